This design comes from an exercise in tuning for small area and a short achievable clock period on the open sky130 flow, not from production work. RTL that was checked went through simulation tests only; none was proved equivalent to the original. Runs are listed by start time; runs that overlapped did not see each other's results, and the first one shown may already differ from the original design. Not every run is shown, and edits may drop behaviour that the tests do not exercise. Function not checked in runs 1, 6 to 11, 13, 14, 18, 19, 24 to 26, 29, 30 and 32 to 34: the RTL went through the layout flow alone.

===== design/flow/run.sh =====
#!/bin/bash
# synth_recipe.tcl (not shown) runs the flow's synth.tcl, then flattens the netlist and writes it again
# the make line also repeats each setting of config.mk as NAME=value (left out here)
make -C /OpenROAD-flow-scripts/flow DESIGN_CONFIG=/design/flow/config.mk WORK_HOME=/design/flow/orfs CLKGATE_MAP_FILE= SYNTH_SCRIPT=/design/flow/synth_recipe.tcl finish

===== design/flow/config.mk =====
export PLATFORM = sky130hd
export DESIGN_NAME = ks_vandana_fp_div
export DESIGN_NICKNAME = ks_vandana_fp_div
export VERILOG_FILES = /design/flow/design.v
export SDC_FILE = /design/flow/constraint.sdc
export NUM_CORES = 4
export LEC_CHECK = 0
export CAP_MARGIN = 20
export CORE_MARGIN = 2
export CORE_UTILIZATION = 40
export SLEW_MARGIN = 20

===== design/flow/constraint.sdc =====
create_clock -name core_clock -period 120.0 [get_ports {clk}]
set_input_delay 24.0000 -clock core_clock [delete_from_list [all_inputs] [get_ports {clk}]]
set_output_delay 24.0000 -clock core_clock [all_outputs]
set_load 0.01 [all_outputs]

===== design/flow/design.v =====
module ks_vandana_fp_div(
	a1,
	b1,
	c,
	clk
);
	input wire [31:0] a1;
	input wire [31:0] b1;
	input wire clk;
	output reg [31:0] c;
	reg [31:0] a;
	reg [31:0] b;
	reg sa;
	reg sb;
	reg sc;
	reg [7:0] ea;
	reg [7:0] eb;
	reg [7:0] ec;
	reg [23:0] ma;
	reg [23:0] mb;
	reg [23:0] mc;
	reg [49:0] rq;
	always @(posedge clk) begin
		a <= a1;
		b <= b1;
		c[31] <= sc;
		c[30:23] <= ec;
		c[22:0] <= mc[22:0];
	end
	always @(*) begin : sv2v_autoblock_1
		reg [0:1] _sv2v_jump;
		_sv2v_jump = 2'b00;
		sa = a[31];
		sb = b[31];
		sc = sa ^ sb;
		ea = a[30:23];
		eb = b[30:23];
		ec = (ea - eb) + 8'b01111111;
		ma = 24'b000000000000000000000000 + a[22:0];
		mb = 24'b000000000000000000000000 + b[22:0];
		mc = 24'b000000000000000000000000;
		rq = 50'b00000000000000000000000000000000000000000000000000;
		ma[23] = 1;
		mb[23] = 1;
		rq[46:23] = ma[23:0];
		begin : sv2v_autoblock_2
			reg signed [31:0] t;
			for (t = 0; t < 24; t = t + 1)
				begin
					rq = rq << 1;
					rq[49] = 0;
					rq[49:24] = rq[49:24] - mb[23:0];
					if (rq[49] == 1)
						rq[49:24] = rq[49:24] + mb[23:0];
					else
						rq[0] = 1;
				end
		end
		mc = rq[23:0];
		begin : sv2v_autoblock_3
			reg signed [31:0] l;
			begin : sv2v_autoblock_4
				reg signed [31:0] _sv2v_value_on_break;
				for (l = 0; l < 25; l = l + 1)
					if (_sv2v_jump < 2'b10) begin
						_sv2v_jump = 2'b00;
						if (~mc[23]) begin
							if (mc != 0) begin
								mc = mc << 1;
								ec = ec - 1;
								if (mc[23])
									_sv2v_jump = 2'b10;
							end
							else
								mc = mc;
						end
						_sv2v_value_on_break = l;
					end
				if (!(_sv2v_jump < 2'b10))
					l = _sv2v_value_on_break;
				if (_sv2v_jump != 2'b11)
					_sv2v_jump = 2'b00;
			end
		end
	end
endmodule

==> flow_summary.toml, run 1 <==
[worst_setup_path]
startpoint_type = "register"
cp_num_cells = 634
r2r_start = "b[0]$_DFF_P_"
critPathKind = "register to register"
end_kind = "register"
r2r-end = "c[29]$_DFF_P_"
cp-endpoint = "c[29]$_DFF_P_"
cp_max_fo = 35
crit_buf_inv = 31
critical_path.most_common_cell = "a21o_1"
cp.arrival_ns = 110.81
reg2regPathDepth = 634
worstSetupStartpoint = "b[0]$_DFF_P_"
rrSetupSlack_ns = 9.52
critPathRequiredTime_ns = 120.33
crit_slowest_cell = "a31oi_1"
critPathMaxStageDelay_ns = 0.71
cpLargestDelayFamily = "compound AO/OA/AOI/OAI gates"

[clock_network]
cts_tree = "done"
cts.clk_slew.worst_paths_ns = 0.10
htree_levels = 3
cts_buffer_depth = 2
clock-sinks = 96
root_buffer = "clkbuf_16"
clock_latency_ns = 0.41
numCtsBuffers = 9

[detailed_routing]
vias_per_cell = 5.85
postRouteAntennaNets = 0
dr.pass1.iters = 8
wl_um = 230000
vias = 63200
drt_iter0_markers = 4839
drc = 0
avgRoutedWirePerCell_um = 21.3

[sta]
fmax_ghz = 0.00905
hold_violations = 0
tightest_slew_ns = 1.30
layout_min_cycle_time_ns = 110.48
drv_slew = 0
finClkSkew_ns = 0.0285
slew_headroom = 0.121
layout_setup_ws_ns = 9.52
finalHoldWorstSlack_ns = 0.433
fin_setup_tns_ns = 0
fin_crit_sh = 0.921
setup_viol = 0

[worst_hold_path]
hold_path.startpoint = "b[31]$_DFF_P_"
min_to = "c[31]$_DFF_P_"
holdPathStages = 1
min_path_type = "register to register"

[place]
place.gp.congestion = 0.995
dpl.cell_count = 10700
io_buffers = 96
dp_slack_ns = -0.693
dpl.hpwl_um = 181000

[finish]
fill_cells = 15400
final_cell_mix = "1084 x ha_1, 838 x a21oi_1, 806 x nand2_1, 710 x nor2_1, 686 x o21ai_0"
fin_cells = 10800
diodes = 0
final_nets = 9960
drive_above_1_share = 0.0772
final_common_cell = "ha_1"
synthToLayoutAreaGrowth_pct = 10.2

[synthesis]
synthXorXnorAreaFrac = 0.147
ys.flop_type = "dfxtp_1"
synth_top_family_by_area = "compound AO/OA/AOI/OAI gates"
synth.area.top_cells = "ha_1 23%, xnor2_1 9.4%, a21oi_1 7.3%, o21ai_0 6.6%, nand2_1 5.1%"
synth-compound-area-share = 0.315
syn_area_um2 = 60000
yosys.area.top_type = "ha_1"
yosys_warnings = 1
synth_seq_cells = 96
synth_cell_types = 131
async_flop_share = 0
synthCells = 8610
synth-adder-area-share = 0.235
synth_edf_count = 0
yosysSeqAreaShare = 0.0320
syn_area_per_cell_um2 = 6.97
synthSimpleGateAreaFrac = 0.195
muxShareOfSynthArea = 0.0265
netlist.area_leader.share = 0.227

[flow_run]
drv_cap = 0

[grt]
grt_start_max_net_pins = 53
grt_pass1_vias = 60000
overflow = 0
grt_pass1_wl_um = 348000
grt_usage = 0.289
antenna_found_initial = 16

[floorplan]
die_w_um = 391
core_um2 = 149000
die-area_um2 = 153000
start_util = 0.402
die_h_um = 391
ioPinCount = 97
num_rows = 142

[status]
outcome = "timing/DRC/antenna clean"
## state kept, by name, indices dropped and copies added (netlist names)
name	flops
c	32
a	32
b	32
## cells in the mapped netlist (14+ instances only)
| cell type | n |
|---|---|
| ha_1 | 1088 |
| a21oi_1 | 878 |
| nand2_1 | 813 |
| o21ai_0 | 787 |
| nor2_1 | 719 |
| xnor2_1 | 642 |
| inv_1 | 562 |
| a21o_1 | 322 |
| xor2_1 | 319 |
| o21bai_1 | 268 |
| nor3_1 | 168 |
| nand2b_1 | 155 |
| clkbuf_1 | 145 |
| nand3_1 | 129 |
| o21a_1 | 127 |
| nor2b_1 | 105 |
| dfxtp_1 | 96 |
| a21boi_0 | 84 |
| mux2_2 | 81 |
| and2_1 | 69 |
| a211oi_1 | 65 |
| nand4_1 | 61 |
| and3_1 | 52 |
| o31ai_1 | 52 |
| mux2i_1 | 51 |
| o211ai_1 | 48 |
| or3_1 | 48 |
| a31oi_1 | 42 |
| o21ai_1 | 40 |
| or2_2 | 36 |
| buf_1 | 31 |
| nor4_1 | 31 |
| a211o_1 | 26 |
| fa_1 | 25 |
| o2111ai_1 | 20 |
| or4_1 | 18 |
| a22oi_1 | 17 |
| and4_1 | 17 |
| buf_2 | 17 |
| o22ai_1 | 17 |
| a221oi_1 | 14 |
| a41oi_1 | 14 |
| nor3b_1 | 14 |
## stage by stage
stage / instance area, um^2 / utilization
after floorplan: 60000 / -
after global placement: 64500 / 0.431
after detailed placement: 64500 / 0.431
after CTS: 64800 / 0.434
after global routing: 66100 / 0.443
final: 66100 / 0.443
## cell type report
cell class | instances | area, um^2 | area share
sequential | 96 | 1940 | 0.0293
tap | 2016 | 2520 | 0.0381
timing repair buffer | 358 | 3060 | 0.0463
inverter | 564 | 2120 | 0.0320
clock buffer | 12 | 268 | 0.00405
clock inverter | 3 | 22.5 | 0.000341
multi-input combinational | 7753 | 56200 | 0.850
## repair_timing
action / CTS / global route
hold buffers: 0 / 0
hold endpoints to repair: 0 / 0
resized for setup: 19 / 316
gates cloned: 0 / 2
setup endpoints to repair: 7 / 29
setup buffers: 2 / 47
pin swaps: 1 / 62
## metal layers
metal / vias up / global-route usage / share of wire
li1: 31400 / - / -
met2: 1818 / 0.496 / 0.46
met3: 398 / 0.0287 / 0.060
met1: 29600 / 0.377 / 0.44
met4: 8 / 0.0935 / 0.038
met5: - / 0 / 0.00022
## cell families (layout without fill, tap and decap cells)
| family | after synthesis | after routing |
|---|---|---|
| flops | 96 | 96 |
| mux | 142 | 142 |
| xor+xnor | 982 | 982 |
| buf+inv | 762 | 937 |
| fa+ha+maj | 1114 | 1114 |
| compound gates | 3014 | 3014 |
| simple gates | 2500 | 2501 |
Power of run 1 is not shown: the default activity estimate is doubtful for this run.
==> run 2, diff against run 1 <==
==> design/flow/design.v (replaced) <==
module ks_vandana_fp_div(
	a1,
	b1,
	c,
	clk
);
	input wire [31:0] a1;
	input wire [31:0] b1;
	input wire clk;
	output wire [31:0] c;
	localparam integer K1 = 7;
	localparam integer K2 = 18;
	wire [26:0] ys [0:24];
	wire [26:0] yc [0:24];
	wire [23:0] qp;    
	wire [23:0] qn;    
	wire [23:0] mb_s [0:24];
	wire [26:0] w_s, w_c;
	wire        sc0 = a1[31] ^ b1[31];
	wire [7:0]  e0  = (a1[30:23] - b1[30:23]) + 8'd127;
	assign ys[0] = {3'b000, 1'b1, a1[22:0]};
	assign yc[0] = 27'd0;
	assign mb_s[0] = {1'b1, b1[22:0]};
	reg        sc1, sc2;
	reg [7:0]  e1, e2;
	reg [22:0] mb1, mb2;
	reg [26:0] ys1, yc1, ys2, yc2;
	wire [23:0] dp, dn;   
	reg [23:24-K1] qp1, qn1;
	reg [23:24-K2] qp2, qn2;
	genvar j;
	generate
		for (j = 1; j <= 24; j = j + 1) begin : step
			wire [26:0] s_in, c_in;
			wire [23:0] mb;
			if (j == K1 + 1) begin : from1
				assign s_in = ys1;
				assign c_in = yc1;
				assign mb = {1'b1, mb1};
			end else if (j == K2 + 1) begin : from2
				assign s_in = ys2;
				assign c_in = yc2;
				assign mb = {1'b1, mb2};
			end else begin : direct
				assign s_in = ys[j-1];
				assign c_in = yc[j-1];
				assign mb = mb_s[j-1];
			end
			wire [3:0] est = s_in[26:23] + c_in[26:23];
			wire pos = ~est[3];
			wire neg = est[3] & ~(&est);
			wire [26:0] m = ({27{pos}} & ~{3'b000, mb}) | ({27{neg}} & {3'b000, mb});
			wire [26:0] so = s_in ^ c_in ^ m;
			wire [26:0] co = (s_in & c_in) | (s_in & m) | (c_in & m);
			wire [26:0] wc = {co[25:0], pos};
			assign ys[j] = {so[25:0], 1'b0};
			assign yc[j] = {wc[25:0], 1'b0};
			assign mb_s[j] = mb;
			if (j == 24) begin : last
				assign w_s = so;
				assign w_c = wc;
			end
			assign dp[24-j] = pos;
			assign dn[24-j] = neg;
		end
	endgenerate
	always @(posedge clk) begin
		sc1 <= sc0;
		e1 <= e0;
		mb1 <= b1[22:0];
		ys1 <= ys[K1];
		yc1 <= yc[K1];
		sc2 <= sc1;
		e2 <= e1;
		mb2 <= mb1;
		ys2 <= ys[K2];
		yc2 <= yc[K2];
		qp1[23:24-K1] <= dp[23:24-K1];
		qn1[23:24-K1] <= dn[23:24-K1];
		qp2[23:24-K2] <= {qp1[23:24-K1], dp[23-K1:24-K2]};
		qn2[23:24-K2] <= {qn1[23:24-K1], dn[23-K1:24-K2]};
	end
	assign qp = {qp2[23:24-K2], dp[23-K2:0]};
	assign qn = {qn2[23:24-K2], dn[23-K2:0]};
	wire [26:0] w = w_s + w_c;
	wire [23:0] f = qp - qn - {23'd0, w[26]};
	wire [22:0] frac = f[23] ? f[22:0] : {f[21:0], 1'b0};
	wire [7:0]  ex = f[23] ? e2 : e2 - 8'd1;
	assign c = {sc2, ex, frac};
endmodule
==> flow_summary.toml, run 2 <==
[status]
outcome = "timing/DRC/antenna clean"

[floorplan]
die_h_um = 273
start_util = 0.404
num_rows = 98
ioPinCount = 97
die-area_um2 = 74500
core_um2 = 71500
die_w_um = 273

[finish]
final_common_cell = "inv_1"
final_cell_mix = "589 x inv_1, 535 x fa_1, 352 x a21oi_1, 344 x nor2_1, 253 x nand2_1"
synthToLayoutAreaGrowth_pct = 8.84
reg.largest.list = "ys1 x26, ys2 x26"
drive_above_1_share = 0.0479
final_nets = 4070

[synthesis]
async_flop_share = 0
synth_common_cells = "589 x inv_1, 535 x fa_1, 352 x a21oi_1, 344 x nor2_1, 253 x nand2_1"
ys.flop_type = "dfxtp_1"
synth_most_common_cell = "inv_1"
yosysSeqAreaShare = 0.145
synth.area.top_cells = "fa_1 37%, dfxtp_1 15%, ha_1 8.2%, inv_1 7.6%, a21oi_1 6.1%"
synth_seq_cells = 210
synthCells = 3323
syn_area_um2 = 28900
synth_cell_types = 73
syn_area_per_cell_um2 = 8.70
yosys_warnings = 1
yosys.area.top_type = "fa_1"
synth_edf_count = 0
netlist.area_leader.share = 0.370

[grt]
overflow = 0
grt_usage = 0.206
antenna_found_initial = 2
grt_start_max_net_pins = 47
grt_pass1_wl_um = 122000
grt_pass1_vias = 22100

[sta]
drv_slew = 0
tightest_slew_ns = 1.14
fin_setup_tns_ns = 0
layout_min_cycle_time_ns = 45.19
grt_setup_unrepaired = "false"
fmax_ghz = 0.0221
setup_viol = 0
fin_crit_sh = 0.377
finClkSkew_ns = 0.0258
slew_headroom = 0.236
hold_violations = 0

[clock_network]
numCtsBuffers = 25
cts_buffer_depth = 3
cts.repair.resized = 0
root_buffer = "clkbuf_16"
cts.clk_slew.worst_paths_ns = 0.06
clock_latency_ns = 0.54
post_cts_buffers = 0
clock-sinks = 210
cts_hold_buf = 0
htree_levels = 1
cts_tree = "done"

[place]
io_buffers = 96
place.gp.congestion = 0.866
dpl.hpwl_um = 60800

[worst_setup_path]
end_kind = "primary output"
cp.arrival_ns = 21.19
cp_max_fo = 36
reg2regPathDepth = 111
cpLargestDelayFamily = "adder cells"
worstSetupStartpoint = "ys2[24]$_DFF_P_"
cp_num_cells = 89
r2r_start = "ys1[24]$_DFF_P_"
startpoint_type = "register"
critPathKind = "register to primary output"
crit_buf_inv = 23
critical_path.most_common_cell = "inv_1"
r2r-end = "ys2[16]$_DFF_P_"
cp-endpoint = "c[30]"
crit_slowest_cell = "and2_1"
rrSetupSlack_ns = 89.93
critPathRequiredTime_ns = 96.00
critPathMaxStageDelay_ns = 0.77

[flow_run]
drv_cap = 0

[detailed_routing]
drt_iter0_markers = 1008
dr.pass1.iters = 5
wl_um = 74500
vias_per_cell = 4.95
drc = 0
avgRoutedWirePerCell_um = 17.5
postRouteAntennaNets = 0
vias = 21000

[worst_hold_path]
min_path_type = "register to register"
## run 2: cell types whose count changed after synthesis, moves of 281 or more
cell	previous run	this run
a21oi_1	878	352
fa_1	25	535
ha_1	1088	190
nand2_1	813	253
nor2_1	719	344
o21ai_0	787	228
xnor2_1	642	90
xor2_1	319	38
## run 2: layer usage
| layer | global-route usage | part of all wire | up-vias |
|---|---|---|---|
| met5 | 0 | 0 | - |
| met4 | 0.0613 | 0.032 | 0 |
| li1 | - | - | 10300 |
| met2 | 0.377 | 0.51 | 379 |
| met1 | 0.260 | 0.42 | 10200 |
| met3 | 0.0131 | 0.029 | 117 |
## run 2: cell families after synthesis
| group | synth area share |
|---|---|
| AOI/OAI and AO/OA | 0.136 |
| and+or+nand+nor | 0.101 |
| muxes | 0.00896 |
| DFF | 0.145 |
| adders and majority gates | 0.453 |
| buffers and inverters | 0.106 |
| xor gates and xnor gates | 0.0502 |
## run 2: worst min path at each step
stage | startpoint | to | slack, ns | cells past startpoint
2_1_floorplan | e1[0]$_DFF_P_ | e2[0]$_DFF_P_ | 0.31 | 0
3_3_place_gp | e1[5]$_DFF_P_ | e2[5]$_DFF_P_ | 0.31 | 0
3_5_place_dp | qn1[0]$_DFF_P_ | qn2[11]$_DFF_P_ | 0.31 | 0
4_1_cts | qn1[0]$_DFF_P_ | qn2[11]$_DFF_P_ | 0.33 | 0
5_1_grt | e1[4]$_DFF_P_ | e2[4]$_DFF_P_ | 0.33 | 0
6_report | sc1$_DFF_P_ | sc2$_DFF_P_ | 0.33 | 0
## run 2: layout make-up
cell class	count	area, um^2
Clock buffer	32	692
Clock inverter	13	141
Tap cell	950	1190
Timing Repair Buffer	139	1280
Inverter	595	2240
Sequential cell	210	4210
Multi-Input combinational cell	2309	21700
Fill cell	6995	40000
Antenna cell	1	2.50
## run 2: through the flow
stage           util  setup slack [ns]  hold WS (ns)  instances  area, um^2
2_1_floorplan      -             77.15         0.310       3323       28900
3_3_place_gp   0.429             75.71         0.311       4203       30600
3_5_place_dp   0.429             75.35         0.312       4203       30600
4_1_cts        0.440             74.73         0.326       4248       31500
5_1_grt        0.440             73.10         0.331       4248       31500
6_report       0.440             74.81         0.326       4249       31500
Power of run 2 is not shown: default switching activity piles up to over one toggle a cycle in this logic, so the estimate is an artifact.
==> run 3, diff against run 2 <==
==> design/flow/design.v (replaced) <==
module ks_vandana_fp_div(
	a1,
	b1,
	c,
	clk
);
	input wire [31:0] a1;
	input wire [31:0] b1;
	input wire clk;
	output wire [31:0] c;
	localparam integer K1 = 3;
	localparam integer K2 = 12;
	function [2:0] sel;    
		input [6:0] est;
		input [2:0] di;
		reg signed [6:0] e, m2, m1, m0, mm1;
		reg ge2, ge1, ge0, gem1;
		begin
			e = est;
			case (di)
				3'd0: begin m2 = 7'sd12; m1 = 7'sd4; m0 = -7'sd4; mm1 = -7'sd13; end
				3'd1: begin m2 = 7'sd14; m1 = 7'sd4; m0 = -7'sd6; mm1 = -7'sd15; end
				3'd2: begin m2 = 7'sd15; m1 = 7'sd4; m0 = -7'sd6; mm1 = -7'sd16; end
				3'd3: begin m2 = 7'sd16; m1 = 7'sd4; m0 = -7'sd6; mm1 = -7'sd18; end
				3'd4: begin m2 = 7'sd18; m1 = 7'sd6; m0 = -7'sd8; mm1 = -7'sd20; end
				3'd5: begin m2 = 7'sd20; m1 = 7'sd6; m0 = -7'sd8; mm1 = -7'sd20; end
				3'd6: begin m2 = 7'sd20; m1 = 7'sd8; m0 = -7'sd8; mm1 = -7'sd22; end
				default: begin m2 = 7'sd24; m1 = 7'sd8; m0 = -7'sd8; mm1 = -7'sd24; end
			endcase
			ge2 = e >= m2;
			ge1 = e >= m1;
			ge0 = e >= m0;
			gem1 = e >= mm1;
			sel = {ge1, ge2 | ~gem1, (ge1 & ~ge2) | (gem1 & ~ge0)};
		end
	endfunction
	wire        sc0 = a1[31] ^ b1[31];
	wire [7:0]  e0  = (a1[30:23] - b1[30:23]) + 8'd127;
	wire        q1  = a1[22] | ~b1[22];
	wire [26:0] ys [2:13];
	wire [26:0] yc [2:13];
	wire [23:0] mbv [1:13];
	wire [2:0]  dig [2:13];    
	wire [24:0] vs, vc;        
	assign mbv[1] = {1'b1, b1[22:0]};
	assign ys[2] = {2'b00, 1'b1, a1[22:0], q1};
	assign yc[2] = q1 ? ~{1'b0, 1'b1, b1[22:0], 2'b00} : 27'd0;
	reg        sc1, sc2;
	reg [7:0]  e1, e2;
	reg [22:0] mb1, mb2;
	reg [26:0] ys1, yc1, ys2, yc2;
	reg        q1_1, q1_2;
	reg [3*K1-1:0] dg1;         
	reg [3*K2-1:0] dg2;         
	genvar j;
	generate
		for (j = 2; j <= 13; j = j + 1) begin : step
			wire [26:0] s_in, c_in;
			wire [23:0] mb;
			if (j == K1 + 1) begin : from1
				assign s_in = ys1;
				assign c_in = yc1;
				assign mb = {1'b1, mb1};
			end else if (j == K2 + 1) begin : from2
				assign s_in = ys2;
				assign c_in = yc2;
				assign mb = {1'b1, mb2};
			end else begin : direct
				assign s_in = ys[j];
				assign c_in = yc[j];
				assign mb = mbv[j-1];
			end
			assign mbv[j] = mb;
			wire [6:0] est = s_in[26:20] + c_in[26:20];
			wire [2:0] q = sel(est, mb[22:20]);
			wire qpos = q[2];
			wire two = q[1];
			wire one = q[0];
			wire [24:0] t = ({25{one}} & {1'b0, mb}) | ({25{two}} & {mb, 1'b0});
			wire [24:0] m = t ^ {25{qpos}};
			wire [24:0] so = s_in[24:0] ^ c_in[24:0] ^ m;
			wire [24:0] co = (s_in[24:0] & c_in[24:0]) | (s_in[24:0] & m) | (c_in[24:0] & m);
			wire [24:0] wc = {co[23:0], qpos};
			assign dig[j] = q;
			if (j < 13) begin : nxt
				assign ys[j+1] = {so, 2'b00};
				assign yc[j+1] = {wc, 2'b00};
			end else begin : last
				assign vs = so;
				assign vc = wc;
			end
		end
	endgenerate
	wire [3*12-1:0] dall;
	generate
		for (j = 2; j <= 13; j = j + 1) begin : gath
			assign dall[3*(13-j)+2:3*(13-j)] = dig[j];
		end
	endgenerate
	always @(posedge clk) begin
		sc1 <= sc0;
		e1 <= e0;
		mb1 <= b1[22:0];
		q1_1 <= q1;
		ys1 <= ys[K1+1];
		yc1 <= yc[K1+1];
		dg1 <= dall[35:36-3*(K1-1)];
		sc2 <= sc1;
		e2 <= e1;
		mb2 <= mb1;
		q1_2 <= q1_1;
		ys2 <= ys[K2+1];
		yc2 <= yc[K2+1];
		dg2 <= {dg1, dall[35-3*(K1-1):36-3*(K2-1)]};
	end
	wire [35:0] dq = {dg2, dall[35-3*(K2-1):0]};
	wire [24:0] qp, qn;
	assign qp[24] = q1_2;
	assign qn[24] = 1'b0;
	generate
		for (j = 2; j <= 13; j = j + 1) begin : conv
			wire [2:0] d = dq[3*(13-j)+2:3*(13-j)];
			assign qp[2*(13-j)+1:2*(13-j)] = d[2] ? d[1:0] : 2'b00;
			assign qn[2*(13-j)+1:2*(13-j)] = d[2] ? 2'b00 : d[1:0];
		end
	endgenerate
	wire [24:0] v = vs + vc;
	wire [24:0] f = qp - qn - {24'd0, v[24]};
	wire [22:0] frac = f[23] ? f[22:0] : {f[21:0], 1'b0};
	wire [7:0]  ex = f[23] ? e2 : e2 - 8'd1;
	assign c = {sc2, ex, frac};
endmodule
==> flow_summary.toml, run 3 <==
[detailed_routing]
drt_iter0_markers = 1339
drc = 0
vias_per_cell = 5.46
avgRoutedWirePerCell_um = 18.4
vias = 20300
wl_um = 68400
postRouteAntennaNets = 0
dr.pass1.iters = 5

[worst_setup_path]
critical_path.most_common_cell = "fa_1"
worstSetupStartpoint = "mb1[22]$_DFF_P_"
end_kind = "register"
r2r_start = "mb1[22]$_DFF_P_"
r2r-end = "ys2[22]$_DFF_P_"
critPathMaxStageDelay_ns = 0.97
critPathKind = "register to register"
cp-endpoint = "ys2[22]$_DFF_P_"
cp_max_fo = 44
cp.arrival_ns = 39.76
crit_slowest_cell = "o21ai_2"
startpoint_type = "register"
rrSetupSlack_ns = 80.58
reg2regPathDepth = 135
critPathRequiredTime_ns = 120.35

[place]
dpl.hpwl_um = 55500
dpl_cell_area_um2 = 27900
io_buffers = 96
dpl.cell_count = 3683
place.gp.congestion = 0.903

[synthesis]
async_flop_share = 0
syn_area_per_cell_um2 = 9.12
synth_seq_cells = 197
synth_top_family_by_area = "adder cells"
synth_edf_count = 0
synth-adder-area-share = 0.343
muxShareOfSynthArea = 0.0217
synth.area.top_cells = "fa_1 19%, ha_1 15%, dfxtp_1 15%, xnor2_1 9.1%, a22oi_1 6.8%"
synth_common_cells = "378 x inv_1, 319 x ha_1, 272 x xnor2_1, 249 x fa_1, 239 x a22oi_1"
ys.flop_type = "dfxtp_1"
synthCells = 2874
yosysSeqAreaShare = 0.151
synth-compound-area-share = 0.190
syn_area_um2 = 26200
synthSimpleGateAreaFrac = 0.0802
synth_cell_types = 90
yosys_warnings = 1
netlist.area_leader.share = 0.190
synth_most_common_cell = "inv_1"
yosys.area.top_type = "fa_1"
synthXorXnorAreaFrac = 0.133

[sta]
setup_viol = 0
drv_slew = 0
layout_min_cycle_time_ns = 39.42
grt_setup_unrepaired = "false"
finClkSkew_ns = 0.0175
fin_setup_tns_ns = 0
slew_headroom = 0.276
hold_violations = 0
fin_crit_sh = 0.328
fmax_ghz = 0.0254
tightest_slew_ns = 1.08

[clock_network]
root_buffer = "clkbuf_16"
cts_tree = "done"
htree_levels = 4
clock-sinks = 197
cts.repair.resized = 0
cts_hold_buf = 0
cts_buffer_depth = 2
numCtsBuffers = 17
cts.clk_slew.worst_paths_ns = 0.08
clock_latency_ns = 0.47
post_cts_buffers = 0

[finish]
final_common_cell = "inv_1"
final_cell_mix = "378 x inv_1, 319 x ha_1, 272 x xnor2_1, 249 x fa_1, 239 x a22oi_1"
reg.largest.list = "dg2 x33, ys1 x25, ys2 x25"
regMostFlops = "dg2"
largest_register_ff_count = 33
design_area_um2 = 28500
multi_input_area_um2 = 20300
fin_cells = 3716
fill_cells = 6266
regArea_um2 = 3940
synthToLayoutAreaGrowth_pct = 8.90
drive_above_1_share = 0.0476
final_nets = 3482

[grt]
grt_start_max_net_pins = 45
overflow = 0
antenna_found_initial = 0
grt_usage = 0.204
grt_pass1_vias = 21100
grt_pass1_wl_um = 112000

[floorplan]
start_util = 0.406
die-area_um2 = 67600
die_w_um = 260
num_rows = 93
ioPinCount = 97
die_h_um = 260
core_um2 = 64600

[worst_hold_path]
min_path_type = "register to register"

[status]
outcome = "timing/DRC/antenna clean"

[flow_run]
drv_cap = 0
run 3: changes by cell type after synthesis, moves of 83 or more:
cell	delta
xor2_1	+83
o21ai_0	-178
a22oi_1	+233
nand2_1	-148
ha_1	+129
a21oi_1	-246
fa_1	-286
xnor2_1	+182
inv_1	-211
nor2_1	-250
run 3: kinds of logic after synthesis:
group,after synthesis
flops,197
buf+inv,555
simple gates,415
mux,54
xor+xnor,395
fa+ha+maj,570
compound gates,688
run 3: area by class of cell:
class	instances	share of cell area
flip-flops and latches	197	0.138
multi-input cells	2122	0.710
inverters	382	0.0502
repair buffers	129	0.0432
clock inverters	12	0.00500
well taps	855	0.0375
diodes	1	0.0000877
clock buffers	18	0.0154
run 3: how the worst min path moves through the flow:
stage / cells past startpoint / start / end / slack, ns
final: 0 / e1[0]$_DFF_P_ / e2[0]$_DFF_P_ / 0.33
after global placement: 0 / e1[0]$_DFF_P_ / e2[0]$_DFF_P_ / 0.31
after floorplan: 0 / dg1[0]$_DFF_P_ / dg2[27]$_DFF_P_ / 0.31
after CTS: 0 / e1[5]$_DFF_P_ / e2[5]$_DFF_P_ / 0.33
after global routing: 0 / e1[0]$_DFF_P_ / e2[0]$_DFF_P_ / 0.33
after detailed placement: 0 / e1[5]$_DFF_P_ / e2[5]$_DFF_P_ / 0.31
run 3: worst max-delay path, delay by kind of cell (launching register included):
family | cells | cell delay (ns)
AOI/OAI and AO/OA | 45 | 13.40
xor gates and xnor gates | 16 | 4.00
adders and majority gates | 34 | 13.18
buffers and inverters | 13 | 1.74
DFF | 1 | 0.30
muxes | 5 | 2.16
and+or+nand+nor | 22 | 4.46
run 3: per-stage QoR:
| step | hold WS, ns | setup WS [ns] | util |
|---|---|---|---|
| after detailed placement | 0.312 | 80.56 | 0.432 |
| after CTS | 0.328 | 80.46 | 0.441 |
| final | 0.328 | 80.58 | 0.442 |
| after floorplan | 0.310 | 85.57 | - |
| after global placement | 0.310 | 81.44 | 0.432 |
| after global routing | 0.332 | 77.78 | 0.442 |
run 3: per-layer routing:
layer / share of wire / wire length [um] / global-route usage
met4: 0.019 / 1280 / 0.0503
met5: 0 / 0 / 0
met2: 0.49 / 33800 / 0.359
met1: 0.45 / 31100 / 0.269
met3: 0.033 / 2270 / 0.0187
Power of run 3 is left out for the same reason.
==> run 4, diff against run 3 <==
--- a/design/flow/design.v
+++ b/design/flow/design.v
@@ -10,30 +10,6 @@
 	output wire [31:0] c;
 	localparam integer K1 = 3;
 	localparam integer K2 = 12;
-	function [2:0] sel;    
-		input [6:0] est;
-		input [2:0] di;
-		reg signed [6:0] e, m2, m1, m0, mm1;
-		reg ge2, ge1, ge0, gem1;
-		begin
-			e = est;
-			case (di)
-				3'd0: begin m2 = 7'sd12; m1 = 7'sd4; m0 = -7'sd4; mm1 = -7'sd13; end
-				3'd1: begin m2 = 7'sd14; m1 = 7'sd4; m0 = -7'sd6; mm1 = -7'sd15; end
-				3'd2: begin m2 = 7'sd15; m1 = 7'sd4; m0 = -7'sd6; mm1 = -7'sd16; end
-				3'd3: begin m2 = 7'sd16; m1 = 7'sd4; m0 = -7'sd6; mm1 = -7'sd18; end
-				3'd4: begin m2 = 7'sd18; m1 = 7'sd6; m0 = -7'sd8; mm1 = -7'sd20; end
-				3'd5: begin m2 = 7'sd20; m1 = 7'sd6; m0 = -7'sd8; mm1 = -7'sd20; end
-				3'd6: begin m2 = 7'sd20; m1 = 7'sd8; m0 = -7'sd8; mm1 = -7'sd22; end
-				default: begin m2 = 7'sd24; m1 = 7'sd8; m0 = -7'sd8; mm1 = -7'sd24; end
-			endcase
-			ge2 = e >= m2;
-			ge1 = e >= m1;
-			ge0 = e >= m0;
-			gem1 = e >= mm1;
-			sel = {ge1, ge2 | ~gem1, (ge1 & ~ge2) | (gem1 & ~ge0)};
-		end
-	endfunction
 	wire        sc0 = a1[31] ^ b1[31];
 	wire [7:0]  e0  = (a1[30:23] - b1[30:23]) + 8'd127;
 	wire        q1  = a1[22] | ~b1[22];
@@ -71,15 +47,18 @@
 				assign mb = mbv[j-1];
 			end
 			assign mbv[j] = mb;
-			wire [6:0] est = s_in[26:20] + c_in[26:20];
-			wire [2:0] q = sel(est, mb[22:20]);
-			wire qpos = q[2];
-			wire two = q[1];
-			wire one = q[0];
-			wire [24:0] t = ({25{one}} & {1'b0, mb}) | ({25{two}} & {mb, 1'b0});
-			wire [24:0] m = t ^ {25{qpos}};
-			wire [24:0] so = s_in[24:0] ^ c_in[24:0] ^ m;
-			wire [24:0] co = (s_in[24:0] & c_in[24:0]) | (s_in[24:0] & m) | (c_in[24:0] & m);
+			wire qpos, two, one;
+			r4_sel u_sel (.sh(s_in[26:20]), .ch(c_in[26:20]), .di(mb[22:20]),
+				.qpos(qpos), .two(two), .one(one));
+			wire [2:0] q = {qpos, two, one};
+			wire [24:0] so, co;
+			wire [24:0] mbl = {1'b0, mb};
+			wire [24:0] mbh = {mb, 1'b0};
+			genvar i;
+			for (i = 0; i < 25; i = i + 1) begin : bt
+				wire m = ((one & mbl[i]) | (two & mbh[i])) ^ qpos;
+				r4_fa u_fa (.a(s_in[i]), .b(c_in[i]), .ci(m), .s(so[i]), .co(co[i]));
+			end
 			wire [24:0] wc = {co[23:0], qpos};
 			assign dig[j] = q;
 			if (j < 13) begin : nxt
@@ -130,3 +109,34 @@
 	wire [7:0]  ex = f[23] ? e2 : e2 - 8'd1;
 	assign c = {sc2, ex, frac};
 endmodule
+module r4_sel(sh, ch, di, qpos, two, one);
+input wire [6:0] sh; input wire [6:0] ch; input wire [2:0] di; output wire qpos, two, one;
+wire [6:0] e = sh + ch;
+wire ge1 = ~e[6] & (e[5] | e[4] | e[3] | (e[2] & (~di[2] | e[1])));
+wire ge0 = ~e[6] | (e[5] & e[4] & e[3] & (e[2] | (di[2] ? (e[1] | e[0]) : (e[1] & e[0]))));
+reg ge2, gem1;
+always @(*) begin
+  case (di)
+    3'd0: begin ge2 = ~e[6] & (e[5:0] >= 6'd12); gem1 = ~e[6] | (e[5:0] >= 6'd51); end
+    3'd1: begin ge2 = ~e[6] & (e[5:0] >= 6'd14); gem1 = ~e[6] | (e[5:0] >= 6'd49); end
+    3'd2: begin ge2 = ~e[6] & (e[5:0] >= 6'd15); gem1 = ~e[6] | (e[5:0] >= 6'd48); end
+    3'd3: begin ge2 = ~e[6] & (e[5:0] >= 6'd16); gem1 = ~e[6] | (e[5:0] >= 6'd46); end
+    3'd4: begin ge2 = ~e[6] & (e[5:0] >= 6'd18); gem1 = ~e[6] | (e[5:0] >= 6'd44); end
+    3'd5: begin ge2 = ~e[6] & (e[5:0] >= 6'd20); gem1 = ~e[6] | (e[5:0] >= 6'd44); end
+    3'd6: begin ge2 = ~e[6] & (e[5:0] >= 6'd20); gem1 = ~e[6] | (e[5:0] >= 6'd42); end
+    3'd7: begin ge2 = ~e[6] & (e[5:0] >= 6'd24); gem1 = ~e[6] | (e[5:0] >= 6'd40); end
+  endcase
+end
+assign qpos = ge1;
+assign two = ge2 | ~gem1;
+assign one = (ge1 & ~ge2) | (gem1 & ~ge0);
+endmodule
+module r4_fa(a, b, ci, s, co);
+	input wire a;
+	input wire b;
+	input wire ci;
+	output wire s;
+	output wire co;
+	assign s = a ^ b ^ ci;
+	assign co = (a & b) | (a & ci) | (b & ci);
+endmodule
--- a/design/flow/config.mk
+++ b/design/flow/config.mk
@@ -9,3 +9,4 @@
 export CORE_MARGIN = 2
 export CORE_UTILIZATION = 40
 export SLEW_MARGIN = 20
+export SYNTH_HIERARCHICAL = 1
==> flow_summary.toml, run 4 <==
[detailed_routing]
wl_um = 58900
drt_iter0_markers = 1071
vias = 18500
dr.pass1.iters = 6
vias_per_cell = 5.72
postRouteAntennaNets = 0
drc = 0
avgRoutedWirePerCell_um = 18.2

[floorplan]
die-area_um2 = 62700
ioPinCount = 97
die_w_um = 250
num_rows = 90
die_h_um = 250
core_um2 = 60100
start_util = 0.404

[synthesis]
ys.flop_type = "dfxtp_1"
synthXorXnorAreaFrac = 0.135
synth.area.top_cells = "fa_1 26%, dfxtp_1 17%, xnor2_1 12%, a22oi_1 8.2%, ha_1 6.8%"
synth_common_cells = "327 x xnor2_1, 313 x fa_1, 264 x a22oi_1, 201 x dfxtp_1, 141 x clkbuf_1"
synth_most_common_cell = "xnor2_1"
synth_top_family_by_area = "adder cells"
yosysSeqAreaShare = 0.166
synth-adder-area-share = 0.331
synthSimpleGateAreaFrac = 0.0872
synth_edf_count = 0
synthCells = 2414
synth-compound-area-share = 0.225
synth_seq_cells = 201
yosys_warnings = 8
syn_area_um2 = 24300
syn_area_per_cell_um2 = 10.1
netlist.area_leader.share = 0.258
yosys.area.top_type = "fa_1"
synth_cell_types = 73
async_flop_share = 0
muxShareOfSynthArea = 0.0166

[finish]
drive_above_1_share = 0.0878
synthToLayoutAreaGrowth_pct = 10.9
final_common_cell = "xnor2_1"
fill_cells = 5815
final_nets = 2944
fin_cells = 3232
regMostFlops = "dg2"
final_cell_mix = "327 x xnor2_1, 313 x fa_1, 264 x a22oi_1, 198 x dfxtp_1, 132 x ha_1"
diodes = 0
largest_register_ff_count = 32

[clock_network]
post_cts_buffers = 0
root_buffer = "clkbuf_16"
cts.repair.resized = 0
cts_tree = "done"
cts_buffer_depth = 3
cts_hold_buf = 0
htree_levels = 1
clock_latency_ns = 0.52
cts.clk_slew.worst_paths_ns = 0.07
clock-sinks = 201
numCtsBuffers = 22

[sta]
finalHoldWorstSlack_ns = 0.323
tightest_slew_ns = 0.972
slew_headroom = 0.351
finClkSkew_ns = 0.0234
hold_violations = 0
layout_min_cycle_time_ns = 33.25
fin_crit_sh = 0.277
fin_setup_tns_ns = 0
setup_viol = 0
grt_setup_unrepaired = "false"
fmax_ghz = 0.0301
drv_slew = 0

[worst_setup_path]
r2r_start = "ys1[20]$_DFF_P_"
cp_max_fo = 17
end_kind = "primary output"
rrSetupSlack_ns = 89.37
worstSetupStartpoint = "ys2[20]$_DFF_P_"
cp.arrival_ns = 9.25
critPathKind = "register to primary output"
startpoint_type = "register"
critPathMaxStageDelay_ns = 0.64
critPathRequiredTime_ns = 96.00
crit_slowest_cell = "fa_1"
critical_path.most_common_cell = "ha_1"

[place]
dpl.cell_count = 3192
place.gp.congestion = 0.871
dpl.hpwl_um = 46200
io_buffers = 96

[grt]
grt_pass1_vias = 19200
overflow = 0
grt_usage = 0.187
antenna_found_initial = 0
grt_pass1_wl_um = 98200
grt_start_max_net_pins = 83

[worst_hold_path]
min_path_type = "register to register"
hold_path.startpoint = "e1[7]$_DFF_P_"

[flow_run]
drv_cap = 0

[status]
outcome = "timing/DRC/antenna clean"
## run 4: area by class of cell
type / count / area, um^2 / share of cell area
Clock buffer: 26 / 617 / 0.0229
Clock inverter: 14 / 145 / 0.00539
Inverter: 69 / 259 / 0.00962
Multi-Input combinational cell: 2014 / 19700 / 0.732
Sequential cell: 201 / 4030 / 0.150
Tap cell: 782 / 978 / 0.0363
Timing Repair Buffer: 126 / 1190 / 0.0443
## run 4: modules after synthesis (local to each module, per instance)
module / flops+latches / cells
r4_fa: 0 / 1
ks_vandana_fp_div: 201 / 1346
r4_sel: 0 / 64
## run 4: cells by family after synthesis
| family | count (synthesis) |
|---|---|
| buffers and inverters | 246 |
| adder cells (fa/ha/maj) | 457 |
| other | 2 |
| multiplexers | 37 |
| flip-flops | 201 |
| AO/OA/AOI/OAI | 708 |
| AND/OR/NAND/NOR | 390 |
| XOR/XNOR | 373 |
## run 4: path summary, 6_finish.rpt
| check | cells after the start | endpoint |
|---|---|---|
| max | 28 | c[26] |
| min | 0 | e2[7]$_DFF_P_ |
| max reg2reg | 90 | ys2[21]$_DFF_P_ |
| min reg2reg | 0 | e2[7]$_DFF_P_ |
## run 4: metal layers
| layer | global-route usage | part of all wire |
|---|---|---|
| met1 | 0.244 | 0.45 |
| met2 | 0.333 | 0.49 |
| met3 | 0.0202 | 0.037 |
| met4 | 0.0376 | 0.018 |
| met5 | 0 | 0 |
## run 4: per-stage QoR
stage	area, um^2	setup WS [ns]	utilization
floorplan	24400	88.57	-
global placement	26100	87.19	0.435
detailed placement	26200	87.33	0.435
CTS	26900	86.75	0.448
global route	26900	86.17	0.448
finish	26900	86.75	0.448
## run 4: critical path, delay by kind of cell, from the launching register on
| family | cells | cell delay, ns |
|---|---|---|
| fa+ha+maj | 5 | 1.99 |
| buf+inv | 2 | 0.80 |
| compound gates | 13 | 3.14 |
| simple gates | 5 | 1.79 |
| flops | 1 | 0.34 |
| xor+xnor | 3 | 0.69 |
Power of run 4 is left out for the same reason.
==> run 5, diff against run 4 <==
--- a/design/flow/config.mk
+++ b/design/flow/config.mk
@@ -7,6 +7,7 @@
 export LEC_CHECK = 0
 export CAP_MARGIN = 20
 export CORE_MARGIN = 2
-export CORE_UTILIZATION = 40
+export CORE_UTILIZATION = 65
+export PLACE_DENSITY = 0.75
 export SLEW_MARGIN = 20
 export SYNTH_HIERARCHICAL = 1
==> flow_summary.toml, run 5 <==
[status]
outcome = "timing/DRC/antenna clean"

[synthesis]
synth_cell_types = 73
syn_area_um2 = 24300
synth_edf_count = 0
synth_common_cells = "327 x xnor2_1, 313 x fa_1, 264 x a22oi_1, 201 x dfxtp_1, 141 x clkbuf_1"
yosys_warnings = 8
synth_most_common_cell = "xnor2_1"
ys.flop_type = "dfxtp_1"
netlist.area_leader.share = 0.258
synthCells = 2414
syn_area_per_cell_um2 = 10.1
yosysSeqAreaShare = 0.166
yosys.area.top_type = "fa_1"
synth.area.top_cells = "fa_1 26%, dfxtp_1 17%, xnor2_1 12%, a22oi_1 8.2%, ha_1 6.8%"
async_flop_share = 0
synth_seq_cells = 201

[worst_setup_path]
critPathRequiredTime_ns = 96.00
critPathKind = "register to primary output"
end_kind = "primary output"
crit_slowest_cell = "o32ai_4"
cp_max_fo = 19
critPathMaxStageDelay_ns = 0.76
startpoint_type = "register"
critical_path.most_common_cell = "ha_1"
cp.arrival_ns = 9.32

[grt]
grt_pass1_vias = 19500
grt_usage = 0.303
antenna_found_initial = 0
grt_start_max_net_pins = 83
overflow = 0
grt_pass1_wl_um = 97200

[finish]
regMostFlops = "dg2"
drive_above_1_share = 0.0870
final_nets = 2943
final_common_cell = "xnor2_1"
synthToLayoutAreaGrowth_pct = 9.41
largest_register_ff_count = 32
final_cell_mix = "327 x xnor2_1, 313 x fa_1, 264 x a22oi_1, 198 x dfxtp_1, 132 x ha_1"

[detailed_routing]
wl_um = 58700
vias = 18900
drc = 0
avgRoutedWirePerCell_um = 20.1
postRouteAntennaNets = 0
drt_iter0_markers = 1376
dr.pass1.iters = 6
vias_per_cell = 6.47

[clock_network]
post_cts_buffers = 0
clock-sinks = 201
clock_latency_ns = 0.51
cts.clk_slew.worst_paths_ns = 0.06
numCtsBuffers = 22
htree_levels = 1
cts_tree = "done"
cts_buffer_depth = 3
root_buffer = "clkbuf_16"
cts.repair.resized = 0
cts_hold_buf = 0

[worst_hold_path]
min_path_type = "register to register"

[floorplan]
ioPinCount = 97
start_util = 0.661
die_w_um = 197
num_rows = 70
core_um2 = 36700
die-area_um2 = 38900
die_h_um = 197

[sta]
tightest_slew_ns = 0.952
fmax_ghz = 0.0300
hold_violations = 0
fin_crit_sh = 0.278
slew_headroom = 0.365
layout_min_cycle_time_ns = 33.32
grt_setup_unrepaired = "false"
finClkSkew_ns = 0.0161
drv_slew = 0
setup_viol = 0
fin_setup_tns_ns = 0

[flow_run]
drv_cap = 0

[place]
place.gp.congestion = 0.910
dpl.hpwl_um = 44500
io_buffers = 96
-- run 5: cell counts after synthesis --
No cell type changed its count.
-- run 5: path summary, 6_finish.rpt --
check	slack [ns]	from	depth (start not counted)	endpoint
hold reg to reg	0.33	dg1[1]$_DFF_P_	0	dg2[28]$_DFF_P_
hold / removal	0.33	dg1[1]$_DFF_P_	0	dg2[28]$_DFF_P_
setup / recovery	86.68	ys2[20]$_DFF_P_	28	c[26]
setup reg to reg	89.23	ys1[20]$_DFF_P_	90	ys2[20]$_DFF_P_
-- run 5: metal layers --
layer	vias to the layer above	GRT usage	wire, um
met5	-	0	0
met4	0	0.0905	1570
met3	110	0.0306	3060
met2	656	0.553	29800
met1	9436	0.380	24200
li1	8680	-	-
-- run 5: cell families after synthesis --
logic type / Yosys count / synth area share
multiplexers: 37 / 0.0166
buffers and inverters: 246 / 0.0394
XOR/XNOR: 373 / 0.135
other: 2 / 0.000309
AO/OA/AOI/OAI: 708 / 0.225
flip-flops: 201 / 0.166
AND/OR/NAND/NOR: 390 / 0.0872
adder cells (fa/ha/maj): 457 / 0.331
-- run 5: layout make-up --
cell class              count  area, um^2
well taps                 468         586
clock inverters            14         188
diodes                      1        2.50
clock buffers              26         607
inverters                  69         259
repair buffers            125        1180
flip-flops and latches    201        4030
multi-input cells        2014       19700
fillers                  2738       10100
-- run 5: stage by stage --
stage / hold slack [ns] / std cells / util / area, um^2 / setup WS (ns)
CTS: 0.326 / 2916 / 0.723 / 26500 / 86.51
floorplan: 0.310 / 2461 / - / 24400 / 88.57
detailed placement: 0.312 / 2876 / 0.701 / 25700 / 87.04
global route: 0.329 / 2917 / 0.723 / 26500 / 86.18
finish: 0.326 / 2918 / 0.723 / 26500 / 86.68
global placement: 0.310 / 2876 / 0.701 / 25700 / 87.24
-- run 5: per-module statistics from Yosys (local to each module, per instance) --
module / flip-flops and latches / cells inside
ks_vandana_fp_div: 201 / 1346
r4_sel: 0 / 64
r4_fa: 0 / 1
-- run 5: worst max-delay path: cells and delay by family (launching register included) --
kind                     cells  cell delay (ns)
AND/OR/NAND/NOR              7             2.15
flip-flops                   1             0.33
AO/OA/AOI/OAI               11             2.76
buffers and inverters        2             0.81
adder cells (fa/ha/maj)      5             2.03
XOR/XNOR                     3             0.71
Power of run 5 is left out for the same reason.
==> run 6, diff against run 5 <==
==> design/flow/design.v (replaced) <==
module ks_vandana_fp_div(
	a1,
	b1,
	c,
	clk
);
	input wire [31:0] a1;
	input wire [31:0] b1;
	input wire clk;
	output wire [31:0] c;
	localparam integer K1 = 3;
	function [2:0] sel;    
		input [6:0] e;
		input [2:0] di;
		reg ge1, ge0, ge2, gem1;
		begin
			ge1 = ~e[6] & (e[5] | e[4] | e[3] | (e[2] & (~di[2] | e[1])));
			ge0 = ~e[6] | (e[5] & e[4] & e[3] & (e[2] | (di[2] ? (e[1] | e[0]) : (e[1] & e[0]))));
			case (di)
				3'd0: begin ge2 = ~e[6] & (e[5:0] >= 6'd12); gem1 = ~e[6] | (e[5:0] >= 6'd51); end
				3'd1: begin ge2 = ~e[6] & (e[5:0] >= 6'd14); gem1 = ~e[6] | (e[5:0] >= 6'd49); end
				3'd2: begin ge2 = ~e[6] & (e[5:0] >= 6'd15); gem1 = ~e[6] | (e[5:0] >= 6'd48); end
				3'd3: begin ge2 = ~e[6] & (e[5:0] >= 6'd16); gem1 = ~e[6] | (e[5:0] >= 6'd46); end
				3'd4: begin ge2 = ~e[6] & (e[5:0] >= 6'd18); gem1 = ~e[6] | (e[5:0] >= 6'd44); end
				3'd5: begin ge2 = ~e[6] & (e[5:0] >= 6'd20); gem1 = ~e[6] | (e[5:0] >= 6'd44); end
				3'd6: begin ge2 = ~e[6] & (e[5:0] >= 6'd20); gem1 = ~e[6] | (e[5:0] >= 6'd42); end
				3'd7: begin ge2 = ~e[6] & (e[5:0] >= 6'd24); gem1 = ~e[6] | (e[5:0] >= 6'd40); end
			endcase
			sel = {ge1, ge2 | ~gem1, (ge1 & ~ge2) | (gem1 & ~ge0)};
		end
	endfunction
	wire        sc0 = a1[31] ^ b1[31];
	wire [7:0]  e0  = (a1[30:23] - b1[30:23]) + 8'd127;
	wire        q1  = a1[22] | ~b1[22];
	wire [26:0] ys [2:13];
	wire [26:0] yc [2:13];
	wire [23:0] mbv [1:13];
	wire [2:0]  dig [2:13];    
	wire [24:0] vs, vc;        
	assign mbv[1] = {1'b1, b1[22:0]};
	assign ys[2] = {2'b00, 1'b1, a1[22:0], q1};
	assign yc[2] = q1 ? ~{1'b0, 1'b1, b1[22:0], 2'b00} : 27'd0;
	reg        sc1, sc2;
	reg [7:0]  e1, e2;
	reg [22:0] mb1;
	reg [26:0] ys1, yc1;
	reg [24:0] vs2, vc2;
	reg        q1_1, q1_2;
	reg [3*K1-1:3] dg1;         
	reg [35:0] dg2;             
	genvar j;
	generate
		for (j = 2; j <= 13; j = j + 1) begin : step
			wire [26:0] s_in, c_in;
			wire [23:0] mb;
			if (j == K1 + 1) begin : from1
				assign s_in = ys1;
				assign c_in = yc1;
				assign mb = {1'b1, mb1};
			end else begin : direct
				assign s_in = ys[j];
				assign c_in = yc[j];
				assign mb = mbv[j-1];
			end
			assign mbv[j] = mb;
			wire qpos, two, one;
			wire [6:0] est;
			r4_est u_est (.a(s_in[26:20]), .b(c_in[26:20]), .e(est));
			assign {qpos, two, one} = sel(est, mb[22:20]);
			wire [2:0] q = {qpos, two, one};
			wire [24:0] so, co;
			wire [24:0] mbl = {1'b0, mb};
			wire [24:0] mbh = {mb, 1'b0};
			genvar i;
			for (i = 0; i < 25; i = i + 1) begin : bt
				wire nt, m;
				r4_aoi22 u_t (.a(one), .b(mbl[i]), .c(two), .d(mbh[i]), .y(nt));
				r4_xnor2 u_m (.a(nt), .b(qpos), .y(m));
				r4_fa u_fa (.a(s_in[i]), .b(c_in[i]), .ci(m), .s(so[i]), .co(co[i]));
			end
			wire [24:0] wc = {co[23:0], qpos};
			assign dig[j] = q;
			if (j < 13) begin : nxt
				assign ys[j+1] = {so, 2'b00};
				assign yc[j+1] = {wc, 2'b00};
			end else begin : last
				assign vs = so;
				assign vc = wc;
			end
		end
	endgenerate
	wire [3*12-1:0] dall;
	generate
		for (j = 2; j <= 13; j = j + 1) begin : gath
			assign dall[3*(13-j)+2:3*(13-j)] = dig[j];
		end
	endgenerate
	always @(posedge clk) begin
		sc1 <= sc0;
		e1 <= e0;
		mb1 <= b1[22:0];
		q1_1 <= q1;
		ys1 <= ys[K1+1];
		yc1 <= yc[K1+1];
		dg1 <= dall[35:36-3*(K1-1)];
		sc2 <= sc1;
		e2 <= e1;
		q1_2 <= q1_1;
		vs2 <= vs;
		vc2 <= vc;
		dg2 <= {dg1, dall[35-3*(K1-1):0]};
	end
	wire [35:0] dq = dg2;
	wire [24:0] qp, qn;
	assign qp[24] = q1_2;
	assign qn[24] = 1'b0;
	generate
		for (j = 2; j <= 13; j = j + 1) begin : conv
			wire [2:0] d = dq[3*(13-j)+2:3*(13-j)];
			assign qp[2*(13-j)+1:2*(13-j)] = d[2] ? d[1:0] : 2'b00;
			assign qn[2*(13-j)+1:2*(13-j)] = d[2] ? 2'b00 : d[1:0];
		end
	endgenerate
	wire [24:0] v = vs2 + vc2;
	wire [24:0] f = qp - qn - {24'd0, v[24]};
	wire [22:0] frac = f[23] ? f[22:0] : {f[21:0], 1'b0};
	wire [7:0]  ex = f[23] ? e2 : e2 - 8'd1;
	assign c = {sc2, ex, frac};
endmodule
module r4_fa(a, b, ci, s, co);
	input wire a;
	input wire b;
	input wire ci;
	output wire s;
	output wire co;
	assign s = a ^ b ^ ci;
	assign co = (a & b) | (a & ci) | (b & ci);
endmodule
module r4_est(a, b, e);
	input wire [6:0] a;
	input wire [6:0] b;
	output wire [6:0] e;
	wire [6:0] g, p;
	genvar k;
	generate
		for (k = 0; k < 7; k = k + 1) begin : pg
			r4_ha u_ha (.a(a[k]), .b(b[k]), .s(p[k]), .co(g[k]));
		end
	endgenerate
	wire c1 = g[0];
	wire c2, c3, c4, c5, c6, g32, p32, g54, p54;
	r4_ao21 u_c2 (.a(p[1]), .b(g[0]), .c(g[1]), .y(c2));
	r4_ao21 u_g32 (.a(p[3]), .b(g[2]), .c(g[3]), .y(g32));
	r4_and2 u_p32 (.a(p[3]), .b(p[2]), .y(p32));
	r4_ao21 u_g54 (.a(p[5]), .b(g[4]), .c(g[5]), .y(g54));
	r4_and2 u_p54 (.a(p[5]), .b(p[4]), .y(p54));
	r4_ao21 u_c3 (.a(p[2]), .b(c2), .c(g[2]), .y(c3));
	r4_ao21 u_c4 (.a(p32), .b(c2), .c(g32), .y(c4));
	r4_ao21 u_c5 (.a(p[4]), .b(c4), .c(g[4]), .y(c5));
	r4_ao21 u_c6 (.a(p54), .b(c4), .c(g54), .y(c6));
	assign e[0] = p[0];
	r4_xor2 u_e1 (.a(p[1]), .b(c1), .y(e[1]));
	r4_xor2 u_e2 (.a(p[2]), .b(c2), .y(e[2]));
	r4_xor2 u_e3 (.a(p[3]), .b(c3), .y(e[3]));
	r4_xor2 u_e4 (.a(p[4]), .b(c4), .y(e[4]));
	r4_xor2 u_e5 (.a(p[5]), .b(c5), .y(e[5]));
	r4_xor2 u_e6 (.a(p[6]), .b(c6), .y(e[6]));
endmodule
module r4_ha(a, b, s, co);
	input wire a;
	input wire b;
	output wire s;
	output wire co;
	assign s = a ^ b;
	assign co = a & b;
endmodule
module r4_ao21(a, b, c, y);
	input wire a;
	input wire b;
	input wire c;
	output wire y;
	assign y = (a & b) | c;
endmodule
module r4_and2(a, b, y);
	input wire a;
	input wire b;
	output wire y;
	assign y = a & b;
endmodule
module r4_xor2(a, b, y);
	input wire a;
	input wire b;
	output wire y;
	assign y = a ^ b;
endmodule
module r4_aoi22(a, b, c, d, y);
	input wire a;
	input wire b;
	input wire c;
	input wire d;
	output wire y;
	assign y = ~((a & b) | (c & d));
endmodule
module r4_xnor2(a, b, y);
	input wire a;
	input wire b;
	output wire y;
	assign y = ~(a ^ b);
endmodule
--- a/design/flow/config.mk
+++ b/design/flow/config.mk
@@ -7,7 +7,6 @@
 export LEC_CHECK = 0
 export CAP_MARGIN = 20
 export CORE_MARGIN = 2
-export CORE_UTILIZATION = 65
-export PLACE_DENSITY = 0.75
+export CORE_UTILIZATION = 40
 export SLEW_MARGIN = 20
 export SYNTH_HIERARCHICAL = 1
==> flow_summary.toml, run 6 <==
[status]
outcome = "timing/DRC/antenna clean"

[grt]
grt_pass1_vias = 18200
grt_usage = 0.204
grt_pass1_wl_um = 98500
overflow = 0
antenna_found_initial = 0
grt_start_max_net_pins = 65

[synthesis]
netlist.area_leader.share = 0.257
synth_cell_types = 68
yosys_warnings = 7
yosysSeqAreaShare = 0.154
synth_common_cells = "327 x xnor2_1, 301 x fa_1, 300 x a22oi_2, 181 x dfxtp_1, 142 x ha_1"
syn_area_um2 = 23500
synthCells = 2157
yosys.area.top_type = "fa_1"
async_flop_share = 0
synth_edf_count = 0
synth_most_common_cell = "xnor2_1"
synth.area.top_cells = "fa_1 26%, a22oi_2 16%, dfxtp_1 15%, xnor2_1 12%, ha_1 7.6%"
ys.flop_type = "dfxtp_1"
syn_area_per_cell_um2 = 10.9
synth_seq_cells = 181

[finish]
final_common_cell = "xnor2_1"
reg.largest.list = "dg2 x36, vs2 x25, ys1 x25"
drive_above_1_share = 0.184
synthToLayoutAreaGrowth_pct = 14.1
diodes = 0
largest_register_ff_count = 36
regMostFlops = "dg2"
final_core_util = 0.463
final_cell_mix = "327 x xnor2_1, 301 x fa_1, 300 x a22oi_2, 178 x dfxtp_1, 142 x ha_1"
fill_cells = 5437
final_nets = 2851

[worst_hold_path]
min_path_type = "register to register"

[sta]
finClkSkew_ns = 0.0134
fin_setup_tns_ns = 0
fin_crit_sh = 0.307
layout_min_cycle_time_ns = 36.85
hold_violations = 0
tightest_slew_ns = 1.13
layout_setup_ws_ns = 83.15
setup_viol = 0
drv_slew = 0
grt_setup_unrepaired = "false"
finalHoldWorstSlack_ns = 0.324
fmax_ghz = 0.0271
slew_headroom = 0.245

[detailed_routing]
dr.pass1.iters = 5
drc = 0
vias = 17300
postRouteAntennaNets = 0
vias_per_cell = 5.54
avgRoutedWirePerCell_um = 19.7
drt_iter0_markers = 1113
wl_um = 61600

[worst_setup_path]
startpoint_type = "register"
end_kind = "register"
cp_max_fo = 42
critPathRequiredTime_ns = 120.32
crit_slowest_cell = "a21oi_4"
critPathKind = "register to register"
critPathMaxStageDelay_ns = 0.93
cp.arrival_ns = 37.17
rrSetupSlack_ns = 83.15
critical_path.most_common_cell = "a21o_1"

[floorplan]
num_rows = 88
core_um2 = 57900
die_w_um = 246
die-area_um2 = 60700
start_util = 0.406
ioPinCount = 97
die_h_um = 246

[clock_network]
clock-sinks = 181
clock_latency_ns = 0.44
htree_levels = 4
cts.repair.resized = 0
post_cts_buffers = 0
cts_tree = "done"
cts_hold_buf = 0
numCtsBuffers = 17
root_buffer = "clkbuf_16"
cts.clk_slew.worst_paths_ns = 0.08
cts_buffer_depth = 2

[place]
dpl.hpwl_um = 48200
io_buffers = 96
dp_slack_ns = 82.20
place.gp.congestion = 0.868

[flow_run]
drv_cap = 0
-- run 6: cell types whose count changed after synthesis, moves of 39 or more --
cell | previous run | this run
a21oi_1 | 69 | 123
xor2_1 | 46 | 85
nor2_1 | 113 | 70
clkbuf_1 | 141 | 56
a22oi_2 | 0 | 300
a22oi_1 | 264 | 1
a21o_1 | 19 | 106
-- run 6: final cells by class --
| type | count | area, um^2 | area share |
|---|---|---|---|
| clock buffer | 18 | 429 | 0.0160 |
| clock inverter | 12 | 145 | 0.00542 |
| inverter | 47 | 176 | 0.00658 |
| multi-input combinational | 1951 | 20000 | 0.746 |
| sequential | 181 | 3630 | 0.135 |
| tap | 765 | 957 | 0.0357 |
| timing repair buffer | 145 | 1470 | 0.0548 |
-- run 6: through the flow --
step / instances / instance area [um^2]
final: 3119 / 26800
after global routing: 3119 / 26800
after CTS: 3114 / 26700
after detailed placement: 3084 / 26100
after global placement: 3082 / 26000
after floorplan: 2252 / 23800
-- run 6: per-module statistics from Yosys (local to each module, per instance) --
module | flops+latches | cells inside
r4_ao21 | 0 | 1
ks_vandana_fp_div | 181 | 981
r4_xor2 | 0 | 1
r4_aoi22 | 0 | 1
r4_xnor2 | 0 | 1
r4_ha | 0 | 1
r4_est | 0 | 1
r4_and2 | 0 | 1
r4_fa | 0 | 1
-- run 6: cells by family (layout without fill, tap and decap cells) --
| family | after synthesis | after routing | synth area share |
|---|---|---|---|
| AO/OA/AOI/OAI | 683 | 683 | 0.267 |
| XOR/XNOR | 412 | 412 | 0.154 |
| AND/OR/NAND/NOR | 295 | 295 | 0.0611 |
| adder cells (fa/ha/maj) | 445 | 445 | 0.333 |
| multiplexers | 19 | 19 | 0.00884 |
| buffers and inverters | 120 | 222 | 0.0219 |
| flip-flops | 181 | 181 | 0.154 |
| other | 2 | 97 | 0.000320 |
-- run 6: worst paths after layout --
kind / end / start / cells past startpoint
worst min register to register: e2[3]$_DFF_P_ / e1[3]$_DFF_P_ / 0
worst min-delay path: e2[3]$_DFF_P_ / e1[3]$_DFF_P_ / 0
worst max register to register: vs2[21]$_DFF_P_ / mb1[21]$_DFF_P_ / 111
worst max-delay path: vs2[21]$_DFF_P_ / mb1[21]$_DFF_P_ / 111
-- run 6: worst max-delay path: cells and delay by family, from the launching register on --
| kind | cells | cell delay, ns |
|---|---|---|
| AOI/OAI and AO/OA | 52 | 14.67 |
| DFF | 1 | 0.32 |
| buffers and inverters | 11 | 4.42 |
| xor gates and xnor gates | 19 | 6.36 |
| and+or+nand+nor | 10 | 2.73 |
| adders and majority gates | 19 | 8.11 |
-- run 6: routing by layer --
layer,routed length [um],global-route usage,vias up
met2,30600,0.361,385
met4,1310,0.0521,0
li1,-,-,8050
met5,0,0,-
met1,27800,0.266,8770
met3,1850,0.0195,77
Power of run 6 is left out for the same reason.
==> run 7, diff against run 6 <==
--- a/design/flow/design.v
+++ b/design/flow/design.v
@@ -10,10 +10,13 @@
 	output wire [31:0] c;
 	localparam integer K1 = 3;
 	function [2:0] sel;    
-		input [6:0] e;
+		input [6:0] sh;
+		input [6:0] ch;
 		input [2:0] di;
+		reg [6:0] e;
 		reg ge1, ge0, ge2, gem1;
 		begin
+			e = sh + ch;
 			ge1 = ~e[6] & (e[5] | e[4] | e[3] | (e[2] & (~di[2] | e[1])));
 			ge0 = ~e[6] | (e[5] & e[4] & e[3] & (e[2] | (di[2] ? (e[1] | e[0]) : (e[1] & e[0]))));
 			case (di)
@@ -64,18 +67,14 @@
 			end
 			assign mbv[j] = mb;
 			wire qpos, two, one;
-			wire [6:0] est;
-			r4_est u_est (.a(s_in[26:20]), .b(c_in[26:20]), .e(est));
-			assign {qpos, two, one} = sel(est, mb[22:20]);
+			assign {qpos, two, one} = sel(s_in[26:20], c_in[26:20], mb[22:20]);
 			wire [2:0] q = {qpos, two, one};
 			wire [24:0] so, co;
 			wire [24:0] mbl = {1'b0, mb};
 			wire [24:0] mbh = {mb, 1'b0};
 			genvar i;
 			for (i = 0; i < 25; i = i + 1) begin : bt
-				wire nt, m;
-				r4_aoi22 u_t (.a(one), .b(mbl[i]), .c(two), .d(mbh[i]), .y(nt));
-				r4_xnor2 u_m (.a(nt), .b(qpos), .y(m));
+				wire m = ((one & mbl[i]) | (two & mbh[i])) ^ qpos;
 				r4_fa u_fa (.a(s_in[i]), .b(c_in[i]), .ci(m), .s(so[i]), .co(co[i]));
 			end
 			wire [24:0] wc = {co[23:0], qpos};
@@ -136,74 +135,3 @@
 	assign s = a ^ b ^ ci;
 	assign co = (a & b) | (a & ci) | (b & ci);
 endmodule
-module r4_est(a, b, e);
-	input wire [6:0] a;
-	input wire [6:0] b;
-	output wire [6:0] e;
-	wire [6:0] g, p;
-	genvar k;
-	generate
-		for (k = 0; k < 7; k = k + 1) begin : pg
-			r4_ha u_ha (.a(a[k]), .b(b[k]), .s(p[k]), .co(g[k]));
-		end
-	endgenerate
-	wire c1 = g[0];
-	wire c2, c3, c4, c5, c6, g32, p32, g54, p54;
-	r4_ao21 u_c2 (.a(p[1]), .b(g[0]), .c(g[1]), .y(c2));
-	r4_ao21 u_g32 (.a(p[3]), .b(g[2]), .c(g[3]), .y(g32));
-	r4_and2 u_p32 (.a(p[3]), .b(p[2]), .y(p32));
-	r4_ao21 u_g54 (.a(p[5]), .b(g[4]), .c(g[5]), .y(g54));
-	r4_and2 u_p54 (.a(p[5]), .b(p[4]), .y(p54));
-	r4_ao21 u_c3 (.a(p[2]), .b(c2), .c(g[2]), .y(c3));
-	r4_ao21 u_c4 (.a(p32), .b(c2), .c(g32), .y(c4));
-	r4_ao21 u_c5 (.a(p[4]), .b(c4), .c(g[4]), .y(c5));
-	r4_ao21 u_c6 (.a(p54), .b(c4), .c(g54), .y(c6));
-	assign e[0] = p[0];
-	r4_xor2 u_e1 (.a(p[1]), .b(c1), .y(e[1]));
-	r4_xor2 u_e2 (.a(p[2]), .b(c2), .y(e[2]));
-	r4_xor2 u_e3 (.a(p[3]), .b(c3), .y(e[3]));
-	r4_xor2 u_e4 (.a(p[4]), .b(c4), .y(e[4]));
-	r4_xor2 u_e5 (.a(p[5]), .b(c5), .y(e[5]));
-	r4_xor2 u_e6 (.a(p[6]), .b(c6), .y(e[6]));
-endmodule
-module r4_ha(a, b, s, co);
-	input wire a;
-	input wire b;
-	output wire s;
-	output wire co;
-	assign s = a ^ b;
-	assign co = a & b;
-endmodule
-module r4_ao21(a, b, c, y);
-	input wire a;
-	input wire b;
-	input wire c;
-	output wire y;
-	assign y = (a & b) | c;
-endmodule
-module r4_and2(a, b, y);
-	input wire a;
-	input wire b;
-	output wire y;
-	assign y = a & b;
-endmodule
-module r4_xor2(a, b, y);
-	input wire a;
-	input wire b;
-	output wire y;
-	assign y = a ^ b;
-endmodule
-module r4_aoi22(a, b, c, d, y);
-	input wire a;
-	input wire b;
-	input wire c;
-	input wire d;
-	output wire y;
-	assign y = ~((a & b) | (c & d));
-endmodule
-module r4_xnor2(a, b, y);
-	input wire a;
-	input wire b;
-	output wire y;
-	assign y = ~(a ^ b);
-endmodule
--- a/design/flow/config.mk
+++ b/design/flow/config.mk
@@ -5,6 +5,7 @@
 export SDC_FILE = /design/flow/constraint.sdc
 export NUM_CORES = 4
 export LEC_CHECK = 0
+export ABC_AREA = 1
 export CAP_MARGIN = 20
 export CORE_MARGIN = 2
 export CORE_UTILIZATION = 40
==> flow_summary.toml, run 7 <==
[status]
outcome = "timing/DRC/antenna clean"

[worst_setup_path]
cpLargestDelayFamily = "adder cells"
critPathRequiredTime_ns = 120.35
cp_max_fo = 27
critical_path.most_common_cell = "nand2_1"
crit_slowest_cell = "clkinv_1"
critPathKind = "register to register"
crit_buf_inv = 24
cp.arrival_ns = 35.08
end_kind = "register"
startpoint_type = "register"
critPathMaxStageDelay_ns = 0.81

[grt]
antenna_found_initial = 0
grt_usage = 0.227
grt-busiest-layer = "met2"
gr-usage-met2 = 0.382
met1_usage = 0.315
grt_pass1_vias = 23200
overflow = 0
grtUsageMet3 = 0.0237
grt_pass1_wl_um = 123000
grt_start_max_net_pins = 32

[synthesis]
synth_common_cells = "1677 x nand2_1, 405 x nand3_1, 313 x fa_1, 201 x inv_1, 181 x dfxtp_1"
synth_edf_count = 0
async_flop_share = 0
yosys.area.top_type = "nand2_1"
synth_seq_cells = 181
ys.flop_type = "dfxtp_1"
yosys_warnings = 7
syn_area_um2 = 25700
synth.area.top_cells = "nand2_1 24%, fa_1 24%, dfxtp_1 14%, nand3_1 7.9%, ha_1 6.3%"
synth_most_common_cell = "nand2_1"
syn_area_per_cell_um2 = 6.80
yosysSeqAreaShare = 0.141
netlist.area_leader.share = 0.245
synthCells = 3787
synth_cell_types = 65

[place]
dpl.hpwl_um = 59800
dpl_cell_area_um2 = 27200
place.gp.congestion = 0.891
dpl.cell_count = 4611
io_buffers = 96

[detailed_routing]
postRouteAntennaNets = 0
avgRoutedWirePerCell_um = 16.1
dr.pass1.iters = 6
vias_per_cell = 5.20
wl_um = 75000
drt_iter0_markers = 1895
drc = 0
vias = 24200

[clock_network]
cts.clk_slew.worst_paths_ns = 0.08
cts_buffer_depth = 2
clock-sinks = 181
cts.repair.resized = 0
cts_tree = "done"
post_cts_buffers = 0
cts_hold_buf = 0
numCtsBuffers = 17
clock_latency_ns = 0.49
root_buffer = "clkbuf_16"
htree_levels = 4

[floorplan]
die-area_um2 = 66400
start_util = 0.406
ioPinCount = 97
core_um2 = 63300
num_rows = 92
die_w_um = 258
die_h_um = 258

[sta]
fin_setup_tns_ns = 0
finClkSkew_ns = 0.0203
setup_viol = 0
slew_headroom = 0.224
tightest_slew_ns = 1.16
drv_slew = 0
layout_min_cycle_time_ns = 34.73
finalHoldWorstSlack_ns = 0.331
fin_crit_sh = 0.289
fmax_ghz = 0.0288
grt_setup_unrepaired = "false"
hold_violations = 0

[finish]
final_common_cell = "nand2_1"
design_area_um2 = 27800
diodes = 0
final_cell_mix = "1677 x nand2_1, 405 x nand3_1, 313 x fa_1, 201 x inv_1, 181 x dfxtp_1"
final_nets = 4291
drive_above_1_share = 0.0416
synthToLayoutAreaGrowth_pct = 8.20
largest_register_ff_count = 36
fin_cells = 4643
regMostFlops = "dg2"
reg.largest.list = "dg2 x36, vs2 x25, ys1 x25"

[worst_hold_path]
min_path_type = "register to register"

[flow_run]
drv_cap = 0
==> run 7: changes by cell type after synthesis, sizes merged, moves of 103 or more <==
| cell | delta |
|---|---|
| a21o | -103 |
| a22oi | -299 |
| inv | +184 |
| nand2 | +1629 |
| nand3 | +382 |
| xnor2 | -302 |
==> run 7: metrics by stage <==
stage | util | setup slack [ns]
after floorplan | - | 89.94
after global placement | 0.429 | 85.44
after detailed placement | 0.430 | 85.28
after CTS | 0.440 | 85.19
after global routing | 0.440 | 82.15
final | 0.440 | 85.27
==> run 7: layer usage <==
metal | vias up | part of all wire
met1 | 11400 | 0.46
met3 | 72 | 0.050
met4 | 0 | 0.014
li1 | 12000 | -
met2 | 691 | 0.47
met5 | - | 0
==> run 7: final timing paths <==
check                  startpoint              end  slack (ns)  depth (start not counted)
hold / removal      e1[0]$_DFF_P_    e2[0]$_DFF_P_        0.33                          0
setup reg to reg  ys1[20]$_DFF_P_  vs2[19]$_DFF_P_       85.27                        140
hold reg to reg     e1[0]$_DFF_P_    e2[0]$_DFF_P_        0.33                          0
setup / recovery  ys1[20]$_DFF_P_  vs2[19]$_DFF_P_       85.27                        140
==> run 7: Yosys stat by module, one instance, submodules excluded <==
| module | copies in the design | cell area, um^2 | flops+latches |
|---|---|---|---|
| r4_fa | 300 | 20.0 | 0 |
| ks_vandana_fp_div | 1 | 19700 | 181 |
==> run 7: cell type report <==
type                       instances  area (um^2)
tap                              846         1060
clock buffer                      17          425
clock inverter                    15          225
inverter                         237          890
multi-input combinational       3229        20500
fill                            6586        35500
timing repair buffer             118         1130
sequential                       181         3620
==> run 7: logic make-up after synthesis <==
kind of cell	share of synthesized area
and+or+nand+nor	0.373
adders and majority gates	0.306
buffers and inverters	0.0696
AOI/OAI and AO/OA	0.0667
DFF	0.141
xor gates and xnor gates	0.0437
other	0.000292
==> run 7: worst register-to-register path: cells and delay by family (launching register included) <==
family          cells  cell delay [ns]
fa+ha+maj          30            11.57
buf+inv            24             7.91
flops               1             0.34
compound gates     15             2.14
simple gates       64            10.50
xor+xnor            7             2.20
Power of run 7 is left out for the same reason.
==> run 8, diff against run 7 <==
--- a/design/flow/design.v
+++ b/design/flow/design.v
@@ -9,6 +9,7 @@
 	input wire clk;
 	output wire [31:0] c;
 	localparam integer K1 = 3;
+	localparam integer K2 = 12;
 	function [2:0] sel;    
 		input [6:0] sh;
 		input [6:0] ch;
@@ -45,12 +46,11 @@
 	assign yc[2] = q1 ? ~{1'b0, 1'b1, b1[22:0], 2'b00} : 27'd0;
 	reg        sc1, sc2;
 	reg [7:0]  e1, e2;
-	reg [22:0] mb1;
-	reg [26:0] ys1, yc1;
-	reg [24:0] vs2, vc2;
+	reg [22:0] mb1, mb2;
+	reg [26:0] ys1, yc1, ys2, yc2;
 	reg        q1_1, q1_2;
-	reg [3*K1-1:3] dg1;         
-	reg [35:0] dg2;             
+	reg [3*K1-1:0] dg1;         
+	reg [3*K2-1:0] dg2;         
 	genvar j;
 	generate
 		for (j = 2; j <= 13; j = j + 1) begin : step
@@ -60,6 +60,10 @@
 				assign s_in = ys1;
 				assign c_in = yc1;
 				assign mb = {1'b1, mb1};
+			end else if (j == K2 + 1) begin : from2
+				assign s_in = ys2;
+				assign c_in = yc2;
+				assign mb = {1'b1, mb2};
 			end else begin : direct
 				assign s_in = ys[j];
 				assign c_in = yc[j];
@@ -104,12 +108,13 @@
 		dg1 <= dall[35:36-3*(K1-1)];
 		sc2 <= sc1;
 		e2 <= e1;
+		mb2 <= mb1;
 		q1_2 <= q1_1;
-		vs2 <= vs;
-		vc2 <= vc;
-		dg2 <= {dg1, dall[35-3*(K1-1):0]};
+		ys2 <= ys[K2+1];
+		yc2 <= yc[K2+1];
+		dg2 <= {dg1, dall[35-3*(K1-1):36-3*(K2-1)]};
 	end
-	wire [35:0] dq = dg2;
+	wire [35:0] dq = {dg2, dall[35-3*(K2-1):0]};
 	wire [24:0] qp, qn;
 	assign qp[24] = q1_2;
 	assign qn[24] = 1'b0;
@@ -120,7 +125,7 @@
 			assign qn[2*(13-j)+1:2*(13-j)] = d[2] ? 2'b00 : d[1:0];
 		end
 	endgenerate
-	wire [24:0] v = vs2 + vc2;
+	wire [24:0] v = vs + vc;
 	wire [24:0] f = qp - qn - {24'd0, v[24]};
 	wire [22:0] frac = f[23] ? f[22:0] : {f[21:0], 1'b0};
 	wire [7:0]  ex = f[23] ? e2 : e2 - 8'd1;
--- a/design/flow/config.mk
+++ b/design/flow/config.mk
@@ -5,7 +5,6 @@
 export SDC_FILE = /design/flow/constraint.sdc
 export NUM_CORES = 4
 export LEC_CHECK = 0
-export ABC_AREA = 1
 export CAP_MARGIN = 20
 export CORE_MARGIN = 2
 export CORE_UTILIZATION = 40
==> flow_summary.toml, run 8 <==
[status]
outcome = "timing/DRC/antenna clean"

[worst_hold_path]
min_to = "e2[4]$_DFF_P_"
hold_path.startpoint = "e1[4]$_DFF_P_"
holdPathStages = 0
min_path_type = "register to register"

[clock_network]
cts_buffer_depth = 3
cts.clk_slew.worst_paths_ns = 0.06
cts_tree = "done"
root_buffer = "clkbuf_16"
clock_latency_ns = 0.55
numCtsBuffers = 24
clock-sinks = 201
cts_hold_buf = 0
htree_levels = 1
cts.repair.resized = 0
post_cts_buffers = 0

[finish]
synthToLayoutAreaGrowth_pct = 10.2
final_nets = 2885
final_common_cell = "xnor2_1"
final_cell_mix = "331 x xnor2_1, 314 x fa_1, 209 x a22oi_1, 199 x dfxtp_1, 132 x a21oi_1"
multi_input_area_um2 = 18700
fill_cells = 5418
drive_above_1_share = 0.0735
diodes = 0
regMostFlops = "dg2"
regArea_um2 = 4030
largest_register_ff_count = 32

[worst_setup_path]
cp_max_fo = 34
critPathMaxStageDelay_ns = 0.55
crit_slowest_cell = "clkdlybuf4s50_1"
startpoint_type = "register"
crit_buf_inv = 4
r2r-end = "ys2[7]$_DFF_P_"
reg2regPathDepth = 106
r2r_start = "ys1[20]$_DFF_P_"
cp.arrival_ns = 9.96
critPathKind = "register to primary output"
end_kind = "primary output"
cp_num_cells = 34
critPathRequiredTime_ns = 96.00
rrSetupSlack_ns = 86.64
cpLargestDelayFamily = "compound AO/OA/AOI/OAI gates"

[synthesis]
syn_area_um2 = 23600
synthCells = 2367
synth_most_common_cell = "xnor2_1"
yosys.area.top_type = "fa_1"
netlist.area_leader.share = 0.267
syn_area_per_cell_um2 = 9.96
yosysSeqAreaShare = 0.171
synth_edf_count = 0
synth_seq_cells = 201
async_flop_share = 0
synth_common_cells = "331 x xnor2_1, 314 x fa_1, 209 x a22oi_1, 201 x dfxtp_1, 135 x a21oi_1"
synth.area.top_cells = "fa_1 27%, dfxtp_1 17%, xnor2_1 12%, ha_1 6.9%, a22oi_1 6.7%"
yosys_warnings = 7
ys.flop_type = "dfxtp_1"
synth_cell_types = 93

[grt]
overflow = 0
antenna_found_initial = 0
grt_usage = 0.200
grt_start_max_net_pins = 57
grt_pass1_wl_um = 99400
grt_pass1_vias = 18400

[detailed_routing]
dr.pass1.iters = 5
avgRoutedWirePerCell_um = 19.5
drt_iter0_markers = 1355
drc = 0
vias_per_cell = 5.71
wl_um = 61500
postRouteAntennaNets = 0
vias = 18000

[floorplan]
num_rows = 88
die-area_um2 = 60900
die_w_um = 247
start_util = 0.406
die_h_um = 247
core_um2 = 58000
ioPinCount = 97

[sta]
layout_min_cycle_time_ns = 33.96
grt_setup_unrepaired = "false"
fin_setup_tns_ns = 0
fmax_ghz = 0.0294
setup_viol = 0
finClkSkew_ns = 0.0207
slew_headroom = 0.252
fin_crit_sh = 0.283
hold_violations = 0
drv_slew = 0
tightest_slew_ns = 1.12

[place]
dpl.hpwl_um = 48200
place.gp.congestion = 0.851
io_buffers = 96

[flow_run]
drv_cap = 0
-- run 8: cell count changes in the layout (fill, tap and decap cells not counted), sizes merged, moves of 49 or more --
cell	delta
xor2	-65
nor2	-51
a221oi	+49
nand3	-380
inv	-163
a22oi	+242
xnor2	+308
nand2	-1609
-- run 8: through the flow --
stage / worst slack, ns / hold WS [ns] / instances / cell area (um^2) / util
final: 86.04 / 0.325 / 3158 / 26000 / 0.448
after global routing: 84.12 / 0.333 / 3158 / 26000 / 0.448
after floorplan: 88.62 / 0.310 / 2410 / 23700 / -
after global placement: 86.67 / 0.312 / 3115 / 25100 / 0.433
after CTS: 86.00 / 0.326 / 3158 / 26000 / 0.448
after detailed placement: 86.63 / 0.312 / 3115 / 25100 / 0.433
-- run 8: worst max path at each step --
stage,startpoint,to
after floorplan,ys2[20]$_DFF_P_,c[10]
after global placement,yc2[21]$_DFF_P_,c[30]
after detailed placement,yc2[21]$_DFF_P_,c[30]
after CTS,yc2[21]$_DFF_P_,c[30]
after global routing,ys1[20]$_DFF_P_,ys2[18]$_DFF_P_
final,yc2[21]$_DFF_P_,c[30]
-- run 8: cell families after synthesis --
family                     after synthesis  share of synthesized area
muxes                                   21                     0.0104
DFF                                    201                      0.171
xor gates and xnor gates               362                      0.135
and+or+nand+nor                        357                     0.0752
AOI/OAI and AO/OA                      715                      0.222
other                                    2                   0.000318
adders and majority gates              454                      0.340
buffers and inverters                  255                     0.0460
-- run 8: modules after synthesis, one instance, submodules excluded --
| module | times used | cells inside |
|---|---|---|
| ks_vandana_fp_div | 1 | 2067 |
| r4_fa | 300 | 1 |
-- run 8: final cells by class --
| type | count | share of cell area |
|---|---|---|
| timing repair buffer | 124 | 0.0451 |
| clock buffer | 28 | 0.0253 |
| inverter | 71 | 0.0103 |
| tap | 765 | 0.0368 |
| clock inverter | 15 | 0.00795 |
| multi-input combinational | 1954 | 0.720 |
| sequential | 201 | 0.155 |
-- run 8: routing by layer --
metal  part of all wire  routed length (um)  GRT usage
met5                  0                   0          0
met1               0.45               27800      0.274
met4              0.020                1230     0.0452
met3              0.045                2750     0.0203
met2               0.48               29700      0.341
-- run 8: worst reg2reg max path: cells and delay by family (launching register included) --
family	cells	cell delay [ns]
AO/OA/AOI/OAI	48	13.26
adder cells (fa/ha/maj)	26	10.21
XOR/XNOR	15	4.67
AND/OR/NAND/NOR	15	3.93
multiplexers	1	0.55
flip-flops	1	0.34
buffers and inverters	1	0.30
Power of run 8 is left out for the same reason.
==> run 9, diff against run 8 <==
==> design/flow/design.v (replaced) <==
module ks_vandana_fp_div(
	a1,
	b1,
	c,
	clk
);
	input wire [31:0] a1;
	input wire [31:0] b1;
	input wire clk;
	output wire [31:0] c;
	localparam integer K1 = 3;
	wire        sc0 = a1[31] ^ b1[31];
	wire [7:0]  e0  = (a1[30:23] - b1[30:23]) + 8'd127;
	wire        q1  = a1[22] | ~b1[22];
	wire [26:0] ys [2:13];
	wire [26:0] yc [2:13];
	wire [23:0] mbv [1:13];
	wire [2:0]  dig [2:13];    
	wire [24:0] vs, vc;        
	assign mbv[1] = {1'b1, b1[22:0]};
	assign ys[2] = {2'b00, 1'b1, a1[22:0], q1};
	assign yc[2] = q1 ? ~{1'b0, 1'b1, b1[22:0], 2'b00} : 27'd0;
	reg        sc1, sc2;
	reg [7:0]  e1, e2;
	reg [22:0] mb1;
	reg [26:0] ys1, yc1;
	reg [24:0] vs2, vc2;
	reg        q1_1, q1_2;
	reg [3*K1-1:3] dg1;         
	reg [35:0] dg2;             
	genvar j;
	generate
		for (j = 2; j <= 13; j = j + 1) begin : step
			wire [26:0] s_in, c_in;
			wire [23:0] mb;
			if (j == K1 + 1) begin : from1
				assign s_in = ys1;
				assign c_in = yc1;
				assign mb = {1'b1, mb1};
			end else begin : direct
				assign s_in = ys[j];
				assign c_in = yc[j];
				assign mb = mbv[j-1];
			end
			assign mbv[j] = mb;
			wire qpos, two, one;
			r4_sel u_sel (.sh(s_in[26:20]), .ch(c_in[26:20]), .di(mb[22:20]),
				.qpos(qpos), .two(two), .one(one));
			wire [2:0] q = {qpos, two, one};
			wire [24:0] so, co;
			wire [24:0] mbl = {1'b0, mb};
			wire [24:0] mbh = {mb, 1'b0};
			genvar i;
			for (i = 0; i < 25; i = i + 1) begin : bt
				wire m = ((one & mbl[i]) | (two & mbh[i])) ^ qpos;
				r4_fa u_fa (.a(s_in[i]), .b(c_in[i]), .ci(m), .s(so[i]), .co(co[i]));
			end
			wire [24:0] wc = {co[23:0], qpos};
			assign dig[j] = q;
			if (j < 13) begin : nxt
				assign ys[j+1] = {so, 2'b00};
				assign yc[j+1] = {wc, 2'b00};
			end else begin : last
				assign vs = so;
				assign vc = wc;
			end
		end
	endgenerate
	wire [3*12-1:0] dall;
	generate
		for (j = 2; j <= 13; j = j + 1) begin : gath
			assign dall[3*(13-j)+2:3*(13-j)] = dig[j];
		end
	endgenerate
	always @(posedge clk) begin
		sc1 <= sc0;
		e1 <= e0;
		mb1 <= b1[22:0];
		q1_1 <= q1;
		ys1 <= ys[K1+1];
		yc1 <= yc[K1+1];
		dg1 <= dall[35:36-3*(K1-1)];
		sc2 <= sc1;
		e2 <= e1;
		q1_2 <= q1_1;
		vs2 <= vs;
		vc2 <= vc;
		dg2 <= {dg1, dall[35-3*(K1-1):0]};
	end
	wire [35:0] dq = dg2;
	wire [24:0] qp, qn;
	assign qp[24] = q1_2;
	assign qn[24] = 1'b0;
	generate
		for (j = 2; j <= 13; j = j + 1) begin : conv
			wire [2:0] d = dq[3*(13-j)+2:3*(13-j)];
			assign qp[2*(13-j)+1:2*(13-j)] = d[2] ? d[1:0] : 2'b00;
			assign qn[2*(13-j)+1:2*(13-j)] = d[2] ? 2'b00 : d[1:0];
		end
	endgenerate
	wire [24:0] v = vs2 + vc2;
	wire [24:0] f = qp - qn - {24'd0, v[24]};
	wire [22:0] frac = f[23] ? f[22:0] : {f[21:0], 1'b0};
	wire [7:0]  ex = f[23] ? e2 : e2 - 8'd1;
	assign c = {sc2, ex, frac};
endmodule
module r4_sel(sh, ch, di, qpos, two, one);
input wire [6:0] sh; input wire [6:0] ch; input wire [2:0] di; output wire qpos, two, one;
wire [6:0] e = sh + ch;
wire ge1 = ~e[6] & (e[5] | e[4] | e[3] | (e[2] & (~di[2] | e[1])));
wire ge0 = ~e[6] | (e[5] & e[4] & e[3] & (e[2] | (di[2] ? (e[1] | e[0]) : (e[1] & e[0]))));
reg ge2, gem1;
always @(*) begin
  case (di)
    3'd0: begin ge2 = ~e[6] & (e[5:0] >= 6'd12); gem1 = ~e[6] | (e[5:0] >= 6'd51); end
    3'd1: begin ge2 = ~e[6] & (e[5:0] >= 6'd14); gem1 = ~e[6] | (e[5:0] >= 6'd49); end
    3'd2: begin ge2 = ~e[6] & (e[5:0] >= 6'd15); gem1 = ~e[6] | (e[5:0] >= 6'd48); end
    3'd3: begin ge2 = ~e[6] & (e[5:0] >= 6'd16); gem1 = ~e[6] | (e[5:0] >= 6'd46); end
    3'd4: begin ge2 = ~e[6] & (e[5:0] >= 6'd18); gem1 = ~e[6] | (e[5:0] >= 6'd44); end
    3'd5: begin ge2 = ~e[6] & (e[5:0] >= 6'd20); gem1 = ~e[6] | (e[5:0] >= 6'd44); end
    3'd6: begin ge2 = ~e[6] & (e[5:0] >= 6'd20); gem1 = ~e[6] | (e[5:0] >= 6'd42); end
    3'd7: begin ge2 = ~e[6] & (e[5:0] >= 6'd24); gem1 = ~e[6] | (e[5:0] >= 6'd40); end
  endcase
end
assign qpos = ge1;
assign two = ge2 | ~gem1;
assign one = (ge1 & ~ge2) | (gem1 & ~ge0);
endmodule
module r4_fa(a, b, ci, s, co);
	input wire a;
	input wire b;
	input wire ci;
	output wire s;
	output wire co;
	assign s = a ^ b ^ ci;
	assign co = (a & b) | (a & ci) | (b & ci);
endmodule
==> flow_summary.toml, run 9 <==
[sta]
drv_slew = 0
fin_crit_sh = 0.277
finClkSkew_ns = 0.0106
setup_viol = 0
slew_headroom = 0.302
tightest_slew_ns = 1.05
fmax_ghz = 0.0300
grt_setup_unrepaired = "false"
hold_violations = 0
fin_setup_tns_ns = 0
layout_min_cycle_time_ns = 33.28
finalHoldWorstSlack_ns = 0.326

[finish]
diodes = 0
synthToLayoutAreaGrowth_pct = 10.7
final_common_cell = "xnor2_1"
largest_register_ff_count = 36
regMostFlops = "dg2"
final_core_util = 0.448
reg.largest.list = "dg2 x36, vs2 x25, ys1 x25"
drive_above_1_share = 0.0832
final_nets = 2912
final_cell_mix = "324 x xnor2_1, 313 x fa_1, 265 x a22oi_1, 178 x dfxtp_1, 130 x ha_1"
fin_cells = 3190

[floorplan]
num_rows = 89
die_w_um = 248
start_util = 0.404
ioPinCount = 97
die-area_um2 = 61500
core_um2 = 58900
die_h_um = 248

[worst_setup_path]
critPathMaxStageDelay_ns = 0.67
critical_path.most_common_cell = "fa_1"
crit_slowest_cell = "o32ai_2"
startpoint_type = "register"
reg2regPathDepth = 98
cp-endpoint = "vs2[14]$_DFF_P_"
cp_max_fo = 25
cp.arrival_ns = 33.60
rrSetupSlack_ns = 86.72
r2r-end = "vs2[14]$_DFF_P_"
end_kind = "register"
critPathRequiredTime_ns = 120.32
critPathKind = "register to register"
worstSetupStartpoint = "ys1[20]$_DFF_P_"
r2r_start = "ys1[20]$_DFF_P_"

[clock_network]
cts.clk_slew.worst_paths_ns = 0.07
cts_buffer_depth = 2
cts.repair.resized = 0
cts_tree = "done"
htree_levels = 4
cts_hold_buf = 0
post_cts_buffers = 0
numCtsBuffers = 17
root_buffer = "clkbuf_16"
clock_latency_ns = 0.45
clock-sinks = 181

[synthesis]
synth_edf_count = 0
netlist.area_leader.share = 0.263
synthCells = 2384
syn_area_per_cell_um2 = 9.99
synth.area.top_cells = "fa_1 26%, dfxtp_1 15%, xnor2_1 12%, a22oi_1 8.4%, ha_1 6.8%"
syn_area_um2 = 23800
async_flop_share = 0
synth_most_common_cell = "xnor2_1"
yosys.area.top_type = "fa_1"
ys.flop_type = "dfxtp_1"
synth_cell_types = 74
synth_common_cells = "324 x xnor2_1, 313 x fa_1, 265 x a22oi_1, 181 x dfxtp_1, 154 x clkbuf_1"
synth_seq_cells = 181
yosysSeqAreaShare = 0.152
yosys_warnings = 8

[status]
outcome = "timing/DRC/antenna clean"

[grt]
grt_usage = 0.200
overflow = 0
grt_start_max_net_pins = 91
grt_pass1_vias = 18900
antenna_found_initial = 0
grt_pass1_wl_um = 99800

[detailed_routing]
avgRoutedWirePerCell_um = 19.2
dr.pass1.iters = 6
drc = 0
wl_um = 61100
postRouteAntennaNets = 0
vias_per_cell = 5.84
drt_iter0_markers = 1450
vias = 18600

[place]
dpl.hpwl_um = 48200
dpl.cell_count = 3158
place.gp.congestion = 0.848
io_buffers = 96

[flow_run]
drv_cap = 0

[worst_hold_path]
min_path_type = "register to register"
==> run 9: kinds of logic (layout without fill, tap and decap cells) <==
family | Yosys count | in the layout | share of synthesized area
AOI/OAI and AO/OA | 715 | 715 | 0.229
xor gates and xnor gates | 371 | 371 | 0.136
adders and majority gates | 455 | 455 | 0.336
buffers and inverters | 239 | 225 | 0.0388
DFF | 181 | 181 | 0.152
muxes | 39 | 39 | 0.0193
other | 2 | 49 | 0.000315
and+or+nand+nor | 382 | 382 | 0.0875
==> run 9: modules after synthesis (local to each module, per instance) <==
module,flip-flops and latches,times used,area (um^2),cells inside
ks_vandana_fp_div,181,1,11800,1316
r4_sel,0,12,504,64
r4_fa,0,300,20.0,1
==> run 9: metrics by stage <==
step	worst slack, ns	instance area [um^2]
3_3_place_gp	87.34	25700
4_1_cts	86.86	26400
5_1_grt	84.92	26400
2_1_floorplan	86.26	24000
3_5_place_dp	86.94	25700
6_report	86.72	26400
==> run 9: worst min path at each step <==
stage	from	slack (ns)	cells after the start	to
5_1_grt	e1[0]$_DFF_P_	0.33	0	e2[0]$_DFF_P_
4_1_cts	dg1[3]$_DFF_P_	0.33	0	dg2[30]$_DFF_P_
6_report	dg1[8]$_DFF_P_	0.33	0	dg2[35]$_DFF_P_
2_1_floorplan	dg1[3]$_DFF_P_	0.31	0	dg2[30]$_DFF_P_
3_3_place_gp	sc1$_DFF_P_	0.31	0	sc2$_DFF_P_
3_5_place_dp	dg1[3]$_DFF_P_	0.31	0	dg2[30]$_DFF_P_
==> run 9: cell type report <==
cell class | count | area, um^2
clock buffers | 20 | 467
clock inverters | 12 | 190
fillers | 5532 | 32500
inverters | 68 | 255
multi-input cells | 2011 | 19700
flip-flops and latches | 181 | 3630
well taps | 773 | 967
repair buffers | 125 | 1180
==> run 9: per-layer routing <==
metal / global-route usage / wire length (um) / vias up
li1: - / - / 8608
met1: 0.268 / 27500 / 9421
met2: 0.337 / 29600 / 509
met3: 0.0256 / 2550 / 99
met4: 0.0549 / 1410 / 0
met5: 0 / 0 / -
==> run 9: critical path, delay by kind of cell, from the launching register on <==
kind | cells | cell delay, ns
AO/OA/AOI/OAI | 49 | 13.76
adder cells (fa/ha/maj) | 29 | 13.55
buffers and inverters | 8 | 2.51
XOR/XNOR | 10 | 2.34
multiplexers | 1 | 0.46
flip-flops | 1 | 0.33
AND/OR/NAND/NOR | 1 | 0.14
Power of run 9 is left out for the same reason.
==> run 10, diff against run 9 <==
--- a/design/flow/design.v
+++ b/design/flow/design.v
@@ -9,6 +9,29 @@
 	input wire clk;
 	output wire [31:0] c;
 	localparam integer K1 = 3;
+	function [2:0] sel;    
+		input [6:0] sh;
+		input [6:0] ch;
+		input [2:0] di;
+		reg [6:0] e;
+		reg ge1, ge0, ge2, gem1;
+		begin
+			e = sh + ch;
+			ge1 = ~e[6] & (e[5] | e[4] | e[3] | (e[2] & (~di[2] | e[1])));
+			ge0 = ~e[6] | (e[5] & e[4] & e[3] & (e[2] | (di[2] ? (e[1] | e[0]) : (e[1] & e[0]))));
+			case (di)
+				3'd0: begin ge2 = ~e[6] & (e[5:0] >= 6'd12); gem1 = ~e[6] | (e[5:0] >= 6'd51); end
+				3'd1: begin ge2 = ~e[6] & (e[5:0] >= 6'd14); gem1 = ~e[6] | (e[5:0] >= 6'd49); end
+				3'd2: begin ge2 = ~e[6] & (e[5:0] >= 6'd15); gem1 = ~e[6] | (e[5:0] >= 6'd48); end
+				3'd3: begin ge2 = ~e[6] & (e[5:0] >= 6'd16); gem1 = ~e[6] | (e[5:0] >= 6'd46); end
+				3'd4: begin ge2 = ~e[6] & (e[5:0] >= 6'd18); gem1 = ~e[6] | (e[5:0] >= 6'd44); end
+				3'd5: begin ge2 = ~e[6] & (e[5:0] >= 6'd20); gem1 = ~e[6] | (e[5:0] >= 6'd44); end
+				3'd6: begin ge2 = ~e[6] & (e[5:0] >= 6'd20); gem1 = ~e[6] | (e[5:0] >= 6'd42); end
+				3'd7: begin ge2 = ~e[6] & (e[5:0] >= 6'd24); gem1 = ~e[6] | (e[5:0] >= 6'd40); end
+			endcase
+			sel = {ge1, ge2 | ~gem1, (ge1 & ~ge2) | (gem1 & ~ge0)};
+		end
+	endfunction
 	wire        sc0 = a1[31] ^ b1[31];
 	wire [7:0]  e0  = (a1[30:23] - b1[30:23]) + 8'd127;
 	wire        q1  = a1[22] | ~b1[22];
@@ -44,16 +67,22 @@
 			end
 			assign mbv[j] = mb;
 			wire qpos, two, one;
-			r4_sel u_sel (.sh(s_in[26:20]), .ch(c_in[26:20]), .di(mb[22:20]),
-				.qpos(qpos), .two(two), .one(one));
+			assign {qpos, two, one} = sel(s_in[26:20], c_in[26:20], mb[22:20]);
 			wire [2:0] q = {qpos, two, one};
 			wire [24:0] so, co;
 			wire [24:0] mbl = {1'b0, mb};
 			wire [24:0] mbh = {mb, 1'b0};
 			genvar i;
-			for (i = 0; i < 25; i = i + 1) begin : bt
+			for (i = (j == 2) ? 0 : 2; i < 25; i = i + 1) begin : bt
 				wire m = ((one & mbl[i]) | (two & mbh[i])) ^ qpos;
 				r4_fa u_fa (.a(s_in[i]), .b(c_in[i]), .ci(m), .s(so[i]), .co(co[i]));
+			end
+			if (j > 2) begin : blo
+				for (i = 0; i < 2; i = i + 1) begin : bl
+					wire m = ((one & mbl[i]) | (two & mbh[i])) ^ qpos;
+					assign so[i] = m;
+					assign co[i] = 1'b0;
+				end
 			end
 			wire [24:0] wc = {co[23:0], qpos};
 			assign dig[j] = q;
@@ -104,28 +133,6 @@
 	wire [7:0]  ex = f[23] ? e2 : e2 - 8'd1;
 	assign c = {sc2, ex, frac};
 endmodule
-module r4_sel(sh, ch, di, qpos, two, one);
-input wire [6:0] sh; input wire [6:0] ch; input wire [2:0] di; output wire qpos, two, one;
-wire [6:0] e = sh + ch;
-wire ge1 = ~e[6] & (e[5] | e[4] | e[3] | (e[2] & (~di[2] | e[1])));
-wire ge0 = ~e[6] | (e[5] & e[4] & e[3] & (e[2] | (di[2] ? (e[1] | e[0]) : (e[1] & e[0]))));
-reg ge2, gem1;
-always @(*) begin
-  case (di)
-    3'd0: begin ge2 = ~e[6] & (e[5:0] >= 6'd12); gem1 = ~e[6] | (e[5:0] >= 6'd51); end
-    3'd1: begin ge2 = ~e[6] & (e[5:0] >= 6'd14); gem1 = ~e[6] | (e[5:0] >= 6'd49); end
-    3'd2: begin ge2 = ~e[6] & (e[5:0] >= 6'd15); gem1 = ~e[6] | (e[5:0] >= 6'd48); end
-    3'd3: begin ge2 = ~e[6] & (e[5:0] >= 6'd16); gem1 = ~e[6] | (e[5:0] >= 6'd46); end
-    3'd4: begin ge2 = ~e[6] & (e[5:0] >= 6'd18); gem1 = ~e[6] | (e[5:0] >= 6'd44); end
-    3'd5: begin ge2 = ~e[6] & (e[5:0] >= 6'd20); gem1 = ~e[6] | (e[5:0] >= 6'd44); end
-    3'd6: begin ge2 = ~e[6] & (e[5:0] >= 6'd20); gem1 = ~e[6] | (e[5:0] >= 6'd42); end
-    3'd7: begin ge2 = ~e[6] & (e[5:0] >= 6'd24); gem1 = ~e[6] | (e[5:0] >= 6'd40); end
-  endcase
-end
-assign qpos = ge1;
-assign two = ge2 | ~gem1;
-assign one = (ge1 & ~ge2) | (gem1 & ~ge0);
-endmodule
 module r4_fa(a, b, ci, s, co);
 	input wire a;
 	input wire b;
==> flow_summary.toml, run 10 <==
[worst_setup_path]
critPathMaxStageDelay_ns = 0.93
crit_buf_inv = 4
cp.arrival_ns = 38.84
critical_path.most_common_cell = "fa_1"
critPathKind = "register to register"
cpLargestDelayFamily = "compound AO/OA/AOI/OAI gates"
critPathRequiredTime_ns = 120.35
cp_max_fo = 47
end_kind = "register"
startpoint_type = "register"
crit_slowest_cell = "dfxtp_2"

[synthesis]
netlist.area_leader.share = 0.242
yosysSeqAreaShare = 0.147
yosys.area.top_type = "fa_1"
syn_area_per_cell_um2 = 9.38
synth_cell_types = 101
synthCells = 2561
ys.flop_type = "dfxtp_1"
synth_most_common_cell = "fa_1"
synth_edf_count = 0
syn_area_um2 = 24000
synth_common_cells = "291 x fa_1, 204 x xnor2_1, 200 x a21oi_1, 186 x clkbuf_1, 177 x dfxtp_1"
yosys_warnings = 7
synth_seq_cells = 177
synth.area.top_cells = "fa_1 24%, dfxtp_1 15%, xnor2_1 7.4%, ha_1 6.6%, a22oi_1 4.4%"
async_flop_share = 0

[status]
outcome = "timing/DRC/antenna clean"

[sta]
finClkSkew_ns = 0.0166
hold_violations = 0
setup_viol = 0
grt_setup_unrepaired = "false"
tightest_slew_ns = 1.08
fmax_ghz = 0.0260
slew_headroom = 0.279
fin_crit_sh = 0.321
drv_slew = 0
layout_min_cycle_time_ns = 38.49
fin_setup_tns_ns = 0

[detailed_routing]
vias = 20200
wl_um = 67700
dr.pass1.iters = 6
drt_iter0_markers = 1566
postRouteAntennaNets = 0
avgRoutedWirePerCell_um = 20.8
drc = 0
vias_per_cell = 6.20

[floorplan]
die-area_um2 = 62100
die_w_um = 249
num_rows = 89
ioPinCount = 97
core_um2 = 59200
start_util = 0.406
die_h_um = 249

[grt]
grt_pass1_wl_um = 109000
grt_pass1_vias = 19600
antenna_found_initial = 1
grt_usage = 0.213
overflow = 0
grt_start_max_net_pins = 51

[finish]
synthToLayoutAreaGrowth_pct = 8.15
reg.largest.list = "dg2 x36, vs2 x25, ys1 x25"
final_common_cell = "fa_1"
largest_register_ff_count = 36
final_nets = 2959
final_cell_mix = "291 x fa_1, 204 x xnor2_1, 197 x a21oi_1, 158 x dfxtp_1, 141 x a22oi_1"
drive_above_1_share = 0.0824
regMostFlops = "dg2"
design_area_um2 = 26000
diodes = 0

[flow_run]
drv_cap = 0

[place]
dpl.hpwl_um = 52300
dpl_cell_area_um2 = 25300
io_buffers = 96
place.gp.congestion = 0.869

[clock_network]
cts_tree = "done"
htree_levels = 4
root_buffer = "clkbuf_16"
clock-sinks = 177
cts.clk_slew.worst_paths_ns = 0.07
cts_hold_buf = 0
cts_buffer_depth = 2
post_cts_buffers = 0
cts.repair.resized = 0
clock_latency_ns = 0.48
numCtsBuffers = 17

[worst_hold_path]
min_path_type = "register to register"
[run 10: cell count changes in the layout (fill, tap and decap cells not counted), moves of 28 or more]
cell and change:
a21o_1 +38, a32oi_1 +44, conb_1 -28, nand2_1 +42, nor2_1 -31, a221oi_1 +92
xnor2_1 -120, a22oi_1 -124, a21oi_1 +126, a221o_1 +57
[run 10: area by class of cell]
cell class	count	area, um^2
Timing Repair Buffer	135	1260
Fill cell	5715	33300
Inverter	80	300
Clock inverter	15	184
Clock buffer	17	425
Tap cell	773	967
Sequential cell	177	3570
Multi-Input combinational cell	2065	19300
[run 10: logic make-up (layout without fill, tap and decap cells)]
logic type,after synthesis,in the layout,share of synthesized area
buffers and inverters,338,247,0.0577
other,2,21,0.000313
xor gates and xnor gates,241,241,0.0885
adders and majority gates,424,424,0.311
and+or+nand+nor,386,386,0.0823
DFF,177,177,0.147
AOI/OAI and AO/OA,945,945,0.291
muxes,48,48,0.0220
[run 10: worst paths after layout]
| check | startpoint | end | slack [ns] | cells past startpoint |
|---|---|---|---|---|
| setup / recovery | mb1[20]$_DFF_P_ | vs2[4]$_DFF_P_ | 81.51 | 118 |
| setup reg to reg | mb1[20]$_DFF_P_ | vs2[4]$_DFF_P_ | 81.51 | 118 |
| hold reg to reg | e1[1]$_DFF_P_ | e2[1]$_DFF_P_ | 0.32 | 0 |
| hold / removal | e1[1]$_DFF_P_ | e2[1]$_DFF_P_ | 0.32 | 0 |
[run 10: stage by stage]
stage / utilization / cells / hold slack [ns] / worst slack (ns)
2_1_floorplan: - / 2580 / 0.310 / 88.99
3_3_place_gp: 0.427 / 3228 / 0.311 / 82.52
3_5_place_dp: 0.428 / 3230 / 0.312 / 81.70
4_1_cts: 0.438 / 3262 / 0.325 / 81.65
5_1_grt: 0.439 / 3262 / 0.338 / 78.76
6_report: 0.439 / 3262 / 0.324 / 81.51
[run 10: modules after synthesis, one instance, submodules excluded]
| module | cell area [um^2] | cells | copies in the design |
|---|---|---|---|
| ks_vandana_fp_div | 18500 | 2283 | 1 |
| r4_fa | 20.0 | 1 | 278 |
[run 10: per-layer routing]
layer / vias to the layer above / wire [um] / track usage
li1: 9286 / - / -
met1: 10100 / 30400 / 0.294
met2: 710 / 32500 / 0.358
met3: 79 / 3550 / 0.0206
met4: 0 / 1310 / 0.0575
met5: - / 0 / 0
Power of run 10 is left out for the same reason.
==> run 11, diff against run 10 <==
--- a/design/flow/design.v
+++ b/design/flow/design.v
@@ -70,16 +70,22 @@
 			assign {qpos, two, one} = sel(s_in[26:20], c_in[26:20], mb[22:20]);
 			wire [2:0] q = {qpos, two, one};
 			wire [24:0] so, co;
+			wire one_b, two_b, qpos_b;
+			r4_buf u_b1 (.a(one), .y(one_b));
+			r4_buf u_b2 (.a(two), .y(two_b));
+			r4_buf u_b3 (.a(qpos), .y(qpos_b));
 			wire [24:0] mbl = {1'b0, mb};
 			wire [24:0] mbh = {mb, 1'b0};
 			genvar i;
 			for (i = (j == 2) ? 0 : 2; i < 25; i = i + 1) begin : bt
-				wire m = ((one & mbl[i]) | (two & mbh[i])) ^ qpos;
+				wire m = (i >= 16) ? (((one & mbl[i]) | (two & mbh[i])) ^ qpos)
+					: (((one_b & mbl[i]) | (two_b & mbh[i])) ^ qpos_b);
 				r4_fa u_fa (.a(s_in[i]), .b(c_in[i]), .ci(m), .s(so[i]), .co(co[i]));
 			end
 			if (j > 2) begin : blo
 				for (i = 0; i < 2; i = i + 1) begin : bl
-					wire m = ((one & mbl[i]) | (two & mbh[i])) ^ qpos;
+					wire m = (i >= 16) ? (((one & mbl[i]) | (two & mbh[i])) ^ qpos)
+					: (((one_b & mbl[i]) | (two_b & mbh[i])) ^ qpos_b);
 					assign so[i] = m;
 					assign co[i] = 1'b0;
 				end
@@ -142,3 +148,8 @@
 	assign s = a ^ b ^ ci;
 	assign co = (a & b) | (a & ci) | (b & ci);
 endmodule
+module r4_buf(a, y);
+	input wire a;
+	output wire y;
+	assign y = a;
+endmodule
==> flow_summary.toml, run 11 <==
[synthesis]
async_flop_share = 0
synth_most_common_cell = "xnor2_1"
synth_seq_cells = 177
yosys_warnings = 7
ys.flop_type = "dfxtp_1"
yosysSeqAreaShare = 0.154
synth.area.top_cells = "fa_1 25%, dfxtp_1 15%, xnor2_1 12%, a22oi_1 7.1%, ha_1 6.9%"
syn_area_per_cell_um2 = 9.51
netlist.area_leader.share = 0.254
syn_area_um2 = 23000
synthCells = 2415
synth_common_cells = "326 x xnor2_1, 291 x fa_1, 218 x a22oi_1, 177 x dfxtp_1, 159 x clkbuf_1"
yosys.area.top_type = "fa_1"
synth_edf_count = 0
synth_cell_types = 97

[sta]
setup_viol = 0
slew_headroom = 0.262
finClkSkew_ns = 0.0111
layout_min_cycle_time_ns = 38.22
fin_setup_tns_ns = 0
fmax_ghz = 0.0262
tightest_slew_ns = 1.11
fin_crit_sh = 0.319
drv_slew = 0
grt_setup_unrepaired = "false"
hold_violations = 0

[finish]
reg.largest.list = "dg2 x36, vs2 x25, ys1 x25"
final_nets = 2831
diodes = 0
final_common_cell = "xnor2_1"
largest_register_ff_count = 36
drive_above_1_share = 0.0542
final_core_util = 0.438
final_cell_mix = "325 x xnor2_1, 291 x fa_1, 218 x a22oi_1, 174 x dfxtp_1, 144 x a21oi_1"
synthToLayoutAreaGrowth_pct = 7.95
regMostFlops = "dg2"
fill_cells = 5485

[clock_network]
cts.repair.resized = 0
cts_hold_buf = 0
post_cts_buffers = 0
cts.clk_slew.worst_paths_ns = 0.07
clock_latency_ns = 0.48
root_buffer = "clkbuf_16"
htree_levels = 4
cts_tree = "done"
numCtsBuffers = 17
cts_buffer_depth = 2
clock-sinks = 177

[floorplan]
core_um2 = 56600
start_util = 0.406
die-area_um2 = 59300
die_w_um = 244
die_h_um = 244
num_rows = 87
ioPinCount = 97

[place]
place.gp.congestion = 0.900
dpl.hpwl_um = 50700
io_buffers = 96

[grt]
grt_pass1_wl_um = 103000
grt_usage = 0.218
grt_pass1_vias = 18900
grt_start_max_net_pins = 57
antenna_found_initial = 0
overflow = 0

[worst_setup_path]
critPathRequiredTime_ns = 120.36
cp_max_fo = 43
startpoint_type = "register"
critical_path.most_common_cell = "fa_1"
cp.arrival_ns = 38.58
crit_slowest_cell = "a32o_1"
critPathMaxStageDelay_ns = 0.89
critPathKind = "register to register"
end_kind = "register"

[detailed_routing]
drt_iter0_markers = 1461
vias = 18400
drc = 0
dr.pass1.iters = 8
wl_um = 64400
vias_per_cell = 5.89
avgRoutedWirePerCell_um = 20.7
postRouteAntennaNets = 0

[worst_hold_path]
min_path_type = "register to register"

[flow_run]
drv_cap = 0

[status]
outcome = "timing/DRC/antenna clean"
## run 11: cell type report
type	instances	area (um^2)	share of cell area
Tap cell	756	946	0.0382
Clock inverter	12	149	0.00601
Timing Repair Buffer	126	1190	0.0480
Inverter	69	262	0.0105
Multi-Input combinational cell	1957	18300	0.737
Clock buffer	19	433	0.0175
Sequential cell	177	3550	0.143
## run 11: critical path: cells and delay by family (launching register included)
family / cells / cell delay [ns]
buffers and inverters: 7 / 2.39
AO/OA/AOI/OAI: 58 / 16.23
flip-flops: 1 / 0.31
XOR/XNOR: 14 / 4.23
adder cells (fa/ha/maj): 27 / 10.64
AND/OR/NAND/NOR: 16 / 4.16
## run 11: path summary, 6_finish.rpt
path	end	start	cells after the start	slack, ns
setup / recovery	vs2[8]$_DFF_P_	mb1[22]$_DFF_P_	122	81.78
hold / removal	e2[1]$_DFF_P_	e1[1]$_DFF_P_	0	0.32
setup reg to reg	vs2[8]$_DFF_P_	mb1[22]$_DFF_P_	122	81.78
hold reg to reg	e2[1]$_DFF_P_	e1[1]$_DFF_P_	0	0.32
## run 11: kinds of logic after synthesis
kind of cell | after synthesis | share of synthesized area
xor+xnor | 365 | 0.141
other cells | 2 | 0.000327
flops | 177 | 0.154
buf+inv | 300 | 0.0571
simple gates | 395 | 0.0810
compound gates | 730 | 0.231
fa+ha+maj | 423 | 0.325
mux | 23 | 0.0105
## run 11: stage by stage
step / std cells / hold slack [ns] / worst slack, ns / cell area [um^2]
final: 3116 / 0.321 / 81.78 / 24800
after global routing: 3116 / 0.334 / 79.02 / 24800
after CTS: 3115 / 0.325 / 81.03 / 24800
after detailed placement: 3084 / 0.312 / 81.09 / 24200
after global placement: 3084 / 0.312 / 82.31 / 24200
after floorplan: 2434 / 0.310 / 88.24 / 23000
## run 11: per-layer routing
| layer | global-route usage | vias up | part of all wire | wire length [um] |
|---|---|---|---|---|
| met4 | 0.0834 | 0 | 0.030 | 1920 |
| met2 | 0.382 | 628 | 0.51 | 32600 |
| met5 | 0 | - | 0 | 0 |
| met1 | 0.272 | 9221 | 0.42 | 26800 |
| li1 | - | 8402 | - | - |
| met3 | 0.0300 | 116 | 0.047 | 3050 |
## run 11: modules after synthesis (local to each module, per instance)
module | cells | flops+latches | cell area (um^2) | copies in the design
ks_vandana_fp_div | 2101 | 177 | 17100 | 1
r4_buf | 1 | 0 | 7.51 | 36
r4_fa | 1 | 0 | 20.0 | 278
Power of run 11 is left out for the same reason.
==> run 12, diff against run 11 <==
--- a/design/flow/design.v
+++ b/design/flow/design.v
@@ -9,29 +9,6 @@
 	input wire clk;
 	output wire [31:0] c;
 	localparam integer K1 = 3;
-	function [2:0] sel;    
-		input [6:0] sh;
-		input [6:0] ch;
-		input [2:0] di;
-		reg [6:0] e;
-		reg ge1, ge0, ge2, gem1;
-		begin
-			e = sh + ch;
-			ge1 = ~e[6] & (e[5] | e[4] | e[3] | (e[2] & (~di[2] | e[1])));
-			ge0 = ~e[6] | (e[5] & e[4] & e[3] & (e[2] | (di[2] ? (e[1] | e[0]) : (e[1] & e[0]))));
-			case (di)
-				3'd0: begin ge2 = ~e[6] & (e[5:0] >= 6'd12); gem1 = ~e[6] | (e[5:0] >= 6'd51); end
-				3'd1: begin ge2 = ~e[6] & (e[5:0] >= 6'd14); gem1 = ~e[6] | (e[5:0] >= 6'd49); end
-				3'd2: begin ge2 = ~e[6] & (e[5:0] >= 6'd15); gem1 = ~e[6] | (e[5:0] >= 6'd48); end
-				3'd3: begin ge2 = ~e[6] & (e[5:0] >= 6'd16); gem1 = ~e[6] | (e[5:0] >= 6'd46); end
-				3'd4: begin ge2 = ~e[6] & (e[5:0] >= 6'd18); gem1 = ~e[6] | (e[5:0] >= 6'd44); end
-				3'd5: begin ge2 = ~e[6] & (e[5:0] >= 6'd20); gem1 = ~e[6] | (e[5:0] >= 6'd44); end
-				3'd6: begin ge2 = ~e[6] & (e[5:0] >= 6'd20); gem1 = ~e[6] | (e[5:0] >= 6'd42); end
-				3'd7: begin ge2 = ~e[6] & (e[5:0] >= 6'd24); gem1 = ~e[6] | (e[5:0] >= 6'd40); end
-			endcase
-			sel = {ge1, ge2 | ~gem1, (ge1 & ~ge2) | (gem1 & ~ge0)};
-		end
-	endfunction
 	wire        sc0 = a1[31] ^ b1[31];
 	wire [7:0]  e0  = (a1[30:23] - b1[30:23]) + 8'd127;
 	wire        q1  = a1[22] | ~b1[22];
@@ -67,25 +44,20 @@
 			end
 			assign mbv[j] = mb;
 			wire qpos, two, one;
-			assign {qpos, two, one} = sel(s_in[26:20], c_in[26:20], mb[22:20]);
+			r4_sel u_sel (.sh(s_in[26:20]), .ch(c_in[26:20]), .di(mb[22:20]),
+				.qpos(qpos), .two(two), .one(one));
 			wire [2:0] q = {qpos, two, one};
 			wire [24:0] so, co;
-			wire one_b, two_b, qpos_b;
-			r4_buf u_b1 (.a(one), .y(one_b));
-			r4_buf u_b2 (.a(two), .y(two_b));
-			r4_buf u_b3 (.a(qpos), .y(qpos_b));
 			wire [24:0] mbl = {1'b0, mb};
 			wire [24:0] mbh = {mb, 1'b0};
 			genvar i;
 			for (i = (j == 2) ? 0 : 2; i < 25; i = i + 1) begin : bt
-				wire m = (i >= 16) ? (((one & mbl[i]) | (two & mbh[i])) ^ qpos)
-					: (((one_b & mbl[i]) | (two_b & mbh[i])) ^ qpos_b);
+				wire m = ((one & mbl[i]) | (two & mbh[i])) ^ qpos;
 				r4_fa u_fa (.a(s_in[i]), .b(c_in[i]), .ci(m), .s(so[i]), .co(co[i]));
 			end
 			if (j > 2) begin : blo
 				for (i = 0; i < 2; i = i + 1) begin : bl
-					wire m = (i >= 16) ? (((one & mbl[i]) | (two & mbh[i])) ^ qpos)
-					: (((one_b & mbl[i]) | (two_b & mbh[i])) ^ qpos_b);
+					wire m = ((one & mbl[i]) | (two & mbh[i])) ^ qpos;
 					assign so[i] = m;
 					assign co[i] = 1'b0;
 				end
@@ -139,6 +111,28 @@
 	wire [7:0]  ex = f[23] ? e2 : e2 - 8'd1;
 	assign c = {sc2, ex, frac};
 endmodule
+module r4_sel(sh, ch, di, qpos, two, one);
+input wire [6:0] sh; input wire [6:0] ch; input wire [2:0] di; output wire qpos, two, one;
+wire [6:0] e = sh + ch;
+wire ge1 = ~e[6] & (e[5] | e[4] | e[3] | (e[2] & (~di[2] | e[1])));
+wire ge0 = ~e[6] | (e[5] & e[4] & e[3] & (e[2] | (di[2] ? (e[1] | e[0]) : (e[1] & e[0]))));
+reg ge2, gem1;
+always @(*) begin
+  case (di)
+    3'd0: begin ge2 = ~e[6] & (e[5:0] >= 6'd12); gem1 = ~e[6] | (e[5:0] >= 6'd51); end
+    3'd1: begin ge2 = ~e[6] & (e[5:0] >= 6'd14); gem1 = ~e[6] | (e[5:0] >= 6'd49); end
+    3'd2: begin ge2 = ~e[6] & (e[5:0] >= 6'd15); gem1 = ~e[6] | (e[5:0] >= 6'd48); end
+    3'd3: begin ge2 = ~e[6] & (e[5:0] >= 6'd16); gem1 = ~e[6] | (e[5:0] >= 6'd46); end
+    3'd4: begin ge2 = ~e[6] & (e[5:0] >= 6'd18); gem1 = ~e[6] | (e[5:0] >= 6'd44); end
+    3'd5: begin ge2 = ~e[6] & (e[5:0] >= 6'd20); gem1 = ~e[6] | (e[5:0] >= 6'd44); end
+    3'd6: begin ge2 = ~e[6] & (e[5:0] >= 6'd20); gem1 = ~e[6] | (e[5:0] >= 6'd42); end
+    3'd7: begin ge2 = ~e[6] & (e[5:0] >= 6'd24); gem1 = ~e[6] | (e[5:0] >= 6'd40); end
+  endcase
+end
+assign qpos = ge1;
+assign two = ge2 | ~gem1;
+assign one = (ge1 & ~ge2) | (gem1 & ~ge0);
+endmodule
 module r4_fa(a, b, ci, s, co);
 	input wire a;
 	input wire b;
@@ -148,8 +142,3 @@
 	assign s = a ^ b ^ ci;
 	assign co = (a & b) | (a & ci) | (b & ci);
 endmodule
-module r4_buf(a, y);
-	input wire a;
-	output wire y;
-	assign y = a;
-endmodule
==> flow_summary.toml, run 12 <==
[detailed_routing]
vias_per_cell = 5.78
avgRoutedWirePerCell_um = 19.0
wl_um = 59300
vias = 18000
drc = 0
dr.pass1.iters = 7
postRouteAntennaNets = 0
drt_iter0_markers = 1309

[sta]
layout_min_cycle_time_ns = 33.21
fin_setup_tns_ns = 0
fin_crit_sh = 0.277
hold_violations = 0
grt_setup_unrepaired = "false"
finalHoldWorstSlack_ns = 0.329
setup_viol = 0
fmax_ghz = 0.0301
layout_setup_ws_ns = 86.79
slew_headroom = 0.292
drv_slew = 0
finClkSkew_ns = 0.0116
tightest_slew_ns = 1.06

[grt]
antenna_found_initial = 0
grt_start_max_net_pins = 91
grt_usage = 0.198
overflow = 0
grt_pass1_wl_um = 98000
grt_pass1_vias = 18500

[synthesis]
async_flop_share = 0
ys.flop_type = "dfxtp_1"
synth_most_common_cell = "xnor2_1"
yosys.area.top_type = "fa_1"
synth_edf_count = 0
synth_seq_cells = 177
synthCells = 2342
yosysSeqAreaShare = 0.152
yosys_warnings = 8
synth.area.top_cells = "fa_1 25%, dfxtp_1 15%, xnor2_1 12%, a22oi_1 8.5%, ha_1 6.9%"
netlist.area_leader.share = 0.251
synth_cell_types = 80
syn_area_um2 = 23200
synth_common_cells = "327 x xnor2_1, 291 x fa_1, 264 x a22oi_1, 177 x dfxtp_1, 153 x clkbuf_1"
syn_area_per_cell_um2 = 9.92

[place]
place.gp.congestion = 0.844
dp_slack_ns = 87.03
dpl.hpwl_um = 47000
io_buffers = 96
dpl_cell_area_um2 = 25000

[finish]
final_cell_mix = "327 x xnor2_1, 291 x fa_1, 264 x a22oi_1, 174 x dfxtp_1, 128 x ha_1"
drive_above_1_share = 0.0851
design_area_um2 = 25600
reg.largest.list = "dg2 x36, vs2 x25, ys1 x25"
final_common_cell = "xnor2_1"
synthToLayoutAreaGrowth_pct = 10.3
regMostFlops = "dg2"
diodes = 0
largest_register_ff_count = 36
final_nets = 2822

[worst_setup_path]
cp_max_fo = 25
reg2regPathDepth = 100
critPathMaxStageDelay_ns = 0.67
crit_slowest_cell = "fa_1"
cp.arrival_ns = 33.54
end_kind = "register"
startpoint_type = "register"
critPathRequiredTime_ns = 120.34
critical_path.most_common_cell = "fa_1"
critPathKind = "register to register"

[floorplan]
die_w_um = 245
die-area_um2 = 60000
num_rows = 88
core_um2 = 57600
ioPinCount = 97
start_util = 0.404
die_h_um = 245

[status]
outcome = "timing/DRC/antenna clean"

[clock_network]
cts_hold_buf = 0
numCtsBuffers = 17
cts.clk_slew.worst_paths_ns = 0.08
cts_buffer_depth = 2
cts_tree = "done"
post_cts_buffers = 0
root_buffer = "clkbuf_16"
htree_levels = 4
cts.repair.resized = 0
clock-sinks = 177
clock_latency_ns = 0.46

[worst_hold_path]
holdPathStages = 0
min_path_type = "register to register"

[flow_run]
drv_cap = 0
run 12: cell count changes after synthesis, sizes merged, moves of 16 or more:
cell    change
o32ai      +34
a22oi      +41
a221oi     -20
or2        +33
a21oi      -82
a221o      -24
a311o      +21
nand2      -63
nor3b      +26
o21bai     -19
a21o       -40
buf        -54
mux2       +16
a211oi     +23
run 12: cell type report:
type	instances	area, um^2
inverters	66	250
well taps	765	957
repair buffers	125	1180
fillers	5495	31900
clock buffers	17	425
clock inverters	15	184
flip-flops and latches	177	3550
multi-input cells	1951	19100
run 12: final timing paths:
| check | from | end | slack (ns) |
|---|---|---|---|
| setup / recovery | ys1[20]$_DFF_P_ | vs2[16]$_DFF_P_ | 86.79 |
| hold / removal | dg1[8]$_DFF_P_ | dg2[35]$_DFF_P_ | 0.33 |
| setup reg to reg | ys1[20]$_DFF_P_ | vs2[16]$_DFF_P_ | 86.79 |
| hold reg to reg | dg1[8]$_DFF_P_ | dg2[35]$_DFF_P_ | 0.33 |
run 12: modules after synthesis, one instance, submodules excluded:
| module | flip-flops and latches | cells |
|---|---|---|
| r4_fa | 0 | 1 |
| r4_sel | 0 | 64 |
| ks_vandana_fp_div | 177 | 1296 |
run 12: kinds of logic after synthesis:
| kind of cell | after synthesis | share of synthesized area |
|---|---|---|
| buf+inv | 237 | 0.0394 |
| simple gates | 366 | 0.0878 |
| xor+xnor | 371 | 0.140 |
| other cells | 2 | 0.000323 |
| fa+ha+maj | 431 | 0.325 |
| compound gates | 713 | 0.235 |
| mux | 45 | 0.0207 |
| flops | 177 | 0.152 |
run 12: per-stage QoR:
step,instances,util
CTS,3116,0.445
finish,3116,0.445
global route,3116,0.445
detailed placement,3084,0.435
floorplan,2365,-
global placement,3084,0.435
run 12: layer usage:
layer / vias up / global-route usage / wire, um
li1: 8443 / - / -
met1: 9172 / 0.260 / 26900
met2: 359 / 0.351 / 29800
met3: 52 / 0.0224 / 1750
met4: 0 / 0.0398 / 852
met5: - / 0 / 0
run 12: worst max-delay path, delay by kind of cell, from the launching register on:
| family | cells | cell delay, ns |
|---|---|---|
| DFF | 1 | 0.34 |
| buffers and inverters | 10 | 3.13 |
| xor gates and xnor gates | 10 | 2.37 |
| adders and majority gates | 30 | 14.11 |
| AOI/OAI and AO/OA | 50 | 13.06 |
Power of run 12 is left out for the same reason.
==> run 13, diff against run 12 <==
--- a/design/flow/design.v
+++ b/design/flow/design.v
@@ -48,16 +48,22 @@
 				.qpos(qpos), .two(two), .one(one));
 			wire [2:0] q = {qpos, two, one};
 			wire [24:0] so, co;
+			wire one_b, two_b, qpos_b;
+			r4_buf u_b1 (.a(one), .y(one_b));
+			r4_buf u_b2 (.a(two), .y(two_b));
+			r4_buf u_b3 (.a(qpos), .y(qpos_b));
 			wire [24:0] mbl = {1'b0, mb};
 			wire [24:0] mbh = {mb, 1'b0};
 			genvar i;
 			for (i = (j == 2) ? 0 : 2; i < 25; i = i + 1) begin : bt
-				wire m = ((one & mbl[i]) | (two & mbh[i])) ^ qpos;
+				wire m = (i >= 16) ? (((one & mbl[i]) | (two & mbh[i])) ^ qpos)
+					: (((one_b & mbl[i]) | (two_b & mbh[i])) ^ qpos_b);
 				r4_fa u_fa (.a(s_in[i]), .b(c_in[i]), .ci(m), .s(so[i]), .co(co[i]));
 			end
 			if (j > 2) begin : blo
 				for (i = 0; i < 2; i = i + 1) begin : bl
-					wire m = ((one & mbl[i]) | (two & mbh[i])) ^ qpos;
+					wire m = (i >= 16) ? (((one & mbl[i]) | (two & mbh[i])) ^ qpos)
+					: (((one_b & mbl[i]) | (two_b & mbh[i])) ^ qpos_b);
 					assign so[i] = m;
 					assign co[i] = 1'b0;
 				end
@@ -142,3 +148,8 @@
 	assign s = a ^ b ^ ci;
 	assign co = (a & b) | (a & ci) | (b & ci);
 endmodule
+module r4_buf(a, y);
+	input wire a;
+	output wire y;
+	assign y = a;
+endmodule
==> flow_summary.toml, run 13 <==
[finish]
reg.largest.list = "dg2 x36, vs2 x25, ys1 x25"
fill_cells = 5486
diodes = 0
final_nets = 2812
regMostFlops = "dg2"
drive_above_1_share = 0.0854
largest_register_ff_count = 36
synthToLayoutAreaGrowth_pct = 8.96
final_common_cell = "xnor2_1"
final_core_util = 0.442
final_cell_mix = "325 x xnor2_1, 291 x fa_1, 264 x a22oi_1, 174 x dfxtp_1, 128 x ha_1"

[worst_setup_path]
critPathMaxStageDelay_ns = 0.67
rrSetupSlack_ns = 86.01
critical_path.most_common_cell = "fa_1"
reg2regPathDepth = 100
startpoint_type = "register"
cp_max_fo = 25
r2r-end = "vs2[6]$_DFF_P_"
critPathRequiredTime_ns = 120.32
critPathKind = "register to register"
r2r_start = "ys1[20]$_DFF_P_"
cp.arrival_ns = 34.31
crit_slowest_cell = "fa_1"
end_kind = "register"

[synthesis]
synth_cell_types = 72
synth_common_cells = "325 x xnor2_1, 291 x fa_1, 264 x a22oi_1, 177 x dfxtp_1, 169 x clkbuf_1"
netlist.area_leader.share = 0.248
synth_most_common_cell = "xnor2_1"
syn_area_um2 = 23500
syn_area_per_cell_um2 = 9.86
synthCells = 2380
yosys_warnings = 8
async_flop_share = 0
synth_seq_cells = 177
synth_edf_count = 0
yosysSeqAreaShare = 0.151
yosys.area.top_type = "fa_1"
ys.flop_type = "dfxtp_1"
synth.area.top_cells = "fa_1 25%, dfxtp_1 15%, xnor2_1 12%, a22oi_1 8.4%, ha_1 6.8%"

[sta]
layout_min_cycle_time_ns = 33.99
setup_viol = 0
fin_crit_sh = 0.283
tightest_slew_ns = 1.06
drv_slew = 0
grt_setup_unrepaired = "false"
fmax_ghz = 0.0294
finalHoldWorstSlack_ns = 0.329
finClkSkew_ns = 0.0164
slew_headroom = 0.296
fin_setup_tns_ns = 0
hold_violations = 0

[clock_network]
numCtsBuffers = 17
root_buffer = "clkbuf_16"
cts_tree = "done"
cts.clk_slew.worst_paths_ns = 0.08
clock_latency_ns = 0.46
post_cts_buffers = 0
cts_buffer_depth = 2
cts.repair.resized = 0
htree_levels = 4
cts_hold_buf = 0
clock-sinks = 177

[grt]
grt_pass1_wl_um = 94600
grt_usage = 0.190
grt_start_max_net_pins = 91
antenna_found_initial = 0
overflow = 0
grt_pass1_vias = 18100

[detailed_routing]
vias_per_cell = 5.74
wl_um = 57900
drt_iter0_markers = 1012
drc = 0
dr.pass1.iters = 5
vias = 17800
postRouteAntennaNets = 0
avgRoutedWirePerCell_um = 18.6

[worst_hold_path]
hold_path.startpoint = "sc1$_DFF_P_"
min_to = "sc2$_DFF_P_"
min_path_type = "register to register"
holdPathStages = 0

[floorplan]
die-area_um2 = 60600
ioPinCount = 97
die_h_um = 246
die_w_um = 246
start_util = 0.406
core_um2 = 57800
num_rows = 88

[place]
io_buffers = 96
dpl.hpwl_um = 44700
place.gp.congestion = 0.866

[status]
outcome = "timing/DRC/antenna clean"

[flow_run]
drv_cap = 0
[run 13: critical path: cells and delay by family, from the launching register on]
kind	cells	cell delay [ns]
fa+ha+maj	30	14.25
compound gates	50	13.43
xor+xnor	10	2.30
flops	1	0.35
buf+inv	10	3.38
[run 13: per-module statistics from Yosys (local to each module, per instance)]
| module | cells inside | area, um^2 |
|---|---|---|
| ks_vandana_fp_div | 1298 | 11600 |
| r4_buf | 1 | 7.51 |
| r4_fa | 1 | 20.0 |
| r4_sel | 64 | 504 |
[run 13: area by class of cell]
class,count,area (um^2),area share
inverter,68,255,0.00999
tap,765,957,0.0374
timing repair buffer,125,1180,0.0461
clock inverter,15,188,0.00734
sequential,177,3550,0.139
multi-input combinational,1939,19000,0.744
clock buffer,17,425,0.0166
[run 13: worst max path at each step]
stage                       to  slack, ns       startpoint  cells past startpoint
2_1_floorplan  vs2[10]$_DFF_P_      87.63  mb1[20]$_DFF_P_                    109
3_3_place_gp   vs2[16]$_DFF_P_      86.59  ys1[20]$_DFF_P_                    100
3_5_place_dp   vs2[16]$_DFF_P_      86.07  ys1[20]$_DFF_P_                    100
4_1_cts         vs2[6]$_DFF_P_      85.99  ys1[20]$_DFF_P_                    100
5_1_grt        vs2[16]$_DFF_P_      84.24  ys1[20]$_DFF_P_                    100
6_report        vs2[6]$_DFF_P_      86.01  ys1[20]$_DFF_P_                    100
[run 13: cells by family after synthesis]
logic type / Yosys count / synth area share
compound gates: 700 / 0.228
xor+xnor: 376 / 0.140
fa+ha+maj: 431 / 0.322
buf+inv: 287 / 0.0523
flops: 177 / 0.151
mux: 45 / 0.0208
other cells: 2 / 0.000320
simple gates: 362 / 0.0850
[run 13: stage by stage]
stage	setup slack (ns)	instance area, um^2	instances
5_1_grt	84.24	25600	3106
4_1_cts	85.99	25600	3106
2_1_floorplan	87.63	23500	2403
3_5_place_dp	86.07	24900	3074
6_report	86.01	25600	3106
3_3_place_gp	86.59	24900	3074
[run 13: metal layers]
metal,part of all wire,track usage,vias to the layer above
li1,-,-,8390
met1,0.47,0.261,9029
met2,0.48,0.320,368
met3,0.034,0.0225,55
met4,0.012,0.0371,0
met5,0,0,-
Power of run 13 is left out for the same reason.
==> run 14, diff against run 13 <==
--- a/design/flow/design.v
+++ b/design/flow/design.v
@@ -48,22 +48,16 @@
 				.qpos(qpos), .two(two), .one(one));
 			wire [2:0] q = {qpos, two, one};
 			wire [24:0] so, co;
-			wire one_b, two_b, qpos_b;
-			r4_buf u_b1 (.a(one), .y(one_b));
-			r4_buf u_b2 (.a(two), .y(two_b));
-			r4_buf u_b3 (.a(qpos), .y(qpos_b));
 			wire [24:0] mbl = {1'b0, mb};
 			wire [24:0] mbh = {mb, 1'b0};
 			genvar i;
 			for (i = (j == 2) ? 0 : 2; i < 25; i = i + 1) begin : bt
-				wire m = (i >= 16) ? (((one & mbl[i]) | (two & mbh[i])) ^ qpos)
-					: (((one_b & mbl[i]) | (two_b & mbh[i])) ^ qpos_b);
+				wire m = ((one & mbl[i]) | (two & mbh[i])) ^ qpos;
 				r4_fa u_fa (.a(s_in[i]), .b(c_in[i]), .ci(m), .s(so[i]), .co(co[i]));
 			end
 			if (j > 2) begin : blo
 				for (i = 0; i < 2; i = i + 1) begin : bl
-					wire m = (i >= 16) ? (((one & mbl[i]) | (two & mbh[i])) ^ qpos)
-					: (((one_b & mbl[i]) | (two_b & mbh[i])) ^ qpos_b);
+					wire m = ((one & mbl[i]) | (two & mbh[i])) ^ qpos;
 					assign so[i] = m;
 					assign co[i] = 1'b0;
 				end
@@ -119,7 +113,8 @@
 endmodule
 module r4_sel(sh, ch, di, qpos, two, one);
 input wire [6:0] sh; input wire [6:0] ch; input wire [2:0] di; output wire qpos, two, one;
-wire [6:0] e = sh + ch;
+wire [6:0] e;
+r4_est u_est (.a(sh), .b(ch), .e(e));
 wire ge1 = ~e[6] & (e[5] | e[4] | e[3] | (e[2] & (~di[2] | e[1])));
 wire ge0 = ~e[6] | (e[5] & e[4] & e[3] & (e[2] | (di[2] ? (e[1] | e[0]) : (e[1] & e[0]))));
 reg ge2, gem1;
@@ -148,8 +143,60 @@
 	assign s = a ^ b ^ ci;
 	assign co = (a & b) | (a & ci) | (b & ci);
 endmodule
-module r4_buf(a, y);
-	input wire a;
+module r4_est(a, b, e);
+	input wire [6:0] a;
+	input wire [6:0] b;
+	output wire [6:0] e;
+	wire [6:0] g, p;
+	genvar k;
+	generate
+		for (k = 0; k < 7; k = k + 1) begin : pg
+			r4_ha u_ha (.a(a[k]), .b(b[k]), .s(p[k]), .co(g[k]));
+		end
+	endgenerate
+	wire c1 = g[0];
+	wire c2, c3, c4, c5, c6, g32, p32, g54, p54;
+	r4_ao21 u_c2 (.a(p[1]), .b(g[0]), .c(g[1]), .y(c2));
+	r4_ao21 u_g32 (.a(p[3]), .b(g[2]), .c(g[3]), .y(g32));
+	r4_and2 u_p32 (.a(p[3]), .b(p[2]), .y(p32));
+	r4_ao21 u_g54 (.a(p[5]), .b(g[4]), .c(g[5]), .y(g54));
+	r4_and2 u_p54 (.a(p[5]), .b(p[4]), .y(p54));
+	r4_ao21 u_c3 (.a(p[2]), .b(c2), .c(g[2]), .y(c3));
+	r4_ao21 u_c4 (.a(p32), .b(c2), .c(g32), .y(c4));
+	r4_ao21 u_c5 (.a(p[4]), .b(c4), .c(g[4]), .y(c5));
+	r4_ao21 u_c6 (.a(p54), .b(c4), .c(g54), .y(c6));
+	assign e[0] = p[0];
+	r4_xor2 u_e1 (.a(p[1]), .b(c1), .y(e[1]));
+	r4_xor2 u_e2 (.a(p[2]), .b(c2), .y(e[2]));
+	r4_xor2 u_e3 (.a(p[3]), .b(c3), .y(e[3]));
+	r4_xor2 u_e4 (.a(p[4]), .b(c4), .y(e[4]));
+	r4_xor2 u_e5 (.a(p[5]), .b(c5), .y(e[5]));
+	r4_xor2 u_e6 (.a(p[6]), .b(c6), .y(e[6]));
+endmodule
+module r4_ha(a, b, s, co);
+	input wire a;
+	input wire b;
+	output wire s;
+	output wire co;
+	assign s = a ^ b;
+	assign co = a & b;
+endmodule
+module r4_ao21(a, b, c, y);
+	input wire a;
+	input wire b;
+	input wire c;
 	output wire y;
-	assign y = a;
-endmodule
+	assign y = (a & b) | c;
+endmodule
+module r4_and2(a, b, y);
+	input wire a;
+	input wire b;
+	output wire y;
+	assign y = a & b;
+endmodule
+module r4_xor2(a, b, y);
+	input wire a;
+	input wire b;
+	output wire y;
+	assign y = a ^ b;
+endmodule
==> flow_summary.toml, run 14 <==
[worst_setup_path]
cp.arrival_ns = 37.10
cp_max_fo = 25
critPathRequiredTime_ns = 120.31
startpoint_type = "register"
critPathMaxStageDelay_ns = 0.87
critical_path.most_common_cell = "a21o_1"
end_kind = "register"
critPathKind = "register to register"
crit_slowest_cell = "o31a_1"

[clock_network]
numCtsBuffers = 17
cts.repair.resized = 0
clock-sinks = 177
post_cts_buffers = 0
cts_buffer_depth = 2
cts_tree = "done"
root_buffer = "clkbuf_16"
htree_levels = 4
clock_latency_ns = 0.45
cts.clk_slew.worst_paths_ns = 0.08
cts_hold_buf = 0

[finish]
regMostFlops = "dg2"
fin_cells = 3014
final_nets = 2729
final_common_cell = "xnor2_1"
regArea_um2 = 3550
fill_cells = 5291
synthToLayoutAreaGrowth_pct = 8.92
largest_register_ff_count = 36
reg.largest.list = "dg2 x36, vs2 x25, ys1 x25"
final_cell_mix = "308 x xnor2_1, 279 x fa_1, 264 x a22oi_1, 174 x dfxtp_1, 140 x ha_1"
diodes = 0
multi_input_area_um2 = 18100
drive_above_1_share = 0.0660

[sta]
finalHoldWorstSlack_ns = 0.328
tightest_slew_ns = 1.08
fin_setup_tns_ns = 0
finClkSkew_ns = 0.0179
slew_headroom = 0.278
hold_violations = 0
setup_viol = 0
fmax_ghz = 0.0272
drv_slew = 0
layout_setup_ws_ns = 83.21
grt_setup_unrepaired = "false"
layout_min_cycle_time_ns = 36.79
fin_crit_sh = 0.307

[detailed_routing]
vias = 17100
wl_um = 55200
drt_iter0_markers = 1232
dr.pass1.iters = 5
vias_per_cell = 5.67
postRouteAntennaNets = 0
drc = 0
avgRoutedWirePerCell_um = 18.3

[grt]
grt_start_max_net_pins = 91
grt_pass1_wl_um = 91100
grt_pass1_vias = 17600
grt_usage = 0.186
antenna_found_initial = 0
overflow = 0

[worst_hold_path]
min_path_type = "register to register"

[synthesis]
synth.area.top_cells = "fa_1 25%, dfxtp_1 16%, xnor2_1 12%, a22oi_1 8.8%, ha_1 7.8%"
netlist.area_leader.share = 0.247
yosys.area.top_type = "fa_1"
async_flop_share = 0
synth_most_common_cell = "xnor2_1"
yosysSeqAreaShare = 0.157
ys.flop_type = "dfxtp_1"
synth_cell_types = 74
synth_common_cells = "308 x xnor2_1, 279 x fa_1, 264 x a22oi_1, 177 x dfxtp_1"
syn_area_per_cell_um2 = 9.89
syn_area_um2 = 22600
synthCells = 2282
synth_seq_cells = 177
synth_edf_count = 0
yosys_warnings = 8

[floorplan]
ioPinCount = 97
die_w_um = 242
core_um2 = 56100
die-area_um2 = 58300
die_h_um = 242
num_rows = 87
start_util = 0.403

[flow_run]
drv_cap = 0

[place]
dpl.cell_count = 2982
dpl.hpwl_um = 43000
dp_slack_ns = 83.99
place.gp.congestion = 0.850
io_buffers = 96

[status]
outcome = "timing/DRC/antenna clean"
==> run 14: metrics by stage <==
| step | cell area (um^2) | util |
|---|---|---|
| floorplan | 22700 | - |
| global placement | 24000 | 0.428 |
| detailed placement | 24000 | 0.428 |
| CTS | 24600 | 0.439 |
| global route | 24600 | 0.439 |
| finish | 24600 | 0.439 |
==> run 14: cells by family after synthesis <==
group / synth area share
other: 0.000333
AND/OR/NAND/NOR: 0.0802
flip-flops: 0.157
multiplexers: 0.00432
buffers and inverters: 0.0494
AO/OA/AOI/OAI: 0.216
XOR/XNOR: 0.157
adder cells (fa/ha/maj): 0.336
==> run 14: path summary, 6_finish.rpt <==
kind / endpoint / slack, ns / cells past startpoint / from
worst max register to register: vs2[8]$_DFF_P_ / 83.21 / 119 / yc1[21]$_DFF_P_
worst max-delay path: vs2[8]$_DFF_P_ / 83.21 / 119 / yc1[21]$_DFF_P_
worst min register to register: dg2[35]$_DFF_P_ / 0.33 / 0 / dg1[8]$_DFF_P_
worst min-delay path: dg2[35]$_DFF_P_ / 0.33 / 0 / dg1[8]$_DFF_P_
==> run 14: critical path: cells and delay by family (launching register included) <==
kind | cells | cell delay [ns]
XOR/XNOR | 20 | 7.05
AO/OA/AOI/OAI | 54 | 15.77
AND/OR/NAND/NOR | 24 | 4.68
flip-flops | 1 | 0.34
adder cells (fa/ha/maj) | 20 | 8.41
buffers and inverters | 1 | 0.34
==> run 14: metal layers <==
layer	track usage	share of wire
met1	0.245	0.45
met2	0.327	0.49
met3	0.0191	0.039
met4	0.0462	0.016
met5	0	0
==> run 14: cell type report <==
cell class,instances,area share
Multi-Input combinational cell,1864,0.736
Sequential cell,177,0.144
Timing Repair Buffer,127,0.0485
Tap cell,756,0.0385
Clock buffer,19,0.0184
Inverter,58,0.00885
Clock inverter,13,0.00509
==> run 14: Yosys stat by module, one instance, submodules excluded, excerpt <==
module / flops+latches / cell area, um^2 / cells
r4_fa: 0 / 20.0 / 1
r4_and2: 0 / 6.26 / 1
r4_ao21: 0 / 7.51 / 1
r4_est: 0 / 7.51 / 1
r4_sel: 0 / 234 / 34
r4_ha: 0 / 12.5 / 1
ks_vandana_fp_div: 177 / 11600 / 1320
Power of run 14 is left out for the same reason.
==> run 15, diff against run 14 <==
--- a/design/flow/design.v
+++ b/design/flow/design.v
@@ -113,8 +113,7 @@
 endmodule
 module r4_sel(sh, ch, di, qpos, two, one);
 input wire [6:0] sh; input wire [6:0] ch; input wire [2:0] di; output wire qpos, two, one;
-wire [6:0] e;
-r4_est u_est (.a(sh), .b(ch), .e(e));
+wire [6:0] e = sh + ch;
 wire ge1 = ~e[6] & (e[5] | e[4] | e[3] | (e[2] & (~di[2] | e[1])));
 wire ge0 = ~e[6] | (e[5] & e[4] & e[3] & (e[2] | (di[2] ? (e[1] | e[0]) : (e[1] & e[0]))));
 reg ge2, gem1;
@@ -143,60 +142,3 @@
 	assign s = a ^ b ^ ci;
 	assign co = (a & b) | (a & ci) | (b & ci);
 endmodule
-module r4_est(a, b, e);
-	input wire [6:0] a;
-	input wire [6:0] b;
-	output wire [6:0] e;
-	wire [6:0] g, p;
-	genvar k;
-	generate
-		for (k = 0; k < 7; k = k + 1) begin : pg
-			r4_ha u_ha (.a(a[k]), .b(b[k]), .s(p[k]), .co(g[k]));
-		end
-	endgenerate
-	wire c1 = g[0];
-	wire c2, c3, c4, c5, c6, g32, p32, g54, p54;
-	r4_ao21 u_c2 (.a(p[1]), .b(g[0]), .c(g[1]), .y(c2));
-	r4_ao21 u_g32 (.a(p[3]), .b(g[2]), .c(g[3]), .y(g32));
-	r4_and2 u_p32 (.a(p[3]), .b(p[2]), .y(p32));
-	r4_ao21 u_g54 (.a(p[5]), .b(g[4]), .c(g[5]), .y(g54));
-	r4_and2 u_p54 (.a(p[5]), .b(p[4]), .y(p54));
-	r4_ao21 u_c3 (.a(p[2]), .b(c2), .c(g[2]), .y(c3));
-	r4_ao21 u_c4 (.a(p32), .b(c2), .c(g32), .y(c4));
-	r4_ao21 u_c5 (.a(p[4]), .b(c4), .c(g[4]), .y(c5));
-	r4_ao21 u_c6 (.a(p54), .b(c4), .c(g54), .y(c6));
-	assign e[0] = p[0];
-	r4_xor2 u_e1 (.a(p[1]), .b(c1), .y(e[1]));
-	r4_xor2 u_e2 (.a(p[2]), .b(c2), .y(e[2]));
-	r4_xor2 u_e3 (.a(p[3]), .b(c3), .y(e[3]));
-	r4_xor2 u_e4 (.a(p[4]), .b(c4), .y(e[4]));
-	r4_xor2 u_e5 (.a(p[5]), .b(c5), .y(e[5]));
-	r4_xor2 u_e6 (.a(p[6]), .b(c6), .y(e[6]));
-endmodule
-module r4_ha(a, b, s, co);
-	input wire a;
-	input wire b;
-	output wire s;
-	output wire co;
-	assign s = a ^ b;
-	assign co = a & b;
-endmodule
-module r4_ao21(a, b, c, y);
-	input wire a;
-	input wire b;
-	input wire c;
-	output wire y;
-	assign y = (a & b) | c;
-endmodule
-module r4_and2(a, b, y);
-	input wire a;
-	input wire b;
-	output wire y;
-	assign y = a & b;
-endmodule
-module r4_xor2(a, b, y);
-	input wire a;
-	input wire b;
-	output wire y;
-	assign y = a ^ b;
-endmodule
--- a/design/flow/config.mk
+++ b/design/flow/config.mk
@@ -5,8 +5,8 @@
 export SDC_FILE = /design/flow/constraint.sdc
 export NUM_CORES = 4
 export LEC_CHECK = 0
-export CAP_MARGIN = 20
+export CAP_MARGIN = 0
 export CORE_MARGIN = 2
 export CORE_UTILIZATION = 40
-export SLEW_MARGIN = 20
+export SLEW_MARGIN = 0
 export SYNTH_HIERARCHICAL = 1
==> flow_summary.toml, run 15 <==
[status]
outcome = "timing/DRC/antenna clean"

[detailed_routing]
postRouteAntennaNets = 0
avgRoutedWirePerCell_um = 19.0
vias_per_cell = 5.78
drc = 0
vias = 18000
dr.pass1.iters = 7
wl_um = 59300
drt_iter0_markers = 1309

[floorplan]
die_w_um = 245
die_h_um = 245
core_um2 = 57600
num_rows = 88
ioPinCount = 97
start_util = 0.404
die-area_um2 = 60000

[flow_run]
drv_cap = 0

[sta]
hold_violations = 0
grt_setup_unrepaired = "false"
layout_setup_ws_ns = 86.79
fin_setup_tns_ns = 0
tightest_slew_ns = 1.06
fmax_ghz = 0.0301
layout_min_cycle_time_ns = 33.21
finClkSkew_ns = 0.0116
fin_crit_sh = 0.277
setup_viol = 0
slew_headroom = 0.292
drv_slew = 0

[worst_setup_path]
cpLargestDelayFamily = "adder cells"
startpoint_type = "register"
critPathKind = "register to register"
rrSetupSlack_ns = 86.79
crit_buf_inv = 10
cp_max_fo = 25
end_kind = "register"
r2r_start = "ys1[20]$_DFF_P_"
critical_path.most_common_cell = "fa_1"
reg2regPathDepth = 100
critPathRequiredTime_ns = 120.34
cp_num_cells = 100
critPathMaxStageDelay_ns = 0.67
cp.arrival_ns = 33.54
worstSetupStartpoint = "ys1[20]$_DFF_P_"
r2r-end = "vs2[16]$_DFF_P_"
crit_slowest_cell = "fa_1"

[synthesis]
synth_edf_count = 0
async_flop_share = 0
yosys_warnings = 8
yosys.area.top_type = "fa_1"
synth_most_common_cell = "xnor2_1"
synth_cell_types = 80
yosysSeqAreaShare = 0.152
synth.area.top_cells = "fa_1 25%, dfxtp_1 15%, xnor2_1 12%, a22oi_1 8.5%, ha_1 6.9%"
syn_area_um2 = 23200
netlist.area_leader.share = 0.251
syn_area_per_cell_um2 = 9.92
synthCells = 2342
synth_common_cells = "327 x xnor2_1, 291 x fa_1, 264 x a22oi_1, 177 x dfxtp_1, 153 x clkbuf_1"
synth_seq_cells = 177
ys.flop_type = "dfxtp_1"

[finish]
fill_cells = 5495
final_nets = 2822
diodes = 0
final_cell_mix = "327 x xnor2_1, 291 x fa_1, 264 x a22oi_1, 174 x dfxtp_1, 128 x ha_1"
synthToLayoutAreaGrowth_pct = 10.3
drive_above_1_share = 0.0851
reg.largest.list = "dg2 x36, vs2 x25, ys1 x25"
regMostFlops = "dg2"
largest_register_ff_count = 36
final_common_cell = "xnor2_1"

[place]
place.gp.congestion = 0.844
dpl.hpwl_um = 47000
dp_slack_ns = 87.03
io_buffers = 96

[worst_hold_path]
holdPathStages = 0
min_to = "dg2[35]$_DFF_P_"
hold_path.startpoint = "dg1[8]$_DFF_P_"
min_path_type = "register to register"

[grt]
grt_pass1_vias = 18500
grt_usage = 0.198
grt_pass1_wl_um = 98000
antenna_found_initial = 0
overflow = 0
grt_start_max_net_pins = 91

[clock_network]
clock-sinks = 177
root_buffer = "clkbuf_16"
clock_latency_ns = 0.46
cts_hold_buf = 0
cts_tree = "done"
cts.clk_slew.worst_paths_ns = 0.08
cts.repair.resized = 0
cts_buffer_depth = 2
post_cts_buffers = 0
numCtsBuffers = 17
htree_levels = 4
==> run 15: cells by family after synthesis <==
| kind of cell | after synthesis | synth area share |
|---|---|---|
| mux | 45 | 0.0207 |
| simple gates | 366 | 0.0878 |
| buf+inv | 237 | 0.0394 |
| compound gates | 713 | 0.235 |
| fa+ha+maj | 431 | 0.325 |
| other cells | 2 | 0.000323 |
| xor+xnor | 371 | 0.140 |
| flops | 177 | 0.152 |
==> run 15: routing by layer <==
layer,vias up,GRT usage,wire length (um)
met2,359,0.351,29800
met3,52,0.0224,1750
met1,9172,0.260,26900
li1,8443,-,-
met4,0,0.0398,852
met5,-,0,0
==> run 15: worst max path at each step <==
stage	endpoint	slack [ns]
after floorplan	vs2[10]$_DFF_P_	86.26
after global placement	ys1[18]$_DFF_P_	87.64
after detailed placement	vs2[16]$_DFF_P_	87.03
after CTS	vs2[16]$_DFF_P_	86.97
after global routing	vs2[16]$_DFF_P_	85.01
final	vs2[16]$_DFF_P_	86.79
==> run 15: Yosys stat by module, one instance, submodules excluded <==
module / cells inside / area (um^2)
r4_fa: 1 / 20.0
ks_vandana_fp_div: 1296 / 11600
r4_sel: 64 / 504
==> run 15: per-stage QoR <==
step	hold WS, ns	area (um^2)	instances	util
after floorplan	0.310	23300	2365	-
after global placement	0.310	25000	3084	0.435
after detailed placement	0.312	25000	3084	0.435
after CTS	0.330	25600	3116	0.445
after global routing	0.333	25600	3116	0.445
final	0.329	25600	3116	0.445
==> run 15: final cells by class <==
class | count | area (um^2) | share of cell area
multi-input cells | 1951 | 19100 | 0.745
flip-flops and latches | 177 | 3550 | 0.138
repair buffers | 125 | 1180 | 0.0460
well taps | 765 | 957 | 0.0373
clock buffers | 17 | 425 | 0.0166
inverters | 66 | 250 | 0.00976
clock inverters | 15 | 184 | 0.00717
Power of run 15 is left out for the same reason.
==> run 16, diff against run 15 <==
==> design/flow/config.mk (replaced) <==
export PLATFORM = sky130hd
export DESIGN_NAME = ks_vandana_fp_div
export DESIGN_NICKNAME = ks_vandana_fp_div
export VERILOG_FILES = /design/flow/design.v
export SDC_FILE = /design/flow/constraint.sdc
export NUM_CORES = 4
export LEC_CHECK = 0
export CAP_MARGIN = 20
export CORE_MARGIN = 2
export CORE_UTILIZATION = 60
export PLACE_DENSITY = 0.85
export SLEW_MARGIN = 20
export SYNTH_HIERARCHICAL = 1
==> flow_summary.toml, run 16 <==
[status]
outcome = "timing/DRC/antenna clean"

[clock_network]
numCtsBuffers = 17
clock-sinks = 177
cts_buffer_depth = 2
clock_latency_ns = 0.45
cts.repair.resized = 0
cts_hold_buf = 0
htree_levels = 4
root_buffer = "clkbuf_16"
cts_tree = "done"
post_cts_buffers = 0
cts.clk_slew.worst_paths_ns = 0.07

[synthesis]
synthXorXnorAreaFrac = 0.140
synth-adder-area-share = 0.325
synth_top_family_by_area = "adder cells"
synth_common_cells = "327 x xnor2_1, 291 x fa_1, 264 x a22oi_1, 177 x dfxtp_1, 153 x clkbuf_1"
ys.flop_type = "dfxtp_1"
synth-compound-area-share = 0.235
synthCells = 2342
synth.area.top_cells = "fa_1 25%, dfxtp_1 15%, xnor2_1 12%, a22oi_1 8.5%, ha_1 6.9%"
syn_area_per_cell_um2 = 9.92
synth_cell_types = 80
synth_edf_count = 0
synth_seq_cells = 177
netlist.area_leader.share = 0.251
yosysSeqAreaShare = 0.152
async_flop_share = 0
synth_most_common_cell = "xnor2_1"
yosys_warnings = 8
yosys.area.top_type = "fa_1"
synthSimpleGateAreaFrac = 0.0878
muxShareOfSynthArea = 0.0207
syn_area_um2 = 23200

[grt]
antenna_found_initial = 0
grt_start_max_net_pins = 91
overflow = 0
grt_pass1_wl_um = 96500
grt_usage = 0.289
grt_pass1_vias = 19000

[sta]
setup_viol = 0
slew_headroom = 0.307
layout_min_cycle_time_ns = 33.52
fin_setup_tns_ns = 0
finClkSkew_ns = 0.0107
hold_violations = 0
drv_slew = 0
fmax_ghz = 0.0298
tightest_slew_ns = 1.04
layout_setup_ws_ns = 86.48
grt_setup_unrepaired = "false"
fin_crit_sh = 0.279

[floorplan]
start_util = 0.604
ioPinCount = 97
num_rows = 72
core_um2 = 38500
die_w_um = 201
die_h_um = 201
die-area_um2 = 40300

[worst_hold_path]
holdPathStages = 0
hold_path.startpoint = "e1[2]$_DFF_P_"
min_path_type = "register to register"
min_to = "e2[2]$_DFF_P_"

[detailed_routing]
vias_per_cell = 6.54
drc = 0
drt_iter0_markers = 1704
avgRoutedWirePerCell_um = 20.5
postRouteAntennaNets = 0
dr.pass1.iters = 6
wl_um = 58700
vias = 18800

[worst_setup_path]
rrSetupSlack_ns = 86.48
critPathRequiredTime_ns = 120.32
startpoint_type = "register"
end_kind = "register"
reg2regPathDepth = 99
cp.arrival_ns = 33.83
cp_max_fo = 25
critPathKind = "register to register"
crit_slowest_cell = "fa_1"
critPathMaxStageDelay_ns = 0.67
r2r-end = "vs2[8]$_DFF_P_"
r2r_start = "ys1[21]$_DFF_P_"
critical_path.most_common_cell = "fa_1"

[place]
dpl_cell_area_um2 = 24700
dp_slack_ns = 86.88
io_buffers = 96
dpl.cell_count = 2837
dpl.hpwl_um = 44900
place.gp.congestion = 0.915

[finish]
largest_register_ff_count = 36
diodes = 0
regArea_um2 = 3550
multi_input_area_um2 = 19100
fin_cells = 2869
drive_above_1_share = 0.0846
reg.largest.list = "dg2 x36, vs2 x25, ys1 x25"
fill_cells = 2877
final_nets = 2822
final_cell_mix = "327 x xnor2_1, 291 x fa_1, 264 x a22oi_1, 174 x dfxtp_1, 128 x ha_1"
final_common_cell = "xnor2_1"
regMostFlops = "dg2"
design_area_um2 = 25300
synthToLayoutAreaGrowth_pct = 8.96

[flow_run]
drv_cap = 0
==> run 16: worst max-delay path by stage <==
| stage | start | end |
|---|---|---|
| after floorplan | mb1[20]$_DFF_P_ | vs2[10]$_DFF_P_ |
| after global placement | b1[22] | ys1[20]$_DFF_P_ |
| after detailed placement | ys1[21]$_DFF_P_ | vs2[8]$_DFF_P_ |
| after CTS | ys1[21]$_DFF_P_ | vs2[8]$_DFF_P_ |
| after global routing | ys1[21]$_DFF_P_ | vs2[8]$_DFF_P_ |
| final | ys1[21]$_DFF_P_ | vs2[8]$_DFF_P_ |
==> run 16: area by class of cell <==
type	count	area share
Sequential cell	177	0.140
Inverter	66	0.00988
Tap cell	518	0.0256
Clock inverter	14	0.00697
Clock buffer	18	0.0169
Timing Repair Buffer	125	0.0465
Multi-Input combinational cell	1951	0.754
==> run 16: logic make-up (layout without fill, tap and decap cells) <==
family	after synthesis	after routing
adder cells (fa/ha/maj)	431	431
other	2	25
AND/OR/NAND/NOR	366	366
flip-flops	177	177
multiplexers	45	45
buffers and inverters	237	223
XOR/XNOR	371	371
AO/OA/AOI/OAI	713	713
==> run 16: per-layer routing <==
layer,track usage,vias to the layer above,routed length (um),share of wire
met2,0.510,851,29800,0.51
met3,0.0347,137,3610,0.061
met5,0,-,0,0
met1,0.367,9329,23600,0.40
met4,0.102,0,1670,0.028
li1,-,8449,-,-
==> run 16: metrics by stage <==
| step | hold WS, ns | util |
|---|---|---|
| floorplan | 0.310 | - |
| global placement | 0.311 | 0.643 |
| detailed placement | 0.312 | 0.643 |
| CTS | 0.327 | 0.658 |
| global route | 0.335 | 0.658 |
| finish | 0.327 | 0.658 |
==> run 16: critical path: cells and delay by family (launching register included) <==
family / cells / cell delay (ns)
and+or+nand+nor: 1 / 0.15
adders and majority gates: 29 / 13.56
xor gates and xnor gates: 10 / 2.39
muxes: 1 / 0.47
DFF: 1 / 0.48
buffers and inverters: 9 / 2.83
AOI/OAI and AO/OA: 49 / 13.42
==> run 16: modules after synthesis, one instance, submodules excluded <==
module	cells	area (um^2)
r4_sel	64	504
r4_fa	1	20.0
ks_vandana_fp_div	1296	11600
Power of run 16 is left out for the same reason.
==> run 17, diff against run 16 <==
--- a/design/flow/config.mk
+++ b/design/flow/config.mk
@@ -5,9 +5,9 @@
 export SDC_FILE = /design/flow/constraint.sdc
 export NUM_CORES = 4
 export LEC_CHECK = 0
+export ABC_AREA = 1
 export CAP_MARGIN = 20
 export CORE_MARGIN = 2
-export CORE_UTILIZATION = 60
-export PLACE_DENSITY = 0.85
+export CORE_UTILIZATION = 40
 export SLEW_MARGIN = 20
 export SYNTH_HIERARCHICAL = 1
==> flow_summary.toml, run 17 <==
[status]
outcome = "timing/DRC/antenna clean"

[sta]
fmax_ghz = 0.0277
setup_viol = 0
fin_setup_tns_ns = 0
fin_crit_sh = 0.301
grt_setup_unrepaired = "false"
drv_slew = 0
finClkSkew_ns = 0.0185
hold_violations = 0
tightest_slew_ns = 1.09
layout_min_cycle_time_ns = 36.10
slew_headroom = 0.270

[flow_run]
drv_cap = 0

[synthesis]
synth_cell_types = 45
netlist.area_leader.share = 0.231
synth_edf_count = 0
synth_common_cells = "655 x nand2_1, 332 x xor2_1, 291 x fa_1, 275 x nand3_1, 271 x inv_1"
synth_seq_cells = 177
synth.area.top_cells = "fa_1 23%, dfxtp_1 14%, xor2_1 12%, nand2_1 9.7%, o22ai_1 6.5%"
yosys_warnings = 8
synthCells = 3246
syn_area_per_cell_um2 = 7.77
async_flop_share = 0
yosysSeqAreaShare = 0.140
ys.flop_type = "dfxtp_1"
yosys.area.top_type = "fa_1"
synth_most_common_cell = "nand2_1"
syn_area_um2 = 25200

[finish]
drive_above_1_share = 0.0691
final_nets = 3713
diodes = 0
final_cell_mix = "655 x nand2_1, 332 x xor2_1, 291 x fa_1, 275 x nand3_1, 271 x inv_1"
synthToLayoutAreaGrowth_pct = 8.70
reg.largest.list = "dg2 x36, vs2 x25, ys1 x25"
largest_register_ff_count = 36
regMostFlops = "dg2"
final_common_cell = "nand2_1"

[detailed_routing]
vias_per_cell = 5.29
drt_iter0_markers = 1571
postRouteAntennaNets = 0
avgRoutedWirePerCell_um = 17.2
dr.pass1.iters = 13
drc = 0
vias = 21600
wl_um = 70500

[floorplan]
num_rows = 92
die-area_um2 = 65100
core_um2 = 62700
die_w_um = 255
ioPinCount = 97
start_util = 0.402
die_h_um = 255

[grt]
antenna_found_initial = 1
overflow = 0
grt_usage = 0.219
grt_pass1_vias = 20900
grt_start_max_net_pins = 33
grt_pass1_wl_um = 113000

[worst_setup_path]
r2r_start = "ys1[20]$_DFF_P_"
critical_path.most_common_cell = "nand2_1"
startpoint_type = "register"
cp.arrival_ns = 36.45
worstSetupStartpoint = "ys1[20]$_DFF_P_"
crit_slowest_cell = "a21oi_4"
critPathRequiredTime_ns = 120.35
critPathKind = "register to register"
end_kind = "register"
critPathMaxStageDelay_ns = 0.86
cp_max_fo = 27

[worst_hold_path]
hold_path.startpoint = "e1[0]$_DFF_P_"
min_path_type = "register to register"

[clock_network]
root_buffer = "clkbuf_16"
cts_tree = "done"
cts_hold_buf = 0
cts.clk_slew.worst_paths_ns = 0.07
post_cts_buffers = 0
htree_levels = 4
numCtsBuffers = 17
cts_buffer_depth = 2
clock-sinks = 177
clock_latency_ns = 0.48
cts.repair.resized = 0

[place]
place.gp.congestion = 0.869
dpl.hpwl_um = 55600
io_buffers = 96
==> run 17: cell count changes in the layout (fill, tap and decap cells not counted), sizes merged, moves of 263 or more <==
cell / delta
xor2: +312
nand2: +620
a22oi: -264
xnor2: -302
o22ai: +263
nand3: +270
==> run 17: stage by stage <==
stage	util	setup WS (ns)	std cells	instance area (um^2)	hold WS [ns]
final	0.437	83.90	4088	27400	0.328
after detailed placement	0.427	84.13	4056	26800	0.313
after floorplan	-	89.55	3269	25300	0.310
after CTS	0.437	84.09	4088	27400	0.330
after global placement	0.427	84.93	4056	26800	0.310
after global routing	0.437	80.88	4088	27400	0.333
==> run 17: path summary, 6_finish.rpt <==
kind	depth (start not counted)	to	slack, ns
setup / recovery	150	vs2[4]$_DFF_P_	83.90
hold / removal	0	e2[0]$_DFF_P_	0.33
setup reg to reg	150	vs2[4]$_DFF_P_	83.90
hold reg to reg	0	e2[0]$_DFF_P_	0.33
==> run 17: cells by family after synthesis <==
kind of cell,Yosys count,synth area share
other,2,0.000298
AND/OR/NAND/NOR,1276,0.225
adder cells (fa/ha/maj),419,0.294
buffers and inverters,480,0.0766
flip-flops,177,0.140
AO/OA/AOI/OAI,511,0.120
XOR/XNOR,381,0.143
==> run 17: per-module statistics from Yosys (local to each module, per instance) <==
module	times used	flip-flops and latches	area (um^2)	cells
ks_vandana_fp_div	1	177	11600	1480
r4_fa	278	0	20.0	1
r4_sel	12	0	671	124
==> run 17: routing by layer <==
metal	GRT usage	wire length [um]	vias up
met3	0.0268	3410	114
met4	0.0784	2520	0
met5	0	0	-
met1	0.294	31900	10300
li1	-	-	10500
met2	0.364	32700	668
==> run 17: area by class of cell <==
type,instances,area (um^2)
clock buffers,18,439
inverters,311,1170
clock inverters,14,170
multi-input cells,2612,20000
well taps,846,1060
fillers,6313,35300
flip-flops and latches,177,3550
repair buffers,110,1070
==> run 17: worst max-delay path: cells and delay by family, from the launching register on <==
family / cells / cell delay [ns]
adders and majority gates: 30 / 12.51
and+or+nand+nor: 76 / 8.61
AOI/OAI and AO/OA: 20 / 7.39
buffers and inverters: 14 / 4.86
xor gates and xnor gates: 10 / 2.09
DFF: 1 / 0.33
Power of run 17 is left out for the same reason.
==> run 18, diff against run 17 <==
--- a/design/flow/design.v
+++ b/design/flow/design.v
@@ -44,23 +44,18 @@
 			end
 			assign mbv[j] = mb;
 			wire qpos, two, one;
-			r4_sel u_sel (.sh(s_in[26:20]), .ch(c_in[26:20]), .di(mb[22:20]),
-				.qpos(qpos), .two(two), .one(one));
+			wire [24:0] m;
+			r4_ctl u_ctl (.sh(s_in[26:20]), .ch(c_in[26:20]), .mb(mb),
+				.qpos(qpos), .two(two), .one(one), .m(m));
 			wire [2:0] q = {qpos, two, one};
 			wire [24:0] so, co;
-			wire [24:0] mbl = {1'b0, mb};
-			wire [24:0] mbh = {mb, 1'b0};
 			genvar i;
 			for (i = (j == 2) ? 0 : 2; i < 25; i = i + 1) begin : bt
-				wire m = ((one & mbl[i]) | (two & mbh[i])) ^ qpos;
-				r4_fa u_fa (.a(s_in[i]), .b(c_in[i]), .ci(m), .s(so[i]), .co(co[i]));
+				r4_fa u_fa (.a(s_in[i]), .b(c_in[i]), .ci(m[i]), .s(so[i]), .co(co[i]));
 			end
 			if (j > 2) begin : blo
-				for (i = 0; i < 2; i = i + 1) begin : bl
-					wire m = ((one & mbl[i]) | (two & mbh[i])) ^ qpos;
-					assign so[i] = m;
-					assign co[i] = 1'b0;
-				end
+				assign so[1:0] = m[1:0];
+				assign co[1:0] = 2'b00;
 			end
 			wire [24:0] wc = {co[23:0], qpos};
 			assign dig[j] = q;
@@ -133,6 +128,18 @@
 assign two = ge2 | ~gem1;
 assign one = (ge1 & ~ge2) | (gem1 & ~ge0);
 endmodule
+module r4_ctl(sh, ch, mb, qpos, two, one, m);
+	input wire [6:0] sh;
+	input wire [6:0] ch;
+	input wire [23:0] mb;
+	output wire qpos;
+	output wire two;
+	output wire one;
+	output wire [24:0] m;
+	r4_sel u_sel (.sh(sh), .ch(ch), .di(mb[22:20]), .qpos(qpos), .two(two), .one(one));
+	wire [24:0] t = ({25{one}} & {1'b0, mb}) | ({25{two}} & {mb, 1'b0});
+	assign m = t ^ {25{qpos}};
+endmodule
 module r4_fa(a, b, ci, s, co);
 	input wire a;
 	input wire b;
--- a/design/flow/config.mk
+++ b/design/flow/config.mk
@@ -5,7 +5,6 @@
 export SDC_FILE = /design/flow/constraint.sdc
 export NUM_CORES = 4
 export LEC_CHECK = 0
-export ABC_AREA = 1
 export CAP_MARGIN = 20
 export CORE_MARGIN = 2
 export CORE_UTILIZATION = 40
==> flow_summary.toml, run 18 <==
[clock_network]
numCtsBuffers = 17
htree_levels = 4
cts.repair.resized = 0
clock_latency_ns = 0.47
root_buffer = "clkbuf_16"
post_cts_buffers = 0
cts_tree = "done"
cts.clk_slew.worst_paths_ns = 0.07
cts_buffer_depth = 2
cts_hold_buf = 0
clock-sinks = 177

[finish]
regMostFlops = "dg2"
diodes = 0
fill_cells = 5867
multi_input_area_um2 = 20900
synthToLayoutAreaGrowth_pct = 9.70
reg.largest.list = "dg2 x36, vs2 x25, ys1 x25"
largest_register_ff_count = 36
final_nets = 3013
final_cell_mix = "353 x xnor2_1, 291 x fa_1, 216 x a22oi_2, 173 x dfxtp_1, 128 x ha_1"
drive_above_1_share = 0.163
final_common_cell = "xnor2_1"
regArea_um2 = 3550

[synthesis]
synth_seq_cells = 177
synth_edf_count = 0
synth.area.top_cells = "fa_1 23%, dfxtp_1 14%, xnor2_1 12%, a22oi_2 11%, ha_1 6.3%"
synth_common_cells = "353 x xnor2_1, 291 x fa_1, 216 x a22oi_2, 177 x dfxtp_1, 128 x ha_1"
netlist.area_leader.share = 0.231
async_flop_share = 0
yosysSeqAreaShare = 0.140
yosys_warnings = 8
synth_most_common_cell = "xnor2_1"
syn_area_um2 = 25300
ys.flop_type = "dfxtp_1"
yosys.area.top_type = "fa_1"
synthCells = 2452
synth_cell_types = 78
syn_area_per_cell_um2 = 10.3

[worst_setup_path]
cp_num_cells = 119
critPathMaxStageDelay_ns = 0.91
reg2regPathDepth = 119
crit_slowest_cell = "a31oi_4"
cpLargestDelayFamily = "compound AO/OA/AOI/OAI gates"
cp.arrival_ns = 40.45
critical_path.most_common_cell = "fa_1"
r2r_start = "ys1[20]$_DFF_P_"
critPathKind = "register to register"
cp-endpoint = "vs2[3]$_DFF_P_"
worstSetupStartpoint = "ys1[20]$_DFF_P_"
r2r-end = "vs2[3]$_DFF_P_"
critPathRequiredTime_ns = 120.34
crit_buf_inv = 7
cp_max_fo = 28
rrSetupSlack_ns = 79.89
end_kind = "register"
startpoint_type = "register"

[detailed_routing]
avgRoutedWirePerCell_um = 19.7
vias = 19500
drt_iter0_markers = 1317
postRouteAntennaNets = 0
dr.pass1.iters = 5
wl_um = 66700
vias_per_cell = 5.75
drc = 0

[floorplan]
die_h_um = 255
die-area_um2 = 65200
core_um2 = 62700
ioPinCount = 97
die_w_um = 255
start_util = 0.403
num_rows = 92

[worst_hold_path]
min_path_type = "register to register"

[sta]
fmax_ghz = 0.0249
hold_violations = 0
layout_setup_ws_ns = 79.89
finClkSkew_ns = 0.0146
grt_setup_unrepaired = "false"
fin_setup_tns_ns = 0
slew_headroom = 0.217
setup_viol = 0
tightest_slew_ns = 1.17
fin_crit_sh = 0.334
drv_slew = 0
layout_min_cycle_time_ns = 40.11

[place]
dp_slack_ns = 78.61
place.gp.congestion = 0.868
dpl.hpwl_um = 51700
io_buffers = 96

[grt]
grt_usage = 0.202
overflow = 0
met1_usage = 0.270
antenna_found_initial = 0
grt_pass1_vias = 20000
grtUsageMet3 = 0.0283
grt_start_max_net_pins = 59
grt_pass1_wl_um = 108000
gr-usage-met2 = 0.346
grt-busiest-layer = "met2"

[status]
outcome = "timing/DRC/antenna clean"

[flow_run]
drv_cap = 0
run 18: cell types whose count changed after synthesis, moves of 44 or more:
cell,delta
nand2_1,-537
xnor2_1,+340
xor2_1,-308
o22ai_1,-239
nand3_1,-223
a22oi_2,+216
inv_1,-190
clkbuf_1,-108
nor2_1,-102
a22oi_1,+60
o21ai_0,-51
a31oi_1,+50
a21o_1,+47
buf_6,+44
run 18: logic make-up (layout without fill, tap and decap cells):
kind of cell	after synthesis	count (layout)	synth area share
AOI/OAI and AO/OA	714	714	0.251
xor gates and xnor gates	402	402	0.147
adders and majority gates	431	431	0.299
buffers and inverters	206	248	0.0543
and+or+nand+nor	490	490	0.0960
other	2	49	0.000297
DFF	177	177	0.140
muxes	30	30	0.0126
run 18: routing by layer:
metal	up-vias	share of wire	wire, um
li1	8959	-	-
met1	9887	0.45	30100
met2	543	0.49	32500
met3	76	0.044	2930
met4	0	0.018	1200
met5	-	0	0
run 18: layout make-up:
cell class              count  area share
clock buffers              17      0.0153
clock inverters            14     0.00578
inverters                  81      0.0110
multi-input cells        2116       0.753
flip-flops and latches    177       0.128
well taps                 846      0.0382
repair buffers            136      0.0491
run 18: worst min-delay path by stage:
stage	startpoint	to	slack (ns)	cells past startpoint
6_report	e1[5]$_DFF_P_	e2[5]$_DFF_P_	0.33	0
5_1_grt	dg1[7]$_DFF_P_	dg2[34]$_DFF_P_	0.34	0
4_1_cts	e1[5]$_DFF_P_	e2[5]$_DFF_P_	0.33	0
3_5_place_dp	e1[5]$_DFF_P_	e2[5]$_DFF_P_	0.31	0
3_3_place_gp	dg1[3]$_DFF_P_	dg2[30]$_DFF_P_	0.31	0
2_1_floorplan	dg1[3]$_DFF_P_	dg2[30]$_DFF_P_	0.31	0
run 18: modules after synthesis, one instance, submodules excluded:
| module | times used | flops+latches | cells | cell area, um^2 |
|---|---|---|---|---|
| r4_ctl | 12 | 0 | 57 | 557 |
| r4_sel | 12 | 0 | 76 | 548 |
| ks_vandana_fp_div | 1 | 177 | 578 | 6450 |
| r4_fa | 278 | 0 | 1 | 20.0 |
run 18: stage by stage:
stage,util,hold WS [ns],std cells,cell area (um^2)
after floorplan,-,0.310,2499,25400
after global placement,0.430,0.311,3351,27000
after detailed placement,0.431,0.313,3352,27000
after CTS,0.440,0.331,3383,27600
after global routing,0.442,0.335,3387,27700
final,0.442,0.331,3387,27700
Power of run 18 is left out for the same reason.
==> run 19, diff against run 18 <==
--- a/design/flow/design.v
+++ b/design/flow/design.v
@@ -44,18 +44,23 @@
 			end
 			assign mbv[j] = mb;
 			wire qpos, two, one;
-			wire [24:0] m;
-			r4_ctl u_ctl (.sh(s_in[26:20]), .ch(c_in[26:20]), .mb(mb),
-				.qpos(qpos), .two(two), .one(one), .m(m));
+			r4_sel u_sel (.sh(s_in[26:20]), .ch(c_in[26:20]), .di(mb[22:20]),
+				.qpos(qpos), .two(two), .one(one));
 			wire [2:0] q = {qpos, two, one};
 			wire [24:0] so, co;
+			wire [24:0] mbl = {1'b0, mb};
+			wire [24:0] mbh = {mb, 1'b0};
 			genvar i;
 			for (i = (j == 2) ? 0 : 2; i < 25; i = i + 1) begin : bt
-				r4_fa u_fa (.a(s_in[i]), .b(c_in[i]), .ci(m[i]), .s(so[i]), .co(co[i]));
+				wire m = ((one & mbl[i]) | (two & mbh[i])) ^ qpos;
+				r4_fa u_fa (.a(s_in[i]), .b(c_in[i]), .ci(m), .s(so[i]), .co(co[i]));
 			end
 			if (j > 2) begin : blo
-				assign so[1:0] = m[1:0];
-				assign co[1:0] = 2'b00;
+				for (i = 0; i < 2; i = i + 1) begin : bl
+					wire m = ((one & mbl[i]) | (two & mbh[i])) ^ qpos;
+					assign so[i] = m;
+					assign co[i] = 1'b0;
+				end
 			end
 			wire [24:0] wc = {co[23:0], qpos};
 			assign dig[j] = q;
@@ -113,32 +118,21 @@
 wire ge0 = ~e[6] | (e[5] & e[4] & e[3] & (e[2] | (di[2] ? (e[1] | e[0]) : (e[1] & e[0]))));
 reg ge2, gem1;
 always @(*) begin
-  case (di)
-    3'd0: begin ge2 = ~e[6] & (e[5:0] >= 6'd12); gem1 = ~e[6] | (e[5:0] >= 6'd51); end
-    3'd1: begin ge2 = ~e[6] & (e[5:0] >= 6'd14); gem1 = ~e[6] | (e[5:0] >= 6'd49); end
-    3'd2: begin ge2 = ~e[6] & (e[5:0] >= 6'd15); gem1 = ~e[6] | (e[5:0] >= 6'd48); end
-    3'd3: begin ge2 = ~e[6] & (e[5:0] >= 6'd16); gem1 = ~e[6] | (e[5:0] >= 6'd46); end
-    3'd4: begin ge2 = ~e[6] & (e[5:0] >= 6'd18); gem1 = ~e[6] | (e[5:0] >= 6'd44); end
-    3'd5: begin ge2 = ~e[6] & (e[5:0] >= 6'd20); gem1 = ~e[6] | (e[5:0] >= 6'd44); end
-    3'd6: begin ge2 = ~e[6] & (e[5:0] >= 6'd20); gem1 = ~e[6] | (e[5:0] >= 6'd42); end
-    3'd7: begin ge2 = ~e[6] & (e[5:0] >= 6'd24); gem1 = ~e[6] | (e[5:0] >= 6'd40); end
-  endcase
+  if (di[2]) begin
+    if (di[1]) begin ge2 = ~e[6] & (e[5:0] >= 6'd22); gem1 = ~e[6] | (e[5:0] >= 6'd41); end
+    else begin ge2 = ~e[6] & (e[5:0] >= 6'd19); gem1 = ~e[6] | (e[5:0] >= 6'd44); end
+  end else begin
+    case (di[1:0])
+      2'd0: begin ge2 = ~e[6] & (e[5:0] >= 6'd12); gem1 = ~e[6] | (e[5:0] >= 6'd51); end
+      2'd1: begin ge2 = ~e[6] & (e[5:0] >= 6'd14); gem1 = ~e[6] | (e[5:0] >= 6'd49); end
+      2'd2: begin ge2 = ~e[6] & (e[5:0] >= 6'd15); gem1 = ~e[6] | (e[5:0] >= 6'd48); end
+      default: begin ge2 = ~e[6] & (e[5:0] >= 6'd16); gem1 = ~e[6] | (e[5:0] >= 6'd46); end
+    endcase
+  end
 end
 assign qpos = ge1;
 assign two = ge2 | ~gem1;
 assign one = (ge1 & ~ge2) | (gem1 & ~ge0);
-endmodule
-module r4_ctl(sh, ch, mb, qpos, two, one, m);
-	input wire [6:0] sh;
-	input wire [6:0] ch;
-	input wire [23:0] mb;
-	output wire qpos;
-	output wire two;
-	output wire one;
-	output wire [24:0] m;
-	r4_sel u_sel (.sh(sh), .ch(ch), .di(mb[22:20]), .qpos(qpos), .two(two), .one(one));
-	wire [24:0] t = ({25{one}} & {1'b0, mb}) | ({25{two}} & {mb, 1'b0});
-	assign m = t ^ {25{qpos}};
 endmodule
 module r4_fa(a, b, ci, s, co);
 	input wire a;
==> flow_summary.toml, run 19 <==
[synthesis]
synthCells = 2381
yosys_warnings = 8
yosys.area.top_type = "fa_1"
synth_common_cells = "348 x xnor2_1, 291 x fa_1, 264 x a22oi_1, 177 x dfxtp_1, 143 x clkbuf_1"
async_flop_share = 0
yosysSeqAreaShare = 0.151
syn_area_per_cell_um2 = 9.85
synth_seq_cells = 177
synth_most_common_cell = "xnor2_1"
synth_edf_count = 0
synth.area.top_cells = "fa_1 25%, dfxtp_1 15%, xnor2_1 13%, a22oi_1 8.5%, ha_1 6.8%"
netlist.area_leader.share = 0.249
synth_cell_types = 79
ys.flop_type = "dfxtp_1"
syn_area_um2 = 23400

[place]
dpl.hpwl_um = 46600
place.gp.congestion = 0.860
dpl.cell_count = 3112
io_buffers = 96

[clock_network]
numCtsBuffers = 17
htree_levels = 4
cts.repair.resized = 0
cts.clk_slew.worst_paths_ns = 0.07
root_buffer = "clkbuf_16"
cts_tree = "done"
cts_buffer_depth = 2
post_cts_buffers = 0
cts_hold_buf = 0
clock-sinks = 177
clock_latency_ns = 0.46

[worst_setup_path]
cp.arrival_ns = 38.34
startpoint_type = "register"
crit_slowest_cell = "a21oi_2"
critPathRequiredTime_ns = 120.34
cp_max_fo = 25
critPathKind = "register to register"
end_kind = "register"
rrSetupSlack_ns = 82.00
critPathMaxStageDelay_ns = 0.87

[sta]
grt_setup_unrepaired = "false"
setup_viol = 0
layout_min_cycle_time_ns = 38.00
tightest_slew_ns = 1.09
fmax_ghz = 0.0263
finClkSkew_ns = 0.0150
hold_violations = 0
finalHoldWorstSlack_ns = 0.324
fin_setup_tns_ns = 0
slew_headroom = 0.269
drv_slew = 0
fin_crit_sh = 0.317

[status]
outcome = "timing/DRC/antenna clean"

[finish]
drive_above_1_share = 0.0663
fin_cells = 3147
diodes = 0
reg.largest.list = "dg2 x36, vs2 x25, ys1 x25"
final_nets = 2853
largest_register_ff_count = 36
final_common_cell = "xnor2_1"
final_cell_mix = "348 x xnor2_1, 291 x fa_1, 264 x a22oi_1, 174 x dfxtp_1, 128 x ha_1"
regMostFlops = "dg2"
synthToLayoutAreaGrowth_pct = 9.66

[detailed_routing]
drc = 0
dr.pass1.iters = 7
wl_um = 60000
avgRoutedWirePerCell_um = 19.1
drt_iter0_markers = 1106
postRouteAntennaNets = 0
vias_per_cell = 5.84
vias = 18400

[grt]
grt_pass1_vias = 18900
overflow = 0
grt_start_max_net_pins = 95
antenna_found_initial = 0
grt_pass1_wl_um = 98200
grt_usage = 0.199

[floorplan]
start_util = 0.406
die-area_um2 = 60600
die_w_um = 246
ioPinCount = 97
die_h_um = 246
core_um2 = 57800
num_rows = 88

[flow_run]
drv_cap = 0

[worst_hold_path]
min_path_type = "register to register"
==> run 19: logic make-up after synthesis <==
logic type | share of synthesized area
compound gates | 0.230
fa+ha+maj | 0.322
xor+xnor | 0.152
simple gates | 0.0890
buf+inv | 0.0427
flops | 0.151
mux | 0.0121
other cells | 0.000320
==> run 19: critical path: cells and delay by family (launching register included) <==
family,cells,cell delay (ns)
compound gates,48,13.57
flops,1,0.33
xor+xnor,20,3.82
simple gates,12,7.08
fa+ha+maj,30,12.98
==> run 19: layout make-up <==
cell class | instances | area (um^2)
clock buffers | 17 | 425
clock inverters | 15 | 149
fillers | 5402 | 32100
inverters | 65 | 244
multi-input cells | 1990 | 19200
flip-flops and latches | 177 | 3550
well taps | 765 | 957
repair buffers | 118 | 1170
==> run 19: final timing paths <==
check | from | end | cells after the start
hold reg to reg | e1[6]$_DFF_P_ | e2[6]$_DFF_P_ | 0
setup reg to reg | ys1[20]$_DFF_P_ | vs2[10]$_DFF_P_ | 110
setup / recovery | ys1[20]$_DFF_P_ | vs2[10]$_DFF_P_ | 110
hold / removal | e1[6]$_DFF_P_ | e2[6]$_DFF_P_ | 0
==> run 19: modules after synthesis (local to each module, per instance) <==
module | flip-flops and latches | area, um^2 | times used
ks_vandana_fp_div | 177 | 11700 | 1
r4_fa | 0 | 20.0 | 278
r4_sel | 0 | 514 | 12
==> run 19: metal layers <==
layer / part of all wire / wire length [um] / GRT usage / up-vias
li1: - / - / - / 8549
met1: 0.45 / 26700 / 0.260 / 9303
met2: 0.50 / 29900 / 0.346 / 440
met3: 0.038 / 2290 / 0.0211 / 79
met4: 0.019 / 1130 / 0.0569 / 0
met5: 0 / 0 / 0 / -
==> run 19: metrics by stage <==
stage	util	setup slack, ns	cell area [um^2]
floorplan	-	85.54	23500
global placement	0.433	81.27	25000
detailed placement	0.433	80.58	25000
CTS	0.443	80.59	25600
global route	0.445	79.52	25700
finish	0.445	82.00	25700
Power of run 19 is left out for the same reason.
==> run 20, diff against run 19 <==
--- a/design/flow/design.v
+++ b/design/flow/design.v
@@ -118,17 +118,16 @@
 wire ge0 = ~e[6] | (e[5] & e[4] & e[3] & (e[2] | (di[2] ? (e[1] | e[0]) : (e[1] & e[0]))));
 reg ge2, gem1;
 always @(*) begin
-  if (di[2]) begin
-    if (di[1]) begin ge2 = ~e[6] & (e[5:0] >= 6'd22); gem1 = ~e[6] | (e[5:0] >= 6'd41); end
-    else begin ge2 = ~e[6] & (e[5:0] >= 6'd19); gem1 = ~e[6] | (e[5:0] >= 6'd44); end
-  end else begin
-    case (di[1:0])
-      2'd0: begin ge2 = ~e[6] & (e[5:0] >= 6'd12); gem1 = ~e[6] | (e[5:0] >= 6'd51); end
-      2'd1: begin ge2 = ~e[6] & (e[5:0] >= 6'd14); gem1 = ~e[6] | (e[5:0] >= 6'd49); end
-      2'd2: begin ge2 = ~e[6] & (e[5:0] >= 6'd15); gem1 = ~e[6] | (e[5:0] >= 6'd48); end
-      default: begin ge2 = ~e[6] & (e[5:0] >= 6'd16); gem1 = ~e[6] | (e[5:0] >= 6'd46); end
-    endcase
-  end
+  case (di)
+    3'd0: begin ge2 = ~e[6] & (e[5:0] >= 6'd12); gem1 = ~e[6] | (e[5:0] >= 6'd51); end
+    3'd1: begin ge2 = ~e[6] & (e[5:0] >= 6'd14); gem1 = ~e[6] | (e[5:0] >= 6'd49); end
+    3'd2: begin ge2 = ~e[6] & (e[5:0] >= 6'd15); gem1 = ~e[6] | (e[5:0] >= 6'd48); end
+    3'd3: begin ge2 = ~e[6] & (e[5:0] >= 6'd16); gem1 = ~e[6] | (e[5:0] >= 6'd46); end
+    3'd4: begin ge2 = ~e[6] & (e[5:0] >= 6'd18); gem1 = ~e[6] | (e[5:0] >= 6'd44); end
+    3'd5: begin ge2 = ~e[6] & (e[5:0] >= 6'd20); gem1 = ~e[6] | (e[5:0] >= 6'd44); end
+    3'd6: begin ge2 = ~e[6] & (e[5:0] >= 6'd20); gem1 = ~e[6] | (e[5:0] >= 6'd42); end
+    3'd7: begin ge2 = ~e[6] & (e[5:0] >= 6'd24); gem1 = ~e[6] | (e[5:0] >= 6'd40); end
+  endcase
 end
 assign qpos = ge1;
 assign two = ge2 | ~gem1;
--- a/design/flow/config.mk
+++ b/design/flow/config.mk
@@ -8,5 +8,6 @@
 export CAP_MARGIN = 20
 export CORE_MARGIN = 2
 export CORE_UTILIZATION = 40
+export CTS_BUF_LIST = sky130_fd_sc_hd__clkbuf_4 sky130_fd_sc_hd__clkbuf_8
 export SLEW_MARGIN = 20
 export SYNTH_HIERARCHICAL = 1
==> flow_summary.toml, run 20 <==
[synthesis]
synth_most_common_cell = "xnor2_1"
yosys.area.top_type = "fa_1"
async_flop_share = 0
synth_common_cells = "327 x xnor2_1, 291 x fa_1, 264 x a22oi_1, 177 x dfxtp_1, 153 x clkbuf_1"
synth_cell_types = 80
netlist.area_leader.share = 0.251
synth_edf_count = 0
ys.flop_type = "dfxtp_1"
synth_seq_cells = 177
syn_area_per_cell_um2 = 9.92
syn_area_um2 = 23200
yosys_warnings = 8
synth.area.top_cells = "fa_1 25%, dfxtp_1 15%, xnor2_1 12%, a22oi_1 8.5%, ha_1 6.9%"
synthCells = 2342
yosysSeqAreaShare = 0.152

[floorplan]
num_rows = 88
core_um2 = 57600
start_util = 0.404
ioPinCount = 97
die_h_um = 245
die-area_um2 = 60000
die_w_um = 245

[detailed_routing]
drt_iter0_markers = 1231
drc = 0
wl_um = 59300
postRouteAntennaNets = 0
avgRoutedWirePerCell_um = 19.0
dr.pass1.iters = 5
vias_per_cell = 5.77
vias = 18000

[clock_network]
cts_buffer_depth = 2
cts.repair.resized = 0
clock_latency_ns = 0.52
numCtsBuffers = 17
cts.clk_slew.worst_paths_ns = 0.11
htree_levels = 4
cts_hold_buf = 0
root_buffer = "clkbuf_8"
post_cts_buffers = 0
clock-sinks = 177
cts_tree = "done"

[status]
outcome = "timing/DRC/antenna clean"

[worst_setup_path]
cp_max_fo = 25
cpLargestDelayFamily = "adder cells"
critPathKind = "register to register"
cp.arrival_ns = 33.60
crit_slowest_cell = "fa_1"
startpoint_type = "register"
end_kind = "register"
crit_buf_inv = 10
critPathRequiredTime_ns = 120.38
critPathMaxStageDelay_ns = 0.67
critical_path.most_common_cell = "fa_1"

[finish]
drive_above_1_share = 0.0851
synthToLayoutAreaGrowth_pct = 9.49
regMostFlops = "dg2"
fill_cells = 5524
final_common_cell = "xnor2_1"
reg.largest.list = "dg2 x36, vs2 x25, ys1 x25"
final_nets = 2822
diodes = 0
largest_register_ff_count = 36
final_cell_mix = "327 x xnor2_1, 291 x fa_1, 264 x a22oi_1, 174 x dfxtp_1, 128 x ha_1"

[sta]
slew_headroom = 0.289
fin_crit_sh = 0.277
grt_setup_unrepaired = "false"
finClkSkew_ns = 0.0258
layout_min_cycle_time_ns = 33.22
tightest_slew_ns = 1.07
hold_violations = 0
drv_slew = 0
setup_viol = 0
fin_setup_tns_ns = 0
fmax_ghz = 0.0301

[place]
dpl.hpwl_um = 47000
io_buffers = 96
place.gp.congestion = 0.844

[worst_hold_path]
min_path_type = "register to register"

[grt]
grt_pass1_wl_um = 97800
antenna_found_initial = 0
grt_pass1_vias = 18500
overflow = 0
grt_usage = 0.198
grt_start_max_net_pins = 91

[flow_run]
drv_cap = 0
run 20: cell types whose count changed after synthesis, sizes merged, moves of 14 or more:
cell	previous run	this run
nand4	44	4
nor2	89	105
a21o	29	11
mux2	11	25
xor2	60	44
a21oi	121	71
nor3b	1	26
nor2b	1	15
xnor2	348	327
nand4b	15	1
o32ai	1	36
a2bb2oi	0	15
nand2	45	62
o21bai	40	8
run 20: path summary, 6_finish.rpt:
kind                    from         endpoint  slack, ns  cells past startpoint
max          ys1[20]$_DFF_P_  vs2[16]$_DFF_P_      86.78                    100
min            e1[5]$_DFF_P_    e2[5]$_DFF_P_       0.34                      0
max reg2reg  ys1[20]$_DFF_P_  vs2[16]$_DFF_P_      86.78                    100
min reg2reg    e1[5]$_DFF_P_    e2[5]$_DFF_P_       0.34                      0
run 20: modules after synthesis, one instance, submodules excluded:
module	cell area (um^2)	flops+latches
r4_fa	20.0	0
ks_vandana_fp_div	11600	177
r4_sel	504	0
run 20: per-stage QoR:
stage          utilization  std cells  instance area, um^2  setup WS [ns]  hold slack, ns
5_1_grt              0.442       3116                25400          85.00           0.342
3_5_place_dp         0.435       3084                25000          87.03           0.312
3_3_place_gp         0.435       3084                25000          87.64           0.310
6_report             0.442       3116                25400          86.78           0.336
4_1_cts              0.442       3116                25400          86.96           0.338
2_1_floorplan            -       2365                23300          86.26           0.310
run 20: per-layer routing:
| layer | vias up | wire length, um | global-route usage | part of all wire |
|---|---|---|---|---|
| met3 | 50 | 1970 | 0.0206 | 0.033 |
| li1 | 8443 | - | - | - |
| met2 | 382 | 29700 | 0.349 | 0.50 |
| met1 | 9114 | 26800 | 0.260 | 0.45 |
| met5 | - | 0 | 0 | 0 |
| met4 | 0 | 841 | 0.0425 | 0.014 |
run 20: kinds of logic after synthesis:
kind of cell	share of synthesized area
AOI/OAI and AO/OA	0.235
xor gates and xnor gates	0.140
adders and majority gates	0.325
buffers and inverters	0.0394
DFF	0.152
muxes	0.0207
other	0.000323
and+or+nand+nor	0.0878
run 20: layout make-up:
class | instances | area [um^2] | area share
sequential | 177 | 3550 | 0.139
multi-input combinational | 1951 | 19100 | 0.750
clock inverter | 15 | 184 | 0.00723
timing repair buffer | 125 | 1180 | 0.0463
tap | 765 | 957 | 0.0376
clock buffer | 17 | 234 | 0.00919
inverter | 66 | 250 | 0.00983
Power of run 20 is left out for the same reason.
==> run 21, diff against run 20 <==
==> design/flow/flow/run.sh (new file) <==
#!/bin/bash
# The standard layout (standard.sh), with the input and output ports
# buffered by the smallest buffer cell instead of the flow's default one.
# The full output of the flow goes to flow.log in this folder.
export BUFFER_PORTS_ARGS="-buffer_cell sky130_fd_sc_hd__buf_1"
bash standard.sh > flow.log 2>&1
==> design/flow/standard.sh (new file) <==
#!/bin/bash
# synth_recipe.tcl (not shown) runs the flow's synth.tcl, then flattens the netlist and writes it again
# the make line also repeats each setting of config.mk as NAME=value (left out here)
make -C /OpenROAD-flow-scripts/flow DESIGN_CONFIG=/design/flow/config.mk WORK_HOME=/design/flow/orfs CLKGATE_MAP_FILE= SYNTH_SCRIPT=/design/flow/synth_recipe.tcl "${@:-finish}"
--- a/design/flow/config.mk
+++ b/design/flow/config.mk
@@ -8,6 +8,5 @@
 export CAP_MARGIN = 20
 export CORE_MARGIN = 2
 export CORE_UTILIZATION = 40
-export CTS_BUF_LIST = sky130_fd_sc_hd__clkbuf_4 sky130_fd_sc_hd__clkbuf_8
 export SLEW_MARGIN = 20
 export SYNTH_HIERARCHICAL = 1
removed: design/flow/run.sh
==> flow_summary.toml, run 21 <==
[status]
outcome = "timing/DRC/antenna clean"

[synthesis]
synth_seq_cells = 177
synthSimpleGateAreaFrac = 0.0878
synthXorXnorAreaFrac = 0.140
synth_most_common_cell = "xnor2_1"
synth_common_cells = "327 x xnor2_1, 291 x fa_1, 264 x a22oi_1, 177 x dfxtp_1, 153 x clkbuf_1"
synth-compound-area-share = 0.235
synth_top_family_by_area = "adder cells"
syn_area_um2 = 23200
syn_area_per_cell_um2 = 9.92
ys.flop_type = "dfxtp_1"
yosysSeqAreaShare = 0.152
netlist.area_leader.share = 0.251
synth_cell_types = 80
muxShareOfSynthArea = 0.0207
synth-adder-area-share = 0.325
yosys_warnings = 8
yosys.area.top_type = "fa_1"
synth_edf_count = 0
synthCells = 2342
synth.area.top_cells = "fa_1 25%, dfxtp_1 15%, xnor2_1 12%, a22oi_1 8.5%, ha_1 6.9%"
async_flop_share = 0

[sta]
tightest_slew_ns = 1.06
layout_min_cycle_time_ns = 34.22
finalHoldWorstSlack_ns = 0.322
slew_headroom = 0.290
finClkSkew_ns = 0.0198
drv_slew = 0
fmax_ghz = 0.0292
layout_setup_ws_ns = 85.78
hold_violations = 0
grt_setup_unrepaired = "false"
setup_viol = 0
fin_setup_tns_ns = 0
fin_crit_sh = 0.285

[finish]
fill_cells = 5464
final_cell_mix = "327 x xnor2_1, 291 x fa_1, 264 x a22oi_1, 173 x dfxtp_1, 128 x ha_1"
final_common_cell = "xnor2_1"
final_nets = 2825
multi_input_area_um2 = 19100
drive_above_1_share = 0.0867
regMostFlops = "dg2"
regArea_um2 = 3550
largest_register_ff_count = 36
reg.largest.list = "dg2 x36, vs2 x25, ys1 x25"
synthToLayoutAreaGrowth_pct = 7.82
diodes = 0

[worst_setup_path]
startpoint_type = "register"
critPathKind = "register to register"
crit_slowest_cell = "dfxtp_2"
critPathRequiredTime_ns = 120.34
cp_max_fo = 56
critPathMaxStageDelay_ns = 0.89
end_kind = "register"
cp.arrival_ns = 34.55
critical_path.most_common_cell = "fa_1"

[clock_network]
cts_buffer_depth = 2
clock-sinks = 177
cts_tree = "done"
numCtsBuffers = 17
cts.clk_slew.worst_paths_ns = 0.08
htree_levels = 4
post_cts_buffers = 0
cts.repair.resized = 0
root_buffer = "clkbuf_16"
cts_hold_buf = 0
clock_latency_ns = 0.46

[flow_run]
drv_cap = 0

[floorplan]
die_h_um = 245
ioPinCount = 97
core_um2 = 57600
die-area_um2 = 60000
num_rows = 88
die_w_um = 245
start_util = 0.404

[detailed_routing]
drt_iter0_markers = 1153
drc = 0
avgRoutedWirePerCell_um = 19.7
wl_um = 61400
postRouteAntennaNets = 0
dr.pass1.iters = 5
vias_per_cell = 5.84
vias = 18200

[grt]
grt_pass1_wl_um = 99300
grt_start_max_net_pins = 66
antenna_found_initial = 0
grt_pass1_vias = 18900
grt_usage = 0.203
overflow = 0

[place]
dp_slack_ns = 86.13
io_buffers = 96
dpl.hpwl_um = 46700
place.gp.congestion = 0.898

[worst_hold_path]
min_path_type = "register to register"
-- run 21: worst max-delay path, delay by kind of cell (launching register included) --
family          cells  cell delay (ns)
xor+xnor           10             2.24
mux                 1             0.51
compound gates     49            13.11
flops               1             0.89
buf+inv            10             3.74
fa+ha+maj          28            13.36
-- run 21: area by class of cell --
class,count,share of cell area
Sequential cell,177,0.142
Multi-Input combinational cell,1951,0.762
Inverter,66,0.00999
Timing Repair Buffer,128,0.0248
Clock buffer,17,0.0170
Tap cell,765,0.0382
Clock inverter,15,0.00644
-- run 21: worst paths after layout --
| kind | from | end | slack (ns) | depth (start not counted) |
|---|---|---|---|---|
| setup reg to reg | mb1[20]$_DFF_P_ | vs2[5]$_DFF_P_ | 85.78 | 98 |
| hold / removal | dg1[4]$_DFF_P_ | dg2[31]$_DFF_P_ | 0.32 | 0 |
| setup / recovery | mb1[20]$_DFF_P_ | vs2[5]$_DFF_P_ | 85.78 | 98 |
| hold reg to reg | dg1[4]$_DFF_P_ | dg2[31]$_DFF_P_ | 0.32 | 0 |
-- run 21: cell families (layout without fill, tap and decap cells) --
group                    after synthesis  after routing
AO/OA/AOI/OAI                        713            713
buffers and inverters                237            226
XOR/XNOR                             371            371
AND/OR/NAND/NOR                      366            366
adder cells (fa/ha/maj)              431            431
flip-flops                           177            177
multiplexers                          45             45
other                                  2             25
-- run 21: metrics by stage --
| step | std cells | area (um^2) | utilization |
|---|---|---|---|
| final | 3119 | 25100 | 0.435 |
| after global routing | 3119 | 25100 | 0.435 |
| after CTS | 3119 | 25100 | 0.435 |
| after detailed placement | 3087 | 24500 | 0.425 |
| after global placement | 3086 | 24400 | 0.424 |
| after floorplan | 2365 | 23300 | - |
-- run 21: routing by layer --
layer | wire length (um) | up-vias | track usage | share of wire
li1 | - | 8443 | - | -
met1 | 27800 | 9231 | 0.268 | 0.45
met2 | 29800 | 485 | 0.347 | 0.49
met3 | 2890 | 62 | 0.0308 | 0.047
met4 | 921 | 0 | 0.0484 | 0.015
met5 | 0 | - | 0 | 0
-- run 21: modules after synthesis (local to each module, per instance) --
module,cells inside,flops+latches
r4_sel,64,0
r4_fa,1,0
ks_vandana_fp_div,1296,177
Power of run 21 is left out for the same reason.
==> run 22, diff against run 21 <==
==> design/flow/run.sh (new file) <==
#!/bin/bash
# synth_recipe.tcl (not shown) runs the flow's synth.tcl, then flattens the netlist and writes it again
# the make line also repeats each setting of config.mk as NAME=value (left out here)
make -C /OpenROAD-flow-scripts/flow DESIGN_CONFIG=/design/flow/config.mk WORK_HOME=/design/flow/orfs CLKGATE_MAP_FILE= SYNTH_SCRIPT=/design/flow/synth_recipe.tcl finish
--- a/design/flow/config.mk
+++ b/design/flow/config.mk
@@ -8,5 +8,6 @@
 export CAP_MARGIN = 20
 export CORE_MARGIN = 2
 export CORE_UTILIZATION = 40
+export CTS_BUF_LIST = sky130_fd_sc_hd__clkbuf_8
 export SLEW_MARGIN = 20
 export SYNTH_HIERARCHICAL = 1
removed: design/flow/flow/run.sh
removed: design/flow/standard.sh
==> flow_summary.toml, run 22 <==
[finish]
final_common_cell = "xnor2_1"
final_nets = 2822
multi_input_area_um2 = 19100
regMostFlops = "dg2"
fill_cells = 5524
reg.largest.list = "dg2 x36, vs2 x25, ys1 x25"
diodes = 0
fin_cells = 3116
regArea_um2 = 3550
final_cell_mix = "327 x xnor2_1, 291 x fa_1, 264 x a22oi_1, 174 x dfxtp_1, 128 x ha_1"
drive_above_1_share = 0.0851
largest_register_ff_count = 36
synthToLayoutAreaGrowth_pct = 9.49

[place]
io_buffers = 96
place.gp.congestion = 0.844
dp_slack_ns = 87.03
dpl.hpwl_um = 47000
dpl.cell_count = 3084

[clock_network]
numCtsBuffers = 17
clock-sinks = 177
cts.repair.resized = 0
cts_buffer_depth = 2
htree_levels = 4
cts.clk_slew.worst_paths_ns = 0.11
cts_tree = "done"
clock_latency_ns = 0.52
post_cts_buffers = 0
cts_hold_buf = 0
root_buffer = "clkbuf_8"

[synthesis]
synthCells = 2342
async_flop_share = 0
syn_area_per_cell_um2 = 9.92
synth.area.top_cells = "fa_1 25%, dfxtp_1 15%, xnor2_1 12%, a22oi_1 8.5%, ha_1 6.9%"
synth_most_common_cell = "xnor2_1"
ys.flop_type = "dfxtp_1"
yosys_warnings = 8
syn_area_um2 = 23200
yosys.area.top_type = "fa_1"
netlist.area_leader.share = 0.251
synth_common_cells = "327 x xnor2_1, 291 x fa_1, 264 x a22oi_1, 177 x dfxtp_1, 153 x clkbuf_1"
synth_seq_cells = 177
synth_cell_types = 80
synth_edf_count = 0
yosysSeqAreaShare = 0.152

[worst_setup_path]
cp.arrival_ns = 33.60
critPathKind = "register to register"
critPathMaxStageDelay_ns = 0.67
end_kind = "register"
critical_path.most_common_cell = "fa_1"
startpoint_type = "register"
critPathRequiredTime_ns = 120.38
crit_slowest_cell = "fa_1"
cp_max_fo = 25

[sta]
setup_viol = 0
hold_violations = 0
layout_min_cycle_time_ns = 33.22
layout_setup_ws_ns = 86.78
fin_setup_tns_ns = 0
drv_slew = 0
grt_setup_unrepaired = "false"
slew_headroom = 0.289
tightest_slew_ns = 1.07
fin_crit_sh = 0.277
finClkSkew_ns = 0.0258
fmax_ghz = 0.0301

[floorplan]
die_h_um = 245
ioPinCount = 97
num_rows = 88
die-area_um2 = 60000
start_util = 0.404
core_um2 = 57600
die_w_um = 245

[detailed_routing]
wl_um = 59300
vias_per_cell = 5.77
dr_wl_met3_um = 1970
highest_layer = "met4"
drc = 0
avgRoutedWirePerCell_um = 19.0
postRouteAntennaNets = 0
drt_iter0_markers = 1231
dr.pass1.iters = 5
vias = 18000
wl_met1_um = 26800
met2_length_um = 29700

[grt]
grt_pass1_vias = 18500
grt_pass1_wl_um = 97800
overflow = 0
grt_usage = 0.198
grt_start_max_net_pins = 91
antenna_found_initial = 0

[flow_run]
drv_cap = 0

[status]
outcome = "timing/DRC/antenna clean"

[worst_hold_path]
min_path_type = "register to register"
[run 22: layout make-up]
cell class	count	area share
Multi-Input combinational cell	1951	0.750
Sequential cell	177	0.139
Timing Repair Buffer	125	0.0463
Tap cell	765	0.0376
Inverter	66	0.00983
Clock buffer	17	0.00919
Clock inverter	15	0.00723
[run 22: per-stage QoR]
step | area [um^2] | hold WS, ns | utilization
floorplan | 23300 | 0.310 | -
global placement | 25000 | 0.310 | 0.435
detailed placement | 25000 | 0.312 | 0.435
CTS | 25400 | 0.338 | 0.442
global route | 25400 | 0.342 | 0.442
finish | 25400 | 0.336 | 0.442
[run 22: path summary, 6_finish.rpt]
kind / start / end / slack, ns / cells after the start
worst min-delay path: e1[5]$_DFF_P_ / e2[5]$_DFF_P_ / 0.34 / 0
worst max-delay path: ys1[20]$_DFF_P_ / vs2[16]$_DFF_P_ / 86.78 / 100
worst max register to register: ys1[20]$_DFF_P_ / vs2[16]$_DFF_P_ / 86.78 / 100
worst min register to register: e1[5]$_DFF_P_ / e2[5]$_DFF_P_ / 0.34 / 0
[run 22: metal layers]
metal / vias up / GRT usage
met3: 50 / 0.0206
met5: - / 0
met1: 9114 / 0.260
met2: 382 / 0.349
met4: 0 / 0.0425
li1: 8443 / -
[run 22: worst max-delay path: cells and delay by family (launching register included)]
family | cells | cell delay (ns)
buffers and inverters | 10 | 3.16
adders and majority gates | 30 | 14.12
DFF | 1 | 0.35
xor gates and xnor gates | 10 | 2.38
AOI/OAI and AO/OA | 50 | 13.06
[run 22: kinds of logic after synthesis]
group                      share of synthesized area
AOI/OAI and AO/OA                              0.235
adders and majority gates                      0.325
xor gates and xnor gates                       0.140
and+or+nand+nor                               0.0878
buffers and inverters                         0.0394
DFF                                            0.152
muxes                                         0.0207
other                                       0.000323
[run 22: modules after synthesis, one instance, submodules excluded]
module             copies in the design  flip-flops and latches  cells
r4_sel                               12                       0     64
ks_vandana_fp_div                     1                     177   1296
r4_fa                               278                       0      1
Power of run 22 is left out for the same reason.
==> run 23, diff against run 22 <==
==> design/flow/flow/run.sh (new file) <==
#!/bin/bash
# The standard layout (standard.sh), with the input and output ports
# buffered by the two-drive buffer cell instead of the flow's default one.
# The full output of the flow goes to flow.log in this folder.
export BUFFER_PORTS_ARGS="-buffer_cell sky130_fd_sc_hd__buf_2"
bash standard.sh > flow.log 2>&1
==> design/flow/standard.sh (new file) <==
#!/bin/bash
# synth_recipe.tcl (not shown) runs the flow's synth.tcl, then flattens the netlist and writes it again
# the make line also repeats each setting of config.mk as NAME=value (left out here)
make -C /OpenROAD-flow-scripts/flow DESIGN_CONFIG=/design/flow/config.mk WORK_HOME=/design/flow/orfs CLKGATE_MAP_FILE= SYNTH_SCRIPT=/design/flow/synth_recipe.tcl "${@:-finish}"
removed: design/flow/run.sh
==> flow_summary.toml, run 23 <==
[synthesis]
synth_cell_types = 80
yosys.area.top_type = "fa_1"
synthCells = 2342
synth_common_cells = "327 x xnor2_1, 291 x fa_1, 264 x a22oi_1, 177 x dfxtp_1, 153 x clkbuf_1"
synth_edf_count = 0
synth_seq_cells = 177
synth_top_family_by_area = "adder cells"
syn_area_um2 = 23200
yosys_warnings = 8
async_flop_share = 0
yosysSeqAreaShare = 0.152
synth-adder-area-share = 0.325
synth.area.top_cells = "fa_1 25%, dfxtp_1 15%, xnor2_1 12%, a22oi_1 8.5%, ha_1 6.9%"
synth_most_common_cell = "xnor2_1"
netlist.area_leader.share = 0.251
syn_area_per_cell_um2 = 9.92
ys.flop_type = "dfxtp_1"
muxShareOfSynthArea = 0.0207
synthSimpleGateAreaFrac = 0.0878
synthXorXnorAreaFrac = 0.140
synth-compound-area-share = 0.235

[clock_network]
root_buffer = "clkbuf_8"
cts_tree = "done"
post_cts_buffers = 0
cts_hold_buf = 0
cts_buffer_depth = 2
cts.repair.resized = 0
numCtsBuffers = 17
htree_levels = 4
cts.clk_slew.worst_paths_ns = 0.11
clock_latency_ns = 0.51
clock-sinks = 177

[sta]
slew_headroom = 0.264
drv_slew = 0
fin_crit_sh = 0.275
hold_violations = 0
fin_setup_tns_ns = 0
fmax_ghz = 0.0302
layout_setup_ws_ns = 86.94
finClkSkew_ns = 0.0185
layout_min_cycle_time_ns = 33.06
finalHoldWorstSlack_ns = 0.318
setup_viol = 0
grt_setup_unrepaired = "false"
tightest_slew_ns = 1.10

[detailed_routing]
postRouteAntennaNets = 0
vias_per_cell = 5.82
vias = 18100
dr.pass1.iters = 6
drc = 0
wl_um = 61200
drt_iter0_markers = 1223
avgRoutedWirePerCell_um = 19.6

[worst_setup_path]
crit_buf_inv = 8
critPathRequiredTime_ns = 120.38
reg2regPathDepth = 96
end_kind = "register"
r2r-end = "vs2[17]$_DFF_P_"
cpLargestDelayFamily = "compound AO/OA/AOI/OAI gates"
critical_path.most_common_cell = "fa_1"
r2r_start = "mb1[22]$_DFF_P_"
crit_slowest_cell = "dfxtp_2"
critPathKind = "register to register"
cp_num_cells = 96
cp.arrival_ns = 33.44
critPathMaxStageDelay_ns = 0.77
cp_max_fo = 50
rrSetupSlack_ns = 86.94
startpoint_type = "register"

[floorplan]
die-area_um2 = 60000
start_util = 0.404
ioPinCount = 97
die_w_um = 245
die_h_um = 245
core_um2 = 57600
num_rows = 88

[finish]
final_cell_mix = "327 x xnor2_1, 291 x fa_1, 264 x a22oi_1, 173 x dfxtp_1, 128 x ha_1"
design_area_um2 = 25000
final_common_cell = "xnor2_1"
largest_register_ff_count = 36
regMostFlops = "dg2"
fill_cells = 5519
synthToLayoutAreaGrowth_pct = 7.44
reg.largest.list = "dg2 x36, vs2 x25, ys1 x25"
final_nets = 2824
drive_above_1_share = 0.127

[worst_hold_path]
holdPathStages = 0
min_to = "dg2[35]$_DFF_P_"
min_path_type = "register to register"
hold_path.startpoint = "dg1[8]$_DFF_P_"

[place]
dp_slack_ns = 87.17
dpl.hpwl_um = 48300
dpl_cell_area_um2 = 24600
io_buffers = 96
place.gp.congestion = 0.871

[grt]
grt_usage = 0.202
grt_start_max_net_pins = 71
grt_pass1_wl_um = 98200
antenna_found_initial = 1
grt_pass1_vias = 18200
overflow = 0

[flow_run]
drv_cap = 0

[status]
outcome = "timing/DRC/antenna clean"
## run 23: cells by family (layout without fill, tap and decap cells)
kind of cell	after synthesis	in the layout
AOI/OAI and AO/OA	713	713
xor gates and xnor gates	371	371
other	2	26
adders and majority gates	431	431
DFF	177	177
buffers and inverters	237	225
muxes	45	45
and+or+nand+nor	366	366
## run 23: per-stage QoR
step                cells  utilization
finish               3119        0.434
global route         3119        0.434
CTS                  3118        0.434
detailed placement   3086        0.427
global placement     3086        0.427
floorplan            2365            -
## run 23: metal layers
layer	wire, um	vias to the layer above	GRT usage
met4	1070	0	0.0488
met2	30100	486	0.349
met3	2620	57	0.0213
met1	27400	9156	0.270
li1	-	8440	-
met5	0	-	0
## run 23: worst max-delay path by stage
stage | start | to | slack, ns
global route | mb1[22]$_DFF_P_ | vs2[4]$_DFF_P_ | 85.17
detailed placement | mb1[22]$_DFF_P_ | vs2[8]$_DFF_P_ | 87.17
finish | mb1[22]$_DFF_P_ | vs2[17]$_DFF_P_ | 86.94
floorplan | mb1[20]$_DFF_P_ | vs2[10]$_DFF_P_ | 86.26
global placement | mb1[22]$_DFF_P_ | vs2[20]$_DFF_P_ | 87.90
CTS | mb1[22]$_DFF_P_ | vs2[8]$_DFF_P_ | 87.08
## run 23: worst reg2reg max path: cells and delay by family (launching register included)
family | cells | cell delay [ns]
and+or+nand+nor | 2 | 0.28
adders and majority gates | 26 | 12.23
AOI/OAI and AO/OA | 47 | 13.26
xor gates and xnor gates | 10 | 2.18
buffers and inverters | 8 | 2.81
muxes | 3 | 1.39
DFF | 1 | 0.77
## run 23: per-module statistics from Yosys, one instance, submodules excluded
module | area, um^2 | flip-flops and latches | cells
r4_sel | 504 | 0 | 64
r4_fa | 20.0 | 0 | 1
ks_vandana_fp_div | 11600 | 177 | 1296
## run 23: area by class of cell
| type | count | area (um^2) | share of cell area |
|---|---|---|---|
| clock buffer | 17 | 234 | 0.00937 |
| timing repair buffer | 127 | 713 | 0.0286 |
| antenna | 1 | 2.50 | 0.000100 |
| sequential | 177 | 3550 | 0.142 |
| clock inverter | 15 | 170 | 0.00681 |
| inverter | 66 | 250 | 0.0100 |
| multi-input combinational | 1951 | 19100 | 0.765 |
| tap | 765 | 957 | 0.0383 |
Power of run 23 is left out for the same reason.
==> run 24, diff against run 23 <==
--- a/design/flow/design.v
+++ b/design/flow/design.v
@@ -8,49 +8,326 @@
 	input wire [31:0] b1;
 	input wire clk;
 	output wire [31:0] c;
-	localparam integer K1 = 3;
+	localparam integer KS = 3;
+	function [2:0] q1sel;
+		input [7:0] ab;
+		begin
+			case (ab)
+			8'h00: q1sel = 3'd2;
+			8'h01: q1sel = 3'd2;
+			8'h02: q1sel = 3'd2;
+			8'h03: q1sel = 3'd2;
+			8'h04: q1sel = 3'd2;
+			8'h05: q1sel = 3'd2;
+			8'h06: q1sel = 3'd1;
+			8'h07: q1sel = 3'd1;
+			8'h08: q1sel = 3'd1;
+			8'h09: q1sel = 3'd1;
+			8'h0a: q1sel = 3'd1;
+			8'h0b: q1sel = 3'd1;
+			8'h0c: q1sel = 3'd1;
+			8'h0d: q1sel = 3'd1;
+			8'h0e: q1sel = 3'd1;
+			8'h0f: q1sel = 3'd1;
+			8'h10: q1sel = 3'd2;
+			8'h11: q1sel = 3'd2;
+			8'h12: q1sel = 3'd2;
+			8'h13: q1sel = 3'd2;
+			8'h14: q1sel = 3'd2;
+			8'h15: q1sel = 3'd2;
+			8'h16: q1sel = 3'd2;
+			8'h17: q1sel = 3'd1;
+			8'h18: q1sel = 3'd1;
+			8'h19: q1sel = 3'd1;
+			8'h1a: q1sel = 3'd1;
+			8'h1b: q1sel = 3'd1;
+			8'h1c: q1sel = 3'd1;
+			8'h1d: q1sel = 3'd1;
+			8'h1e: q1sel = 3'd1;
+			8'h1f: q1sel = 3'd1;
+			8'h20: q1sel = 3'd2;
+			8'h21: q1sel = 3'd2;
+			8'h22: q1sel = 3'd2;
+			8'h23: q1sel = 3'd2;
+			8'h24: q1sel = 3'd2;
+			8'h25: q1sel = 3'd2;
+			8'h26: q1sel = 3'd2;
+			8'h27: q1sel = 3'd2;
+			8'h28: q1sel = 3'd2;
+			8'h29: q1sel = 3'd1;
+			8'h2a: q1sel = 3'd1;
+			8'h2b: q1sel = 3'd1;
+			8'h2c: q1sel = 3'd1;
+			8'h2d: q1sel = 3'd1;
+			8'h2e: q1sel = 3'd1;
+			8'h2f: q1sel = 3'd1;
+			8'h30: q1sel = 3'd2;
+			8'h31: q1sel = 3'd2;
+			8'h32: q1sel = 3'd2;
+			8'h33: q1sel = 3'd2;
+			8'h34: q1sel = 3'd2;
+			8'h35: q1sel = 3'd2;
+			8'h36: q1sel = 3'd2;
+			8'h37: q1sel = 3'd2;
+			8'h38: q1sel = 3'd2;
+			8'h39: q1sel = 3'd2;
+			8'h3a: q1sel = 3'd1;
+			8'h3b: q1sel = 3'd1;
+			8'h3c: q1sel = 3'd1;
+			8'h3d: q1sel = 3'd1;
+			8'h3e: q1sel = 3'd1;
+			8'h3f: q1sel = 3'd1;
+			8'h40: q1sel = 3'd2;
+			8'h41: q1sel = 3'd2;
+			8'h42: q1sel = 3'd2;
+			8'h43: q1sel = 3'd2;
+			8'h44: q1sel = 3'd2;
+			8'h45: q1sel = 3'd2;
+			8'h46: q1sel = 3'd2;
+			8'h47: q1sel = 3'd2;
+			8'h48: q1sel = 3'd2;
+			8'h49: q1sel = 3'd2;
+			8'h4a: q1sel = 3'd2;
+			8'h4b: q1sel = 3'd1;
+			8'h4c: q1sel = 3'd1;
+			8'h4d: q1sel = 3'd1;
+			8'h4e: q1sel = 3'd1;
+			8'h4f: q1sel = 3'd1;
+			8'h50: q1sel = 3'd3;
+			8'h51: q1sel = 3'd2;
+			8'h52: q1sel = 3'd2;
+			8'h53: q1sel = 3'd2;
+			8'h54: q1sel = 3'd2;
+			8'h55: q1sel = 3'd2;
+			8'h56: q1sel = 3'd2;
+			8'h57: q1sel = 3'd2;
+			8'h58: q1sel = 3'd2;
+			8'h59: q1sel = 3'd2;
+			8'h5a: q1sel = 3'd2;
+			8'h5b: q1sel = 3'd2;
+			8'h5c: q1sel = 3'd2;
+			8'h5d: q1sel = 3'd1;
+			8'h5e: q1sel = 3'd1;
+			8'h5f: q1sel = 3'd1;
+			8'h60: q1sel = 3'd3;
+			8'h61: q1sel = 3'd3;
+			8'h62: q1sel = 3'd2;
+			8'h63: q1sel = 3'd2;
+			8'h64: q1sel = 3'd2;
+			8'h65: q1sel = 3'd2;
+			8'h66: q1sel = 3'd2;
+			8'h67: q1sel = 3'd2;
+			8'h68: q1sel = 3'd2;
+			8'h69: q1sel = 3'd2;
+			8'h6a: q1sel = 3'd2;
+			8'h6b: q1sel = 3'd2;
+			8'h6c: q1sel = 3'd2;
+			8'h6d: q1sel = 3'd2;
+			8'h6e: q1sel = 3'd1;
+			8'h6f: q1sel = 3'd1;
+			8'h70: q1sel = 3'd3;
+			8'h71: q1sel = 3'd3;
+			8'h72: q1sel = 3'd3;
+			8'h73: q1sel = 3'd2;
+			8'h74: q1sel = 3'd2;
+			8'h75: q1sel = 3'd2;
+			8'h76: q1sel = 3'd2;
+			8'h77: q1sel = 3'd2;
+			8'h78: q1sel = 3'd2;
+			8'h79: q1sel = 3'd2;
+			8'h7a: q1sel = 3'd2;
+			8'h7b: q1sel = 3'd2;
+			8'h7c: q1sel = 3'd2;
+			8'h7d: q1sel = 3'd2;
+			8'h7e: q1sel = 3'd2;
+			8'h7f: q1sel = 3'd1;
+			8'h80: q1sel = 3'd3;
+			8'h81: q1sel = 3'd3;
+			8'h82: q1sel = 3'd3;
+			8'h83: q1sel = 3'd3;
+			8'h84: q1sel = 3'd2;
+			8'h85: q1sel = 3'd2;
+			8'h86: q1sel = 3'd2;
+			8'h87: q1sel = 3'd2;
+			8'h88: q1sel = 3'd2;
+			8'h89: q1sel = 3'd2;
+			8'h8a: q1sel = 3'd2;
+			8'h8b: q1sel = 3'd2;
+			8'h8c: q1sel = 3'd2;
+			8'h8d: q1sel = 3'd2;
+			8'h8e: q1sel = 3'd2;
+			8'h8f: q1sel = 3'd2;
+			8'h90: q1sel = 3'd3;
+			8'h91: q1sel = 3'd3;
+			8'h92: q1sel = 3'd3;
+			8'h93: q1sel = 3'd3;
+			8'h94: q1sel = 3'd2;
+			8'h95: q1sel = 3'd2;
+			8'h96: q1sel = 3'd2;
+			8'h97: q1sel = 3'd2;
+			8'h98: q1sel = 3'd2;
+			8'h99: q1sel = 3'd2;
+			8'h9a: q1sel = 3'd2;
+			8'h9b: q1sel = 3'd2;
+			8'h9c: q1sel = 3'd2;
+			8'h9d: q1sel = 3'd2;
+			8'h9e: q1sel = 3'd2;
+			8'h9f: q1sel = 3'd2;
+			8'ha0: q1sel = 3'd3;
+			8'ha1: q1sel = 3'd3;
+			8'ha2: q1sel = 3'd3;
+			8'ha3: q1sel = 3'd3;
+			8'ha4: q1sel = 3'd3;
+			8'ha5: q1sel = 3'd2;
+			8'ha6: q1sel = 3'd2;
+			8'ha7: q1sel = 3'd2;
+			8'ha8: q1sel = 3'd2;
+			8'ha9: q1sel = 3'd2;
+			8'haa: q1sel = 3'd2;
+			8'hab: q1sel = 3'd2;
+			8'hac: q1sel = 3'd2;
+			8'had: q1sel = 3'd2;
+			8'hae: q1sel = 3'd2;
+			8'haf: q1sel = 3'd2;
+			8'hb0: q1sel = 3'd3;
+			8'hb1: q1sel = 3'd3;
+			8'hb2: q1sel = 3'd3;
+			8'hb3: q1sel = 3'd3;
+			8'hb4: q1sel = 3'd3;
+			8'hb5: q1sel = 3'd3;
+			8'hb6: q1sel = 3'd2;
+			8'hb7: q1sel = 3'd2;
+			8'hb8: q1sel = 3'd2;
+			8'hb9: q1sel = 3'd2;
+			8'hba: q1sel = 3'd2;
+			8'hbb: q1sel = 3'd2;
+			8'hbc: q1sel = 3'd2;
+			8'hbd: q1sel = 3'd2;
+			8'hbe: q1sel = 3'd2;
+			8'hbf: q1sel = 3'd2;
+			8'hc0: q1sel = 3'd3;
+			8'hc1: q1sel = 3'd3;
+			8'hc2: q1sel = 3'd3;
+			8'hc3: q1sel = 3'd3;
+			8'hc4: q1sel = 3'd3;
+			8'hc5: q1sel = 3'd3;
+			8'hc6: q1sel = 3'd3;
+			8'hc7: q1sel = 3'd2;
+			8'hc8: q1sel = 3'd2;
+			8'hc9: q1sel = 3'd2;
+			8'hca: q1sel = 3'd2;
+			8'hcb: q1sel = 3'd2;
+			8'hcc: q1sel = 3'd2;
+			8'hcd: q1sel = 3'd2;
+			8'hce: q1sel = 3'd2;
+			8'hcf: q1sel = 3'd2;
+			8'hd0: q1sel = 3'd4;
+			8'hd1: q1sel = 3'd3;
+			8'hd2: q1sel = 3'd3;
+			8'hd3: q1sel = 3'd3;
+			8'hd4: q1sel = 3'd3;
+			8'hd5: q1sel = 3'd3;
+			8'hd6: q1sel = 3'd3;
+			8'hd7: q1sel = 3'd3;
+			8'hd8: q1sel = 3'd2;
+			8'hd9: q1sel = 3'd2;
+			8'hda: q1sel = 3'd2;
+			8'hdb: q1sel = 3'd2;
+			8'hdc: q1sel = 3'd2;
+			8'hdd: q1sel = 3'd2;
+			8'hde: q1sel = 3'd2;
+			8'hdf: q1sel = 3'd2;
+			8'he0: q1sel = 3'd4;
+			8'he1: q1sel = 3'd3;
+			8'he2: q1sel = 3'd3;
+			8'he3: q1sel = 3'd3;
+			8'he4: q1sel = 3'd3;
+			8'he5: q1sel = 3'd3;
+			8'he6: q1sel = 3'd3;
+			8'he7: q1sel = 3'd3;
+			8'he8: q1sel = 3'd2;
+			8'he9: q1sel = 3'd2;
+			8'hea: q1sel = 3'd2;
+			8'heb: q1sel = 3'd2;
+			8'hec: q1sel = 3'd2;
+			8'hed: q1sel = 3'd2;
+			8'hee: q1sel = 3'd2;
+			8'hef: q1sel = 3'd2;
+			8'hf0: q1sel = 3'd4;
+			8'hf1: q1sel = 3'd4;
+			8'hf2: q1sel = 3'd3;
+			8'hf3: q1sel = 3'd3;
+			8'hf4: q1sel = 3'd3;
+			8'hf5: q1sel = 3'd3;
+			8'hf6: q1sel = 3'd3;
+			8'hf7: q1sel = 3'd3;
+			8'hf8: q1sel = 3'd3;
+			8'hf9: q1sel = 3'd2;
+			8'hfa: q1sel = 3'd2;
+			8'hfb: q1sel = 3'd2;
+			8'hfc: q1sel = 3'd2;
+			8'hfd: q1sel = 3'd2;
+			8'hfe: q1sel = 3'd2;
+			8'hff: q1sel = 3'd2;
+			endcase
+		end
+	endfunction
 	wire        sc0 = a1[31] ^ b1[31];
 	wire [7:0]  e0  = (a1[30:23] - b1[30:23]) + 8'd127;
-	wire        q1  = a1[22] | ~b1[22];
-	wire [26:0] ys [2:13];
-	wire [26:0] yc [2:13];
-	wire [23:0] mbv [1:13];
-	wire [2:0]  dig [2:13];    
+	wire [2:0]  q1  = q1sel({a1[22:19], b1[22:19]});
+	wire [23:0] mb0 = {1'b1, b1[22:0]};
+	wire [26:0] p0 = {1'b1, a1[22:0], 3'b010};
+	wire [26:0] p1 = ~({27{q1[0]}} & {1'b0, mb0, 2'b00});
+	wire [26:0] p2 = ~(({27{q1[1]}} & {mb0, 3'b000}) | ({27{q1[2]}} & {mb0[22:0], 4'b0000}));
+	wire [26:0] s0, c0;
+	genvar i;
+	generate
+		for (i = 0; i < 27; i = i + 1) begin : first
+			r4_fa u_fa (.a(p0[i]), .b(p1[i]), .ci(p2[i]), .s(s0[i]), .co(c0[i]));
+		end
+	endgenerate
+	wire [26:0] ys [2:12];
+	wire [26:0] yc [2:12];
+	wire [23:0] mbv [1:12];
+	wire [2:0]  dig [2:12];    
+	wire [2:0]  dsel [2:12];   
 	wire [24:0] vs, vc;        
-	assign mbv[1] = {1'b1, b1[22:0]};
-	assign ys[2] = {2'b00, 1'b1, a1[22:0], q1};
-	assign yc[2] = q1 ? ~{1'b0, 1'b1, b1[22:0], 2'b00} : 27'd0;
+	assign mbv[1] = mb0;
+	assign ys[2] = s0;
+	assign yc[2] = {c0[25:0], 1'b0};
 	reg        sc1, sc2;
 	reg [7:0]  e1, e2;
 	reg [22:0] mb1;
 	reg [26:0] ys1, yc1;
+	reg [2:0]  qs1;            
 	reg [24:0] vs2, vc2;
-	reg        q1_1, q1_2;
-	reg [3*K1-1:3] dg1;         
-	reg [35:0] dg2;             
+	reg [2:0]  q1_1, q1_2;
+	reg [3*(KS-1)-1:0] dg1;    
+	reg [32:0] dg2;            
 	genvar j;
 	generate
-		for (j = 2; j <= 13; j = j + 1) begin : step
+		for (j = 2; j <= 12; j = j + 1) begin : step
 			wire [26:0] s_in, c_in;
 			wire [23:0] mb;
-			if (j == K1 + 1) begin : from1
+			wire qpos, two, one;
+			r4_sel u_sel (.sh(ys[j][26:20]), .ch(yc[j][26:20]), .di(mbv[j-1][22:20]),
+				.qpos(dsel[j][2]), .two(dsel[j][1]), .one(dsel[j][0]));
+			if (j == KS) begin : from1
 				assign s_in = ys1;
 				assign c_in = yc1;
 				assign mb = {1'b1, mb1};
+				assign {qpos, two, one} = qs1;
 			end else begin : direct
 				assign s_in = ys[j];
 				assign c_in = yc[j];
 				assign mb = mbv[j-1];
+				assign {qpos, two, one} = dsel[j];
 			end
 			assign mbv[j] = mb;
-			wire qpos, two, one;
-			r4_sel u_sel (.sh(s_in[26:20]), .ch(c_in[26:20]), .di(mb[22:20]),
-				.qpos(qpos), .two(two), .one(one));
-			wire [2:0] q = {qpos, two, one};
+			assign dig[j] = {qpos, two, one};
 			wire [24:0] so, co;
 			wire [24:0] mbl = {1'b0, mb};
 			wire [24:0] mbh = {mb, 1'b0};
-			genvar i;
 			for (i = (j == 2) ? 0 : 2; i < 25; i = i + 1) begin : bt
 				wire m = ((one & mbl[i]) | (two & mbh[i])) ^ qpos;
 				r4_fa u_fa (.a(s_in[i]), .b(c_in[i]), .ci(m), .s(so[i]), .co(co[i]));
@@ -63,8 +340,7 @@
 				end
 			end
 			wire [24:0] wc = {co[23:0], qpos};
-			assign dig[j] = q;
-			if (j < 13) begin : nxt
+			if (j < 12) begin : nxt
 				assign ys[j+1] = {so, 2'b00};
 				assign yc[j+1] = {wc, 2'b00};
 			end else begin : last
@@ -73,10 +349,10 @@
 			end
 		end
 	endgenerate
-	wire [3*12-1:0] dall;
+	wire [32:0] dall;
 	generate
-		for (j = 2; j <= 13; j = j + 1) begin : gath
-			assign dall[3*(13-j)+2:3*(13-j)] = dig[j];
+		for (j = 2; j <= 12; j = j + 1) begin : gath
+			assign dall[3*(12-j)+2:3*(12-j)] = dig[j];
 		end
 	endgenerate
 	always @(posedge clk) begin
@@ -84,25 +360,25 @@
 		e1 <= e0;
 		mb1 <= b1[22:0];
 		q1_1 <= q1;
-		ys1 <= ys[K1+1];
-		yc1 <= yc[K1+1];
-		dg1 <= dall[35:36-3*(K1-1)];
+		ys1 <= ys[KS];
+		yc1 <= yc[KS];
+		qs1 <= dsel[KS];
+		dg1 <= {dall[32:33-3*(KS-2)], dsel[KS]};
 		sc2 <= sc1;
 		e2 <= e1;
 		q1_2 <= q1_1;
 		vs2 <= vs;
 		vc2 <= vc;
-		dg2 <= {dg1, dall[35-3*(K1-1):0]};
+		dg2 <= {dg1, dall[32-3*(KS-1):0]};
 	end
-	wire [35:0] dq = dg2;
 	wire [24:0] qp, qn;
-	assign qp[24] = q1_2;
-	assign qn[24] = 1'b0;
+	assign qp[24:22] = q1_2;
+	assign qn[24:22] = 3'd0;
 	generate
-		for (j = 2; j <= 13; j = j + 1) begin : conv
-			wire [2:0] d = dq[3*(13-j)+2:3*(13-j)];
-			assign qp[2*(13-j)+1:2*(13-j)] = d[2] ? d[1:0] : 2'b00;
-			assign qn[2*(13-j)+1:2*(13-j)] = d[2] ? 2'b00 : d[1:0];
+		for (j = 2; j <= 12; j = j + 1) begin : conv
+			wire [2:0] d = dg2[3*(12-j)+2:3*(12-j)];
+			assign qp[2*(12-j)+1:2*(12-j)] = d[2] ? d[1:0] : 2'b00;
+			assign qn[2*(12-j)+1:2*(12-j)] = d[2] ? 2'b00 : d[1:0];
 		end
 	endgenerate
 	wire [24:0] v = vs2 + vc2;
==> flow_summary.toml, run 24 <==
[grt]
grt_pass1_wl_um = 101000
grt_usage = 0.208
antenna_found_initial = 0
grt_pass1_vias = 18600
overflow = 0
grt_start_max_net_pins = 73

[clock_network]
cts.repair.resized = 0
clock_latency_ns = 0.54
cts.clk_slew.worst_paths_ns = 0.10
htree_levels = 4
numCtsBuffers = 17
cts_buffer_depth = 2
root_buffer = "clkbuf_8"
clock-sinks = 176
cts_tree = "done"
cts_hold_buf = 0
post_cts_buffers = 0

[flow_run]
drv_cap = 0

[sta]
fin_crit_sh = 0.337
finClkSkew_ns = 0.0228
hold_violations = 0
fmax_ghz = 0.0247
layout_min_cycle_time_ns = 40.42
slew_headroom = 0.288
grt_setup_unrepaired = "false"
drv_slew = 0
tightest_slew_ns = 1.07
setup_viol = 0
fin_setup_tns_ns = 0

[place]
io_buffers = 96
place.gp.congestion = 0.913
dpl.hpwl_um = 49400

[detailed_routing]
postRouteAntennaNets = 0
dr.pass1.iters = 7
wl_um = 63200
drt_iter0_markers = 1374
vias = 18700
drc = 0
avgRoutedWirePerCell_um = 19.5
vias_per_cell = 5.78

[worst_setup_path]
startpoint_type = "register"
cp.arrival_ns = 40.83
end_kind = "register"
rrSetupSlack_ns = 79.58
cp_max_fo = 52
critPathMaxStageDelay_ns = 0.90
reg2regPathDepth = 112
critPathKind = "register to register"
r2r_start = "mb1[20]$_DFF_P_"
crit_slowest_cell = "a22o_1"
critical_path.most_common_cell = "xnor2_1"
r2r-end = "vs2[17]$_DFF_P_"
critPathRequiredTime_ns = 120.41

[finish]
largest_register_ff_count = 33
synthToLayoutAreaGrowth_pct = 5.72
regMostFlops = "dg2"
final_cell_mix = "330 x xnor2_1, 294 x fa_1, 262 x a22oi_1, 194 x nand2_1, 173 x dfxtp_1"
fill_cells = 5648
final_common_cell = "xnor2_1"
diodes = 0
reg.largest.list = "dg2 x33, vs2 x25"
final_nets = 2938
final_core_util = 0.429
drive_above_1_share = 0.118

[floorplan]
num_rows = 88
die-area_um2 = 60700
die_w_um = 246
core_um2 = 57900
die_h_um = 246
ioPinCount = 97
start_util = 0.406

[synthesis]
synth_seq_cells = 176
netlist.area_leader.share = 0.250
synth_cell_types = 78
synth_edf_count = 0
synth_most_common_cell = "xnor2_1"
synth_top_family_by_area = "adder cells"
yosysSeqAreaShare = 0.150
syn_area_um2 = 23500
synthCells = 2475
synth-adder-area-share = 0.316
synth-compound-area-share = 0.228
synth_common_cells = "330 x xnor2_1, 294 x fa_1, 262 x a22oi_1, 194 x nand2_1, 176 x dfxtp_1"
synthXorXnorAreaFrac = 0.139
yosys_warnings = 8
ys.flop_type = "dfxtp_1"
synthSimpleGateAreaFrac = 0.113
muxShareOfSynthArea = 0.0106
async_flop_share = 0
syn_area_per_cell_um2 = 9.50
yosys.area.top_type = "fa_1"
synth.area.top_cells = "fa_1 25%, dfxtp_1 15%, xnor2_1 12%, a22oi_1 8.4%, ha_1 6.5%"

[worst_hold_path]
holdPathStages = 0
hold_path.startpoint = "e1[3]$_DFF_P_"
min_to = "e2[3]$_DFF_P_"
min_path_type = "register to register"

[status]
outcome = "timing/DRC/antenna clean"
-- run 24: changes by cell type after synthesis, sizes merged, moves of 22 or more --
| cell | previous run | this run |
|---|---|---|
| or2 | 37 | 5 |
| a311o | 24 | 1 |
| nand2 | 62 | 194 |
| a21oi | 71 | 166 |
| inv | 66 | 44 |
| o32ai | 36 | 0 |
-- run 24: cell families after synthesis --
family                   Yosys count
AND/OR/NAND/NOR                  516
XOR/XNOR                         370
AO/OA/AOI/OAI                    742
buffers and inverters            228
multiplexers                      24
other                              2
flip-flops                       176
adder cells (fa/ha/maj)          417
-- run 24: worst max-delay path by stage --
stage	startpoint	endpoint	slack (ns)	cells after the start
after floorplan	b1[20]	dg1[0]$_DFF_P_	88.81	28
after global placement	mb1[20]$_DFF_P_	vs2[14]$_DFF_P_	81.25	112
after detailed placement	mb1[20]$_DFF_P_	vs2[17]$_DFF_P_	79.94	112
after CTS	mb1[20]$_DFF_P_	vs2[17]$_DFF_P_	79.89	112
after global routing	mb1[20]$_DFF_P_	vs2[18]$_DFF_P_	77.07	112
final	mb1[20]$_DFF_P_	vs2[17]$_DFF_P_	79.58	112
-- run 24: routing by layer --
| layer | GRT usage | routed length (um) | vias to the layer above |
|---|---|---|---|
| met1 | 0.279 | 28300 | 9345 |
| met4 | 0.0555 | 1330 | 0 |
| met3 | 0.0276 | 2830 | 62 |
| met2 | 0.353 | 30700 | 552 |
| li1 | - | - | 8738 |
| met5 | 0 | 0 | - |
-- run 24: Yosys stat by module (local to each module, per instance) --
module             cell area, um^2  flip-flops and latches  times used
ks_vandana_fp_div            11600                     176           1
r4_sel                         571                       0          11
r4_fa                         20.0                       0         282
-- run 24: layout make-up --
cell class                      instances  area (um^2)  share of cell area
Sequential cell                       176         3530               0.142
Clock buffer                           18          248             0.00997
Tap cell                              765          957              0.0385
Inverter                               44          165             0.00665
Timing Repair Buffer                  120          661              0.0266
Clock inverter                         14          168             0.00675
Multi-Input combinational cell       2098        19100               0.769
-- run 24: critical path, delay by kind of cell, from the launching register on --
family	cells	cell delay, ns
flip-flops	1	0.89
adder cells (fa/ha/maj)	27	11.14
AND/OR/NAND/NOR	18	1.95
AO/OA/AOI/OAI	46	21.01
buffers and inverters	2	0.85
XOR/XNOR	19	4.30
-- run 24: metrics by stage --
step                      cells  setup WS, ns  area [um^2]  hold slack (ns)
after detailed placement   3203         79.94        24400            0.312
final                      3235         79.58        24800            0.334
after floorplan            2502         88.81        23600            0.310
after global placement     3203         81.25        24400            0.310
after CTS                  3235         79.89        24800            0.331
after global routing       3235         77.07        24800            0.342
Power of run 24 is left out for the same reason.
==> run 25, diff against run 24 <==
--- a/design/flow/design.v
+++ b/design/flow/design.v
@@ -312,17 +312,21 @@
 			wire qpos, two, one;
 			r4_sel u_sel (.sh(ys[j][26:20]), .ch(yc[j][26:20]), .di(mbv[j-1][22:20]),
 				.qpos(dsel[j][2]), .two(dsel[j][1]), .one(dsel[j][0]));
+			wire [2:0] qd;             
 			if (j == KS) begin : from1
 				assign s_in = ys1;
 				assign c_in = yc1;
 				assign mb = {1'b1, mb1};
-				assign {qpos, two, one} = qs1;
+				assign qd = qs1;
 			end else begin : direct
 				assign s_in = ys[j];
 				assign c_in = yc[j];
 				assign mb = mbv[j-1];
-				assign {qpos, two, one} = dsel[j];
+				assign qd = dsel[j];
 			end
+			r4_buf u_bp (.a(qd[2]), .y(qpos));
+			r4_buf u_bt (.a(qd[1]), .y(two));
+			r4_buf u_bo (.a(qd[0]), .y(one));
 			assign mbv[j] = mb;
 			assign dig[j] = {qpos, two, one};
 			wire [24:0] so, co;
@@ -418,3 +422,8 @@
 	assign s = a ^ b ^ ci;
 	assign co = (a & b) | (a & ci) | (b & ci);
 endmodule
+module r4_buf(a, y);
+	input wire a;
+	output wire y;
+	assign y = a;
+endmodule
==> flow_summary.toml, run 25 <==
[synthesis]
async_flop_share = 0
yosys.area.top_type = "fa_1"
yosysSeqAreaShare = 0.148
netlist.area_leader.share = 0.248
synth.area.top_cells = "fa_1 25%, dfxtp_1 15%, xnor2_1 12%, a22oi_1 8.3%, ha_1 6.4%"
synthCells = 2508
synth_edf_count = 0
synth_cell_types = 78
ys.flop_type = "dfxtp_1"
syn_area_per_cell_um2 = 9.47
synth_common_cells = "330 x xnor2_1, 294 x fa_1, 262 x a22oi_1, 194 x nand2_1, 176 x dfxtp_1"
syn_area_um2 = 23800
synth_most_common_cell = "xnor2_1"
synth_seq_cells = 176
yosys_warnings = 8

[sta]
hold_violations = 0
setup_viol = 0
grt_setup_unrepaired = "false"
tightest_slew_ns = 1.09
fmax_ghz = 0.0248
finClkSkew_ns = 0.0227
fin_setup_tns_ns = 0
slew_headroom = 0.272
fin_crit_sh = 0.336
layout_min_cycle_time_ns = 40.32
drv_slew = 0

[grt]
overflow = 0
grt_usage = 0.205
grt_pass1_vias = 18800
grt_start_max_net_pins = 73
antenna_found_initial = 0
grt_pass1_wl_um = 101000

[clock_network]
cts_hold_buf = 0
cts_tree = "done"
numCtsBuffers = 17
cts_buffer_depth = 2
cts.clk_slew.worst_paths_ns = 0.11
root_buffer = "clkbuf_8"
clock_latency_ns = 0.52
clock-sinks = 176
htree_levels = 4
cts.repair.resized = 0
post_cts_buffers = 0

[worst_setup_path]
cp.arrival_ns = 40.72
startpoint_type = "register"
critical_path.most_common_cell = "xnor2_1"
end_kind = "register"
crit_slowest_cell = "a22o_1"
critPathRequiredTime_ns = 120.40
cp_max_fo = 52
critPathKind = "register to register"
reg2regPathDepth = 112
critPathMaxStageDelay_ns = 0.89

[finish]
largest_register_ff_count = 33
final_cell_mix = "330 x xnor2_1, 294 x fa_1, 262 x a22oi_1, 194 x nand2_1, 173 x dfxtp_1"
final_common_cell = "xnor2_1"
drive_above_1_share = 0.119
final_nets = 2939
reg.largest.list = "dg2 x33, vs2 x25"
diodes = 0
fill_cells = 5724
final_core_util = 0.422
regMostFlops = "dg2"
synthToLayoutAreaGrowth_pct = 4.77

[detailed_routing]
postRouteAntennaNets = 0
avgRoutedWirePerCell_um = 19.4
vias = 18800
vias_per_cell = 5.80
dr.pass1.iters = 6
drt_iter0_markers = 1292
drc = 0
wl_um = 62900

[floorplan]
ioPinCount = 97
die_h_um = 248
num_rows = 89
die-area_um2 = 61300
core_um2 = 58900
start_util = 0.403
die_w_um = 248

[place]
io_buffers = 96
dpl.hpwl_um = 49000
place.gp.congestion = 0.906

[worst_hold_path]
holdPathStages = 0
min_path_type = "register to register"

[status]
outcome = "timing/DRC/antenna clean"

[flow_run]
drv_cap = 0
## run 25: cell types whose count changed in the layout (fill, tap and decap cells not counted), sizes merged
| cell | previous run | this run |
|---|---|---|
| inv | 49 | 51 |
| clkbuf | 18 | 17 |
| buf | 120 | 121 |
| clkinvlp | 1 | 0 |
## run 25: modules after synthesis, one instance, submodules excluded
| module | cells inside | flops+latches | area [um^2] |
|---|---|---|---|
| ks_vandana_fp_div | 1302 | 176 | 11600 |
| r4_sel | 81 | 0 | 571 |
| r4_fa | 1 | 0 | 20.0 |
| r4_buf | 1 | 0 | 7.51 |
## run 25: cells by family (layout without fill, tap and decap cells)
group	after synthesis	after routing	synth area share
adder cells (fa/ha/maj)	417	417	0.313
AO/OA/AOI/OAI	742	742	0.226
AND/OR/NAND/NOR	516	516	0.112
flip-flops	176	176	0.148
other	2	29	0.000316
multiplexers	24	24	0.0105
XOR/XNOR	370	370	0.137
buffers and inverters	261	197	0.0529
## run 25: area by class of cell
type / instances / area, um^2 / share of cell area
sequential: 176 / 3530 / 0.142
tap: 773 / 967 / 0.0389
multi-input combinational: 2098 / 19100 / 0.768
clock inverter: 15 / 199 / 0.00800
timing repair buffer: 121 / 668 / 0.0269
inverter: 44 / 165 / 0.00664
clock buffer: 17 / 234 / 0.00940
## run 25: final timing paths
path                        start               to  slack, ns
hold reg to reg     e1[1]$_DFF_P_    e2[1]$_DFF_P_       0.34
setup / recovery  mb1[20]$_DFF_P_  vs2[11]$_DFF_P_      79.68
hold / removal      e1[1]$_DFF_P_    e2[1]$_DFF_P_       0.34
setup reg to reg  mb1[20]$_DFF_P_  vs2[11]$_DFF_P_      79.68
## run 25: layer usage
| layer | GRT usage | share of wire |
|---|---|---|
| met3 | 0.0239 | 0.043 |
| met1 | 0.275 | 0.45 |
| met4 | 0.0646 | 0.026 |
| met2 | 0.343 | 0.48 |
| met5 | 0 | 0 |
## run 25: stage by stage
step | hold slack (ns) | worst slack, ns | area [um^2] | cells
CTS | 0.338 | 79.80 | 24900 | 3244
detailed placement | 0.312 | 79.85 | 24400 | 3212
floorplan | 0.310 | 88.25 | 23900 | 2535
finish | 0.336 | 79.68 | 24900 | 3244
global route | 0.342 | 76.85 | 24900 | 3244
global placement | 0.310 | 81.16 | 24400 | 3212
## run 25: worst max-delay path, delay by kind of cell (launching register included)
kind,cells,cell delay [ns]
simple gates,18,2.02
xor+xnor,19,4.46
fa+ha+maj,27,11.14
flops,1,0.88
compound gates,46,20.65
buf+inv,2,0.86
Power of run 25 is left out for the same reason.
==> run 26, diff against run 25 <==
--- a/design/flow/config.mk
+++ b/design/flow/config.mk
@@ -9,5 +9,6 @@
 export CORE_MARGIN = 2
 export CORE_UTILIZATION = 40
 export CTS_BUF_LIST = sky130_fd_sc_hd__clkbuf_8
+export GPL_TIMING_DRIVEN = 0
 export SLEW_MARGIN = 20
 export SYNTH_HIERARCHICAL = 1
==> flow_summary.toml, run 26 <==
[synthesis]
syn_area_um2 = 23800
synth.area.top_cells = "fa_1 25%, dfxtp_1 15%, xnor2_1 12%, a22oi_1 8.3%, ha_1 6.4%"
yosysSeqAreaShare = 0.148
synth_cell_types = 78
synth_most_common_cell = "xnor2_1"
synth_common_cells = "330 x xnor2_1, 294 x fa_1, 262 x a22oi_1, 194 x nand2_1, 176 x dfxtp_1"
yosys_warnings = 8
ys.flop_type = "dfxtp_1"
synth_seq_cells = 176
netlist.area_leader.share = 0.248
synthCells = 2508
synth_edf_count = 0
async_flop_share = 0
yosys.area.top_type = "fa_1"
syn_area_per_cell_um2 = 9.47

[finish]
final_cell_mix = "330 x xnor2_1, 294 x fa_1, 262 x a22oi_1, 194 x nand2_1, 173 x dfxtp_1"
regArea_um2 = 3530
reg.largest.list = "dg2 x33, vs2 x25"
fill_cells = 5776
multi_input_area_um2 = 19100
regMostFlops = "dg2"
largest_register_ff_count = 33
synthToLayoutAreaGrowth_pct = 8.54
drive_above_1_share = 0.120
final_common_cell = "xnor2_1"
final_nets = 3133

[worst_setup_path]
reg2regPathDepth = 122
cp_max_fo = 39
rrSetupSlack_ns = 83.16
startpoint_type = "register"
critPathRequiredTime_ns = 120.43
critPathKind = "register to register"
r2r-end = "vs2[6]$_DFF_P_"
critPathMaxStageDelay_ns = 0.71
crit_slowest_cell = "clkbuf_1"
cp.arrival_ns = 37.27
r2r_start = "mb1[20]$_DFF_P_"
end_kind = "register"

[floorplan]
start_util = 0.403
die_w_um = 248
core_um2 = 58900
ioPinCount = 97
num_rows = 89
die_h_um = 248
die-area_um2 = 61300

[detailed_routing]
met2_length_um = 34100
wl_um = 72400
vias_per_cell = 5.77
dr.pass1.iters = 6
drc = 0
wl_met1_um = 30800
postRouteAntennaNets = 0
drt_iter0_markers = 1631
highest_layer = "met4"
avgRoutedWirePerCell_um = 21.0
dr_wl_met3_um = 4410
vias = 19900

[sta]
slew_headroom = 0.275
fin_crit_sh = 0.307
fin_setup_tns_ns = 0
finClkSkew_ns = 0.0193
setup_viol = 0
tightest_slew_ns = 1.09
drv_slew = 0
fmax_ghz = 0.0271
layout_min_cycle_time_ns = 36.84
finalHoldWorstSlack_ns = 0.337
grt_setup_unrepaired = "false"
hold_violations = 0

[grt]
overflow = 0
grt_start_max_net_pins = 40
antenna_found_initial = 1
grt_usage = 0.237
grt_pass1_vias = 20100
grt_pass1_wl_um = 113000

[clock_network]
clock-sinks = 176
cts_tree = "done"
cts.clk_slew.worst_paths_ns = 0.10
root_buffer = "clkbuf_8"
post_cts_buffers = 0
htree_levels = 4
clock_latency_ns = 0.56
cts.repair.resized = 0
cts_hold_buf = 0
numCtsBuffers = 17
cts_buffer_depth = 2

[worst_hold_path]
min_path_type = "register to register"
min_to = "e2[2]$_DFF_P_"
hold_path.startpoint = "e1[2]$_DFF_P_"
holdPathStages = 0

[flow_run]
drv_cap = 0

[place]
io_buffers = 96
place.gp.congestion = 0.938
dpl.hpwl_um = 58300

[status]
outcome = "timing/DRC/antenna clean"
[run 26: changes by cell type in the layout (fill, tap and decap cells not counted), sizes merged]
cell | before | now
clkinvlp | 0 | 1
clkbuf | 17 | 162
buf | 121 | 170
inv | 51 | 50
diode | 0 | 2
[run 26: worst max path at each step]
stage / cells past startpoint / slack (ns) / endpoint / startpoint
floorplan: 120 / 88.25 / vs2[10]$_DFF_P_ / mb1[20]$_DFF_P_
global placement: 121 / 82.47 / vs2[21]$_DFF_P_ / mb1[20]$_DFF_P_
detailed placement: 121 / 83.46 / vs2[21]$_DFF_P_ / mb1[20]$_DFF_P_
CTS: 121 / 83.34 / vs2[16]$_DFF_P_ / mb1[20]$_DFF_P_
global route: 124 / 81.25 / vs2[3]$_DFF_P_ / mb1[20]$_DFF_P_
finish: 122 / 83.16 / vs2[6]$_DFF_P_ / mb1[20]$_DFF_P_
[run 26: layout make-up]
| class | count | area share |
|---|---|---|
| Antenna cell | 2 | 0.000194 |
| Buffer | 217 | 0.0423 |
| Clock buffer | 17 | 0.00908 |
| Clock inverter | 15 | 0.00728 |
| Inverter | 44 | 0.00641 |
| Multi-Input combinational cell | 2098 | 0.740 |
| Sequential cell | 176 | 0.137 |
| Tap cell | 773 | 0.0375 |
| Timing Repair Buffer | 98 | 0.0205 |
[run 26: critical path, delay by kind of cell, from the launching register on]
| kind | cells | cell delay (ns) |
|---|---|---|
| AOI/OAI and AO/OA | 30 | 7.39 |
| xor gates and xnor gates | 18 | 4.07 |
| adders and majority gates | 27 | 11.57 |
| buffers and inverters | 28 | 10.66 |
| DFF | 1 | 0.66 |
| muxes | 1 | 0.20 |
| and+or+nand+nor | 18 | 2.08 |
[run 26: cell families after synthesis]
group / synth area share
AOI/OAI and AO/OA: 0.226
xor gates and xnor gates: 0.137
adders and majority gates: 0.313
buffers and inverters: 0.0529
and+or+nand+nor: 0.112
DFF: 0.148
other: 0.000316
muxes: 0.0105
[run 26: routing by layer]
layer / vias to the layer above / track usage
li1: 9141 / -
met1: 9799 / 0.305
met2: 758 / 0.391
met3: 162 / 0.0380
met4: 0 / 0.105
met5: - / 0
[run 26: through the flow]
stage,setup slack (ns),area (um^2),util,instances
after global routing,81.25,25800,0.438,3439
after floorplan,88.25,23900,-,2535
after CTS,83.34,25800,0.438,3438
after global placement,82.47,25300,0.429,3404
after detailed placement,83.46,25400,0.430,3406
final,83.16,25800,0.438,3440
[run 26: Yosys stat by module (local to each module, per instance)]
module             cells inside  area, um^2  flops+latches  copies in the design
r4_buf                        1        7.51              0                    33
r4_sel                       81         571              0                    11
ks_vandana_fp_div          1302       11600            176                     1
r4_fa                         1        20.0              0                   282
Power of run 26 is left out for the same reason.
==> run 27, diff against run 26 <==
==> design/flow/design.v: back to that of run 12 <==
==> flow_summary.toml, run 27 <==
[synthesis]
synth_seq_cells = 177
synth_edf_count = 0
synth_most_common_cell = "xnor2_1"
syn_area_per_cell_um2 = 9.92
synth_cell_types = 80
syn_area_um2 = 23200
yosys_warnings = 8
yosysSeqAreaShare = 0.152
synth_common_cells = "327 x xnor2_1, 291 x fa_1, 264 x a22oi_1, 177 x dfxtp_1, 153 x clkbuf_1"
synth.area.top_cells = "fa_1 25%, dfxtp_1 15%, xnor2_1 12%, a22oi_1 8.5%, ha_1 6.9%"
synthCells = 2342
ys.flop_type = "dfxtp_1"
netlist.area_leader.share = 0.251
yosys.area.top_type = "fa_1"
async_flop_share = 0

[place]
io_buffers = 96
place.gp.congestion = 0.927
dpl.hpwl_um = 54500

[finish]
final_cell_mix = "327 x xnor2_1, 291 x fa_1, 264 x a22oi_1, 174 x dfxtp_1, 153 x clkbuf_1"
fill_cells = 5576
largest_register_ff_count = 36
final_common_cell = "xnor2_1"
reg.largest.list = "dg2 x36, vs2 x25, ys1 x25"
synthToLayoutAreaGrowth_pct = 8.33
drive_above_1_share = 0.105
regMostFlops = "dg2"
final_nets = 2964

[detailed_routing]
drc = 0
vias = 18800
dr.pass1.iters = 5
wl_um = 64800
vias_per_cell = 5.76
drt_iter0_markers = 1312
postRouteAntennaNets = 0
avgRoutedWirePerCell_um = 19.9

[worst_setup_path]
critPathKind = "register to register"
critPathMaxStageDelay_ns = 0.81
r2r-end = "vs2[6]$_DFF_P_"
cp.arrival_ns = 41.08
startpoint_type = "register"
end_kind = "register"
critPathRequiredTime_ns = 120.37
crit_slowest_cell = "o32ai_2"
r2r_start = "ys1[20]$_DFF_P_"
cp_max_fo = 10
rrSetupSlack_ns = 79.29
reg2regPathDepth = 110

[worst_hold_path]
min_to = "e2[6]$_DFF_P_"
min_path_type = "register to register"
hold_path.startpoint = "e1[6]$_DFF_P_"
holdPathStages = 0

[clock_network]
numCtsBuffers = 17
cts_hold_buf = 0
root_buffer = "clkbuf_8"
cts.clk_slew.worst_paths_ns = 0.11
clock_latency_ns = 0.50
clock-sinks = 177
cts_buffer_depth = 2
cts_tree = "done"
post_cts_buffers = 0
htree_levels = 4
cts.repair.resized = 0

[sta]
setup_viol = 0
grt_setup_unrepaired = "false"
layout_min_cycle_time_ns = 40.71
tightest_slew_ns = 0.973
fin_setup_tns_ns = 0
fmax_ghz = 0.0246
slew_headroom = 0.343
hold_violations = 0
finClkSkew_ns = 0.0246
fin_crit_sh = 0.339
drv_slew = 0

[floorplan]
die-area_um2 = 60000
die_w_um = 245
core_um2 = 57600
ioPinCount = 97
num_rows = 88
die_h_um = 245
start_util = 0.404

[status]
outcome = "timing/DRC/antenna clean"

[grt]
grt_start_max_net_pins = 73
antenna_found_initial = 1
grt_usage = 0.214
grt_pass1_wl_um = 103000
grt_pass1_vias = 18900
overflow = 0

[flow_run]
drv_cap = 0
-- run 27: cell types whose count changed in the layout (fill, tap and decap cells not counted), sizes merged, moves of 21 or more --
cell,previous run,this run
nand2,194,62
a21oi,166,71
buf,170,114
o32ai,0,36
or2,5,37
inv,50,75
a311o,1,24
nor2,126,105
-- run 27: metal layers --
metal  track usage  vias up  part of all wire
li1              -     8722                 -
met1         0.281     9457              0.45
met2         0.370      496              0.49
met3        0.0226       87             0.042
met4        0.0613        0             0.025
met5             0        -                 0
-- run 27: modules after synthesis (local to each module, per instance) --
module | flip-flops and latches | cells inside | times used
r4_sel | 0 | 64 | 12
ks_vandana_fp_div | 177 | 1296 | 1
r4_fa | 0 | 1 | 278
-- run 27: final cells by class --
class                           count  area [um^2]  share of cell area
Buffer                            171          664              0.0264
Clock inverter                     15          164             0.00651
Antenna cell                        1         2.50           0.0000994
Multi-Input combinational cell   1951        18900               0.749
Sequential cell                   177         3550               0.141
Clock buffer                       17          234             0.00929
Inverter                           66          250             0.00994
Tap cell                          765          957              0.0380
Timing Repair Buffer               96          480              0.0191
-- run 27: worst max path at each step --
stage	start	end
2_1_floorplan	mb1[20]$_DFF_P_	vs2[10]$_DFF_P_
3_3_place_gp	mb1[20]$_DFF_P_	vs2[9]$_DFF_P_
3_5_place_dp	ys1[20]$_DFF_P_	vs2[6]$_DFF_P_
4_1_cts	ys1[20]$_DFF_P_	vs2[6]$_DFF_P_
5_1_grt	ys1[20]$_DFF_P_	vs2[7]$_DFF_P_
6_report	ys1[20]$_DFF_P_	vs2[6]$_DFF_P_
-- run 27: per-stage QoR --
step	hold slack (ns)	worst slack [ns]	util	instances	instance area [um^2]
global route	0.341	77.47	0.437	3259	25200
detailed placement	0.312	79.68	0.430	3226	24800
CTS	0.332	79.54	0.437	3258	25200
floorplan	0.310	86.26	-	2365	23300
global placement	0.311	78.85	0.430	3226	24800
finish	0.335	79.29	0.437	3259	25200
-- run 27: worst max-delay path, delay by kind of cell, from the launching register on --
kind | cells | cell delay [ns]
AO/OA/AOI/OAI | 44 | 16.72
XOR/XNOR | 10 | 2.14
adder cells (fa/ha/maj) | 30 | 12.39
buffers and inverters | 20 | 7.83
flip-flops | 1 | 0.37
multiplexers | 2 | 0.61
AND/OR/NAND/NOR | 4 | 0.41
-- run 27: cells by family after synthesis --
group           Yosys count  synth area share
compound gates          713             0.235
fa+ha+maj               431             0.325
other cells               2          0.000323
flops                   177             0.152
mux                      45            0.0207
simple gates            366            0.0878
xor+xnor                371             0.140
buf+inv                 237            0.0394
Power of run 27 is left out for the same reason.
==> run 28, diff against run 27 <==
--- a/design/flow/config.mk
+++ b/design/flow/config.mk
@@ -9,6 +9,5 @@
 export CORE_MARGIN = 2
 export CORE_UTILIZATION = 40
 export CTS_BUF_LIST = sky130_fd_sc_hd__clkbuf_8
-export GPL_TIMING_DRIVEN = 0
-export SLEW_MARGIN = 20
+export SLEW_MARGIN = 70
 export SYNTH_HIERARCHICAL = 1
==> flow_summary.toml, run 28 <==
[status]
outcome = "timing/DRC/antenna clean"

[floorplan]
num_rows = 88
ioPinCount = 97
die-area_um2 = 60000
start_util = 0.404
core_um2 = 57600
die_w_um = 245
die_h_um = 245

[clock_network]
cts.clk_slew.worst_paths_ns = 0.11
cts_buffer_depth = 2
clock-sinks = 177
post_cts_buffers = 0
clock_latency_ns = 0.51
cts_tree = "done"
cts_hold_buf = 0
root_buffer = "clkbuf_8"
numCtsBuffers = 17
htree_levels = 4
cts.repair.resized = 0

[synthesis]
synth_top_family_by_area = "adder cells"
synthSimpleGateAreaFrac = 0.0878
synth-adder-area-share = 0.325
synth_common_cells = "327 x xnor2_1, 291 x fa_1, 264 x a22oi_1, 177 x dfxtp_1, 153 x clkbuf_1"
synth_seq_cells = 177
yosys_warnings = 8
synth_cell_types = 80
synth_edf_count = 0
synthXorXnorAreaFrac = 0.140
syn_area_per_cell_um2 = 9.92
synth_most_common_cell = "xnor2_1"
muxShareOfSynthArea = 0.0207
syn_area_um2 = 23200
synth.area.top_cells = "fa_1 25%, dfxtp_1 15%, xnor2_1 12%, a22oi_1 8.5%, ha_1 6.9%"
synthCells = 2342
synth-compound-area-share = 0.235
ys.flop_type = "dfxtp_1"
async_flop_share = 0
yosys.area.top_type = "fa_1"
yosysSeqAreaShare = 0.152
netlist.area_leader.share = 0.251

[worst_setup_path]
reg2regPathDepth = 100
cp_num_cells = 100
worstSetupStartpoint = "ys1[20]$_DFF_P_"
r2r-end = "vs2[8]$_DFF_P_"
cp.arrival_ns = 32.88
critPathRequiredTime_ns = 120.38
critical_path.most_common_cell = "fa_1"
cpLargestDelayFamily = "adder cells"
cp-endpoint = "vs2[8]$_DFF_P_"
startpoint_type = "register"
crit_buf_inv = 10
cp_max_fo = 25
rrSetupSlack_ns = 87.50
crit_slowest_cell = "fa_1"
r2r_start = "ys1[20]$_DFF_P_"
critPathMaxStageDelay_ns = 0.67
critPathKind = "register to register"
end_kind = "register"

[place]
io_buffers = 96
place.gp.congestion = 0.871
dpl.cell_count = 3090
dpl.hpwl_um = 48800

[sta]
layout_min_cycle_time_ns = 32.50
drv_slew = 0
setup_viol = 0
hold_violations = 0
fin_crit_sh = 0.271
fmax_ghz = 0.0308
fin_setup_tns_ns = 0
finClkSkew_ns = 0.0169
finalHoldWorstSlack_ns = 0.319
grt_setup_unrepaired = "false"

[finish]
fill_cells = 5471
final_cell_mix = "327 x xnor2_1, 291 x fa_1, 264 x a22oi_1, 155 x dfxtp_1, 128 x ha_1"
final_nets = 2831
fin_cells = 3127
regMostFlops = "dg2"
multi_input_area_um2 = 19400
synthToLayoutAreaGrowth_pct = 9.52
drive_above_1_share = 0.152
regArea_um2 = 3620
reg.largest.list = "dg2 x36, vs2 x25, ys1 x25"
final_common_cell = "xnor2_1"
largest_register_ff_count = 36

[detailed_routing]
drt_iter0_markers = 1231
vias_per_cell = 5.79
vias = 18100
avgRoutedWirePerCell_um = 19.7
drc = 0
wl_um = 61600
postRouteAntennaNets = 0
dr.pass1.iters = 5

[grt]
grt_usage = 0.203
grt_start_max_net_pins = 71
overflow = 0
antenna_found_initial = 2
grt_pass1_vias = 18400
grt_pass1_wl_um = 99000

[flow_run]
drv_cap = 0

[worst_hold_path]
hold_path.startpoint = "dg1[8]$_DFF_P_"
min_path_type = "register to register"
==> run 28: cell counts after synthesis <==
No cell type changed its count.
==> run 28: cell families (layout without fill, tap and decap cells) <==
| family | after synthesis | after routing |
|---|---|---|
| and+or+nand+nor | 366 | 366 |
| muxes | 45 | 45 |
| DFF | 177 | 177 |
| xor gates and xnor gates | 371 | 371 |
| buffers and inverters | 237 | 232 |
| adders and majority gates | 431 | 431 |
| other | 2 | 27 |
| AOI/OAI and AO/OA | 713 | 713 |
==> run 28: worst register-to-register path, delay by kind of cell (launching register included) <==
kind	cells	cell delay, ns
adders and majority gates	30	14.03
buffers and inverters	10	3.12
xor gates and xnor gates	10	1.97
AOI/OAI and AO/OA	50	12.91
DFF	1	0.35
==> run 28: layout make-up <==
cell class,count,share of cell area
multi-input cells,1951,0.761
flip-flops and latches,177,0.142
well taps,765,0.0376
repair buffers,134,0.0345
inverters,66,0.00983
clock buffers,17,0.00919
clock inverters,15,0.00580
diodes,2,0.000197
==> run 28: worst min path at each step <==
stage / endpoint / slack (ns) / cells after the start
final: dg2[35]$_DFF_P_ / 0.32 / 0
after global routing: dg2[35]$_DFF_P_ / 0.33 / 0
after CTS: dg2[35]$_DFF_P_ / 0.32 / 0
after detailed placement: dg2[31]$_DFF_P_ / 0.31 / 0
after global placement: sc2$_DFF_P_ / 0.31 / 0
after floorplan: dg2[30]$_DFF_P_ / 0.31 / 0
==> run 28: metrics by stage <==
step	instance area, um^2	worst slack, ns	utilization
after floorplan	23300	86.26	-
after global placement	24600	87.90	0.427
after detailed placement	24900	87.74	0.433
after CTS	25300	87.67	0.439
after global routing	25500	85.69	0.442
final	25500	87.50	0.442
==> run 28: routing by layer <==
metal	up-vias	global-route usage	routed length, um
li1	8457	-	-
met1	9150	0.269	27600
met2	444	0.351	30300
met3	62	0.0245	2440
met4	0	0.0516	1260
met5	-	0	0
==> run 28: per-module statistics from Yosys, one instance, submodules excluded <==
module,flip-flops and latches,times used,cell area [um^2],cells inside
ks_vandana_fp_div,177,1,11600,1296
r4_fa,0,278,20.0,1
r4_sel,0,12,504,64
Power of run 28 is left out for the same reason.
==> run 29, diff against run 28 <==
==> design/flow/design.v: back to that of run 25 <==
==> flow_summary.toml, run 29 <==
[worst_setup_path]
critPathMaxStageDelay_ns = 0.63
reg2regPathDepth = 116
critPathKind = "register to register"
critPathRequiredTime_ns = 120.39
crit_slowest_cell = "o41a_4"
cp.arrival_ns = 32.91
cp_max_fo = 25
r2r_start = "dg1[1]$_DFF_P_"
startpoint_type = "register"
critical_path.most_common_cell = "fa_1"
cpLargestDelayFamily = "compound AO/OA/AOI/OAI gates"
r2r-end = "vs2[11]$_DFF_P_"
end_kind = "register"
rrSetupSlack_ns = 87.48
crit_buf_inv = 9

[synthesis]
synth_common_cells = "330 x xnor2_1, 294 x fa_1, 262 x a22oi_1, 194 x nand2_1, 176 x dfxtp_1"
synth_most_common_cell = "xnor2_1"
synth_edf_count = 0
synth_seq_cells = 176
syn_area_um2 = 23800
yosys.area.top_type = "fa_1"
yosysSeqAreaShare = 0.148
synthCells = 2508
ys.flop_type = "dfxtp_1"
async_flop_share = 0
synth_cell_types = 78
yosys_warnings = 8
netlist.area_leader.share = 0.248
syn_area_per_cell_um2 = 9.47
synth.area.top_cells = "fa_1 25%, dfxtp_1 15%, xnor2_1 12%, a22oi_1 8.3%, ha_1 6.4%"

[clock_network]
clock_latency_ns = 0.52
cts.repair.resized = 0
htree_levels = 4
root_buffer = "clkbuf_8"
cts_tree = "done"
cts_hold_buf = 0
cts.clk_slew.worst_paths_ns = 0.11
numCtsBuffers = 17
cts_buffer_depth = 2
post_cts_buffers = 0
clock-sinks = 176

[sta]
layout_min_cycle_time_ns = 32.52
setup_viol = 0
fmax_ghz = 0.0308
drv_slew = 0
hold_violations = 0
layout_setup_ws_ns = 87.48
fin_setup_tns_ns = 0
grt_setup_unrepaired = "false"
fin_crit_sh = 0.271
finClkSkew_ns = 0.0227

[finish]
fill_cells = 5605
largest_register_ff_count = 33
regMostFlops = "dg2"
synthToLayoutAreaGrowth_pct = 9.05
regArea_um2 = 3600
final_nets = 2955
drive_above_1_share = 0.150
final_common_cell = "xnor2_1"
final_cell_mix = "302 x xnor2_1, 294 x fa_1, 262 x a22oi_1, 194 x nand2_1, 165 x a21oi_1"
diodes = 0
multi_input_area_um2 = 19700
reg.largest.list = "dg2 x33, vs2 x25"

[grt]
overflow = 0
grt_usage = 0.207
grt_pass1_wl_um = 102000
grt_pass1_vias = 19000
antenna_found_initial = 0
grt_start_max_net_pins = 58

[place]
io_buffers = 96
dp_slack_ns = 86.16
dpl.hpwl_um = 50200
place.gp.congestion = 0.906

[detailed_routing]
wl_um = 64100
avgRoutedWirePerCell_um = 19.7
vias = 19000
drc = 0
drt_iter0_markers = 1465
postRouteAntennaNets = 0
dr.pass1.iters = 6
vias_per_cell = 5.83

[floorplan]
start_util = 0.403
die_w_um = 248
num_rows = 89
ioPinCount = 97
die_h_um = 248
die-area_um2 = 61300
core_um2 = 58900

[worst_hold_path]
min_path_type = "register to register"
holdPathStages = 0
hold_path.startpoint = "e1[4]$_DFF_P_"
min_to = "e2[4]$_DFF_P_"

[flow_run]
drv_cap = 0

[status]
outcome = "timing/DRC/antenna clean"
[run 29: changes by cell type in the layout (fill, tap and decap cells not counted), sizes merged, moves of 17 or more]
| cell | change |
|---|---|
| a311o | -23 |
| o32ai | -36 |
| nor2 | +21 |
| mux2 | -17 |
| nand2 | +132 |
| or2 | -32 |
| a21oi | +95 |
| inv | -25 |
[run 29: final cells by class]
type | instances | share of cell area
inverter | 44 | 0.00638
multi-input combinational | 2098 | 0.759
tap | 773 | 0.0373
clock buffer | 17 | 0.00903
sequential | 176 | 0.139
timing repair buffer | 137 | 0.0423
clock inverter | 15 | 0.00710
[run 29: stage by stage]
stage / util / instances / instance area (um^2) / hold slack (ns)
3_5_place_dp: 0.426 / 3223 / 25100 / 0.312
3_3_place_gp: 0.415 / 3212 / 24400 / 0.310
4_1_cts: 0.433 / 3255 / 25500 / 0.330
2_1_floorplan: - / 2535 / 23900 / 0.310
6_report: 0.440 / 3260 / 25900 / 0.330
5_1_grt: 0.440 / 3260 / 25900 / 0.338
[run 29: metal layers]
metal	track usage	vias up	share of wire
li1	-	8768	-
met1	0.276	9613	0.44
met2	0.352	541	0.49
met3	0.0255	81	0.045
met4	0.0611	0	0.024
met5	0	-	0
[run 29: kinds of logic (layout without fill, tap and decap cells)]
| kind of cell | after synthesis | count (layout) | share of synthesized area |
|---|---|---|---|
| AND/OR/NAND/NOR | 516 | 516 | 0.112 |
| multiplexers | 24 | 24 | 0.0105 |
| other | 2 | 29 | 0.000316 |
| flip-flops | 176 | 176 | 0.148 |
| adder cells (fa/ha/maj) | 417 | 417 | 0.313 |
| AO/OA/AOI/OAI | 742 | 742 | 0.226 |
| XOR/XNOR | 370 | 370 | 0.137 |
| buffers and inverters | 261 | 213 | 0.0529 |
[run 29: how the worst max path moves through the flow]
stage                     slack, ns              end            start  cells past startpoint
after detailed placement      86.16  vs2[11]$_DFF_P_   dg1[1]$_DFF_P_                    112
after CTS                     86.08   vs2[9]$_DFF_P_   dg1[1]$_DFF_P_                    114
final                         87.48  vs2[11]$_DFF_P_   dg1[1]$_DFF_P_                    116
after global placement        81.16  vs2[14]$_DFF_P_  mb1[20]$_DFF_P_                    112
after global routing          85.56  vs2[15]$_DFF_P_   dg1[1]$_DFF_P_                    116
after floorplan               88.25  vs2[10]$_DFF_P_  mb1[20]$_DFF_P_                    120
[run 29: Yosys stat by module (local to each module, per instance)]
module | cells | flops+latches | area (um^2) | copies in the design
ks_vandana_fp_div | 1302 | 176 | 11600 | 1
r4_buf | 1 | 0 | 7.51 | 33
r4_fa | 1 | 0 | 20.0 | 282
r4_sel | 81 | 0 | 571 | 11
[run 29: worst register-to-register path, delay by kind of cell, from the launching register on]
family / cells / cell delay [ns]
multiplexers: 5 / 0.77
flip-flops: 1 / 0.33
AND/OR/NAND/NOR: 16 / 3.02
buffers and inverters: 9 / 2.52
AO/OA/AOI/OAI: 48 / 12.28
XOR/XNOR: 10 / 1.84
adder cells (fa/ha/maj): 28 / 11.66
Power of run 29 is left out for the same reason.
==> run 30, diff against run 29 <==
--- a/design/flow/config.mk
+++ b/design/flow/config.mk
@@ -9,5 +9,5 @@
 export CORE_MARGIN = 2
 export CORE_UTILIZATION = 40
 export CTS_BUF_LIST = sky130_fd_sc_hd__clkbuf_8
-export SLEW_MARGIN = 70
+export SLEW_MARGIN = 90
 export SYNTH_HIERARCHICAL = 1
==> flow_summary.toml, run 30 <==
[status]
outcome = "aborted with a tool error"
lastStage = "global routing"
stop_error = "[ERROR GRT-0232] Routing congestion too high. Check the congestion heatmap in the GUI."

[clock_network]
numCtsBuffers = 17
clock-sinks = 176
htree_levels = 4
post_cts_buffers = 0
cts_buffer_depth = 2
cts.repair.resized = 0
root_buffer = "clkbuf_8"
cts_hold_buf = 0

[synthesis]
synthCells = 2508
synth_common_cells = "330 x xnor2_1, 294 x fa_1, 262 x a22oi_1, 194 x nand2_1, 176 x dfxtp_1"
yosysSeqAreaShare = 0.148
synth_most_common_cell = "xnor2_1"
yosys.area.top_type = "fa_1"
syn_area_per_cell_um2 = 9.47
synth.area.top_cells = "fa_1 25%, dfxtp_1 15%, xnor2_1 12%, a22oi_1 8.3%, ha_1 6.4%"
synth_cell_types = 78
syn_area_um2 = 23800
synth_seq_cells = 176
yosys_warnings = 8
ys.flop_type = "dfxtp_1"
async_flop_share = 0
netlist.area_leader.share = 0.248
synth_edf_count = 0

[floorplan]
die_h_um = 248
die_w_um = 248
ioPinCount = 97
start_util = 0.403
num_rows = 89

[grt]
overflow = 8757
grt_usage = 1.10
grt_start_max_net_pins = 21

[place]
dpl.hpwl_um = 108000
place.gp.congestion = 0.906
io_buffers = 96
[run 30: kinds of logic after synthesis]
family | synth area share
muxes | 0.0105
DFF | 0.148
AOI/OAI and AO/OA | 0.226
other | 0.000316
and+or+nand+nor | 0.112
buffers and inverters | 0.0529
xor gates and xnor gates | 0.137
adders and majority gates | 0.313
[run 30: how the worst max path moves through the flow]
stage,to,depth (start not counted)
floorplan,vs2[10]$_DFF_P_,120
global placement,vs2[14]$_DFF_P_,112
detailed placement,vs2[17]$_DFF_P_,233
CTS,vs2[16]$_DFF_P_,234
[run 30: stage by stage]
stage | cell area (um^2) | setup slack, ns | hold WS, ns | std cells
floorplan | 23900 | 88.25 | 0.310 | 2535
global placement | 24400 | 81.16 | 0.310 | 3212
detailed placement | 46200 | 47.43 | 0.313 | 4584
CTS | 46600 | 46.45 | 0.333 | 4616
[run 30: layer usage]
metal	overflow	global-route usage
met1	167	0.904
met2	6822	1.55
met3	157	0.793
met4	1588	1.25
met5	23	0.467
[run 30: per-module statistics from Yosys (local to each module, per instance)]
module / cells inside / flip-flops and latches / copies in the design / cell area, um^2
r4_sel: 81 / 0 / 11 / 571
r4_buf: 1 / 0 / 33 / 7.51
r4_fa: 1 / 0 / 282 / 20.0
ks_vandana_fp_div: 1302 / 176 / 1 / 11600
==> run 31, diff against run 30 <==
==> design/flow/design.v: back to that of run 12 <==
==> flow_summary.toml, run 31 <==
[status]
outcome = "aborted with a tool error"
lastStage = "global routing"
stop_error = "[ERROR DPL-0038] Utilization greater than 100%, impossible to legalize"

[synthesis]
synth_most_common_cell = "xnor2_1"
synthXorXnorAreaFrac = 0.140
yosys_warnings = 8
synthSimpleGateAreaFrac = 0.0878
synth-compound-area-share = 0.235
synth-adder-area-share = 0.325
synth_edf_count = 0
ys.flop_type = "dfxtp_1"
synthCells = 2342
synth_top_family_by_area = "adder cells"
synth_common_cells = "327 x xnor2_1, 291 x fa_1, 264 x a22oi_1, 177 x dfxtp_1, 153 x clkbuf_1"
async_flop_share = 0
synth_seq_cells = 177
syn_area_um2 = 23200
muxShareOfSynthArea = 0.0207
yosys.area.top_type = "fa_1"
netlist.area_leader.share = 0.251
synth_cell_types = 80
synth.area.top_cells = "fa_1 25%, dfxtp_1 15%, xnor2_1 12%, a22oi_1 8.5%, ha_1 6.9%"
syn_area_per_cell_um2 = 9.92
yosysSeqAreaShare = 0.152

[clock_network]
cts_hold_buf = 0
numCtsBuffers = 17
htree_levels = 4
post_cts_buffers = 0
root_buffer = "clkbuf_8"
clock-sinks = 177
cts.repair.resized = 0
cts_buffer_depth = 2

[place]
dpl.hpwl_um = 101000
dpl.cell_count = 4379
io_buffers = 96
place.gp.congestion = 0.871

[grt]
grt_start_max_net_pins = 19

[floorplan]
die_h_um = 245
ioPinCount = 97
start_util = 0.404
num_rows = 88
die_w_um = 245
-- run 31: cell families after synthesis --
group / Yosys count
AOI/OAI and AO/OA: 713
adders and majority gates: 431
xor gates and xnor gates: 371
and+or+nand+nor: 366
buffers and inverters: 237
DFF: 177
muxes: 45
other: 2
-- run 31: worst max-delay path by stage --
| stage | start | end | slack (ns) | cells after the start |
|---|---|---|---|---|
| 2_1_floorplan | mb1[20]$_DFF_P_ | vs2[10]$_DFF_P_ | 86.26 | 107 |
| 3_3_place_gp | mb1[22]$_DFF_P_ | vs2[20]$_DFF_P_ | 87.90 | 97 |
| 3_5_place_dp | yc1[26]$_DFF_P_ | vs2[17]$_DFF_P_ | 34.22 | 234 |
| 4_1_cts | yc1[26]$_DFF_P_ | vs2[17]$_DFF_P_ | 32.97 | 234 |
-- run 31: through the flow --
stage	cell area, um^2	setup WS, ns	utilization	hold slack [ns]
after CTS	46100	32.97	0.800	0.337
after floorplan	23300	86.26	-	0.310
after global placement	24600	87.90	0.427	0.310
after detailed placement	45700	34.22	0.793	0.312
-- run 31: modules after synthesis, one instance, submodules excluded --
module             cells  flops+latches
r4_sel                64              0
r4_fa                  1              0
ks_vandana_fp_div   1296            177
==> run 32, diff against run 31 <==
--- a/design/flow/design.v
+++ b/design/flow/design.v
@@ -113,7 +113,8 @@
 endmodule
 module r4_sel(sh, ch, di, qpos, two, one);
 input wire [6:0] sh; input wire [6:0] ch; input wire [2:0] di; output wire qpos, two, one;
-wire [6:0] e = sh + ch;
+wire [6:0] e;
+r4_est u_est (.a(sh), .b(ch), .e(e));
 wire ge1 = ~e[6] & (e[5] | e[4] | e[3] | (e[2] & (~di[2] | e[1])));
 wire ge0 = ~e[6] | (e[5] & e[4] & e[3] & (e[2] | (di[2] ? (e[1] | e[0]) : (e[1] & e[0]))));
 reg ge2, gem1;
@@ -142,3 +143,60 @@
 	assign s = a ^ b ^ ci;
 	assign co = (a & b) | (a & ci) | (b & ci);
 endmodule
+module r4_est(a, b, e);
+	input wire [6:0] a;
+	input wire [6:0] b;
+	output wire [6:0] e;
+	wire [6:0] g, p;
+	genvar k;
+	generate
+		for (k = 0; k < 7; k = k + 1) begin : pg
+			r4_ha u_ha (.a(a[k]), .b(b[k]), .s(p[k]), .co(g[k]));
+		end
+	endgenerate
+	wire c1 = g[0];
+	wire c2, c3, c4, c5, c6, g32, p32, g54, p54;
+	r4_ao21 u_c2 (.a(p[1]), .b(g[0]), .c(g[1]), .y(c2));
+	r4_ao21 u_g32 (.a(p[3]), .b(g[2]), .c(g[3]), .y(g32));
+	r4_and2 u_p32 (.a(p[3]), .b(p[2]), .y(p32));
+	r4_ao21 u_g54 (.a(p[5]), .b(g[4]), .c(g[5]), .y(g54));
+	r4_and2 u_p54 (.a(p[5]), .b(p[4]), .y(p54));
+	r4_ao21 u_c3 (.a(p[2]), .b(c2), .c(g[2]), .y(c3));
+	r4_ao21 u_c4 (.a(p32), .b(c2), .c(g32), .y(c4));
+	r4_ao21 u_c5 (.a(p[4]), .b(c4), .c(g[4]), .y(c5));
+	r4_ao21 u_c6 (.a(p54), .b(c4), .c(g54), .y(c6));
+	assign e[0] = p[0];
+	r4_xor2 u_e1 (.a(p[1]), .b(c1), .y(e[1]));
+	r4_xor2 u_e2 (.a(p[2]), .b(c2), .y(e[2]));
+	r4_xor2 u_e3 (.a(p[3]), .b(c3), .y(e[3]));
+	r4_xor2 u_e4 (.a(p[4]), .b(c4), .y(e[4]));
+	r4_xor2 u_e5 (.a(p[5]), .b(c5), .y(e[5]));
+	r4_xor2 u_e6 (.a(p[6]), .b(c6), .y(e[6]));
+endmodule
+module r4_ha(a, b, s, co);
+	input wire a;
+	input wire b;
+	output wire s;
+	output wire co;
+	assign s = a ^ b;
+	assign co = a & b;
+endmodule
+module r4_ao21(a, b, c, y);
+	input wire a;
+	input wire b;
+	input wire c;
+	output wire y;
+	assign y = (a & b) | c;
+endmodule
+module r4_and2(a, b, y);
+	input wire a;
+	input wire b;
+	output wire y;
+	assign y = a & b;
+endmodule
+module r4_xor2(a, b, y);
+	input wire a;
+	input wire b;
+	output wire y;
+	assign y = a ^ b;
+endmodule
--- a/design/flow/config.mk
+++ b/design/flow/config.mk
@@ -9,5 +9,5 @@
 export CORE_MARGIN = 2
 export CORE_UTILIZATION = 40
 export CTS_BUF_LIST = sky130_fd_sc_hd__clkbuf_8
-export SLEW_MARGIN = 90
+export SLEW_MARGIN = 80
 export SYNTH_HIERARCHICAL = 1
==> flow_summary.toml, run 32 <==
[synthesis]
yosysSeqAreaShare = 0.157
synth_common_cells = "308 x xnor2_1, 279 x fa_1, 264 x a22oi_1, 177 x dfxtp_1"
synth_most_common_cell = "xnor2_1"
syn_area_um2 = 22600
synth_edf_count = 0
yosys_warnings = 8
syn_area_per_cell_um2 = 9.89
yosys.area.top_type = "fa_1"
synth_seq_cells = 177
synthCells = 2282
netlist.area_leader.share = 0.247
async_flop_share = 0
synth.area.top_cells = "fa_1 25%, dfxtp_1 16%, xnor2_1 12%, a22oi_1 8.8%, ha_1 7.8%"
ys.flop_type = "dfxtp_1"
synth_cell_types = 74

[status]
outcome = "timing/DRC/antenna clean"

[floorplan]
start_util = 0.403
die_h_um = 242
die_w_um = 242
core_um2 = 56100
num_rows = 87
ioPinCount = 97
die-area_um2 = 58300

[grt]
overflow = 0
grt_start_max_net_pins = 32
grt_usage = 0.191
grt_pass1_vias = 18000
antenna_found_initial = 1
grt_pass1_wl_um = 93000

[clock_network]
cts_buffer_depth = 2
cts_tree = "done"
clock_latency_ns = 0.49
htree_levels = 4
root_buffer = "clkbuf_8"
cts.repair.resized = 0
post_cts_buffers = 0
cts_hold_buf = 0
numCtsBuffers = 17
clock-sinks = 177
cts.clk_slew.worst_paths_ns = 0.09

[worst_setup_path]
critPathMaxStageDelay_ns = 0.55
cp_max_fo = 25
end_kind = "register"
cp.arrival_ns = 35.62
startpoint_type = "register"
critPathKind = "register to register"
crit_slowest_cell = "fa_1"
critPathRequiredTime_ns = 120.35
critical_path.most_common_cell = "a21o_1"

[detailed_routing]
drc = 0
avgRoutedWirePerCell_um = 18.4
wl_um = 56400
dr.pass1.iters = 5
vias_per_cell = 5.67
vias = 17400
drt_iter0_markers = 1149
postRouteAntennaNets = 0

[sta]
layout_min_cycle_time_ns = 35.26
fin_setup_tns_ns = 0
drv_slew = 0
finClkSkew_ns = 0.0175
fmax_ghz = 0.0284
fin_crit_sh = 0.294
setup_viol = 0
grt_setup_unrepaired = "false"
hold_violations = 0

[finish]
reg.largest.list = "dg2 x36, vs2 x25, ys1 x25"
synthToLayoutAreaGrowth_pct = 16.1
design_area_um2 = 26200
largest_register_ff_count = 36
fin_cells = 3065
final_core_util = 0.467
drive_above_1_share = 0.184
final_common_cell = "xnor2_1"
final_cell_mix = "305 x xnor2_1, 279 x fa_1, 264 x a22oi_1, 153 x dfxtp_1, 137 x ha_1"
final_nets = 2780
regMostFlops = "dg2"

[place]
dpl_cell_area_um2 = 25400
dpl.hpwl_um = 45000
io_buffers = 96
dpl.cell_count = 3020
place.gp.congestion = 0.838

[worst_hold_path]
min_path_type = "register to register"

[flow_run]
drv_cap = 0
-- run 32: cell count changes after synthesis, moves of 25 or more --
cell,before,now
a21o_1,11,104
clkbuf_2,0,36
nand2_1,62,93
nor2_1,105,62
nor3b_1,26,1
o21ai_0,71,45
xor2_1,44,96
-- run 32: critical path: cells and delay by family (launching register included) --
family,cells,cell delay (ns)
flip-flops,1,0.35
adder cells (fa/ha/maj),20,8.73
buffers and inverters,11,2.67
AND/OR/NAND/NOR,20,5.14
AO/OA/AOI/OAI,60,14.02
XOR/XNOR,20,4.10
-- run 32: final timing paths --
check | to | slack [ns] | from | cells past startpoint
worst max-delay path | vs2[9]$_DFF_P_ | 84.74 | ys1[21]$_DFF_P_ | 131
worst min-delay path | e2[1]$_DFF_P_ | 0.33 | e1[1]$_DFF_P_ | 0
worst max register to register | vs2[9]$_DFF_P_ | 84.74 | ys1[21]$_DFF_P_ | 131
worst min register to register | e2[1]$_DFF_P_ | 0.33 | e1[1]$_DFF_P_ | 0
-- run 32: kinds of logic after synthesis --
kind of cell    count (synthesis)  synth area share
flops                         177             0.157
mux                             9           0.00432
other cells                     2          0.000333
simple gates                  334            0.0802
buf+inv                       264            0.0494
fa+ha+maj                     443             0.336
xor+xnor                      404             0.157
compound gates                649             0.216
-- run 32: through the flow --
stage	hold slack, ns	setup WS, ns
floorplan	0.310	85.85
global placement	0.311	85.19
detailed placement	0.312	84.77
CTS	0.334	84.66
global route	0.340	82.93
finish	0.333	84.74
-- run 32: metal layers --
metal  global-route usage  vias up  wire length, um
met3               0.0223       58             2270
li1                     -     8009                -
met4               0.0407        0              644
met5                    0        -                0
met1                0.256     8885            25400
met2                0.331      437            28100
-- run 32: modules after synthesis (local to each module, per instance) --
module	flip-flops and latches	cell area, um^2
r4_xor2	0	8.76
r4_est	0	7.51
r4_ao21	0	7.51
r4_fa	0	20.0
r4_sel	0	234
ks_vandana_fp_div	177	11600
r4_ha	0	12.5
r4_and2	0	6.26
-- run 32: final cells by class --
| type | instances | area (um^2) |
|---|---|---|
| multi-input cells | 1864 | 19700 |
| inverters | 58 | 219 |
| well taps | 756 | 946 |
| flip-flops and latches | 177 | 3630 |
| fillers | 5102 | 29900 |
| diodes | 1 | 2.50 |
| clock buffers | 19 | 262 |
| repair buffers | 178 | 1330 |
| clock inverters | 12 | 81.3 |
Power of run 32 is left out for the same reason.
==> run 33, diff against run 32 <==
--- a/design/flow/config.mk
+++ b/design/flow/config.mk
@@ -9,5 +9,5 @@
 export CORE_MARGIN = 2
 export CORE_UTILIZATION = 40
 export CTS_BUF_LIST = sky130_fd_sc_hd__clkbuf_8
-export SLEW_MARGIN = 80
+export SLEW_MARGIN = 70
 export SYNTH_HIERARCHICAL = 1
==> flow_summary.toml, run 33 <==
[clock_network]
cts.repair.resized = 0
cts_buffer_depth = 2
clock-sinks = 177
cts.clk_slew.worst_paths_ns = 0.08
post_cts_buffers = 0
root_buffer = "clkbuf_8"
cts_tree = "done"
numCtsBuffers = 17
htree_levels = 4
clock_latency_ns = 0.49
cts_hold_buf = 0

[synthesis]
syn_area_per_cell_um2 = 9.89
netlist.area_leader.share = 0.247
synth_cell_types = 74
yosys.area.top_type = "fa_1"
synth_common_cells = "308 x xnor2_1, 279 x fa_1, 264 x a22oi_1, 177 x dfxtp_1"
syn_area_um2 = 22600
synth.area.top_cells = "fa_1 25%, dfxtp_1 16%, xnor2_1 12%, a22oi_1 8.8%, ha_1 7.8%"
synth_seq_cells = 177
yosys_warnings = 8
async_flop_share = 0
synth_edf_count = 0
synthCells = 2282
synth_most_common_cell = "xnor2_1"
yosysSeqAreaShare = 0.157
ys.flop_type = "dfxtp_1"

[finish]
final_cell_mix = "308 x xnor2_1, 279 x fa_1, 264 x a22oi_1, 154 x dfxtp_1, 140 x ha_1"
regMostFlops = "dg2"
synthToLayoutAreaGrowth_pct = 9.80
fill_cells = 5218
multi_input_area_um2 = 18600
reg.largest.list = "dg2 x36, vs2 x25, ys1 x25"
largest_register_ff_count = 36
drive_above_1_share = 0.154
final_common_cell = "xnor2_1"
final_nets = 2747
regArea_um2 = 3620

[worst_setup_path]
cp_max_fo = 25
cpLargestDelayFamily = "compound AO/OA/AOI/OAI gates"
startpoint_type = "register"
critPathRequiredTime_ns = 120.35
crit_slowest_cell = "fa_1"
rrSetupSlack_ns = 86.23
critPathMaxStageDelay_ns = 0.54
crit_buf_inv = 10
critPathKind = "register to register"
r2r_start = "ys1[21]$_DFF_P_"
end_kind = "register"
r2r-end = "vs2[7]$_DFF_P_"
reg2regPathDepth = 130
cp.arrival_ns = 34.12
critical_path.most_common_cell = "a21o_1"

[floorplan]
die_h_um = 242
ioPinCount = 97
die-area_um2 = 58300
start_util = 0.403
num_rows = 87
core_um2 = 56100
die_w_um = 242

[place]
io_buffers = 96
dpl.hpwl_um = 43500
place.gp.congestion = 0.838

[sta]
setup_viol = 0
hold_violations = 0
fin_crit_sh = 0.281
fin_setup_tns_ns = 0
finClkSkew_ns = 0.0183
grt_setup_unrepaired = "false"
drv_slew = 0
layout_min_cycle_time_ns = 33.77
fmax_ghz = 0.0296

[detailed_routing]
drc = 0
wl_um = 54600
vias_per_cell = 5.63
drt_iter0_markers = 1122
vias = 17100
dr.pass1.iters = 5
avgRoutedWirePerCell_um = 18.0
postRouteAntennaNets = 0

[worst_hold_path]
min_path_type = "register to register"
holdPathStages = 0
min_to = "dg2[34]$_DFF_P_"
hold_path.startpoint = "dg1[7]$_DFF_P_"

[flow_run]
drv_cap = 0

[status]
outcome = "timing/DRC/antenna clean"

[grt]
overflow = 0
grt_pass1_vias = 17700
grt_usage = 0.184
grt_start_max_net_pins = 47
antenna_found_initial = 1
grt_pass1_wl_um = 90300
-- run 33: cell counts after synthesis --
Identical to the previous run, type by type.
-- run 33: worst reg2reg max path: cells and delay by family, from the launching register on --
family                     cells  cell delay [ns]
and+or+nand+nor               20             5.27
AOI/OAI and AO/OA             60            12.19
adders and majority gates     20             8.52
xor gates and xnor gates      20             4.27
buffers and inverters         10             3.12
DFF                            1             0.35
-- run 33: final cells by class --
class / instances / share of cell area
Clock inverter: 13 / 0.00793
Inverter: 58 / 0.00878
Tap cell: 756 / 0.0382
Clock buffer: 18 / 0.0100
Multi-Input combinational cell: 1864 / 0.749
Sequential cell: 177 / 0.146
Timing Repair Buffer: 145 / 0.0393
Antenna cell: 1 / 0.000101
-- run 33: through the flow --
stage          area [um^2]   util  hold slack, ns  setup WS (ns)  std cells
6_report             24800  0.442           0.332          86.23       3032
5_1_grt              24800  0.442           0.338          84.16       3032
4_1_cts              24700  0.440           0.334          86.36       3030
3_5_place_dp         24200  0.433           0.312          86.41       2999
3_3_place_gp         23500  0.419           0.311          85.19       2980
2_1_floorplan        22700      -           0.310          85.85       2305
-- run 33: layer usage --
layer  vias to the layer above  global-route usage  routed length, um  share of wire
li1                       7920                   -                  -              -
met3                        66              0.0214               2170          0.040
met4                         0              0.0440                839          0.015
met2                       440               0.320              26700           0.49
met1                      8652               0.245              24900           0.46
met5                         -                   0                  0              0
-- run 33: how the worst max path moves through the flow --
stage	from	endpoint	slack, ns	depth (start not counted)
final	ys1[21]$_DFF_P_	vs2[7]$_DFF_P_	86.23	130
after global routing	ys1[21]$_DFF_P_	vs2[2]$_DFF_P_	84.16	130
after CTS	ys1[21]$_DFF_P_	vs2[5]$_DFF_P_	86.36	130
after detailed placement	ys1[21]$_DFF_P_	vs2[5]$_DFF_P_	86.41	130
after global placement	ys1[21]$_DFF_P_	vs2[23]$_DFF_P_	85.19	121
after floorplan	ys1[21]$_DFF_P_	vs2[10]$_DFF_P_	85.85	130
-- run 33: kinds of logic (layout without fill, tap and decap cells) --
| group | count (synthesis) | in the layout | synth area share |
|---|---|---|---|
| XOR/XNOR | 404 | 404 | 0.157 |
| AO/OA/AOI/OAI | 649 | 649 | 0.216 |
| AND/OR/NAND/NOR | 334 | 334 | 0.0802 |
| multiplexers | 9 | 9 | 0.00432 |
| buffers and inverters | 264 | 234 | 0.0494 |
| flip-flops | 177 | 177 | 0.157 |
| adder cells (fa/ha/maj) | 443 | 443 | 0.336 |
| other | 2 | 26 | 0.000333 |
-- run 33: modules after synthesis (local to each module, per instance) --
module / flops+latches / cell area [um^2]
ks_vandana_fp_div: 177 / 11600
r4_sel: 0 / 234
r4_fa: 0 / 20.0
r4_ha: 0 / 12.5
r4_xor2: 0 / 8.76
r4_ao21: 0 / 7.51
r4_est: 0 / 7.51
r4_and2: 0 / 6.26
Power of run 33 is left out for the same reason.
==> run 34, diff against run 33 <==
--- a/design/flow/design.v
+++ b/design/flow/design.v
@@ -8,49 +8,330 @@
 	input wire [31:0] b1;
 	input wire clk;
 	output wire [31:0] c;
-	localparam integer K1 = 3;
+	localparam integer KS = 3;
+	function [2:0] q1sel;
+		input [7:0] ab;
+		begin
+			case (ab)
+			8'h00: q1sel = 3'd2;
+			8'h01: q1sel = 3'd2;
+			8'h02: q1sel = 3'd2;
+			8'h03: q1sel = 3'd2;
+			8'h04: q1sel = 3'd2;
+			8'h05: q1sel = 3'd2;
+			8'h06: q1sel = 3'd1;
+			8'h07: q1sel = 3'd1;
+			8'h08: q1sel = 3'd1;
+			8'h09: q1sel = 3'd1;
+			8'h0a: q1sel = 3'd1;
+			8'h0b: q1sel = 3'd1;
+			8'h0c: q1sel = 3'd1;
+			8'h0d: q1sel = 3'd1;
+			8'h0e: q1sel = 3'd1;
+			8'h0f: q1sel = 3'd1;
+			8'h10: q1sel = 3'd2;
+			8'h11: q1sel = 3'd2;
+			8'h12: q1sel = 3'd2;
+			8'h13: q1sel = 3'd2;
+			8'h14: q1sel = 3'd2;
+			8'h15: q1sel = 3'd2;
+			8'h16: q1sel = 3'd2;
+			8'h17: q1sel = 3'd1;
+			8'h18: q1sel = 3'd1;
+			8'h19: q1sel = 3'd1;
+			8'h1a: q1sel = 3'd1;
+			8'h1b: q1sel = 3'd1;
+			8'h1c: q1sel = 3'd1;
+			8'h1d: q1sel = 3'd1;
+			8'h1e: q1sel = 3'd1;
+			8'h1f: q1sel = 3'd1;
+			8'h20: q1sel = 3'd2;
+			8'h21: q1sel = 3'd2;
+			8'h22: q1sel = 3'd2;
+			8'h23: q1sel = 3'd2;
+			8'h24: q1sel = 3'd2;
+			8'h25: q1sel = 3'd2;
+			8'h26: q1sel = 3'd2;
+			8'h27: q1sel = 3'd2;
+			8'h28: q1sel = 3'd2;
+			8'h29: q1sel = 3'd1;
+			8'h2a: q1sel = 3'd1;
+			8'h2b: q1sel = 3'd1;
+			8'h2c: q1sel = 3'd1;
+			8'h2d: q1sel = 3'd1;
+			8'h2e: q1sel = 3'd1;
+			8'h2f: q1sel = 3'd1;
+			8'h30: q1sel = 3'd2;
+			8'h31: q1sel = 3'd2;
+			8'h32: q1sel = 3'd2;
+			8'h33: q1sel = 3'd2;
+			8'h34: q1sel = 3'd2;
+			8'h35: q1sel = 3'd2;
+			8'h36: q1sel = 3'd2;
+			8'h37: q1sel = 3'd2;
+			8'h38: q1sel = 3'd2;
+			8'h39: q1sel = 3'd2;
+			8'h3a: q1sel = 3'd1;
+			8'h3b: q1sel = 3'd1;
+			8'h3c: q1sel = 3'd1;
+			8'h3d: q1sel = 3'd1;
+			8'h3e: q1sel = 3'd1;
+			8'h3f: q1sel = 3'd1;
+			8'h40: q1sel = 3'd2;
+			8'h41: q1sel = 3'd2;
+			8'h42: q1sel = 3'd2;
+			8'h43: q1sel = 3'd2;
+			8'h44: q1sel = 3'd2;
+			8'h45: q1sel = 3'd2;
+			8'h46: q1sel = 3'd2;
+			8'h47: q1sel = 3'd2;
+			8'h48: q1sel = 3'd2;
+			8'h49: q1sel = 3'd2;
+			8'h4a: q1sel = 3'd2;
+			8'h4b: q1sel = 3'd1;
+			8'h4c: q1sel = 3'd1;
+			8'h4d: q1sel = 3'd1;
+			8'h4e: q1sel = 3'd1;
+			8'h4f: q1sel = 3'd1;
+			8'h50: q1sel = 3'd3;
+			8'h51: q1sel = 3'd2;
+			8'h52: q1sel = 3'd2;
+			8'h53: q1sel = 3'd2;
+			8'h54: q1sel = 3'd2;
+			8'h55: q1sel = 3'd2;
+			8'h56: q1sel = 3'd2;
+			8'h57: q1sel = 3'd2;
+			8'h58: q1sel = 3'd2;
+			8'h59: q1sel = 3'd2;
+			8'h5a: q1sel = 3'd2;
+			8'h5b: q1sel = 3'd2;
+			8'h5c: q1sel = 3'd2;
+			8'h5d: q1sel = 3'd1;
+			8'h5e: q1sel = 3'd1;
+			8'h5f: q1sel = 3'd1;
+			8'h60: q1sel = 3'd3;
+			8'h61: q1sel = 3'd3;
+			8'h62: q1sel = 3'd2;
+			8'h63: q1sel = 3'd2;
+			8'h64: q1sel = 3'd2;
+			8'h65: q1sel = 3'd2;
+			8'h66: q1sel = 3'd2;
+			8'h67: q1sel = 3'd2;
+			8'h68: q1sel = 3'd2;
+			8'h69: q1sel = 3'd2;
+			8'h6a: q1sel = 3'd2;
+			8'h6b: q1sel = 3'd2;
+			8'h6c: q1sel = 3'd2;
+			8'h6d: q1sel = 3'd2;
+			8'h6e: q1sel = 3'd1;
+			8'h6f: q1sel = 3'd1;
+			8'h70: q1sel = 3'd3;
+			8'h71: q1sel = 3'd3;
+			8'h72: q1sel = 3'd3;
+			8'h73: q1sel = 3'd2;
+			8'h74: q1sel = 3'd2;
+			8'h75: q1sel = 3'd2;
+			8'h76: q1sel = 3'd2;
+			8'h77: q1sel = 3'd2;
+			8'h78: q1sel = 3'd2;
+			8'h79: q1sel = 3'd2;
+			8'h7a: q1sel = 3'd2;
+			8'h7b: q1sel = 3'd2;
+			8'h7c: q1sel = 3'd2;
+			8'h7d: q1sel = 3'd2;
+			8'h7e: q1sel = 3'd2;
+			8'h7f: q1sel = 3'd1;
+			8'h80: q1sel = 3'd3;
+			8'h81: q1sel = 3'd3;
+			8'h82: q1sel = 3'd3;
+			8'h83: q1sel = 3'd3;
+			8'h84: q1sel = 3'd2;
+			8'h85: q1sel = 3'd2;
+			8'h86: q1sel = 3'd2;
+			8'h87: q1sel = 3'd2;
+			8'h88: q1sel = 3'd2;
+			8'h89: q1sel = 3'd2;
+			8'h8a: q1sel = 3'd2;
+			8'h8b: q1sel = 3'd2;
+			8'h8c: q1sel = 3'd2;
+			8'h8d: q1sel = 3'd2;
+			8'h8e: q1sel = 3'd2;
+			8'h8f: q1sel = 3'd2;
+			8'h90: q1sel = 3'd3;
+			8'h91: q1sel = 3'd3;
+			8'h92: q1sel = 3'd3;
+			8'h93: q1sel = 3'd3;
+			8'h94: q1sel = 3'd2;
+			8'h95: q1sel = 3'd2;
+			8'h96: q1sel = 3'd2;
+			8'h97: q1sel = 3'd2;
+			8'h98: q1sel = 3'd2;
+			8'h99: q1sel = 3'd2;
+			8'h9a: q1sel = 3'd2;
+			8'h9b: q1sel = 3'd2;
+			8'h9c: q1sel = 3'd2;
+			8'h9d: q1sel = 3'd2;
+			8'h9e: q1sel = 3'd2;
+			8'h9f: q1sel = 3'd2;
+			8'ha0: q1sel = 3'd3;
+			8'ha1: q1sel = 3'd3;
+			8'ha2: q1sel = 3'd3;
+			8'ha3: q1sel = 3'd3;
+			8'ha4: q1sel = 3'd3;
+			8'ha5: q1sel = 3'd2;
+			8'ha6: q1sel = 3'd2;
+			8'ha7: q1sel = 3'd2;
+			8'ha8: q1sel = 3'd2;
+			8'ha9: q1sel = 3'd2;
+			8'haa: q1sel = 3'd2;
+			8'hab: q1sel = 3'd2;
+			8'hac: q1sel = 3'd2;
+			8'had: q1sel = 3'd2;
+			8'hae: q1sel = 3'd2;
+			8'haf: q1sel = 3'd2;
+			8'hb0: q1sel = 3'd3;
+			8'hb1: q1sel = 3'd3;
+			8'hb2: q1sel = 3'd3;
+			8'hb3: q1sel = 3'd3;
+			8'hb4: q1sel = 3'd3;
+			8'hb5: q1sel = 3'd3;
+			8'hb6: q1sel = 3'd2;
+			8'hb7: q1sel = 3'd2;
+			8'hb8: q1sel = 3'd2;
+			8'hb9: q1sel = 3'd2;
+			8'hba: q1sel = 3'd2;
+			8'hbb: q1sel = 3'd2;
+			8'hbc: q1sel = 3'd2;
+			8'hbd: q1sel = 3'd2;
+			8'hbe: q1sel = 3'd2;
+			8'hbf: q1sel = 3'd2;
+			8'hc0: q1sel = 3'd3;
+			8'hc1: q1sel = 3'd3;
+			8'hc2: q1sel = 3'd3;
+			8'hc3: q1sel = 3'd3;
+			8'hc4: q1sel = 3'd3;
+			8'hc5: q1sel = 3'd3;
+			8'hc6: q1sel = 3'd3;
+			8'hc7: q1sel = 3'd2;
+			8'hc8: q1sel = 3'd2;
+			8'hc9: q1sel = 3'd2;
+			8'hca: q1sel = 3'd2;
+			8'hcb: q1sel = 3'd2;
+			8'hcc: q1sel = 3'd2;
+			8'hcd: q1sel = 3'd2;
+			8'hce: q1sel = 3'd2;
+			8'hcf: q1sel = 3'd2;
+			8'hd0: q1sel = 3'd4;
+			8'hd1: q1sel = 3'd3;
+			8'hd2: q1sel = 3'd3;
+			8'hd3: q1sel = 3'd3;
+			8'hd4: q1sel = 3'd3;
+			8'hd5: q1sel = 3'd3;
+			8'hd6: q1sel = 3'd3;
+			8'hd7: q1sel = 3'd3;
+			8'hd8: q1sel = 3'd2;
+			8'hd9: q1sel = 3'd2;
+			8'hda: q1sel = 3'd2;
+			8'hdb: q1sel = 3'd2;
+			8'hdc: q1sel = 3'd2;
+			8'hdd: q1sel = 3'd2;
+			8'hde: q1sel = 3'd2;
+			8'hdf: q1sel = 3'd2;
+			8'he0: q1sel = 3'd4;
+			8'he1: q1sel = 3'd3;
+			8'he2: q1sel = 3'd3;
+			8'he3: q1sel = 3'd3;
+			8'he4: q1sel = 3'd3;
+			8'he5: q1sel = 3'd3;
+			8'he6: q1sel = 3'd3;
+			8'he7: q1sel = 3'd3;
+			8'he8: q1sel = 3'd2;
+			8'he9: q1sel = 3'd2;
+			8'hea: q1sel = 3'd2;
+			8'heb: q1sel = 3'd2;
+			8'hec: q1sel = 3'd2;
+			8'hed: q1sel = 3'd2;
+			8'hee: q1sel = 3'd2;
+			8'hef: q1sel = 3'd2;
+			8'hf0: q1sel = 3'd4;
+			8'hf1: q1sel = 3'd4;
+			8'hf2: q1sel = 3'd3;
+			8'hf3: q1sel = 3'd3;
+			8'hf4: q1sel = 3'd3;
+			8'hf5: q1sel = 3'd3;
+			8'hf6: q1sel = 3'd3;
+			8'hf7: q1sel = 3'd3;
+			8'hf8: q1sel = 3'd3;
+			8'hf9: q1sel = 3'd2;
+			8'hfa: q1sel = 3'd2;
+			8'hfb: q1sel = 3'd2;
+			8'hfc: q1sel = 3'd2;
+			8'hfd: q1sel = 3'd2;
+			8'hfe: q1sel = 3'd2;
+			8'hff: q1sel = 3'd2;
+			endcase
+		end
+	endfunction
 	wire        sc0 = a1[31] ^ b1[31];
 	wire [7:0]  e0  = (a1[30:23] - b1[30:23]) + 8'd127;
-	wire        q1  = a1[22] | ~b1[22];
-	wire [26:0] ys [2:13];
-	wire [26:0] yc [2:13];
-	wire [23:0] mbv [1:13];
-	wire [2:0]  dig [2:13];    
+	wire [2:0]  q1  = q1sel({a1[22:19], b1[22:19]});
+	wire [23:0] mb0 = {1'b1, b1[22:0]};
+	wire [26:0] p0 = {1'b1, a1[22:0], 3'b010};
+	wire [26:0] p1 = ~({27{q1[0]}} & {1'b0, mb0, 2'b00});
+	wire [26:0] p2 = ~(({27{q1[1]}} & {mb0, 3'b000}) | ({27{q1[2]}} & {mb0[22:0], 4'b0000}));
+	wire [26:0] s0, c0;
+	genvar i;
+	generate
+		for (i = 0; i < 27; i = i + 1) begin : first
+			r4_fa u_fa (.a(p0[i]), .b(p1[i]), .ci(p2[i]), .s(s0[i]), .co(c0[i]));
+		end
+	endgenerate
+	wire [26:0] ys [2:12];
+	wire [26:0] yc [2:12];
+	wire [23:0] mbv [1:12];
+	wire [2:0]  dig [2:12];    
+	wire [2:0]  dsel [2:12];   
 	wire [24:0] vs, vc;        
-	assign mbv[1] = {1'b1, b1[22:0]};
-	assign ys[2] = {2'b00, 1'b1, a1[22:0], q1};
-	assign yc[2] = q1 ? ~{1'b0, 1'b1, b1[22:0], 2'b00} : 27'd0;
+	assign mbv[1] = mb0;
+	assign ys[2] = s0;
+	assign yc[2] = {c0[25:0], 1'b0};
 	reg        sc1, sc2;
 	reg [7:0]  e1, e2;
 	reg [22:0] mb1;
 	reg [26:0] ys1, yc1;
+	reg [2:0]  qs1;            
 	reg [24:0] vs2, vc2;
-	reg        q1_1, q1_2;
-	reg [3*K1-1:3] dg1;         
-	reg [35:0] dg2;             
+	reg [2:0]  q1_1, q1_2;
+	reg [3*(KS-1)-1:0] dg1;    
+	reg [32:0] dg2;            
 	genvar j;
 	generate
-		for (j = 2; j <= 13; j = j + 1) begin : step
+		for (j = 2; j <= 12; j = j + 1) begin : step
 			wire [26:0] s_in, c_in;
 			wire [23:0] mb;
-			if (j == K1 + 1) begin : from1
+			wire qpos, two, one;
+			r4_sel u_sel (.sh(ys[j][26:20]), .ch(yc[j][26:20]), .di(mbv[j-1][22:20]),
+				.qpos(dsel[j][2]), .two(dsel[j][1]), .one(dsel[j][0]));
+			wire [2:0] qd;             
+			if (j == KS) begin : from1
 				assign s_in = ys1;
 				assign c_in = yc1;
 				assign mb = {1'b1, mb1};
+				assign qd = qs1;
 			end else begin : direct
 				assign s_in = ys[j];
 				assign c_in = yc[j];
 				assign mb = mbv[j-1];
+				assign qd = dsel[j];
 			end
+			r4_buf u_bp (.a(qd[2]), .y(qpos));
+			r4_buf u_bt (.a(qd[1]), .y(two));
+			r4_buf u_bo (.a(qd[0]), .y(one));
 			assign mbv[j] = mb;
-			wire qpos, two, one;
-			r4_sel u_sel (.sh(s_in[26:20]), .ch(c_in[26:20]), .di(mb[22:20]),
-				.qpos(qpos), .two(two), .one(one));
-			wire [2:0] q = {qpos, two, one};
+			assign dig[j] = {qpos, two, one};
 			wire [24:0] so, co;
 			wire [24:0] mbl = {1'b0, mb};
 			wire [24:0] mbh = {mb, 1'b0};
-			genvar i;
 			for (i = (j == 2) ? 0 : 2; i < 25; i = i + 1) begin : bt
 				wire m = ((one & mbl[i]) | (two & mbh[i])) ^ qpos;
 				r4_fa u_fa (.a(s_in[i]), .b(c_in[i]), .ci(m), .s(so[i]), .co(co[i]));
@@ -63,8 +344,7 @@
 				end
 			end
 			wire [24:0] wc = {co[23:0], qpos};
-			assign dig[j] = q;
-			if (j < 13) begin : nxt
+			if (j < 12) begin : nxt
 				assign ys[j+1] = {so, 2'b00};
 				assign yc[j+1] = {wc, 2'b00};
 			end else begin : last
@@ -73,10 +353,10 @@
 			end
 		end
 	endgenerate
-	wire [3*12-1:0] dall;
+	wire [32:0] dall;
 	generate
-		for (j = 2; j <= 13; j = j + 1) begin : gath
-			assign dall[3*(13-j)+2:3*(13-j)] = dig[j];
+		for (j = 2; j <= 12; j = j + 1) begin : gath
+			assign dall[3*(12-j)+2:3*(12-j)] = dig[j];
 		end
 	endgenerate
 	always @(posedge clk) begin
@@ -84,25 +364,25 @@
 		e1 <= e0;
 		mb1 <= b1[22:0];
 		q1_1 <= q1;
-		ys1 <= ys[K1+1];
-		yc1 <= yc[K1+1];
-		dg1 <= dall[35:36-3*(K1-1)];
+		ys1 <= ys[KS];
+		yc1 <= yc[KS];
+		qs1 <= dsel[KS];
+		dg1 <= {dall[32:33-3*(KS-2)], dsel[KS]};
 		sc2 <= sc1;
 		e2 <= e1;
 		q1_2 <= q1_1;
 		vs2 <= vs;
 		vc2 <= vc;
-		dg2 <= {dg1, dall[35-3*(K1-1):0]};
+		dg2 <= {dg1, dall[32-3*(KS-1):0]};
 	end
-	wire [35:0] dq = dg2;
 	wire [24:0] qp, qn;
-	assign qp[24] = q1_2;
-	assign qn[24] = 1'b0;
+	assign qp[24:22] = q1_2;
+	assign qn[24:22] = 3'd0;
 	generate
-		for (j = 2; j <= 13; j = j + 1) begin : conv
-			wire [2:0] d = dq[3*(13-j)+2:3*(13-j)];
-			assign qp[2*(13-j)+1:2*(13-j)] = d[2] ? d[1:0] : 2'b00;
-			assign qn[2*(13-j)+1:2*(13-j)] = d[2] ? 2'b00 : d[1:0];
+		for (j = 2; j <= 12; j = j + 1) begin : conv
+			wire [2:0] d = dg2[3*(12-j)+2:3*(12-j)];
+			assign qp[2*(12-j)+1:2*(12-j)] = d[2] ? d[1:0] : 2'b00;
+			assign qn[2*(12-j)+1:2*(12-j)] = d[2] ? 2'b00 : d[1:0];
 		end
 	endgenerate
 	wire [24:0] v = vs2 + vc2;
@@ -200,3 +480,8 @@
 	output wire y;
 	assign y = a ^ b;
 endmodule
+module r4_buf(a, y);
+	input wire a;
+	output wire y;
+	assign y = a;
+endmodule
==> flow_summary.toml, run 34 <==
[status]
outcome = "timing/DRC/antenna clean"

[worst_setup_path]
critPathKind = "register to register"
r2r-end = "vs2[13]$_DFF_P_"
cp-endpoint = "vs2[13]$_DFF_P_"
r2r_start = "dg1[1]$_DFF_P_"
cp_max_fo = 25
critical_path.most_common_cell = "a21o_1"
startpoint_type = "register"
crit_slowest_cell = "fa_1"
worstSetupStartpoint = "dg1[1]$_DFF_P_"
end_kind = "register"
rrSetupSlack_ns = 86.28
critPathMaxStageDelay_ns = 0.61
reg2regPathDepth = 121
critPathRequiredTime_ns = 120.41
cp.arrival_ns = 34.12

[worst_hold_path]
holdPathStages = 0
min_path_type = "register to register"

[sta]
layout_min_cycle_time_ns = 33.72
grt_setup_unrepaired = "false"
drv_slew = 0
finClkSkew_ns = 0.0221
fmax_ghz = 0.0297
finalHoldWorstSlack_ns = 0.336
hold_violations = 0
fin_crit_sh = 0.281
fin_setup_tns_ns = 0
setup_viol = 0

[synthesis]
synth_common_cells = "286 x xnor2_1, 283 x fa_1, 262 x a22oi_1, 176 x dfxtp_1, 145 x clkbuf_1"
async_flop_share = 0
yosysSeqAreaShare = 0.149
synth_cell_types = 74
netlist.area_leader.share = 0.239
yosys_warnings = 8
synth_edf_count = 0
syn_area_um2 = 23700
synth_most_common_cell = "xnor2_1"
synthCells = 2431
ys.flop_type = "dfxtp_1"
synth.area.top_cells = "fa_1 24%, dfxtp_1 15%, xnor2_1 11%, a22oi_1 8.3%, ha_1 7.0%"
syn_area_per_cell_um2 = 9.75
synth_seq_cells = 176
yosys.area.top_type = "fa_1"

[floorplan]
die_w_um = 247
die_h_um = 247
die-area_um2 = 61200
num_rows = 89
core_um2 = 58800
start_util = 0.403
ioPinCount = 97

[clock_network]
cts_buffer_depth = 2
post_cts_buffers = 0
cts.repair.resized = 0
cts.clk_slew.worst_paths_ns = 0.11
cts_hold_buf = 0
clock_latency_ns = 0.52
cts_tree = "done"
clock-sinks = 176
numCtsBuffers = 17
root_buffer = "clkbuf_8"
htree_levels = 4

[grt]
grt_start_max_net_pins = 59
grt_pass1_wl_um = 97900
grt_pass1_vias = 17900
antenna_found_initial = 0
grt_usage = 0.197
overflow = 0

[finish]
regMostFlops = "dg2"
final_cell_mix = "286 x xnor2_1, 283 x fa_1, 262 x a22oi_1, 152 x dfxtp_1, 133 x ha_1"
final_nets = 2804
synthToLayoutAreaGrowth_pct = 9.79
reg.largest.list = "dg2 x33, vs2 x25"
largest_register_ff_count = 33
final_common_cell = "xnor2_1"
diodes = 0
drive_above_1_share = 0.149

[detailed_routing]
vias_per_cell = 5.80
vias = 18000
avgRoutedWirePerCell_um = 19.4
postRouteAntennaNets = 0
dr.pass1.iters = 9
drc = 0
drt_iter0_markers = 1713
wl_um = 60200

[place]
dpl.hpwl_um = 47500
place.gp.congestion = 0.847
io_buffers = 96

[flow_run]
drv_cap = 0
## run 34: worst min path at each step
| stage | from | to |
|---|---|---|
| 5_1_grt | dg1[4]$_DFF_P_ | dg2[31]$_DFF_P_ |
| 2_1_floorplan | dg1[3]$_DFF_P_ | dg2[30]$_DFF_P_ |
| 3_5_place_dp | dg1[3]$_DFF_P_ | dg2[30]$_DFF_P_ |
| 3_3_place_gp | sc1$_DFF_P_ | sc2$_DFF_P_ |
| 6_report | dg1[4]$_DFF_P_ | dg2[31]$_DFF_P_ |
| 4_1_cts | dg1[3]$_DFF_P_ | dg2[30]$_DFF_P_ |
## run 34: cell families (layout without fill, tap and decap cells)
group                    Yosys count  count (layout)  share of synthesized area
AND/OR/NAND/NOR                  362             362                     0.0768
buffers and inverters            338             216                     0.0808
adder cells (fa/ha/maj)          428             428                      0.314
XOR/XNOR                         381             381                      0.142
other                              2              29                   0.000317
AO/OA/AOI/OAI                    720             720                      0.227
flip-flops                       176             176                      0.149
multiplexers                      24              24                     0.0111
## run 34: metrics by stage
step	setup WS, ns	std cells	util	instance area, um^2
3_3_place_gp	80.53	3046	0.404	23700
4_1_cts	86.79	3109	0.436	25600
6_report	86.28	3109	0.443	26000
3_5_place_dp	86.91	3077	0.429	25200
2_1_floorplan	88.95	2458	-	23800
5_1_grt	84.47	3109	0.443	26000
## run 34: metal layers
metal | track usage | vias to the layer above | wire, um
met2 | 0.327 | 546 | 28900
li1 | - | 8319 | -
met1 | 0.273 | 9117 | 27700
met4 | 0.0507 | 0 | 1120
met3 | 0.0200 | 65 | 2530
met5 | 0 | - | 0
## run 34: per-module statistics from Yosys (local to each module, per instance)
| module | flip-flops and latches | copies in the design | area (um^2) |
|---|---|---|---|
| r4_ha | 0 | 77 | 12.5 |
| r4_est | 0 | 11 | 7.51 |
| r4_ao21 | 0 | 77 | 7.51 |
| r4_buf | 0 | 33 | 7.51 |
| r4_xor2 | 0 | 66 | 8.76 |
| r4_and2 | 0 | 22 | 6.26 |
| ks_vandana_fp_div | 176 | 1 | 11600 |
| r4_sel | 0 | 11 | 354 |
| r4_fa | 0 | 282 | 20.0 |
## run 34: cell type report
type,instances,area (um^2)
repair buffers,140,941
multi-input cells,1944,19900
fillers,5511,32800
inverters,44,165
clock buffers,17,234
flip-flops and latches,176,3610
clock inverters,15,198
well taps,773,967
## run 34: critical path: cells and delay by family (launching register included)
family	cells	cell delay, ns
flops	1	0.42
compound gates	73	18.85
buf+inv	2	0.43
xor+xnor	19	4.32
fa+ha+maj	19	8.52
simple gates	8	0.95
Power of run 34 is left out for the same reason.

## separate check: timing with driven ports
How much do the figures lean on ideal ports? The routed layouts below were timed once more, with nothing changed but the port constraints.
Step 1: set_driving_cell puts a clkbuf_16 on clk and a buf_2 on each other input, an assumption about the parent block.
Step 2, shift: input delay + t, output delay - t, t = (earliest + latest rising clock arrival at the registers) / 2. This alone moves slack from input paths to output paths.
a / b / c = ideal ports / drivers / drivers and shift; a / b = the first two.
run	t (ns)	setup WS [ns]	worst register clock-pin slew, ns	worst slew at a driven data input, ns
run 1	0.447	9.524 / 9.524 / 9.524	0.10 / 0.10	0.12
run 2	0.581	74.809 / 74.753 / 75.334	0.06 / 0.06	0.14
run 3	0.516	80.584 / 80.584 / 80.584	0.08 / 0.08	0.06
run 4	0.567	86.754 / 86.700 / 87.267	0.07 / 0.07	0.10
run 5	0.558	86.679 / 86.625 / 87.183	0.07 / 0.07	0.08
run 6	0.489	83.148 / 83.148 / 83.148	0.08 / 0.08	0.04
run 7	0.536	85.266 / 85.266 / 85.266	0.09 / 0.09	0.05
run 8	0.595	86.037 / 85.983 / 86.524	0.08 / 0.08	0.05
run 9	0.494	86.720 / 86.720 / 86.720	0.07 / 0.07	0.05
run 10	0.528	81.508 / 81.508 / 81.508	0.09 / 0.09	0.06
run 11	0.534	81.779 / 81.779 / 81.779	0.07 / 0.07	0.10
run 12	0.508	86.790 / 86.790 / 86.790	0.08 / 0.08	0.05
run 13	0.499	86.013 / 86.013 / 86.013	0.08 / 0.08	0.04
run 14	0.498	83.211 / 83.211 / 83.211	0.08 / 0.08	0.06
run 15	0.508	86.790 / 86.790 / 86.790	0.08 / 0.08	0.05
run 16	0.492	86.485 / 86.485 / 86.485	0.08 / 0.08	0.05
run 17	0.528	83.902 / 83.902 / 83.902	0.09 / 0.09	0.07
run 18	0.523	79.893 / 79.893 / 79.893	0.08 / 0.08	0.06
run 19	0.510	81.997 / 81.997 / 81.997	0.08 / 0.08	0.05
run 20	0.557	86.780 / 86.780 / 86.780	0.12 / 0.12	0.05
run 21	0.513	85.782 / 85.782 / 85.782	0.08 / 0.08	0.05
run 22	0.557	86.780 / 86.780 / 86.780	0.12 / 0.12	0.05
run 23	0.554	86.940 / 86.940 / 86.940	0.11 / 0.11	0.05
run 24	0.584	79.577 / 79.577 / 79.577	0.12 / 0.12	0.04
run 25	0.563	79.678 / 79.678 / 79.678	0.12 / 0.12	0.05
run 26	0.605	83.158 / 83.158 / 83.158	0.11 / 0.11	0.07
run 27	0.552	79.294 / 79.294 / 79.294	0.12 / 0.12	0.04
run 28	0.554	87.498 / 87.498 / 87.498	0.11 / 0.11	0.05
run 29	0.562	87.485 / 87.485 / 87.485	0.12 / 0.12	0.05
run 32	0.543	84.738 / 84.738 / 84.738	0.10 / 0.10	0.04
run 33	0.539	86.231 / 86.231 / 86.231	0.10 / 0.10	0.04
run 34	0.561	86.283 / 86.283 / 86.283	0.12 / 0.12	0.04
After both steps every run listed still meets setup and hold.
